This is an optimization exercise on Yosys and OpenROAD, whose aim is small area, a short achievable clock period and few clock cycles, not a production implementation. At most, simulation tests tie the RTL to the original design; equivalence was not proved. Order is by start time. A run may have started before the one above it ended, and the first run may already hold edits. The series may have gaps, and a smaller design here may also do less where the tests do not look. Only the layout flow was run in runs 5 to 7, 9 to 11, 16, 17, 20 to 26 and 35; the RTL was not checked for function there.

===== flow/run.sh =====
#!/bin/bash
# synth_recipe.tcl (not shown) runs the flow's synth.tcl, then flattens the netlist and writes it again
# the make line also repeats each setting of config.mk as NAME=value (left out here)
make -C /OpenROAD-flow-scripts/flow DESIGN_CONFIG=/design/flow/config.mk WORK_HOME=/design/flow/orfs CLKGATE_MAP_FILE= SYNTH_SCRIPT=/design/flow/synth_recipe.tcl finish

===== flow/constraint.sdc =====
create_clock -name core_clock -period 5.0 [get_ports {clk}]
set_input_delay 1.0000 -clock core_clock [delete_from_list [all_inputs] [get_ports {clk}]]
set_output_delay 1.0000 -clock core_clock [all_outputs]
set_load 0.01 [all_outputs]

===== flow/config.mk =====
export PLATFORM = sky130hd
export DESIGN_NAME = RISC_SPM
export DESIGN_NICKNAME = RISC_SPM
export VERILOG_FILES = /design/flow/design.v
export SDC_FILE = /design/flow/constraint.sdc
export NUM_CORES = 4
export LEC_CHECK = 0
export CAP_MARGIN = 20
export CORE_MARGIN = 2
export CORE_UTILIZATION = 40
export SLEW_MARGIN = 20

===== flow/design.v =====
module RISC_SPM (clk, rst, mem_rdata, mem_addr, mem_wdata, mem_we, halted);
  parameter word_size = 8;
  parameter Sel1_size = 3;
  parameter Sel2_size = 2;
  wire [Sel1_size-1: 0] Sel_Bus_1_Mux;
  wire [Sel2_size-1: 0] Sel_Bus_2_Mux;
  input clk, rst;
  input  [word_size-1: 0] mem_rdata;
  output [word_size-1: 0] mem_addr, mem_wdata;
  output mem_we;
  output halted;
  wire zero;
  wire [word_size-1: 0] instruction, address, Bus_1, mem_word;
  wire Load_R0, Load_R1, Load_R2, Load_R3, Load_PC, Inc_PC, Load_IR;   
  wire Load_Add_R, Load_Reg_Y, Load_Reg_Z;
  wire write;
  Processing_Unit M0_Processor (instruction, zero, address, Bus_1, mem_word, Load_R0, Load_R1,
    Load_R2, Load_R3, Load_PC, Inc_PC, Sel_Bus_1_Mux, Load_IR, Load_Add_R, Load_Reg_Y,
    Load_Reg_Z,  Sel_Bus_2_Mux, clk, rst);
  Control_Unit M1_Controller (Load_R0, Load_R1, Load_R2, Load_R3, Load_PC, Inc_PC, 
    Sel_Bus_1_Mux, Sel_Bus_2_Mux , Load_IR, Load_Add_R, Load_Reg_Y, Load_Reg_Z, 
    write, halted, instruction, zero, clk, rst);
  assign mem_word  = mem_rdata;
  assign mem_addr  = address;
  assign mem_wdata = Bus_1;
  assign mem_we    = write;
endmodule
module Processing_Unit (instruction, Zflag, address, Bus_1, mem_word, Load_R0, Load_R1, Load_R2, 
  Load_R3, Load_PC, Inc_PC, Sel_Bus_1_Mux, Load_IR, Load_Add_R, Load_Reg_Y, Load_Reg_Z, 
  Sel_Bus_2_Mux, clk, rst);
  parameter word_size = 8;
  parameter op_size = 4;
  parameter Sel1_size = 3;
  parameter Sel2_size = 2;
  output [word_size-1: 0] 	instruction, address, Bus_1;
  output Zflag;
  input [word_size-1: 0]  	mem_word;
  input 			Load_R0, Load_R1, Load_R2, Load_R3, Load_PC, Inc_PC;
  input [Sel1_size-1: 0] 	Sel_Bus_1_Mux;
  input [Sel2_size-1: 0] 	Sel_Bus_2_Mux;
  input 			Load_IR, Load_Add_R, Load_Reg_Y, Load_Reg_Z;
  input 			clk, rst;
  wire			Load_R0, Load_R1, Load_R2, Load_R3;
  wire [word_size-1: 0] 	Bus_2;
  wire [word_size-1: 0] 	R0_out, R1_out, R2_out, R3_out;
  wire [word_size-1: 0] 	PC_count, Y_value, alu_out;
  wire 			alu_zero_flag;
  wire [op_size-1 : 0] 	opcode = instruction [word_size-1: word_size-op_size];
  Register_Unit 		R0 	(R0_out, Bus_2, Load_R0, clk, rst);
  Register_Unit 		R1 	(R1_out, Bus_2, Load_R1, clk, rst);
  Register_Unit 		R2 	(R2_out, Bus_2, Load_R2, clk, rst);
  Register_Unit 		R3 	(R3_out, Bus_2, Load_R3, clk, rst);
  Register_Unit 		Reg_Y 	(Y_value, Bus_2, Load_Reg_Y, clk, rst);
  D_flop 			Reg_Z 	(Zflag, alu_zero_flag, Load_Reg_Z, clk, rst);
  Address_Register 	Add_R	(address, Bus_2, Load_Add_R, clk, rst);
  Instruction_Register	IR	(instruction, Bus_2, Load_IR, clk, rst);
  Program_Counter 	PC	(PC_count, Bus_2, Load_PC, Inc_PC, clk, rst);
  Multiplexer_5ch 		Mux_1 	(Bus_1, R0_out, R1_out, R2_out, R3_out, PC_count, Sel_Bus_1_Mux);
  Multiplexer_3ch 		Mux_2	(Bus_2, alu_out, Bus_1, mem_word, Sel_Bus_2_Mux);
  Alu_RISC 		ALU	(alu_zero_flag, alu_out, Y_value, Bus_1, opcode);
endmodule 
module Register_Unit (data_out, data_in, load, clk, rst);
  parameter 		word_size = 8;
  output [word_size-1: 0] 	data_out;
  input 	[word_size-1: 0] 	data_in;
  input 			load;
  input 			clk, rst;
  reg 	[word_size-1: 0]	data_out;
  always @ (posedge clk or negedge rst)
    if (rst == 0) data_out <= 0; else if (load) data_out <= data_in;
endmodule
module D_flop (data_out, data_in, load, clk, rst);
  output 		data_out;
  input 		data_in;
  input 		load;
  input 		clk, rst;
  reg 		data_out;
  always @ (posedge clk or negedge rst)
    if (rst == 0) data_out <= 0; else if (load == 1)data_out <= data_in;
endmodule
 module Address_Register (data_out, data_in, load, clk, rst);
  parameter word_size = 8;
  output [word_size-1: 0] 	data_out;
  input 	[word_size-1: 0] 	data_in;
  input 			load, clk, rst;
  reg 	[word_size-1: 0]	data_out;
  always @ (posedge clk or negedge rst)
    if (rst == 0) data_out <= 0; else if (load) data_out <= data_in;
endmodule
module Instruction_Register (data_out, data_in, load, clk, rst);
  parameter word_size = 8;
  output [word_size-1: 0] 	data_out;
  input 	[word_size-1: 0] 	data_in;
  input 			load;
  input 			clk, rst;
  reg 	[word_size-1: 0]	data_out;
  always @ (posedge clk or negedge rst)
    if (rst == 0) data_out <= 0; else if (load) data_out <= data_in; 
endmodule
module Program_Counter (count, data_in, Load_PC, Inc_PC, clk, rst);
  parameter word_size = 8;
  output [word_size-1: 0] 	count;
  input 	[word_size-1: 0] 	data_in;
  input 			Load_PC, Inc_PC;
  input 			clk, rst;
  reg 	[word_size-1: 0]	count;
  always @ (posedge clk or negedge rst)
    if (rst == 0) count <= 0; else if (Load_PC) count <= data_in; else if  (Inc_PC) count <= count +1;
endmodule
module Multiplexer_5ch (mux_out, data_a, data_b, data_c, data_d, data_e, sel);
  parameter word_size = 8;
  output [word_size-1: 0] 	mux_out;
  input 	[word_size-1: 0] 	data_a, data_b, data_c, data_d, data_e;
  input 	[2: 0] sel;
  assign  mux_out = (sel == 0) 	? data_a: (sel == 1) 
? data_b : (sel == 2) 
? data_c: (sel == 3) 
? data_d : (sel == 4) 
? data_e : {word_size{1'b0}};
endmodule
module Multiplexer_3ch (mux_out, data_a, data_b, data_c, sel);
  parameter 	word_size = 8;
  output 		[word_size-1: 0]	 mux_out;
  input 		[word_size-1: 0] 	data_a, data_b, data_c;
  input 		[1: 0] sel;
  assign  mux_out = (sel == 0) ? data_a: (sel == 1) ? data_b : (sel == 2) ? data_c: {word_size{1'b0}};
endmodule
module Alu_RISC (alu_zero_flag, alu_out, data_1, data_2, sel);
  parameter word_size = 8;
  parameter op_size = 4;
  parameter NOP 	= 4'b0000;
  parameter ADD 	= 4'b0001;
  parameter SUB 	= 4'b0010;
  parameter AND 	= 4'b0011;
  parameter NOT 	= 4'b0100;
  parameter RD  		= 4'b0101;
  parameter WR		= 4'b0110;
  parameter BR		= 4'b0111;
  parameter BRZ 		= 4'b1000;
  output 			alu_zero_flag;
  output [word_size-1: 0] 	alu_out;
  input 	[word_size-1: 0] 	data_1, data_2;
  input 	[op_size-1: 0] 	sel;
  reg 	[word_size-1: 0]	alu_out;
  assign  alu_zero_flag = ~|alu_out;
  always @ (sel or data_1 or data_2)  
     case  (sel)
      NOP:	alu_out = 0;
      ADD:	alu_out = data_1 + data_2;   
      SUB:	alu_out = data_2 - data_1;
      AND:	alu_out = data_1 & data_2;
      NOT:	alu_out = ~ data_2;	  
      default: 	alu_out = 0;
    endcase 
endmodule
module Control_Unit (
  Load_R0, Load_R1, 
  Load_R2, Load_R3, 
  Load_PC, Inc_PC, 
  Sel_Bus_1_Mux, Sel_Bus_2_Mux,
  Load_IR, Load_Add_R, Load_Reg_Y, Load_Reg_Z, 
  write, halted, instruction, zero, clk, rst);
  parameter word_size = 8, op_size = 4, state_size = 4;
  parameter src_size = 2, dest_size = 2, Sel1_size = 3, Sel2_size = 2;
  parameter S_idle = 0, S_fet1 = 1, S_fet2 = 2, S_dec = 3;
  parameter  S_ex1 = 4, S_rd1 = 5, S_rd2 = 6;  
  parameter S_wr1 = 7, S_wr2 = 8, S_br1 = 9, S_br2 = 10, S_halt = 11;  
  parameter NOP = 0, ADD = 1, SUB = 2, AND = 3, NOT = 4;
  parameter RD  = 5, WR =  6,  BR =  7, BRZ = 8;  
  parameter R0 = 0, R1 = 1, R2 = 2, R3 = 3;  
  output Load_R0, Load_R1, Load_R2, Load_R3;
  output Load_PC, Inc_PC;
  output [Sel1_size-1:0] Sel_Bus_1_Mux;
  output Load_IR, Load_Add_R;
  output Load_Reg_Y, Load_Reg_Z;
  output [Sel2_size-1: 0] Sel_Bus_2_Mux;
  output write;
  output halted;
  input [word_size-1: 0] instruction;
  input zero;
  input clk, rst;
  reg [state_size-1: 0] state, next_state;
  reg Load_R0, Load_R1, Load_R2, Load_R3, Load_PC, Inc_PC;
  reg Load_IR, Load_Add_R, Load_Reg_Y;
  reg Sel_ALU, Sel_Bus_1, Sel_Mem;
  reg Sel_R0, Sel_R1, Sel_R2, Sel_R3, Sel_PC;
  reg Load_Reg_Z, write;
  reg err_flag;
  assign halted = (state == S_halt);
  wire [op_size-1:0] opcode = instruction [word_size-1: word_size - op_size];
  wire [src_size-1: 0] src = instruction [src_size + dest_size -1: dest_size];
  wire [dest_size-1:0] dest = instruction [dest_size -1:0];
  assign  Sel_Bus_1_Mux[Sel1_size-1:0] = Sel_R0 ? 0:
				 Sel_R1 ? 1:
				 Sel_R2 ? 2:
				 Sel_R3 ? 3:
				 Sel_PC ? 4: 3'b000;   
  assign  Sel_Bus_2_Mux[Sel2_size-1:0] = Sel_ALU ? 0:
				 Sel_Bus_1 ? 1:
				 Sel_Mem ? 2: 2'b00;
  always @ (posedge clk or negedge rst) begin: State_transitions
    if (rst == 0) state <= S_idle; else state <= next_state; end
  always @ (state or opcode or zero) begin: Output_and_next_state 
    Sel_R0 = 0; 	Sel_R1 = 0;     	Sel_R2 = 0;    	Sel_R3 = 0;     	Sel_PC = 0;
    Load_R0 = 0; 	Load_R1 = 0; 	Load_R2 = 0; 	Load_R3 = 0;	Load_PC = 0;
    Load_IR = 0;	Load_Add_R = 0;	Load_Reg_Y = 0;	Load_Reg_Z = 0;
    Inc_PC = 0; 
    Sel_Bus_1 = 0; 
    Sel_ALU = 0; 
    Sel_Mem = 0; 
    write = 0; 
    err_flag = 0;	 
    next_state = state;
     case  (state)	S_idle:		next_state = S_fet1;      
S_fet1:		begin       	  	  	
  next_state = S_fet2; 
      	  	  		  Sel_PC = 1;
      	  	  		  Sel_Bus_1 = 1;
      	  	   		  Load_Add_R = 1; 
    				end
      		S_fet2:		begin 		
  next_state = S_dec; 
  Sel_Mem = 1;
      	  	  		  Load_IR = 1; 
      	  	  		  Inc_PC = 1;
    				end
      		S_dec:  	 	case  (opcode) 
      		 		  NOP: next_state = S_fet1;
		  		  ADD, SUB, AND: begin
 		    		    next_state = S_ex1;
		    		    Sel_Bus_1 = 1;
		    		    Load_Reg_Y = 1;
		     		    case  (src)
		      		      R0: 		Sel_R0 = 1; 
		      		      R1: 		Sel_R1 = 1; 
		      		      R2: 		Sel_R2 = 1;
		      		      R3: 		Sel_R3 = 1; 
		      		      default : 	err_flag = 1;
		    		    endcase   
  end  
			 	  NOT: begin
			    	    next_state = S_fet1;
			    	    Load_Reg_Z = 1;
			    	    Sel_Bus_1 = 1; 
			    	    Sel_ALU = 1; 
		 	     	    case  (src)
			      	      R0: 		Sel_R0 = 1;			      
      				      R1: 		Sel_R1 = 1;
			      	      R2: 		Sel_R2 = 1;			      
 			      	      R3: 		Sel_R3 = 1; 
			      	      default : 	err_flag = 1;
			    	    endcase   
  			     	    case  (dest)
			      	      R0: 		Load_R0 = 1; 
			      	      R1: 		Load_R1 = 1;			      
      				      R2: 		Load_R2 = 1;
			      	      R3: 		Load_R3 = 1;			      
      				      default: 	err_flag = 1;
			    	    endcase   
  end  
  RD: begin
			    	    next_state = S_rd1;
			    	    Sel_PC = 1; Sel_Bus_1 = 1; Load_Add_R = 1; 
  end  
			  	  WR: begin
			    	    next_state = S_wr1;
			    	    Sel_PC = 1; Sel_Bus_1 = 1; Load_Add_R = 1; 
  end   
			  	  BR: begin 
			    	    next_state = S_br1;  
    Sel_PC = 1; Sel_Bus_1 = 1; Load_Add_R = 1; 
			    	  end   
  				  BRZ: if (zero == 1) begin
			    	    next_state = S_br1; 
    Sel_PC = 1; Sel_Bus_1 = 1; Load_Add_R = 1; 
			    	  end  
			  	  else begin 
    next_state = S_fet1; 
    Inc_PC = 1; 
  end
        		  		  default : next_state = S_halt;
				endcase   
    	      	S_ex1:		begin 
  			  	  next_state = S_fet1;
			  	  Load_Reg_Z = 1;
			  	  Sel_ALU = 1; 
		 	   	  case  (dest)
  	    		    	    R0: begin Sel_R0 = 1; Load_R0 = 1; end
			    	    R1: begin Sel_R1 = 1; Load_R1 = 1; end
			    	    R2: begin Sel_R2 = 1; Load_R2 = 1; end
			    	    R3: begin Sel_R3 = 1; Load_R3 = 1; end
			    	    default : err_flag = 1; 
			   	  endcase  
				end 
    	      	S_rd1:		begin 
  next_state = S_rd2;
			  	  Sel_Mem = 1;
			  	  Load_Add_R = 1; 
			  	  Inc_PC = 1;
				end
    	      	S_wr1: 		begin
			  	  next_state = S_wr2;
			  	  Sel_Mem = 1;
			  	  Load_Add_R = 1; 
			  	  Inc_PC = 1;
				end 
      		S_rd2:		begin 
  			  	  next_state = S_fet1;
			  	  Sel_Mem = 1;
		 	   	  case  (dest) 
    			    	    R0: 		Load_R0 = 1; 
		 	    	    R1: 		Load_R1 = 1; 
		 	    	    R2: 		Load_R2 = 1; 
		 	    	    R3: 		Load_R3 = 1; 
			    	    default : 	err_flag = 1;
			  	  endcase  
				end
    	      	S_wr2:		begin 
     			  	  next_state = S_fet1;
			  	  write = 1;
		 	  	  case  (src)
    			    	    R0: 		Sel_R0 = 1;		 	    
    				    R1: 		Sel_R1 = 1;		 	    
   				    R2: 		Sel_R2 = 1; 		 	    
   				    R3: 		Sel_R3 = 1;			    
    				    default : 	err_flag = 1;
			  	  endcase  
				end
    	      	S_br1:		begin next_state = S_br2; Sel_Mem = 1; Load_Add_R = 1; end
    	      	S_br2:		begin next_state = S_fet1; Sel_Mem = 1; Load_PC = 1; end
    	      	S_halt:  		next_state = S_halt;
		default:		next_state = S_idle;
     endcase    
  end
endmodule

==> metrics.md, run 1 <==
| Metric | Value |
|---|---|
| Outcome | `no timing/DRC/antenna violations` |
| Worst-path fanout max | `12` |
| Syn Nets | `503` |
| Worst-Skew Late Latency | `0.36 ns` |
| Simple-Gate Fraction of Synth Area | `20.0%` |
| I/O Pins | `28` |
| Max Clk Rate | `0.210 GHz` |
| Global route overflow | `0` |
| Synth async-reset ratio | `100%` |
| Clock transition at the registers of the reported paths | `0.07 ns` |
| Iteration-0 DRC Markers | `342` |
| # port buffers | `27` |
| Adder-cell share of the synthesized area | `3.64%` |
| CTS tree | `done` |
| Final ANT Viol Nets | `0` |
| Worst slew margin | `30.4%` |
| Worst Tran Pin Value | `1.04 ns` |
| Layout cells sized above 1 | `14.4%` |
| Final Skew | `0.00674 ns` |
| Vias per Instance | `5.95` |
| Flops & latches, synth | `69` |
| Num rows | `37` |
| Vias | `3826` |
| Root buf cell | `clkbuf_8` |
| Hold crit path type | `reg -> reg` |
| GPL Wtd Cong | `0.974` |
| Yosys warns | `7` |
| Drt total wl | `12.8 mm` |
| Area post-placement | `0.00475 mm^2` |
| Post-route DRC | `0` |
| Netlist cell types | `72` |
| Initial antenna violation count | `0` |
| Setup Viol. Count Final | `0` |
| Final instance area | `0.00499 mm^2` |
| Register area share after synthesis | `39.9%` |
| Compound-Gate Fraction of Synth Area | `24.4%` |
| Final hold violations | `0` |
| Die area | `0.0117 mm^2` |
| Post-synth EDFFs | `0` |
| DP HPWL | `9.26 mm` |
| WP data arrival | `4.99 ns` |
| CP Data Required Time | `5.24 ns` |
| Die height | `108 um` |
| ANT cells | `0` |
| Die width | `108 um` |
| Synth Cell Area | `0.00433 mm^2` |
| # clock sinks | `69` |
| CP Launch Type | `flop` |
| Area grow syn2layout | `15.2%` |
| Max Root-Sink Buffers | `2` |
| Worst setup path class | `reg -> reg` |
| Tmin final | `4.75 ns` |
| Pins Over Slew Limit | `0` |
| Vias in the first global route | `3598` |
| Multiplexer share of the synthesized area | `5.35%` |
| DR pass1 iterations | `5` |
| Inserted Clock Buffers | `9` |
| Total Nets Final | `526` |
| Synthesized area per cell | `9.00 um^2` |
| Core box area | `0.0104 mm^2` |
| CP endpoint kind | `flop` |
| H-tree depth | `3` |
| Drt wl/cell | `19.8 um` |
| First-pass GRT wire length | `20.1 mm` |
| # Max-Cap Violations | `0` |
| Starting Density | `41.6%` |
| GRT Total Usage | `22.8%` |
| Main combinational cell family by area after synthesis | `compound AO/OA/AOI/OAI gates` |
| Synth Flop Type | `dfrtp_1` |
| Hold Crit Depth | `2` |
| Crit share post-route | `95.0%` |
| # fillers | `983` |
| Path depth of the worst reg2reg path | `16` |
| Pin count of the biggest net entering global routing | `37` |
| Synth Area in XOR/XNOR | `2.63%` |
| R2R Setup Slk | `0.25 ns` |
| Post-Syn Instances | `481` |
## critical path, stage by stage, from the launching register on
cell and delay [ns]:
dfrtp_1 0.53, o21a_1 0.32, or4_1 0.65, and2_4 0.22, nand4_2 0.10, o211a_2 0.26, ha_1 0.17, inv_1 0.05
fa_1 0.41, a21o_1 0.20, a21oi_1 0.24, o21bai_1 0.10, a21oi_1 0.20, xnor2_1 0.11, a221oi_1 0.46, o21bai_2 0.28
mux2_2 0.33
## per-layer routing
metal | track usage, % | part of all wire [%]
met4 | 9.07 | 2.5
met2 | 34.1 | 45
met3 | 5.79 | 7.0
met5 | 0 | 0
met1 | 31.7 | 46
## layout by cell type (no fill, tap or decap), types with 4 or more instances in the layout
cell | synthesis | final
nand2b_1 | 6 | 6
nor2b_1 | 7 | 7
o21ai_0 | 34 | 34
nor3_1 | 6 | 6
nor2_1 | 47 | 47
and3_1 | 7 | 7
or2_2 | 4 | 4
clkbuf_8 | 0 | 10
mux2i_1 | 4 | 4
a21o_1 | 6 | 6
dfrtp_1 | 69 | 69
mux2_2 | 17 | 17
a21oi_1 | 46 | 46
a31oi_1 | 4 | 4
xnor2_1 | 12 | 12
a311oi_1 | 5 | 5
nor4_1 | 4 | 4
a22o_1 | 7 | 7
inv_1 | 18 | 18
nand3_1 | 11 | 11
and2_1 | 5 | 5
o21ai_1 | 5 | 5
a211oi_1 | 4 | 4
ha_1 | 11 | 11
buf_4 | 0 | 13
nand2_1 | 42 | 42
clkdlybuf4s50_1 | 0 | 26
## area by class of cell
class	count	area, um^2	share of cell area (%)
clock buffers	10	138	2.76
clock inverters	4	73.8	1.48
inverters	18	67.6	1.35
multi-input cells	366	2450	49.1
flip-flops and latches	69	1730	34.6
well taps	136	170	3.41
repair buffers	40	363	7.27
## per-stage QoR
stage               utilization (%)  hold slack [ns]  TNS, ns  cells  setup slack, ns
floorplan                         -            0.444        0    481            0.890
global placement               45.6            0.470        0    629            0.215
detailed placement             45.6            0.474        0    629            0.108
CTS                            47.7            0.498        0    643           0.0698
global route                   47.9            0.527  -0.0233    643         -0.00807
finish                         47.9            0.487        0    643            0.249
## timing repair
item / CTS / global route
hold buffers: 0 / 0
setup buffers: 0 / 0
resized for setup: 0 / 4
endpoints found under the setup margin: 0 / 7
## kinds of logic (layout without fill, tap and decap cells)
family / count (synthesis) / in the layout
simple gates: 164 / 164
compound gates: 156 / 156
flops: 69 / 69
buf+inv: 46 / 72
mux: 21 / 21
xor+xnor: 13 / 13
fa+ha+maj: 12 / 12
## cells in the mapped netlist (4+ instances only)
| cell | number | area [um^2] |
|---|---|---|
| a211oi_1 | 4 | 30.0 |
| a22o_1 | 7 | 61.3 |
| a21oi_1 | 46 | 230 |
| o21ai_1 | 5 | 25.0 |
| or2_2 | 4 | 25.0 |
| nor2_1 | 47 | 176 |
| inv_1 | 18 | 67.6 |
| a31oi_1 | 4 | 25.0 |
| nor2b_1 | 7 | 43.8 |
| and2_1 | 5 | 31.3 |
| nand3_1 | 11 | 55.1 |
| buf_2 | 4 | 20.0 |
| and3_1 | 7 | 43.8 |
| ha_1 | 11 | 138 |
| o21ai_0 | 34 | 170 |
| clkbuf_1 | 23 | 86.3 |
| dfrtp_1 | 69 | 1730 |
| a311oi_1 | 5 | 43.8 |
| nor3_1 | 6 | 30.0 |
| nor4_1 | 4 | 25.0 |
| xnor2_1 | 12 | 105 |
| nand2_1 | 42 | 158 |
| o21bai_1 | 4 | 30.0 |
| nand2b_1 | 6 | 37.5 |
| mux2_2 | 17 | 191 |
| a21o_1 | 6 | 45.0 |
| mux2i_1 | 4 | 40.0 |
## flip-flops by register name (all words and copies together) (netlist names)
register,cells
M0_Processor.IR.data_out,8
M0_Processor.R1.data_out,8
M0_Processor.PC.count,8
M1_Controller.state,4
M0_Processor.R3.data_out,8
M0_Processor.R2.data_out,8
M0_Processor.Reg_Z.data_out,1
M0_Processor.Reg_Y.data_out,8
M0_Processor.R0.data_out,8
M0_Processor.Add_R.data_out,8
## worst paths after layout
check,end,start
worst min-delay path,M0_Processor.Add_R.data_out[2],M0_Processor.Add_R.data_out[2]
worst min register to register,M0_Processor.Add_R.data_out[2],M0_Processor.Add_R.data_out[2]
min in group asynchronous,M0_Processor.IR.data_out[0],rst
max in group asynchronous,M0_Processor.PC.count[3],rst
worst max-delay path,M0_Processor.R2.data_out[6],M0_Processor.IR.data_out[5]
worst max register to register,M0_Processor.R2.data_out[6],M0_Processor.IR.data_out[5]
Testbench counts, summed over its fixed seeds: cycles 86,277.
Power of run 1 is not shown: the default activity estimate is doubtful for this run.
==> inputs of run 2 (changes only) <==
==> flow/design.v (replaced) <==
module RISC_SPM (clk, rst, mem_rdata, mem_addr, mem_wdata, mem_we, halted);
  input        clk, rst;
  input  [7:0] mem_rdata;
  output [7:0] mem_addr, mem_wdata;
  output       mem_we;
  output       halted;
  reg [7:0] R0, R1, R2, R3;
  reg [7:0] PC, MA;
  reg [6:0] IR;           
  reg       sA, sD;       
  reg       Z;
  reg       halted;
  wire       sF  = ~sA & ~sD & ~halted;
  wire [2:0] iop = IR[6:4];
  wire [1:0] src = IR[3:2];
  wire [1:0] dst = IR[1:0];
  wire i_add = (iop == 3'd1);
  wire i_sub = (iop == 3'd2);
  wire i_and = (iop == 3'd3);
  wire i_not = (iop == 3'd4);
  wire ex    = sF & (i_add | i_sub | i_and | i_not);
  reg [7:0] opA, opB;
  always @* begin
    case (dst)
      2'd0: opA = R0; 2'd1: opA = R1; 2'd2: opA = R2; default: opA = R3;
    endcase
    case (src)
      2'd0: opB = R0; 2'd1: opB = R1; 2'd2: opB = R2; default: opB = R3;
    endcase
  end
  reg [7:0] alu;
  always @* begin
    case (iop)
      3'd1:    alu = opA + opB;
      3'd2:    alu = opA - opB;
      3'd3:    alu = opA & opB;
      default: alu = ~opB;
    endcase
  end
  wire [7:0] axb  = opA ^ opB;
  wire [7:0] aob  = opA | opB;
  wire       zadd = ~|(axb ^ {aob[6:0], 1'b0});
  wire       zsub = ~|axb;
  wire       zand = ~|(opA & opB);
  wire       znot = &opB;
  reg        zt;
  always @* begin
    case (iop)
      3'd1:    zt = zadd;
      3'd2:    zt = zsub;
      3'd3:    zt = zand;
      default: zt = znot;
    endcase
  end
  wire Zn = ex ? zt : Z;
  wire [3:0] fo     = mem_rdata[7:4];
  wire       f_two  = ~fo[3] & fo[2] & (fo[1] | fo[0]);    
  wire       f_brz  = (fo == 4'd8);
  wire       f_halt = fo[3] & (|fo[2:0]);
  wire       f_skip = f_brz & ~Zn;
  wire d_rd = sD & (iop == 3'd5);
  wire d_wr = sD & (iop == 3'd6);
  wire d_br = sD & ~iop[2] | sD & iop[1] & iop[0];       
  wire [7:0] PC1 = PC + 8'd1;
  wire [7:0] PC2 = PC + 8'd2;
  wire [7:0] T1  = mem_rdata + 8'd1;
  wire [3:0] wsel = 4'b1 << dst;
  wire [7:0] wdat = d_rd ? mem_rdata : alu;
  wire       wen  = ex | d_rd;
  always @(posedge clk or negedge rst)
    if (!rst) begin
      R0 <= 8'd0; R1 <= 8'd0; R2 <= 8'd0; R3 <= 8'd0;
    end else begin
      if (wen & wsel[0]) R0 <= wdat;
      if (wen & wsel[1]) R1 <= wdat;
      if (wen & wsel[2]) R2 <= wdat;
      if (wen & wsel[3]) R3 <= wdat;
    end
  always @(posedge clk or negedge rst)
    if (!rst) Z <= 1'b0;
    else if (ex) Z <= zt;
  always @(posedge clk or negedge rst)
    if (!rst) begin
      PC <= 8'd1; MA <= 8'd0; IR <= 7'd0;
      sA <= 1'b0; sD <= 1'b0; halted <= 1'b0;
    end else if (sF) begin
      IR <= {fo[2:0], mem_rdata[3:0]};
      if (f_halt) halted <= 1'b1;
      else if (f_skip) begin MA <= PC1; PC <= PC2; end
      else begin
        MA <= PC; PC <= PC1;
        sA <= f_two | f_brz;
      end
    end else if (sA) begin
      MA <= mem_rdata; sA <= 1'b0; sD <= 1'b1;
    end else if (sD) begin
      sD <= 1'b0;
      if (d_br) begin MA <= mem_rdata; PC <= T1; end
      else begin MA <= PC; PC <= PC1; end
    end
  assign mem_addr  = MA;
  assign mem_wdata = opB;
  assign mem_we    = d_wr;
endmodule
==> metrics.md, run 2 <==
| Metric | Value |
|---|---|
| Outcome | `no timing/DRC/antenna violations (unchanged)` |
| Pins Over Slew Limit | `0 (unchanged)` |
| Largest cells by area after synthesis | `dfrtp_1 (32%), mux4_2 (8.4%), ha_1 (7.7%) (was dfrtp_1 (40%), a21oi_1 (5.3%), mux2_2 (4.4%))` |
| # Max-Cap Violations | `0 (unchanged)` |
| Netlist cell types | `59 (was 72)` |
| Syn Nets | `523 (was 503)` |
| Pin count of the biggest net entering global routing | `60 (was 37)` |
| Max Root-Sink Buffers | `2 (unchanged)` |
| CP Launch Type | `flop (unchanged)` |
| H-tree depth | `3 (unchanged)` |
| Die area | `0.0122 mm^2 (was 0.0117 mm^2)` |
| Post-synth top area share | `31.9% (was 39.9%)` |
| ANT cells | `0 (unchanged)` |
| Most common cell after layout, fill and taps aside | `dfrtp_1 (unchanged)` |
| Buf/Inv on CP | `1 (unchanged)` |
| CTS Hold Bufs | `0 (unchanged)` |
| Final cell count without fillers | `643 (unchanged)` |
| Die width | `111 um (was 108 um)` |
| Max Clk Rate | `0.258 GHz (was 0.210 GHz)` |
| # fillers | `1042 (was 983)` |
| First-pass GRT wire length | `21.2 mm (was 20.1 mm)` |
| Vias | `3930 (was 3826)` |
| GPL Wtd Cong | `0.927 (was 0.974)` |
| Worst-Skew Late Latency | `0.34 ns (was 0.36 ns)` |
| Num rows | `38 (was 37)` |
| Commonest non-fill, non-tap cells in the layout | `dfrtp_1 (58), nand2_1 (56), nor2_1 (33), ha_1 (28) (was dfrtp_1 (69), nor2_1 (47), a21oi_1 (46), nand2_1 (42), o21ai_0 (34))` |
| Setup Viol. Count Final | `0 (unchanged)` |
| CTS tree | `done (unchanged)` |
| Worst Hold Margin | `0.503 ns (was 0.487 ns)` |
| CP top delay family | `multiplexers (was compound AO/OA/AOI/OAI gates)` |
| Register area share after synthesis | `32.5% (was 39.9%)` |
| Drt wl/cell | `20.2 um (was 19.8 um)` |
| Inserted Clock Buffers | `9 (unchanged)` |
| Final hold violations | `0 (unchanged)` |
| Worst Tran Pin Value | `0.925 ns (was 1.04 ns)` |
| Top-count cell post-synth | `dfrtp_1 (unchanged)` |
| Slowest-stage cell, CP | `dfrtp_1 (was or4_1)` |
| Layout cells sized above 1 | `15.5% (was 14.4%)` |
| Worst setup path class | `reg -> reg (unchanged)` |
| # clock sinks | `59 (was 69)` |
| Global route overflow | `0 (unchanged)` |
| Worst-path fanout max | `10 (was 12)` |
| Initial antenna violation count | `0 (unchanged)` |
| Crit share post-route | `77.5% (was 95.0%)` |
| DR pass1 iterations | `5 (unchanged)` |
| Synth Cell Area | `0.00455 mm^2 (was 0.00433 mm^2)` |
| Flops & latches, synth | `59 (was 69)` |
| Yosys warns | `1 (was 7)` |
| Placed cells | `627 (was 629)` |
| Worst slew margin | `38.1% (was 30.4%)` |
| Clock transition at the registers of the reported paths | `0.06 ns (was 0.07 ns)` |
| Post-Syn Instances | `484 (was 481)` |
| Drt total wl | `13.0 mm (was 12.8 mm)` |
| Post-CTS Resized | `0 (unchanged)` |
| RSZ-0062 raised after global routing | `false` |
| CP endpoint kind | `flop (unchanged)` |
| WP data arrival | `4.10 ns (was 4.99 ns)` |
| Tmin final | `3.87 ns (was 4.75 ns)` |
| # port buffers | `27 (unchanged)` |
| Setup bufs post-CTS | `0 (unchanged)` |
| Synthesized area per cell | `9.39 um^2 (was 9.00 um^2)` |
| Root buf cell | `clkbuf_16 (was clkbuf_8)` |
| Crit-path cells | `mux4_2 -> inv_1 -> ha_1 -> a31oi_1 -> xnor2_1 -> ha_1 -> o2111a_1 -> nor3_1 -> or3_1 -> a31oi_1 -> nand3_1 -> mux2_2 (was o21a_1 -> or4_1 -> and2_4 -> nand4_2 -> o211a_2 -> ha_1 -> inv_1 -> fa_1 -> a21o_1 -> a21oi_1 -> o21bai_1 -> a21oi_1 -> xnor2_1 -> a221oi_1 -> o21bai_2 -> mux2_2)` |
| Synth Flop Type | `dfrtp_1 (unchanged)` |
| Area grow syn2layout | `14.7% (was 15.2%)` |
| Post-synth EDFFs | `0 (unchanged)` |
| Vias in the first global route | `3831 (was 3598)` |
| Area of the multi-input gates | `0.00288 mm^2 (was 0.00245 mm^2)` |
| Reg area | `0.00148 mm^2 (was 0.00173 mm^2)` |
| Starting Density | `41.4% (was 41.6%)` |
| Commonest cells post-synth | `dfrtp_1 (58), nand2_1 (56), nor2_1 (33), ha_1 (28), mux2_2 (26) (was dfrtp_1 (69), nor2_1 (47), a21oi_1 (46), nand2_1 (42), o21ai_0 (34))` |
| Cell taking the most area after synthesis | `dfrtp_1 (unchanged)` |
| Synth async-reset ratio | `100% (unchanged)` |
| Setup TNS Final | `0 ns (unchanged)` |
| Total Nets Final | `537 (was 526)` |
| Final ANT Viol Nets | `0 (unchanged)` |
| Die height | `111 um (was 108 um)` |
| DP HPWL | `9.64 mm (was 9.26 mm)` |
| Post-route DRC | `0 (unchanged)` |
| Hold crit path type | `reg -> reg (unchanged)` |
| CP Data Required Time | `5.22 ns (was 5.24 ns)` |
| Iteration-0 DRC Markers | `392 (was 342)` |
| I/O Pins | `28 (unchanged)` |
| Vias per Instance | `6.11 (was 5.95)` |
| Biggest cell delay along the critical path | `0.70 ns (was 0.65 ns)` |
| Final Skew | `0.00852 ns (was 0.00674 ns)` |
| GRT Total Usage | `21.9% (was 22.8%)` |
| Core box area | `0.0110 mm^2 (was 0.0104 mm^2)` |
[run 2: stage by stage]
stage	utilization (%)	cell area [um^2]	setup WS, ns
5_1_grt	47.5	5210	0.835
2_1_floorplan	-	4550	1.50
6_report	47.5	5210	1.13
3_5_place_dp	44.6	4900	1.17
3_3_place_gp	44.6	4900	1.24
4_1_cts	47.5	5210	1.13
[run 2: final timing paths]
| check | slack [ns] | to | cells past startpoint | from |
|---|---|---|---|---|
| setup / recovery | 1.13 | R0[7] | 12 | IR[2] |
| hold / removal | 0.50 | R3[5] | 2 | R3[5] |
| setup reg to reg | 1.13 | R0[7] | 12 | IR[2] |
| hold reg to reg | 0.50 | R3[5] | 2 | R3[5] |
| max in group asynchronous | 3.66 | R0[7] | 2 | rst |
| min in group asynchronous | 0.83 | PC[5] | 2 | rst |
[run 2: cell families (layout without fill, tap and decap cells)]
kind of cell | count (synthesis) | count (layout) | share of synthesized area (%)
AND/OR/NAND/NOR | 171 | 171 | 18.6
AO/OA/AOI/OAI | 94 | 94 | 14.1
flip-flops | 59 | 59 | 32.5
buffers and inverters | 51 | 70 | 4.46
multiplexers | 50 | 50 | 16.4
XOR/XNOR | 30 | 30 | 5.78
adder cells (fa/ha/maj) | 29 | 29 | 8.15
[run 2: area by class of cell]
cell class / count / share of cell area, %
Clock inverter: 6 / 1.37
Multi-Input combinational cell: 374 / 55.2
Tap cell: 140 / 3.36
Inverter: 25 / 1.80
Clock buffer: 10 / 4.58
Sequential cell: 59 / 28.3
Timing Repair Buffer: 29 / 5.38
[run 2: worst register-to-register path, cell delays in order (launching register included)]
cell and delay (ns):
dfrtp_1 0.70, mux4_2 0.65, inv_1 0.17, ha_1 0.22
a31oi_1 0.10, xnor2_1 0.16, ha_1 0.39, o2111a_1 0.24
nor3_1 0.07, or3_1 0.41, a31oi_1 0.18, nand3_1 0.15
mux2_2 0.30
[run 2: layer usage]
layer / GRT usage [%] / routed length (um) / vias up
met4: 6.92 / 314 / 0
li1: - / - / 1812
met5: 0 / 0 / -
met1: 30.3 / 5750 / 1934
met2: 34.0 / 5980 / 159
met3: 5.10 / 952 / 25
Testbench counts for the RTL of run 2, summed over its fixed seeds: cycles 39,150.
Power of run 2 is not shown: default switching activity piles up to over one toggle a cycle in this logic, so the estimate is an artifact.
==> inputs of run 3 (changes only) <==
--- a/flow/config.mk
+++ b/flow/config.mk
@@ -5,7 +5,9 @@
 export SDC_FILE = /design/flow/constraint.sdc
 export NUM_CORES = 4
 export LEC_CHECK = 0
+export ABC_CLOCK_PERIOD_IN_PS = 2500
 export CAP_MARGIN = 20
 export CORE_MARGIN = 2
 export CORE_UTILIZATION = 40
+export SETUP_SLACK_MARGIN = 2.0
 export SLEW_MARGIN = 20
==> metrics.md, run 3 <==
| Metric | Value |
|---|---|
| H-tree depth | `3 (unchanged)` |
| Post-synth EDFFs | `0 (unchanged)` |
| # Max-Cap Violations | `0 (unchanged)` |
| Pin count of the biggest net entering global routing | `60 (unchanged)` |
| Vias | `4214 (was 3930)` |
| GPL Wtd Cong | `0.909 (was 0.927)` |
| Core box area | `0.0110 mm^2 (unchanged)` |
| WP data arrival | `3.63 ns (was 4.10 ns)` |
| Area post-placement | `0.00492 mm^2 (was 0.00490 mm^2)` |
| Commonest non-fill, non-tap cells in the layout | `nand2_1 (55), dfrtp_1 (54), buf_4 (43), nor2_1 (30) (was dfrtp_1 (58), nand2_1 (56), nor2_1 (33), ha_1 (28))` |
| Vias in the first global route | `3981 (was 3831)` |
| Post-Syn Instances | `484 (unchanged)` |
| CP Launch Type | `flop (unchanged)` |
| Setup WS pre-CTS | `1.19 ns (was 1.17 ns)` |
| Num rows | `38 (unchanged)` |
| Outcome | `no timing/DRC/antenna violations (unchanged)` |
| Netlist cell types | `59 (unchanged)` |
| Final instance area | `0.00617 mm^2 (was 0.00521 mm^2)` |
| Die width | `111 um (unchanged)` |
| Root buf cell | `clkbuf_16 (unchanged)` |
| Flops & latches, synth | `59 (unchanged)` |
| Crit share post-route | `68.3% (was 77.5%)` |
| DR pass1 iterations | `8 (was 5)` |
| CP Data Required Time | `5.22 ns (about the same)` |
| Drt total wl | `15.0 mm (was 13.0 mm)` |
| Synth Flop Type | `dfrtp_1 (unchanged)` |
| CP endpoint kind | `flop (unchanged)` |
| Final hold violations | `0 (unchanged)` |
| Area grow syn2layout | `35.7% (was 14.7%)` |
| CTS Hold Bufs | `0 (unchanged)` |
| Clock transition at the registers of the reported paths | `0.05 ns (was 0.06 ns)` |
| I/O Pins | `28 (unchanged)` |
| Drt wl/cell | `21.5 um (was 20.2 um)` |
| First-pass GRT wire length | `21.6 mm (was 21.2 mm)` |
| Yosys warns | `1 (unchanged)` |
| Layout cells sized above 1 | `34.8% (was 15.5%)` |
| Worst Tran Pin Value | `0.905 ns (was 0.925 ns)` |
| # clock sinks | `59 (unchanged)` |
| GRT Total Usage | `22.2% (was 21.9%)` |
| Starting Density | `41.4% (unchanged)` |
| Iteration-0 DRC Markers | `358 (was 392)` |
| Final Skew | `0.00870 ns (was 0.00852 ns)` |
| Synth async-reset ratio | `100% (unchanged)` |
| Inserted Clock Buffers | `9 (unchanged)` |
| Vias per Instance | `6.07 (was 6.11)` |
| Worst setup path class | `reg -> reg (unchanged)` |
| Pins Over Slew Limit | `0 (unchanged)` |
| Max Root-Sink Buffers | `2 (unchanged)` |
| # port buffers | `27 (unchanged)` |
| Initial antenna violation count | `0 (unchanged)` |
| Worst-Skew Late Latency | `0.33 ns (was 0.34 ns)` |
| Die area | `0.0122 mm^2 (unchanged)` |
| Synth Cell Area | `0.00455 mm^2 (unchanged)` |
| ANT cells | `0 (unchanged)` |
| Post-route DRC | `0 (unchanged)` |
| Syn Nets | `523 (unchanged)` |
| Setup TNS Final | `0 ns (unchanged)` |
| Setup Viol. Count Final | `0 (unchanged)` |
| Commonest cells post-synth | `dfrtp_1 (58), nand2_1 (56), nor2_1 (33), ha_1 (28), mux2_2 (26) (unchanged)` |
| Largest cells by area after synthesis | `dfrtp_1 (32%), mux4_2 (8.4%), ha_1 (7.7%) (unchanged)` |
| Max Clk Rate | `0.293 GHz (was 0.258 GHz)` |
| Fin worst setup slack | `1.59 ns (was 1.13 ns)` |
| Most common cell after layout, fill and taps aside | `nand2_1 (was dfrtp_1)` |
| Die height | `111 um (unchanged)` |
| Post-synth top area share | `31.9% (unchanged)` |
| Worst Hold Margin | `0.497 ns (was 0.503 ns)` |
| Register area share after synthesis | `32.5% (unchanged)` |
| Synthesized area per cell | `9.39 um^2 (unchanged)` |
| Cell taking the most area after synthesis | `dfrtp_1 (unchanged)` |
| Worst slew margin | `39.7% (was 38.1%)` |
| Total Nets Final | `589 (was 537)` |
| Tmin final | `3.41 ns (was 3.87 ns)` |
| DP HPWL | `9.41 mm (was 9.64 mm)` |
| Global route overflow | `0 (unchanged)` |
| Top-count cell post-synth | `dfrtp_1 (unchanged)` |
| Hold crit path type | `reg -> reg (unchanged)` |
| RSZ-0062 raised after global routing | `true (was false)` |
| Worst-path fanout max | `6 (was 10)` |
| CTS tree | `done (unchanged)` |
| Final ANT Viol Nets | `0 (unchanged)` |
run 3: cell count changes in the layout (fill, tap and decap cells not counted), moves of 6 or more:
cell             change
buf_4               +41
ha_1                -10
ha_4                 +9
mux2_2               -9
mux2_4               +9
buf_6                +7
clkdlybuf4s50_1      -7
a21oi_1              -6
a21oi_2              +6
run 3: what timing repair did:
| item | in CTS | in global routing |
|---|---|---|
| pin swaps | 12 | 33 |
| buffers inserted | 25 | 28 |
| resized for setup | 23 | 84 |
| setup endpoints to repair | 57 | 51 |
run 3: critical path, cell delays in order (launching register included):
cell and delay (ns):
dfrtp_2 0.37, buf_12 0.13, mux4_2 0.62, inv_4 0.14, ha_4 0.16, nor2_1 0.06, xnor2_1 0.13, ha_1 0.37
o2111a_2 0.27, nor3_4 0.06, or3_4 0.39, a31oi_4 0.19, nand3_2 0.12, mux2_2 0.28
run 3: area by class of cell:
class,instances,area (um^2)
fillers,932,4810
multi-input cells,374,3340
flip-flops and latches,59,1490
repair buffers,81,741
clock buffers,11,253
well taps,140,175
inverters,25,104
clock inverters,4,73.8
run 3: final timing paths:
| check | cells after the start | from | end | slack, ns |
|---|---|---|---|---|
| hold / removal | 2 | MA[1] | MA[1] | 0.50 |
| setup / recovery | 13 | IR[2] | R0[7] | 1.59 |
| min in group asynchronous | 2 | rst | PC[2] | 0.82 |
| setup reg to reg | 13 | IR[2] | R0[7] | 1.59 |
| max in group asynchronous | 2 | rst | IR[0] | 3.59 |
| hold reg to reg | 2 | MA[1] | MA[1] | 0.50 |
run 3: cells by family after synthesis:
family                     synth area share, %
and+or+nand+nor                           18.6
DFF                                       32.5
buffers and inverters                     4.46
AOI/OAI and AO/OA                         14.1
xor gates and xnor gates                  5.78
muxes                                     16.4
adders and majority gates                 8.15
run 3: per-stage QoR:
| stage | instances | util [%] |
|---|---|---|
| detailed placement | 626 | 44.8 |
| global placement | 626 | 44.8 |
| floorplan | 484 | - |
| finish | 694 | 56.2 |
| global route | 694 | 56.2 |
| CTS | 666 | 50.1 |
run 3: routing by layer:
layer  share of wire (%)  global-route usage [%]  routed length, um
met5                   0                       0                  0
met3                 5.3                    3.73                796
met2                  50                    36.5               7510
met4                 3.9                    7.42                577
met1                  41                    29.7               6070
Power of run 3 is left out for the same reason.
==> inputs of run 4 (changes only) <==
==> flow/config.mk (replaced) <==
export PLATFORM = sky130hd
export DESIGN_NAME = RISC_SPM
export DESIGN_NICKNAME = RISC_SPM
export VERILOG_FILES = /design/flow/design.v
export SDC_FILE = /design/flow/constraint.sdc
export NUM_CORES = 4
export LEC_CHECK = 0
export ABC_CLOCK_PERIOD_IN_PS = 1800
export CAP_MARGIN = 20
export CORE_MARGIN = 2
export CORE_UTILIZATION = 40
export SETUP_SLACK_MARGIN = 3.0
export SLEW_MARGIN = 20
==> metrics.md, run 4 <==
| Metric | Value |
|---|---|
| First-pass GRT wire length | `22.3 mm (was 21.6 mm)` |
| H-tree depth | `3 (unchanged)` |
| Netlist cell types | `59 (unchanged)` |
| Vias in the first global route | `4066 (was 3981)` |
| Max Clk Rate | `0.290 GHz (was 0.293 GHz)` |
| Post-Syn Instances | `484 (unchanged)` |
| Final Skew | `0.00701 ns (was 0.00870 ns)` |
| DR pass1 iterations | `5 (was 8)` |
| Placed cells | `628 (was 626)` |
| Iteration-0 DRC Markers | `482 (was 358)` |
| Biggest cell delay along the critical path | `0.57 ns (was 0.62 ns)` |
| Hold Path Origin | `R3[4] (was MA[1])` |
| RSZ-0062 raised after global routing | `true (unchanged)` |
| Die area | `0.0122 mm^2 (unchanged)` |
| Post-synth top area share | `31.9% (unchanged)` |
| WP data arrival | `3.67 ns (was 3.63 ns)` |
| Synth Cell Area | `0.00455 mm^2 (unchanged)` |
| Commonest non-fill, non-tap cells in the layout | `nand2_1 (53), dfrtp_1 (51), buf_4 (44), buf_6 (33), nor2_1 (28) (was nand2_1 (55), dfrtp_1 (54), buf_4 (43), nor2_1 (30))` |
| Final hold violations | `0 (unchanged)` |
| Drt wl/cell | `21.0 um (was 21.5 um)` |
| Worst setup path class | `reg -> reg (unchanged)` |
| Total Nets Final | `611 (was 589)` |
| Cell taking the most area after synthesis | `dfrtp_1 (unchanged)` |
| Worst-path fanout max | `5 (was 6)` |
| Slowest-stage cell, CP | `mux4_2 (unchanged)` |
| Synthesized area per cell | `9.39 um^2 (unchanged)` |
| Worst Setup SP | `IR[2] (unchanged)` |
| Die width | `111 um (unchanged)` |
| Area of the multi-input gates | `0.00352 mm^2 (was 0.00334 mm^2)` |
| Vias per Instance | `6.21 (was 6.07)` |
| DP HPWL | `9.39 mm (was 9.41 mm)` |
| ANT cells | `0 (unchanged)` |
| Layout cells sized above 1 | `42.9% (was 34.8%)` |
| Pin count of the biggest net entering global routing | `60 (unchanged)` |
| Top layer in use | `met4 (unchanged)` |
| # fillers | `870 (was 932)` |
| Setup TNS Final | `0 ns (unchanged)` |
| Wl on met1 | `6.74 mm (was 6.07 mm)` |
| Die height | `111 um (unchanged)` |
| Hold crit path type | `reg -> reg (unchanged)` |
| Flops & latches, synth | `59 (unchanged)` |
| Core box area | `0.0110 mm^2 (unchanged)` |
| # Max-Cap Violations | `0 (unchanged)` |
| Setup Viol. Count Final | `0 (unchanged)` |
| Largest cells by area after synthesis | `dfrtp_1 (32%), mux4_2 (8.4%), ha_1 (7.7%) (unchanged)` |
| Fin worst setup slack | `1.55 ns (was 1.59 ns)` |
| Num rows | `38 (unchanged)` |
| CP endpoint kind | `flop (unchanged)` |
| Tmin final | `3.45 ns (was 3.41 ns)` |
| Final cell count without fillers | `716 (was 694)` |
| # clock sinks | `59 (unchanged)` |
| Vias | `4446 (was 4214)` |
| CP Launch Type | `flop (unchanged)` |
| Worst slew margin | `28.1% (was 39.7%)` |
| Yosys warns | `1 (unchanged)` |
| Crit share post-route | `69.0% (was 68.3%)` |
| Post-route DRC | `0 (unchanged)` |
| Area grow syn2layout | `43.7% (was 35.7%)` |
| GRT Total Usage | `22.9% (was 22.2%)` |
| Commonest cells post-synth | `dfrtp_1 (58), nand2_1 (56), nor2_1 (33), ha_1 (28), mux2_2 (26) (unchanged)` |
| Top-count cell post-synth | `dfrtp_1 (unchanged)` |
| Clock transition at the registers of the reported paths | `0.05 ns (about the same)` |
| Outcome | `no timing/DRC/antenna violations (unchanged)` |
| # port buffers | `27 (unchanged)` |
| I/O Pins | `28 (unchanged)` |
| Inserted Clock Buffers | `9 (unchanged)` |
| Drt total wl | `15.0 mm (about the same)` |
| Register area share after synthesis | `32.5% (unchanged)` |
| Most common cell after layout, fill and taps aside | `nand2_1 (unchanged)` |
| Met2 wire length | `6.84 mm (was 7.51 mm)` |
| Post-synth EDFFs | `0 (unchanged)` |
| Max Root-Sink Buffers | `2 (unchanged)` |
| Worst Hold Margin | `0.499 ns (was 0.497 ns)` |
| CP Data Required Time | `5.21 ns (was 5.22 ns)` |
| Syn Nets | `523 (unchanged)` |
| Initial antenna violation count | `0 (unchanged)` |
| CTS tree | `done (unchanged)` |
| Reg area | `0.00149 mm^2 (about the same)` |
| Setup WS pre-CTS | `0.956 ns (was 1.19 ns)` |
| Starting Density | `41.4% (unchanged)` |
| Synth Flop Type | `dfrtp_1 (unchanged)` |
| CP top delay family | `multiplexers (unchanged)` |
| Crit-path cells | `buf_12 -> mux4_2 -> buf_6 -> ha_4 -> mux2i_2 -> ha_1 -> nor2b_4 -> o2111a_2 -> nor3_4 -> or3_4 -> a31oi_4 -> nand3_4 -> mux2_4 (was buf_12 -> mux4_2 -> inv_4 -> ha_4 -> nor2_1 -> xnor2_1 -> ha_1 -> o2111a_2 -> nor3_4 -> or3_4 -> a31oi_4 -> nand3_2 -> mux2_2)` |
| Global route overflow | `0 (unchanged)` |
| Met3 routed WL | `1.10 mm (was 796 um)` |
| Pins Over Slew Limit | `0 (unchanged)` |
| GPL Wtd Cong | `0.913 (was 0.909)` |
| Reg-to-reg critical path startpoint | `IR[2] (unchanged)` |
| Final ANT Viol Nets | `0 (unchanged)` |
| Synth async-reset ratio | `100% (unchanged)` |
| Worst-Skew Late Latency | `0.33 ns (about the same)` |
| R2R Setup Slk | `1.55 ns (was 1.59 ns)` |
| Buf/Inv on CP | `2 (unchanged)` |
| Worst Tran Pin Value | `1.07 ns (was 0.905 ns)` |
| Root buf cell | `clkbuf_16 (unchanged)` |
run 4: cell counts after synthesis:
No cell type changed its count.
run 4: cells by family after synthesis:
logic type,share of synthesized area (%)
compound gates,14.1
xor+xnor,5.78
fa+ha+maj,8.15
buf+inv,4.46
flops,32.5
mux,16.4
simple gates,18.6
run 4: metrics by stage:
stage          util (%)  cell area, um^2
2_1_floorplan         -             4600
3_3_place_gp       45.1             4950
3_5_place_dp       45.1             4950
4_1_cts            52.6             5780
5_1_grt            59.5             6530
6_report           59.5             6530
run 4: worst paths after layout:
| check | cells past startpoint | endpoint |
|---|---|---|
| hold reg to reg | 2 | R3[4] |
| hold / removal | 2 | R3[4] |
| max in group asynchronous | 2 | IR[0] |
| setup reg to reg | 13 | R2[7] |
| min in group asynchronous | 2 | R0[3] |
| setup / recovery | 13 | R2[7] |
run 4: layout make-up:
cell class                 instances  area share (%)
clock buffer                      10            3.66
clock inverter                     5           0.460
inverter                          25            1.51
multi-input combinational        375            53.9
sequential                        59            22.8
tap                              140            2.68
timing repair buffer             102            15.0
run 4: worst min-delay path, delay by kind of cell (launching register included):
family	cells	cell delay, ns
compound gates	1	0.06
flops	1	0.35
simple gates	1	0.06
run 4: what timing repair did:
item / 4_1_cts / 5_1_grt
hold buffers: 0 / 0
pin swaps: 28 / 50
setup endpoints to repair: 69 / 65
setup buffers: 37 / 35
gates cloned: 0 / 1
resized for setup: 123 / 97
run 4: routing by layer:
metal | up-vias | global-route usage (%)
met3 | 41 | 4.01
li1 | 1962 | -
met4 | 0 | 6.67
met5 | - | 0
met2 | 187 | 34.4
met1 | 2256 | 33.8
Power of run 4 is left out for the same reason.
==> inputs of run 5 (changes only) <==
--- a/flow/design.v
+++ b/flow/design.v
@@ -28,13 +28,39 @@
       2'd0: opB = R0; 2'd1: opB = R1; 2'd2: opB = R2; default: opB = R3;
     endcase
   end
+  wire [7:0] bx = opB ^ {8{i_sub}};
+  wire [7:0] p0 = opA ^ bx;
+  wire [7:0] g0 = opA & bx;
+  wire [8:0] G0 = {g0, i_sub}, P0 = {p0, 1'b0};
+  wire [8:0] G1, P1, G2, P2, G3;
+  genvar k;
+  generate
+    for (k = 0; k < 9; k = k + 1) begin : ks
+      if (k >= 1) begin : a1
+        assign G1[k] = G0[k] | P0[k] & G0[k-1]; assign P1[k] = P0[k] & P0[k-1];
+      end else begin : b1
+        assign G1[k] = G0[k]; assign P1[k] = P0[k];
+      end
+      if (k >= 2) begin : a2
+        assign G2[k] = G1[k] | P1[k] & G1[k-2]; assign P2[k] = P1[k] & P1[k-2];
+      end else begin : b2
+        assign G2[k] = G1[k]; assign P2[k] = P1[k];
+      end
+      if (k >= 4) begin : a3
+        assign G3[k] = G2[k] | P2[k] & G2[k-4];
+      end else begin : b3
+        assign G3[k] = G2[k];
+      end
+    end
+  endgenerate
+  wire [7:0] cin = G3[7:0];
+  wire [7:0] sum = p0 ^ cin;
   reg [7:0] alu;
   always @* begin
     case (iop)
-      3'd1:    alu = opA + opB;
-      3'd2:    alu = opA - opB;
-      3'd3:    alu = opA & opB;
-      default: alu = ~opB;
+      3'd1, 3'd2: alu = sum;
+      3'd3:       alu = opA & opB;
+      default:    alu = ~opB;
     endcase
   end
   wire [7:0] axb  = opA ^ opB;
@@ -61,42 +87,42 @@
   wire d_rd = sD & (iop == 3'd5);
   wire d_wr = sD & (iop == 3'd6);
   wire d_br = sD & ~iop[2] | sD & iop[1] & iop[0];       
-  wire [7:0] PC1 = PC + 8'd1;
-  wire [7:0] PC2 = PC + 8'd2;
-  wire [7:0] T1  = mem_rdata + 8'd1;
+  wire [6:0] hi1 = PC[7:1] + 7'd1;
+  wire [7:0] PC1 = {PC[0] ? hi1 : PC[7:1], ~PC[0]};
+  wire [7:0] PC2 = {hi1, PC[0]};
   wire [3:0] wsel = 4'b1 << dst;
-  wire [7:0] wdat = d_rd ? mem_rdata : alu;
-  wire       wen  = ex | d_rd;
+  wire [3:0] wa   = {4{ex}} & wsel;
+  wire [3:0] wr   = {4{d_rd}} & wsel;
   always @(posedge clk or negedge rst)
     if (!rst) begin
       R0 <= 8'd0; R1 <= 8'd0; R2 <= 8'd0; R3 <= 8'd0;
     end else begin
-      if (wen & wsel[0]) R0 <= wdat;
-      if (wen & wsel[1]) R1 <= wdat;
-      if (wen & wsel[2]) R2 <= wdat;
-      if (wen & wsel[3]) R3 <= wdat;
+      R0 <= wa[0] ? alu : wr[0] ? mem_rdata : R0;
+      R1 <= wa[1] ? alu : wr[1] ? mem_rdata : R1;
+      R2 <= wa[2] ? alu : wr[2] ? mem_rdata : R2;
+      R3 <= wa[3] ? alu : wr[3] ? mem_rdata : R3;
     end
   always @(posedge clk or negedge rst)
     if (!rst) Z <= 1'b0;
     else if (ex) Z <= zt;
   always @(posedge clk or negedge rst)
     if (!rst) begin
-      PC <= 8'd1; MA <= 8'd0; IR <= 7'd0;
+      PC <= 8'd0; MA <= 8'd0; IR <= 7'd0;
       sA <= 1'b0; sD <= 1'b0; halted <= 1'b0;
     end else if (sF) begin
       IR <= {fo[2:0], mem_rdata[3:0]};
       if (f_halt) halted <= 1'b1;
-      else if (f_skip) begin MA <= PC1; PC <= PC2; end
       else begin
-        MA <= PC; PC <= PC1;
-        sA <= f_two | f_brz;
+        MA <= f_skip ? PC2 : PC1;
+        PC <= f_skip ? PC2 : PC1;
+        sA <= f_two | f_brz & Zn;
       end
     end else if (sA) begin
-      MA <= mem_rdata; sA <= 1'b0; sD <= 1'b1;
+      MA <= mem_rdata; PC <= PC1; sA <= 1'b0; sD <= 1'b1;
     end else if (sD) begin
       sD <= 1'b0;
-      if (d_br) begin MA <= mem_rdata; PC <= T1; end
-      else begin MA <= PC; PC <= PC1; end
+      if (d_br) begin MA <= mem_rdata; PC <= mem_rdata; end
+      else MA <= PC;
     end
   assign mem_addr  = MA;
   assign mem_wdata = opB;
==> flow/config.mk (replaced) <==
export PLATFORM = sky130hd
export DESIGN_NAME = RISC_SPM
export DESIGN_NICKNAME = RISC_SPM
export VERILOG_FILES = /design/flow/design.v
export SDC_FILE = /design/flow/constraint.sdc
export NUM_CORES = 4
export LEC_CHECK = 0
export CAP_MARGIN = 20
export CORE_MARGIN = 2
export CORE_UTILIZATION = 40
export SLEW_MARGIN = 20
==> metrics.md, run 5 <==
| Metric | Value |
|---|---|
| Post-synth EDFFs | `0 (unchanged)` |
| CTS Hold Bufs | `0 (unchanged)` |
| Syn Nets | `601 (was 523)` |
| Top layer in use | `met4 (unchanged)` |
| Netlist cell types | `63 (was 59)` |
| Global route overflow | `0 (unchanged)` |
| Iteration-0 DRC Markers | `438 (was 482)` |
| CP endpoint kind | `flop (unchanged)` |
| CP Data Required Time | `5.25 ns (was 5.21 ns)` |
| Flops & latches, synth | `59 (unchanged)` |
| Area post-placement | `0.00512 mm^2 (was 0.00495 mm^2)` |
| Total Nets Final | `611 (unchanged)` |
| Synth async-reset ratio | `100% (unchanged)` |
| Met3 routed WL | `1.01 mm (was 1.10 mm)` |
| Register area share after synthesis | `30.9% (was 32.5%)` |
| Post-synth top area share | `30.9% (was 31.9%)` |
| ANT cells | `0 (unchanged)` |
| Max Clk Rate | `0.255 GHz (was 0.290 GHz)` |
| Yosys warns | `1 (unchanged)` |
| Pin count of the biggest net entering global routing | `38 (was 60)` |
| Hold crit path type | `reg -> reg (unchanged)` |
| Post-CTS Resized | `0 (was 123)` |
| I/O Pins | `28 (unchanged)` |
| Commonest non-fill, non-tap cells in the layout | `nand2_1 (90), nor2_1 (60), dfrtp_1 (59), o21ai_0 (34), clkdlybuf4s50_1 (26) (was nand2_1 (53), dfrtp_1 (51), buf_4 (44), buf_6 (33), nor2_1 (28))` |
| Worst Tran Pin Value | `0.900 ns (was 1.07 ns)` |
| Reg area | `0.00148 mm^2 (was 0.00149 mm^2)` |
| Final Skew | `0.0112 ns (was 0.00701 ns)` |
| Final ANT Viol Nets | `0 (unchanged)` |
| Setup TNS Final | `0 ns (unchanged)` |
| Top-count cell post-synth | `nand2_1 (was dfrtp_1)` |
| Starting Density | `41.4% (about the same)` |
| GRT Total Usage | `23.3% (was 22.9%)` |
| Worst slew margin | `39.6% (was 28.1%)` |
| # Max-Cap Violations | `0 (unchanged)` |
| Reg-to-Reg End | `MA[1] (was R2[7])` |
| Worst-Skew Late Latency | `0.33 ns (about the same)` |
| Path depth of the worst reg2reg path | `9 (was 13)` |
| Reg-to-reg critical path startpoint | `IR[0] (was IR[2])` |
| Cell taking the most area after synthesis | `dfrtp_1 (unchanged)` |
| Most common cell after layout, fill and taps aside | `nand2_1 (unchanged)` |
| WP data arrival | `4.17 ns (was 3.67 ns)` |
| Fin util | `47.1% (was 59.5%)` |
| CP Launch Type | `flop (unchanged)` |
| GPL Wtd Cong | `0.922 (was 0.913)` |
| Layout cells sized above 1 | `10.3% (was 42.9%)` |
| Max Root-Sink Buffers | `2 (unchanged)` |
| Post-route DRC | `0 (unchanged)` |
| # port buffers | `27 (unchanged)` |
| # clock sinks | `59 (unchanged)` |
| Synth Flop Type | `dfrtp_1 (unchanged)` |
| Inserted Clock Buffers | `9 (unchanged)` |
| Commonest cells post-synth | `nand2_1 (90), nor2_1 (60), dfrtp_1 (59), o21ai_0 (34), clkbuf_1 (25) (was dfrtp_1 (58), nand2_1 (56), nor2_1 (33), ha_1 (28), mux2_2 (26))` |
| # fillers | `1100 (was 870)` |
| Area grow syn2layout | `13.7% (was 43.7%)` |
| Final hold violations | `0 (unchanged)` |
| Vias in the first global route | `4453 (was 4066)` |
| Root buf cell | `clkbuf_16 (unchanged)` |
| Vias | `4467 (was 4446)` |
| Tmin final | `3.93 ns (was 3.45 ns)` |
| Synth Cell Area | `0.00477 mm^2 (was 0.00455 mm^2)` |
| Final instance area | `0.00543 mm^2 (was 0.00653 mm^2)` |
| Drt wl/cell | `19.7 um (was 21.0 um)` |
| Synthesized area per cell | `8.40 um^2 (was 9.39 um^2)` |
| DR pass1 iterations | `16 (was 5)` |
| H-tree depth | `3 (unchanged)` |
| Die area | `0.0128 mm^2 (was 0.0122 mm^2)` |
| Die height | `113 um (was 111 um)` |
| Pins Over Slew Limit | `0 (unchanged)` |
| Post-Syn Instances | `568 (was 484)` |
| Crit share post-route | `78.5% (was 69.0%)` |
| CTS tree | `done (unchanged)` |
| First-pass GRT wire length | `23.5 mm (was 22.3 mm)` |
| RSZ-0062 raised after global routing | `false (was true)` |
| Worst setup path class | `reg -> reg (unchanged)` |
| Setup Viol. Count Final | `0 (unchanged)` |
| DP HPWL | `10.5 mm (was 9.39 mm)` |
| Setup bufs post-CTS | `0 (was 37)` |
| Core box area | `0.0115 mm^2 (was 0.0110 mm^2)` |
| Hold Crit Depth | `2 (unchanged)` |
| R2R Setup Slk | `1.07 ns (was 1.55 ns)` |
| Initial antenna violation count | `0 (unchanged)` |
| Num rows | `39 (was 38)` |
| Die width | `113 um (was 111 um)` |
| Met2 wire length | `6.82 mm (was 6.84 mm)` |
| Area of the multi-input gates | `0.00307 mm^2 (was 0.00352 mm^2)` |
| Outcome | `no timing/DRC/antenna violations (unchanged)` |
| Worst setup path end | `MA[1] (was R2[7])` |
| Drt total wl | `14.3 mm (was 15.0 mm)` |
| Clock transition at the registers of the reported paths | `0.05 ns (about the same)` |
| Worst Setup SP | `IR[0] (was IR[2])` |
| Vias per Instance | `6.15 (was 6.21)` |
| Wl on met1 | `6.18 mm (was 6.74 mm)` |
| Largest cells by area after synthesis | `dfrtp_1 (31%), mux4_2 (7.6%), nand2_1 (7.1%) (was dfrtp_1 (32%), mux4_2 (8.4%), ha_1 (7.7%))` |
| Worst-path fanout max | `13 (was 5)` |
## run 5: cell count changes in the layout (fill, tap and decap cells not counted), moves of 8 or more
cell / change
mux2_4: -15
a21oi_2: -11
o31ai_1: +9
nand2_1: +37
o21ai_0: +31
dfrtp_1: +8
clkdlybuf4s50_1: +18
nor3_1: +9
ha_4: -8
buf_4: -36
xnor2_1: +11
buf_6: -33
nor4_1: +10
nor2_1: +32
## run 5: routing by layer
layer,up-vias,GRT usage (%)
met1,2147,32.0
li1,2089,-
met3,28,3.27
met2,203,37.0
met4,0,10.1
met5,-,0
## run 5: final cells by class
type	instances	area share [%]
Multi-Input combinational cell	453	56.5
Timing Repair Buffer	35	6.00
Sequential cell	59	27.2
Clock buffer	10	4.40
Inverter	20	1.38
Clock inverter	6	1.20
Tap cell	143	3.30
## run 5: cells by family (layout without fill, tap and decap cells)
kind of cell / count (synthesis) / in the layout / share of synthesized area, %
AOI/OAI and AO/OA: 136 / 136 / 19.1
xor gates and xnor gates: 32 / 32 / 5.87
adders and majority gates: 23 / 23 / 6.03
buffers and inverters: 56 / 71 / 4.90
DFF: 59 / 59 / 30.9
muxes: 30 / 30 / 10.6
and+or+nand+nor: 232 / 232 / 22.4
## run 5: worst max-delay path: stages, from the launching register on
cell and delay, ns:
dfrtp_1 0.77, mux4_2 0.65, ha_1 0.35, or4b_2 0.63, nor4_1 0.24, a2111o_1 0.21
o21ai_2 0.19, mux2_2 0.37, mux2_2 0.27, a31oi_1 0.16
## run 5: worst min-delay path by stage
stage | to | slack, ns | start
4_1_cts | MA[2] | 0.49 | MA[2]
3_5_place_dp | MA[2] | 0.48 | MA[2]
6_report | MA[2] | 0.49 | MA[2]
3_3_place_gp | R2[3] | 0.47 | R2[3]
2_1_floorplan | R2[0] | 0.46 | R2[0]
5_1_grt | MA[2] | 0.51 | MA[2]
## run 5: stage by stage
step / std cells / hold WS [ns] / worst slack [ns]
final: 726 / 0.493 / 1.07
after global routing: 726 / 0.512 / 0.870
after CTS: 726 / 0.493 / 1.10
after detailed placement: 710 / 0.481 / 0.818
after global placement: 710 / 0.471 / 0.895
after floorplan: 568 / 0.460 / 1.60
Power of run 5 is not shown: the default activity estimate is doubtful for this run.
==> inputs of run 6 (changes only) <==
--- a/flow/config.mk
+++ b/flow/config.mk
@@ -5,7 +5,9 @@
 export SDC_FILE = /design/flow/constraint.sdc
 export NUM_CORES = 4
 export LEC_CHECK = 0
+export ABC_CLOCK_PERIOD_IN_PS = 2200
 export CAP_MARGIN = 20
 export CORE_MARGIN = 2
 export CORE_UTILIZATION = 40
+export SETUP_SLACK_MARGIN = 2.5
 export SLEW_MARGIN = 20
==> metrics.md, run 6 <==
| Metric | Value |
|---|---|
| Fin worst setup slack | `1.75 ns (was 1.07 ns)` |
| Synth Flop Type | `dfrtp_1 (unchanged)` |
| Root buf cell | `clkbuf_16 (unchanged)` |
| Core box area | `0.0115 mm^2 (unchanged)` |
| Worst Tran Pin Value | `0.988 ns (was 0.900 ns)` |
| DP HPWL | `10.5 mm (about the same)` |
| Worst-path fanout max | `5 (was 13)` |
| Drt wl/cell | `20.3 um (was 19.7 um)` |
| CP Data Required Time | `5.26 ns (was 5.25 ns)` |
| Biggest cell delay along the critical path | `0.61 ns (was 0.77 ns)` |
| Global route overflow | `0 (unchanged)` |
| Tmin final | `3.25 ns (was 3.93 ns)` |
| Final hold violations | `0 (unchanged)` |
| Drt total wl | `16.0 mm (was 14.3 mm)` |
| Slowest-stage cell, CP | `mux4_2 (was dfrtp_1)` |
| Initial antenna violation count | `0 (unchanged)` |
| Yosys warns | `1 (unchanged)` |
| DR pass1 iterations | `16 (unchanged)` |
| Netlist cell types | `63 (unchanged)` |
| Iteration-0 DRC Markers | `472 (was 438)` |
| Largest cells by area after synthesis | `dfrtp_1 (31%), mux4_2 (7.6%), nand2_1 (7.1%) (unchanged)` |
| Starting Density | `41.4% (unchanged)` |
| Pins Over Slew Limit | `0 (unchanged)` |
| Die width | `113 um (unchanged)` |
| # Max-Cap Violations | `0 (unchanged)` |
| Post-Syn Instances | `568 (unchanged)` |
| Vias | `4776 (was 4467)` |
| Area post-placement | `0.00530 mm^2 (was 0.00512 mm^2)` |
| Vias in the first global route | `4967 (was 4453)` |
| WP data arrival | `3.51 ns (was 4.17 ns)` |
| Top-count cell post-synth | `nand2_1 (unchanged)` |
| Setup Viol. Count Final | `0 (unchanged)` |
| Pin count of the biggest net entering global routing | `60 (was 38)` |
| Setup TNS Final | `0 ns (unchanged)` |
| Worst slew margin | `33.6% (was 39.6%)` |
| Setup WS pre-CTS | `0.739 ns (was 0.818 ns)` |
| Most common cell after layout, fill and taps aside | `nand2_1 (unchanged)` |
| CTS Hold Bufs | `0 (unchanged)` |
| GRT Total Usage | `25.5% (was 23.3%)` |
| Synth async-reset ratio | `100% (unchanged)` |
| # clock sinks | `59 (unchanged)` |
| CP Launch Type | `flop (unchanged)` |
| Inserted Clock Buffers | `9 (unchanged)` |
| Cell taking the most area after synthesis | `dfrtp_1 (unchanged)` |
| Clock transition at the registers of the reported paths | `0.06 ns (was 0.05 ns)` |
| GPL Wtd Cong | `0.917 (was 0.922)` |
| Total Nets Final | `672 (was 611)` |
| Final Skew | `0.00563 ns (was 0.0112 ns)` |
| Post-synth EDFFs | `0 (unchanged)` |
| Commonest cells post-synth | `nand2_1 (90), nor2_1 (60), dfrtp_1 (59), o21ai_0 (34), clkbuf_1 (25) (unchanged)` |
| Die area | `0.0128 mm^2 (unchanged)` |
| Syn Nets | `601 (unchanged)` |
| Num rows | `39 (unchanged)` |
| Max Clk Rate | `0.308 GHz (was 0.255 GHz)` |
| I/O Pins | `28 (unchanged)` |
| ANT cells | `0 (unchanged)` |
| Final instance area | `0.00685 mm^2 (was 0.00543 mm^2)` |
| # port buffers | `27 (unchanged)` |
| Area grow syn2layout | `43.5% (was 13.7%)` |
| Vias per Instance | `6.07 (was 6.15)` |
| RSZ-0062 raised after global routing | `true (was false)` |
| Die height | `113 um (unchanged)` |
| Flops & latches, synth | `59 (unchanged)` |
| Max Root-Sink Buffers | `2 (unchanged)` |
| Crit share post-route | `65.0% (was 78.5%)` |
| CP endpoint kind | `flop (unchanged)` |
| Register area share after synthesis | `30.9% (unchanged)` |
| Outcome | `no timing/DRC/antenna violations (unchanged)` |
| Worst-Skew Late Latency | `0.33 ns (about the same)` |
| H-tree depth | `3 (unchanged)` |
| Final ANT Viol Nets | `0 (unchanged)` |
| Synthesized area per cell | `8.40 um^2 (unchanged)` |
| Cell mode on critical path | `mux2_4 (was mux2_2)` |
| Layout cells sized above 1 | `35.9% (was 10.3%)` |
| Post-synth top area share | `30.9% (unchanged)` |
| Post-route DRC | `0 (unchanged)` |
| Crit-path cells | `mux4_2 -> ha_4 -> or4b_4 -> nor4_4 -> a2111o_1 -> o21ai_4 -> buf_12 -> mux2_4 -> mux2_4 -> a31oi_1 (was mux4_2 -> ha_1 -> or4b_2 -> nor4_1 -> a2111o_1 -> o21ai_2 -> mux2_2 -> mux2_2 -> a31oi_1)` |
| Commonest non-fill, non-tap cells in the layout | `nand2_1 (86), nor2_1 (54), dfrtp_1 (53), buf_4 (39), buf_6 (29) (was nand2_1 (90), nor2_1 (60), dfrtp_1 (59), o21ai_0 (34), clkdlybuf4s50_1 (26))` |
| First-pass GRT wire length | `26.0 mm (was 23.5 mm)` |
| Synth Cell Area | `0.00477 mm^2 (unchanged)` |
| Worst setup path class | `reg -> reg (unchanged)` |
| CTS tree | `done (unchanged)` |
| Hold crit path type | `reg -> reg (unchanged)` |
## run 6: what timing repair did
action                     in CTS  in global routing
pin swaps                      37                 41
resized for setup             123                 67
setup endpoints to repair      59                 58
setup buffers                  46                 17
## run 6: path summary, 6_finish.rpt
path | end | slack (ns) | cells past startpoint | startpoint
min in group asynchronous | halted | 0.84 | 2 | rst
max in group asynchronous | IR[2] | 3.57 | 2 | rst
setup / recovery | MA[1] | 1.75 | 10 | IR[2]
setup reg to reg | MA[1] | 1.75 | 10 | IR[2]
hold reg to reg | MA[0] | 0.48 | 2 | MA[0]
hold / removal | MA[0] | 0.48 | 2 | MA[0]
## run 6: per-stage QoR
| stage | utilization [%] | cells | hold slack (ns) |
|---|---|---|---|
| after floorplan | - | 568 | 0.460 |
| after global placement | 46.0 | 708 | 0.473 |
| after detailed placement | 46.0 | 708 | 0.471 |
| after CTS | 55.9 | 770 | 0.483 |
| after global routing | 59.5 | 787 | 0.522 |
| final | 59.5 | 787 | 0.485 |
## run 6: kinds of logic (layout without fill, tap and decap cells)
family / Yosys count / after routing / share of synthesized area [%]
simple gates: 232 / 232 / 22.4
compound gates: 136 / 136 / 19.1
flops: 59 / 59 / 30.9
buf+inv: 56 / 132 / 4.90
xor+xnor: 32 / 32 / 5.87
mux: 30 / 30 / 10.6
fa+ha+maj: 23 / 23 / 6.03
## run 6: final cells by class
cell class | count | area (um^2)
clock inverters | 7 | 92.6
well taps | 143 | 179
inverters | 20 | 78.8
clock buffers | 9 | 225
repair buffers | 96 | 923
multi-input cells | 453 | 3860
fillers | 945 | 4670
flip-flops and latches | 59 | 1490
## run 6: layer usage
layer,share of wire [%],vias up,wire [um],GRT usage (%)
met2,50,178,7950,42.3
li1,-,2217,-,-
met5,0,-,0,0
met1,41,2340,6630,33.7
met3,5.6,41,888,3.27
met4,3.3,0,521,11.1
## run 6: critical path, delay by kind of cell (launching register included)
family | cells | cell delay [ns]
muxes | 3 | 1.12
and+or+nand+nor | 2 | 0.65
DFF | 1 | 0.48
AOI/OAI and AO/OA | 3 | 0.46
adders and majority gates | 1 | 0.28
buffers and inverters | 1 | 0.18
Power of run 6 is not shown: the default activity estimate is doubtful for this run.
==> inputs of run 7 (changes only) <==
==> flow/config.mk (replaced) <==
export PLATFORM = sky130hd
export DESIGN_NAME = RISC_SPM
export DESIGN_NICKNAME = RISC_SPM
export VERILOG_FILES = /design/flow/design.v
export SDC_FILE = /design/flow/constraint.sdc
export NUM_CORES = 4
export LEC_CHECK = 0
export ABC_AREA = 1
export CAP_MARGIN = 20
export CORE_MARGIN = 2
export CORE_UTILIZATION = 40
export SLEW_MARGIN = 20
==> metrics.md, run 7 <==
| Metric | Value |
|---|---|
| Worst-Skew Late Latency | `0.33 ns (about the same)` |
| Max Root-Sink Buffers | `2 (unchanged)` |
| Synth Cell Area | `0.00484 mm^2 (was 0.00477 mm^2)` |
| DP HPWL | `10.9 mm (was 10.5 mm)` |
| Cell taking the most area after synthesis | `dfrtp_1 (unchanged)` |
| RSZ-0062 raised after global routing | `false (was true)` |
| Tmin final | `3.46 ns (was 3.25 ns)` |
| # port buffers | `27 (unchanged)` |
| CTS Hold Bufs | `0 (unchanged)` |
| Outcome | `no timing/DRC/antenna violations (unchanged)` |
| Global route overflow | `0 (unchanged)` |
| Vias in the first global route | `4483 (was 4967)` |
| Post-route DRC | `0 (unchanged)` |
| Max Clk Rate | `0.289 GHz (was 0.308 GHz)` |
| Final ANT Viol Nets | `0 (unchanged)` |
| Most common cell after layout, fill and taps aside | `nand2_1 (unchanged)` |
| GRT Total Usage | `23.2% (was 25.5%)` |
| Starting Density | `40.6% (was 41.4%)` |
| Iteration-0 DRC Markers | `385 (was 472)` |
| H-tree depth | `3 (unchanged)` |
| Die width | `114 um (was 113 um)` |
| Register area share after synthesis | `30.5% (was 30.9%)` |
| Post-CTS Resized | `0 (was 123)` |
| Crit share post-route | `69.2% (was 65.0%)` |
| CTS tree | `done (unchanged)` |
| Setup Viol. Count Final | `0 (unchanged)` |
| Pins Over Slew Limit | `0 (unchanged)` |
| Initial antenna violation count | `0 (unchanged)` |
| Yosys warns | `1 (unchanged)` |
| Netlist cell types | `41 (was 63)` |
| Final Skew | `0.00706 ns (was 0.00563 ns)` |
| Vias per Instance | `5.52 (was 6.07)` |
| Commonest non-fill, non-tap cells in the layout | `nand2_1 (163), nor2_1 (74), inv_1 (68), o21ai_0 (67), dfrtp_1 (59) (was nand2_1 (86), nor2_1 (54), dfrtp_1 (53), buf_4 (39), buf_6 (29))` |
| I/O Pins | `28 (unchanged)` |
| Total Nets Final | `752 (was 672)` |
| WP data arrival | `3.68 ns (was 3.51 ns)` |
| Commonest cells post-synth | `nand2_1 (163), nor2_1 (74), inv_1 (68), o21ai_0 (67), dfrtp_1 (59) (was nand2_1 (90), nor2_1 (60), dfrtp_1 (59), o21ai_0 (34), clkbuf_1 (25))` |
| Setup bufs post-CTS | `0 (was 46)` |
| Post-Syn Instances | `697 (was 568)` |
| Final hold violations | `0 (unchanged)` |
| Top-count cell post-synth | `nand2_1 (unchanged)` |
| Drt total wl | `14.4 mm (was 16.0 mm)` |
| Syn Nets | `730 (was 601)` |
| Post-synth EDFFs | `0 (unchanged)` |
| Synth async-reset ratio | `100% (unchanged)` |
| GPL Wtd Cong | `0.923 (was 0.917)` |
| Vias | `4799 (was 4776)` |
| Hold crit path type | `reg -> reg (unchanged)` |
| CP Data Required Time | `5.21 ns (was 5.26 ns)` |
| Worst slew margin | `42.5% (was 33.6%)` |
| Largest cells by area after synthesis | `dfrtp_1 (31%), nand2_1 (13%), o21ai_0 (6.9%) (was dfrtp_1 (31%), mux4_2 (7.6%), nand2_1 (7.1%))` |
| Post-synth top area share | `30.5% (was 30.9%)` |
| CP endpoint kind | `flop (unchanged)` |
| Die height | `114 um (was 113 um)` |
| Worst setup path class | `reg -> reg (unchanged)` |
| DR pass1 iterations | `5 (was 16)` |
| Pin count of the biggest net entering global routing | `60 (unchanged)` |
| # clock sinks | `59 (unchanged)` |
| Synth Flop Type | `dfrtp_1 (unchanged)` |
| Drt wl/cell | `16.5 um (was 20.3 um)` |
| Layout cells sized above 1 | `11.9% (was 35.9%)` |
| Die area | `0.0130 mm^2 (was 0.0128 mm^2)` |
| Clock transition at the registers of the reported paths | `0.05 ns (was 0.06 ns)` |
| Root buf cell | `clkbuf_16 (unchanged)` |
| CP Launch Type | `flop (unchanged)` |
| Area grow syn2layout | `13.6% (was 43.5%)` |
| Inserted Clock Buffers | `9 (unchanged)` |
| First-pass GRT wire length | `23.4 mm (was 26.0 mm)` |
| # Max-Cap Violations | `0 (unchanged)` |
| Worst-path fanout max | `11 (was 5)` |
| ANT cells | `0 (unchanged)` |
| Synthesized area per cell | `6.94 um^2 (was 8.40 um^2)` |
| Num rows | `40 (was 39)` |
| Flops & latches, synth | `59 (unchanged)` |
| Core box area | `0.0119 mm^2 (was 0.0115 mm^2)` |
| Worst Tran Pin Value | `0.854 ns (was 0.988 ns)` |
| Setup TNS Final | `0 ns (unchanged)` |
-- run 7: kinds of logic after synthesis --
family | count (synthesis) | share of synthesized area, %
fa+ha+maj | 23 | 5.95
buf+inv | 100 | 8.35
simple gates | 346 | 33.9
xor+xnor | 15 | 2.72
flops | 59 | 30.5
compound gates | 154 | 18.5
-- run 7: stage by stage --
stage               instances  worst slack [ns]  util, %  area [um^2]  hold slack, ns
floorplan                 697              2.53        -         4840           0.458
global placement          855              1.59     43.8         5210           0.469
detailed placement        855              1.64     43.8         5210           0.482
CTS                       870              1.61     46.1         5500           0.494
global route              870              1.23     46.1         5500           0.507
finish                    870              1.54     46.1         5500           0.498
-- run 7: final cells by class --
| cell class | instances | area (um^2) |
|---|---|---|
| clock inverters | 5 | 55.1 |
| flip-flops and latches | 59 | 1480 |
| repair buffers | 31 | 295 |
| fillers | 1188 | 6410 |
| clock buffers | 10 | 229 |
| multi-input cells | 538 | 2960 |
| well taps | 147 | 184 |
| inverters | 80 | 300 |
-- run 7: critical path, cell delays in order (launching register included) --
cell and delay, ns:
dfrtp_1 0.54, inv_1 0.12, nor2_1 0.43, inv_1 0.18
o221ai_1 0.24, o21ai_0 0.22, inv_1 0.14, ha_1 0.28
nand2_1 0.08, inv_1 0.04, nor2_1 0.07, nand2_1 0.05
nor2_1 0.15, nand3_1 0.09, nand2_1 0.07, o21bai_4 0.13
nand2_8 0.14, nand2_8 0.14, nand2_2 0.07, nand3_2 0.08
a21oi_1 0.07
-- run 7: worst paths after layout --
check / from / end / slack [ns] / cells past startpoint
max reg2reg: IR[0] / PC[2] / 1.54 / 20
max in group asynchronous: rst / MA[5] / 3.64 / 2
min in group asynchronous: rst / MA[4] / 0.81 / 2
min reg2reg: sA / sD / 0.50 / 0
min: sA / sD / 0.50 / 0
max: IR[0] / PC[2] / 1.54 / 20
-- run 7: per-layer routing --
metal  track usage [%]  part of all wire [%]  up-vias
met1              32.7                    47     2242
met3              3.77                   6.4       29
met5                 0                     0        -
li1                  -                     -     2348
met2              35.4                    44      180
met4              9.51                   3.0        0
Power of run 7 is not shown: the default activity estimate is doubtful for this run.
==> inputs of run 8 (changes only) <==
==> flow/design.v: back to that of run 2 <==
==> metrics.md, run 8 <==
| Metric | Value |
|---|---|
| I/O Pins | `28 (unchanged)` |
| Tmin final | `3.93 ns (was 3.46 ns)` |
| Hold crit path type | `reg -> reg (unchanged)` |
| Vias | `4789 (was 4799)` |
| Max Clk Rate | `0.254 GHz (was 0.289 GHz)` |
| Cell mode on critical path | `nand2_1 (was inv_1)` |
| Num rows | `40 (unchanged)` |
| Path depth of the worst reg2reg path | `19 (was 20)` |
| Iteration-0 DRC Markers | `370 (was 385)` |
| GPL Wtd Cong | `0.894 (was 0.923)` |
| Root buf cell | `clkbuf_16 (unchanged)` |
| RSZ-0062 raised after global routing | `false (unchanged)` |
| Worst setup path class | `reg -> reg (unchanged)` |
| CP endpoint kind | `flop (unchanged)` |
| # clock sinks | `59 (unchanged)` |
| Die area | `0.0129 mm^2 (was 0.0130 mm^2)` |
| Cell taking the most area after synthesis | `dfrtp_1 (unchanged)` |
| Grt met2 use | `38.7% (was 35.4%)` |
| Final hold violations | `0 (unchanged)` |
| Core box area | `0.0119 mm^2 (about the same)` |
| Total Nets Final | `774 (was 752)` |
| Synth Flop Type | `dfrtp_1 (unchanged)` |
| Slowest-stage cell, CP | `dfrtp_1 (unchanged)` |
| Post-synth top area share | `30.2% (was 30.5%)` |
| Vias in the first global route | `4631 (was 4483)` |
| DP HPWL | `11.2 mm (was 10.9 mm)` |
| Syn Nets | `756 (was 730)` |
| Commonest cells post-synth | `nand2_1 (180), nand3_1 (84), o21ai_0 (79), inv_1 (78) (was nand2_1 (163), nor2_1 (74), inv_1 (68), o21ai_0 (67), dfrtp_1 (59))` |
| DR pass1 iterations | `5 (unchanged)` |
| Grt met1 use | `30.5% (was 32.7%)` |
| Worst setup path end | `R3[6] (was PC[2])` |
| CTS Hold Bufs | `0 (unchanged)` |
| ANT cells | `0 (unchanged)` |
| Setup Viol. Count Final | `0 (unchanged)` |
| # Max-Cap Violations | `0 (unchanged)` |
| First-pass GRT wire length | `23.6 mm (was 23.4 mm)` |
| Vias per Instance | `5.40 (was 5.52)` |
| H-tree depth | `3 (unchanged)` |
| CP Launch Type | `flop (unchanged)` |
| Netlist cell types | `42 (was 41)` |
| Drt total wl | `14.6 mm (was 14.4 mm)` |
| Die width | `114 um (about the same)` |
| Die height | `114 um (about the same)` |
| Met3 usage | `2.71% (was 3.77%)` |
| Grt peak-use layer | `met2 (unchanged)` |
| Worst Setup SP | `IR[2] (was IR[0])` |
| # port buffers | `27 (unchanged)` |
| Crit share post-route | `78.6% (was 69.2%)` |
| Commonest non-fill, non-tap cells in the layout | `nand2_1 (180), nand3_1 (84), o21ai_0 (79), inv_1 (78), dfrtp_1 (58) (was nand2_1 (163), nor2_1 (74), inv_1 (68), o21ai_0 (67), dfrtp_1 (59))` |
| Setup bufs post-CTS | `0 (unchanged)` |
| R2R Setup Slk | `1.07 ns (was 1.54 ns)` |
| Reg-to-Reg End | `R3[6] (was PC[2])` |
| Crit-path cells | `nand2_2 -> or2_2 -> nand2_1 -> inv_1 -> ha_1 -> o21ai_0 -> fa_1 -> nand2_1 -> inv_1 -> o21ai_0 -> and2_1 -> nor2_1 -> o21ai_0 -> nand2_1 -> nand2_1 -> nand2_1 -> o21ai_0 -> nand3_1 -> nand2_1 (was inv_1 -> nor2_1 -> inv_1 -> o221ai_1 -> o21ai_0 -> inv_1 -> ha_1 -> nand2_1 -> inv_1 -> nor2_1 -> nand2_1 -> nor2_1 -> nand3_1 -> nand2_1 -> o21bai_4 -> nand2_8 -> nand2_8 -> nand2_2 -> nand3_2 -> a21oi_1)` |
| Area grow syn2layout | `13.5% (was 13.6%)` |
| Synthesized area per cell | `6.70 um^2 (was 6.94 um^2)` |
| Most common cell after layout, fill and taps aside | `nand2_1 (unchanged)` |
| Final instance area | `0.00546 mm^2 (was 0.00550 mm^2)` |
| WP data arrival | `4.19 ns (was 3.68 ns)` |
| Worst Tran Pin Value | `0.777 ns (was 0.854 ns)` |
| Worst Hold Margin | `0.474 ns (was 0.498 ns)` |
| Pins Over Slew Limit | `0 (unchanged)` |
| Synth async-reset ratio | `100% (unchanged)` |
| Initial antenna violation count | `0 (unchanged)` |
| Post-synth EDFFs | `0 (unchanged)` |
| Largest cells by area after synthesis | `dfrtp_1 (30%), nand2_1 (14%), nand3_1 (8.7%) (was dfrtp_1 (31%), nand2_1 (13%), o21ai_0 (6.9%))` |
| GRT Total Usage | `23.4% (was 23.2%)` |
| Drt wl/cell | `16.4 um (was 16.5 um)` |
| Biggest cell delay along the critical path | `0.70 ns (was 0.54 ns)` |
| Layout cells sized above 1 | `7.84% (was 11.9%)` |
| Worst-path fanout max | `18 (was 11)` |
| Inserted Clock Buffers | `9 (unchanged)` |
| CP Data Required Time | `5.26 ns (was 5.21 ns)` |
| Worst slew margin | `48.0% (was 42.5%)` |
| Clock transition at the registers of the reported paths | `0.05 ns (about the same)` |
| Global route overflow | `0 (unchanged)` |
| Area post-placement | `0.00516 mm^2 (was 0.00521 mm^2)` |
| CTS tree | `done (unchanged)` |
| Register area share after synthesis | `30.7% (was 30.5%)` |
| Pin count of the biggest net entering global routing | `60 (unchanged)` |
| Outcome | `no timing/DRC/antenna violations (unchanged)` |
| Post-CTS Resized | `0 (unchanged)` |
| Final ANT Viol Nets | `0 (unchanged)` |
| Reg-to-reg critical path startpoint | `IR[2] (was IR[0])` |
| Yosys warns | `1 (unchanged)` |
| Starting Density | `40.5% (was 40.6%)` |
| Synth Cell Area | `0.00481 mm^2 (was 0.00484 mm^2)` |
| Post-route DRC | `0 (unchanged)` |
| Top-count cell post-synth | `nand2_1 (unchanged)` |
| Max Root-Sink Buffers | `2 (unchanged)` |
| Post-Syn Instances | `717 (was 697)` |
| Worst-Skew Late Latency | `0.33 ns (about the same)` |
| Setup TNS Final | `0 ns (unchanged)` |
| Flops & latches, synth | `59 (unchanged)` |
| Final Skew | `0.00977 ns (was 0.00706 ns)` |
run 8: changes by cell type in the layout (fill, tap and decap cells not counted), moves of 5 or more:
cell      before  now
nand3_1       45   84
nand3_2       22    3
a21oi_1       42   25
nand2_1      163  180
nor2_1        74   57
o21ai_0       67   79
o211ai_1      17    6
inv_1         68   78
xor2_1        10   19
a22oi_1        7    2
ha_1          23   28
run 8: cells by family (layout without fill, tap and decap cells):
group,Yosys count,after routing,synth area share (%)
AOI/OAI and AO/OA,133,133,14.9
buffers and inverters,111,134,9.37
DFF,59,59,30.7
and+or+nand+nor,364,364,33.4
xor gates and xnor gates,21,21,3.83
adders and majority gates,29,29,7.70
run 8: worst min-delay path by stage:
| stage | start | end | slack [ns] | depth (start not counted) |
|---|---|---|---|---|
| global placement | sA | sD | 0.44 | 0 |
| detailed placement | sA | sD | 0.46 | 0 |
| global route | sA | sD | 0.49 | 0 |
| floorplan | R3[7] | R3[7] | 0.45 | 2 |
| CTS | sA | sD | 0.47 | 0 |
| finish | sA | sD | 0.47 | 0 |
run 8: through the flow:
| step | util, % | instances | setup WS, ns |
|---|---|---|---|
| 3_3_place_gp | 43.5 | 871 | 1.31 |
| 3_5_place_dp | 43.5 | 871 | 1.12 |
| 6_report | 46.0 | 887 | 1.07 |
| 5_1_grt | 46.0 | 887 | 0.599 |
| 4_1_cts | 46.0 | 887 | 1.09 |
| 2_1_floorplan | - | 717 | 1.86 |
run 8: cell type report:
class                   count  area [um^2]
multi-input cells         547         2880
well taps                 147          184
fillers                  1213         6400
repair buffers             30          288
inverters                  88          330
clock buffers              11          243
flip-flops and latches     59         1480
clock inverters             5         52.6
run 8: metal layers:
layer  wire, um  vias up
met3        478       35
met5          0        -
met1       6510     2230
met2       7020      143
li1           -     2381
met4        576        0
run 8: critical path: cells and delay by family, from the launching register on:
kind            cells  cell delay [ns]
simple gates       11             1.31
fa+ha+maj           2             0.79
compound gates      4             0.88
buf+inv             2             0.19
flops               1             0.70
Testbench counts for the RTL of run 8, summed over its fixed seeds: cycles 39,150.
Power of run 8 is not shown: the default activity estimate is doubtful for this run.
==> inputs of run 9 (changes only) <==
==> flow/design.v: back to that of run 5 <==
--- a/flow/config.mk
+++ b/flow/config.mk
@@ -9,4 +9,5 @@
 export CAP_MARGIN = 20
 export CORE_MARGIN = 2
 export CORE_UTILIZATION = 40
+export SETUP_SLACK_MARGIN = 1.7
 export SLEW_MARGIN = 20
==> metrics.md, run 9 <==
| Metric | Value |
|---|---|
| Commonest non-fill, non-tap cells in the layout | `nand2_1 (162), nor2_1 (73), inv_1 (68), o21ai_0 (66), dfrtp_1 (56) (was nand2_1 (180), nand3_1 (84), o21ai_0 (79), inv_1 (78), dfrtp_1 (58))` |
| Worst Tran Pin Value | `0.907 ns (was 0.777 ns)` |
| GRT Total Usage | `23.2% (was 23.4%)` |
| # port buffers | `27 (unchanged)` |
| Core box area | `0.0119 mm^2 (about the same)` |
| Drt wl/cell | `16.6 um (was 16.4 um)` |
| Post-route DRC | `0 (unchanged)` |
| DP HPWL | `10.9 mm (was 11.2 mm)` |
| Flops & latches, synth | `59 (unchanged)` |
| # Max-Cap Violations | `0 (unchanged)` |
| # clock sinks | `59 (unchanged)` |
| Pins Over Slew Limit | `0 (unchanged)` |
| Worst-Skew Late Latency | `0.33 ns (about the same)` |
| Area post-placement | `0.00521 mm^2 (was 0.00516 mm^2)` |
| Register area share after synthesis | `30.5% (was 30.7%)` |
| Syn Nets | `730 (was 756)` |
| Tmin final | `3.10 ns (was 3.93 ns)` |
| CTS Hold Bufs | `0 (unchanged)` |
| Vias per Instance | `5.52 (was 5.40)` |
| Area grow syn2layout | `14.7% (was 13.5%)` |
| H-tree depth | `3 (unchanged)` |
| Synth Flop Type | `dfrtp_1 (unchanged)` |
| Num rows | `40 (unchanged)` |
| ANT cells | `0 (unchanged)` |
| Final instance area | `0.00555 mm^2 (was 0.00546 mm^2)` |
| GPL Wtd Cong | `0.923 (was 0.894)` |
| I/O Pins | `28 (unchanged)` |
| Post-Syn Instances | `697 (was 717)` |
| Synth async-reset ratio | `100% (unchanged)` |
| Outcome | `no timing/DRC/antenna violations (unchanged)` |
| Die width | `114 um (about the same)` |
| First-pass GRT wire length | `23.3 mm (was 23.6 mm)` |
| Global route overflow | `0 (unchanged)` |
| Max Root-Sink Buffers | `2 (unchanged)` |
| Vias | `4814 (was 4789)` |
| Inserted Clock Buffers | `9 (unchanged)` |
| Final Skew | `0.00747 ns (was 0.00977 ns)` |
| Iteration-0 DRC Markers | `488 (was 370)` |
| Top-count cell post-synth | `nand2_1 (unchanged)` |
| CTS tree | `done (unchanged)` |
| Vias in the first global route | `4483 (was 4631)` |
| Initial antenna violation count | `0 (unchanged)` |
| Pin count of the biggest net entering global routing | `60 (unchanged)` |
| CP endpoint kind | `output port (was flop)` |
| # fillers | `1177 (was 1213)` |
| Total Nets Final | `754 (was 774)` |
| Die height | `114 um (about the same)` |
| Post-synth top area share | `30.5% (was 30.2%)` |
| CP Data Required Time | `4.00 ns (was 5.26 ns)` |
| RSZ-0062 raised after global routing | `false (unchanged)` |
| Final ANT Viol Nets | `0 (unchanged)` |
| CP Launch Type | `flop (unchanged)` |
| Largest cells by area after synthesis | `dfrtp_1 (31%), nand2_1 (13%), o21ai_0 (6.9%) (was dfrtp_1 (30%), nand2_1 (14%), nand3_1 (8.7%))` |
| Synthesized area per cell | `6.94 um^2 (was 6.70 um^2)` |
| Synth Cell Area | `0.00484 mm^2 (was 0.00481 mm^2)` |
| WP data arrival | `2.10 ns (was 4.19 ns)` |
| Hold crit path type | `reg -> reg (unchanged)` |
| Crit share post-route | `61.9% (was 78.6%)` |
| Worst slew margin | `38.9% (was 48.0%)` |
| Post-synth EDFFs | `0 (unchanged)` |
| Cell taking the most area after synthesis | `dfrtp_1 (unchanged)` |
| Die area | `0.0130 mm^2 (was 0.0129 mm^2)` |
| Worst-path fanout max | `12 (was 18)` |
| Layout cells sized above 1 | `12.8% (was 7.84%)` |
| Worst setup path class | `reg -> out (was reg -> reg)` |
| Commonest cells post-synth | `nand2_1 (163), nor2_1 (74), inv_1 (68), o21ai_0 (67), dfrtp_1 (59) (was nand2_1 (180), nand3_1 (84), o21ai_0 (79), inv_1 (78))` |
| DR pass1 iterations | `6 (was 5)` |
| Final hold violations | `0 (unchanged)` |
| Max Clk Rate | `0.323 GHz (was 0.254 GHz)` |
| Starting Density | `40.6% (was 40.5%)` |
| Setup TNS Final | `0 ns (unchanged)` |
| Drt total wl | `14.4 mm (was 14.6 mm)` |
| Setup Viol. Count Final | `0 (unchanged)` |
| Root buf cell | `clkbuf_16 (unchanged)` |
| Yosys warns | `1 (unchanged)` |
| Netlist cell types | `41 (was 42)` |
| Clock transition at the registers of the reported paths | `0.06 ns (was 0.05 ns)` |
| Most common cell after layout, fill and taps aside | `nand2_1 (unchanged)` |
## run 9: cell count changes after synthesis, sizes merged, moves of 9 or more
cell and change:
nor2 +21, nand2 -14, nand3 -20, o21ai -13, a21oi +16, xor2 -9, o211ai +11
## run 9: per-stage QoR
step	instances	hold slack, ns	util [%]	setup slack [ns]
floorplan	697	0.458	-	2.53
global placement	855	0.469	43.8	1.59
detailed placement	855	0.482	43.8	1.64
CTS	870	0.494	46.2	1.77
global route	872	0.507	46.6	1.71
finish	872	0.492	46.6	1.90
## run 9: repair_timing
item / 4_1_cts / 5_1_grt
endpoints found under the setup margin: 16 / 43
setup buffers: 0 / 2
gates resized for setup: 1 / 8
## run 9: kinds of logic (layout without fill, tap and decap cells)
| family | count (synthesis) | after routing | synth area share, % |
|---|---|---|---|
| AO/OA/AOI/OAI | 154 | 154 | 18.5 |
| buffers and inverters | 100 | 128 | 8.35 |
| AND/OR/NAND/NOR | 346 | 346 | 33.9 |
| flip-flops | 59 | 59 | 30.5 |
| adder cells (fa/ha/maj) | 23 | 23 | 5.95 |
| XOR/XNOR | 15 | 15 | 2.72 |
## run 9: worst paths after layout
| check | depth (start not counted) | start | end | slack [ns] |
|---|---|---|---|---|
| min | 0 | sA | sD | 0.49 |
| max in group asynchronous | 2 | rst | IR[2] | 3.59 |
| min in group asynchronous | 2 | rst | MA[4] | 0.82 |
| max reg2reg | 10 | sA | R0[1] | 1.95 |
| min reg2reg | 0 | sA | sD | 0.49 |
| max | 6 | IR[3] | mem_wdata[7] | 1.90 |
## run 9: layer usage
| layer | track usage [%] | wire, um | up-vias |
|---|---|---|---|
| met5 | 0 | 0 | - |
| met4 | 8.86 | 378 | 0 |
| met3 | 3.72 | 980 | 28 |
| met2 | 35.7 | 6520 | 176 |
| met1 | 32.7 | 6560 | 2255 |
| li1 | - | - | 2355 |
## run 9: critical path, cell delays in order (launching register included)
cell,delay (ns)
dfrtp_1,0.51
nor2_4,0.25
nand2_1,0.08
nand3_1,0.10
nand2_1,0.12
inv_1,0.16
clkdlybuf4s50_1,0.56
## run 9: cell type report
| class | instances | area [um^2] | share of cell area, % |
|---|---|---|---|
| sequential | 59 | 1480 | 26.7 |
| timing repair buffer | 33 | 323 | 5.82 |
| multi-input combinational | 538 | 2980 | 53.7 |
| tap | 147 | 184 | 3.32 |
| clock buffer | 10 | 229 | 4.13 |
| inverter | 80 | 300 | 5.41 |
| clock inverter | 5 | 55.1 | 0.992 |
Power of run 9 is not shown: the default activity estimate is doubtful for this run.
==> inputs of run 10 (changes only) <==
--- a/flow/config.mk
+++ b/flow/config.mk
@@ -9,5 +9,5 @@
 export CAP_MARGIN = 20
 export CORE_MARGIN = 2
 export CORE_UTILIZATION = 40
-export SETUP_SLACK_MARGIN = 1.7
+export SETUP_SLACK_MARGIN = 2.0
 export SLEW_MARGIN = 20
==> metrics.md, run 10 <==
| Metric | Value |
|---|---|
| Outcome | `no timing/DRC/antenna violations (unchanged)` |
| Synth Cell Area | `0.00484 mm^2 (unchanged)` |
| Tmin final | `2.93 ns (was 3.10 ns)` |
| Starting Density | `40.6% (unchanged)` |
| WP data arrival | `1.93 ns (was 2.10 ns)` |
| Commonest non-fill, non-tap cells in the layout | `nand2_1 (159), nor2_1 (72), inv_1 (65), o21ai_0 (57), dfrtp_1 (55) (was nand2_1 (162), nor2_1 (73), inv_1 (68), o21ai_0 (66), dfrtp_1 (56))` |
| # clock sinks | `59 (unchanged)` |
| Top layer in use | `met4 (unchanged)` |
| Wl on met1 | `6.77 mm (was 6.56 mm)` |
| ANT cells | `0 (unchanged)` |
| Netlist cell types | `41 (unchanged)` |
| Reg area | `0.00148 mm^2 (about the same)` |
| I/O Pins | `28 (unchanged)` |
| Flops & latches, synth | `59 (unchanged)` |
| Met2 wire length | `6.86 mm (was 6.52 mm)` |
| Max Root-Sink Buffers | `2 (unchanged)` |
| Die area | `0.0130 mm^2 (unchanged)` |
| Most common cell after layout, fill and taps aside | `nand2_1 (unchanged)` |
| Syn Nets | `730 (unchanged)` |
| Layout cells sized above 1 | `18.8% (was 12.8%)` |
| Synth async-reset ratio | `100% (unchanged)` |
| GRT Total Usage | `23.3% (was 23.2%)` |
| RSZ-0062 raised after global routing | `true (was false)` |
| Pin count of the biggest net entering global routing | `60 (unchanged)` |
| Worst Tran Pin Value | `0.820 ns (was 0.907 ns)` |
| Global route overflow | `0 (unchanged)` |
| Yosys warns | `1 (unchanged)` |
| Post-route DRC | `0 (unchanged)` |
| # fillers | `1144 (was 1177)` |
| Buf/Inv on CP | `2 (unchanged)` |
| H-tree depth | `3 (unchanged)` |
| Die height | `114 um (unchanged)` |
| Top-count cell post-synth | `nand2_1 (unchanged)` |
| # port buffers | `27 (unchanged)` |
| Worst setup path class | `reg -> out (unchanged)` |
| Worst-Skew Late Latency | `0.34 ns (was 0.33 ns)` |
| Final hold violations | `0 (unchanged)` |
| GPL Wtd Cong | `0.923 (unchanged)` |
| Placed cells | `855 (unchanged)` |
| Worst slew margin | `45.3% (was 38.9%)` |
| Slowest-stage cell, CP | `clkdlybuf4s50_1 (unchanged)` |
| Cell taking the most area after synthesis | `dfrtp_1 (unchanged)` |
| Post-Syn Instances | `697 (unchanged)` |
| CP Data Required Time | `4.00 ns (about the same)` |
| Register area share after synthesis | `30.5% (unchanged)` |
| Synth Flop Type | `dfrtp_1 (unchanged)` |
| Total Nets Final | `775 (was 754)` |
| Largest cells by area after synthesis | `dfrtp_1 (31%), nand2_1 (13%), o21ai_0 (6.9%) (unchanged)` |
| CP Launch Type | `flop (unchanged)` |
| Fin util | `49.1% (was 46.6%)` |
| Area of the multi-input gates | `0.00311 mm^2 (was 0.00298 mm^2)` |
| Drt total wl | `15.1 mm (was 14.4 mm)` |
| CTS tree | `done (unchanged)` |
| Synthesized area per cell | `6.94 um^2 (unchanged)` |
| DR pass1 iterations | `5 (was 6)` |
| Setup TNS Final | `0 ns (unchanged)` |
| Area post-placement | `0.00521 mm^2 (unchanged)` |
| First-pass GRT wire length | `23.6 mm (was 23.3 mm)` |
| Pins Over Slew Limit | `0 (unchanged)` |
| CP endpoint kind | `output port (unchanged)` |
| Root buf cell | `clkbuf_16 (unchanged)` |
| Die width | `114 um (unchanged)` |
| Worst-path fanout max | `8 (was 12)` |
| Vias | `4956 (was 4814)` |
| Num rows | `40 (unchanged)` |
| Inserted Clock Buffers | `9 (unchanged)` |
| Initial antenna violation count | `0 (unchanged)` |
| Iteration-0 DRC Markers | `593 (was 488)` |
| Final cell count without fillers | `893 (was 872)` |
| Final instance area | `0.00585 mm^2 (was 0.00555 mm^2)` |
| Hold crit path type | `reg -> reg (unchanged)` |
| DP HPWL | `10.9 mm (unchanged)` |
| Core box area | `0.0119 mm^2 (unchanged)` |
| Setup Viol. Count Final | `0 (unchanged)` |
| # Max-Cap Violations | `0 (unchanged)` |
| Post-synth EDFFs | `0 (unchanged)` |
| Max Clk Rate | `0.342 GHz (was 0.323 GHz)` |
| Met3 routed WL | `1.01 mm (was 980 um)` |
| Final Skew | `0.00865 ns (was 0.00747 ns)` |
| Crit share post-route | `58.5% (was 61.9%)` |
| Biggest cell delay along the critical path | `0.54 ns (was 0.56 ns)` |
| Post-synth top area share | `30.5% (unchanged)` |
| Vias in the first global route | `4536 (was 4483)` |
| Vias per Instance | `5.55 (was 5.52)` |
| Final ANT Viol Nets | `0 (unchanged)` |
| Clock transition at the registers of the reported paths | `0.05 ns (was 0.06 ns)` |
| Area grow syn2layout | `21.0% (was 14.7%)` |
| CP top delay family | `buffers and inverters (unchanged)` |
| Drt wl/cell | `16.9 um (was 16.6 um)` |
| Crit-path cells | `nor2_4 -> nand2_1 -> nand3_2 -> nand2_4 -> inv_1 -> clkdlybuf4s50_1 (was nor2_4 -> nand2_1 -> nand3_1 -> nand2_1 -> inv_1 -> clkdlybuf4s50_1)` |
| Commonest cells post-synth | `nand2_1 (163), nor2_1 (74), inv_1 (68), o21ai_0 (67), dfrtp_1 (59) (unchanged)` |
## run 10: cell counts after synthesis
Identical to the previous run, type by type.
## run 10: per-layer routing
layer	track usage, %	vias up
li1	-	2394
met4	9.27	0
met2	36.0	223
met1	32.6	2303
met5	0	-
met3	3.83	36
## run 10: per-stage QoR
step	hold slack [ns]	worst slack, ns
final	0.486	2.07
after detailed placement	0.482	1.64
after floorplan	0.458	2.53
after global placement	0.469	1.59
after CTS	0.494	2.00
after global routing	0.507	1.96
## run 10: worst register-to-register path, cell delays in order (launching register included)
cell,delay (ns)
dfrtp_2,0.42
buf_12,0.14
nor2_4,0.14
inv_1,0.13
o221ai_2,0.23
o21ai_2,0.11
inv_1,0.15
ha_4,0.23
nand2_1,0.07
inv_1,0.04
nor2_1,0.07
nand2_1,0.05
nor2_1,0.15
nand3_1,0.09
nand2_1,0.07
o21bai_4,0.17
nand2_8,0.12
nand2_8,0.14
nand2_2,0.07
nand3_2,0.08
a21oi_1,0.07
## run 10: timing repair
action / in CTS / in global routing
hold buffers: 0 / 0
gates cloned: 0 / 1
endpoints found under the setup margin: 51 / 53
endpoints found under the hold margin: 0 / 0
pin swaps: 1 / 5
setup buffers: 4 / 18
gates resized for setup: 11 / 41
## run 10: area by class of cell
type	count	area share (%)
Clock buffer	10	3.91
Clock inverter	5	0.941
Inverter	80	5.13
Multi-Input combinational cell	539	53.2
Sequential cell	59	25.3
Tap cell	147	3.14
Timing Repair Buffer	53	8.34
## run 10: logic make-up (layout without fill, tap and decap cells)
family	after synthesis	in the layout	synth area share, %
xor gates and xnor gates	15	15	2.72
buffers and inverters	100	148	8.35
and+or+nand+nor	346	347	33.9
AOI/OAI and AO/OA	154	154	18.5
adders and majority gates	23	23	5.95
DFF	59	59	30.5
## run 10: final timing paths
kind	from	slack (ns)	endpoint	cells past startpoint
hold reg to reg	sA	0.49	sD	0
min in group asynchronous	rst	0.82	MA[4]	2
setup / recovery	IR[3]	2.07	mem_wdata[6]	6
max in group asynchronous	rst	3.60	IR[2]	2
setup reg to reg	IR[0]	2.13	PC[2]	20
hold / removal	sA	0.49	sD	0
Power of run 10 is not shown: the default activity estimate is doubtful for this run.
==> inputs of run 11 (changes only) <==
--- a/flow/config.mk
+++ b/flow/config.mk
@@ -9,5 +9,5 @@
 export CAP_MARGIN = 20
 export CORE_MARGIN = 2
 export CORE_UTILIZATION = 40
-export SETUP_SLACK_MARGIN = 2.0
+export SETUP_SLACK_MARGIN = 2.2
 export SLEW_MARGIN = 20
==> metrics.md, run 11 <==
| Metric | Value |
|---|---|
| Outcome | `no timing/DRC/antenna violations (unchanged)` |
| Yosys warns | `1 (unchanged)` |
| Worst Setup SP | `IR[1] (was IR[3])` |
| Register area share after synthesis | `30.5% (unchanged)` |
| Num rows | `40 (unchanged)` |
| Netlist cell types | `41 (unchanged)` |
| Crit share post-route | `55.7% (was 58.5%)` |
| Synth Flop Type | `dfrtp_1 (unchanged)` |
| Iteration-0 DRC Markers | `576 (was 593)` |
| Vias | `5226 (was 4956)` |
| Worst-Skew Late Latency | `0.34 ns (about the same)` |
| Vias in the first global route | `4654 (was 4536)` |
| Most common cell after layout, fill and taps aside | `nand2_1 (unchanged)` |
| Final ANT Viol Nets | `0 (unchanged)` |
| Area grow syn2layout | `36.5% (was 21.0%)` |
| # port buffers | `27 (unchanged)` |
| WP data arrival | `3.01 ns (was 1.93 ns)` |
| Synthesized area per cell | `6.94 um^2 (unchanged)` |
| Inserted Clock Buffers | `9 (unchanged)` |
| Die width | `114 um (unchanged)` |
| First-pass GRT wire length | `24.3 mm (was 23.6 mm)` |
| Hold crit path type | `reg -> reg (unchanged)` |
| Synth async-reset ratio | `100% (unchanged)` |
| Post-synth EDFFs | `0 (unchanged)` |
| Final Skew | `0.00648 ns (was 0.00865 ns)` |
| Vias per Instance | `5.66 (was 5.55)` |
| CP endpoint kind | `flop (was output port)` |
| # fillers | `1062 (was 1144)` |
| Worst-path fanout max | `6 (was 8)` |
| Die height | `114 um (unchanged)` |
| Max Clk Rate | `0.359 GHz (was 0.342 GHz)` |
| Hold Path Origin | `sA (unchanged)` |
| Global route overflow | `0 (unchanged)` |
| Tmin final | `2.78 ns (was 2.93 ns)` |
| Commonest non-fill, non-tap cells in the layout | `nand2_1 (143), nor2_1 (65), dfrtp_1 (53), inv_1 (52) (was nand2_1 (159), nor2_1 (72), inv_1 (65), o21ai_0 (57), dfrtp_1 (55))` |
| CTS Hold Bufs | `0 (unchanged)` |
| Total Nets Final | `806 (was 775)` |
| Post-Syn Instances | `697 (unchanged)` |
| Fin util | `55.4% (was 49.1%)` |
| Setup TNS Final | `0 ns (unchanged)` |
| Clock transition at the registers of the reported paths | `0.06 ns (was 0.05 ns)` |
| Pins Over Slew Limit | `0 (unchanged)` |
| RSZ-0062 raised after global routing | `true (unchanged)` |
| Flops & latches, synth | `59 (unchanged)` |
| Worst Tran Pin Value | `0.804 ns (was 0.820 ns)` |
| Die area | `0.0130 mm^2 (unchanged)` |
| CP Launch Type | `flop (unchanged)` |
| Top-count cell post-synth | `nand2_1 (unchanged)` |
| Max Root-Sink Buffers | `2 (unchanged)` |
| Cell taking the most area after synthesis | `dfrtp_1 (unchanged)` |
| Drt total wl | `16.8 mm (was 15.1 mm)` |
| GRT Total Usage | `24.0% (was 23.3%)` |
| ANT cells | `0 (unchanged)` |
| Largest cells by area after synthesis | `dfrtp_1 (31%), nand2_1 (13%), o21ai_0 (6.9%) (unchanged)` |
| CP Data Required Time | `5.23 ns (was 4.00 ns)` |
| H-tree depth | `3 (unchanged)` |
| Worst slew margin | `46.4% (was 45.3%)` |
| Starting Density | `40.6% (unchanged)` |
| DR pass1 iterations | `7 (was 5)` |
| Layout cells sized above 1 | `33.5% (was 18.8%)` |
| Worst setup path class | `reg -> reg (was reg -> out)` |
| DP HPWL | `10.9 mm (unchanged)` |
| Core box area | `0.0119 mm^2 (unchanged)` |
| Setup Viol. Count Final | `0 (unchanged)` |
| # Max-Cap Violations | `0 (unchanged)` |
| CTS tree | `done (unchanged)` |
| Commonest cells post-synth | `nand2_1 (163), nor2_1 (74), inv_1 (68), o21ai_0 (67), dfrtp_1 (59) (unchanged)` |
| Initial antenna violation count | `0 (unchanged)` |
| Post-route DRC | `0 (unchanged)` |
| Pin count of the biggest net entering global routing | `60 (unchanged)` |
| # clock sinks | `59 (unchanged)` |
| I/O Pins | `28 (unchanged)` |
| GPL Wtd Cong | `0.923 (unchanged)` |
| Drt wl/cell | `18.1 um (was 16.9 um)` |
| Reg-to-reg critical path startpoint | `IR[1] (was IR[0])` |
| Syn Nets | `730 (unchanged)` |
| Post-synth top area share | `30.5% (unchanged)` |
| Final hold violations | `0 (unchanged)` |
| Root buf cell | `clkbuf_16 (unchanged)` |
| Synth Cell Area | `0.00484 mm^2 (unchanged)` |
run 11: changes by cell type in the layout (fill, tap and decap cells not counted), moves of 8 or more:
cell,previous run,this run
nand2_4,2,15
inv_1,65,52
a21oi_1,40,26
buf_4,24,46
a21oi_2,2,16
nand3_2,22,36
o21ai_0,57,46
nand2_1,159,143
nand3_1,44,26
o21ai_2,9,17
run 11: cell families (layout without fill, tap and decap cells):
family | count (synthesis) | after routing | synth area share [%]
flops | 59 | 59 | 30.5
buf+inv | 100 | 179 | 8.35
fa+ha+maj | 23 | 23 | 5.95
compound gates | 154 | 154 | 18.5
xor+xnor | 15 | 15 | 2.72
simple gates | 346 | 347 | 33.9
run 11: critical path: stages (launching register included):
cell and delay [ns]:
dfrtp_2 0.50, clkbuf_2 0.21, o21ai_0 0.15, nand3_2 0.14
nand2_2 0.12, inv_2 0.05, buf_4 0.14, ha_4 0.26
nand2_1 0.06, o21ai_2 0.18, nand2_1 0.09, nand2_1 0.08
a21oi_2 0.06, or2_1 0.27, nand3_4 0.13, nand3_2 0.09
nand2_1 0.10, nand2_1 0.05
run 11: path summary, 6_finish.rpt:
path / endpoint / depth (start not counted) / slack, ns
max in group asynchronous: IR[2] / 2 / 3.58
min reg2reg: sD / 0 / 0.49
max: R3[4] / 17 / 2.22
min: sD / 0 / 0.49
max reg2reg: R3[4] / 17 / 2.22
min in group asynchronous: MA[6] / 2 / 0.83
run 11: area by class of cell:
type / count / area [um^2] / share of cell area [%]
repair buffers: 84 / 743 / 11.3
clock buffers: 10 / 229 / 3.47
inverters: 80 / 320 / 4.85
flip-flops and latches: 59 / 1480 / 22.5
well taps: 147 / 184 / 2.79
multi-input cells: 539 / 3590 / 54.3
clock inverters: 5 / 55.1 / 0.834
run 11: per-layer routing:
metal / up-vias / part of all wire, % / GRT usage, % / routed length, um
li1: 2452 / - / - / -
met1: 2469 / 43 / 33.2 / 7140
met2: 255 / 47 / 36.7 / 7880
met3: 50 / 6.5 / 4.36 / 1090
met4: 0 / 3.8 / 10.7 / 643
met5: - / 0 / 0 / 0
run 11: repair_timing:
item                       CTS  global route
setup buffers               17            36
gates cloned                 0             1
pin swaps                    7            47
setup endpoints to repair   58            53
resized for setup           39           157
run 11: metrics by stage:
stage,instances,setup slack (ns),instance area (um^2),hold WS [ns]
final,924,2.22,6600,0.492
after global routing,924,2.05,6600,0.514
after CTS,887,2.19,5730,0.494
after detailed placement,855,1.64,5210,0.482
after global placement,855,1.59,5210,0.469
after floorplan,697,2.53,4840,0.458
Power of run 11 is not shown: the default activity estimate is doubtful for this run.
==> inputs of run 12 (changes only) <==
--- a/flow/design.v
+++ b/flow/design.v
@@ -6,28 +6,18 @@
   output       halted;
   reg [7:0] R0, R1, R2, R3;
   reg [7:0] PC, MA;
-  reg [6:0] IR;           
-  reg       sA, sD;       
+  reg [2:0] iop;          
+  reg [3:0] srcv, dstv;   
+  reg       sA, sB, sD;   
   reg       Z;
   reg       halted;
-  wire       sF  = ~sA & ~sD & ~halted;
-  wire [2:0] iop = IR[6:4];
-  wire [1:0] src = IR[3:2];
-  wire [1:0] dst = IR[1:0];
   wire i_add = (iop == 3'd1);
   wire i_sub = (iop == 3'd2);
   wire i_and = (iop == 3'd3);
   wire i_not = (iop == 3'd4);
-  wire ex    = sF & (i_add | i_sub | i_and | i_not);
-  reg [7:0] opA, opB;
-  always @* begin
-    case (dst)
-      2'd0: opA = R0; 2'd1: opA = R1; 2'd2: opA = R2; default: opA = R3;
-    endcase
-    case (src)
-      2'd0: opB = R0; 2'd1: opB = R1; 2'd2: opB = R2; default: opB = R3;
-    endcase
-  end
+  wire ex    = i_add | i_sub | i_and | i_not;
+  wire [7:0] opA = {8{dstv[0]}} & R0 | {8{dstv[1]}} & R1 | {8{dstv[2]}} & R2 | {8{dstv[3]}} & R3;
+  wire [7:0] opB = {8{srcv[0]}} & R0 | {8{srcv[1]}} & R1 | {8{srcv[2]}} & R2 | {8{srcv[3]}} & R3;
   wire [7:0] bx = opB ^ {8{i_sub}};
   wire [7:0] p0 = opA ^ bx;
   wire [7:0] g0 = opA & bx;
@@ -53,8 +43,7 @@
       end
     end
   endgenerate
-  wire [7:0] cin = G3[7:0];
-  wire [7:0] sum = p0 ^ cin;
+  wire [7:0] sum = p0 ^ G3[7:0];
   reg [7:0] alu;
   always @* begin
     case (iop)
@@ -78,21 +67,20 @@
       default: zt = znot;
     endcase
   end
-  wire Zn = ex ? zt : Z;
+  wire fF = ~sA & ~sD & ~halted & (~sB | ~Z);
+  wire bT = sB & Z;                                        
   wire [3:0] fo     = mem_rdata[7:4];
   wire       f_two  = ~fo[3] & fo[2] & (fo[1] | fo[0]);    
   wire       f_brz  = (fo == 4'd8);
   wire       f_halt = fo[3] & (|fo[2:0]);
-  wire       f_skip = f_brz & ~Zn;
   wire d_rd = sD & (iop == 3'd5);
   wire d_wr = sD & (iop == 3'd6);
   wire d_br = sD & ~iop[2] | sD & iop[1] & iop[0];       
   wire [6:0] hi1 = PC[7:1] + 7'd1;
   wire [7:0] PC1 = {PC[0] ? hi1 : PC[7:1], ~PC[0]};
   wire [7:0] PC2 = {hi1, PC[0]};
-  wire [3:0] wsel = 4'b1 << dst;
-  wire [3:0] wa   = {4{ex}} & wsel;
-  wire [3:0] wr   = {4{d_rd}} & wsel;
+  wire [3:0] wa = {4{ex}} & dstv;
+  wire [3:0] wr = {4{d_rd}} & dstv;
   always @(posedge clk or negedge rst)
     if (!rst) begin
       R0 <= 8'd0; R1 <= 8'd0; R2 <= 8'd0; R3 <= 8'd0;
@@ -107,24 +95,29 @@
     else if (ex) Z <= zt;
   always @(posedge clk or negedge rst)
     if (!rst) begin
-      PC <= 8'd0; MA <= 8'd0; IR <= 7'd0;
-      sA <= 1'b0; sD <= 1'b0; halted <= 1'b0;
-    end else if (sF) begin
-      IR <= {fo[2:0], mem_rdata[3:0]};
+      PC <= 8'd0; MA <= 8'd0; iop <= 3'd0; srcv <= 4'd0; dstv <= 4'd0;
+      sA <= 1'b0; sB <= 1'b0; sD <= 1'b0; halted <= 1'b0;
+    end else if (fF) begin
+      iop  <= fo[2:0] & {3{~fo[3]}};    
+      srcv <= 4'b1 << mem_rdata[3:2];
+      dstv <= 4'b1 << mem_rdata[1:0];
+      sB   <= 1'b0;
       if (f_halt) halted <= 1'b1;
       else begin
-        MA <= f_skip ? PC2 : PC1;
-        PC <= f_skip ? PC2 : PC1;
-        sA <= f_two | f_brz & Zn;
+        MA <= PC1;
+        PC <= f_brz ? PC2 : PC1;
+        sA <= f_two;
+        sB <= f_brz;
       end
-    end else if (sA) begin
-      MA <= mem_rdata; PC <= PC1; sA <= 1'b0; sD <= 1'b1;
+    end else if (sA | bT) begin
+      MA <= mem_rdata; sA <= 1'b0; sB <= 1'b0; sD <= 1'b1;
+      if (sA) PC <= PC1;
     end else if (sD) begin
       sD <= 1'b0;
       if (d_br) begin MA <= mem_rdata; PC <= mem_rdata; end
       else MA <= PC;
     end
-  assign mem_addr  = MA;
+  assign mem_addr  = (sB & ~Z) ? PC : MA;
   assign mem_wdata = opB;
   assign mem_we    = d_wr;
 endmodule
==> flow/flow/run.sh (new file) <==
#!/bin/bash
# The standard layout, with the port buffers made from buf_2 instead of the
# delay cell the resizer picks by default.
set -euo pipefail
export BUFFER_PORTS_ARGS="-buffer_cell sky130_fd_sc_hd__buf_2"
bash standard.sh finish > standard.log 2>&1
==> flow/standard.sh (new file) <==
#!/bin/bash
# synth_recipe.tcl (not shown) runs the flow's synth.tcl, then flattens the netlist and writes it again
# the make line also repeats each setting of config.mk as NAME=value (left out here)
make -C /OpenROAD-flow-scripts/flow DESIGN_CONFIG=/design/flow/config.mk WORK_HOME=/design/flow/orfs CLKGATE_MAP_FILE= SYNTH_SCRIPT=/design/flow/synth_recipe.tcl "${@:-finish}"
--- a/flow/config.mk
+++ b/flow/config.mk
@@ -9,5 +9,5 @@
 export CAP_MARGIN = 20
 export CORE_MARGIN = 2
 export CORE_UTILIZATION = 40
-export SETUP_SLACK_MARGIN = 2.2
+export SETUP_SLACK_MARGIN = 2.0
 export SLEW_MARGIN = 20
removed: flow/run.sh
==> metrics.md, run 12 <==
| Metric | Value |
|---|---|
| Reg-to-Reg End | `R3[6] (was R3[4])` |
| Setup bufs post-CTS | `0 (was 17)` |
| GPL Wtd Cong | `0.896 (was 0.923)` |
| Tmin final | `2.84 ns (was 2.78 ns)` |
| First-pass GRT wire length | `24.1 mm (was 24.3 mm)` |
| Post-CTS Resized | `1 (was 39)` |
| R2R Setup Slk | `2.22 ns (about the same)` |
| Top-count cell post-synth | `nand2_1 (unchanged)` |
| GRT Total Usage | `23.7% (was 24.0%)` |
| Path depth of the worst reg2reg path | `15 (was 17)` |
| Max Clk Rate | `0.352 GHz (was 0.359 GHz)` |
| Total Nets Final | `756 (was 806)` |
| # Max-Cap Violations | `0 (unchanged)` |
| Hold crit path type | `reg -> reg (unchanged)` |
| # port buffers | `27 (unchanged)` |
| Synth Flop Type | `dfrtp_1 (unchanged)` |
| Synth Cell Area | `0.00486 mm^2 (was 0.00484 mm^2)` |
| Setup Viol. Count Final | `0 (unchanged)` |
| Reg-to-reg critical path startpoint | `srcv[0] (was IR[1])` |
| Starting Density | `40.7% (was 40.6%)` |
| Initial antenna violation count | `0 (unchanged)` |
| Die area | `0.0131 mm^2 (was 0.0130 mm^2)` |
| Worst-Skew Late Latency | `0.33 ns (was 0.34 ns)` |
| Drt total wl | `15.1 mm (was 16.8 mm)` |
| Worst-path fanout max | `7 (was 6)` |
| Worst Hold Margin | `0.483 ns (was 0.492 ns)` |
| Hold Path Origin | `MA[2] (was sA)` |
| Die width | `114 um (about the same)` |
| Pin count of the biggest net entering global routing | `38 (was 60)` |
| Vias in the first global route | `4733 (was 4654)` |
| Flops & latches, synth | `64 (was 59)` |
| Worst Tran Pin Value | `0.736 ns (was 0.804 ns)` |
| Syn Nets | `736 (was 730)` |
| Vias | `4931 (was 5226)` |
| Iteration-0 DRC Markers | `446 (was 576)` |
| Pins Over Slew Limit | `0 (unchanged)` |
| Setup TNS Final | `0 ns (unchanged)` |
| WP data arrival | `1.84 ns (was 3.01 ns)` |
| Num rows | `40 (unchanged)` |
| Vias per Instance | `5.64 (was 5.66)` |
| H-tree depth | `3 (unchanged)` |
| Grt met1 use | `31.2% (was 33.2%)` |
| Root buf cell | `clkbuf_16 (unchanged)` |
| Max Root-Sink Buffers | `2 (unchanged)` |
| DP HPWL | `11.2 mm (was 10.9 mm)` |
| Outcome | `no timing/DRC/antenna violations (unchanged)` |
| Worst slew margin | `50.9% (was 46.4%)` |
| CTS tree | `done (unchanged)` |
| Inserted Clock Buffers | `9 (unchanged)` |
| Post-synth top area share | `32.9% (was 30.5%)` |
| CP endpoint kind | `output port (was flop)` |
| Post-synth EDFFs | `0 (unchanged)` |
| DR pass1 iterations | `6 (was 7)` |
| Commonest cells post-synth | `nand2_1 (183), inv_1 (87), nor2_1 (68), dfrtp_1 (64), o21ai_0 (58) (was nand2_1 (163), nor2_1 (74), inv_1 (68), o21ai_0 (67), dfrtp_1 (59))` |
| ANT cells | `0 (unchanged)` |
| Final Skew | `0.00988 ns (was 0.00648 ns)` |
| Hold EP | `MA[2] (was sD)` |
| Post-Syn Instances | `703 (was 697)` |
| Worst setup path class | `reg -> out (was reg -> reg)` |
| Grt peak-use layer | `met2 (unchanged)` |
| Final hold violations | `0 (unchanged)` |
| Global route overflow | `0 (unchanged)` |
| CP Data Required Time | `4.00 ns (was 5.23 ns)` |
| Commonest non-fill, non-tap cells in the layout | `nand2_1 (183), inv_1 (86), dfrtp_1 (64), nor2_1 (64), o21ai_0 (58) (was nand2_1 (143), nor2_1 (65), dfrtp_1 (53), inv_1 (52))` |
| Cell taking the most area after synthesis | `dfrtp_1 (unchanged)` |
| Area grow syn2layout | `11.6% (was 36.5%)` |
| Drt wl/cell | `17.3 um (was 18.1 um)` |
| Register area share after synthesis | `32.9% (was 30.5%)` |
| Crit share post-route | `56.8% (was 55.7%)` |
| CTS Hold Bufs | `0 (unchanged)` |
| Clock transition at the registers of the reported paths | `0.06 ns (about the same)` |
| Hold Crit Depth | `2 (was 0)` |
| I/O Pins | `28 (unchanged)` |
| Post-route DRC | `0 (unchanged)` |
| Layout cells sized above 1 | `10.7% (was 33.5%)` |
| Met3 usage | `3.55% (was 4.36%)` |
| Core box area | `0.0120 mm^2 (was 0.0119 mm^2)` |
| Yosys warns | `1 (unchanged)` |
| Grt met2 use | `39.3% (was 36.7%)` |
| RSZ-0062 raised after global routing | `true (unchanged)` |
| # clock sinks | `64 (was 59)` |
| Synthesized area per cell | `6.92 um^2 (was 6.94 um^2)` |
| CP Launch Type | `flop (unchanged)` |
| Netlist cell types | `45 (was 41)` |
| Largest cells by area after synthesis | `dfrtp_1 (33%), nand2_1 (14%), inv_1 (6.7%) (was dfrtp_1 (31%), nand2_1 (13%), o21ai_0 (6.9%))` |
| Die height | `114 um (about the same)` |
| Synth async-reset ratio | `100% (unchanged)` |
| Most common cell after layout, fill and taps aside | `nand2_1 (unchanged)` |
| Final ANT Viol Nets | `0 (unchanged)` |
-- run 12: worst max-delay path by stage --
| stage | startpoint | end | slack [ns] | cells after the start |
|---|---|---|---|---|
| 2_1_floorplan | iop[2] | R0[4] | 2.67 | 15 |
| 3_3_place_gp | iop[2] | R0[4] | 2.05 | 13 |
| 3_5_place_dp | iop[2] | R1[6] | 1.99 | 15 |
| 4_1_cts | srcv[0] | mem_wdata[2] | 2.05 | 5 |
| 5_1_grt | Z | PC[3] | 1.95 | 9 |
| 6_report | srcv[0] | mem_wdata[5] | 2.16 | 5 |
-- run 12: area by class of cell --
type,count,area [um^2]
Fill cell,1232,6540
Sequential cell,64,1600
Timing Repair Buffer,28,143
Multi-Input combinational cell,526,2820
Clock inverter,3,65.1
Clock buffer,12,256
Tap cell,147,184
Inverter,94,359
-- run 12: stage by stage --
stage                     instance area, um^2  std cells  setup WS, ns  utilization [%]
after floorplan                          4860        703          2.67                -
after global placement                   5080        859          2.05             42.5
after detailed placement                 5080        859          1.99             42.5
after CTS                                5410        874          2.05             45.2
after global routing                     5430        874          1.95             45.4
final                                    5430        874          2.16             45.4
-- run 12: logic make-up after synthesis --
| group | Yosys count | synth area share (%) |
|---|---|---|
| AO/OA/AOI/OAI | 155 | 19.2 |
| XOR/XNOR | 18 | 3.24 |
| adder cells (fa/ha/maj) | 23 | 5.92 |
| buffers and inverters | 113 | 9.60 |
| flip-flops | 64 | 32.9 |
| multiplexers | 1 | 0.206 |
| AND/OR/NAND/NOR | 329 | 28.9 |
-- run 12: worst max-delay path, cell delays in order (launching register included) --
cell     delay (ns)
dfrtp_1        0.40
inv_1          0.28
o22ai_1        0.14
nor2_1         0.38
inv_1          0.13
buf_2          0.16
-- run 12: routing by layer --
layer | routed length [um] | share of wire [%] | up-vias
met4 | 369 | 2.4 | 0
met3 | 1010 | 6.7 | 30
met5 | 0 | 0 | -
met1 | 6590 | 44 | 2310
met2 | 7120 | 47 | 213
li1 | - | - | 2378
Testbench counts for the RTL of run 12, summed over its fixed seeds: cycles 39,150.
Power of run 12 is not shown: the default activity estimate is doubtful for this run.
==> inputs of run 13 (changes only) <==
==> flow/run.sh (new file) <==
#!/bin/bash
# synth_recipe.tcl (not shown) runs the flow's synth.tcl, then flattens the netlist and writes it again
# the make line also repeats each setting of config.mk as NAME=value (left out here)
make -C /OpenROAD-flow-scripts/flow DESIGN_CONFIG=/design/flow/config.mk WORK_HOME=/design/flow/orfs CLKGATE_MAP_FILE= SYNTH_SCRIPT=/design/flow/synth_recipe.tcl finish
removed: flow/flow/run.sh
removed: flow/standard.sh
==> metrics.md, run 13 <==
| Metric | Value |
|---|---|
| DR pass1 iterations | `5 (was 6)` |
| Drt total wl | `14.7 mm (was 15.1 mm)` |
| Initial antenna violation count | `0 (unchanged)` |
| H-tree depth | `3 (unchanged)` |
| Setup Viol. Count Final | `0 (unchanged)` |
| Synth Cell Area | `0.00486 mm^2 (unchanged)` |
| Multiplexer share of the synthesized area | `0.206% (unchanged)` |
| Drt wl/cell | `16.7 um (was 17.3 um)` |
| Pin count of the biggest net entering global routing | `65 (was 38)` |
| # Max-Cap Violations | `0 (unchanged)` |
| Placed cells | `859 (unchanged)` |
| Post-route DRC | `0 (unchanged)` |
| Commonest cells post-synth | `nand2_1 (183), inv_1 (87), nor2_1 (68), dfrtp_1 (64), o21ai_0 (58) (unchanged)` |
| GRT Total Usage | `23.8% (was 23.7%)` |
| Global route overflow | `0 (unchanged)` |
| Die height | `114 um (unchanged)` |
| Largest cells by area after synthesis | `dfrtp_1 (33%), nand2_1 (14%), inv_1 (6.7%) (unchanged)` |
| Synth async-reset ratio | `100% (unchanged)` |
| Total Nets Final | `758 (was 756)` |
| Main combinational cell family by area after synthesis | `simple AND/OR/NAND/NOR gates (unchanged)` |
| CTS Hold Bufs | `0 (unchanged)` |
| Hold Path Origin | `R1[6] (was MA[2])` |
| Hold EP | `R1[6] (was MA[2])` |
| Worst setup path class | `reg -> out (unchanged)` |
| RSZ-0062 raised after global routing | `false (was true)` |
| ANT cells | `0 (unchanged)` |
| Num rows | `40 (unchanged)` |
| Most common cell after layout, fill and taps aside | `nand2_1 (unchanged)` |
| Worst slew margin | `43.5% (was 50.9%)` |
| CP Launch Type | `flop (unchanged)` |
| Final instance area | `0.00554 mm^2 (was 0.00543 mm^2)` |
| Worst Tran Pin Value | `0.848 ns (was 0.736 ns)` |
| Top-count cell post-synth | `nand2_1 (unchanged)` |
| Netlist cell types | `45 (unchanged)` |
| Reg-to-reg critical path startpoint | `sB (was srcv[0])` |
| Final ANT Viol Nets | `0 (unchanged)` |
| CP endpoint kind | `output port (unchanged)` |
| Inserted Clock Buffers | `9 (unchanged)` |
| Area post-placement | `0.00521 mm^2 (was 0.00508 mm^2)` |
| Synth Flop Type | `dfrtp_1 (unchanged)` |
| Register area share after synthesis | `32.9% (unchanged)` |
| Root buf cell | `clkbuf_16 (unchanged)` |
| Tmin final | `2.92 ns (was 2.84 ns)` |
| Area grow syn2layout | `13.9% (was 11.6%)` |
| Post-synth EDFFs | `0 (unchanged)` |
| Iteration-0 DRC Markers | `264 (was 446)` |
| Hold crit path type | `reg -> reg (unchanged)` |
| Final hold violations | `0 (unchanged)` |
| Synth Area in XOR/XNOR | `3.24% (unchanged)` |
| # port buffers | `27 (unchanged)` |
| Slowest-stage cell, CP | `clkdlybuf4s50_1 (was dfrtp_1)` |
| Setup TNS Final | `0 ns (unchanged)` |
| Flops & latches, synth | `64 (unchanged)` |
| Syn Nets | `736 (unchanged)` |
| Reg-to-Reg End | `PC[3] (was R3[6])` |
| Worst-Skew Late Latency | `0.33 ns (about the same)` |
| Final Skew | `0.00469 ns (was 0.00988 ns)` |
| CP top delay family | `buffers and inverters (unchanged)` |
| I/O Pins | `28 (unchanged)` |
| Crit-path cells | `inv_2 -> o22ai_1 -> nor2_2 -> inv_1 -> clkdlybuf4s50_1 (was inv_1 -> o22ai_1 -> nor2_1 -> inv_1 -> buf_2)` |
| Simple-Gate Fraction of Synth Area | `28.9% (unchanged)` |
| # clock sinks | `64 (unchanged)` |
| Commonest non-fill, non-tap cells in the layout | `nand2_1 (182), inv_1 (85), nor2_1 (62), dfrtp_1 (61), o21ai_0 (58) (was nand2_1 (183), inv_1 (86), dfrtp_1 (64), nor2_1 (64), o21ai_0 (58))` |
| Die area | `0.0131 mm^2 (unchanged)` |
| Post-synth top area share | `32.9% (unchanged)` |
| CP Data Required Time | `4.00 ns (about the same)` |
| First-pass GRT wire length | `24.3 mm (was 24.1 mm)` |
| Hold Crit Depth | `2 (unchanged)` |
| Path depth of the worst reg2reg path | `9 (was 15)` |
| DP HPWL | `11.1 mm (was 11.2 mm)` |
| Vias in the first global route | `4839 (was 4733)` |
| Vias per Instance | `5.51 (was 5.64)` |
| Core box area | `0.0120 mm^2 (unchanged)` |
| Layout cells sized above 1 | `8.36% (was 10.7%)` |
| Yosys warns | `1 (unchanged)` |
| Max Root-Sink Buffers | `2 (unchanged)` |
| Buf/Inv on CP | `3 (unchanged)` |
| Biggest cell delay along the critical path | `0.49 ns (was 0.40 ns)` |
| GPL Wtd Cong | `0.955 (was 0.896)` |
| Cell taking the most area after synthesis | `dfrtp_1 (unchanged)` |
| Synthesized area per cell | `6.92 um^2 (unchanged)` |
| R2R Setup Slk | `2.26 ns (was 2.22 ns)` |
| Adder-cell share of the synthesized area | `5.92% (unchanged)` |
| Starting Density | `40.7% (unchanged)` |
| # fillers | `1230 (was 1232)` |
| WP data arrival | `1.92 ns (was 1.84 ns)` |
| Pins Over Slew Limit | `0 (unchanged)` |
| Vias | `4835 (was 4931)` |
| Worst-path fanout max | `7 (unchanged)` |
| Crit share post-route | `58.4% (was 56.8%)` |
| Post-Syn Instances | `703 (unchanged)` |
| Max Clk Rate | `0.342 GHz (was 0.352 GHz)` |
| Die width | `114 um (unchanged)` |
| CTS tree | `done (unchanged)` |
| Clock transition at the registers of the reported paths | `0.05 ns (was 0.06 ns)` |
| Final cell count without fillers | `877 (was 874)` |
| Compound-Gate Fraction of Synth Area | `19.2% (unchanged)` |
| Outcome | `no timing/DRC/antenna violations (unchanged)` |
run 13: per-layer routing:
metal | GRT usage, % | vias up | share of wire [%] | routed length, um
li1 | - | 2378 | - | -
met1 | 30.7 | 2260 | 44 | 6460
met2 | 40.1 | 161 | 47 | 6920
met3 | 3.55 | 36 | 5.5 | 806
met4 | 9.67 | 0 | 3.2 | 466
met5 | 0 | - | 0 | 0
run 13: logic make-up after synthesis:
logic type | Yosys count
buffers and inverters | 113
DFF | 64
and+or+nand+nor | 329
muxes | 1
adders and majority gates | 23
AOI/OAI and AO/OA | 155
xor gates and xnor gates | 18
run 13: per-stage QoR:
step | hold WS (ns) | utilization, % | setup slack [ns]
after floorplan | 0.449 | - | 2.67
after global placement | 0.467 | 43.5 | 1.96
after detailed placement | 0.466 | 43.5 | 1.86
after CTS | 0.481 | 46.0 | 2.00
after global routing | 0.515 | 46.3 | 2.00
final | 0.479 | 46.3 | 2.08
run 13: layout make-up:
type                    count  area (um^2)  share of cell area [%]
clock inverters             4         20.0                   0.362
flip-flops and latches     64         1610                    29.0
well taps                 147          184                    3.32
multi-input cells         526         2830                    51.2
repair buffers             30          288                    5.20
clock buffers              12          246                    4.45
inverters                  94          362                    6.53
run 13: what timing repair did:
action / 4_1_cts / 5_1_grt
pin swaps: 1 / 2
setup endpoints to repair: 10 / 34
setup buffers: 0 / 2
gates resized for setup: 10 / 7
hold endpoints to repair: 0 / 0
gates cloned: 0 / 0
run 13: worst reg2reg max path: stages (launching register included):
cell and delay, ns:
dfrtp_1 0.38, nand2_1 0.10, nand2_1 0.40, inv_2 0.25, nand2_2 0.37, clkinvlp_4 0.59
o21ai_0 0.24, a21oi_1 0.06, o21ai_0 0.16, o21ai_1 0.08
run 13: worst max path at each step:
stage	startpoint	endpoint	slack (ns)	depth (start not counted)
floorplan	iop[2]	R0[4]	2.67	15
detailed placement	mem_rdata[4]	PC[7]	1.86	10
global route	srcv[0]	mem_wdata[5]	2.00	5
CTS	sB	PC[3]	2.00	9
finish	srcv[0]	mem_wdata[5]	2.08	5
global placement	mem_rdata[4]	PC[7]	1.96	10
Power of run 13 is not shown: the default activity estimate is doubtful for this run.
==> inputs of run 14 (changes only) <==
==> flow/flow/run.sh (new file) <==
#!/bin/bash
# The standard layout, with the port buffers made from buf_2 instead of the
# delay cell the resizer picks by default.
set -euo pipefail
export BUFFER_PORTS_ARGS="-buffer_cell sky130_fd_sc_hd__buf_2"
bash standard.sh finish > standard.log 2>&1
==> flow/standard.sh (new file) <==
#!/bin/bash
# synth_recipe.tcl (not shown) runs the flow's synth.tcl, then flattens the netlist and writes it again
# the make line also repeats each setting of config.mk as NAME=value (left out here)
make -C /OpenROAD-flow-scripts/flow DESIGN_CONFIG=/design/flow/config.mk WORK_HOME=/design/flow/orfs CLKGATE_MAP_FILE= SYNTH_SCRIPT=/design/flow/synth_recipe.tcl "${@:-finish}"
--- a/flow/config.mk
+++ b/flow/config.mk
@@ -8,6 +8,6 @@
 export ABC_AREA = 1
 export CAP_MARGIN = 20
 export CORE_MARGIN = 2
-export CORE_UTILIZATION = 40
+export CORE_UTILIZATION = 65
 export SETUP_SLACK_MARGIN = 2.0
 export SLEW_MARGIN = 20
removed: flow/run.sh
==> metrics.md, run 14 <==
| Metric | Value |
|---|---|
| Die height | `90.5 um (was 114 um)` |
| Drt wl/cell | `17.2 um (was 16.7 um)` |
| Synth Flop Type | `dfrtp_1 (unchanged)` |
| DR pass1 iterations | `6 (was 5)` |
| Worst setup path end | `R1[4] (was mem_wdata[5])` |
| Tmin final | `2.85 ns (was 2.92 ns)` |
| Max Clk Rate | `0.351 GHz (was 0.342 GHz)` |
| Top layer in use | `met4 (unchanged)` |
| Top-count cell post-synth | `nand2_1 (unchanged)` |
| CTS tree | `done (unchanged)` |
| Drt total wl | `14.3 mm (was 14.7 mm)` |
| Synth async-reset ratio | `100% (unchanged)` |
| RSZ-0062 raised after global routing | `false (unchanged)` |
| Area grow syn2layout | `7.31% (was 13.9%)` |
| Syn Nets | `736 (unchanged)` |
| Final instance area | `0.00522 mm^2 (was 0.00554 mm^2)` |
| H-tree depth | `3 (unchanged)` |
| Max Root-Sink Buffers | `2 (unchanged)` |
| GPL Wtd Cong | `0.994 (was 0.955)` |
| Worst slew margin | `55.2% (was 43.5%)` |
| Setup bufs post-CTS | `0 (unchanged)` |
| Largest cells by area after synthesis | `dfrtp_1 (33%), nand2_1 (14%), inv_1 (6.7%) (unchanged)` |
| Final hold violations | `0 (unchanged)` |
| Met3 routed WL | `1.55 mm (was 806 um)` |
| Initial antenna violation count | `0 (unchanged)` |
| Crit-path cells | `a22o_1 -> nor2_2 -> xor2_1 -> ha_1 -> a21oi_1 -> o21ai_2 -> nand2_1 -> nor2_2 -> nor2_1 -> nand2_1 -> nand3_1 -> nand3_1 -> o21ai_0 -> nand2_1 (was inv_2 -> o22ai_1 -> nor2_2 -> inv_1 -> clkdlybuf4s50_1)` |
| Iteration-0 DRC Markers | `706 (was 264)` |
| WP data arrival | `3.08 ns (was 1.92 ns)` |
| Pins Over Slew Limit | `0 (unchanged)` |
| # Max-Cap Violations | `0 (unchanged)` |
| Hold crit path type | `reg -> reg (unchanged)` |
| Vias per Instance | `6.18 (was 5.51)` |
| Pin count of the biggest net entering global routing | `41 (was 65)` |
| Path depth of the worst reg2reg path | `14 (was 9)` |
| Cell mode on critical path | `nand2_1` |
| Worst-path fanout max | `7 (unchanged)` |
| # port buffers | `27 (unchanged)` |
| Post-route DRC | `0 (unchanged)` |
| Slowest-stage cell, CP | `dfrtp_1 (was clkdlybuf4s50_1)` |
| Worst Setup SP | `srcv[2] (was srcv[0])` |
| Area post-placement | `0.00502 mm^2 (was 0.00521 mm^2)` |
| Global route overflow | `0 (unchanged)` |
| Commonest non-fill, non-tap cells in the layout | `nand2_1 (183), inv_1 (87), dfrtp_1 (64), nor2_1 (64), o21ai_0 (58) (was nand2_1 (182), inv_1 (85), nor2_1 (62), dfrtp_1 (61), o21ai_0 (58))` |
| I/O Pins | `28 (unchanged)` |
| Layout cells sized above 1 | `10.7% (was 8.36%)` |
| R2R Setup Slk | `2.15 ns (was 2.26 ns)` |
| Reg-to-Reg End | `R1[4] (was PC[3])` |
| Most common cell after layout, fill and taps aside | `nand2_1 (unchanged)` |
| # clock sinks | `64 (unchanged)` |
| Cell taking the most area after synthesis | `dfrtp_1 (unchanged)` |
| Starting Density | `67.1% (was 40.7%)` |
| CP Launch Type | `flop (unchanged)` |
| Worst Tran Pin Value | `0.672 ns (was 0.848 ns)` |
| Core box area | `0.00725 mm^2 (was 0.0120 mm^2)` |
| # fillers | `622 (was 1230)` |
| Flops & latches, synth | `64 (unchanged)` |
| Netlist cell types | `45 (unchanged)` |
| Worst-Skew Late Latency | `0.36 ns (was 0.33 ns)` |
| Vias in the first global route | `4635 (was 4839)` |
| Worst setup path class | `reg -> reg (was reg -> out)` |
| DP HPWL | `10.6 mm (was 11.1 mm)` |
| CP endpoint kind | `flop (was output port)` |
| CTS Hold Bufs | `0 (unchanged)` |
| Total Nets Final | `756 (was 758)` |
| Biggest cell delay along the critical path | `0.51 ns (was 0.49 ns)` |
| Final Skew | `0.0146 ns (was 0.00469 ns)` |
| Num rows | `31 (was 40)` |
| Post-synth EDFFs | `0 (unchanged)` |
| Setup TNS Final | `0 ns (unchanged)` |
| Inserted Clock Buffers | `9 (unchanged)` |
| Final ANT Viol Nets | `0 (unchanged)` |
| Register area share after synthesis | `32.9% (unchanged)` |
| Wl on met1 | `5.96 mm (was 6.46 mm)` |
| Synthesized area per cell | `6.92 um^2 (unchanged)` |
| Met2 wire length | `6.26 mm (was 6.92 mm)` |
| Clock transition at the registers of the reported paths | `0.07 ns (was 0.05 ns)` |
| CP Data Required Time | `5.23 ns (was 4.00 ns)` |
| Die area | `0.00819 mm^2 (was 0.0131 mm^2)` |
| Post-synth top area share | `32.9% (unchanged)` |
| Synth Cell Area | `0.00486 mm^2 (unchanged)` |
| Yosys warns | `1 (unchanged)` |
| Post-Syn Instances | `703 (unchanged)` |
| Outcome | `no timing/DRC/antenna violations (unchanged)` |
| ANT cells | `0 (unchanged)` |
| Root buf cell | `clkbuf_8 (was clkbuf_16)` |
| Vias | `5114 (was 4835)` |
| Commonest cells post-synth | `nand2_1 (183), inv_1 (87), nor2_1 (68), dfrtp_1 (64), o21ai_0 (58) (unchanged)` |
| Setup Viol. Count Final | `0 (unchanged)` |
| GRT Total Usage | `35.9% (was 23.8%)` |
| Die width | `90.5 um (was 114 um)` |
| First-pass GRT wire length | `23.1 mm (was 24.3 mm)` |
| Crit share post-route | `57.0% (was 58.4%)` |
| Reg-to-reg critical path startpoint | `srcv[2] (was sB)` |
[run 14: cell counts after synthesis]
Identical to the previous run, type by type.
[run 14: how the worst min path moves through the flow]
stage	from	end	slack [ns]	cells past startpoint
after CTS	MA[4]	MA[4]	0.48	2
after detailed placement	MA[4]	MA[4]	0.47	2
after global routing	R0[4]	R0[4]	0.51	2
after global placement	R0[4]	R0[4]	0.46	2
after floorplan	R0[6]	R0[6]	0.45	2
final	MA[4]	MA[4]	0.49	2
[run 14: cell type report]
type / instances / area [um^2] / area share, %
Multi-Input combinational cell: 526 / 2820 / 54.0
Tap cell: 99 / 124 / 2.37
Timing Repair Buffer: 28 / 143 / 2.73
Clock inverter: 5 / 32.5 / 0.623
Inverter: 94 / 359 / 6.88
Sequential cell: 64 / 1600 / 30.7
Clock buffer: 11 / 141 / 2.71
[run 14: per-layer routing]
metal | vias up | global-route usage (%)
met4 | 0 | 14.2
met5 | - | 0
met3 | 50 | 7.68
li1 | 2373 | -
met2 | 326 | 52.9
met1 | 2365 | 51.6
[run 14: repair_timing]
action,in CTS,in global routing
gates resized for setup,1,6
endpoints found under the setup margin,1,33
pin swaps,0,1
[run 14: worst max-delay path: cells and delay by family (launching register included)]
| family | cells | cell delay, ns |
|---|---|---|
| xor gates and xnor gates | 1 | 0.20 |
| adders and majority gates | 1 | 0.31 |
| DFF | 1 | 0.51 |
| AOI/OAI and AO/OA | 4 | 0.82 |
| and+or+nand+nor | 8 | 0.88 |
[run 14: logic make-up after synthesis]
group	count (synthesis)	share of synthesized area (%)
AO/OA/AOI/OAI	155	19.2
XOR/XNOR	18	3.24
adder cells (fa/ha/maj)	23	5.92
buffers and inverters	113	9.60
flip-flops	64	32.9
multiplexers	1	0.206
AND/OR/NAND/NOR	329	28.9
[run 14: per-stage QoR]
| stage | util, % | hold WS, ns | worst slack [ns] | cells |
|---|---|---|---|---|
| 2_1_floorplan | - | 0.449 | 2.67 | 703 |
| 3_3_place_gp | 69.2 | 0.464 | 2.22 | 811 |
| 3_5_place_dp | 69.2 | 0.465 | 2.06 | 811 |
| 4_1_cts | 71.7 | 0.484 | 2.13 | 827 |
| 5_1_grt | 72.0 | 0.514 | 1.98 | 827 |
| 6_report | 72.0 | 0.485 | 2.15 | 827 |
Power of run 14 is not shown: the default activity estimate is doubtful for this run.
==> inputs of run 15 (changes only) <==
--- a/flow/config.mk
+++ b/flow/config.mk
@@ -8,6 +8,6 @@
 export ABC_AREA = 1
 export CAP_MARGIN = 20
 export CORE_MARGIN = 2
-export CORE_UTILIZATION = 65
-export SETUP_SLACK_MARGIN = 2.0
+export CORE_UTILIZATION = 40
+export SETUP_SLACK_MARGIN = 2.3
 export SLEW_MARGIN = 20
==> metrics.md, run 15 <==
| Metric | Value |
|---|---|
| Outcome | `no timing/DRC/antenna violations (unchanged)` |
| CP endpoint kind | `output port (was flop)` |
| Register area share after synthesis | `32.9% (unchanged)` |
| Die width | `114 um (was 90.5 um)` |
| Final ANT Viol Nets | `0 (unchanged)` |
| Worst slew margin | `51.3% (was 55.2%)` |
| Drt total wl | `15.3 mm (was 14.3 mm)` |
| Vias per Instance | `5.61 (was 6.18)` |
| Vias | `4994 (was 5114)` |
| GPL Wtd Cong | `0.896 (was 0.994)` |
| Pin count of the biggest net entering global routing | `38 (was 41)` |
| Iteration-0 DRC Markers | `381 (was 706)` |
| Global route overflow | `0 (unchanged)` |
| Pins Over Slew Limit | `0 (unchanged)` |
| CTS tree | `done (unchanged)` |
| DP HPWL | `11.2 mm (was 10.6 mm)` |
| Critical Path Stages | `6 (was 14)` |
| Synth Flop Type | `dfrtp_1 (unchanged)` |
| Setup Viol. Count Final | `0 (unchanged)` |
| Root buf cell | `clkbuf_16 (was clkbuf_8)` |
| Netlist cell types | `45 (unchanged)` |
| ANT cells | `0 (unchanged)` |
| Clock transition at the registers of the reported paths | `0.06 ns (was 0.07 ns)` |
| Commonest cells post-synth | `nand2_1 (183), inv_1 (87), nor2_1 (68), dfrtp_1 (64), o21ai_0 (58) (unchanged)` |
| CP Launch Type | `flop (unchanged)` |
| DR pass1 iterations | `5 (was 6)` |
| Hold Crit Depth | `2 (unchanged)` |
| CP top delay family | `buffers and inverters (was simple AND/OR/NAND/NOR gates)` |
| Post-Syn Instances | `703 (unchanged)` |
| Worst setup path class | `reg -> out (was reg -> reg)` |
| Setup TNS Final | `0 ns (unchanged)` |
| Final Skew | `0.00988 ns (was 0.0146 ns)` |
| Biggest cell delay along the critical path | `0.40 ns (was 0.51 ns)` |
| Area grow syn2layout | `18.8% (was 7.31%)` |
| Die area | `0.0131 mm^2 (was 0.00819 mm^2)` |
| Path depth of the worst reg2reg path | `16 (was 14)` |
| Post-synth top area share | `32.9% (unchanged)` |
| CP Data Required Time | `4.00 ns (was 5.23 ns)` |
| Hold crit path type | `reg -> reg (unchanged)` |
| Largest cells by area after synthesis | `dfrtp_1 (33%), nand2_1 (14%), inv_1 (6.7%) (unchanged)` |
| Slowest-stage cell, CP | `dfrtp_1 (unchanged)` |
| Worst-Skew Late Latency | `0.33 ns (was 0.36 ns)` |
| First-pass GRT wire length | `24.2 mm (was 23.1 mm)` |
| Starting Density | `40.7% (was 67.1%)` |
| Synth async-reset ratio | `100% (unchanged)` |
| Post-route DRC | `0 (unchanged)` |
| Syn Nets | `736 (unchanged)` |
| Hold EP | `MA[2] (was MA[4])` |
| CTS Hold Bufs | `0 (unchanged)` |
| Commonest non-fill, non-tap cells in the layout | `nand2_1 (180), inv_1 (82), nor2_1 (61), dfrtp_1 (59), o21ai_0 (55) (was nand2_1 (183), inv_1 (87), dfrtp_1 (64), nor2_1 (64), o21ai_0 (58))` |
| Worst-path fanout max | `7 (unchanged)` |
| Synthesized area per cell | `6.92 um^2 (unchanged)` |
| Tmin final | `2.70 ns (was 2.85 ns)` |
| # Max-Cap Violations | `0 (unchanged)` |
| Worst Tran Pin Value | `0.731 ns (was 0.672 ns)` |
| Reg-to-Reg End | `R2[6] (was R1[4])` |
| Cell taking the most area after synthesis | `dfrtp_1 (unchanged)` |
| Crit share post-route | `54.0% (was 57.0%)` |
| Total Nets Final | `772 (was 756)` |
| GRT Total Usage | `23.8% (was 35.9%)` |
| Die height | `114 um (was 90.5 um)` |
| RSZ-0062 raised after global routing | `true (was false)` |
| Most common cell after layout, fill and taps aside | `nand2_1 (unchanged)` |
| Post-synth EDFFs | `0 (unchanged)` |
| Initial antenna violation count | `0 (unchanged)` |
| # clock sinks | `64 (unchanged)` |
| Layout cells sized above 1 | `17.9% (was 10.7%)` |
| H-tree depth | `3 (unchanged)` |
| Max Clk Rate | `0.371 GHz (was 0.351 GHz)` |
| Buf/Inv on CP | `4 (was 0)` |
| Final hold violations | `0 (unchanged)` |
| R2R Setup Slk | `2.35 ns (was 2.15 ns)` |
| Reg-to-reg critical path startpoint | `srcv[1] (was srcv[2])` |
| Crit-path cells | `clkinvlp_4 -> buf_6 -> o22ai_2 -> nor2_2 -> inv_1 -> buf_2 (was a22o_1 -> nor2_2 -> xor2_1 -> ha_1 -> a21oi_1 -> o21ai_2 -> nand2_1 -> nor2_2 -> nor2_1 -> nand2_1 -> nand3_1 -> nand3_1 -> o21ai_0 -> nand2_1)` |
| Yosys warns | `1 (unchanged)` |
| WP data arrival | `1.70 ns (was 3.08 ns)` |
| Num rows | `40 (was 31)` |
| Max Root-Sink Buffers | `2 (unchanged)` |
| Flops & latches, synth | `64 (unchanged)` |
| # port buffers | `27 (unchanged)` |
| Inserted Clock Buffers | `9 (unchanged)` |
| I/O Pins | `28 (unchanged)` |
| Core box area | `0.0120 mm^2 (was 0.00725 mm^2)` |
| Hold Path Origin | `MA[2] (was MA[4])` |
| Drt wl/cell | `17.2 um (about the same)` |
| Vias in the first global route | `4751 (was 4635)` |
| Synth Cell Area | `0.00486 mm^2 (unchanged)` |
| Top-count cell post-synth | `nand2_1 (unchanged)` |
-- run 15: changes by cell type in the layout (fill, tap and decap cells not counted), moves of 5 or more --
cell / before / now
buf_4: 1 / 15
clkbuf_16: 0 / 9
clkbuf_8: 10 / 2
o22ai_1: 22 / 14
nand3_1: 37 / 30
dfrtp_1: 64 / 59
dfrtp_2: 0 / 5
inv_1: 87 / 82
nor2_4: 1 / 6
o22ai_2: 0 / 5
-- run 15: worst max-delay path by stage --
stage | startpoint | endpoint | slack [ns]
CTS | srcv[2] | R1[6] | 2.30
global placement | iop[2] | R0[4] | 2.05
finish | srcv[1] | mem_wdata[5] | 2.30
global route | srcv[1] | R2[6] | 2.19
detailed placement | iop[2] | R1[6] | 1.99
floorplan | iop[2] | R0[4] | 2.67
-- run 15: through the flow --
| step | instance area [um^2] | setup slack [ns] | hold slack [ns] | cells | util [%] |
|---|---|---|---|---|---|
| floorplan | 4860 | 2.67 | 0.449 | 703 | - |
| global placement | 5080 | 2.05 | 0.466 | 859 | 42.5 |
| detailed placement | 5080 | 1.99 | 0.467 | 859 | 42.5 |
| CTS | 5450 | 2.30 | 0.482 | 875 | 45.6 |
| global route | 5780 | 2.19 | 0.503 | 890 | 48.3 |
| finish | 5780 | 2.30 | 0.485 | 890 | 48.3 |
-- run 15: per-layer routing --
layer	vias up	GRT usage, %	share of wire (%)
li1	2408	-	-
met1	2329	31.2	42
met5	-	0	0
met3	32	2.96	7.1
met4	0	10.1	2.6
met2	225	39.8	48
-- run 15: cell families (layout without fill, tap and decap cells) --
group                    Yosys count  in the layout  synth area share (%)
buffers and inverters            113            153                  9.60
XOR/XNOR                          18             18                  3.24
flip-flops                        64             64                  32.9
AND/OR/NAND/NOR                  329            329                  28.9
AO/OA/AOI/OAI                    155            155                  19.2
multiplexers                       1              1                 0.206
adder cells (fa/ha/maj)           23             23                  5.92
-- run 15: layout make-up --
cell class	instances	area, um^2
Fill cell	1214	6180
Inverter	94	372
Tap cell	147	184
Clock buffer	12	256
Sequential cell	64	1610
Timing Repair Buffer	44	270
Clock inverter	3	65.1
Multi-Input combinational cell	526	3020
-- run 15: what timing repair did --
action | in CTS | in global routing
resized for setup | 11 | 52
cloned | 0 | 0
pin swaps | 1 | 16
setup buffers | 1 | 15
endpoints found under the setup margin | 46 | 38
-- run 15: worst register-to-register path: stages (launching register included) --
cell        delay (ns)
dfrtp_1           0.40
clkinvlp_4        0.29
o22ai_4           0.26
nor2_4            0.07
xor2_1            0.14
ha_1              0.33
nand2_1           0.08
o21ai_2           0.14
nand2_1           0.08
nor2_2            0.16
nand3_2           0.11
nand2_1           0.08
nand2_2           0.06
nand3_4           0.10
nand3_2           0.08
nand2_1           0.10
nand2_1           0.05
Power of run 15 is not shown: the default activity estimate is doubtful for this run.
==> inputs of run 16 (changes only) <==
--- a/flow/design.v
+++ b/flow/design.v
@@ -93,14 +93,17 @@
   always @(posedge clk or negedge rst)
     if (!rst) Z <= 1'b0;
     else if (ex) Z <= zt;
+  always @(posedge clk)
+    if (fF) begin
+      srcv <= 4'b1 << mem_rdata[3:2];
+      dstv <= 4'b1 << mem_rdata[1:0];
+    end
   always @(posedge clk or negedge rst)
     if (!rst) begin
-      PC <= 8'd0; MA <= 8'd0; iop <= 3'd0; srcv <= 4'd0; dstv <= 4'd0;
+      PC <= 8'd0; MA <= 8'd0; iop <= 3'd0;
       sA <= 1'b0; sB <= 1'b0; sD <= 1'b0; halted <= 1'b0;
     end else if (fF) begin
       iop  <= fo[2:0] & {3{~fo[3]}};    
-      srcv <= 4'b1 << mem_rdata[3:2];
-      dstv <= 4'b1 << mem_rdata[1:0];
       sB   <= 1'b0;
       if (f_halt) halted <= 1'b1;
       else begin
==> flow/flow/run.sh (replaced) <==
#!/bin/bash
# The standard layout (standard.sh) with two changes:
#  - the port buffers are buf_2 cells instead of the delay cell the resizer
#    picks by default (every port still gets its buffer);
#  - Yosys's abc step runs with flow/abc.script (or yosys's own default abc
#    script if the file says "default") instead of ORFS's script.
# Everything else, registers included, is ORFS's standard synthesis and flow.
set -euo pipefail
here=$(pwd)
export BUFFER_PORTS_ARGS="-buffer_cell sky130_fd_sc_hd__buf_2"
if [[ -f flow/abc.script ]]; then
  if grep -qx default flow/abc.script; then sc=default; else sc=$here/flow/abc.script; fi
  python3 - synth_recipe.tcl "$sc" <<'PY'
import sys
f, sc = sys.argv[1], sys.argv[2]
first, rest = open(f).read().split('\n', 1)
ov = """proc abc {args} {
  set i [lsearch -exact $args -script]
  if {$i >= 0} { set args [lreplace $args $i [expr {$i+1}]] }
  if {"%s" ne "default"} { set args [linsert $args 0 -script %s] }
  puts "abc override: $args"
  yosys abc {*}$args
}""" % (sc, sc)
open(f, 'w').write(first + '\n' + ov + '\n' + rest)
PY
fi
bash standard.sh finish > standard.log 2>&1
--- a/flow/config.mk
+++ b/flow/config.mk
@@ -8,6 +8,6 @@
 export ABC_AREA = 1
 export CAP_MARGIN = 20
 export CORE_MARGIN = 2
-export CORE_UTILIZATION = 40
-export SETUP_SLACK_MARGIN = 2.3
+export CORE_UTILIZATION = 85
+export SETUP_SLACK_MARGIN = 2.2
 export SLEW_MARGIN = 20
==> metrics.md, run 16 <==
| Metric | Value |
|---|---|
| Err | `[ERROR GPL-0301] Utilization 102.032 % exceeds 100%.` |
| Commonest cells post-synth | `nand2_1 (196), inv_1 (86), nor2_1 (75), dfrtp_1 (56), o21ai_0 (37) (was nand2_1 (183), inv_1 (87), nor2_1 (68), dfrtp_1 (64), o21ai_0 (58))` |
| Synthesized area per cell | `7.01 um^2 (was 6.92 um^2)` |
| Register area share after synthesis | `33.2% (was 32.9%)` |
| Post-synth top area share | `28.3% (was 32.9%)` |
| Post-synth EDFFs | `8 (was 0)` |
| Synth Cell Area | `0.00494 mm^2 (was 0.00486 mm^2)` |
| Die height | `80.3 um (was 114 um)` |
| Synth async-reset ratio | `87.5% (was 100%)` |
| Largest cells by area after synthesis | `dfrtp_1 (28%), nand2_1 (15%), inv_1 (6.5%) (was dfrtp_1 (33%), nand2_1 (14%), inv_1 (6.7%))` |
| Starting Density | `88.7% (was 40.7%)` |
| Flops & latches, synth | `64 (unchanged)` |
| Num rows | `27 (was 40)` |
| Die width | `80.3 um (was 114 um)` |
| Cell taking the most area after synthesis | `dfrtp_1 (unchanged)` |
| Top-count cell post-synth | `nand2_1 (unchanged)` |
| Post-Syn Instances | `705 (was 703)` |
| Halt point of the flow | `global placement without I/O (3_1_place_gp_skip_io)` |
| Yosys warns | `1 (unchanged)` |
| Netlist cell types | `47 (was 45)` |
| Syn Nets | `738 (was 736)` |
| Outcome | `aborted with a tool error (was no timing/DRC/antenna violations)` |
| Synth Flop Type | `dfrtp_1 (unchanged)` |
-- run 16: changes by cell type after synthesis, sizes merged, moves of 6 or more --
cell    delta
nand2     +21
a21oi      -8
dfrtp      -8
edfxtp     +8
nor2       +8
o21ai      -8
o22ai      -7
nand4      -6
-- run 16: cells by family after synthesis --
| family | share of synthesized area (%) |
|---|---|
| buf+inv | 9.34 |
| xor+xnor | 3.19 |
| flops | 33.2 |
| fa+ha+maj | 5.82 |
| compound gates | 17.3 |
| simple gates | 31.1 |
==> inputs of run 17 (changes only) <==
--- a/flow/config.mk
+++ b/flow/config.mk
@@ -8,6 +8,6 @@
 export ABC_AREA = 1
 export CAP_MARGIN = 20
 export CORE_MARGIN = 2
-export CORE_UTILIZATION = 85
+export CORE_UTILIZATION = 75
 export SETUP_SLACK_MARGIN = 2.2
 export SLEW_MARGIN = 20
==> metrics.md, run 17 <==
| Metric | Value |
|---|---|
| Pins Over Slew Limit | `0` |
| RSZ-0062 raised after global routing | `true` |
| Drt total wl | `16.0 mm` |
| Vias in the first global route | `5016` |
| Critical Path Stages | `14` |
| CP endpoint kind | `flop` |
| Synth Area in XOR/XNOR | `3.19% (unchanged)` |
| Yosys warns | `1 (unchanged)` |
| Pin count of the biggest net entering global routing | `57` |
| Layout cells sized above 1 | `16.6%` |
| Worst Tran Pin Value | `0.764 ns` |
| Crit-path cells | `buf_4 -> a22o_1 -> nor2_1 -> inv_1 -> ha_1 -> inv_1 -> nor3_2 -> nand2_1 -> nand2_1 -> nand2_1 -> nand3_1 -> nand3_2 -> o21ai_1 -> nand2_1` |
| Max Clk Rate | `0.350 GHz` |
| CTS tree | `done` |
| I/O Pins | `28` |
| Buf/Inv on CP | `3` |
| Vias | `5418` |
| Worst-path fanout max | `6` |
| H-tree depth | `3` |
| Worst-Skew Late Latency | `0.35 ns` |
| Commonest cells post-synth | `nand2_1 (196), inv_1 (86), nor2_1 (75), dfrtp_1 (56), o21ai_0 (37) (unchanged)` |
| Outcome | `no timing/DRC/antenna violations (was aborted with a tool error)` |
| Clock transition at the registers of the reported paths | `0.08 ns` |
| CP top delay family | `simple AND/OR/NAND/NOR gates` |
| Post-Syn Instances | `705 (unchanged)` |
| # clock sinks | `64` |
| Synthesized area per cell | `7.01 um^2 (unchanged)` |
| Die height | `85.2 um (was 80.3 um)` |
| Slowest-stage cell, CP | `edfxtp_1` |
| Die width | `85.2 um (was 80.3 um)` |
| Post-synth top area share | `28.3% (unchanged)` |
| CTS Hold Bufs | `0` |
| DR pass1 iterations | `12` |
| Netlist cell types | `47 (unchanged)` |
| Largest cells by area after synthesis | `dfrtp_1 (28%), nand2_1 (15%), inv_1 (6.5%) (unchanged)` |
| Tmin final | `2.86 ns` |
| Syn Nets | `738 (unchanged)` |
| # port buffers | `27` |
| Post-route DRC | `0` |
| Final Skew | `0.0148 ns` |
| Area of the multi-input gates | `0.00296 mm^2` |
| Compound-Gate Fraction of Synth Area | `17.3% (unchanged)` |
| Starting Density | `77.9% (was 88.7%)` |
| Synth async-reset ratio | `87.5% (unchanged)` |
| DP HPWL | `10.8 mm` |
| # Max-Cap Violations | `0` |
| Vias per Instance | `6.56` |
| Max Root-Sink Buffers | `2` |
| Flops & latches, synth | `64 (unchanged)` |
| Num rows | `29 (was 27)` |
| GPL Wtd Cong | `1.05` |
| Cell taking the most area after synthesis | `dfrtp_1 (unchanged)` |
| Setup Viol. Count Final | `0` |
| Post-synth EDFFs | `8 (unchanged)` |
| First-pass GRT wire length | `23.7 mm` |
| Multiplexer share of the synthesized area | `0% (unchanged)` |
| Global route overflow | `0` |
| Cell mode on critical path | `nand2_1` |
| Inserted Clock Buffers | `9` |
| Commonest non-fill, non-tap cells in the layout | `nand2_1 (196), inv_1 (81), nor2_1 (67), dfrtp_1 (55), o21ai_0 (37)` |
| # fillers | `347` |
| ANT cells | `0` |
| Final ANT Viol Nets | `0` |
| Crit share post-route | `57.2%` |
| Path depth of the worst reg2reg path | `14` |
| Reg area | `0.00164 mm^2` |
| Drt wl/cell | `19.4 um` |
| Final hold violations | `0` |
| Core box area | `0.00635 mm^2` |
| Top-count cell post-synth | `nand2_1 (unchanged)` |
| Hold crit path type | `reg -> reg` |
| Root buf cell | `clkbuf_8` |
| Synth Flop Type | `dfrtp_1 (unchanged)` |
| Final instance area | `0.00550 mm^2` |
| Synth Cell Area | `0.00494 mm^2 (unchanged)` |
| CP Launch Type | `flop` |
| Simple-Gate Fraction of Synth Area | `31.1% (unchanged)` |
| Worst slew margin | `49.1%` |
| Iteration-0 DRC Markers | `1034` |
| Register area share after synthesis | `33.2% (unchanged)` |
| Initial antenna violation count | `0` |
| WP data arrival | `3.09 ns` |
| CP Data Required Time | `5.23 ns` |
| Hold Crit Depth | `2` |
| Adder-cell share of the synthesized area | `5.82% (unchanged)` |
| Main combinational cell family by area after synthesis | `simple AND/OR/NAND/NOR gates (unchanged)` |
| Worst setup path class | `reg -> reg` |
| Setup TNS Final | `0 ns` |
| Most common cell after layout, fill and taps aside | `nand2_1` |
| Biggest cell delay along the critical path | `0.44 ns` |
| Die area | `0.00726 mm^2` |
| Area post-placement | `0.00507 mm^2` |
| Area grow syn2layout | `11.3%` |
| GRT Total Usage | `41.7%` |
| Total Nets Final | `777` |
## run 17: cell counts after synthesis
No cell type changed its count.
## run 17: logic make-up (layout without fill, tap and decap cells)
| logic type | Yosys count | after routing |
|---|---|---|
| compound gates | 137 | 137 |
| xor+xnor | 18 | 18 |
| fa+ha+maj | 23 | 23 |
| buf+inv | 112 | 155 |
| flops | 64 | 64 |
| simple gates | 351 | 352 |
## run 17: area by class of cell
class | count | area share (%)
tap | 77 | 1.75
clock buffer | 9 | 2.25
clock inverter | 7 | 0.819
sequential | 64 | 29.9
multi-input combinational | 530 | 53.7
timing repair buffer | 46 | 5.28
inverter | 93 | 6.34
## run 17: per-stage QoR
| step | worst slack, ns | instances | hold WS, ns | utilization (%) |
|---|---|---|---|---|
| detailed placement | 2.11 | 791 | 0.471 | 79.8 |
| CTS | 2.21 | 808 | 0.490 | 82.7 |
| floorplan | 2.50 | 705 | 0.449 | - |
| global route | 2.05 | 826 | 0.520 | 86.7 |
| finish | 2.14 | 826 | 0.505 | 86.7 |
| global placement | 2.27 | 791 | 0.466 | 79.8 |
## run 17: repair_timing
item	in CTS	in global routing
gates resized for setup	1	30
pin swaps	1	6
gates cloned	1	0
buffers inserted	0	18
endpoints found under the setup margin	7	32
## run 17: worst paths after layout
check	startpoint	slack (ns)	to
worst min-delay path	R0[4]	0.51	R0[4]
worst max-delay path	dstv[2]	2.14	R2[6]
min in group asynchronous	rst	0.80	R3[2]
worst max register to register	dstv[2]	2.14	R2[6]
max in group asynchronous	rst	3.64	iop[2]
worst min register to register	R0[4]	0.51	R0[4]
## run 17: worst min-delay path, cell delays in order (launching register included)
cell	delay, ns
dfrtp_1	0.36
nand2_1	0.06
nand2_1	0.06
## run 17: per-layer routing
| layer | GRT usage (%) | part of all wire [%] | vias up |
|---|---|---|---|
| met4 | 24.7 | 8.0 | 0 |
| met3 | 7.49 | 13 | 147 |
| li1 | - | - | 2397 |
| met1 | 48.8 | 32 | 2353 |
| met5 | 0 | 0 | - |
| met2 | 71.4 | 46 | 521 |
Power of run 17 is not shown: the default activity estimate is doubtful for this run.
==> inputs of run 18 (changes only) <==
--- a/flow/design.v
+++ b/flow/design.v
@@ -93,17 +93,14 @@
   always @(posedge clk or negedge rst)
     if (!rst) Z <= 1'b0;
     else if (ex) Z <= zt;
-  always @(posedge clk)
-    if (fF) begin
-      srcv <= 4'b1 << mem_rdata[3:2];
-      dstv <= 4'b1 << mem_rdata[1:0];
-    end
   always @(posedge clk or negedge rst)
     if (!rst) begin
-      PC <= 8'd0; MA <= 8'd0; iop <= 3'd0;
+      PC <= 8'd0; MA <= 8'd0; iop <= 3'd0; srcv <= 4'd0; dstv <= 4'd0;
       sA <= 1'b0; sB <= 1'b0; sD <= 1'b0; halted <= 1'b0;
     end else if (fF) begin
       iop  <= fo[2:0] & {3{~fo[3]}};    
+      srcv <= 4'b1 << mem_rdata[3:2];
+      dstv <= 4'b1 << mem_rdata[1:0];
       sB   <= 1'b0;
       if (f_halt) halted <= 1'b1;
       else begin
==> metrics.md, run 18 <==
| Metric | Value |
|---|---|
| Iteration-0 DRC Markers | `707 (was 1034)` |
| Buf/Inv on CP | `2 (was 3)` |
| Most common cell after layout, fill and taps aside | `nand2_1 (unchanged)` |
| Worst-path fanout max | `7 (was 6)` |
| Die height | `84.5 um (was 85.2 um)` |
| DR pass1 iterations | `7 (was 12)` |
| Worst setup path class | `reg -> out (was reg -> reg)` |
| Multiplexer share of the synthesized area | `0.206% (was 0%)` |
| Critical Path Stages | `4 (was 14)` |
| CTS Hold Bufs | `0 (unchanged)` |
| Num rows | `29 (unchanged)` |
| Post-Syn Instances | `703 (was 705)` |
| Root buf cell | `clkbuf_8 (unchanged)` |
| Compound-Gate Fraction of Synth Area | `19.2% (was 17.3%)` |
| Biggest cell delay along the critical path | `0.49 ns (was 0.44 ns)` |
| Reg-to-Reg End | `R2[5] (was R2[6])` |
| Synth Area in XOR/XNOR | `3.24% (was 3.19%)` |
| Final Skew | `0.0121 ns (was 0.0148 ns)` |
| Worst Tran Pin Value | `0.818 ns (was 0.764 ns)` |
| Max Root-Sink Buffers | `2 (unchanged)` |
| Vias in the first global route | `4953 (was 5016)` |
| Clock transition at the registers of the reported paths | `0.07 ns (was 0.08 ns)` |
| Slowest-stage cell, CP | `dfrtp_2 (was edfxtp_1)` |
| Vias per Instance | `6.61 (was 6.56)` |
| DP HPWL | `10.5 mm (was 10.8 mm)` |
| Die area | `0.00714 mm^2 (was 0.00726 mm^2)` |
| GRT Total Usage | `41.9% (was 41.7%)` |
| Synth async-reset ratio | `100% (was 87.5%)` |
| Worst Setup SP | `srcv[2] (was dstv[2])` |
| Worst setup path end | `mem_wdata[6] (was R2[6])` |
| Largest cells by area after synthesis | `dfrtp_1 (33%), nand2_1 (14%), inv_1 (6.7%) (was dfrtp_1 (28%), nand2_1 (15%), inv_1 (6.5%))` |
| Register area share after synthesis | `32.9% (was 33.2%)` |
| Crit share post-route | `54.0% (was 57.2%)` |
| Crit-path cells | `a22o_1 -> nor2_1 -> inv_1 -> buf_2 (was buf_4 -> a22o_1 -> nor2_1 -> inv_1 -> ha_1 -> inv_1 -> nor3_2 -> nand2_1 -> nand2_1 -> nand2_1 -> nand3_1 -> nand3_2 -> o21ai_1 -> nand2_1)` |
| # port buffers | `27 (unchanged)` |
| WP data arrival | `1.70 ns (was 3.09 ns)` |
| Area grow syn2layout | `9.00% (was 11.3%)` |
| Syn Nets | `736 (was 738)` |
| Final hold violations | `0 (unchanged)` |
| Synth Cell Area | `0.00486 mm^2 (was 0.00494 mm^2)` |
| Commonest non-fill, non-tap cells in the layout | `nand2_1 (183), inv_1 (83), dfrtp_1 (61), nor2_1 (61), o21ai_0 (58) (was nand2_1 (196), inv_1 (81), nor2_1 (67), dfrtp_1 (55), o21ai_0 (37))` |
| Inserted Clock Buffers | `9 (unchanged)` |
| Outcome | `no timing/DRC/antenna violations (unchanged)` |
| Pin count of the biggest net entering global routing | `65 (was 57)` |
| Post-synth top area share | `32.9% (was 28.3%)` |
| Synthesized area per cell | `6.92 um^2 (was 7.01 um^2)` |
| Commonest cells post-synth | `nand2_1 (183), inv_1 (87), nor2_1 (68), dfrtp_1 (64), o21ai_0 (58) (was nand2_1 (196), inv_1 (86), nor2_1 (75), dfrtp_1 (56), o21ai_0 (37))` |
| Main combinational cell family by area after synthesis | `simple AND/OR/NAND/NOR gates (unchanged)` |
| Max Clk Rate | `0.370 GHz (was 0.350 GHz)` |
| Flops & latches, synth | `64 (unchanged)` |
| Adder-cell share of the synthesized area | `5.92% (was 5.82%)` |
| Top-count cell post-synth | `nand2_1 (unchanged)` |
| RSZ-0062 raised after global routing | `true (unchanged)` |
| Final ANT Viol Nets | `0 (unchanged)` |
| Hold crit path type | `reg -> reg (unchanged)` |
| # Max-Cap Violations | `0 (unchanged)` |
| CTS tree | `done (unchanged)` |
| ANT cells | `0 (unchanged)` |
| Post-route DRC | `0 (unchanged)` |
| Total Nets Final | `759 (was 777)` |
| Post-synth EDFFs | `0 (was 8)` |
| Worst-Skew Late Latency | `0.36 ns (was 0.35 ns)` |
| Path depth of the worst reg2reg path | `16 (was 14)` |
| GPL Wtd Cong | `1.03 (was 1.05)` |
| Starting Density | `77.0% (was 77.9%)` |
| Cell taking the most area after synthesis | `dfrtp_1 (unchanged)` |
| H-tree depth | `3 (unchanged)` |
| Vias | `5342 (was 5418)` |
| Layout cells sized above 1 | `12.7% (was 16.6%)` |
| # fillers | `418 (was 347)` |
| CP Launch Type | `flop (unchanged)` |
| Setup TNS Final | `0 ns (unchanged)` |
| Worst slew margin | `45.5% (was 49.1%)` |
| Die width | `84.5 um (was 85.2 um)` |
| Initial antenna violation count | `0 (unchanged)` |
| Global route overflow | `0 (unchanged)` |
| # clock sinks | `64 (unchanged)` |
| CP top delay family | `flip-flops (was simple AND/OR/NAND/NOR gates)` |
| Tmin final | `2.70 ns (was 2.86 ns)` |
| R2R Setup Slk | `2.34 ns (was 2.14 ns)` |
| Hold Crit Depth | `2 (unchanged)` |
| CP endpoint kind | `output port (was flop)` |
| Yosys warns | `1 (unchanged)` |
| Drt wl/cell | `18.3 um (was 19.4 um)` |
| Reg-to-reg critical path startpoint | `dstv[3] (was dstv[2])` |
| CP Data Required Time | `4.00 ns (was 5.23 ns)` |
| Core box area | `0.00631 mm^2 (was 0.00635 mm^2)` |
| First-pass GRT wire length | `23.7 mm (about the same)` |
| Simple-Gate Fraction of Synth Area | `28.9% (was 31.1%)` |
| I/O Pins | `28 (unchanged)` |
| Setup Viol. Count Final | `0 (unchanged)` |
| Drt total wl | `14.8 mm (was 16.0 mm)` |
| Pins Over Slew Limit | `0 (unchanged)` |
| Netlist cell types | `45 (was 47)` |
| Synth Flop Type | `dfrtp_1 (unchanged)` |
[run 18: worst min path at each step]
stage / to / slack [ns] / start
finish: R1[6] / 0.49 / R1[6]
CTS: R1[6] / 0.48 / R1[6]
global placement: R1[5] / 0.46 / R1[5]
floorplan: R0[6] / 0.45 / R0[6]
detailed placement: R1[6] / 0.47 / R1[6]
global route: R1[6] / 0.50 / R1[6]
[run 18: logic make-up after synthesis]
group                      Yosys count
and+or+nand+nor                    329
AOI/OAI and AO/OA                  155
adders and majority gates           23
DFF                                 64
muxes                                1
xor gates and xnor gates            18
buffers and inverters              113
[run 18: per-stage QoR]
step / utilization [%] / hold WS, ns / cell area [um^2] / cells / worst slack, ns
2_1_floorplan: - / 0.449 / 4860 / 703 / 2.67
3_3_place_gp: 79.1 / 0.464 / 4990 / 789 / 2.23
3_5_place_dp: 79.1 / 0.465 / 4990 / 789 / 2.12
4_1_cts: 82.9 / 0.483 / 5230 / 805 / 2.23
5_1_grt: 84.0 / 0.496 / 5300 / 808 / 2.19
6_report: 84.0 / 0.486 / 5300 / 808 / 2.30
[run 18: routing by layer]
layer	share of wire, %	track usage, %	routed length (um)	up-vias
met4	6.6	25.3	973	0
li1	-	-	-	2378
met5	0	0	0	-
met3	11	6.88	1610	111
met2	46	69.1	6870	452
met1	36	51.7	5360	2401
[run 18: what timing repair did]
item / CTS / global route
setup buffers: 0 / 3
endpoints found under the hold margin: 0 / 0
pin swaps: 0 / 2
endpoints found under the setup margin: 23 / 54
gates resized for setup: 6 / 15
[run 18: cell type report]
cell class                      count  area [um^2]  share of cell area [%]
Sequential cell                    64         1610                    30.3
Inverter                           94          363                    6.84
Tap cell                           77         96.3                    1.82
Clock buffer                       13          179                    3.38
Clock inverter                      3         46.3                   0.873
Multi-Input combinational cell    526         2850                    53.7
Timing Repair Buffer               31          165                    3.12
[run 18: worst register-to-register path, cell delays in order (launching register included)]
cell and delay (ns):
dfrtp_1 0.53, inv_1 0.20, o22ai_1 0.11, nor2_2 0.22, inv_1 0.11, ha_1 0.36
nand2_1 0.06, inv_1 0.05, nand3_1 0.07, nand2_1 0.17, nand2_1 0.11, nand2_1 0.07
nand2_1 0.04, nand3_1 0.16, nand4_1 0.14, nand2_1 0.10, nand2_1 0.05
Testbench counts for the RTL of run 18, summed over its fixed seeds: cycles 39,150.
Power of run 18 is not shown: the default activity estimate is doubtful for this run.
==> inputs of run 19 (changes only) <==
--- a/flow/config.mk
+++ b/flow/config.mk
@@ -9,5 +9,7 @@
 export CAP_MARGIN = 20
 export CORE_MARGIN = 2
 export CORE_UTILIZATION = 75
+export CTS_BUF_LIST = sky130_fd_sc_hd__clkbuf_4 sky130_fd_sc_hd__clkbuf_8
+export CTS_CLUSTER_SIZE = 24
 export SETUP_SLACK_MARGIN = 2.2
 export SLEW_MARGIN = 20
==> metrics.md, run 19 <==
| Metric | Value |
|---|---|
| Clock transition at the registers of the reported paths | `0.07 ns (about the same)` |
| Top-count cell post-synth | `nand2_1 (unchanged)` |
| Max Root-Sink Buffers | `2 (unchanged)` |
| Area grow syn2layout | `9.00% (unchanged)` |
| Root buf cell | `clkbuf_8 (unchanged)` |
| Post-route DRC | `0 (unchanged)` |
| Cell taking the most area after synthesis | `dfrtp_1 (unchanged)` |
| CP Data Required Time | `4.00 ns (about the same)` |
| # Max-Cap Violations | `0 (unchanged)` |
| CP Launch Type | `flop (unchanged)` |
| Worst setup path class | `reg -> out (unchanged)` |
| Flops & latches, synth | `64 (unchanged)` |
| Commonest cells post-synth | `nand2_1 (183), inv_1 (87), nor2_1 (68), dfrtp_1 (64), o21ai_0 (58) (unchanged)` |
| Total Nets Final | `759 (unchanged)` |
| Worst slew margin | `45.5% (unchanged)` |
| Hold crit path type | `reg -> reg (unchanged)` |
| Worst Tran Pin Value | `0.818 ns (unchanged)` |
| Num rows | `29 (unchanged)` |
| Iteration-0 DRC Markers | `707 (unchanged)` |
| Vias in the first global route | `4953 (unchanged)` |
| Synthesized area per cell | `6.92 um^2 (unchanged)` |
| Synth Flop Type | `dfrtp_1 (unchanged)` |
| I/O Pins | `28 (unchanged)` |
| Global route overflow | `0 (unchanged)` |
| Layout cells sized above 1 | `12.7% (unchanged)` |
| CTS Hold Bufs | `0 (unchanged)` |
| Drt wl/cell | `18.3 um (unchanged)` |
| Synth Cell Area | `0.00486 mm^2 (unchanged)` |
| Die area | `0.00714 mm^2 (unchanged)` |
| GPL Wtd Cong | `1.03 (unchanged)` |
| # clock sinks | `64 (unchanged)` |
| Final ANT Viol Nets | `0 (unchanged)` |
| WP data arrival | `1.70 ns (about the same)` |
| DP HPWL | `10.5 mm (unchanged)` |
| Drt total wl | `14.8 mm (unchanged)` |
| GRT Total Usage | `41.9% (unchanged)` |
| Synth async-reset ratio | `100% (unchanged)` |
| Starting Density | `77.0% (unchanged)` |
| Post-synth EDFFs | `0 (unchanged)` |
| Pin count of the biggest net entering global routing | `65 (unchanged)` |
| H-tree depth | `3 (unchanged)` |
| Outcome | `no timing/DRC/antenna violations (unchanged)` |
| Die height | `84.5 um (unchanged)` |
| Setup Viol. Count Final | `0 (unchanged)` |
| Initial antenna violation count | `0 (unchanged)` |
| Crit share post-route | `54.0% (unchanged)` |
| Yosys warns | `1 (unchanged)` |
| Worst-Skew Late Latency | `0.36 ns (about the same)` |
| CP endpoint kind | `output port (unchanged)` |
| Most common cell after layout, fill and taps aside | `nand2_1 (unchanged)` |
| Final hold violations | `0 (unchanged)` |
| DR pass1 iterations | `7 (unchanged)` |
| Commonest non-fill, non-tap cells in the layout | `nand2_1 (183), inv_1 (83), dfrtp_1 (61), nor2_1 (61), o21ai_0 (58) (unchanged)` |
| Netlist cell types | `45 (unchanged)` |
| Tmin final | `2.70 ns (unchanged)` |
| # fillers | `418 (unchanged)` |
| Max Clk Rate | `0.370 GHz (unchanged)` |
| Inserted Clock Buffers | `9 (unchanged)` |
| Register area share after synthesis | `32.9% (unchanged)` |
| CTS tree | `done (unchanged)` |
| Post-synth top area share | `32.9% (unchanged)` |
| Pins Over Slew Limit | `0 (unchanged)` |
| Setup TNS Final | `0 ns (unchanged)` |
| Final Skew | `0.0121 ns (unchanged)` |
| # port buffers | `27 (unchanged)` |
| ANT cells | `0 (unchanged)` |
| Largest cells by area after synthesis | `dfrtp_1 (33%), nand2_1 (14%), inv_1 (6.7%) (unchanged)` |
| RSZ-0062 raised after global routing | `true (unchanged)` |
| Die width | `84.5 um (unchanged)` |
| Core box area | `0.00631 mm^2 (unchanged)` |
| Syn Nets | `736 (unchanged)` |
| Worst-path fanout max | `7 (unchanged)` |
| First-pass GRT wire length | `23.7 mm (unchanged)` |
| Post-Syn Instances | `703 (unchanged)` |
| Vias per Instance | `6.61 (unchanged)` |
| Vias | `5342 (unchanged)` |
[run 19: final timing paths]
| kind | from | to | slack (ns) | cells after the start |
|---|---|---|---|---|
| max | srcv[2] | mem_wdata[6] | 2.30 | 4 |
| min | R1[6] | R1[6] | 0.49 | 2 |
| max reg2reg | dstv[3] | R2[5] | 2.34 | 16 |
| min reg2reg | R1[6] | R1[6] | 0.49 | 2 |
| max in group asynchronous | rst | srcv[2] | 3.59 | 2 |
| min in group asynchronous | rst | R3[0] | 0.82 | 2 |
[run 19: metal layers]
layer  global-route usage [%]  part of all wire [%]  vias to the layer above
li1                         -                     -                     2378
met1                     51.7                    36                     2401
met2                     69.1                    46                      452
met3                     6.88                    11                      111
met4                     25.3                   6.6                        0
met5                        0                     0                        -
[run 19: critical path, cell delays in order, from the launching register on]
cell	delay, ns
dfrtp_2	0.49
a22o_1	0.24
nor2_1	0.34
inv_1	0.12
buf_2	0.16
[run 19: final cells by class]
| cell class | count | area, um^2 | area share [%] |
|---|---|---|---|
| timing repair buffer | 31 | 165 | 3.12 |
| sequential | 64 | 1610 | 30.3 |
| tap | 77 | 96.3 | 1.82 |
| clock inverter | 3 | 46.3 | 0.873 |
| inverter | 94 | 363 | 6.84 |
| multi-input combinational | 526 | 2850 | 53.7 |
| clock buffer | 13 | 179 | 3.38 |
[run 19: per-stage QoR]
stage / area (um^2) / std cells / util, % / hold slack [ns] / setup slack (ns)
3_5_place_dp: 4990 / 789 / 79.1 / 0.465 / 2.12
2_1_floorplan: 4860 / 703 / - / 0.449 / 2.67
4_1_cts: 5230 / 805 / 82.9 / 0.483 / 2.23
6_report: 5300 / 808 / 84.0 / 0.486 / 2.30
3_3_place_gp: 4990 / 789 / 79.1 / 0.464 / 2.23
5_1_grt: 5300 / 808 / 84.0 / 0.496 / 2.19
[run 19: cell families (layout without fill, tap and decap cells)]
logic type,Yosys count,count (layout),synth area share (%)
and+or+nand+nor,329,329,28.9
muxes,1,1,0.206
adders and majority gates,23,23,5.92
AOI/OAI and AO/OA,155,155,19.2
xor gates and xnor gates,18,18,3.24
DFF,64,64,32.9
buffers and inverters,113,141,9.60
[run 19: what timing repair did]
action	4_1_cts	5_1_grt
cloned	0	0
pin swaps	0	2
gates resized for setup	6	15
setup buffers	0	3
setup endpoints to repair	23	54
Power of run 19 is not shown: the default activity estimate is doubtful for this run.
==> inputs of run 20 (changes only) <==
--- a/flow/design.v
+++ b/flow/design.v
@@ -93,22 +93,22 @@
   always @(posedge clk or negedge rst)
     if (!rst) Z <= 1'b0;
     else if (ex) Z <= zt;
+  always @(posedge clk)
+    if (fF) begin
+      srcv <= 4'b1 << mem_rdata[3:2];
+      dstv <= 4'b1 << mem_rdata[1:0];
+    end
   always @(posedge clk or negedge rst)
     if (!rst) begin
-      PC <= 8'd0; MA <= 8'd0; iop <= 3'd0; srcv <= 4'd0; dstv <= 4'd0;
+      PC <= 8'd0; MA <= 8'd0; iop <= 3'd0;
       sA <= 1'b0; sB <= 1'b0; sD <= 1'b0; halted <= 1'b0;
     end else if (fF) begin
       iop  <= fo[2:0] & {3{~fo[3]}};    
-      srcv <= 4'b1 << mem_rdata[3:2];
-      dstv <= 4'b1 << mem_rdata[1:0];
-      sB   <= 1'b0;
-      if (f_halt) halted <= 1'b1;
-      else begin
-        MA <= PC1;
-        PC <= f_brz ? PC2 : PC1;
-        sA <= f_two;
-        sB <= f_brz;
-      end
+      halted <= f_halt;
+      MA <= PC1;
+      PC <= f_brz ? PC2 : PC1;
+      sA <= f_two;
+      sB <= f_brz;
     end else if (sA | bT) begin
       MA <= mem_rdata; sA <= 1'b0; sB <= 1'b0; sD <= 1'b1;
       if (sA) PC <= PC1;
--- a/flow/config.mk
+++ b/flow/config.mk
@@ -9,7 +9,5 @@
 export CAP_MARGIN = 20
 export CORE_MARGIN = 2
 export CORE_UTILIZATION = 75
-export CTS_BUF_LIST = sky130_fd_sc_hd__clkbuf_4 sky130_fd_sc_hd__clkbuf_8
-export CTS_CLUSTER_SIZE = 24
 export SETUP_SLACK_MARGIN = 2.2
 export SLEW_MARGIN = 20
==> metrics.md, run 20 <==
| Metric | Value |
|---|---|
| Outcome | `no timing/DRC/antenna violations (unchanged)` |
| Hold Path Origin | `R1[4] (was R1[6])` |
| Hold crit path type | `reg -> reg (unchanged)` |
| Slowest-stage cell, CP | `edfxtp_1 (was dfrtp_2)` |
| Initial antenna violation count | `0 (unchanged)` |
| CP endpoint kind | `output port (unchanged)` |
| # port buffers | `27 (unchanged)` |
| Most common cell after layout, fill and taps aside | `nand2_1 (unchanged)` |
| CP Data Required Time | `4.00 ns (about the same)` |
| Reg-to-reg critical path startpoint | `srcv[3] (was dstv[3])` |
| GRT Total Usage | `41.1% (was 41.9%)` |
| Crit share post-route | `55.2% (was 54.0%)` |
| Pins Over Slew Limit | `0 (unchanged)` |
| Core box area | `0.00631 mm^2 (unchanged)` |
| Top-count cell post-synth | `nand2_1 (unchanged)` |
| Area grow syn2layout | `8.89% (was 9.00%)` |
| # Max-Cap Violations | `0 (unchanged)` |
| Reg-to-Reg End | `R0[3] (was R2[5])` |
| Inserted Clock Buffers | `9 (unchanged)` |
| Register area share after synthesis | `33.7% (was 32.9%)` |
| Synth Flop Type | `dfrtp_1 (unchanged)` |
| I/O Pins | `28 (unchanged)` |
| Critical Path Stages | `5 (was 4)` |
| Global route overflow | `0 (unchanged)` |
| Pin count of the biggest net entering global routing | `57 (was 65)` |
| Layout cells sized above 1 | `11.6% (was 12.7%)` |
| Drt total wl | `14.6 mm (was 14.8 mm)` |
| Die width | `84.6 um (was 84.5 um)` |
| CTS Hold Bufs | `0 (unchanged)` |
| Worst Tran Pin Value | `0.738 ns (was 0.818 ns)` |
| Setup TNS Final | `0 ns (unchanged)` |
| Max Clk Rate | `0.362 GHz (was 0.370 GHz)` |
| Buf/Inv on CP | `3 (was 2)` |
| Iteration-0 DRC Markers | `783 (was 707)` |
| ANT cells | `0 (unchanged)` |
| Tmin final | `2.76 ns (was 2.70 ns)` |
| Netlist cell types | `47 (was 45)` |
| Worst slew margin | `50.8% (was 45.5%)` |
| DR pass1 iterations | `6 (was 7)` |
| Worst-Skew Late Latency | `0.35 ns (was 0.36 ns)` |
| Die height | `84.6 um (was 84.5 um)` |
| Starting Density | `77.1% (was 77.0%)` |
| Vias in the first global route | `4780 (was 4953)` |
| Synthesized area per cell | `7.00 um^2 (was 6.92 um^2)` |
| Clock transition at the registers of the reported paths | `0.07 ns (about the same)` |
| Biggest cell delay along the critical path | `0.54 ns (was 0.49 ns)` |
| Worst-path fanout max | `7 (unchanged)` |
| H-tree depth | `3 (unchanged)` |
| Synth Cell Area | `0.00487 mm^2 (was 0.00486 mm^2)` |
| Cell taking the most area after synthesis | `dfrtp_1 (unchanged)` |
| Synth async-reset ratio | `87.5% (was 100%)` |
| GPL Wtd Cong | `0.988 (was 1.03)` |
| Worst setup path class | `reg -> out (unchanged)` |
| Worst Hold Margin | `0.484 ns (was 0.486 ns)` |
| Final Skew | `0.00968 ns (was 0.0121 ns)` |
| Path depth of the worst reg2reg path | `14 (was 16)` |
| Total Nets Final | `760 (was 759)` |
| Hold Crit Depth | `2 (unchanged)` |
| DP HPWL | `10.5 mm (about the same)` |
| CTS tree | `done (unchanged)` |
| Post-Syn Instances | `695 (was 703)` |
| Flops & latches, synth | `64 (unchanged)` |
| Num rows | `29 (unchanged)` |
| Commonest non-fill, non-tap cells in the layout | `nand2_1 (186), inv_1 (85), nor2_1 (72), dfrtp_1 (56), o21ai_0 (51) (was nand2_1 (183), inv_1 (83), dfrtp_1 (61), nor2_1 (61), o21ai_0 (58))` |
| Post-route DRC | `0 (unchanged)` |
| Die area | `0.00715 mm^2 (was 0.00714 mm^2)` |
| Vias per Instance | `6.49 (was 6.61)` |
| Hold EP | `R1[4] (was R1[6])` |
| # clock sinks | `64 (unchanged)` |
| Commonest cells post-synth | `nand2_1 (186), inv_1 (89), nor2_1 (76), dfrtp_1 (56), o21ai_0 (55) (was nand2_1 (183), inv_1 (87), nor2_1 (68), dfrtp_1 (64), o21ai_0 (58))` |
| Syn Nets | `728 (was 736)` |
| Root buf cell | `clkbuf_8 (unchanged)` |
| Max Root-Sink Buffers | `2 (unchanged)` |
| RSZ-0062 raised after global routing | `false (was true)` |
| # fillers | `412 (was 418)` |
| Post-synth EDFFs | `8 (was 0)` |
| Crit-path cells | `inv_1 -> o22ai_1 -> nor2_1 -> inv_1 -> buf_2 (was a22o_1 -> nor2_1 -> inv_1 -> buf_2)` |
| CP top delay family | `flip-flops (unchanged)` |
| Cell mode on critical path | `inv_1` |
| Yosys warns | `1 (unchanged)` |
| Setup Viol. Count Final | `0 (unchanged)` |
| R2R Setup Slk | `2.27 ns (was 2.34 ns)` |
| Largest cells by area after synthesis | `dfrtp_1 (29%), nand2_1 (14%), inv_1 (6.9%) (was dfrtp_1 (33%), nand2_1 (14%), inv_1 (6.7%))` |
| Final ANT Viol Nets | `0 (unchanged)` |
| Final hold violations | `0 (unchanged)` |
| Drt wl/cell | `18.0 um (was 18.3 um)` |
| First-pass GRT wire length | `23.1 mm (was 23.7 mm)` |
| Post-synth top area share | `28.8% (was 32.9%)` |
| Vias | `5248 (was 5342)` |
| CP Launch Type | `flop (unchanged)` |
| WP data arrival | `1.76 ns (was 1.70 ns)` |
run 20: metrics by stage:
| stage | instances | setup slack [ns] | util [%] | cell area (um^2) |
|---|---|---|---|---|
| after floorplan | 695 | 2.77 | - | 4870 |
| after global placement | 785 | 2.03 | 79.4 | 5010 |
| after detailed placement | 785 | 1.78 | 79.4 | 5010 |
| after CTS | 801 | 2.22 | 82.7 | 5220 |
| after global routing | 809 | 2.19 | 84.0 | 5300 |
| final | 809 | 2.24 | 84.0 | 5300 |
run 20: cell type report:
class / count / area, um^2 / area share, %
sequential: 64 / 1640 / 31.0
inverter: 96 / 372 / 7.01
tap: 77 / 96.3 / 1.82
multi-input combinational: 520 / 2790 / 52.6
clock buffer: 13 / 159 / 3.00
clock inverter: 3 / 40.0 / 0.755
timing repair buffer: 36 / 203 / 3.82
run 20: worst min-delay path, stage by stage (launching register included):
cell,delay [ns]
dfrtp_1,0.34
nand2_1,0.05
nand2_1,0.06
run 20: logic make-up after synthesis:
logic type	share of synthesized area, %
and+or+nand+nor	29.1
adders and majority gates	5.91
DFF	33.7
xor gates and xnor gates	2.88
AOI/OAI and AO/OA	18.9
buffers and inverters	9.54
run 20: timing repair:
| action | in CTS | in global routing |
|---|---|---|
| pin swaps | 0 | 2 |
| buffers inserted | 0 | 8 |
| endpoints found under the setup margin | 25 | 27 |
| resized for setup | 3 | 13 |
run 20: worst max path at each step:
stage,from,end
6_report,srcv[3],mem_wdata[2]
2_1_floorplan,iop[2],R2[4]
4_1_cts,srcv[1],mem_wdata[6]
3_3_place_gp,Z,PC[1]
3_5_place_dp,Z,PC[1]
5_1_grt,dstv[0],R3[4]
run 20: routing by layer:
metal  part of all wire [%]  GRT usage, %
met5                      0             0
met4                    3.5          14.4
met3                     13          11.7
met2                     44          61.1
met1                     40          58.0
Power of run 20 is not shown: the default activity estimate is doubtful for this run.
==> inputs of run 21 (changes only) <==
--- a/flow/config.mk
+++ b/flow/config.mk
@@ -9,5 +9,6 @@
 export CAP_MARGIN = 20
 export CORE_MARGIN = 2
 export CORE_UTILIZATION = 75
+export CTS_BUF_LIST = sky130_fd_sc_hd__clkbuf_4
 export SETUP_SLACK_MARGIN = 2.2
 export SLEW_MARGIN = 20
==> metrics.md, run 21 <==
| Metric | Value |
|---|---|
| Root buf cell | `clkbuf_4 (was clkbuf_8)` |
| Register area share after synthesis | `33.7% (unchanged)` |
| Worst-Skew Late Latency | `0.43 ns (was 0.35 ns)` |
| Flops & latches, synth | `64 (unchanged)` |
| # port buffers | `27 (unchanged)` |
| Vias in the first global route | `4757 (was 4780)` |
| CP top delay family | `flip-flops (unchanged)` |
| Hold crit path type | `reg -> reg (unchanged)` |
| Buf/Inv on CP | `3 (unchanged)` |
| # fillers | `417 (was 412)` |
| Crit-path cells | `inv_1 -> o22ai_1 -> nor2_2 -> inv_1 -> buf_2 (was inv_1 -> o22ai_1 -> nor2_1 -> inv_1 -> buf_2)` |
| Syn Nets | `728 (unchanged)` |
| # clock sinks | `64 (unchanged)` |
| GPL Wtd Cong | `0.988 (unchanged)` |
| ANT cells | `0 (unchanged)` |
| Setup TNS Final | `0 ns (unchanged)` |
| Synthesized area per cell | `7.00 um^2 (unchanged)` |
| Placed cells | `785 (unchanged)` |
| Post-route DRC | `0 (unchanged)` |
| Largest cells by area after synthesis | `dfrtp_1 (29%), nand2_1 (14%), inv_1 (6.9%) (unchanged)` |
| Initial antenna violation count | `0 (unchanged)` |
| Total Nets Final | `764 (was 760)` |
| # Max-Cap Violations | `0 (unchanged)` |
| Inserted Clock Buffers | `9 (unchanged)` |
| Global route overflow | `0 (unchanged)` |
| Fin util | `83.5% (was 84.0%)` |
| CP Data Required Time | `4.00 ns (about the same)` |
| Die area | `0.00715 mm^2 (unchanged)` |
| Max Clk Rate | `0.363 GHz (was 0.362 GHz)` |
| Synth Flop Type | `dfrtp_1 (unchanged)` |
| Clock transition at the registers of the reported paths | `0.11 ns (was 0.07 ns)` |
| CTS tree | `done (unchanged)` |
| Final ANT Viol Nets | `0 (unchanged)` |
| Max Root-Sink Buffers | `2 (unchanged)` |
| Path depth of the worst reg2reg path | `11 (was 14)` |
| Final hold violations | `0 (unchanged)` |
| Post-synth EDFFs | `8 (unchanged)` |
| Drt wl/cell | `18.0 um (about the same)` |
| Crit share post-route | `55.1% (was 55.2%)` |
| Iteration-0 DRC Markers | `737 (was 783)` |
| Reg-to-Reg End | `R1[6] (was R0[3])` |
| Commonest non-fill, non-tap cells in the layout | `nand2_1 (185), inv_1 (84), nor2_1 (70), dfrtp_1 (56), o21ai_0 (54) (was nand2_1 (186), inv_1 (85), nor2_1 (72), dfrtp_1 (56), o21ai_0 (51))` |
| Post-Syn Instances | `695 (unchanged)` |
| Yosys warns | `1 (unchanged)` |
| Num rows | `29 (unchanged)` |
| Worst Tran Pin Value | `0.737 ns (was 0.738 ns)` |
| R2R Setup Slk | `2.33 ns (was 2.27 ns)` |
| Die width | `84.6 um (unchanged)` |
| GRT Total Usage | `40.7% (was 41.1%)` |
| Pins Over Slew Limit | `0 (unchanged)` |
| First-pass GRT wire length | `22.9 mm (was 23.1 mm)` |
| Biggest cell delay along the critical path | `0.56 ns (was 0.54 ns)` |
| Synth Cell Area | `0.00487 mm^2 (unchanged)` |
| Hold Crit Depth | `2 (unchanged)` |
| DP HPWL | `10.5 mm (unchanged)` |
| Netlist cell types | `47 (unchanged)` |
| Drt total wl | `14.6 mm (about the same)` |
| Cell mode on critical path | `inv_1 (unchanged)` |
| Vias per Instance | `6.42 (was 6.49)` |
| CP Launch Type | `flop (unchanged)` |
| Hold Path Origin | `R1[4] (unchanged)` |
| RSZ-0062 raised after global routing | `true (was false)` |
| Area grow syn2layout | `8.30% (was 8.89%)` |
| Vias | `5217 (was 5248)` |
| Pin count of the biggest net entering global routing | `57 (unchanged)` |
| CTS Hold Bufs | `0 (unchanged)` |
| Final instance area | `0.00527 mm^2 (was 0.00530 mm^2)` |
| Worst Setup SP | `srcv[3] (unchanged)` |
| H-tree depth | `3 (unchanged)` |
| CP endpoint kind | `output port (unchanged)` |
| Most common cell after layout, fill and taps aside | `nand2_1 (unchanged)` |
| Tmin final | `2.76 ns (about the same)` |
| Worst-path fanout max | `7 (unchanged)` |
| Hold EP | `R1[4] (unchanged)` |
| Layout cells sized above 1 | `12.6% (was 11.6%)` |
| Critical Path Stages | `5 (unchanged)` |
| Die height | `84.6 um (unchanged)` |
| Starting Density | `77.1% (unchanged)` |
| Reg-to-reg critical path startpoint | `srcv[3] (unchanged)` |
| Setup Viol. Count Final | `0 (unchanged)` |
| Worst setup path class | `reg -> out (unchanged)` |
| Cell taking the most area after synthesis | `dfrtp_1 (unchanged)` |
| DR pass1 iterations | `9 (was 6)` |
| Final cell count without fillers | `813 (was 809)` |
| Worst slew margin | `50.9% (was 50.8%)` |
| Synth async-reset ratio | `87.5% (unchanged)` |
| Commonest cells post-synth | `nand2_1 (186), inv_1 (89), nor2_1 (76), dfrtp_1 (56), o21ai_0 (55) (unchanged)` |
| Outcome | `no timing/DRC/antenna violations (unchanged)` |
| I/O Pins | `28 (unchanged)` |
| Top-count cell post-synth | `nand2_1 (unchanged)` |
| Core box area | `0.00631 mm^2 (unchanged)` |
| WP data arrival | `1.76 ns (about the same)` |
| Area post-placement | `0.00501 mm^2 (unchanged)` |
| Slowest-stage cell, CP | `edfxtp_1 (unchanged)` |
| Final Skew | `0.0133 ns (was 0.00968 ns)` |
| Post-synth top area share | `28.8% (unchanged)` |
## run 21: cell counts after synthesis
Identical to the previous run, type by type.
## run 21: cell type report
class                      count  area [um^2]  share of cell area, %
sequential                    64         1640                   31.1
clock buffer                  11         82.6                   1.57
timing repair buffer          40          230                   4.37
inverter                      96          372                   7.05
multi-input combinational    520         2800                   53.2
clock inverter                 5         47.5                  0.902
tap                           77         96.3                   1.83
## run 21: what timing repair did
item                                    4_1_cts  5_1_grt
endpoints found under the hold margin         0        0
buffers inserted                              0       12
pin swaps                                     0        2
endpoints found under the setup margin       31       29
cloned                                        0        0
gates resized for setup                       9        9
## run 21: cells by family (layout without fill, tap and decap cells)
kind of cell               Yosys count  in the layout  share of synthesized area, %
adders and majority gates           23             23                          5.91
buffers and inverters              111            152                          9.54
and+or+nand+nor                    332            332                          29.1
DFF                                 64             64                          33.7
AOI/OAI and AO/OA                  149            149                          18.9
xor gates and xnor gates            16             16                          2.88
## run 21: stage by stage
stage | hold slack (ns) | setup slack, ns
after floorplan | 0.449 | 2.77
after detailed placement | 0.468 | 1.78
after CTS | 0.492 | 2.25
final | 0.493 | 2.24
after global placement | 0.464 | 2.03
after global routing | 0.518 | 2.16
## run 21: worst min-delay path: cells and delay by family, from the launching register on
kind             cells  cell delay, ns
and+or+nand+nor      2            0.11
DFF                  1            0.35
## run 21: routing by layer
layer / vias up / routed length (um) / GRT usage, %
met1: 2332 / 5780 / 57.2
li1: 2371 / - / -
met2: 434 / 6270 / 60.1
met5: - / 0 / 0
met4: 0 / 554 / 14.9
met3: 80 / 2010 / 12.4
## run 21: worst max path at each step
stage / end
2_1_floorplan: R2[4]
3_3_place_gp: PC[1]
3_5_place_dp: PC[1]
4_1_cts: mem_wdata[2]
5_1_grt: mem_wdata[7]
6_report: mem_wdata[2]
Power of run 21 is not shown: the default activity estimate is doubtful for this run.
==> inputs of run 22 (changes only) <==
--- a/flow/config.mk
+++ b/flow/config.mk
@@ -9,6 +9,5 @@
 export CAP_MARGIN = 20
 export CORE_MARGIN = 2
 export CORE_UTILIZATION = 75
-export CTS_BUF_LIST = sky130_fd_sc_hd__clkbuf_4
-export SETUP_SLACK_MARGIN = 2.2
+export SETUP_SLACK_MARGIN = 2.4
 export SLEW_MARGIN = 20
==> metrics.md, run 22 <==
| Metric | Value |
|---|---|
| Num rows | `29 (unchanged)` |
| Slowest-stage cell, CP | `edfxtp_1 (unchanged)` |
| Core box area | `0.00631 mm^2 (unchanged)` |
| Vias | `5883 (was 5217)` |
| Area grow syn2layout | `16.3% (was 8.30%)` |
| Clock transition at the registers of the reported paths | `0.07 ns (was 0.11 ns)` |
| GRT Total Usage | `42.3% (was 40.7%)` |
| # Max-Cap Violations | `0 (unchanged)` |
| Synth Flop Type | `dfrtp_1 (unchanged)` |
| Post-synth top area share | `28.8% (unchanged)` |
| Post-route DRC | `0 (unchanged)` |
| Crit-path cells | `nand2_1 -> nand2_1 -> nor2_2 -> xor2_1 -> ha_1 -> nand2_1 -> o21ai_2 -> nand4_1 -> nand2_1 -> nand2_1 -> nand3_2 -> nand2_4 -> o21ai_1 -> nand2_1 (was inv_1 -> o22ai_1 -> nor2_2 -> inv_1 -> buf_2)` |
| Die width | `84.6 um (unchanged)` |
| DR pass1 iterations | `10 (was 9)` |
| Drt total wl | `18.4 mm (was 14.6 mm)` |
| Fin util | `89.7% (was 83.5%)` |
| GPL Wtd Cong | `0.988 (unchanged)` |
| Synth Cell Area | `0.00487 mm^2 (unchanged)` |
| Setup TNS Final | `0 ns (unchanged)` |
| Grt met2 use | `64.2% (was 60.1%)` |
| Post-Syn Instances | `695 (unchanged)` |
| Tmin final | `2.85 ns (was 2.76 ns)` |
| Outcome | `no timing/DRC/antenna violations (unchanged)` |
| Vias per Instance | `7.09 (was 6.42)` |
| Crit share post-route | `57.0% (was 55.1%)` |
| Register area share after synthesis | `33.7% (unchanged)` |
| Synth async-reset ratio | `87.5% (unchanged)` |
| Worst Tran Pin Value | `0.731 ns (was 0.737 ns)` |
| Pin count of the biggest net entering global routing | `57 (unchanged)` |
| ANT cells | `0 (unchanged)` |
| # clock sinks | `64 (unchanged)` |
| DP HPWL | `10.5 mm (unchanged)` |
| Synthesized area per cell | `7.00 um^2 (unchanged)` |
| Grt met1 use | `59.4% (was 57.2%)` |
| Root buf cell | `clkbuf_8 (was clkbuf_4)` |
| Yosys warns | `1 (unchanged)` |
| Total Nets Final | `781 (was 764)` |
| Syn Nets | `728 (unchanged)` |
| Netlist cell types | `47 (unchanged)` |
| Hold crit path type | `reg -> reg (unchanged)` |
| Vias in the first global route | `4916 (was 4757)` |
| WP data arrival | `3.08 ns (was 1.76 ns)` |
| Max Root-Sink Buffers | `2 (unchanged)` |
| Starting Density | `77.1% (unchanged)` |
| Final ANT Viol Nets | `0 (unchanged)` |
| Layout cells sized above 1 | `18.9% (was 12.6%)` |
| First-pass GRT wire length | `23.8 mm (was 22.9 mm)` |
| Post-synth EDFFs | `8 (unchanged)` |
| H-tree depth | `3 (unchanged)` |
| CP Data Required Time | `5.23 ns (was 4.00 ns)` |
| Final hold violations | `0 (unchanged)` |
| RSZ-0062 raised after global routing | `true (unchanged)` |
| Setup Viol. Count Final | `0 (unchanged)` |
| Grt peak-use layer | `met2 (unchanged)` |
| CP Launch Type | `flop (unchanged)` |
| # fillers | `314 (was 417)` |
| Worst-Skew Late Latency | `0.36 ns (was 0.43 ns)` |
| Die area | `0.00715 mm^2 (unchanged)` |
| Flops & latches, synth | `64 (unchanged)` |
| Max Clk Rate | `0.351 GHz (was 0.363 GHz)` |
| Biggest cell delay along the critical path | `0.50 ns (was 0.56 ns)` |
| Inserted Clock Buffers | `9 (unchanged)` |
| Commonest cells post-synth | `nand2_1 (186), inv_1 (89), nor2_1 (76), dfrtp_1 (56), o21ai_0 (55) (unchanged)` |
| Pins Over Slew Limit | `0 (unchanged)` |
| Global route overflow | `0 (unchanged)` |
| I/O Pins | `28 (unchanged)` |
| Commonest non-fill, non-tap cells in the layout | `nand2_1 (180), inv_1 (78), nor2_1 (66), dfrtp_1 (56), o21ai_0 (49) (was nand2_1 (185), inv_1 (84), nor2_1 (70), dfrtp_1 (56), o21ai_0 (54))` |
| Worst-path fanout max | `4 (was 7)` |
| Initial antenna violation count | `1 (was 0)` |
| Cell mode on critical path | `nand2_1 (was inv_1)` |
| CTS tree | `done (unchanged)` |
| Top-count cell post-synth | `nand2_1 (unchanged)` |
| Final Skew | `0.0115 ns (was 0.0133 ns)` |
| # port buffers | `27 (unchanged)` |
| R2R Setup Slk | `2.15 ns (was 2.33 ns)` |
| Worst slew margin | `51.3% (was 50.9%)` |
| Cell taking the most area after synthesis | `dfrtp_1 (unchanged)` |
| Iteration-0 DRC Markers | `1161 (was 737)` |
| Die height | `84.6 um (unchanged)` |
| CP endpoint kind | `flop (was output port)` |
| Most common cell after layout, fill and taps aside | `nand2_1 (unchanged)` |
| Largest cells by area after synthesis | `dfrtp_1 (29%), nand2_1 (14%), inv_1 (6.9%) (unchanged)` |
| Met3 usage | `10.6% (was 12.4%)` |
| Worst setup path class | `reg -> reg (was reg -> out)` |
| Drt wl/cell | `22.1 um (was 18.0 um)` |
[run 22: cell counts after synthesis]
No cell type changed its count.
[run 22: metal layers]
metal	vias to the layer above	part of all wire, %	wire length (um)
met2	665	43	7800
met3	217	15	2810
met4	0	8.9	1630
li1	2410	-	-
met1	2591	33	6110
met5	-	0	0
[run 22: worst max-delay path, delay by kind of cell (launching register included)]
| kind | cells | cell delay, ns |
|---|---|---|
| xor+xnor | 1 | 0.13 |
| compound gates | 2 | 0.42 |
| simple gates | 10 | 1.30 |
| fa+ha+maj | 1 | 0.37 |
| flops | 1 | 0.50 |
[run 22: per-stage QoR]
| stage | cell area [um^2] | setup WS [ns] | hold slack [ns] | cells |
|---|---|---|---|---|
| global route | 5660 | 2.06 | 0.509 | 830 |
| floorplan | 4870 | 2.77 | 0.449 | 695 |
| detailed placement | 5010 | 1.78 | 0.468 | 785 |
| global placement | 5010 | 2.03 | 0.464 | 785 |
| CTS | 5300 | 2.39 | 0.484 | 809 |
| finish | 5660 | 2.15 | 0.484 | 830 |
[run 22: repair_timing]
action                     in CTS  in global routing
pin swaps                       2                 22
hold buffers                    0                  0
setup endpoints to repair      58                 34
cloned                          0                  0
setup buffers                   8                 21
gates resized for setup        15                 57
[run 22: area by class of cell]
type                       count  area (um^2)  share of cell area [%]
tap                           77         96.3                    1.70
multi-input combinational    520         2960                    52.3
clock inverter                 3         40.0                   0.707
timing repair buffer          57          387                    6.83
inverter                      96          379                    6.70
clock buffer                  13          159                    2.81
sequential                    64         1640                    29.0
[run 22: logic make-up (layout without fill, tap and decap cells)]
logic type,after synthesis,in the layout,share of synthesized area [%]
flip-flops,64,64,33.7
XOR/XNOR,16,16,2.88
AO/OA/AOI/OAI,149,149,18.9
adder cells (fa/ha/maj),23,23,5.91
buffers and inverters,111,169,9.54
AND/OR/NAND/NOR,332,332,29.1
[run 22: worst paths after layout]
path                          from     end  cells after the start
setup / recovery           srcv[0]   R2[6]                     14
hold / removal               R1[4]   R1[4]                      2
setup reg to reg           srcv[0]   R2[6]                     14
hold reg to reg              R1[4]   R1[4]                      2
max in group asynchronous      rst  iop[0]                      2
min in group asynchronous      rst   MA[3]                      2
Power of run 22 is not shown: the default activity estimate is doubtful for this run.
==> inputs of run 23 (changes only) <==
--- a/flow/flow/run.sh
+++ b/flow/flow/run.sh
@@ -8,6 +8,7 @@
 set -euo pipefail
 here=$(pwd)
 export BUFFER_PORTS_ARGS="-buffer_cell sky130_fd_sc_hd__buf_2"
+export RECOVER_POWER=50
 if [[ -f flow/abc.script ]]; then
   if grep -qx default flow/abc.script; then sc=default; else sc=$here/flow/abc.script; fi
   python3 - synth_recipe.tcl "$sc" <<'PY'
--- a/flow/config.mk
+++ b/flow/config.mk
@@ -9,5 +9,6 @@
 export CAP_MARGIN = 20
 export CORE_MARGIN = 2
 export CORE_UTILIZATION = 75
-export SETUP_SLACK_MARGIN = 2.4
+export CTS_BUF_LIST = sky130_fd_sc_hd__clkbuf_4
+export SETUP_SLACK_MARGIN = 2.2
 export SLEW_MARGIN = 20
==> metrics.md, run 23 <==
| Metric | Value |
|---|---|
| Inserted Clock Buffers | `9 (unchanged)` |
| Post-synth EDFFs | `8 (unchanged)` |
| Biggest cell delay along the critical path | `0.98 ns (was 0.50 ns)` |
| # clock sinks | `64 (unchanged)` |
| ANT cells | `0 (unchanged)` |
| # Max-Cap Violations | `0 (unchanged)` |
| Flops & latches, synth | `64 (unchanged)` |
| Crit-path cells | `nand2_1 -> inv_1 -> nor2_1 -> nand3_2 -> clkinvlp_4 -> nor2_1 -> nor3_1 -> a21oi_1 (was nand2_1 -> nand2_1 -> nor2_2 -> xor2_1 -> ha_1 -> nand2_1 -> o21ai_2 -> nand4_1 -> nand2_1 -> nand2_1 -> nand3_2 -> nand2_4 -> o21ai_1 -> nand2_1)` |
| Worst-Skew Late Latency | `0.43 ns (was 0.36 ns)` |
| Synth async-reset ratio | `87.5% (unchanged)` |
| Core box area | `0.00631 mm^2 (unchanged)` |
| RSZ-0062 raised after global routing | `true (unchanged)` |
| I/O Pins | `28 (unchanged)` |
| Drt wl/cell | `18.0 um (was 22.1 um)` |
| Die width | `84.6 um (unchanged)` |
| Post-route DRC | `0 (unchanged)` |
| Area grow syn2layout | `7.61% (was 16.3%)` |
| Yosys warns | `1 (unchanged)` |
| Root buf cell | `clkbuf_4 (was clkbuf_8)` |
| Starting Density | `77.1% (unchanged)` |
| Cell mode on critical path | `nor2_1 (was nand2_1)` |
| Num rows | `29 (unchanged)` |
| Outcome | `no timing/DRC/antenna violations (unchanged)` |
| Iteration-0 DRC Markers | `730 (was 1161)` |
| Setup Viol. Count Final | `0 (unchanged)` |
| # port buffers | `27 (unchanged)` |
| Pin count of the biggest net entering global routing | `57 (unchanged)` |
| CP Launch Type | `flop (unchanged)` |
| Vias | `5250 (was 5883)` |
| Synthesized area per cell | `7.00 um^2 (unchanged)` |
| Final instance area | `0.00524 mm^2 (was 0.00566 mm^2)` |
| Worst Tran Pin Value | `1.31 ns (was 0.731 ns)` |
| Syn Nets | `728 (unchanged)` |
| Final hold violations | `0 (unchanged)` |
| Global route overflow | `0 (unchanged)` |
| Fin util | `83.0% (was 89.7%)` |
| Vias in the first global route | `4757 (was 4916)` |
| Max Clk Rate | `0.295 GHz (was 0.351 GHz)` |
| Cell taking the most area after synthesis | `dfrtp_1 (unchanged)` |
| Final Skew | `0.0174 ns (was 0.0115 ns)` |
| First-pass GRT wire length | `22.9 mm (was 23.8 mm)` |
| Register area share after synthesis | `33.7% (unchanged)` |
| Commonest cells post-synth | `nand2_1 (186), inv_1 (89), nor2_1 (76), dfrtp_1 (56), o21ai_0 (55) (unchanged)` |
| Hold crit path type | `reg -> reg (unchanged)` |
| Post-Syn Instances | `695 (unchanged)` |
| Most common cell after layout, fill and taps aside | `nand2_1 (unchanged)` |
| CTS tree | `done (unchanged)` |
| Top-count cell post-synth | `nand2_1 (unchanged)` |
| DR pass1 iterations | `7 (was 10)` |
| Worst-path fanout max | `23 (was 4)` |
| Worst setup path class | `reg -> reg (unchanged)` |
| GRT Total Usage | `40.7% (was 42.3%)` |
| Tmin final | `3.39 ns (was 2.85 ns)` |
| CP top delay family | `simple AND/OR/NAND/NOR gates (unchanged)` |
| Max Root-Sink Buffers | `2 (unchanged)` |
| Layout cells sized above 1 | `11.5% (was 18.9%)` |
| WP data arrival | `3.70 ns (was 3.08 ns)` |
| Die area | `0.00715 mm^2 (unchanged)` |
| GPL Wtd Cong | `0.988 (unchanged)` |
| Buf/Inv on CP | `2 (was 0)` |
| DP HPWL | `10.5 mm (unchanged)` |
| Largest cells by area after synthesis | `dfrtp_1 (29%), nand2_1 (14%), inv_1 (6.9%) (unchanged)` |
| Drt total wl | `14.6 mm (was 18.4 mm)` |
| Area post-placement | `0.00501 mm^2 (unchanged)` |
| CP endpoint kind | `flop (unchanged)` |
| Post-synth top area share | `28.8% (unchanged)` |
| Initial antenna violation count | `0 (was 1)` |
| Setup TNS Final | `0 ns (unchanged)` |
| H-tree depth | `3 (unchanged)` |
| Worst slew margin | `12.1% (was 51.3%)` |
| Vias per Instance | `6.46 (was 7.09)` |
| Clock transition at the registers of the reported paths | `0.12 ns (was 0.07 ns)` |
| Netlist cell types | `47 (unchanged)` |
| Synth Flop Type | `dfrtp_1 (unchanged)` |
| Final ANT Viol Nets | `0 (unchanged)` |
| Worst Hold Margin | `0.493 ns (was 0.484 ns)` |
| Crit share post-route | `67.9% (was 57.0%)` |
| Total Nets Final | `764 (was 781)` |
| Slowest-stage cell, CP | `nor2_1 (was edfxtp_1)` |
| Die height | `84.6 um (unchanged)` |
| Commonest non-fill, non-tap cells in the layout | `nand2_1 (185), inv_1 (84), nor2_1 (72), dfrtp_1 (56), o21ai_0 (55) (was nand2_1 (180), inv_1 (78), nor2_1 (66), dfrtp_1 (56), o21ai_0 (49))` |
| Pins Over Slew Limit | `0 (unchanged)` |
| Synth Cell Area | `0.00487 mm^2 (unchanged)` |
| CP Data Required Time | `5.31 ns (was 5.23 ns)` |
run 23: repair_timing:
item / 4_1_cts / 5_1_grt
endpoints found under the setup margin: 31 / 29
pin swaps: 0 / 2
hold buffers: 0 / 0
setup buffers: 0 / 12
cloned: 0 / 0
gates resized for setup: 9 / 9
run 23: worst paths after layout:
check                       from     to  slack, ns  cells after the start
max                           sB  PC[0]       1.61                      8
min                        R1[4]  R1[4]       0.49                      2
max reg2reg                   sB  PC[0]       1.61                      8
min reg2reg                R1[4]  R1[4]       0.49                      2
max in group asynchronous    rst  R0[6]       3.81                      2
min in group asynchronous    rst  MA[3]       0.69                      2
run 23: final cells by class:
cell class / instances / area [um^2]
Multi-Input combinational cell: 520 / 2770
Sequential cell: 64 / 1640
Fill cell: 422 / 1070
Inverter: 96 / 372
Timing Repair Buffer: 40 / 225
Tap cell: 77 / 96.3
Clock buffer: 11 / 82.6
Clock inverter: 5 / 47.5
run 23: logic make-up (layout without fill, tap and decap cells):
group / Yosys count / in the layout / synth area share (%)
flip-flops: 64 / 64 / 33.7
XOR/XNOR: 16 / 16 / 2.88
buffers and inverters: 111 / 152 / 9.54
AND/OR/NAND/NOR: 332 / 332 / 29.1
AO/OA/AOI/OAI: 149 / 149 / 18.9
adder cells (fa/ha/maj): 23 / 23 / 5.91
run 23: metal layers:
metal  up-vias  global-route usage, %  part of all wire, %
met1      2362                   57.2                   40
li1       2376                      -                    -
met2       428                   60.1                   43
met3        84                   12.4                   13
met4         0                   14.9                  3.9
met5         -                      0                    0
run 23: through the flow:
step / setup WS, ns / cells
final: 1.61 / 813
after global routing: 1.33 / 813
after CTS: 2.25 / 801
after detailed placement: 1.78 / 785
after global placement: 2.03 / 785
after floorplan: 2.77 / 695
run 23: worst min-delay path, delay by kind of cell, from the launching register on:
family	cells	cell delay [ns]
and+or+nand+nor	2	0.11
DFF	1	0.35
Power of run 23 is not shown: the default activity estimate is doubtful for this run.
==> inputs of run 24 (changes only) <==
--- a/flow/design.v
+++ b/flow/design.v
@@ -7,17 +7,18 @@
   reg [7:0] R0, R1, R2, R3;
   reg [7:0] PC, MA;
   reg [2:0] iop;          
-  reg [3:0] srcv, dstv;   
+  reg [3:0] dstv;         
+  reg [7:0] opA, opB;     
   reg       sA, sB, sD;   
+  reg       sBn;          
+  reg       k_sub;        
   reg       Z;
   reg       halted;
   wire i_add = (iop == 3'd1);
-  wire i_sub = (iop == 3'd2);
+  wire i_sub = k_sub;
   wire i_and = (iop == 3'd3);
   wire i_not = (iop == 3'd4);
   wire ex    = i_add | i_sub | i_and | i_not;
-  wire [7:0] opA = {8{dstv[0]}} & R0 | {8{dstv[1]}} & R1 | {8{dstv[2]}} & R2 | {8{dstv[3]}} & R3;
-  wire [7:0] opB = {8{srcv[0]}} & R0 | {8{srcv[1]}} & R1 | {8{srcv[2]}} & R2 | {8{srcv[3]}} & R3;
   wire [7:0] bx = opB ^ {8{i_sub}};
   wire [7:0] p0 = opA ^ bx;
   wire [7:0] g0 = opA & bx;
@@ -67,8 +68,8 @@
       default: zt = znot;
     endcase
   end
-  wire fF = ~sA & ~sD & ~halted & (~sB | ~Z);
-  wire bT = sB & Z;                                        
+  wire fF = ~sA & ~sD & ~halted & (~sB | sBn);
+  wire bT = sB & ~sBn;                                     
   wire [3:0] fo     = mem_rdata[7:4];
   wire       f_two  = ~fo[3] & fo[2] & (fo[1] | fo[0]);    
   wire       f_brz  = (fo == 4'd8);
@@ -93,15 +94,29 @@
   always @(posedge clk or negedge rst)
     if (!rst) Z <= 1'b0;
     else if (ex) Z <= zt;
+  wire [1:0] fs = mem_rdata[3:2];
+  wire [1:0] fd = mem_rdata[1:0];
+  reg  [7:0] rS, rD;
+  always @* begin
+    case (fs)
+      2'd0: rS = R0; 2'd1: rS = R1; 2'd2: rS = R2; default: rS = R3;
+    endcase
+    case (fd)
+      2'd0: rD = R0; 2'd1: rD = R1; 2'd2: rD = R2; default: rD = R3;
+    endcase
+  end
+  wire fwS = ex & dstv[fs];
+  wire fwD = ex & dstv[fd];
   always @(posedge clk)
     if (fF) begin
-      srcv <= 4'b1 << mem_rdata[3:2];
-      dstv <= 4'b1 << mem_rdata[1:0];
+      dstv <= 4'b1 << fd;
+      opA  <= fwD ? alu : rD;
+      opB  <= fwS ? alu : rS;
     end
   always @(posedge clk or negedge rst)
     if (!rst) begin
       PC <= 8'd0; MA <= 8'd0; iop <= 3'd0;
-      sA <= 1'b0; sB <= 1'b0; sD <= 1'b0; halted <= 1'b0;
+      sA <= 1'b0; sB <= 1'b0; sBn <= 1'b0; sD <= 1'b0; halted <= 1'b0; k_sub <= 1'b0;
     end else if (fF) begin
       iop  <= fo[2:0] & {3{~fo[3]}};    
       halted <= f_halt;
@@ -109,15 +124,17 @@
       PC <= f_brz ? PC2 : PC1;
       sA <= f_two;
       sB <= f_brz;
+      sBn <= f_brz & ~(ex ? zt : Z);
+      k_sub <= (fo == 4'd2);
     end else if (sA | bT) begin
-      MA <= mem_rdata; sA <= 1'b0; sB <= 1'b0; sD <= 1'b1;
+      MA <= mem_rdata; sA <= 1'b0; sB <= 1'b0; sBn <= 1'b0; sD <= 1'b1;
       if (sA) PC <= PC1;
     end else if (sD) begin
       sD <= 1'b0;
       if (d_br) begin MA <= mem_rdata; PC <= mem_rdata; end
       else MA <= PC;
     end
-  assign mem_addr  = (sB & ~Z) ? PC : MA;
+  assign mem_addr  = sBn ? PC : MA;
   assign mem_wdata = opB;
   assign mem_we    = d_wr;
 endmodule
--- a/flow/flow/run.sh
+++ b/flow/flow/run.sh
@@ -8,7 +8,6 @@
 set -euo pipefail
 here=$(pwd)
 export BUFFER_PORTS_ARGS="-buffer_cell sky130_fd_sc_hd__buf_2"
-export RECOVER_POWER=50
 if [[ -f flow/abc.script ]]; then
   if grep -qx default flow/abc.script; then sc=default; else sc=$here/flow/abc.script; fi
   python3 - synth_recipe.tcl "$sc" <<'PY'
--- a/flow/config.mk
+++ b/flow/config.mk
@@ -9,6 +9,5 @@
 export CAP_MARGIN = 20
 export CORE_MARGIN = 2
 export CORE_UTILIZATION = 75
-export CTS_BUF_LIST = sky130_fd_sc_hd__clkbuf_4
 export SETUP_SLACK_MARGIN = 2.2
 export SLEW_MARGIN = 20
==> metrics.md, run 24 <==
| Metric | Value |
|---|---|
| Outcome | `no timing/DRC/antenna violations (unchanged)` |
| Final Skew | `0.0134 ns (was 0.0174 ns)` |
| Hold crit path type | `reg -> reg (unchanged)` |
| Post-Syn Instances | `804 (was 695)` |
| Top-count cell post-synth | `nand2_1 (unchanged)` |
| Total Nets Final | `861 (was 764)` |
| Synth async-reset ratio | `74.4% (was 87.5%)` |
| Multiplexer share of the synthesized area | `0% (unchanged)` |
| Worst-Skew Late Latency | `0.37 ns (was 0.43 ns)` |
| Tmin final | `2.67 ns (was 3.39 ns)` |
| GPL Wtd Cong | `1.00 (was 0.988)` |
| CTS Hold Bufs | `0 (unchanged)` |
| Commonest cells post-synth | `nand2_1 (233), inv_1 (90), o21ai_0 (65), dfrtp_1 (58), nand3_1 (57) (was nand2_1 (186), inv_1 (89), nor2_1 (76), dfrtp_1 (56), o21ai_0 (55))` |
| Buf/Inv on CP | `2 (unchanged)` |
| Slowest-stage cell, CP | `nand4_2 (was nor2_1)` |
| Setup Viol. Count Final | `0 (unchanged)` |
| Cell mode on critical path | `nor2_1 (unchanged)` |
| Max Root-Sink Buffers | `2 (unchanged)` |
| Clock transition at the registers of the reported paths | `0.08 ns (was 0.12 ns)` |
| Worst slew margin | `46.7% (was 12.1%)` |
| Synth Area in XOR/XNOR | `1.51% (was 2.88%)` |
| Simple-Gate Fraction of Synth Area | `31.2% (was 29.1%)` |
| GRT Total Usage | `41.4% (was 40.7%)` |
| Adder-cell share of the synthesized area | `5.18% (was 5.91%)` |
| Iteration-0 DRC Markers | `947 (was 730)` |
| Synthesized area per cell | `7.21 um^2 (was 7.00 um^2)` |
| Yosys warns | `1 (unchanged)` |
| Register area share after synthesis | `35.4% (was 33.7%)` |
| Core box area | `0.00761 mm^2 (was 0.00631 mm^2)` |
| Fin util | `81.8% (was 83.0%)` |
| Num rows | `32 (was 29)` |
| H-tree depth | `3 (unchanged)` |
| # clock sinks | `78 (was 64)` |
| Setup TNS Final | `0 ns (unchanged)` |
| Layout cells sized above 1 | `12.1% (was 11.5%)` |
| Global route overflow | `0 (unchanged)` |
| CP Launch Type | `flop (unchanged)` |
| Critical Path Stages | `8 (unchanged)` |
| CP Data Required Time | `5.28 ns (was 5.31 ns)` |
| CP endpoint kind | `flop (unchanged)` |
| ANT cells | `0 (unchanged)` |
| Hold Path Origin | `R2[6] (was R1[4])` |
| Starting Density | `76.2% (was 77.1%)` |
| Largest cells by area after synthesis | `dfrtp_1 (25%), nand2_1 (15%), edfxtp_1 (10%) (was dfrtp_1 (29%), nand2_1 (14%), inv_1 (6.9%))` |
| Area grow syn2layout | `7.32% (was 7.61%)` |
| Vias per Instance | `6.52 (was 6.46)` |
| Pins Over Slew Limit | `0 (unchanged)` |
| Final ANT Viol Nets | `0 (unchanged)` |
| Crit share post-route | `53.5% (was 67.9%)` |
| Worst setup path class | `reg -> reg (unchanged)` |
| Worst-path fanout max | `24 (was 23)` |
| Hold EP | `R2[6] (was R1[4])` |
| Final hold violations | `0 (unchanged)` |
| Most common cell after layout, fill and taps aside | `nand2_1 (unchanged)` |
| Biggest cell delay along the critical path | `0.61 ns (was 0.98 ns)` |
| Synth Cell Area | `0.00580 mm^2 (was 0.00487 mm^2)` |
| Post-synth top area share | `25.0% (was 28.8%)` |
| CTS tree | `done (unchanged)` |
| Initial antenna violation count | `1 (was 0)` |
| CP top delay family | `simple AND/OR/NAND/NOR gates (unchanged)` |
| Netlist cell types | `50 (was 47)` |
| Flops & latches, synth | `78 (was 64)` |
| Path depth of the worst reg2reg path | `8 (unchanged)` |
| Vias in the first global route | `5670 (was 4757)` |
| Cell taking the most area after synthesis | `dfrtp_1 (unchanged)` |
| WP data arrival | `2.96 ns (was 3.70 ns)` |
| Syn Nets | `838 (was 728)` |
| DR pass1 iterations | `8 (was 7)` |
| Inserted Clock Buffers | `9 (unchanged)` |
| # port buffers | `27 (unchanged)` |
| Post-synth EDFFs | `20 (was 8)` |
| Hold Crit Depth | `2 (unchanged)` |
| Die height | `91.9 um (was 84.6 um)` |
| DP HPWL | `12.6 mm (was 10.5 mm)` |
| R2R Setup Slk | `2.33 ns (was 1.61 ns)` |
| Die width | `91.9 um (was 84.6 um)` |
| Worst Tran Pin Value | `0.797 ns (was 1.31 ns)` |
| Commonest non-fill, non-tap cells in the layout | `nand2_1 (233), inv_1 (89), o21ai_0 (65), dfrtp_1 (58), nand3_1 (57) (was nand2_1 (185), inv_1 (84), nor2_1 (72), dfrtp_1 (56), o21ai_0 (55))` |
| Pin count of the biggest net entering global routing | `59 (was 57)` |
| I/O Pins | `28 (unchanged)` |
| # Max-Cap Violations | `0 (unchanged)` |
| Crit-path cells | `inv_2 -> nand2_4 -> nand4_2 -> nor2_1 -> inv_1 -> o21ai_0 -> nor2_1 -> a21oi_1 (was nand2_1 -> inv_1 -> nor2_1 -> nand3_2 -> clkinvlp_4 -> nor2_1 -> nor3_1 -> a21oi_1)` |
| Root buf cell | `clkbuf_8 (was clkbuf_4)` |
| Post-route DRC | `0 (unchanged)` |
| Drt wl/cell | `18.1 um (was 18.0 um)` |
| Reg-to-reg critical path startpoint | `sBn (was sB)` |
| Compound-Gate Fraction of Synth Area | `18.0% (was 18.9%)` |
| First-pass GRT wire length | `27.4 mm (was 22.9 mm)` |
| Main combinational cell family by area after synthesis | `simple AND/OR/NAND/NOR gates (unchanged)` |
| Die area | `0.00845 mm^2 (was 0.00715 mm^2)` |
| Vias | `6093 (was 5250)` |
| Synth Flop Type | `dfrtp_1 (unchanged)` |
| Drt total wl | `16.9 mm (was 14.6 mm)` |
| RSZ-0062 raised after global routing | `true (unchanged)` |
| Reg-to-Reg End | `PC[3] (was PC[0])` |
| Max Clk Rate | `0.374 GHz (was 0.295 GHz)` |
## run 24: worst reg2reg max path: stages (launching register included)
cell and delay (ns):
dfrtp_1 0.59, inv_2 0.14, nand2_4 0.11, nand4_2 0.61, nor2_1 0.58, inv_1 0.16
o21ai_0 0.18, nor2_1 0.08, a21oi_1 0.16
## run 24: area by class of cell
cell class                 instances  area [um^2]
clock buffer                      12          176
fill                             525         1390
timing repair inverter             1         5.00
sequential                        78         2050
multi-input combinational        605         3240
tap                              102          128
clock inverter                     4         73.8
inverter                         104          403
timing repair buffer              28          143
## run 24: through the flow
stage | hold WS [ns] | std cells | cell area (um^2) | setup WS, ns
6_report | 0.503 | 934 | 6220 | 2.33
5_1_grt | 0.535 | 934 | 6220 | 2.15
3_5_place_dp | 0.488 | 917 | 5960 | 2.04
3_3_place_gp | 0.470 | 917 | 5960 | 2.21
4_1_cts | 0.506 | 933 | 6220 | 2.31
2_1_floorplan | 0.449 | 804 | 5800 | 2.78
## run 24: repair_timing
action	in CTS	in global routing
endpoints found under the setup margin	30	1
gates cloned	0	1
setup buffers	0	0
gates resized for setup	1	0
## run 24: logic make-up after synthesis
kind of cell	after synthesis
simple gates	393
compound gates	178
buf+inv	121
flops	78
fa+ha+maj	24
xor+xnor	10
## run 24: how the worst max path moves through the flow
stage,startpoint,end
6_report,sBn,PC[3]
5_1_grt,sBn,PC[3]
4_1_cts,sBn,k_sub
3_5_place_dp,sBn,k_sub
3_3_place_gp,sBn,k_sub
2_1_floorplan,mem_rdata[1],opA[0]
## run 24: layer usage
layer	vias up	global-route usage (%)	wire, um
met2	508	65.4	7680
met3	80	8.96	2340
met4	2	13.9	513
met5	-	0	13
li1	2730	-	-
met1	2773	57.1	6380
Power of run 24 is not shown: the default activity estimate is doubtful for this run.
==> inputs of run 25 (changes only) <==
--- a/flow/config.mk
+++ b/flow/config.mk
@@ -9,5 +9,5 @@
 export CAP_MARGIN = 20
 export CORE_MARGIN = 2
 export CORE_UTILIZATION = 75
-export SETUP_SLACK_MARGIN = 2.2
+export SETUP_SLACK_MARGIN = 2.5
 export SLEW_MARGIN = 20
==> metrics.md, run 25 <==
| Metric | Value |
|---|---|
| Worst Hold Margin | `0.503 ns (about the same)` |
| CP Launch Type | `flop (unchanged)` |
| Syn Nets | `838 (unchanged)` |
| Drt wl/cell | `18.2 um (was 18.1 um)` |
| First-pass GRT wire length | `27.4 mm (about the same)` |
| Flops & latches, synth | `78 (unchanged)` |
| Max Root-Sink Buffers | `2 (unchanged)` |
| Pins Over Slew Limit | `0 (unchanged)` |
| Core box area | `0.00761 mm^2 (unchanged)` |
| Die height | `91.9 um (unchanged)` |
| Final hold violations | `0 (unchanged)` |
| # clock sinks | `78 (unchanged)` |
| Post-Syn Instances | `804 (unchanged)` |
| Die width | `91.9 um (unchanged)` |
| Netlist cell types | `50 (unchanged)` |
| Post-synth top area share | `25.0% (unchanged)` |
| Cell taking the most area after synthesis | `dfrtp_1 (unchanged)` |
| Crit share post-route | `49.2% (was 53.5%)` |
| CP endpoint kind | `output port (was flop)` |
| Initial antenna violation count | `1 (unchanged)` |
| Worst-path fanout max | `4 (was 24)` |
| Vias per Instance | `6.52 (about the same)` |
| RSZ-0062 raised after global routing | `false (was true)` |
| Top-count cell post-synth | `nand2_1 (unchanged)` |
| Most common cell after layout, fill and taps aside | `nand2_1 (unchanged)` |
| Total Nets Final | `867 (was 861)` |
| Register area share after synthesis | `35.4% (unchanged)` |
| Worst-Skew Late Latency | `0.37 ns (about the same)` |
| Worst setup path class | `reg -> out (was reg -> reg)` |
| Layout cells sized above 1 | `13.6% (was 12.1%)` |
| Iteration-0 DRC Markers | `990 (was 947)` |
| Synthesized area per cell | `7.21 um^2 (unchanged)` |
| Area post-placement | `0.00596 mm^2 (unchanged)` |
| Vias in the first global route | `5735 (was 5670)` |
| Vias | `6129 (was 6093)` |
| Setup Viol. Count Final | `0 (unchanged)` |
| Setup TNS Final | `0 ns (unchanged)` |
| Synth Flop Type | `dfrtp_1 (unchanged)` |
| Die area | `0.00845 mm^2 (unchanged)` |
| Worst Tran Pin Value | `0.774 ns (was 0.797 ns)` |
| Tmin final | `2.46 ns (was 2.67 ns)` |
| WP data arrival | `1.46 ns (was 2.96 ns)` |
| Commonest non-fill, non-tap cells in the layout | `nand2_1 (233), inv_1 (89), o21ai_0 (64), nand3_1 (55), dfrtp_1 (54) (was nand2_1 (233), inv_1 (89), o21ai_0 (65), dfrtp_1 (58), nand3_1 (57))` |
| CTS Hold Bufs | `0 (unchanged)` |
| Final Skew | `0.0139 ns (was 0.0134 ns)` |
| Pin count of the biggest net entering global routing | `59 (unchanged)` |
| GPL Wtd Cong | `1.00 (unchanged)` |
| Area grow syn2layout | `8.57% (was 7.32%)` |
| H-tree depth | `3 (unchanged)` |
| Commonest cells post-synth | `nand2_1 (233), inv_1 (90), o21ai_0 (65), dfrtp_1 (58), nand3_1 (57) (unchanged)` |
| ANT cells | `0 (unchanged)` |
| GRT Total Usage | `41.4% (about the same)` |
| Synth Cell Area | `0.00580 mm^2 (unchanged)` |
| Final instance area | `0.00629 mm^2 (was 0.00622 mm^2)` |
| CTS tree | `done (unchanged)` |
| I/O Pins | `28 (unchanged)` |
| Post-synth EDFFs | `20 (unchanged)` |
| CP Data Required Time | `4.00 ns (was 5.28 ns)` |
| Hold crit path type | `reg -> reg (unchanged)` |
| Final ANT Viol Nets | `0 (unchanged)` |
| Synth async-reset ratio | `74.4% (unchanged)` |
| # Max-Cap Violations | `0 (unchanged)` |
| Drt total wl | `17.1 mm (was 16.9 mm)` |
| DP HPWL | `12.6 mm (unchanged)` |
| Clock transition at the registers of the reported paths | `0.09 ns (was 0.08 ns)` |
| Global route overflow | `0 (unchanged)` |
| Worst slew margin | `48.4% (was 46.7%)` |
| Yosys warns | `1 (unchanged)` |
| Num rows | `32 (unchanged)` |
| Starting Density | `76.2% (unchanged)` |
| Post-route DRC | `0 (unchanged)` |
| # port buffers | `27 (unchanged)` |
| Root buf cell | `clkbuf_8 (unchanged)` |
| Max Clk Rate | `0.406 GHz (was 0.374 GHz)` |
| Inserted Clock Buffers | `9 (unchanged)` |
| DR pass1 iterations | `6 (was 8)` |
| Outcome | `no timing/DRC/antenna violations (unchanged)` |
| Largest cells by area after synthesis | `dfrtp_1 (25%), nand2_1 (15%), edfxtp_1 (10%) (unchanged)` |
-- run 25: layer usage --
layer | share of wire (%) | track usage (%)
met3 | 13 | 8.96
met2 | 45 | 65.1
met5 | 0.24 | 0
met1 | 38 | 56.4
met4 | 3.4 | 16.3
-- run 25: final cells by class --
class	instances	area, um^2
Multi-Input combinational cell	605	3270
Fill cell	514	1310
Tap cell	102	128
Timing Repair inverter	1	5.00
Sequential cell	78	2060
Inverter	104	403
Clock buffer	12	176
Clock inverter	4	73.8
Timing Repair Buffer	34	185
-- run 25: through the flow --
step | utilization, % | setup slack [ns] | cells
2_1_floorplan | - | 2.78 | 804
3_3_place_gp | 78.4 | 2.21 | 917
3_5_place_dp | 78.4 | 2.04 | 917
4_1_cts | 81.8 | 2.44 | 934
5_1_grt | 82.7 | 2.51 | 940
6_report | 82.7 | 2.54 | 940
-- run 25: cells by family after synthesis --
family,Yosys count,share of synthesized area (%)
and+or+nand+nor,393,31.2
AOI/OAI and AO/OA,178,18.0
buffers and inverters,121,8.70
DFF,78,35.4
adders and majority gates,24,5.18
xor gates and xnor gates,10,1.51
-- run 25: worst paths after layout --
check	from	endpoint	slack [ns]	cells past startpoint
min in group asynchronous	rst	MA[6]	0.76	2
worst max register to register	k_sub	opB[6]	2.65	11
worst min register to register	R2[6]	R2[6]	0.50	2
worst min-delay path	R2[6]	R2[6]	0.50	2
worst max-delay path	sD	mem_we	2.54	3
max in group asynchronous	rst	sBn	3.67	2
-- run 25: critical path: stages, from the launching register on --
cell	delay [ns]
dfrtp_1	0.45
inv_1	0.14
nor4_2	0.32
buf_2	0.19
-- run 25: timing repair --
item,in CTS,in global routing
setup buffers,0,6
endpoints found under the hold margin,0,0
cloned,1,0
endpoints found under the setup margin,35,47
resized for setup,3,7
Power of run 25 is not shown: the default activity estimate is doubtful for this run.
==> inputs of run 26 (changes only) <==
--- a/flow/design.v
+++ b/flow/design.v
@@ -7,8 +7,7 @@
   reg [7:0] R0, R1, R2, R3;
   reg [7:0] PC, MA;
   reg [2:0] iop;          
-  reg [3:0] dstv;         
-  reg [7:0] opA, opB;     
+  reg [3:0] srcv, dstv;   
   reg       sA, sB, sD;   
   reg       sBn;          
   reg       k_sub;        
@@ -19,6 +18,8 @@
   wire i_and = (iop == 3'd3);
   wire i_not = (iop == 3'd4);
   wire ex    = i_add | i_sub | i_and | i_not;
+  wire [7:0] opA = {8{dstv[0]}} & R0 | {8{dstv[1]}} & R1 | {8{dstv[2]}} & R2 | {8{dstv[3]}} & R3;
+  wire [7:0] opB = {8{srcv[0]}} & R0 | {8{srcv[1]}} & R1 | {8{srcv[2]}} & R2 | {8{srcv[3]}} & R3;
   wire [7:0] bx = opB ^ {8{i_sub}};
   wire [7:0] p0 = opA ^ bx;
   wire [7:0] g0 = opA & bx;
@@ -94,24 +95,10 @@
   always @(posedge clk or negedge rst)
     if (!rst) Z <= 1'b0;
     else if (ex) Z <= zt;
-  wire [1:0] fs = mem_rdata[3:2];
-  wire [1:0] fd = mem_rdata[1:0];
-  reg  [7:0] rS, rD;
-  always @* begin
-    case (fs)
-      2'd0: rS = R0; 2'd1: rS = R1; 2'd2: rS = R2; default: rS = R3;
-    endcase
-    case (fd)
-      2'd0: rD = R0; 2'd1: rD = R1; 2'd2: rD = R2; default: rD = R3;
-    endcase
-  end
-  wire fwS = ex & dstv[fs];
-  wire fwD = ex & dstv[fd];
   always @(posedge clk)
     if (fF) begin
-      dstv <= 4'b1 << fd;
-      opA  <= fwD ? alu : rD;
-      opB  <= fwS ? alu : rS;
+      srcv <= 4'b1 << mem_rdata[3:2];
+      dstv <= 4'b1 << mem_rdata[1:0];
     end
   always @(posedge clk or negedge rst)
     if (!rst) begin
--- a/flow/config.mk
+++ b/flow/config.mk
@@ -9,5 +9,5 @@
 export CAP_MARGIN = 20
 export CORE_MARGIN = 2
 export CORE_UTILIZATION = 75
-export SETUP_SLACK_MARGIN = 2.5
+export SETUP_SLACK_MARGIN = 2.2
 export SLEW_MARGIN = 20
==> metrics.md, run 26 <==
| Metric | Value |
|---|---|
| Outcome | `no timing/DRC/antenna violations (unchanged)` |
| Flops & latches, synth | `66 (was 78)` |
| Final cell count without fillers | `816 (was 940)` |
| CP Launch Type | `flop (unchanged)` |
| Die width | `85.4 um (was 91.9 um)` |
| Reg-to-Reg End | `R2[7] (was opB[6])` |
| Final ANT Viol Nets | `0 (unchanged)` |
| Synthesized area per cell | `7.10 um^2 (was 7.21 um^2)` |
| Post-route DRC | `0 (unchanged)` |
| R2R Setup Slk | `2.11 ns (was 2.65 ns)` |
| Grt peak-use layer | `met2 (unchanged)` |
| Largest cells by area after synthesis | `dfrtp_1 (29%), nand2_1 (15%), inv_1 (6.0%) (was dfrtp_1 (25%), nand2_1 (15%), edfxtp_1 (10%))` |
| Starting Density | `77.8% (was 76.2%)` |
| Inserted Clock Buffers | `9 (unchanged)` |
| Top-count cell post-synth | `nand2_1 (unchanged)` |
| WP data arrival | `3.13 ns (was 1.46 ns)` |
| Tmin final | `2.89 ns (was 2.46 ns)` |
| Setup WS pre-CTS | `1.97 ns (was 2.04 ns)` |
| Area grow syn2layout | `9.56% (was 8.57%)` |
| Commonest cells post-synth | `nand2_1 (198), inv_1 (79), dfrtp_1 (58), a21oi_1 (49) (was nand2_1 (233), inv_1 (90), o21ai_0 (65), dfrtp_1 (58), nand3_1 (57))` |
| Worst slew margin | `48.4% (about the same)` |
| RSZ-0062 raised after global routing | `true (was false)` |
| Post-synth EDFFs | `8 (was 20)` |
| Synth async-reset ratio | `87.9% (was 74.4%)` |
| Worst-Skew Late Latency | `0.36 ns (was 0.37 ns)` |
| Path depth of the worst reg2reg path | `13 (was 11)` |
| # port buffers | `27 (unchanged)` |
| First-pass GRT wire length | `23.3 mm (was 27.4 mm)` |
| DP HPWL | `10.3 mm (was 12.6 mm)` |
| Reg-to-reg critical path startpoint | `srcv[2] (was k_sub)` |
| # fillers | `401 (was 514)` |
| Vias per Instance | `6.69 (was 6.52)` |
| Worst Setup SP | `srcv[2] (was sD)` |
| Root buf cell | `clkbuf_8 (unchanged)` |
| GPL Wtd Cong | `0.968 (was 1.00)` |
| Post-Syn Instances | `700 (was 804)` |
| I/O Pins | `28 (unchanged)` |
| Worst-path fanout max | `7 (was 4)` |
| GRT Total Usage | `41.1% (was 41.4%)` |
| Synth Flop Type | `dfrtp_1 (unchanged)` |
| CP Data Required Time | `5.24 ns (was 4.00 ns)` |
| Die area | `0.00729 mm^2 (was 0.00845 mm^2)` |
| Grt met1 use | `50.9% (was 56.4%)` |
| Syn Nets | `733 (was 838)` |
| Register area share after synthesis | `34.0% (was 35.4%)` |
| CP endpoint kind | `flop (was output port)` |
| Hold crit path type | `reg -> reg (unchanged)` |
| Commonest non-fill, non-tap cells in the layout | `nand2_1 (198), inv_1 (74), dfrtp_1 (57), a21oi_1 (48), o21ai_0 (47) (was nand2_1 (233), inv_1 (89), o21ai_0 (64), nand3_1 (55), dfrtp_1 (54))` |
| Max Root-Sink Buffers | `2 (unchanged)` |
| Drt wl/cell | `19.2 um (was 18.2 um)` |
| Clock transition at the registers of the reported paths | `0.08 ns (was 0.09 ns)` |
| Final hold violations | `0 (unchanged)` |
| Most common cell after layout, fill and taps aside | `nand2_1 (unchanged)` |
| Total Nets Final | `767 (was 867)` |
| Setup TNS Final | `0 ns (unchanged)` |
| Initial antenna violation count | `0 (was 1)` |
| Worst setup path end | `R2[7] (was mem_we)` |
| Worst setup path class | `reg -> reg (was reg -> out)` |
| Vias | `5462 (was 6129)` |
| Pins Over Slew Limit | `0 (unchanged)` |
| # clock sinks | `66 (was 78)` |
| Synth Cell Area | `0.00497 mm^2 (was 0.00580 mm^2)` |
| Netlist cell types | `44 (was 50)` |
| Setup Viol. Count Final | `0 (unchanged)` |
| Fin util | `85.3% (was 82.7%)` |
| Fin worst setup slack | `2.11 ns (was 2.54 ns)` |
| Max Clk Rate | `0.346 GHz (was 0.406 GHz)` |
| Vias in the first global route | `4847 (was 5735)` |
| Layout cells sized above 1 | `13.8% (was 13.6%)` |
| Pin count of the biggest net entering global routing | `59 (unchanged)` |
| DR pass1 iterations | `6 (unchanged)` |
| Placed cells | `784 (was 917)` |
| Core box area | `0.00639 mm^2 (was 0.00761 mm^2)` |
| Final Skew | `0.0183 ns (was 0.0139 ns)` |
| # Max-Cap Violations | `0 (unchanged)` |
| Die height | `85.4 um (was 91.9 um)` |
| Grt met2 use | `66.8% (was 65.1%)` |
| ANT cells | `0 (unchanged)` |
| Drt total wl | `15.7 mm (was 17.1 mm)` |
| Iteration-0 DRC Markers | `855 (was 990)` |
| CTS tree | `done (unchanged)` |
| Yosys warns | `1 (unchanged)` |
| Cell taking the most area after synthesis | `dfrtp_1 (unchanged)` |
| H-tree depth | `3 (unchanged)` |
| Crit share post-route | `57.9% (was 49.2%)` |
| Global route overflow | `0 (unchanged)` |
| Post-synth top area share | `29.2% (was 25.0%)` |
| Worst Tran Pin Value | `0.775 ns (was 0.774 ns)` |
| Met3 usage | `5.93% (was 8.96%)` |
| Num rows | `29 (was 32)` |
## run 26: worst max-delay path, stage by stage (launching register included)
cell and delay [ns]:
edfxtp_1 0.55, nand2_1 0.13, nand2_1 0.07, nor2_1 0.31, xor2_1 0.12, ha_1 0.38, a21oi_1 0.27, nor2_1 0.07
a211oi_1 0.28, nand3_1 0.15, nand3_2 0.13, nand3_1 0.12, nand2_1 0.12, nand2_1 0.07
## run 26: repair_timing
item,CTS,global route
resized for setup,5,9
setup endpoints to repair,26,21
buffers inserted,0,15
pin swaps,0,1
gates cloned,1,0
hold buffers,0,0
## run 26: kinds of logic after synthesis
group / synth area share (%)
multiplexers: 0.201
adder cells (fa/ha/maj): 5.79
flip-flops: 34.0
XOR/XNOR: 2.47
AO/OA/AOI/OAI: 20.5
buffers and inverters: 9.11
AND/OR/NAND/NOR: 27.9
## run 26: layout make-up
| cell class | count | area [um^2] | share of cell area, % |
|---|---|---|---|
| Inverter | 88 | 337 | 6.18 |
| Clock inverter | 4 | 30.0 | 0.551 |
| Timing Repair inverter | 1 | 5.00 | 0.0919 |
| Timing Repair Buffer | 43 | 255 | 4.69 |
| Tap cell | 77 | 96.3 | 1.77 |
| Multi-Input combinational cell | 525 | 2850 | 52.4 |
| Clock buffer | 12 | 176 | 3.24 |
| Sequential cell | 66 | 1690 | 31.1 |
## run 26: worst min-delay path by stage
stage / slack, ns / to / start / cells past startpoint
after global placement: 0.47 / R1[6] / R1[6] / 2
after global routing: 0.52 / R1[6] / R1[6] / 2
after detailed placement: 0.48 / R1[6] / R1[6] / 2
after floorplan: 0.45 / R0[5] / R0[5] / 2
final: 0.50 / R1[6] / R1[6] / 2
after CTS: 0.49 / R0[6] / R0[6] / 2
## run 26: routing by layer
layer  up-vias  share of wire (%)  wire length (um)
li1       2404                  -                 -
met1      2452                 35              5540
met2       470                 46              7230
met3       136                 10              1600
met4         0                8.5              1340
met5         -                  0                 0
## run 26: through the flow
step           area (um^2)  hold WS, ns
5_1_grt               5450        0.520
2_1_floorplan         4970        0.449
3_5_place_dp          5090        0.477
3_3_place_gp          5090        0.470
4_1_cts               5320        0.493
6_report              5450        0.497
Power of run 26 is not shown: the default activity estimate is doubtful for this run.
==> inputs of run 27 (changes only) <==
--- a/flow/design.v
+++ b/flow/design.v
@@ -9,12 +9,10 @@
   reg [2:0] iop;          
   reg [3:0] srcv, dstv;   
   reg       sA, sB, sD;   
-  reg       sBn;          
-  reg       k_sub;        
   reg       Z;
   reg       halted;
   wire i_add = (iop == 3'd1);
-  wire i_sub = k_sub;
+  wire i_sub = (iop == 3'd2);
   wire i_and = (iop == 3'd3);
   wire i_not = (iop == 3'd4);
   wire ex    = i_add | i_sub | i_and | i_not;
@@ -69,8 +67,8 @@
       default: zt = znot;
     endcase
   end
-  wire fF = ~sA & ~sD & ~halted & (~sB | sBn);
-  wire bT = sB & ~sBn;                                     
+  wire fF = ~sA & ~sD & ~halted & (~sB | ~Z);
+  wire bT = sB & Z;                                        
   wire [3:0] fo     = mem_rdata[7:4];
   wire       f_two  = ~fo[3] & fo[2] & (fo[1] | fo[0]);    
   wire       f_brz  = (fo == 4'd8);
@@ -95,33 +93,31 @@
   always @(posedge clk or negedge rst)
     if (!rst) Z <= 1'b0;
     else if (ex) Z <= zt;
-  always @(posedge clk)
-    if (fF) begin
+  always @(posedge clk or negedge rst)
+    if (!rst) begin
+      PC <= 8'd0; MA <= 8'd0; iop <= 3'd0; srcv <= 4'd0; dstv <= 4'd0;
+      sA <= 1'b0; sB <= 1'b0; sD <= 1'b0; halted <= 1'b0;
+    end else if (fF) begin
+      iop  <= fo[2:0] & {3{~fo[3]}};    
       srcv <= 4'b1 << mem_rdata[3:2];
       dstv <= 4'b1 << mem_rdata[1:0];
-    end
-  always @(posedge clk or negedge rst)
-    if (!rst) begin
-      PC <= 8'd0; MA <= 8'd0; iop <= 3'd0;
-      sA <= 1'b0; sB <= 1'b0; sBn <= 1'b0; sD <= 1'b0; halted <= 1'b0; k_sub <= 1'b0;
-    end else if (fF) begin
-      iop  <= fo[2:0] & {3{~fo[3]}};    
-      halted <= f_halt;
-      MA <= PC1;
-      PC <= f_brz ? PC2 : PC1;
-      sA <= f_two;
-      sB <= f_brz;
-      sBn <= f_brz & ~(ex ? zt : Z);
-      k_sub <= (fo == 4'd2);
+      sB   <= 1'b0;
+      if (f_halt) halted <= 1'b1;
+      else begin
+        MA <= PC1;
+        PC <= f_brz ? PC2 : PC1;
+        sA <= f_two;
+        sB <= f_brz;
+      end
     end else if (sA | bT) begin
-      MA <= mem_rdata; sA <= 1'b0; sB <= 1'b0; sBn <= 1'b0; sD <= 1'b1;
+      MA <= mem_rdata; sA <= 1'b0; sB <= 1'b0; sD <= 1'b1;
       if (sA) PC <= PC1;
     end else if (sD) begin
       sD <= 1'b0;
       if (d_br) begin MA <= mem_rdata; PC <= mem_rdata; end
       else MA <= PC;
     end
-  assign mem_addr  = sBn ? PC : MA;
+  assign mem_addr  = (sB & ~Z) ? PC : MA;
   assign mem_wdata = opB;
   assign mem_we    = d_wr;
 endmodule
--- a/flow/flow/run.sh
+++ b/flow/flow/run.sh
@@ -8,6 +8,7 @@
 set -euo pipefail
 here=$(pwd)
 export BUFFER_PORTS_ARGS="-buffer_cell sky130_fd_sc_hd__buf_2"
+export ADDER_MAP_FILE=
 if [[ -f flow/abc.script ]]; then
   if grep -qx default flow/abc.script; then sc=default; else sc=$here/flow/abc.script; fi
   python3 - synth_recipe.tcl "$sc" <<'PY'
==> metrics.md, run 27 <==
| Metric | Value |
|---|---|
| Outcome | `no timing/DRC/antenna violations (unchanged)` |
| Synth async-reset ratio | `100% (was 87.9%)` |
| Inserted Clock Buffers | `9 (unchanged)` |
| Crit share post-route | `54.1% (was 57.9%)` |
| Total Nets Final | `827 (was 767)` |
| Drt total wl | `15.4 mm (was 15.7 mm)` |
| Num rows | `29 (unchanged)` |
| Reg-to-reg critical path startpoint | `iop[0] (was srcv[2])` |
| CTS Hold Bufs | `0 (unchanged)` |
| # clock sinks | `64 (was 66)` |
| Setup Viol. Count Final | `0 (unchanged)` |
| Commonest cells post-synth | `nand2_1 (322), inv_1 (78), nor2_1 (68), dfrtp_1 (64), o21ai_0 (49) (was nand2_1 (198), inv_1 (79), dfrtp_1 (58), a21oi_1 (49))` |
| Pin count of the biggest net entering global routing | `49 (was 59)` |
| Most common cell after layout, fill and taps aside | `nand2_1 (unchanged)` |
| Top-count cell post-synth | `nand2_1 (unchanged)` |
| Clock transition at the registers of the reported paths | `0.08 ns (about the same)` |
| DR pass1 iterations | `6 (unchanged)` |
| Flops & latches, synth | `64 (was 66)` |
| CP Data Required Time | `4.00 ns (was 5.24 ns)` |
| Synthesized area per cell | `6.18 um^2 (was 7.10 um^2)` |
| # Max-Cap Violations | `0 (unchanged)` |
| Die area | `0.00729 mm^2 (unchanged)` |
| Hold crit path type | `reg -> reg (unchanged)` |
| GPL Wtd Cong | `1.02 (was 0.968)` |
| Iteration-0 DRC Markers | `744 (was 855)` |
| Max Clk Rate | `0.370 GHz (was 0.346 GHz)` |
| Register area share after synthesis | `32.2% (was 34.0%)` |
| DP HPWL | `10.9 mm (was 10.3 mm)` |
| Initial antenna violation count | `0 (unchanged)` |
| Vias | `5677 (was 5462)` |
| Hold Path Origin | `R1[7] (was R1[6])` |
| Cell taking the most area after synthesis | `dfrtp_1 (unchanged)` |
| Worst-path fanout max | `8 (was 7)` |
| Fin util | `83.1% (was 85.3%)` |
| Starting Density | `77.8% (unchanged)` |
| WP data arrival | `1.71 ns (was 3.13 ns)` |
| Vias in the first global route | `5336 (was 4847)` |
| Synth Area in XOR/XNOR | `1.06% (was 2.47%)` |
| Largest cells by area after synthesis | `dfrtp_1 (32%), nand2_1 (24%), inv_1 (5.9%) (was dfrtp_1 (29%), nand2_1 (15%), inv_1 (6.0%))` |
| Vias per Instance | `6.31 (was 6.69)` |
| Worst slew margin | `55.4% (was 48.4%)` |
| Final hold violations | `0 (unchanged)` |
| Worst Tran Pin Value | `0.663 ns (was 0.775 ns)` |
| Setup TNS Final | `0 ns (unchanged)` |
| Worst Setup SP | `srcv[0] (was srcv[2])` |
| Final ANT Viol Nets | `0 (unchanged)` |
| ANT cells | `0 (unchanged)` |
| Die height | `85.4 um (unchanged)` |
| Multiplexer share of the synthesized area | `0% (was 0.201%)` |
| I/O Pins | `28 (unchanged)` |
| Post-route DRC | `0 (unchanged)` |
| Final Skew | `0.0206 ns (was 0.0183 ns)` |
| Netlist cell types | `41 (was 44)` |
| Worst-Skew Late Latency | `0.36 ns (about the same)` |
| Adder-cell share of the synthesized area | `0% (was 5.79%)` |
| Synth Cell Area | `0.00497 mm^2 (unchanged)` |
| Layout cells sized above 1 | `11.2% (was 13.8%)` |
| CTS tree | `done (unchanged)` |
| CP Launch Type | `flop (unchanged)` |
| Simple-Gate Fraction of Synth Area | `42.3% (was 27.9%)` |
| H-tree depth | `3 (unchanged)` |
| Commonest non-fill, non-tap cells in the layout | `nand2_1 (322), inv_1 (78), nor2_1 (67), dfrtp_1 (64), o21ai_0 (49) (was nand2_1 (198), inv_1 (74), dfrtp_1 (57), a21oi_1 (48), o21ai_0 (47))` |
| Max Root-Sink Buffers | `2 (unchanged)` |
| Post-synth EDFFs | `0 (was 8)` |
| Drt wl/cell | `17.1 um (was 19.2 um)` |
| RSZ-0062 raised after global routing | `false (was true)` |
| Synth Flop Type | `dfrtp_1 (unchanged)` |
| Compound-Gate Fraction of Synth Area | `15.2% (was 20.5%)` |
| First-pass GRT wire length | `24.8 mm (was 23.3 mm)` |
| Die width | `85.4 um (unchanged)` |
| # fillers | `449 (was 401)` |
| Global route overflow | `0 (unchanged)` |
| Post-Syn Instances | `804 (was 700)` |
| Root buf cell | `clkbuf_8 (unchanged)` |
| Worst setup path class | `reg -> out (was reg -> reg)` |
| GRT Total Usage | `43.2% (was 41.1%)` |
| Post-synth top area share | `32.2% (was 29.2%)` |
| Main combinational cell family by area after synthesis | `simple AND/OR/NAND/NOR gates (unchanged)` |
| # port buffers | `27 (unchanged)` |
| Tmin final | `2.71 ns (was 2.89 ns)` |
| Setup bufs post-CTS | `0 (unchanged)` |
| Core box area | `0.00639 mm^2 (unchanged)` |
| CP endpoint kind | `output port (was flop)` |
| Yosys warns | `1 (unchanged)` |
| Area grow syn2layout | `6.70% (was 9.56%)` |
| Syn Nets | `814 (was 733)` |
| Pins Over Slew Limit | `0 (unchanged)` |
run 27: cell types whose count changed in the layout (fill, tap and decap cells not counted), sizes merged, moves of 15 or more:
| cell | before | now |
|---|---|---|
| nand4 | 3 | 23 |
| ha | 23 | 0 |
| nand2 | 205 | 342 |
| nor2 | 54 | 74 |
| buf | 43 | 28 |
| a21oi | 51 | 31 |
| o211ai | 30 | 14 |
run 27: kinds of logic after synthesis:
group | after synthesis
and+or+nand+nor | 494
buffers and inverters | 113
AOI/OAI and AO/OA | 127
xor gates and xnor gates | 6
DFF | 64
run 27: worst paths after layout:
path	end	slack, ns	cells past startpoint
setup / recovery	mem_wdata[7]	2.29	5
hold / removal	R1[7]	0.50	2
setup reg to reg	R3[6]	2.41	16
hold reg to reg	R1[7]	0.50	2
max in group asynchronous	iop[2]	3.47	2
min in group asynchronous	R3[2]	0.55	1
run 27: layout make-up:
| cell class | instances | area [um^2] | share of cell area, % |
|---|---|---|---|
| clock inverters | 4 | 51.3 | 0.967 |
| inverters | 87 | 337 | 6.35 |
| clock buffers | 12 | 155 | 2.93 |
| well taps | 77 | 96.3 | 1.82 |
| multi-input cells | 627 | 2920 | 55.1 |
| repair buffers | 28 | 143 | 2.69 |
| flip-flops and latches | 64 | 1600 | 30.2 |
run 27: worst max-delay path, stage by stage, from the launching register on:
cell     delay [ns]
dfrtp_1        0.56
inv_1          0.17
o22ai_1        0.11
nor2_2         0.24
inv_1          0.12
buf_2          0.15
run 27: what timing repair did:
action	4_1_cts	5_1_grt
endpoints found under the setup margin	5	9
resized for setup	1	6
endpoints found under the hold margin	0	0
run 27: routing by layer:
metal | up-vias | global-route usage [%] | wire length (um)
met4 | 0 | 27.3 | 975
met1 | 2502 | 51.4 | 5630
met5 | - | 0 | 0
li1 | 2628 | - | -
met2 | 438 | 71.3 | 7110
met3 | 109 | 8.95 | 1670
run 27: stage by stage:
step / worst slack [ns] / area [um^2] / instances / hold WS (ns)
2_1_floorplan: 2.79 / 4970 / 804 / 0.449
3_3_place_gp: 2.27 / 5080 / 883 / 0.466
3_5_place_dp: 2.15 / 5080 / 883 / 0.479
4_1_cts: 2.26 / 5290 / 899 / 0.497
5_1_grt: 2.22 / 5300 / 899 / 0.525
6_report: 2.29 / 5300 / 899 / 0.502
Testbench counts for the RTL of run 27, summed over its fixed seeds: cycles 39,150.
Power of run 27 is not shown: the default activity estimate is doubtful for this run.
==> inputs of run 28 (changes only) <==
--- a/flow/flow/run.sh
+++ b/flow/flow/run.sh
@@ -8,7 +8,6 @@
 set -euo pipefail
 here=$(pwd)
 export BUFFER_PORTS_ARGS="-buffer_cell sky130_fd_sc_hd__buf_2"
-export ADDER_MAP_FILE=
 if [[ -f flow/abc.script ]]; then
   if grep -qx default flow/abc.script; then sc=default; else sc=$here/flow/abc.script; fi
   python3 - synth_recipe.tcl "$sc" <<'PY'
--- a/flow/config.mk
+++ b/flow/config.mk
@@ -9,5 +9,5 @@
 export CAP_MARGIN = 20
 export CORE_MARGIN = 2
 export CORE_UTILIZATION = 75
-export SETUP_SLACK_MARGIN = 2.2
+export SETUP_SLACK_MARGIN = 2.1
 export SLEW_MARGIN = 20
==> metrics.md, run 28 <==
| Metric | Value |
|---|---|
| Outcome | `no timing/DRC/antenna violations (unchanged)` |
| Register area share after synthesis | `32.9% (was 32.2%)` |
| Largest cells by area after synthesis | `dfrtp_1 (33%), nand2_1 (14%), inv_1 (6.7%) (was dfrtp_1 (32%), nand2_1 (24%), inv_1 (5.9%))` |
| Vias | `5281 (was 5677)` |
| Die width | `84.5 um (was 85.4 um)` |
| Crit share post-route | `55.3% (was 54.1%)` |
| Vias in the first global route | `4954 (was 5336)` |
| Inserted Clock Buffers | `9 (unchanged)` |
| Die height | `84.5 um (was 85.4 um)` |
| Drt wl/cell | `18.2 um (was 17.1 um)` |
| # fillers | `427 (was 449)` |
| Total Nets Final | `756 (was 827)` |
| First-pass GRT wire length | `23.7 mm (was 24.8 mm)` |
| Global route overflow | `0 (unchanged)` |
| Synthesized area per cell | `6.92 um^2 (was 6.18 um^2)` |
| Max Root-Sink Buffers | `2 (unchanged)` |
| Core box area | `0.00631 mm^2 (was 0.00639 mm^2)` |
| # Max-Cap Violations | `0 (unchanged)` |
| Worst setup path class | `reg -> out (unchanged)` |
| Grt peak-use layer | `met2 (unchanged)` |
| GRT Total Usage | `41.8% (was 43.2%)` |
| Final hold violations | `0 (unchanged)` |
| Hold crit path type | `reg -> reg (unchanged)` |
| # port buffers | `27 (unchanged)` |
| GPL Wtd Cong | `1.03 (was 1.02)` |
| Yosys warns | `1 (unchanged)` |
| DP HPWL | `10.5 mm (was 10.9 mm)` |
| Most common cell after layout, fill and taps aside | `nand2_1 (unchanged)` |
| ANT cells | `0 (unchanged)` |
| CP Launch Type | `flop (unchanged)` |
| Post-synth top area share | `32.9% (was 32.2%)` |
| Clock transition at the registers of the reported paths | `0.07 ns (was 0.08 ns)` |
| Synth Flop Type | `dfrtp_1 (unchanged)` |
| Pins Over Slew Limit | `0 (unchanged)` |
| Area grow syn2layout | `8.21% (was 6.70%)` |
| Synth Cell Area | `0.00486 mm^2 (was 0.00497 mm^2)` |
| Post-synth EDFFs | `0 (unchanged)` |
| Setup Viol. Count Final | `0 (unchanged)` |
| Initial antenna violation count | `0 (unchanged)` |
| Post-Syn Instances | `703 (was 804)` |
| Max Clk Rate | `0.361 GHz (was 0.370 GHz)` |
| Worst Tran Pin Value | `0.825 ns (was 0.663 ns)` |
| DR pass1 iterations | `6 (unchanged)` |
| Flops & latches, synth | `64 (unchanged)` |
| Root buf cell | `clkbuf_8 (unchanged)` |
| CP endpoint kind | `output port (unchanged)` |
| Drt total wl | `14.6 mm (was 15.4 mm)` |
| Reg area | `0.00160 mm^2 (about the same)` |
| RSZ-0062 raised after global routing | `false (unchanged)` |
| Syn Nets | `736 (was 814)` |
| CTS tree | `done (unchanged)` |
| Vias per Instance | `6.56 (was 6.31)` |
| Worst slew margin | `45.0% (was 55.4%)` |
| Final ANT Viol Nets | `0 (unchanged)` |
| Synth async-reset ratio | `100% (unchanged)` |
| I/O Pins | `28 (unchanged)` |
| Worst-Skew Late Latency | `0.36 ns (about the same)` |
| Num rows | `29 (unchanged)` |
| Final Skew | `0.0148 ns (was 0.0206 ns)` |
| # clock sinks | `64 (unchanged)` |
| H-tree depth | `3 (unchanged)` |
| Top-count cell post-synth | `nand2_1 (unchanged)` |
| Iteration-0 DRC Markers | `775 (was 744)` |
| CP Data Required Time | `4.00 ns (about the same)` |
| Netlist cell types | `45 (was 41)` |
| Grt met2 use | `69.5% (was 71.3%)` |
| WP data arrival | `1.77 ns (was 1.71 ns)` |
| Die area | `0.00714 mm^2 (was 0.00729 mm^2)` |
| Worst-path fanout max | `7 (was 8)` |
| Setup bufs post-CTS | `0 (unchanged)` |
| Layout cells sized above 1 | `11.7% (was 11.2%)` |
| Commonest non-fill, non-tap cells in the layout | `nand2_1 (183), inv_1 (83), dfrtp_1 (63), nor2_1 (63), o21ai_0 (58) (was nand2_1 (322), inv_1 (78), nor2_1 (67), dfrtp_1 (64), o21ai_0 (49))` |
| Setup TNS Final | `0 ns (unchanged)` |
| Starting Density | `77.0% (was 77.8%)` |
| Commonest cells post-synth | `nand2_1 (183), inv_1 (87), nor2_1 (68), dfrtp_1 (64), o21ai_0 (58) (was nand2_1 (322), inv_1 (78), nor2_1 (68), dfrtp_1 (64), o21ai_0 (49))` |
| Pin count of the biggest net entering global routing | `65 (was 49)` |
| Post-route DRC | `0 (unchanged)` |
| Area of the multi-input gates | `0.00283 mm^2 (was 0.00292 mm^2)` |
| Cell taking the most area after synthesis | `dfrtp_1 (unchanged)` |
| Met3 usage | `6.78% (was 8.95%)` |
| Grt met1 use | `51.6% (was 51.4%)` |
| Tmin final | `2.77 ns (was 2.71 ns)` |
run 28: cell count changes in the layout (fill, tap and decap cells not counted), sizes merged, moves of 4 or more:
cell	change
ha	+23
nand3	-10
nand2	-154
nor4	+4
o21ai	+15
inv	+6
nor3	+5
o22ai	+18
xor2	+15
nand4	-11
a21oi	-5
a22o	+7
o221ai	-4
run 28: path summary, 6_finish.rpt:
check / startpoint / to / cells past startpoint / slack (ns)
max: srcv[0] / mem_wdata[5] / 5 / 2.23
min: R1[6] / R1[6] / 2 / 0.49
max reg2reg: srcv[2] / R2[5] / 16 / 2.27
min reg2reg: R1[6] / R1[6] / 2 / 0.49
max in group asynchronous: rst / srcv[3] / 2 / 3.59
min in group asynchronous: rst / R3[0] / 2 / 0.82
run 28: what timing repair did:
item / 4_1_cts / 5_1_grt
resized for setup: 1 / 14
setup endpoints to repair: 1 / 41
hold buffers: 0 / 0
run 28: through the flow:
step / instance area, um^2 / cells / hold slack (ns) / util [%] / worst slack [ns]
after floorplan: 4860 / 703 / 0.449 / - / 2.67
after global placement: 4990 / 789 / 0.464 / 79.1 / 2.23
after detailed placement: 4990 / 789 / 0.465 / 79.1 / 2.12
after CTS: 5220 / 805 / 0.483 / 82.7 / 2.13
after global routing: 5260 / 805 / 0.496 / 83.4 / 2.11
final: 5260 / 805 / 0.488 / 83.4 / 2.23
run 28: critical path, stage by stage, from the launching register on:
cell	delay (ns)
dfrtp_1	0.41
inv_2	0.18
o22ai_1	0.13
nor2_1	0.38
inv_1	0.14
buf_2	0.17
run 28: cells by family (layout without fill, tap and decap cells):
| kind of cell | Yosys count | count (layout) | share of synthesized area, % |
|---|---|---|---|
| AO/OA/AOI/OAI | 155 | 155 | 19.2 |
| buffers and inverters | 113 | 138 | 9.60 |
| XOR/XNOR | 18 | 18 | 3.24 |
| flip-flops | 64 | 64 | 32.9 |
| AND/OR/NAND/NOR | 329 | 329 | 28.9 |
| adder cells (fa/ha/maj) | 23 | 23 | 5.92 |
| multiplexers | 1 | 1 | 0.206 |
run 28: area by class of cell:
| type | count | area share (%) |
|---|---|---|
| multi-input combinational | 526 | 53.8 |
| sequential | 64 | 30.5 |
| tap | 77 | 1.83 |
| timing repair buffer | 28 | 2.71 |
| clock inverter | 3 | 0.880 |
| inverter | 94 | 6.89 |
| clock buffer | 13 | 3.40 |
run 28: layer usage:
| layer | wire length, um | part of all wire [%] | up-vias |
|---|---|---|---|
| met4 | 838 | 5.7 | 0 |
| met1 | 5370 | 37 | 2408 |
| met2 | 6920 | 47 | 409 |
| met5 | 0 | 0 | - |
| li1 | - | - | 2378 |
| met3 | 1500 | 10 | 86 |
Power of run 28 is not shown: the default activity estimate is doubtful for this run.
==> inputs of run 29 (changes only) <==
--- a/flow/config.mk
+++ b/flow/config.mk
@@ -8,6 +8,7 @@
 export ABC_AREA = 1
 export CAP_MARGIN = 20
 export CORE_MARGIN = 2
-export CORE_UTILIZATION = 75
-export SETUP_SLACK_MARGIN = 2.1
+export CORE_UTILIZATION = 60
+export PLACE_DENSITY = 0.9
+export SETUP_SLACK_MARGIN = 2.2
 export SLEW_MARGIN = 20
==> metrics.md, run 29 <==
| Metric | Value |
|---|---|
| DR pass1 iterations | `6 (unchanged)` |
| Final hold violations | `0 (unchanged)` |
| Synth Area in XOR/XNOR | `3.24% (unchanged)` |
| RSZ-0062 raised after global routing | `true (was false)` |
| Max Root-Sink Buffers | `2 (unchanged)` |
| Die width | `94.0 um (was 84.5 um)` |
| Simple-Gate Fraction of Synth Area | `28.9% (unchanged)` |
| Drt wl/cell | `17.3 um (was 18.2 um)` |
| Flops & latches, synth | `64 (unchanged)` |
| Worst-Skew Late Latency | `0.36 ns (about the same)` |
| CP Data Required Time | `5.25 ns (was 4.00 ns)` |
| Synth Cell Area | `0.00486 mm^2 (unchanged)` |
| Die height | `94.0 um (was 84.5 um)` |
| Setup TNS Final | `0 ns (unchanged)` |
| Core box area | `0.00781 mm^2 (was 0.00631 mm^2)` |
| Cell mode on critical path | `nand2_1` |
| Final cell count without fillers | `835 (was 805)` |
| Clock transition at the registers of the reported paths | `0.07 ns (about the same)` |
| # Max-Cap Violations | `0 (unchanged)` |
| Setup WS pre-CTS | `2.03 ns (was 2.12 ns)` |
| Total Nets Final | `761 (was 756)` |
| H-tree depth | `3 (unchanged)` |
| Most common cell after layout, fill and taps aside | `nand2_1 (unchanged)` |
| Final Skew | `0.00984 ns (was 0.0148 ns)` |
| Yosys warns | `1 (unchanged)` |
| Synth Flop Type | `dfrtp_1 (unchanged)` |
| Post-synth EDFFs | `0 (unchanged)` |
| Setup Viol. Count Final | `0 (unchanged)` |
| Commonest non-fill, non-tap cells in the layout | `nand2_1 (183), inv_1 (82), nor2_1 (62), dfrtp_1 (60), o21ai_0 (58) (was nand2_1 (183), inv_1 (83), dfrtp_1 (63), nor2_1 (63), o21ai_0 (58))` |
| Main combinational cell family by area after synthesis | `simple AND/OR/NAND/NOR gates (unchanged)` |
| Adder-cell share of the synthesized area | `5.92% (unchanged)` |
| Inserted Clock Buffers | `9 (unchanged)` |
| Post-Syn Instances | `703 (unchanged)` |
| Vias | `5174 (was 5281)` |
| First-pass GRT wire length | `23.3 mm (was 23.7 mm)` |
| DP HPWL | `10.4 mm (was 10.5 mm)` |
| Multiplexer share of the synthesized area | `0.206% (unchanged)` |
| Synthesized area per cell | `6.92 um^2 (unchanged)` |
| # clock sinks | `64 (unchanged)` |
| Netlist cell types | `45 (unchanged)` |
| Top-count cell post-synth | `nand2_1 (unchanged)` |
| Vias per Instance | `6.20 (was 6.56)` |
| Hold crit path type | `reg -> reg (unchanged)` |
| Crit-path cells | `buf_4 -> a22o_1 -> nor2_2 -> xor2_1 -> ha_1 -> a21oi_2 -> o21bai_1 -> a21oi_1 -> nand3_1 -> nand3_2 -> nand4_1 -> nand2_1 -> nand2_1 (was inv_2 -> o22ai_1 -> nor2_1 -> inv_1 -> buf_2)` |
| Post-route DRC | `0 (unchanged)` |
| Max Clk Rate | `0.367 GHz (was 0.361 GHz)` |
| Outcome | `no timing/DRC/antenna violations (unchanged)` |
| Placed cells | `814 (was 789)` |
| Tmin final | `2.73 ns (was 2.77 ns)` |
| Layout cells sized above 1 | `12.8% (was 11.7%)` |
| CP endpoint kind | `flop (was output port)` |
| Iteration-0 DRC Markers | `622 (was 775)` |
| Commonest cells post-synth | `nand2_1 (183), inv_1 (87), nor2_1 (68), dfrtp_1 (64), o21ai_0 (58) (unchanged)` |
| Root buf cell | `clkbuf_8 (unchanged)` |
| CP Launch Type | `flop (unchanged)` |
| Worst-path fanout max | `7 (unchanged)` |
| Pins Over Slew Limit | `0 (unchanged)` |
| Register area share after synthesis | `32.9% (unchanged)` |
| ANT cells | `0 (unchanged)` |
| Initial antenna violation count | `0 (unchanged)` |
| Vias in the first global route | `4765 (was 4954)` |
| Fin worst setup slack | `2.27 ns (was 2.23 ns)` |
| CTS Hold Bufs | `0 (unchanged)` |
| Pin count of the biggest net entering global routing | `65 (unchanged)` |
| # fillers | `637 (was 427)` |
| GRT Total Usage | `34.0% (was 41.8%)` |
| I/O Pins | `28 (unchanged)` |
| WP data arrival | `2.97 ns (was 1.77 ns)` |
| Slowest-stage cell, CP | `dfrtp_2 (was dfrtp_1)` |
| Cell taking the most area after synthesis | `dfrtp_1 (unchanged)` |
| GPL Wtd Cong | `1.06 (was 1.03)` |
| Num rows | `32 (was 29)` |
| Global route overflow | `0 (unchanged)` |
| Worst slew margin | `44.5% (was 45.0%)` |
| Crit share post-route | `54.6% (was 55.3%)` |
| CTS tree | `done (unchanged)` |
| Largest cells by area after synthesis | `dfrtp_1 (33%), nand2_1 (14%), inv_1 (6.7%) (unchanged)` |
| Compound-Gate Fraction of Synth Area | `19.2% (unchanged)` |
| Starting Density | `62.3% (was 77.0%)` |
| Final ANT Viol Nets | `0 (unchanged)` |
| Drt total wl | `14.4 mm (was 14.6 mm)` |
| Syn Nets | `736 (unchanged)` |
| Post-synth top area share | `32.9% (unchanged)` |
| # port buffers | `27 (unchanged)` |
| Biggest cell delay along the critical path | `0.49 ns (was 0.41 ns)` |
| Synth async-reset ratio | `100% (unchanged)` |
| Fin util | `68.0% (was 83.4%)` |
| Worst Tran Pin Value | `0.832 ns (was 0.825 ns)` |
| Die area | `0.00884 mm^2 (was 0.00714 mm^2)` |
| Worst setup path class | `reg -> reg (was reg -> out)` |
| Area grow syn2layout | `9.16% (was 8.21%)` |
run 29: area by class of cell:
| class | count | area, um^2 | area share, % |
|---|---|---|---|
| multi-input cells | 526 | 2840 | 53.5 |
| flip-flops and latches | 64 | 1610 | 30.3 |
| inverters | 94 | 357 | 6.72 |
| repair buffers | 33 | 180 | 3.39 |
| clock buffers | 14 | 163 | 3.06 |
| well taps | 102 | 128 | 2.40 |
| clock inverters | 2 | 37.5 | 0.707 |
run 29: layer usage:
| layer | GRT usage (%) | vias up | wire (um) |
|---|---|---|---|
| li1 | - | 2379 | - |
| met1 | 44.6 | 2324 | 5510 |
| met2 | 53.3 | 395 | 6610 |
| met3 | 6.34 | 76 | 1560 |
| met4 | 18.1 | 0 | 736 |
| met5 | 0 | - | 0 |
run 29: kinds of logic after synthesis:
logic type,Yosys count
and+or+nand+nor,329
AOI/OAI and AO/OA,155
buffers and inverters,113
DFF,64
adders and majority gates,23
xor gates and xnor gates,18
muxes,1
run 29: stage by stage:
| step | cell area (um^2) | hold WS [ns] |
|---|---|---|
| detailed placement | 5020 | 0.470 |
| global placement | 5020 | 0.466 |
| finish | 5310 | 0.486 |
| CTS | 5230 | 0.489 |
| floorplan | 4860 | 0.449 |
| global route | 5310 | 0.513 |
run 29: final timing paths:
check	startpoint	endpoint	slack (ns)	cells past startpoint
setup / recovery	srcv[2]	R1[7]	2.27	13
hold / removal	R1[5]	R1[5]	0.49	2
setup reg to reg	srcv[2]	R1[7]	2.27	13
hold reg to reg	R1[5]	R1[5]	0.49	2
max in group asynchronous	rst	dstv[2]	3.59	2
min in group asynchronous	rst	PC[2]	0.83	2
run 29: timing repair:
item,in CTS,in global routing
gates resized for setup,2,19
buffers inserted,0,5
pin swaps,0,5
endpoints found under the setup margin,22,39
run 29: worst max-delay path, delay by kind of cell, from the launching register on:
| family | cells | cell delay, ns |
|---|---|---|
| AO/OA/AOI/OAI | 4 | 0.76 |
| XOR/XNOR | 1 | 0.11 |
| adder cells (fa/ha/maj) | 1 | 0.39 |
| buffers and inverters | 1 | 0.16 |
| flip-flops | 1 | 0.49 |
| AND/OR/NAND/NOR | 6 | 0.73 |
Power of run 29 is not shown: the default activity estimate is doubtful for this run.
==> inputs of run 30 (changes only) <==
--- a/flow/config.mk
+++ b/flow/config.mk
@@ -8,7 +8,7 @@
 export ABC_AREA = 1
 export CAP_MARGIN = 20
 export CORE_MARGIN = 2
-export CORE_UTILIZATION = 60
-export PLACE_DENSITY = 0.9
+export CORE_UTILIZATION = 75
+export PLACE_DENSITY = 0.85
 export SETUP_SLACK_MARGIN = 2.2
 export SLEW_MARGIN = 20
==> metrics.md, run 30 <==
| Metric | Value |
|---|---|
| Outcome | `no timing/DRC/antenna violations (unchanged)` |
| Final cell count without fillers | `808 (was 835)` |
| Die width | `84.5 um (was 94.0 um)` |
| Num rows | `29 (was 32)` |
| Setup Viol. Count Final | `0 (unchanged)` |
| Slowest-stage cell, CP | `dfrtp_2 (unchanged)` |
| ANT cells | `0 (unchanged)` |
| RSZ-0062 raised after global routing | `true (unchanged)` |
| CP Data Required Time | `4.00 ns (was 5.25 ns)` |
| Simple-Gate Fraction of Synth Area | `28.9% (unchanged)` |
| DP HPWL | `10.5 mm (was 10.4 mm)` |
| I/O Pins | `28 (unchanged)` |
| Initial antenna violation count | `0 (unchanged)` |
| Biggest cell delay along the critical path | `0.49 ns (about the same)` |
| Final ANT Viol Nets | `0 (unchanged)` |
| Synth Flop Type | `dfrtp_1 (unchanged)` |
| GRT Total Usage | `41.9% (was 34.0%)` |
| Hold crit path type | `reg -> reg (unchanged)` |
| Setup TNS Final | `0 ns (unchanged)` |
| Netlist cell types | `45 (unchanged)` |
| Reg area | `0.00161 mm^2 (about the same)` |
| Hold Crit Depth | `2 (unchanged)` |
| WP data arrival | `1.70 ns (was 2.97 ns)` |
| Inserted Clock Buffers | `9 (unchanged)` |
| # port buffers | `27 (unchanged)` |
| Largest cells by area after synthesis | `dfrtp_1 (33%), nand2_1 (14%), inv_1 (6.7%) (unchanged)` |
| Max Clk Rate | `0.370 GHz (was 0.367 GHz)` |
| Pin count of the biggest net entering global routing | `65 (unchanged)` |
| CTS tree | `done (unchanged)` |
| Flops & latches, synth | `64 (unchanged)` |
| Root buf cell | `clkbuf_8 (unchanged)` |
| Worst-path fanout max | `7 (unchanged)` |
| Post-synth top area share | `32.9% (unchanged)` |
| Post-Syn Instances | `703 (unchanged)` |
| Die area | `0.00714 mm^2 (was 0.00884 mm^2)` |
| Crit-path cells | `a22o_1 -> nor2_1 -> inv_1 -> buf_2 (was buf_4 -> a22o_1 -> nor2_2 -> xor2_1 -> ha_1 -> a21oi_2 -> o21bai_1 -> a21oi_1 -> nand3_1 -> nand3_2 -> nand4_1 -> nand2_1 -> nand2_1)` |
| # clock sinks | `64 (unchanged)` |
| GPL Wtd Cong | `1.03 (was 1.06)` |
| Path depth of the worst reg2reg path | `16 (was 13)` |
| Iteration-0 DRC Markers | `707 (was 622)` |
| Buf/Inv on CP | `2 (was 1)` |
| Total Nets Final | `759 (was 761)` |
| Main combinational cell family by area after synthesis | `simple AND/OR/NAND/NOR gates (unchanged)` |
| Commonest non-fill, non-tap cells in the layout | `nand2_1 (183), inv_1 (83), dfrtp_1 (61), nor2_1 (61), o21ai_0 (58) (was nand2_1 (183), inv_1 (82), nor2_1 (62), dfrtp_1 (60), o21ai_0 (58))` |
| Vias in the first global route | `4953 (was 4765)` |
| Synthesized area per cell | `6.92 um^2 (unchanged)` |
| Register area share after synthesis | `32.9% (unchanged)` |
| Final hold violations | `0 (unchanged)` |
| Core box area | `0.00631 mm^2 (was 0.00781 mm^2)` |
| Final Skew | `0.0121 ns (was 0.00984 ns)` |
| Worst slew margin | `45.5% (was 44.5%)` |
| Most common cell after layout, fill and taps aside | `nand2_1 (unchanged)` |
| Post-route DRC | `0 (unchanged)` |
| Top-count cell post-synth | `nand2_1 (unchanged)` |
| Commonest cells post-synth | `nand2_1 (183), inv_1 (87), nor2_1 (68), dfrtp_1 (64), o21ai_0 (58) (unchanged)` |
| Global route overflow | `0 (unchanged)` |
| Cell taking the most area after synthesis | `dfrtp_1 (unchanged)` |
| CP Launch Type | `flop (unchanged)` |
| Drt wl/cell | `18.3 um (was 17.3 um)` |
| CP top delay family | `flip-flops (was compound AO/OA/AOI/OAI gates)` |
| Multiplexer share of the synthesized area | `0.206% (unchanged)` |
| H-tree depth | `3 (unchanged)` |
| Final instance area | `0.00530 mm^2 (was 0.00531 mm^2)` |
| Layout cells sized above 1 | `12.7% (was 12.8%)` |
| Adder-cell share of the synthesized area | `5.92% (unchanged)` |
| Area of the multi-input gates | `0.00285 mm^2 (was 0.00284 mm^2)` |
| Synth async-reset ratio | `100% (unchanged)` |
| # fillers | `418 (was 637)` |
| DR pass1 iterations | `7 (was 6)` |
| Worst Tran Pin Value | `0.818 ns (was 0.832 ns)` |
| Max Root-Sink Buffers | `2 (unchanged)` |
| Critical Path Stages | `4 (was 13)` |
| Post-synth EDFFs | `0 (unchanged)` |
| Area grow syn2layout | `9.00% (was 9.16%)` |
| Setup WS pre-CTS | `2.12 ns (was 2.03 ns)` |
| Vias per Instance | `6.61 (was 6.20)` |
| First-pass GRT wire length | `23.7 mm (was 23.3 mm)` |
| Syn Nets | `736 (unchanged)` |
| Vias | `5342 (was 5174)` |
| Placed cells | `789 (was 814)` |
| Tmin final | `2.70 ns (was 2.73 ns)` |
| CP endpoint kind | `output port (was flop)` |
| Die height | `84.5 um (was 94.0 um)` |
| Synth Cell Area | `0.00486 mm^2 (unchanged)` |
| Yosys warns | `1 (unchanged)` |
| Synth Area in XOR/XNOR | `3.24% (unchanged)` |
| Clock transition at the registers of the reported paths | `0.07 ns (about the same)` |
| Area post-placement | `0.00499 mm^2 (was 0.00502 mm^2)` |
| Compound-Gate Fraction of Synth Area | `19.2% (unchanged)` |
| Worst-Skew Late Latency | `0.36 ns (about the same)` |
| Worst setup path class | `reg -> out (was reg -> reg)` |
| Starting Density | `77.0% (was 62.3%)` |
| Crit share post-route | `54.0% (was 54.6%)` |
| Pins Over Slew Limit | `0 (unchanged)` |
| Drt total wl | `14.8 mm (was 14.4 mm)` |
| # Max-Cap Violations | `0 (unchanged)` |
| Fin worst setup slack | `2.30 ns (was 2.27 ns)` |
run 30: cell count changes in the layout (fill, tap and decap cells not counted), moves of 2 or more:
cell,delta
nor2_4,+2
clkbuf_8,+2
buf_4,-2
clkinvlp_4,+2
clkbuf_1,-3
inv_2,-2
run 30: stage by stage:
step / hold slack (ns) / util [%]
final: 0.486 / 84.0
after global routing: 0.496 / 84.0
after floorplan: 0.449 / -
after CTS: 0.483 / 82.9
after global placement: 0.464 / 79.1
after detailed placement: 0.465 / 79.1
run 30: final cells by class:
class                      count  area share, %
clock buffer                  13           3.38
clock inverter                 3          0.873
inverter                      94           6.84
multi-input combinational    526           53.7
sequential                    64           30.3
tap                           77           1.82
timing repair buffer          31           3.12
run 30: what timing repair did:
item,in CTS,in global routing
hold buffers,0,0
gates resized for setup,6,15
setup buffers,0,3
cloned,0,0
pin swaps,0,2
setup endpoints to repair,23,54
run 30: worst register-to-register path, stage by stage, from the launching register on:
cell	delay [ns]
dfrtp_1	0.53
inv_1	0.20
o22ai_1	0.11
nor2_2	0.22
inv_1	0.11
ha_1	0.36
nand2_1	0.06
inv_1	0.05
nand3_1	0.07
nand2_1	0.17
nand2_1	0.11
nand2_1	0.07
nand2_1	0.04
nand3_1	0.16
nand4_1	0.14
nand2_1	0.10
nand2_1	0.05
run 30: cells by family (layout without fill, tap and decap cells):
kind of cell,after synthesis,after routing
compound gates,155,155
buf+inv,113,141
flops,64,64
fa+ha+maj,23,23
xor+xnor,18,18
mux,1,1
simple gates,329,329
run 30: per-layer routing:
layer  wire (um)  up-vias  global-route usage [%]
met5           0        -                       0
met1        5360     2401                    51.7
li1            -     2378                       -
met4         973        0                    25.3
met2        6870      452                    69.1
met3        1610      111                    6.88
run 30: path summary, 6_finish.rpt:
path / slack, ns / to / from
worst max-delay path: 2.30 / mem_wdata[6] / srcv[2]
worst min-delay path: 0.49 / R1[6] / R1[6]
worst max register to register: 2.34 / R2[5] / dstv[3]
worst min register to register: 0.49 / R1[6] / R1[6]
max in group asynchronous: 3.59 / srcv[2] / rst
min in group asynchronous: 0.82 / R3[0] / rst
Power of run 30 is not shown: the default activity estimate is doubtful for this run.
==> inputs of run 31 (changes only) <==
--- a/flow/config.mk
+++ b/flow/config.mk
@@ -9,6 +9,8 @@
 export CAP_MARGIN = 20
 export CORE_MARGIN = 2
 export CORE_UTILIZATION = 75
-export PLACE_DENSITY = 0.85
+export CTS_BUF_LIST = sky130_fd_sc_hd__clkbuf_8
+export CTS_CLUSTER_DIAMETER = 300
+export CTS_CLUSTER_SIZE = 32
 export SETUP_SLACK_MARGIN = 2.2
 export SLEW_MARGIN = 20
==> metrics.md, run 31 <==
| Metric | Value |
|---|---|
| Outcome | `no timing/DRC/antenna violations (unchanged)` |
| Synth Cell Area | `0.00486 mm^2 (unchanged)` |
| R2R Setup Slk | `2.34 ns (about the same)` |
| Synth async-reset ratio | `100% (unchanged)` |
| # Max-Cap Violations | `0 (unchanged)` |
| Synthesized area per cell | `6.92 um^2 (unchanged)` |
| CTS Hold Bufs | `0 (unchanged)` |
| Final Skew | `0.0121 ns (unchanged)` |
| DR pass1 iterations | `7 (unchanged)` |
| GPL Wtd Cong | `1.03 (unchanged)` |
| Die width | `84.5 um (unchanged)` |
| Area grow syn2layout | `9.00% (unchanged)` |
| Root buf cell | `clkbuf_8 (unchanged)` |
| ANT cells | `0 (unchanged)` |
| Top-count cell post-synth | `nand2_1 (unchanged)` |
| Post-route DRC | `0 (unchanged)` |
| Most common cell after layout, fill and taps aside | `nand2_1 (unchanged)` |
| Die height | `84.5 um (unchanged)` |
| DP HPWL | `10.5 mm (unchanged)` |
| Num rows | `29 (unchanged)` |
| Setup Viol. Count Final | `0 (unchanged)` |
| Synth Flop Type | `dfrtp_1 (unchanged)` |
| Initial antenna violation count | `0 (unchanged)` |
| Global route overflow | `0 (unchanged)` |
| Clock transition at the registers of the reported paths | `0.07 ns (about the same)` |
| Drt total wl | `14.8 mm (unchanged)` |
| # clock sinks | `64 (unchanged)` |
| Final hold violations | `0 (unchanged)` |
| Max Clk Rate | `0.370 GHz (unchanged)` |
| Vias | `5342 (unchanged)` |
| Register area share after synthesis | `32.9% (unchanged)` |
| CTS tree | `done (unchanged)` |
| Commonest non-fill, non-tap cells in the layout | `nand2_1 (183), inv_1 (83), dfrtp_1 (61), nor2_1 (61), o21ai_0 (58) (unchanged)` |
| H-tree depth | `3 (unchanged)` |
| Hold crit path type | `reg -> reg (unchanged)` |
| RSZ-0062 raised after global routing | `true (unchanged)` |
| Largest cells by area after synthesis | `dfrtp_1 (33%), nand2_1 (14%), inv_1 (6.7%) (unchanged)` |
| Worst-path fanout max | `7 (unchanged)` |
| Vias in the first global route | `4953 (unchanged)` |
| Max Root-Sink Buffers | `2 (unchanged)` |
| Yosys warns | `1 (unchanged)` |
| Total Nets Final | `759 (unchanged)` |
| Drt wl/cell | `18.3 um (unchanged)` |
| Worst-Skew Late Latency | `0.36 ns (about the same)` |
| Post-synth top area share | `32.9% (unchanged)` |
| CP Launch Type | `flop (unchanged)` |
| Inserted Clock Buffers | `9 (unchanged)` |
| CP Data Required Time | `4.00 ns (about the same)` |
| Flops & latches, synth | `64 (unchanged)` |
| Worst setup path class | `reg -> out (unchanged)` |
| Post-Syn Instances | `703 (unchanged)` |
| Vias per Instance | `6.61 (unchanged)` |
| Worst slew margin | `45.5% (unchanged)` |
| I/O Pins | `28 (unchanged)` |
| Iteration-0 DRC Markers | `707 (unchanged)` |
| Pin count of the biggest net entering global routing | `65 (unchanged)` |
| # port buffers | `27 (unchanged)` |
| Starting Density | `77.0% (unchanged)` |
| WP data arrival | `1.70 ns (about the same)` |
| Syn Nets | `736 (unchanged)` |
| CP endpoint kind | `output port (unchanged)` |
| Layout cells sized above 1 | `12.7% (unchanged)` |
| Die area | `0.00714 mm^2 (unchanged)` |
| Core box area | `0.00631 mm^2 (unchanged)` |
| Setup TNS Final | `0 ns (unchanged)` |
| Crit share post-route | `54.0% (unchanged)` |
| Final ANT Viol Nets | `0 (unchanged)` |
| Tmin final | `2.70 ns (unchanged)` |
| Netlist cell types | `45 (unchanged)` |
| Cell taking the most area after synthesis | `dfrtp_1 (unchanged)` |
| Post-synth EDFFs | `0 (unchanged)` |
| Pins Over Slew Limit | `0 (unchanged)` |
| Worst Tran Pin Value | `0.818 ns (unchanged)` |
| GRT Total Usage | `41.9% (unchanged)` |
| Commonest cells post-synth | `nand2_1 (183), inv_1 (87), nor2_1 (68), dfrtp_1 (64), o21ai_0 (58) (unchanged)` |
| First-pass GRT wire length | `23.7 mm (unchanged)` |
run 31: cell counts in the layout (fill, tap and decap cells not counted):
No cell type changed its count.
run 31: metal layers:
layer / wire length (um) / vias up / global-route usage, %
li1: - / 2378 / -
met1: 5360 / 2401 / 51.7
met2: 6870 / 452 / 69.1
met3: 1610 / 111 / 6.88
met4: 973 / 0 / 25.3
met5: 0 / - / 0
run 31: cells by family (layout without fill, tap and decap cells):
| family | Yosys count | in the layout | share of synthesized area (%) |
|---|---|---|---|
| AND/OR/NAND/NOR | 329 | 329 | 28.9 |
| AO/OA/AOI/OAI | 155 | 155 | 19.2 |
| buffers and inverters | 113 | 141 | 9.60 |
| flip-flops | 64 | 64 | 32.9 |
| adder cells (fa/ha/maj) | 23 | 23 | 5.92 |
| XOR/XNOR | 18 | 18 | 3.24 |
| multiplexers | 1 | 1 | 0.206 |
run 31: area by class of cell:
class	instances	area, um^2
Multi-Input combinational cell	526	2850
Clock inverter	3	46.3
Inverter	94	363
Fill cell	418	1010
Clock buffer	13	179
Timing Repair Buffer	31	165
Sequential cell	64	1610
Tap cell	77	96.3
run 31: final timing paths:
path                          from            to  depth (start not counted)
max                        srcv[2]  mem_wdata[6]                          4
min                          R1[6]         R1[6]                          2
max reg2reg                dstv[3]         R2[5]                         16
min reg2reg                  R1[6]         R1[6]                          2
max in group asynchronous      rst       srcv[2]                          2
min in group asynchronous      rst         R3[0]                          2
run 31: stage by stage:
step / setup slack [ns] / hold slack (ns) / cell area (um^2) / utilization, % / cells
final: 2.30 / 0.486 / 5300 / 84.0 / 808
after global routing: 2.19 / 0.496 / 5300 / 84.0 / 808
after global placement: 2.23 / 0.464 / 4990 / 79.1 / 789
after floorplan: 2.67 / 0.449 / 4860 / - / 703
after CTS: 2.23 / 0.483 / 5230 / 82.9 / 805
after detailed placement: 2.12 / 0.465 / 4990 / 79.1 / 789
run 31: worst max-delay path, stage by stage, from the launching register on:
cell,delay (ns)
dfrtp_2,0.49
a22o_1,0.24
nor2_1,0.34
inv_1,0.12
buf_2,0.16
run 31: repair_timing:
item                       CTS  global route
hold endpoints to repair     0             0
resized for setup            6            15
pin swaps                    0             2
buffers inserted             0             3
setup endpoints to repair   23            54
Power of run 31 is not shown: the default activity estimate is doubtful for this run.
==> inputs of run 32 (changes only) <==
--- a/flow/config.mk
+++ b/flow/config.mk
@@ -9,8 +9,8 @@
 export CAP_MARGIN = 20
 export CORE_MARGIN = 2
 export CORE_UTILIZATION = 75
-export CTS_BUF_LIST = sky130_fd_sc_hd__clkbuf_8
+export CTS_BUF_LIST = sky130_fd_sc_hd__clkbuf_16
 export CTS_CLUSTER_DIAMETER = 300
-export CTS_CLUSTER_SIZE = 32
+export CTS_CLUSTER_SIZE = 64
 export SETUP_SLACK_MARGIN = 2.2
 export SLEW_MARGIN = 20
==> metrics.md, run 32 <==
| Metric | Value |
|---|---|
| Inserted Clock Buffers | `9 (unchanged)` |
| Largest cells by area after synthesis | `dfrtp_1 (33%), nand2_1 (14%), inv_1 (6.7%) (unchanged)` |
| Vias per Instance | `6.67 (was 6.61)` |
| Pins Over Slew Limit | `0 (unchanged)` |
| Max Clk Rate | `0.364 GHz (was 0.370 GHz)` |
| Syn Nets | `736 (unchanged)` |
| Cell mode on critical path | `nand2_1` |
| GRT Total Usage | `43.4% (was 41.9%)` |
| Crit-path cells | `inv_2 -> o22ai_1 -> nor2_2 -> xor2_1 -> ha_1 -> nand2_1 -> inv_1 -> nand3_1 -> nand2_1 -> nand2_1 -> nand2_1 -> nand2_1 -> nand3_1 -> nand4_1 -> nand2_1 -> nand2_1 (was a22o_1 -> nor2_1 -> inv_1 -> buf_2)` |
| Global route overflow | `0 (unchanged)` |
| Worst slew margin | `45.3% (was 45.5%)` |
| WP data arrival | `2.97 ns (was 1.70 ns)` |
| Total Nets Final | `765 (was 759)` |
| Setup TNS Final | `0 ns (unchanged)` |
| Synth Flop Type | `dfrtp_1 (unchanged)` |
| Die area | `0.00714 mm^2 (unchanged)` |
| # Max-Cap Violations | `0 (unchanged)` |
| Hold crit path type | `reg -> reg (unchanged)` |
| Biggest cell delay along the critical path | `0.41 ns (was 0.49 ns)` |
| Drt total wl | `15.5 mm (was 14.8 mm)` |
| CP endpoint kind | `flop (was output port)` |
| First-pass GRT wire length | `24.6 mm (was 23.7 mm)` |
| Netlist cell types | `45 (unchanged)` |
| Layout cells sized above 1 | `13.3% (was 12.7%)` |
| Worst-Skew Late Latency | `0.33 ns (was 0.36 ns)` |
| H-tree depth | `3 (unchanged)` |
| Final hold violations | `0 (unchanged)` |
| Setup Viol. Count Final | `0 (unchanged)` |
| Synth async-reset ratio | `100% (unchanged)` |
| Die width | `84.5 um (unchanged)` |
| Pin count of the biggest net entering global routing | `65 (unchanged)` |
| Area grow syn2layout | `11.2% (was 9.00%)` |
| Die height | `84.5 um (unchanged)` |
| Slowest-stage cell, CP | `dfrtp_1 (was dfrtp_2)` |
| CP Launch Type | `flop (unchanged)` |
| Most common cell after layout, fill and taps aside | `nand2_1 (unchanged)` |
| Crit share post-route | `55.0% (was 54.0%)` |
| Vias in the first global route | `5154 (was 4953)` |
| DR pass1 iterations | `7 (unchanged)` |
| ANT cells | `0 (unchanged)` |
| Commonest non-fill, non-tap cells in the layout | `nand2_1 (183), inv_1 (82), dfrtp_1 (60), nor2_1 (60), o21ai_0 (57) (was nand2_1 (183), inv_1 (83), dfrtp_1 (61), nor2_1 (61), o21ai_0 (58))` |
| Final Skew | `0.0102 ns (was 0.0121 ns)` |
| Post-synth EDFFs | `0 (unchanged)` |
| CTS tree | `done (unchanged)` |
| Flops & latches, synth | `64 (unchanged)` |
| Root buf cell | `clkbuf_16 (was clkbuf_8)` |
| Initial antenna violation count | `0 (unchanged)` |
| Post-Syn Instances | `703 (unchanged)` |
| Core box area | `0.00631 mm^2 (unchanged)` |
| Commonest cells post-synth | `nand2_1 (183), inv_1 (87), nor2_1 (68), dfrtp_1 (64), o21ai_0 (58) (unchanged)` |
| Yosys warns | `1 (unchanged)` |
| GPL Wtd Cong | `1.03 (unchanged)` |
| Max Root-Sink Buffers | `2 (unchanged)` |
| Synth Cell Area | `0.00486 mm^2 (unchanged)` |
| # fillers | `387 (was 418)` |
| Post-synth top area share | `32.9% (unchanged)` |
| Top-count cell post-synth | `nand2_1 (unchanged)` |
| # port buffers | `27 (unchanged)` |
| Worst Tran Pin Value | `0.821 ns (was 0.818 ns)` |
| Starting Density | `77.0% (unchanged)` |
| # clock sinks | `64 (unchanged)` |
| DP HPWL | `10.5 mm (unchanged)` |
| Num rows | `29 (unchanged)` |
| Final instance area | `0.00541 mm^2 (was 0.00530 mm^2)` |
| Cell taking the most area after synthesis | `dfrtp_1 (unchanged)` |
| Synthesized area per cell | `6.92 um^2 (unchanged)` |
| Register area share after synthesis | `32.9% (unchanged)` |
| RSZ-0062 raised after global routing | `true (unchanged)` |
| Clock transition at the registers of the reported paths | `0.06 ns (was 0.07 ns)` |
| Post-route DRC | `0 (unchanged)` |
| Tmin final | `2.75 ns (was 2.70 ns)` |
| Drt wl/cell | `19.0 um (was 18.3 um)` |
| I/O Pins | `28 (unchanged)` |
| Worst-path fanout max | `7 (unchanged)` |
| Iteration-0 DRC Markers | `833 (was 707)` |
| Vias | `5429 (was 5342)` |
| CP Data Required Time | `5.22 ns (was 4.00 ns)` |
| Final ANT Viol Nets | `0 (unchanged)` |
| Area post-placement | `0.00499 mm^2 (unchanged)` |
| Worst setup path class | `reg -> reg (was reg -> out)` |
| Outcome | `no timing/DRC/antenna violations (unchanged)` |
-- run 32: timing repair --
item | 4_1_cts | 5_1_grt
gates resized for setup | 4 | 22
endpoints found under the setup margin | 21 | 57
buffers inserted | 0 | 8
gates cloned | 0 | 1
hold buffers | 0 | 0
pin swaps | 0 | 3
-- run 32: final cells by class --
class                      instances  area (um^2)  share of cell area [%]
timing repair buffer              36          203                    3.75
clock inverter                     7         61.3                    1.13
clock buffer                       9          225                    4.16
inverter                          94          362                    6.69
multi-input combinational        526         2850                    52.7
timing repair inverter             1         5.00                  0.0925
sequential                        64         1610                    29.7
tap                               77         96.3                    1.78
-- run 32: final timing paths --
path,from,to,slack (ns),cells past startpoint
setup / recovery,srcv[1],R1[5],2.25,16
hold / removal,R1[6],R1[6],0.48,2
setup reg to reg,srcv[1],R1[5],2.25,16
hold reg to reg,R1[6],R1[6],0.48,2
max in group asynchronous,rst,dstv[2],3.57,2
min in group asynchronous,rst,R0[1],0.84,2
-- run 32: cells by family (layout without fill, tap and decap cells) --
| group | count (synthesis) | in the layout | share of synthesized area (%) |
|---|---|---|---|
| AND/OR/NAND/NOR | 329 | 329 | 28.9 |
| AO/OA/AOI/OAI | 155 | 155 | 19.2 |
| buffers and inverters | 113 | 147 | 9.60 |
| flip-flops | 64 | 64 | 32.9 |
| adder cells (fa/ha/maj) | 23 | 23 | 5.92 |
| XOR/XNOR | 18 | 18 | 3.24 |
| multiplexers | 1 | 1 | 0.206 |
-- run 32: worst max-delay path: cells and delay by family, from the launching register on --
| family | cells | cell delay, ns |
|---|---|---|
| AOI/OAI and AO/OA | 1 | 0.16 |
| and+or+nand+nor | 11 | 1.32 |
| DFF | 1 | 0.41 |
| adders and majority gates | 1 | 0.37 |
| xor gates and xnor gates | 1 | 0.12 |
| buffers and inverters | 2 | 0.23 |
-- run 32: routing by layer --
| metal | GRT usage (%) | part of all wire, % | vias up |
|---|---|---|---|
| met2 | 73.1 | 47 | 476 |
| met4 | 24.1 | 6.6 | 0 |
| met3 | 9.14 | 11 | 120 |
| met1 | 51.6 | 35 | 2431 |
| met5 | 0 | 0 | - |
| li1 | - | - | 2402 |
-- run 32: metrics by stage --
stage	cells	utilization, %	setup WS [ns]	hold slack, ns
floorplan	703	-	2.67	0.449
global placement	789	79.1	2.23	0.464
detailed placement	789	79.1	2.12	0.465
CTS	805	83.8	2.16	0.480
global route	814	85.7	2.09	0.492
finish	814	85.7	2.25	0.480
Power of run 32 is not shown: the default activity estimate is doubtful for this run.
==> inputs of run 33 (changes only) <==
--- a/flow/flow/run.sh
+++ b/flow/flow/run.sh
@@ -8,6 +8,7 @@
 set -euo pipefail
 here=$(pwd)
 export BUFFER_PORTS_ARGS="-buffer_cell sky130_fd_sc_hd__buf_2"
+export CTS_ARGS="-sink_clustering_enable -repair_clock_nets -buf_list sky130_fd_sc_hd__clkbuf_16 -root_buf sky130_fd_sc_hd__clkbuf_16 -sink_clustering_size 64 -sink_clustering_max_diameter 300 -sink_buffer_max_cap_derate 1.0"
 if [[ -f flow/abc.script ]]; then
   if grep -qx default flow/abc.script; then sc=default; else sc=$here/flow/abc.script; fi
   python3 - synth_recipe.tcl "$sc" <<'PY'
--- a/flow/config.mk
+++ b/flow/config.mk
@@ -9,8 +9,5 @@
 export CAP_MARGIN = 20
 export CORE_MARGIN = 2
 export CORE_UTILIZATION = 75
-export CTS_BUF_LIST = sky130_fd_sc_hd__clkbuf_16
-export CTS_CLUSTER_DIAMETER = 300
-export CTS_CLUSTER_SIZE = 64
 export SETUP_SLACK_MARGIN = 2.2
 export SLEW_MARGIN = 20
==> metrics.md, run 33 <==
| Metric | Value |
|---|---|
| Outcome | `no timing/DRC/antenna violations (unchanged)` |
| First-pass GRT wire length | `24.6 mm (unchanged)` |
| Post-synth EDFFs | `0 (unchanged)` |
| Fin worst setup slack | `2.25 ns (unchanged)` |
| Post-synth top area share | `32.9% (unchanged)` |
| Vias | `5429 (unchanged)` |
| # port buffers | `27 (unchanged)` |
| # fillers | `387 (unchanged)` |
| Max Clk Rate | `0.364 GHz (unchanged)` |
| Synth Flop Type | `dfrtp_1 (unchanged)` |
| Drt wl/cell | `19.0 um (unchanged)` |
| Initial antenna violation count | `0 (unchanged)` |
| DR pass1 iterations | `7 (unchanged)` |
| GRT Total Usage | `43.4% (unchanged)` |
| CP endpoint kind | `flop (unchanged)` |
| Grt met1 use | `51.6% (unchanged)` |
| Area grow syn2layout | `11.2% (unchanged)` |
| RSZ-0062 raised after global routing | `true (unchanged)` |
| Worst-path fanout max | `7 (unchanged)` |
| Setup TNS Final | `0 ns (unchanged)` |
| Yosys warns | `1 (unchanged)` |
| CP Data Required Time | `5.22 ns (about the same)` |
| Vias in the first global route | `5154 (unchanged)` |
| Layout cells sized above 1 | `13.3% (unchanged)` |
| Final Skew | `0.0102 ns (unchanged)` |
| Worst Tran Pin Value | `0.821 ns (unchanged)` |
| CP Launch Type | `flop (unchanged)` |
| Netlist cell types | `45 (unchanged)` |
| Hold crit path type | `reg -> reg (unchanged)` |
| WP data arrival | `2.97 ns (about the same)` |
| Die height | `84.5 um (unchanged)` |
| Synthesized area per cell | `6.92 um^2 (unchanged)` |
| Syn Nets | `736 (unchanged)` |
| Area of the multi-input gates | `0.00285 mm^2 (unchanged)` |
| CTS Hold Bufs | `0 (unchanged)` |
| Num rows | `29 (unchanged)` |
| Die area | `0.00714 mm^2 (unchanged)` |
| Synth async-reset ratio | `100% (unchanged)` |
| CTS tree | `done (unchanged)` |
| I/O Pins | `28 (unchanged)` |
| Global route overflow | `0 (unchanged)` |
| Grt met2 use | `73.1% (unchanged)` |
| GPL Wtd Cong | `1.03 (unchanged)` |
| Clock transition at the registers of the reported paths | `0.06 ns (about the same)` |
| Commonest non-fill, non-tap cells in the layout | `nand2_1 (183), inv_1 (82), dfrtp_1 (60), nor2_1 (60), o21ai_0 (57) (unchanged)` |
| Flops & latches, synth | `64 (unchanged)` |
| Core box area | `0.00631 mm^2 (unchanged)` |
| Post-route DRC | `0 (unchanged)` |
| Post-Syn Instances | `703 (unchanged)` |
| Setup WS pre-CTS | `2.12 ns (unchanged)` |
| Final hold violations | `0 (unchanged)` |
| Crit share post-route | `55.0% (unchanged)` |
| # clock sinks | `64 (unchanged)` |
| Worst-Skew Late Latency | `0.33 ns (about the same)` |
| Commonest cells post-synth | `nand2_1 (183), inv_1 (87), nor2_1 (68), dfrtp_1 (64), o21ai_0 (58) (unchanged)` |
| Root buf cell | `clkbuf_16 (unchanged)` |
| Largest cells by area after synthesis | `dfrtp_1 (33%), nand2_1 (14%), inv_1 (6.7%) (unchanged)` |
| Vias per Instance | `6.67 (unchanged)` |
| Worst slew margin | `45.3% (unchanged)` |
| Iteration-0 DRC Markers | `833 (unchanged)` |
| Register area share after synthesis | `32.9% (unchanged)` |
| Die width | `84.5 um (unchanged)` |
| Grt peak-use layer | `met2 (unchanged)` |
| Reg area | `0.00161 mm^2 (unchanged)` |
| Synth Cell Area | `0.00486 mm^2 (unchanged)` |
| Max Root-Sink Buffers | `2 (unchanged)` |
| Starting Density | `77.0% (unchanged)` |
| ANT cells | `0 (unchanged)` |
| Setup Viol. Count Final | `0 (unchanged)` |
| Pins Over Slew Limit | `0 (unchanged)` |
| Drt total wl | `15.5 mm (unchanged)` |
| Met3 usage | `9.14% (unchanged)` |
| # Max-Cap Violations | `0 (unchanged)` |
| Cell taking the most area after synthesis | `dfrtp_1 (unchanged)` |
| Worst setup path class | `reg -> reg (unchanged)` |
| DP HPWL | `10.5 mm (unchanged)` |
| Tmin final | `2.75 ns (unchanged)` |
| Pin count of the biggest net entering global routing | `65 (unchanged)` |
| Total Nets Final | `765 (unchanged)` |
| Inserted Clock Buffers | `9 (unchanged)` |
| Final ANT Viol Nets | `0 (unchanged)` |
| Top-count cell post-synth | `nand2_1 (unchanged)` |
| H-tree depth | `3 (unchanged)` |
| Most common cell after layout, fill and taps aside | `nand2_1 (unchanged)` |
==> run 33: cell counts in the layout (fill, tap and decap cells not counted) <==
Identical to the previous run, type by type.
==> run 33: cell type report <==
cell class	instances	area share, %
well taps	77	1.78
flip-flops and latches	64	29.7
clock inverters	7	1.13
multi-input cells	526	52.7
repair buffers	36	3.75
inverters	94	6.69
clock buffers	9	4.16
repair inverters	1	0.0925
==> run 33: timing repair <==
item                                    in CTS  in global routing
cloned                                       0                  1
endpoints found under the setup margin      21                 57
pin swaps                                    0                  3
buffers inserted                             0                  8
gates resized for setup                      4                 22
==> run 33: through the flow <==
step           hold WS (ns)  area, um^2  utilization, %  instances
3_3_place_gp          0.464        4990            79.1        789
6_report              0.480        5410            85.7        814
3_5_place_dp          0.465        4990            79.1        789
5_1_grt               0.492        5410            85.7        814
2_1_floorplan         0.449        4860               -        703
4_1_cts               0.480        5290            83.8        805
==> run 33: cells by family after synthesis <==
family	Yosys count	share of synthesized area [%]
compound gates	155	19.2
buf+inv	113	9.60
mux	1	0.206
xor+xnor	18	3.24
simple gates	329	28.9
flops	64	32.9
fa+ha+maj	23	5.92
==> run 33: path summary, 6_finish.rpt <==
kind	from	end	slack, ns	cells after the start
min	R1[6]	R1[6]	0.48	2
max	srcv[1]	R1[5]	2.25	16
max reg2reg	srcv[1]	R1[5]	2.25	16
max in group asynchronous	rst	dstv[2]	3.57	2
min reg2reg	R1[6]	R1[6]	0.48	2
min in group asynchronous	rst	R0[1]	0.84	2
==> run 33: per-layer routing <==
metal	part of all wire, %	vias to the layer above
li1	-	2402
met1	35	2431
met2	47	476
met3	11	120
met4	6.6	0
met5	0	-
==> run 33: critical path, stage by stage (launching register included) <==
cell and delay [ns]:
dfrtp_1 0.41, inv_2 0.18, o22ai_1 0.16, nor2_2 0.30
xor2_1 0.12, ha_1 0.37, nand2_1 0.06, inv_1 0.05
nand3_1 0.07, nand2_1 0.16, nand2_1 0.11, nand2_1 0.07
nand2_1 0.04, nand3_1 0.16, nand4_1 0.15, nand2_1 0.14
nand2_1 0.06
Power of run 33 is not shown: the default activity estimate is doubtful for this run.
==> inputs of run 34 (changes only) <==
--- a/flow/flow/run.sh
+++ b/flow/flow/run.sh
@@ -8,7 +8,7 @@
 set -euo pipefail
 here=$(pwd)
 export BUFFER_PORTS_ARGS="-buffer_cell sky130_fd_sc_hd__buf_2"
-export CTS_ARGS="-sink_clustering_enable -repair_clock_nets -buf_list sky130_fd_sc_hd__clkbuf_16 -root_buf sky130_fd_sc_hd__clkbuf_16 -sink_clustering_size 64 -sink_clustering_max_diameter 300 -sink_buffer_max_cap_derate 1.0"
+export CTS_ARGS="-sink_clustering_enable -repair_clock_nets -buf_list sky130_fd_sc_hd__clkbuf_8 -root_buf sky130_fd_sc_hd__clkbuf_8 -sink_clustering_size 32 -sink_clustering_max_diameter 300 -sink_buffer_max_cap_derate 1.0"
 if [[ -f flow/abc.script ]]; then
   if grep -qx default flow/abc.script; then sc=default; else sc=$here/flow/abc.script; fi
   python3 - synth_recipe.tcl "$sc" <<'PY'
==> metrics.md, run 34 <==
| Metric | Value |
|---|---|
| Cell taking the most area after synthesis | `dfrtp_1 (unchanged)` |
| Post-synth EDFFs | `0 (unchanged)` |
| Commonest cells post-synth | `nand2_1 (183), inv_1 (87), nor2_1 (68), dfrtp_1 (64), o21ai_0 (58) (unchanged)` |
| Hold crit path type | `reg -> reg (unchanged)` |
| DP HPWL | `10.5 mm (unchanged)` |
| Worst slew margin | `45.5% (was 45.3%)` |
| Vias in the first global route | `4953 (was 5154)` |
| Drt total wl | `14.8 mm (was 15.5 mm)` |
| Setup WS pre-CTS | `2.12 ns (unchanged)` |
| Pins Over Slew Limit | `0 (unchanged)` |
| CTS tree | `done (unchanged)` |
| Crit share post-route | `54.0% (was 55.0%)` |
| First-pass GRT wire length | `23.7 mm (was 24.6 mm)` |
| Global route overflow | `0 (unchanged)` |
| Layout cells sized above 1 | `12.7% (was 13.3%)` |
| Total Nets Final | `759 (was 765)` |
| Synth Cell Area | `0.00486 mm^2 (unchanged)` |
| Netlist cell types | `45 (unchanged)` |
| Post-Syn Instances | `703 (unchanged)` |
| # port buffers | `27 (unchanged)` |
| Final Skew | `0.0121 ns (was 0.0102 ns)` |
| Pin count of the biggest net entering global routing | `65 (unchanged)` |
| GPL Wtd Cong | `1.03 (unchanged)` |
| Die area | `0.00714 mm^2 (unchanged)` |
| Core box area | `0.00631 mm^2 (unchanged)` |
| # Max-Cap Violations | `0 (unchanged)` |
| Initial antenna violation count | `0 (unchanged)` |
| Num rows | `29 (unchanged)` |
| Die width | `84.5 um (unchanged)` |
| Max Clk Rate | `0.370 GHz (was 0.364 GHz)` |
| CP endpoint kind | `output port (was flop)` |
| Commonest non-fill, non-tap cells in the layout | `nand2_1 (183), inv_1 (83), dfrtp_1 (61), nor2_1 (61), o21ai_0 (58) (was nand2_1 (183), inv_1 (82), dfrtp_1 (60), nor2_1 (60), o21ai_0 (57))` |
| DR pass1 iterations | `7 (unchanged)` |
| I/O Pins | `28 (unchanged)` |
| Synth async-reset ratio | `100% (unchanged)` |
| Yosys warns | `1 (unchanged)` |
| Most common cell after layout, fill and taps aside | `nand2_1 (unchanged)` |
| CP Data Required Time | `4.00 ns (was 5.22 ns)` |
| Fin worst setup slack | `2.30 ns (was 2.25 ns)` |
| CP Launch Type | `flop (unchanged)` |
| Tmin final | `2.70 ns (was 2.75 ns)` |
| Largest cells by area after synthesis | `dfrtp_1 (33%), nand2_1 (14%), inv_1 (6.7%) (unchanged)` |
| Vias per Instance | `6.61 (was 6.67)` |
| Starting Density | `77.0% (unchanged)` |
| Die height | `84.5 um (unchanged)` |
| Outcome | `no timing/DRC/antenna violations (unchanged)` |
| Register area share after synthesis | `32.9% (unchanged)` |
| Worst Tran Pin Value | `0.818 ns (was 0.821 ns)` |
| Drt wl/cell | `18.3 um (was 19.0 um)` |
| Worst setup path class | `reg -> out (was reg -> reg)` |
| Post-synth top area share | `32.9% (unchanged)` |
| H-tree depth | `3 (unchanged)` |
| Iteration-0 DRC Markers | `707 (was 833)` |
| RSZ-0062 raised after global routing | `true (unchanged)` |
| Flops & latches, synth | `64 (unchanged)` |
| Max Root-Sink Buffers | `2 (unchanged)` |
| ANT cells | `0 (unchanged)` |
| Vias | `5342 (was 5429)` |
| Inserted Clock Buffers | `9 (unchanged)` |
| Setup TNS Final | `0 ns (unchanged)` |
| Synth Flop Type | `dfrtp_1 (unchanged)` |
| WP data arrival | `1.70 ns (was 2.97 ns)` |
| Worst-Skew Late Latency | `0.36 ns (was 0.33 ns)` |
| Top-count cell post-synth | `nand2_1 (unchanged)` |
| Synthesized area per cell | `6.92 um^2 (unchanged)` |
| Syn Nets | `736 (unchanged)` |
| Worst-path fanout max | `7 (unchanged)` |
| Setup Viol. Count Final | `0 (unchanged)` |
| Post-route DRC | `0 (unchanged)` |
| # clock sinks | `64 (unchanged)` |
| Clock transition at the registers of the reported paths | `0.07 ns (was 0.06 ns)` |
| Final ANT Viol Nets | `0 (unchanged)` |
| Final hold violations | `0 (unchanged)` |
| Area grow syn2layout | `9.00% (was 11.2%)` |
| GRT Total Usage | `41.9% (was 43.4%)` |
| Root buf cell | `clkbuf_8 (was clkbuf_16)` |
run 34: changes by cell type in the layout (fill, tap and decap cells not counted), moves of 2 or more:
cell / change
clkbuf_16: -9
clkbuf_8: +13
buf_4: -5
nor2_2: -2
clkinv_1: -4
run 34: worst paths after layout:
path,from,end,slack (ns),cells past startpoint
max,srcv[2],mem_wdata[6],2.30,4
min,R1[6],R1[6],0.49,2
max reg2reg,dstv[3],R2[5],2.34,16
min reg2reg,R1[6],R1[6],0.49,2
max in group asynchronous,rst,srcv[2],3.59,2
min in group asynchronous,rst,R3[0],0.82,2
run 34: cell type report:
| cell class | instances | area, um^2 |
|---|---|---|
| clock inverters | 3 | 46.3 |
| flip-flops and latches | 64 | 1610 |
| multi-input cells | 526 | 2850 |
| clock buffers | 13 | 179 |
| repair buffers | 31 | 165 |
| inverters | 94 | 363 |
| well taps | 77 | 96.3 |
| fillers | 418 | 1010 |
run 34: per-stage QoR:
stage | hold WS, ns | std cells | cell area (um^2) | util (%)
after floorplan | 0.449 | 703 | 4860 | -
after global placement | 0.464 | 789 | 4990 | 79.1
after detailed placement | 0.465 | 789 | 4990 | 79.1
after CTS | 0.483 | 805 | 5230 | 82.9
after global routing | 0.496 | 808 | 5300 | 84.0
final | 0.486 | 808 | 5300 | 84.0
run 34: critical path, cell delays in order, from the launching register on:
cell and delay [ns]:
dfrtp_2 0.49, a22o_1 0.24, nor2_1 0.34, inv_1 0.12, buf_2 0.16
run 34: logic make-up after synthesis:
logic type,Yosys count,synth area share [%]
xor+xnor,18,3.24
compound gates,155,19.2
buf+inv,113,9.60
simple gates,329,28.9
mux,1,0.206
flops,64,32.9
fa+ha+maj,23,5.92
run 34: metal layers:
layer | track usage, % | share of wire (%) | vias to the layer above | wire length (um)
li1 | - | - | 2378 | -
met1 | 51.7 | 36 | 2401 | 5360
met2 | 69.1 | 46 | 452 | 6870
met3 | 6.88 | 11 | 111 | 1610
met4 | 25.3 | 6.6 | 0 | 973
met5 | 0 | 0 | - | 0
run 34: what timing repair did:
| action | CTS | global route |
|---|---|---|
| resized for setup | 6 | 15 |
| endpoints found under the setup margin | 23 | 54 |
| hold buffers | 0 | 0 |
| setup buffers | 0 | 3 |
| gates cloned | 0 | 0 |
| pin swaps | 0 | 2 |
Power of run 34 is not shown: the default activity estimate is doubtful for this run.
==> inputs of run 35 (changes only) <==
--- a/flow/design.v
+++ b/flow/design.v
@@ -93,22 +93,22 @@
   always @(posedge clk or negedge rst)
     if (!rst) Z <= 1'b0;
     else if (ex) Z <= zt;
+  always @(posedge clk)
+    if (fF) begin
+      srcv <= 4'b1 << mem_rdata[3:2];
+      dstv <= 4'b1 << mem_rdata[1:0];
+    end
   always @(posedge clk or negedge rst)
     if (!rst) begin
-      PC <= 8'd0; MA <= 8'd0; iop <= 3'd0; srcv <= 4'd0; dstv <= 4'd0;
+      PC <= 8'd0; MA <= 8'd0; iop <= 3'd0;
       sA <= 1'b0; sB <= 1'b0; sD <= 1'b0; halted <= 1'b0;
     end else if (fF) begin
       iop  <= fo[2:0] & {3{~fo[3]}};    
-      srcv <= 4'b1 << mem_rdata[3:2];
-      dstv <= 4'b1 << mem_rdata[1:0];
-      sB   <= 1'b0;
-      if (f_halt) halted <= 1'b1;
-      else begin
-        MA <= PC1;
-        PC <= f_brz ? PC2 : PC1;
-        sA <= f_two;
-        sB <= f_brz;
-      end
+      halted <= f_halt;
+      MA <= PC1;
+      PC <= f_brz ? PC2 : PC1;
+      sA <= f_two;
+      sB <= f_brz;
     end else if (sA | bT) begin
       MA <= mem_rdata; sA <= 1'b0; sB <= 1'b0; sD <= 1'b1;
       if (sA) PC <= PC1;
--- a/flow/flow/run.sh
+++ b/flow/flow/run.sh
@@ -8,7 +8,6 @@
 set -euo pipefail
 here=$(pwd)
 export BUFFER_PORTS_ARGS="-buffer_cell sky130_fd_sc_hd__buf_2"
-export CTS_ARGS="-sink_clustering_enable -repair_clock_nets -buf_list sky130_fd_sc_hd__clkbuf_8 -root_buf sky130_fd_sc_hd__clkbuf_8 -sink_clustering_size 32 -sink_clustering_max_diameter 300 -sink_buffer_max_cap_derate 1.0"
 if [[ -f flow/abc.script ]]; then
   if grep -qx default flow/abc.script; then sc=default; else sc=$here/flow/abc.script; fi
   python3 - synth_recipe.tcl "$sc" <<'PY'
--- a/flow/config.mk
+++ b/flow/config.mk
@@ -9,5 +9,6 @@
 export CAP_MARGIN = 20
 export CORE_MARGIN = 2
 export CORE_UTILIZATION = 75
-export SETUP_SLACK_MARGIN = 2.2
+export CTS_BUF_LIST = sky130_fd_sc_hd__clkbuf_4 sky130_fd_sc_hd__clkbuf_8
+export SETUP_SLACK_MARGIN = 2.25
 export SLEW_MARGIN = 20
==> metrics.md, run 35 <==
| Metric | Value |
|---|---|
| Setup TNS Final | `0 ns (unchanged)` |
| Worst setup path class | `reg -> reg (was reg -> out)` |
| Final hold violations | `0 (unchanged)` |
| Worst-Skew Late Latency | `0.36 ns (about the same)` |
| Synth Flop Type | `dfrtp_1 (unchanged)` |
| Initial antenna violation count | `0 (unchanged)` |
| Clock transition at the registers of the reported paths | `0.07 ns (about the same)` |
| First-pass GRT wire length | `23.2 mm (was 23.7 mm)` |
| Cell taking the most area after synthesis | `dfrtp_1 (unchanged)` |
| Synthesized area per cell | `7.00 um^2 (was 6.92 um^2)` |
| Num rows | `29 (unchanged)` |
| Global route overflow | `0 (unchanged)` |
| Layout cells sized above 1 | `13.1% (was 12.7%)` |
| Final ANT Viol Nets | `0 (unchanged)` |
| RSZ-0062 raised after global routing | `true (unchanged)` |
| Largest cells by area after synthesis | `dfrtp_1 (29%), nand2_1 (14%), inv_1 (6.9%) (was dfrtp_1 (33%), nand2_1 (14%), inv_1 (6.7%))` |
| Vias per Instance | `6.47 (was 6.61)` |
| Total Nets Final | `763 (was 759)` |
| Post-synth EDFFs | `8 (was 0)` |
| Synth Cell Area | `0.00487 mm^2 (was 0.00486 mm^2)` |
| Setup Viol. Count Final | `0 (unchanged)` |
| Worst Tran Pin Value | `0.731 ns (was 0.818 ns)` |
| CTS tree | `done (unchanged)` |
| Commonest non-fill, non-tap cells in the layout | `nand2_1 (185), inv_1 (84), nor2_1 (70), dfrtp_1 (56), o21ai_0 (51) (was nand2_1 (183), inv_1 (83), dfrtp_1 (61), nor2_1 (61), o21ai_0 (58))` |
| Netlist cell types | `47 (was 45)` |
| Outcome | `no timing/DRC/antenna violations (unchanged)` |
| WP data arrival | `2.91 ns (was 1.70 ns)` |
| Iteration-0 DRC Markers | `712 (was 707)` |
| GRT Total Usage | `41.1% (was 41.9%)` |
| Die height | `84.6 um (was 84.5 um)` |
| Post-route DRC | `0 (unchanged)` |
| # Max-Cap Violations | `0 (unchanged)` |
| Commonest cells post-synth | `nand2_1 (186), inv_1 (89), nor2_1 (76), dfrtp_1 (56), o21ai_0 (55) (was nand2_1 (183), inv_1 (87), nor2_1 (68), dfrtp_1 (64), o21ai_0 (58))` |
| DP HPWL | `10.5 mm (about the same)` |
| Pins Over Slew Limit | `0 (unchanged)` |
| I/O Pins | `28 (unchanged)` |
| Reg-to-reg critical path startpoint | `dstv[2] (was dstv[3])` |
| Register area share after synthesis | `33.7% (was 32.9%)` |
| Yosys warns | `1 (unchanged)` |
| Synth async-reset ratio | `87.5% (was 100%)` |
| Tmin final | `2.69 ns (was 2.70 ns)` |
| Pin count of the biggest net entering global routing | `57 (was 65)` |
| Max Root-Sink Buffers | `2 (unchanged)` |
| ANT cells | `0 (unchanged)` |
| Final Skew | `0.00529 ns (was 0.0121 ns)` |
| Vias | `5253 (was 5342)` |
| Vias in the first global route | `4770 (was 4953)` |
| Area grow syn2layout | `10.2% (was 9.00%)` |
| Worst Hold Margin | `0.488 ns (was 0.486 ns)` |
| Starting Density | `77.1% (was 77.0%)` |
| Top-count cell post-synth | `nand2_1 (unchanged)` |
| Die area | `0.00715 mm^2 (was 0.00714 mm^2)` |
| CP Launch Type | `flop (unchanged)` |
| Worst slew margin | `51.3% (was 45.5%)` |
| GPL Wtd Cong | `0.988 (was 1.03)` |
| Core box area | `0.00631 mm^2 (unchanged)` |
| Flops & latches, synth | `64 (unchanged)` |
| Inserted Clock Buffers | `9 (unchanged)` |
| CP endpoint kind | `flop (was output port)` |
| CP Data Required Time | `5.23 ns (was 4.00 ns)` |
| Hold Path Origin | `R1[4] (was R1[6])` |
| Post-synth top area share | `28.8% (was 32.9%)` |
| # clock sinks | `64 (unchanged)` |
| # port buffers | `27 (unchanged)` |
| Post-Syn Instances | `695 (was 703)` |
| Worst-path fanout max | `7 (unchanged)` |
| Final cell count without fillers | `812 (was 808)` |
| Root buf cell | `clkbuf_8 (unchanged)` |
| Crit share post-route | `53.7% (was 54.0%)` |
| Most common cell after layout, fill and taps aside | `nand2_1 (unchanged)` |
| CTS Hold Bufs | `0 (unchanged)` |
| H-tree depth | `3 (unchanged)` |
| Drt wl/cell | `18.2 um (was 18.3 um)` |
| Max Clk Rate | `0.372 GHz (was 0.370 GHz)` |
| Hold crit path type | `reg -> reg (unchanged)` |
| Syn Nets | `728 (was 736)` |
| Die width | `84.6 um (was 84.5 um)` |
| DR pass1 iterations | `6 (was 7)` |
| Drt total wl | `14.7 mm (was 14.8 mm)` |
| Placed cells | `785 (was 789)` |
| Worst Setup SP | `dstv[2] (was srcv[2])` |
[run 35: cell count changes in the layout (fill, tap and decap cells not counted), moves of 4 or more]
cell	previous run	this run
nand3_2	2	6
nor2_1	61	70
o211ai_1	12	20
buf_4	4	12
o21ai_0	58	51
o22ai_1	22	14
dfrtp_1	61	56
edfxtp_1	0	8
nand4_1	12	6
[run 35: kinds of logic after synthesis]
family / synth area share, %
buffers and inverters: 9.54
xor gates and xnor gates: 2.88
adders and majority gates: 5.91
and+or+nand+nor: 29.1
DFF: 33.7
AOI/OAI and AO/OA: 18.9
[run 35: worst max-delay path: stages, from the launching register on]
cell and delay (ns):
edfxtp_1 0.54, buf_4 0.22, nand2_1 0.08, nand2_1 0.07, nor2_1 0.15, inv_1 0.10
ha_1 0.36, nand2_1 0.07, inv_1 0.05, nand3_1 0.10, nand2_1 0.13, nand2_1 0.07
nand3_1 0.07, nand2_1 0.14, o21ai_0 0.26, o21ai_0 0.14
[run 35: path summary, 6_finish.rpt]
kind                         end  slack (ns)  cells after the start
hold reg to reg            R1[4]        0.49                      2
min in group asynchronous  MA[3]        0.78                      2
setup / recovery           R0[3]        2.31                     15
setup reg to reg           R0[3]        2.31                     15
hold / removal             R1[4]        0.49                      2
max in group asynchronous  R3[6]        3.74                      2
[run 35: per-layer routing]
layer	track usage, %	vias up	share of wire [%]
met1	58.5	2342	39
li1	-	2373	-
met5	0	-	0
met2	61.6	439	43
met4	14.4	0	4.5
met3	10.6	99	14
[run 35: final cells by class]
cell class | count | area, um^2
tap | 77 | 96.3
fill | 396 | 951
sequential | 64 | 1640
clock inverter | 3 | 40.0
multi-input combinational | 520 | 2820
clock buffer | 13 | 166
timing repair buffer | 39 | 225
inverter | 96 | 374
[run 35: through the flow]
| stage | setup WS [ns] | util, % | area (um^2) |
|---|---|---|---|
| final | 2.31 | 84.9 | 5360 |
| after global routing | 2.21 | 84.9 | 5360 |
| after CTS | 2.26 | 83.0 | 5240 |
| after detailed placement | 1.78 | 79.4 | 5010 |
| after global placement | 2.03 | 79.4 | 5010 |
| after floorplan | 2.77 | - | 4870 |
[run 35: repair_timing]
item | 4_1_cts | 5_1_grt
cloned | 0 | 0
setup buffers | 0 | 11
pin swaps | 0 | 2
endpoints found under the setup margin | 29 | 24
gates resized for setup | 7 | 18
Power of run 35 is not shown: the default activity estimate is doubtful for this run.
==> inputs of run 36 (changes only) <==
--- a/flow/design.v
+++ b/flow/design.v
@@ -81,34 +81,35 @@
   wire [7:0] PC2 = {hi1, PC[0]};
   wire [3:0] wa = {4{ex}} & dstv;
   wire [3:0] wr = {4{d_rd}} & dstv;
+  wire [7:0] wdat = sD ? mem_rdata : alu;
   always @(posedge clk or negedge rst)
     if (!rst) begin
       R0 <= 8'd0; R1 <= 8'd0; R2 <= 8'd0; R3 <= 8'd0;
     end else begin
-      R0 <= wa[0] ? alu : wr[0] ? mem_rdata : R0;
-      R1 <= wa[1] ? alu : wr[1] ? mem_rdata : R1;
-      R2 <= wa[2] ? alu : wr[2] ? mem_rdata : R2;
-      R3 <= wa[3] ? alu : wr[3] ? mem_rdata : R3;
+      if (wa[0] | wr[0]) R0 <= wdat;
+      if (wa[1] | wr[1]) R1 <= wdat;
+      if (wa[2] | wr[2]) R2 <= wdat;
+      if (wa[3] | wr[3]) R3 <= wdat;
     end
   always @(posedge clk or negedge rst)
     if (!rst) Z <= 1'b0;
     else if (ex) Z <= zt;
-  always @(posedge clk)
-    if (fF) begin
-      srcv <= 4'b1 << mem_rdata[3:2];
-      dstv <= 4'b1 << mem_rdata[1:0];
-    end
   always @(posedge clk or negedge rst)
     if (!rst) begin
-      PC <= 8'd0; MA <= 8'd0; iop <= 3'd0;
+      PC <= 8'd0; MA <= 8'd0; iop <= 3'd0; srcv <= 4'd0; dstv <= 4'd0;
       sA <= 1'b0; sB <= 1'b0; sD <= 1'b0; halted <= 1'b0;
     end else if (fF) begin
       iop  <= fo[2:0] & {3{~fo[3]}};    
-      halted <= f_halt;
-      MA <= PC1;
-      PC <= f_brz ? PC2 : PC1;
-      sA <= f_two;
-      sB <= f_brz;
+      srcv <= 4'b1 << mem_rdata[3:2];
+      dstv <= 4'b1 << mem_rdata[1:0];
+      sB   <= 1'b0;
+      if (f_halt) halted <= 1'b1;
+      else begin
+        MA <= PC1;
+        PC <= f_brz ? PC2 : PC1;
+        sA <= f_two;
+        sB <= f_brz;
+      end
     end else if (sA | bT) begin
       MA <= mem_rdata; sA <= 1'b0; sB <= 1'b0; sD <= 1'b1;
       if (sA) PC <= PC1;
--- a/flow/config.mk
+++ b/flow/config.mk
@@ -9,6 +9,5 @@
 export CAP_MARGIN = 20
 export CORE_MARGIN = 2
 export CORE_UTILIZATION = 75
-export CTS_BUF_LIST = sky130_fd_sc_hd__clkbuf_4 sky130_fd_sc_hd__clkbuf_8
-export SETUP_SLACK_MARGIN = 2.25
+export SETUP_SLACK_MARGIN = 2.2
 export SLEW_MARGIN = 20
==> metrics.md, run 36 <==
| Metric | Value |
|---|---|
| DP HPWL | `10.6 mm (was 10.5 mm)` |
| CP endpoint kind | `flop (unchanged)` |
| Vias per Instance | `6.64 (was 6.47)` |
| Top-count cell post-synth | `nand2_1 (unchanged)` |
| Total Nets Final | `747 (was 763)` |
| Iteration-0 DRC Markers | `818 (was 712)` |
| Synthesized area per cell | `6.92 um^2 (was 7.00 um^2)` |
| Clock transition at the registers of the reported paths | `0.08 ns (was 0.07 ns)` |
| Area of the multi-input gates | `0.00273 mm^2 (was 0.00282 mm^2)` |
| GPL Wtd Cong | `1.04 (was 0.988)` |
| Setup WS pre-CTS | `2.26 ns (was 1.78 ns)` |
| CP Launch Type | `flop (unchanged)` |
| Root buf cell | `clkbuf_8 (unchanged)` |
| Worst-Skew Late Latency | `0.35 ns (was 0.36 ns)` |
| # port buffers | `27 (unchanged)` |
| Setup TNS Final | `0 ns (unchanged)` |
| Fin util | `86.0% (was 84.9%)` |
| Synth async-reset ratio | `100% (was 87.5%)` |
| Post-synth EDFFs | `0 (was 8)` |
| Vias | `5269 (was 5253)` |
| Final hold violations | `0 (unchanged)` |
| Drt wl/cell | `19.0 um (was 18.2 um)` |
| Synth Flop Type | `dfrtp_1 (unchanged)` |
| Netlist cell types | `40 (was 47)` |
| Worst-path fanout max | `7 (unchanged)` |
| Max Root-Sink Buffers | `2 (unchanged)` |
| DR pass1 iterations | `7 (was 6)` |
| GRT Total Usage | `43.3% (was 41.1%)` |
| Setup Viol. Count Final | `0 (unchanged)` |
| Outcome | `no timing/DRC/antenna violations (unchanged)` |
| Drt total wl | `15.1 mm (was 14.7 mm)` |
| Worst setup path class | `reg -> reg (unchanged)` |
| ANT cells | `0 (unchanged)` |
| Cell taking the most area after synthesis | `dfrtp_1 (unchanged)` |
| Fin worst setup slack | `2.24 ns (was 2.31 ns)` |
| Die width | `83.3 um (was 84.6 um)` |
| Core box area | `0.00599 mm^2 (was 0.00631 mm^2)` |
| Final instance area | `0.00515 mm^2 (was 0.00536 mm^2)` |
| Yosys warns | `1 (unchanged)` |
| Largest cells by area after synthesis | `dfrtp_1 (34%), nand2_1 (16%), inv_1 (6.7%) (was dfrtp_1 (29%), nand2_1 (14%), inv_1 (6.9%))` |
| Num rows | `28 (was 29)` |
| Commonest non-fill, non-tap cells in the layout | `nand2_1 (206), inv_1 (79), dfrtp_1 (64), o21ai_0 (56), nand3_1 (48) (was nand2_1 (185), inv_1 (84), nor2_1 (70), dfrtp_1 (56), o21ai_0 (51))` |
| Global route overflow | `0 (unchanged)` |
| I/O Pins | `28 (unchanged)` |
| Final ANT Viol Nets | `0 (unchanged)` |
| Die height | `83.3 um (was 84.6 um)` |
| Path depth of the worst reg2reg path | `12 (was 15)` |
| Synth Cell Area | `0.00472 mm^2 (was 0.00487 mm^2)` |
| Pins Over Slew Limit | `0 (unchanged)` |
| Crit share post-route | `55.2% (was 53.7%)` |
| Most common cell after layout, fill and taps aside | `nand2_1 (unchanged)` |
| Hold crit path type | `reg -> reg (unchanged)` |
| WP data arrival | `2.96 ns (was 2.91 ns)` |
| First-pass GRT wire length | `24.0 mm (was 23.2 mm)` |
| Reg area | `0.00160 mm^2 (was 0.00164 mm^2)` |
| Vias in the first global route | `4938 (was 4770)` |
| Flops & latches, synth | `64 (unchanged)` |
| Hold Path Origin | `MA[5] (was R1[4])` |
| # fillers | `350 (was 396)` |
| # clock sinks | `64 (unchanged)` |
| Starting Density | `78.7% (was 77.1%)` |
| Tmin final | `2.76 ns (was 2.69 ns)` |
| CP Data Required Time | `5.20 ns (was 5.23 ns)` |
| Area grow syn2layout | `9.26% (was 10.2%)` |
| Area post-placement | `0.00490 mm^2 (was 0.00501 mm^2)` |
| Worst Setup SP | `srcv[0] (was dstv[2])` |
| Post-Syn Instances | `682 (was 695)` |
| CTS tree | `done (unchanged)` |
| Initial antenna violation count | `0 (unchanged)` |
| Max Clk Rate | `0.362 GHz (was 0.372 GHz)` |
| Post-route DRC | `0 (unchanged)` |
| RSZ-0062 raised after global routing | `true (unchanged)` |
| Commonest cells post-synth | `nand2_1 (206), inv_1 (84), dfrtp_1 (64), o21ai_0 (56), nand3_1 (48) (was nand2_1 (186), inv_1 (89), nor2_1 (76), dfrtp_1 (56), o21ai_0 (55))` |
| Final Skew | `0.00839 ns (was 0.00529 ns)` |
| Worst slew margin | `57.6% (was 51.3%)` |
| Layout cells sized above 1 | `12.9% (was 13.1%)` |
| Post-synth top area share | `34.0% (was 28.8%)` |
| Pin count of the biggest net entering global routing | `41 (was 57)` |
| CTS Hold Bufs | `0 (unchanged)` |
| H-tree depth | `3 (unchanged)` |
| Die area | `0.00694 mm^2 (was 0.00715 mm^2)` |
| # Max-Cap Violations | `0 (unchanged)` |
| Reg-to-reg critical path startpoint | `srcv[0] (was dstv[2])` |
| Syn Nets | `715 (was 728)` |
| Worst Tran Pin Value | `0.633 ns (was 0.731 ns)` |
| Inserted Clock Buffers | `9 (unchanged)` |
| Hold Crit Depth | `2 (unchanged)` |
| Register area share after synthesis | `34.0% (was 33.7%)` |
## run 36: cell count changes in the layout (fill, tap and decap cells not counted), sizes merged, moves of 4 or more
cell and change:
a21oi +10, clkbuf -4, clkinvlp +4, dfrtp +8
edfxtp -8, inv -6, nand2 +22, nand3 +6
nand4 -4, nor2 -38, nor4 +5, o211ai -12
xnor2 +5
## run 36: through the flow
step                cells  hold WS (ns)
finish                794         0.495
global route          794         0.520
detailed placement    772         0.470
global placement      772         0.465
CTS                   788         0.490
floorplan             682         0.449
## run 36: cell families (layout without fill, tap and decap cells)
family,after synthesis,in the layout,share of synthesized area (%)
AND/OR/NAND/NOR,325,325,29.2
buffers and inverters,107,144,8.94
adder cells (fa/ha/maj),23,23,6.10
AO/OA/AOI/OAI,143,143,18.1
XOR/XNOR,20,20,3.71
flip-flops,64,64,34.0
## run 36: cell type report
class / count / area share (%)
sequential: 64 / 31.1
tap: 75 / 1.82
clock buffer: 9 / 2.40
timing repair buffer: 38 / 4.22
clock inverter: 7 / 0.947
multi-input combinational: 511 / 52.9
inverter: 90 / 6.63
## run 36: path summary, 6_finish.rpt
| path | slack (ns) | to |
|---|---|---|
| worst max-delay path | 2.24 | R1[2] |
| worst min-delay path | 0.49 | MA[5] |
| worst max register to register | 2.24 | R1[2] |
| worst min register to register | 0.49 | MA[5] |
| max in group asynchronous | 3.41 | sB |
| min in group asynchronous | 0.64 | R1[6] |
## run 36: layer usage
| layer | wire (um) | vias to the layer above | global-route usage, % |
|---|---|---|---|
| met3 | 2190 | 127 | 14.2 |
| met4 | 898 | 0 | 18.5 |
| li1 | - | 2310 | - |
| met1 | 5490 | 2350 | 58.5 |
| met5 | 0 | - | 0 |
| met2 | 6500 | 482 | 64.1 |
## run 36: worst max-delay path, cell delays in order, from the launching register on
cell,delay [ns]
dfrtp_1,0.42
inv_1,0.21
o22ai_1,0.12
nor2_2,0.22
xor2_1,0.21
ha_1,0.32
a21oi_1,0.19
o21ai_1,0.12
or2_0,0.22
nand3_1,0.09
o2111ai_2,0.19
nand3_1,0.16
o21ai_0,0.14
## run 36: repair_timing
item,4_1_cts,5_1_grt
buffers inserted,0,6
endpoints found under the setup margin,0,34
resized for setup,0,15
Testbench counts for the RTL of run 36, summed over its fixed seeds: cycles 39,150.
Power of run 36 is not shown: the default activity estimate is doubtful for this run.
==> inputs of run 37 (changes only) <==
--- a/flow/config.mk
+++ b/flow/config.mk
@@ -8,6 +8,6 @@
 export ABC_AREA = 1
 export CAP_MARGIN = 20
 export CORE_MARGIN = 2
-export CORE_UTILIZATION = 75
+export CORE_UTILIZATION = 70
 export SETUP_SLACK_MARGIN = 2.2
 export SLEW_MARGIN = 20
==> metrics.md, run 37 <==
| Metric | Value |
|---|---|
| CTS tree | `done (unchanged)` |
| Die area | `0.00741 mm^2 (was 0.00694 mm^2)` |
| Placed cells | `774 (was 772)` |
| DP HPWL | `10.3 mm (was 10.6 mm)` |
| Commonest non-fill, non-tap cells in the layout | `nand2_1 (206), inv_1 (79), dfrtp_1 (62), o21ai_0 (56), nand3_1 (48) (was nand2_1 (206), inv_1 (79), dfrtp_1 (64), o21ai_0 (56), nand3_1 (48))` |
| Synth async-reset ratio | `100% (unchanged)` |
| Worst-Skew Late Latency | `0.35 ns (about the same)` |
| Crit share post-route | `54.6% (was 55.2%)` |
| Path depth of the worst reg2reg path | `14 (was 12)` |
| Pin count of the biggest net entering global routing | `40 (was 41)` |
| Syn Nets | `715 (unchanged)` |
| Final cell count without fillers | `794 (unchanged)` |
| Flops & latches, synth | `64 (unchanged)` |
| Max Clk Rate | `0.366 GHz (was 0.362 GHz)` |
| Hold Path Origin | `MA[5] (unchanged)` |
| Worst Hold Margin | `0.484 ns (was 0.495 ns)` |
| Core box area | `0.00642 mm^2 (was 0.00599 mm^2)` |
| Commonest cells post-synth | `nand2_1 (206), inv_1 (84), dfrtp_1 (64), o21ai_0 (56), nand3_1 (48) (unchanged)` |
| Vias | `5060 (was 5269)` |
| Starting Density | `73.4% (was 78.7%)` |
| I/O Pins | `28 (unchanged)` |
| Root buf cell | `clkbuf_8 (unchanged)` |
| Cell taking the most area after synthesis | `dfrtp_1 (unchanged)` |
| Drt wl/cell | `17.8 um (was 19.0 um)` |
| Pins Over Slew Limit | `0 (unchanged)` |
| GPL Wtd Cong | `1.10 (was 1.04)` |
| CP Data Required Time | `5.23 ns (was 5.20 ns)` |
| Netlist cell types | `40 (unchanged)` |
| Largest cells by area after synthesis | `dfrtp_1 (34%), nand2_1 (16%), inv_1 (6.7%) (unchanged)` |
| R2R Setup Slk | `2.27 ns (was 2.24 ns)` |
| Hold crit path type | `reg -> reg (unchanged)` |
| Clock transition at the registers of the reported paths | `0.08 ns (about the same)` |
| Worst-path fanout max | `7 (unchanged)` |
| Tmin final | `2.73 ns (was 2.76 ns)` |
| Post-route DRC | `0 (unchanged)` |
| # Max-Cap Violations | `0 (unchanged)` |
| Reg-to-reg critical path startpoint | `dstv[2] (was srcv[0])` |
| Top-count cell post-synth | `nand2_1 (unchanged)` |
| Yosys warns | `1 (unchanged)` |
| # port buffers | `27 (unchanged)` |
| Reg-to-Reg End | `R2[4] (was R1[2])` |
| CP Launch Type | `flop (unchanged)` |
| RSZ-0062 raised after global routing | `false (was true)` |
| Vias per Instance | `6.37 (was 6.64)` |
| Global route overflow | `0 (unchanged)` |
| # clock sinks | `64 (unchanged)` |
| Die height | `86.1 um (was 83.3 um)` |
| Inserted Clock Buffers | `9 (unchanged)` |
| Post-synth top area share | `34.0% (unchanged)` |
| Area post-placement | `0.00490 mm^2 (about the same)` |
| Drt total wl | `14.2 mm (was 15.1 mm)` |
| Area grow syn2layout | `9.26% (unchanged)` |
| Most common cell after layout, fill and taps aside | `nand2_1 (unchanged)` |
| Max Root-Sink Buffers | `2 (unchanged)` |
| Layout cells sized above 1 | `12.4% (was 12.9%)` |
| DR pass1 iterations | `8 (was 7)` |
| First-pass GRT wire length | `22.8 mm (was 24.0 mm)` |
| Worst Tran Pin Value | `1.06 ns (was 0.633 ns)` |
| Worst setup path class | `reg -> reg (unchanged)` |
| Final hold violations | `0 (unchanged)` |
| Post-synth EDFFs | `0 (unchanged)` |
| Final instance area | `0.00515 mm^2 (unchanged)` |
| Post-Syn Instances | `682 (unchanged)` |
| Vias in the first global route | `4724 (was 4938)` |
| Hold EP | `MA[5] (unchanged)` |
| H-tree depth | `3 (unchanged)` |
| Initial antenna violation count | `0 (unchanged)` |
| CP endpoint kind | `flop (unchanged)` |
| Num rows | `29 (was 28)` |
| Final Skew | `0.0106 ns (was 0.00839 ns)` |
| Setup Viol. Count Final | `0 (unchanged)` |
| # fillers | `469 (was 350)` |
| Register area share after synthesis | `34.0% (unchanged)` |
| WP data arrival | `2.96 ns (about the same)` |
| Synthesized area per cell | `6.92 um^2 (unchanged)` |
| Hold Crit Depth | `2 (unchanged)` |
| Synth Cell Area | `0.00472 mm^2 (unchanged)` |
| Outcome | `no timing/DRC/antenna violations (unchanged)` |
| Total Nets Final | `745 (was 747)` |
| Worst slew margin | `29.0% (was 57.6%)` |
| Synth Flop Type | `dfrtp_1 (unchanged)` |
| Iteration-0 DRC Markers | `571 (was 818)` |
| Final ANT Viol Nets | `0 (unchanged)` |
| ANT cells | `0 (unchanged)` |
| Setup TNS Final | `0 ns (unchanged)` |
| GRT Total Usage | `39.6% (was 43.3%)` |
| Die width | `86.1 um (was 83.3 um)` |
-- run 37: critical path, stage by stage (launching register included) --
cell,delay [ns]
dfrtp_1,0.48
nand2_1,0.13
nand2_1,0.09
nor2_1,0.33
inv_1,0.12
ha_1,0.33
nand2_1,0.06
o21ai_1,0.25
nand2_1,0.17
o21ai_1,0.14
nand2_1,0.06
nand3_1,0.09
nand3_1,0.17
nand3_1,0.14
nand2_1,0.06
-- run 37: repair_timing --
item | CTS | global route
gates resized for setup | 1 | 12
hold endpoints to repair | 0 | 0
cloned | 0 | 0
buffers inserted | 0 | 4
pin swaps | 0 | 1
setup endpoints to repair | 1 | 23
hold buffers | 0 | 0
-- run 37: stage by stage --
step	worst slack, ns	utilization (%)
final	2.27	80.2
after global routing	2.21	80.2
after CTS	2.26	79.5
after detailed placement	2.26	76.3
after global placement	2.37	76.3
after floorplan	2.70	-
-- run 37: routing by layer --
layer	part of all wire, %	routed length, um	global-route usage, %
met3	13	1860	7.70
met4	3.6	514	13.6
met2	44	6180	60.4
met5	0	0	0
met1	40	5610	56.8
-- run 37: logic make-up after synthesis --
group | Yosys count | synth area share, %
buf+inv | 107 | 8.94
xor+xnor | 20 | 3.71
flops | 64 | 34.0
simple gates | 325 | 29.2
fa+ha+maj | 23 | 6.10
compound gates | 143 | 18.1
-- run 37: how the worst max path moves through the flow --
stage / from / endpoint
finish: dstv[2] / R2[4]
global route: srcv[2] / R3[6]
CTS: srcv[0] / R0[6]
detailed placement: srcv[0] / R0[6]
global placement: srcv[1] / R2[6]
floorplan: iop[0] / R3[6]
-- run 37: cell type report --
class                   instances  area (um^2)  share of cell area, %
multi-input cells             511         2720                   52.7
flip-flops and latches         64         1600                   31.1
inverters                      90          338                   6.55
repair buffers                 36          203                   3.93
clock buffers                  10          138                   2.67
well taps                      77         96.3                   1.87
clock inverters                 6         58.8                   1.14
Power of run 37 is not shown: the default activity estimate is doubtful for this run.
==> inputs of run 38 (changes only) <==
--- a/flow/flow/run.sh
+++ b/flow/flow/run.sh
@@ -8,6 +8,7 @@
 set -euo pipefail
 here=$(pwd)
 export BUFFER_PORTS_ARGS="-buffer_cell sky130_fd_sc_hd__buf_2"
+export ADDER_MAP_FILE=
 if [[ -f flow/abc.script ]]; then
   if grep -qx default flow/abc.script; then sc=default; else sc=$here/flow/abc.script; fi
   python3 - synth_recipe.tcl "$sc" <<'PY'
--- a/flow/config.mk
+++ b/flow/config.mk
@@ -8,6 +8,6 @@
 export ABC_AREA = 1
 export CAP_MARGIN = 20
 export CORE_MARGIN = 2
-export CORE_UTILIZATION = 70
+export CORE_UTILIZATION = 75
 export SETUP_SLACK_MARGIN = 2.2
 export SLEW_MARGIN = 20
==> metrics.md, run 38 <==
| Metric | Value |
|---|---|
| Outcome | `no timing/DRC/antenna violations (unchanged)` |
| First-pass GRT wire length | `22.6 mm (was 22.8 mm)` |
| Synthesized area per cell | `6.43 um^2 (was 6.92 um^2)` |
| Reg-to-Reg End | `PC[6] (was R2[4])` |
| Total Nets Final | `761 (was 745)` |
| Root buf cell | `clkbuf_8 (unchanged)` |
| Inserted Clock Buffers | `9 (unchanged)` |
| Largest cells by area after synthesis | `dfrtp_1 (34%), nand2_1 (22%), o21ai_0 (5.7%) (was dfrtp_1 (34%), nand2_1 (16%), inv_1 (6.7%))` |
| Post-route DRC | `0 (unchanged)` |
| Starting Density | `78.6% (was 73.4%)` |
| Post-synth top area share | `34.0% (about the same)` |
| RSZ-0062 raised after global routing | `false (unchanged)` |
| Met3 routed WL | `1.97 mm (was 1.86 mm)` |
| Synth async-reset ratio | `100% (unchanged)` |
| Final ANT Viol Nets | `0 (unchanged)` |
| GPL Wtd Cong | `1.10 (about the same)` |
| Worst-Skew Late Latency | `0.35 ns (about the same)` |
| Final hold violations | `0 (unchanged)` |
| Die height | `83.2 um (was 86.1 um)` |
| Syn Nets | `742 (was 715)` |
| Setup TNS Final | `0 ns (unchanged)` |
| DR pass1 iterations | `6 (was 8)` |
| Final cell count without fillers | `831 (was 794)` |
| Most common cell after layout, fill and taps aside | `nand2_1 (unchanged)` |
| CTS tree | `done (unchanged)` |
| Worst-path fanout max | `16 (was 7)` |
| Worst Tran Pin Value | `0.822 ns (was 1.06 ns)` |
| # port buffers | `27 (unchanged)` |
| Flops & latches, synth | `64 (unchanged)` |
| Drt wl/cell | `16.9 um (was 17.8 um)` |
| CP Launch Type | `flop (unchanged)` |
| Setup WS pre-CTS | `2.08 ns (was 2.26 ns)` |
| Pin count of the biggest net entering global routing | `44 (was 40)` |
| Placed cells | `815 (was 774)` |
| Setup Viol. Count Final | `0 (unchanged)` |
| Max Clk Rate | `0.378 GHz (was 0.366 GHz)` |
| Global route overflow | `0 (unchanged)` |
| Reg-to-reg critical path startpoint | `sB (was dstv[2])` |
| # Max-Cap Violations | `0 (unchanged)` |
| Hold Path Origin | `R0[6] (was MA[5])` |
| R2R Setup Slk | `2.37 ns (was 2.27 ns)` |
| Synth Cell Area | `0.00471 mm^2 (was 0.00472 mm^2)` |
| Path depth of the worst reg2reg path | `13 (was 14)` |
| Top layer in use | `met4 (unchanged)` |
| Layout cells sized above 1 | `14.0% (was 12.4%)` |
| Hold Crit Depth | `2 (unchanged)` |
| Max Root-Sink Buffers | `2 (unchanged)` |
| Die width | `83.2 um (was 86.1 um)` |
| Worst Setup SP | `sB (was dstv[2])` |
| Vias | `5283 (was 5060)` |
| Synth Flop Type | `dfrtp_1 (unchanged)` |
| Netlist cell types | `39 (was 40)` |
| Wl on met1 | `5.47 mm (was 5.61 mm)` |
| Top-count cell post-synth | `nand2_1 (unchanged)` |
| I/O Pins | `28 (unchanged)` |
| Fin util | `84.0% (was 80.2%)` |
| Vias in the first global route | `4645 (was 4724)` |
| Crit share post-route | `52.9% (was 54.6%)` |
| Iteration-0 DRC Markers | `746 (was 571)` |
| Drt total wl | `14.0 mm (was 14.2 mm)` |
| GRT Total Usage | `40.7% (was 39.6%)` |
| Num rows | `28 (was 29)` |
| Biggest cell delay along the critical path | `0.44 ns (was 0.48 ns)` |
| Commonest cells post-synth | `nand2_1 (281), inv_1 (71), dfrtp_1 (64), o21ai_0 (54), nand3_1 (48) (was nand2_1 (206), inv_1 (84), dfrtp_1 (64), o21ai_0 (56), nand3_1 (48))` |
| ANT cells | `0 (unchanged)` |
| H-tree depth | `3 (unchanged)` |
| DP HPWL | `10.2 mm (was 10.3 mm)` |
| # clock sinks | `64 (unchanged)` |
| Post-Syn Instances | `732 (was 682)` |
| Die area | `0.00692 mm^2 (was 0.00741 mm^2)` |
| Commonest non-fill, non-tap cells in the layout | `nand2_1 (280), inv_1 (71), dfrtp_1 (63), o21ai_0 (54), nand3_1 (48) (was nand2_1 (206), inv_1 (79), dfrtp_1 (62), o21ai_0 (56), nand3_1 (48))` |
| Register area share after synthesis | `34.0% (about the same)` |
| Area grow syn2layout | `6.99% (was 9.26%)` |
| Final Skew | `0.0150 ns (was 0.0106 ns)` |
| Met2 wire length | `6.18 mm (about the same)` |
| Yosys warns | `1 (unchanged)` |
| Slowest-stage cell, CP | `nand2_1 (was dfrtp_1)` |
| Hold crit path type | `reg -> reg (unchanged)` |
| Tmin final | `2.65 ns (was 2.73 ns)` |
| CP endpoint kind | `output port (was flop)` |
| Initial antenna violation count | `0 (unchanged)` |
| Worst slew margin | `44.8% (was 29.0%)` |
| CP Data Required Time | `4.00 ns (was 5.23 ns)` |
| Crit-path cells | `nand2_1 -> nand2_1 -> o21ai_0 -> buf_2 (was nand2_1 -> nand2_1 -> nor2_1 -> inv_1 -> ha_1 -> nand2_1 -> o21ai_1 -> nand2_1 -> o21ai_1 -> nand2_1 -> nand3_1 -> nand3_1 -> nand3_1 -> nand2_1)` |
| Post-synth EDFFs | `0 (unchanged)` |
| Hold EP | `R0[6] (was MA[5])` |
| CTS Hold Bufs | `0 (unchanged)` |
| Clock transition at the registers of the reported paths | `0.08 ns (about the same)` |
| Fin worst setup slack | `2.35 ns (was 2.27 ns)` |
| Cell mode on critical path | `nand2_1 (unchanged)` |
| Core box area | `0.00599 mm^2 (was 0.00642 mm^2)` |
| WP data arrival | `1.65 ns (was 2.96 ns)` |
| Worst setup path class | `reg -> out (was reg -> reg)` |
| Vias per Instance | `6.36 (was 6.37)` |
| Cell taking the most area after synthesis | `dfrtp_1 (unchanged)` |
| Pins Over Slew Limit | `0 (unchanged)` |
==> run 38: repair_timing <==
action | CTS | global route
setup buffers | 0 | 0
endpoints found under the hold margin | 0 | 0
setup endpoints to repair | 7 | 9
gates resized for setup | 1 | 4
==> run 38: per-layer routing <==
metal	up-vias	track usage, %
met5	-	0
li1	2425	-
met2	422	59.6
met1	2373	59.9
met4	0	11.2
met3	63	10.8
==> run 38: worst max path at each step <==
stage	to	slack [ns]	cells after the start
after floorplan	PC[5]	2.79	10
after global placement	PC[5]	2.28	13
after detailed placement	PC[5]	2.08	13
after CTS	PC[6]	2.22	13
after global routing	PC[6]	2.27	13
final	mem_addr[1]	2.35	4
==> run 38: layout make-up <==
type                       count  area [um^2]
clock buffer                  11          141
clock inverter                 5         56.3
fill                         392          956
inverter                      85          327
multi-input combinational    563         2670
sequential                    64         1600
tap                           75         93.8
timing repair buffer          28          143
==> run 38: critical path, delay by kind of cell (launching register included) <==
family          cells  cell delay (ns)
compound gates      1             0.11
buf+inv             1             0.16
flops               1             0.40
simple gates        2             0.62
==> run 38: kinds of logic after synthesis <==
| kind of cell | Yosys count | synth area share, % |
|---|---|---|
| xor gates and xnor gates | 3 | 0.558 |
| buffers and inverters | 105 | 9.25 |
| and+or+nand+nor | 429 | 39.5 |
| DFF | 64 | 34.0 |
| AOI/OAI and AO/OA | 131 | 16.7 |
==> run 38: stage by stage <==
stage	hold slack, ns	area, um^2
3_5_place_dp	0.477	4830
3_3_place_gp	0.465	4830
4_1_cts	0.494	5030
2_1_floorplan	0.449	4710
5_1_grt	0.533	5030
6_report	0.499	5030
Power of run 38 is not shown: the default activity estimate is doubtful for this run.
==> inputs of run 39 (changes only) <==
--- a/flow/flow/run.sh
+++ b/flow/flow/run.sh
@@ -8,7 +8,6 @@
 set -euo pipefail
 here=$(pwd)
 export BUFFER_PORTS_ARGS="-buffer_cell sky130_fd_sc_hd__buf_2"
-export ADDER_MAP_FILE=
 if [[ -f flow/abc.script ]]; then
   if grep -qx default flow/abc.script; then sc=default; else sc=$here/flow/abc.script; fi
   python3 - synth_recipe.tcl "$sc" <<'PY'
--- a/flow/config.mk
+++ b/flow/config.mk
@@ -9,5 +9,5 @@
 export CAP_MARGIN = 20
 export CORE_MARGIN = 2
 export CORE_UTILIZATION = 75
-export SETUP_SLACK_MARGIN = 2.2
+export SETUP_SLACK_MARGIN = 2.35
 export SLEW_MARGIN = 20
==> metrics.md, run 39 <==
| Metric | Value |
|---|---|
| Outcome | `no timing/DRC/antenna violations (unchanged)` |
| Biggest cell delay along the critical path | `0.41 ns (was 0.44 ns)` |
| Grt peak-use layer | `met2 (was met1)` |
| Starting Density | `78.7% (was 78.6%)` |
| Worst setup path class | `reg -> reg (was reg -> out)` |
| Setup Viol. Count Final | `0 (unchanged)` |
| Layout cells sized above 1 | `15.6% (was 14.0%)` |
| Initial antenna violation count | `0 (unchanged)` |
| Grt met1 use | `59.5% (was 59.9%)` |
| Max Clk Rate | `0.383 GHz (was 0.378 GHz)` |
| Post-route DRC | `0 (unchanged)` |
| Vias per Instance | `6.80 (was 6.36)` |
| Die height | `83.3 um (was 83.2 um)` |
| Yosys warns | `1 (unchanged)` |
| DP HPWL | `10.6 mm (was 10.2 mm)` |
| Cell taking the most area after synthesis | `dfrtp_1 (unchanged)` |
| Netlist cell types | `40 (was 39)` |
| Met3 usage | `15.6% (was 10.8%)` |
| Setup TNS Final | `0 ns (unchanged)` |
| Final Skew | `0.00941 ns (was 0.0150 ns)` |
| Total Nets Final | `748 (was 761)` |
| Worst-Skew Late Latency | `0.36 ns (was 0.35 ns)` |
| WP data arrival | `2.83 ns (was 1.65 ns)` |
| Post-synth top area share | `34.0% (about the same)` |
| Drt total wl | `15.6 mm (was 14.0 mm)` |
| Iteration-0 DRC Markers | `741 (was 746)` |
| Worst Tran Pin Value | `0.615 ns (was 0.822 ns)` |
| # port buffers | `27 (unchanged)` |
| Pin count of the biggest net entering global routing | `41 (was 44)` |
| GPL Wtd Cong | `1.04 (was 1.10)` |
| RSZ-0062 raised after global routing | `true (was false)` |
| Top-count cell post-synth | `nand2_1 (unchanged)` |
| Largest cells by area after synthesis | `dfrtp_1 (34%), nand2_1 (16%), inv_1 (6.7%) (was dfrtp_1 (34%), nand2_1 (22%), o21ai_0 (5.7%))` |
| GRT Total Usage | `44.5% (was 40.7%)` |
| Synthesized area per cell | `6.92 um^2 (was 6.43 um^2)` |
| CP Launch Type | `flop (unchanged)` |
| Vias | `5403 (was 5283)` |
| # clock sinks | `64 (unchanged)` |
| Syn Nets | `715 (was 742)` |
| CP Data Required Time | `5.22 ns (was 4.00 ns)` |
| Slowest-stage cell, CP | `dfrtp_1 (was nand2_1)` |
| Flops & latches, synth | `64 (unchanged)` |
| Die width | `83.3 um (was 83.2 um)` |
| Core box area | `0.00599 mm^2 (unchanged)` |
| Tmin final | `2.61 ns (was 2.65 ns)` |
| Commonest cells post-synth | `nand2_1 (206), inv_1 (84), dfrtp_1 (64), o21ai_0 (56), nand3_1 (48) (was nand2_1 (281), inv_1 (71), dfrtp_1 (64), o21ai_0 (54), nand3_1 (48))` |
| Worst slew margin | `58.9% (was 44.8%)` |
| Cell mode on critical path | `nand3_1 (was nand2_1)` |
| Global route overflow | `0 (unchanged)` |
| Post-synth EDFFs | `0 (unchanged)` |
| # Max-Cap Violations | `0 (unchanged)` |
| H-tree depth | `3 (unchanged)` |
| Grt met2 use | `65.9% (was 59.6%)` |
| CTS tree | `done (unchanged)` |
| Most common cell after layout, fill and taps aside | `nand2_1 (unchanged)` |
| Root buf cell | `clkbuf_8 (unchanged)` |
| CP endpoint kind | `flop (was output port)` |
| Clock transition at the registers of the reported paths | `0.08 ns (about the same)` |
| ANT cells | `0 (unchanged)` |
| Max Root-Sink Buffers | `2 (unchanged)` |
| Post-Syn Instances | `682 (was 732)` |
| DR pass1 iterations | `10 (was 6)` |
| Drt wl/cell | `19.6 um (was 16.9 um)` |
| I/O Pins | `28 (unchanged)` |
| Synth Flop Type | `dfrtp_1 (unchanged)` |
| Inserted Clock Buffers | `9 (unchanged)` |
| Final hold violations | `0 (unchanged)` |
| Area grow syn2layout | `10.5% (was 6.99%)` |
| Synth async-reset ratio | `100% (unchanged)` |
| Vias in the first global route | `5023 (was 4645)` |
| Worst-path fanout max | `7 (was 16)` |
| Path depth of the worst reg2reg path | `12 (was 13)` |
| Synth Cell Area | `0.00472 mm^2 (was 0.00471 mm^2)` |
| Pins Over Slew Limit | `0 (unchanged)` |
| Final ANT Viol Nets | `0 (unchanged)` |
| Crit-path cells | `inv_2 -> o22ai_1 -> nor2_2 -> xor2_1 -> ha_1 -> a21oi_1 -> o21ai_1 -> or2_0 -> nand3_1 -> o2111ai_2 -> nand3_1 -> o21ai_0 (was nand2_1 -> nand2_1 -> o21ai_0 -> buf_2)` |
| First-pass GRT wire length | `24.6 mm (was 22.6 mm)` |
| Commonest non-fill, non-tap cells in the layout | `nand2_1 (203), inv_1 (75), dfrtp_1 (60), o21ai_0 (56), nand3_1 (47) (was nand2_1 (280), inv_1 (71), dfrtp_1 (63), o21ai_0 (54), nand3_1 (48))` |
| Crit share post-route | `52.2% (was 52.9%)` |
| Register area share after synthesis | `34.0% (about the same)` |
| Num rows | `28 (unchanged)` |
| Hold Crit Depth | `2 (unchanged)` |
| Die area | `0.00694 mm^2 (was 0.00692 mm^2)` |
| Hold crit path type | `reg -> reg (unchanged)` |
==> run 39: metrics by stage <==
step | utilization, % | cells | worst slack [ns] | cell area (um^2) | hold slack, ns
after floorplan | - | 682 | 2.70 | 4720 | 0.449
after global placement | 81.8 | 772 | 2.33 | 4900 | 0.465
after detailed placement | 81.8 | 772 | 2.26 | 4900 | 0.470
after CTS | 85.0 | 788 | 2.36 | 5090 | 0.490
after global routing | 87.0 | 795 | 2.26 | 5210 | 0.520
final | 87.0 | 795 | 2.39 | 5210 | 0.494
==> run 39: worst paths after layout <==
path | start | slack (ns) | endpoint
setup / recovery | srcv[1] | 2.39 | R3[2]
hold / removal | R1[6] | 0.49 | R1[6]
setup reg to reg | srcv[1] | 2.39 | R3[2]
hold reg to reg | R1[6] | 0.49 | R1[6]
max in group asynchronous | rst | 3.36 | srcv[2]
min in group asynchronous | rst | 0.64 | R2[7]
==> run 39: layer usage <==
metal / up-vias / wire length, um
met3: 146 / 2540
met2: 577 / 6670
li1: 2309 / -
met4: 0 / 942
met5: - / 0
met1: 2371 / 5440
==> run 39: kinds of logic after synthesis <==
group           count (synthesis)  synth area share [%]
buf+inv                       107                  8.94
flops                          64                  34.0
compound gates                143                  18.1
fa+ha+maj                      23                  6.10
xor+xnor                       20                  3.71
simple gates                  325                  29.2
==> run 39: final cells by class <==
class,count,area (um^2)
sequential,64,1610
multi-input combinational,511,2770
fill,334,778
clock inverter,7,48.8
inverter,90,342
timing repair buffer,39,225
tap,75,93.8
clock buffer,9,124
==> run 39: timing repair <==
action	in CTS	in global routing
resized for setup	6	29
hold buffers	0	0
setup endpoints to repair	21	60
setup buffers	0	7
pin swaps	0	7
==> run 39: worst max-delay path, delay by kind of cell (launching register included) <==
kind	cells	cell delay, ns
AOI/OAI and AO/OA	5	0.70
xor gates and xnor gates	1	0.23
adders and majority gates	1	0.31
buffers and inverters	1	0.14
DFF	1	0.41
and+or+nand+nor	4	0.67
Power of run 39 is not shown: the default activity estimate is doubtful for this run.
==> inputs of run 40 (changes only) <==
--- a/flow/config.mk
+++ b/flow/config.mk
@@ -8,6 +8,6 @@
 export ABC_AREA = 1
 export CAP_MARGIN = 20
 export CORE_MARGIN = 2
-export CORE_UTILIZATION = 75
-export SETUP_SLACK_MARGIN = 2.35
+export CORE_UTILIZATION = 70
+export SETUP_SLACK_MARGIN = 2.5
 export SLEW_MARGIN = 20
==> metrics.md, run 40 <==
| Metric | Value |
|---|---|
| Commonest cells post-synth | `nand2_1 (206), inv_1 (84), dfrtp_1 (64), o21ai_0 (56), nand3_1 (48) (unchanged)` |
| Commonest non-fill, non-tap cells in the layout | `nand2_1 (201), inv_1 (71), dfrtp_1 (58), o21ai_0 (54), nand3_1 (47) (was nand2_1 (203), inv_1 (75), dfrtp_1 (60), o21ai_0 (56), nand3_1 (47))` |
| Placed cells | `774 (was 772)` |
| Post-Syn Instances | `682 (unchanged)` |
| Drt wl/cell | `19.1 um (was 19.6 um)` |
| GPL Wtd Cong | `1.10 (was 1.04)` |
| Vias in the first global route | `4751 (was 5023)` |
| Hold crit path type | `reg -> reg (unchanged)` |
| Total Nets Final | `766 (was 748)` |
| Syn Nets | `715 (unchanged)` |
| ANT cells | `0 (unchanged)` |
| Buf/Inv on CP | `3 (was 1)` |
| Drt total wl | `15.6 mm (about the same)` |
| Final cell count without fillers | `815 (was 795)` |
| Die height | `86.1 um (was 83.3 um)` |
| Post-synth top area share | `34.0% (unchanged)` |
| Slowest-stage cell, CP | `dfrtp_2 (was dfrtp_1)` |
| Starting Density | `73.4% (was 78.7%)` |
| CTS tree | `done (unchanged)` |
| Tmin final | `2.56 ns (was 2.61 ns)` |
| Synth Cell Area | `0.00472 mm^2 (unchanged)` |
| Die area | `0.00741 mm^2 (was 0.00694 mm^2)` |
| Flops & latches, synth | `64 (unchanged)` |
| RSZ-0062 raised after global routing | `true (unchanged)` |
| Pins Over Slew Limit | `0 (unchanged)` |
| # Max-Cap Violations | `0 (unchanged)` |
| Final hold violations | `0 (unchanged)` |
| DP HPWL | `10.3 mm (was 10.6 mm)` |
| Layout cells sized above 1 | `20.1% (was 15.6%)` |
| Worst Tran Pin Value | `0.760 ns (was 0.615 ns)` |
| Root buf cell | `clkbuf_8 (unchanged)` |
| Outcome | `no timing/DRC/antenna violations (unchanged)` |
| Clock transition at the registers of the reported paths | `0.08 ns (about the same)` |
| Worst-Skew Late Latency | `0.34 ns (was 0.36 ns)` |
| Synthesized area per cell | `6.92 um^2 (unchanged)` |
| Core box area | `0.00642 mm^2 (was 0.00599 mm^2)` |
| Iteration-0 DRC Markers | `697 (was 741)` |
| Worst setup path class | `reg -> out (was reg -> reg)` |
| Max Clk Rate | `0.391 GHz (was 0.383 GHz)` |
| CP Launch Type | `flop (unchanged)` |
| Vias per Instance | `6.58 (was 6.80)` |
| Worst slew margin | `49.3% (was 58.9%)` |
| Area grow syn2layout | `16.4% (was 10.5%)` |
| CP Data Required Time | `4.00 ns (was 5.22 ns)` |
| First-pass GRT wire length | `23.1 mm (was 24.6 mm)` |
| Yosys warns | `1 (unchanged)` |
| Final Skew | `0.00936 ns (was 0.00941 ns)` |
| Cell taking the most area after synthesis | `dfrtp_1 (unchanged)` |
| Num rows | `29 (was 28)` |
| Top-count cell post-synth | `nand2_1 (unchanged)` |
| Setup TNS Final | `0 ns (unchanged)` |
| Hold Path Origin | `MA[5] (was R1[6])` |
| Vias | `5363 (was 5403)` |
| Largest cells by area after synthesis | `dfrtp_1 (34%), nand2_1 (16%), inv_1 (6.7%) (unchanged)` |
| Post-synth EDFFs | `0 (unchanged)` |
| Initial antenna violation count | `0 (unchanged)` |
| Reg-to-reg critical path startpoint | `iop[2] (was srcv[1])` |
| Cell mode on critical path | `buf_4 (was nand3_1)` |
| Biggest cell delay along the critical path | `0.45 ns (was 0.41 ns)` |
| DR pass1 iterations | `5 (was 10)` |
| # fillers | `390 (was 334)` |
| Crit-path cells | `buf_4 -> buf_4 -> nand2_1 -> nand4_1 -> buf_2 (was inv_2 -> o22ai_1 -> nor2_2 -> xor2_1 -> ha_1 -> a21oi_1 -> o21ai_1 -> or2_0 -> nand3_1 -> o2111ai_2 -> nand3_1 -> o21ai_0)` |
| Most common cell after layout, fill and taps aside | `nand2_1 (unchanged)` |
| CP endpoint kind | `output port (was flop)` |
| Synth async-reset ratio | `100% (unchanged)` |
| Netlist cell types | `40 (unchanged)` |
| Final ANT Viol Nets | `0 (unchanged)` |
| Synth Flop Type | `dfrtp_1 (unchanged)` |
| I/O Pins | `28 (unchanged)` |
| Max Root-Sink Buffers | `2 (unchanged)` |
| GRT Total Usage | `40.3% (was 44.5%)` |
| Register area share after synthesis | `34.0% (unchanged)` |
| Crit share post-route | `51.1% (was 52.2%)` |
| Setup Viol. Count Final | `0 (unchanged)` |
| H-tree depth | `3 (unchanged)` |
| # port buffers | `27 (unchanged)` |
| # clock sinks | `64 (unchanged)` |
| Global route overflow | `0 (unchanged)` |
| Pin count of the biggest net entering global routing | `40 (was 41)` |
| CP top delay family | `buffers and inverters (was compound AO/OA/AOI/OAI gates)` |
| Inserted Clock Buffers | `9 (unchanged)` |
| Post-route DRC | `0 (unchanged)` |
| WP data arrival | `1.56 ns (was 2.83 ns)` |
| Die width | `86.1 um (was 83.3 um)` |
| Worst Setup SP | `srcv[2] (was srcv[1])` |
| Worst-path fanout max | `6 (was 7)` |
run 40: final timing paths:
kind | to | slack, ns | cells after the start
worst max-delay path | mem_wdata[7] | 2.44 | 5
worst min-delay path | MA[5] | 0.48 | 2
worst max register to register | R2[4] | 2.48 | 14
worst min register to register | MA[5] | 0.48 | 2
max in group asynchronous | dstv[2] | 3.31 | 2
min in group asynchronous | R2[6] | 0.73 | 1
run 40: cell families (layout without fill, tap and decap cells):
kind of cell / count (synthesis) / count (layout) / synth area share [%]
compound gates: 143 / 143 / 18.1
buf+inv: 107 / 163 / 8.94
xor+xnor: 20 / 20 / 3.71
simple gates: 325 / 325 / 29.2
fa+ha+maj: 23 / 23 / 6.10
flops: 64 / 64 / 34.0
run 40: stage by stage:
step	hold slack (ns)	area [um^2]	util, %	setup slack (ns)
2_1_floorplan	0.449	4720	-	2.70
3_3_place_gp	0.463	4900	76.3	2.37
3_5_place_dp	0.470	4900	76.3	2.26
4_1_cts	0.488	5200	81.0	2.50
5_1_grt	0.511	5490	85.5	2.39
6_report	0.483	5490	85.5	2.44
run 40: tightest hold or removal path, stage by stage (launching register included):
cell	delay, ns
dfrtp_1	0.35
nand2_1	0.05
nand2_1	0.05
run 40: metal layers:
layer	GRT usage [%]	vias to the layer above	share of wire, %
li1	-	2346	-
met1	56.8	2443	37
met2	61.8	476	44
met3	9.05	98	13
met4	13.1	0	4.9
met5	0	-	0
run 40: timing repair:
action	CTS	global route
pin swaps	6	14
setup endpoints to repair	39	48
hold buffers	0	0
gates resized for setup	23	43
buffers inserted	7	18
run 40: cell type report:
| type | count | area (um^2) | area share [%] |
|---|---|---|---|
| well taps | 77 | 96.3 | 1.76 |
| inverters | 90 | 358 | 6.52 |
| repair buffers | 57 | 364 | 6.63 |
| clock buffers | 10 | 138 | 2.51 |
| clock inverters | 6 | 58.8 | 1.07 |
| multi-input cells | 511 | 2870 | 52.2 |
| flip-flops and latches | 64 | 1610 | 29.3 |
Power of run 40 is not shown: the default activity estimate is doubtful for this run.
==> inputs of run 41 (changes only) <==
--- a/flow/config.mk
+++ b/flow/config.mk
@@ -9,5 +9,5 @@
 export CAP_MARGIN = 20
 export CORE_MARGIN = 2
 export CORE_UTILIZATION = 70
-export SETUP_SLACK_MARGIN = 2.5
+export SETUP_SLACK_MARGIN = 2.35
 export SLEW_MARGIN = 20
==> metrics.md, run 41 <==
| Metric | Value |
|---|---|
| # fillers | `441 (was 390)` |
| DR pass1 iterations | `7 (was 5)` |
| Pin count of the biggest net entering global routing | `40 (unchanged)` |
| Cell mode on critical path | `nand2_1 (was buf_4)` |
| Root buf cell | `clkbuf_8 (unchanged)` |
| Post-synth EDFFs | `0 (unchanged)` |
| Top-count cell post-synth | `nand2_1 (unchanged)` |
| Clock transition at the registers of the reported paths | `0.08 ns (about the same)` |
| Num rows | `29 (unchanged)` |
| Worst-path fanout max | `7 (was 6)` |
| Starting Density | `73.4% (unchanged)` |
| Crit-path cells | `inv_2 -> o22ai_1 -> nor2_1 -> inv_1 -> ha_1 -> nand2_1 -> nand2_1 -> inv_1 -> o21a_1 -> nand3_1 -> nand2_1 -> o21ai_0 -> nand2_1 -> nand2_1 -> nand2_1 -> nand2_1 (was buf_4 -> buf_4 -> nand2_1 -> nand4_1 -> buf_2)` |
| Area grow syn2layout | `11.5% (was 16.4%)` |
| Pins Over Slew Limit | `0 (unchanged)` |
| Final ANT Viol Nets | `0 (unchanged)` |
| GPL Wtd Cong | `1.10 (unchanged)` |
| CP endpoint kind | `flop (was output port)` |
| First-pass GRT wire length | `22.8 mm (was 23.1 mm)` |
| Tmin final | `2.56 ns (about the same)` |
| GRT Total Usage | `39.6% (was 40.3%)` |
| Vias per Instance | `6.37 (was 6.58)` |
| Inserted Clock Buffers | `9 (unchanged)` |
| CP Data Required Time | `5.29 ns (was 4.00 ns)` |
| Area post-placement | `0.00490 mm^2 (unchanged)` |
| Syn Nets | `715 (unchanged)` |
| Post-synth top area share | `34.0% (unchanged)` |
| Worst slew margin | `49.9% (was 49.3%)` |
| WP data arrival | `2.86 ns (was 1.56 ns)` |
| Max Root-Sink Buffers | `2 (unchanged)` |
| # port buffers | `27 (unchanged)` |
| Final hold violations | `0 (unchanged)` |
| Die height | `86.1 um (unchanged)` |
| Drt wl/cell | `18.3 um (was 19.1 um)` |
| RSZ-0062 raised after global routing | `true (unchanged)` |
| Worst Tran Pin Value | `0.751 ns (was 0.760 ns)` |
| # clock sinks | `64 (unchanged)` |
| Core box area | `0.00642 mm^2 (unchanged)` |
| Slowest-stage cell, CP | `dfrtp_1 (was dfrtp_2)` |
| Hold crit path type | `reg -> reg (unchanged)` |
| Crit share post-route | `51.3% (was 51.1%)` |
| Max Clk Rate | `0.390 GHz (was 0.391 GHz)` |
| I/O Pins | `28 (unchanged)` |
| CP Launch Type | `flop (unchanged)` |
| Drt total wl | `14.6 mm (was 15.6 mm)` |
| Vias in the first global route | `4724 (was 4751)` |
| Biggest cell delay along the critical path | `0.48 ns (was 0.45 ns)` |
| Commonest non-fill, non-tap cells in the layout | `nand2_1 (205), inv_1 (76), dfrtp_1 (61), o21ai_0 (56), nand3_1 (47) (was nand2_1 (201), inv_1 (71), dfrtp_1 (58), o21ai_0 (54), nand3_1 (47))` |
| Final instance area | `0.00526 mm^2 (was 0.00549 mm^2)` |
| Post-Syn Instances | `682 (unchanged)` |
| H-tree depth | `3 (unchanged)` |
| Initial antenna violation count | `0 (unchanged)` |
| Flops & latches, synth | `64 (unchanged)` |
| Setup WS pre-CTS | `2.26 ns (unchanged)` |
| Total Nets Final | `751 (was 766)` |
| Commonest cells post-synth | `nand2_1 (206), inv_1 (84), dfrtp_1 (64), o21ai_0 (56), nand3_1 (48) (unchanged)` |
| Fin worst setup slack | `2.44 ns (about the same)` |
| DP HPWL | `10.3 mm (unchanged)` |
| Layout cells sized above 1 | `15.4% (was 20.1%)` |
| # Max-Cap Violations | `0 (unchanged)` |
| Synth Flop Type | `dfrtp_1 (unchanged)` |
| Setup TNS Final | `0 ns (unchanged)` |
| Worst-Skew Late Latency | `0.36 ns (was 0.34 ns)` |
| Worst setup path class | `reg -> reg (was reg -> out)` |
| Die area | `0.00741 mm^2 (unchanged)` |
| Synth async-reset ratio | `100% (unchanged)` |
| Synthesized area per cell | `6.92 um^2 (unchanged)` |
| Vias | `5097 (was 5363)` |
| Most common cell after layout, fill and taps aside | `nand2_1 (unchanged)` |
| Global route overflow | `0 (unchanged)` |
| Die width | `86.1 um (unchanged)` |
| ANT cells | `0 (unchanged)` |
| Netlist cell types | `40 (unchanged)` |
| Iteration-0 DRC Markers | `815 (was 697)` |
| CTS tree | `done (unchanged)` |
| Outcome | `no timing/DRC/antenna violations (unchanged)` |
| Synth Cell Area | `0.00472 mm^2 (unchanged)` |
| Register area share after synthesis | `34.0% (unchanged)` |
| Setup Viol. Count Final | `0 (unchanged)` |
| Yosys warns | `1 (unchanged)` |
| Post-route DRC | `0 (unchanged)` |
| Cell taking the most area after synthesis | `dfrtp_1 (unchanged)` |
| Final Skew | `0.0125 ns (was 0.00936 ns)` |
| Largest cells by area after synthesis | `dfrtp_1 (34%), nand2_1 (16%), inv_1 (6.7%) (unchanged)` |
[run 41: critical path, delay by kind of cell (launching register included)]
kind	cells	cell delay, ns
AO/OA/AOI/OAI	3	0.44
flip-flops	1	0.48
buffers and inverters	3	0.31
adder cells (fa/ha/maj)	1	0.38
AND/OR/NAND/NOR	9	0.89
[run 41: worst paths after layout]
check / from / to / slack [ns] / cells after the start
min reg2reg: MA[5] / MA[5] / 0.49 / 2
max reg2reg: dstv[2] / R0[5] / 2.44 / 16
min: MA[5] / MA[5] / 0.49 / 2
min in group asynchronous: rst / R2[4] / 0.71 / 1
max in group asynchronous: rst / srcv[2] / 3.34 / 2
max: dstv[2] / R0[5] / 2.44 / 16
[run 41: kinds of logic after synthesis]
family	Yosys count	synth area share [%]
xor gates and xnor gates	20	3.71
adders and majority gates	23	6.10
AOI/OAI and AO/OA	143	18.1
and+or+nand+nor	325	29.2
DFF	64	34.0
buffers and inverters	107	8.94
[run 41: final cells by class]
type | count | area (um^2) | share of cell area [%]
Clock buffer | 10 | 138 | 2.62
Sequential cell | 64 | 1610 | 30.5
Multi-Input combinational cell | 512 | 2780 | 52.8
Timing Repair Buffer | 41 | 240 | 4.57
Inverter | 90 | 344 | 6.54
Clock inverter | 6 | 58.8 | 1.12
Tap cell | 77 | 96.3 | 1.83
[run 41: routing by layer]
metal  share of wire, %  vias up  track usage (%)
met4                4.0        0             13.6
met3                 12       69             7.70
met5                  0        -                0
li1                   -     2310                -
met2                 44      376             60.4
met1                 40     2342             56.7
[run 41: per-stage QoR]
| stage | utilization, % | cells | hold slack [ns] |
|---|---|---|---|
| 4_1_cts | 79.7 | 790 | 0.488 |
| 3_3_place_gp | 76.3 | 774 | 0.463 |
| 2_1_floorplan | - | 682 | 0.449 |
| 5_1_grt | 81.9 | 800 | 0.502 |
| 6_report | 81.9 | 800 | 0.485 |
| 3_5_place_dp | 76.3 | 774 | 0.470 |
[run 41: repair_timing]
item,in CTS,in global routing
buffers inserted,0,9
cloned,0,1
pin swaps,0,6
gates resized for setup,7,24
hold buffers,0,0
setup endpoints to repair,21,34
Power of run 41 is not shown: the default activity estimate is doubtful for this run.
==> inputs of run 42 (changes only) <==
--- a/flow/config.mk
+++ b/flow/config.mk
@@ -9,5 +9,5 @@
 export CAP_MARGIN = 20
 export CORE_MARGIN = 2
 export CORE_UTILIZATION = 70
-export SETUP_SLACK_MARGIN = 2.35
+export SETUP_SLACK_MARGIN = 2.42
 export SLEW_MARGIN = 20
==> metrics.md, run 42 <==
| Metric | Value |
|---|---|
| Outcome | `no timing/DRC/antenna violations (unchanged)` |
| Setup TNS Final | `0 ns (unchanged)` |
| Synthesized area per cell | `6.92 um^2 (unchanged)` |
| GRT Total Usage | `39.8% (was 39.6%)` |
| # clock sinks | `64 (unchanged)` |
| Drt total wl | `14.7 mm (was 14.6 mm)` |
| CTS Hold Bufs | `0 (unchanged)` |
| Commonest non-fill, non-tap cells in the layout | `nand2_1 (203), inv_1 (75), dfrtp_1 (60), o21ai_0 (55), nand3_1 (47) (was nand2_1 (205), inv_1 (76), dfrtp_1 (61), o21ai_0 (56), nand3_1 (47))` |
| CP Launch Type | `flop (unchanged)` |
| Largest cells by area after synthesis | `dfrtp_1 (34%), nand2_1 (16%), inv_1 (6.7%) (unchanged)` |
| Fin util | `82.7% (was 81.9%)` |
| Vias | `5101 (was 5097)` |
| Vias in the first global route | `4730 (was 4724)` |
| Global route overflow | `0 (unchanged)` |
| DR pass1 iterations | `5 (was 7)` |
| Flops & latches, synth | `64 (unchanged)` |
| RSZ-0062 raised after global routing | `true (unchanged)` |
| Max Clk Rate | `0.395 GHz (was 0.390 GHz)` |
| Post-Syn Instances | `682 (unchanged)` |
| Total Nets Final | `756 (was 751)` |
| Syn Nets | `715 (unchanged)` |
| Final hold violations | `0 (unchanged)` |
| Die height | `86.1 um (unchanged)` |
| Post-synth EDFFs | `0 (unchanged)` |
| Most common cell after layout, fill and taps aside | `nand2_1 (unchanged)` |
| Grt peak-use layer | `met2 (unchanged)` |
| Final ANT Viol Nets | `0 (unchanged)` |
| Pin count of the biggest net entering global routing | `40 (unchanged)` |
| Inserted Clock Buffers | `9 (unchanged)` |
| Met3 usage | `8.37% (was 7.70%)` |
| H-tree depth | `3 (unchanged)` |
| Biggest cell delay along the critical path | `0.45 ns (was 0.48 ns)` |
| Setup Viol. Count Final | `0 (unchanged)` |
| Pins Over Slew Limit | `0 (unchanged)` |
| Worst Tran Pin Value | `0.738 ns (was 0.751 ns)` |
| Grt met2 use | `61.5% (was 60.4%)` |
| ANT cells | `0 (unchanged)` |
| Layout cells sized above 1 | `16.8% (was 15.4%)` |
| Root buf cell | `clkbuf_8 (unchanged)` |
| Drt wl/cell | `18.2 um (was 18.3 um)` |
| Starting Density | `73.4% (unchanged)` |
| Crit share post-route | `50.7% (was 51.3%)` |
| Worst slew margin | `50.8% (was 49.9%)` |
| Die area | `0.00741 mm^2 (unchanged)` |
| Post-synth top area share | `34.0% (unchanged)` |
| WP data arrival | `1.53 ns (was 2.86 ns)` |
| Final cell count without fillers | `805 (was 800)` |
| CP Data Required Time | `4.00 ns (was 5.29 ns)` |
| Synth Cell Area | `0.00472 mm^2 (unchanged)` |
| GPL Wtd Cong | `1.10 (unchanged)` |
| CP endpoint kind | `output port (was flop)` |
| # Max-Cap Violations | `0 (unchanged)` |
| Cell taking the most area after synthesis | `dfrtp_1 (unchanged)` |
| Max Root-Sink Buffers | `2 (unchanged)` |
| Netlist cell types | `40 (unchanged)` |
| # port buffers | `27 (unchanged)` |
| Commonest cells post-synth | `nand2_1 (206), inv_1 (84), dfrtp_1 (64), o21ai_0 (56), nand3_1 (48) (unchanged)` |
| Top-count cell post-synth | `nand2_1 (unchanged)` |
| Slowest-stage cell, CP | `dfrtp_2 (was dfrtp_1)` |
| First-pass GRT wire length | `22.9 mm (was 22.8 mm)` |
| Area grow syn2layout | `12.7% (was 11.5%)` |
| I/O Pins | `28 (unchanged)` |
| Post-route DRC | `0 (unchanged)` |
| Area post-placement | `0.00490 mm^2 (unchanged)` |
| Vias per Instance | `6.34 (was 6.37)` |
| Yosys warns | `1 (unchanged)` |
| Placed cells | `774 (unchanged)` |
| Iteration-0 DRC Markers | `665 (was 815)` |
| Hold crit path type | `reg -> reg (unchanged)` |
| Worst-Skew Late Latency | `0.35 ns (was 0.36 ns)` |
| Final instance area | `0.00531 mm^2 (was 0.00526 mm^2)` |
| Grt met1 use | `56.2% (was 56.7%)` |
| Crit-path cells | `inv_1 -> o22ai_1 -> nor2_2 -> inv_2 -> buf_2 (was inv_2 -> o22ai_1 -> nor2_1 -> inv_1 -> ha_1 -> nand2_1 -> nand2_1 -> inv_1 -> o21a_1 -> nand3_1 -> nand2_1 -> o21ai_0 -> nand2_1 -> nand2_1 -> nand2_1 -> nand2_1)` |
| Die width | `86.1 um (unchanged)` |
| Worst setup path class | `reg -> out (was reg -> reg)` |
| Initial antenna violation count | `0 (unchanged)` |
| Register area share after synthesis | `34.0% (unchanged)` |
| Final Skew | `0.00765 ns (was 0.0125 ns)` |
| Clock transition at the registers of the reported paths | `0.07 ns (was 0.08 ns)` |
| Num rows | `29 (unchanged)` |
| CTS tree | `done (unchanged)` |
| Synth Flop Type | `dfrtp_1 (unchanged)` |
| Synth async-reset ratio | `100% (unchanged)` |
| Core box area | `0.00642 mm^2 (unchanged)` |
| Tmin final | `2.53 ns (was 2.56 ns)` |
| Worst-path fanout max | `7 (unchanged)` |
| DP HPWL | `10.3 mm (unchanged)` |
==> run 42: layout make-up <==
class                           instances  area (um^2)
Multi-Input combinational cell        511         2790
Timing Repair Buffer                   47          285
Clock inverter                          6         58.8
Tap cell                               77         96.3
Sequential cell                        64         1610
Fill cell                             443         1110
Clock buffer                           10          138
Inverter                               90          344
==> run 42: routing by layer <==
layer / routed length (um) / part of all wire (%)
met1: 5720 / 39
met2: 6600 / 45
met3: 1860 / 13
met4: 500 / 3.4
met5: 0 / 0
==> run 42: path summary, 6_finish.rpt <==
path | startpoint | to | slack, ns | depth (start not counted)
worst min-delay path | MA[5] | MA[5] | 0.48 | 2
max in group asynchronous | rst | iop[2] | 3.34 | 2
worst min register to register | MA[5] | MA[5] | 0.48 | 2
worst max-delay path | srcv[2] | mem_wdata[2] | 2.47 | 5
min in group asynchronous | rst | R3[5] | 0.72 | 1
worst max register to register | srcv[2] | R1[3] | 2.47 | 14
==> run 42: worst max-delay path: cells and delay by family (launching register included) <==
| kind | cells | cell delay [ns] |
|---|---|---|
| AO/OA/AOI/OAI | 1 | 0.11 |
| AND/OR/NAND/NOR | 1 | 0.26 |
| flip-flops | 1 | 0.45 |
| buffers and inverters | 3 | 0.37 |
==> run 42: per-stage QoR <==
| stage | setup slack [ns] | hold slack (ns) |
|---|---|---|
| 2_1_floorplan | 2.70 | 0.449 |
| 3_3_place_gp | 2.37 | 0.463 |
| 3_5_place_dp | 2.26 | 0.470 |
| 4_1_cts | 2.41 | 0.488 |
| 5_1_grt | 2.38 | 0.500 |
| 6_report | 2.47 | 0.484 |
==> run 42: kinds of logic (layout without fill, tap and decap cells) <==
family	after synthesis	in the layout	synth area share, %
buffers and inverters	107	153	8.94
adder cells (fa/ha/maj)	23	23	6.10
AND/OR/NAND/NOR	325	325	29.2
XOR/XNOR	20	20	3.71
flip-flops	64	64	34.0
AO/OA/AOI/OAI	143	143	18.1
==> run 42: repair_timing <==
action	in CTS	in global routing
resized for setup	11	29
pin swaps	6	8
gates cloned	0	0
buffers inserted	5	10
endpoints found under the setup margin	27	45
Power of run 42 is not shown: the default activity estimate is doubtful for this run.
==> inputs of run 43 (changes only) <==
--- a/flow/config.mk
+++ b/flow/config.mk
@@ -8,6 +8,6 @@
 export ABC_AREA = 1
 export CAP_MARGIN = 20
 export CORE_MARGIN = 2
-export CORE_UTILIZATION = 70
+export CORE_UTILIZATION = 65
 export SETUP_SLACK_MARGIN = 2.42
 export SLEW_MARGIN = 20
==> metrics.md, run 43 <==
| Metric | Value |
|---|---|
| Commonest non-fill, non-tap cells in the layout | `nand2_1 (201), inv_1 (75), dfrtp_1 (58), o21ai_0 (54), nand3_1 (44) (was nand2_1 (203), inv_1 (75), dfrtp_1 (60), o21ai_0 (55), nand3_1 (47))` |
| Clock transition at the registers of the reported paths | `0.09 ns (was 0.07 ns)` |
| Setup Viol. Count Final | `0 (unchanged)` |
| Worst-Skew Late Latency | `0.36 ns (was 0.35 ns)` |
| RSZ-0062 raised after global routing | `false (was true)` |
| Post-synth EDFFs | `0 (unchanged)` |
| Syn Nets | `715 (unchanged)` |
| Post-route DRC | `0 (unchanged)` |
| Final hold violations | `0 (unchanged)` |
| Worst setup path class | `reg -> out (unchanged)` |
| Drt wl/cell | `17.9 um (was 18.2 um)` |
| ANT cells | `0 (unchanged)` |
| Netlist cell types | `40 (unchanged)` |
| Layout cells sized above 1 | `18.0% (was 16.8%)` |
| GRT Total Usage | `38.0% (was 39.8%)` |
| CTS Hold Bufs | `0 (unchanged)` |
| Vias per Instance | `6.13 (was 6.34)` |
| WP data arrival | `1.57 ns (was 1.53 ns)` |
| Vias | `5055 (was 5101)` |
| DP HPWL | `10.6 mm (was 10.3 mm)` |
| Worst Hold Margin | `0.488 ns (was 0.484 ns)` |
| Num rows | `31 (was 29)` |
| Die area | `0.00795 mm^2 (was 0.00741 mm^2)` |
| Worst Tran Pin Value | `0.849 ns (was 0.738 ns)` |
| CP Data Required Time | `4.00 ns (about the same)` |
| Post-Syn Instances | `682 (unchanged)` |
| Flops & latches, synth | `64 (unchanged)` |
| Iteration-0 DRC Markers | `539 (was 665)` |
| Outcome | `no timing/DRC/antenna violations (unchanged)` |
| # fillers | `580 (was 443)` |
| I/O Pins | `28 (unchanged)` |
| Largest cells by area after synthesis | `dfrtp_1 (34%), nand2_1 (16%), inv_1 (6.7%) (unchanged)` |
| Setup TNS Final | `0 ns (unchanged)` |
| # port buffers | `27 (unchanged)` |
| Yosys warns | `1 (unchanged)` |
| Synthesized area per cell | `6.92 um^2 (unchanged)` |
| Pin count of the biggest net entering global routing | `65 (was 40)` |
| Placed cells | `792 (was 774)` |
| Root buf cell | `clkbuf_8 (unchanged)` |
| Drt total wl | `14.8 mm (was 14.7 mm)` |
| Area grow syn2layout | `14.7% (was 12.7%)` |
| Max Clk Rate | `0.389 GHz (was 0.395 GHz)` |
| Final ANT Viol Nets | `0 (unchanged)` |
| Worst-path fanout max | `6 (was 7)` |
| Hold crit path type | `reg -> reg (unchanged)` |
| Starting Density | `66.1% (was 73.4%)` |
| Synth Flop Type | `dfrtp_1 (unchanged)` |
| Global route overflow | `0 (unchanged)` |
| Final Skew | `0.0193 ns (was 0.00765 ns)` |
| Worst slew margin | `42.8% (was 50.8%)` |
| # Max-Cap Violations | `0 (unchanged)` |
| Core box area | `0.00714 mm^2 (was 0.00642 mm^2)` |
| Commonest cells post-synth | `nand2_1 (206), inv_1 (84), dfrtp_1 (64), o21ai_0 (56), nand3_1 (48) (unchanged)` |
| Max Root-Sink Buffers | `2 (unchanged)` |
| Final cell count without fillers | `825 (was 805)` |
| Inserted Clock Buffers | `9 (unchanged)` |
| First-pass GRT wire length | `22.8 mm (was 22.9 mm)` |
| Most common cell after layout, fill and taps aside | `nand2_1 (unchanged)` |
| Initial antenna violation count | `0 (unchanged)` |
| Vias in the first global route | `4484 (was 4730)` |
| Setup WS pre-CTS | `2.13 ns (was 2.26 ns)` |
| Tmin final | `2.57 ns (was 2.53 ns)` |
| # clock sinks | `64 (unchanged)` |
| GPL Wtd Cong | `1.07 (was 1.10)` |
| Die width | `89.2 um (was 86.1 um)` |
| CP Launch Type | `flop (unchanged)` |
| Post-synth top area share | `34.0% (unchanged)` |
| Synth async-reset ratio | `100% (unchanged)` |
| Fin worst setup slack | `2.43 ns (was 2.47 ns)` |
| Pins Over Slew Limit | `0 (unchanged)` |
| Cell taking the most area after synthesis | `dfrtp_1 (unchanged)` |
| Die height | `89.2 um (was 86.1 um)` |
| CP endpoint kind | `output port (unchanged)` |
| Register area share after synthesis | `34.0% (unchanged)` |
| H-tree depth | `3 (unchanged)` |
| Crit share post-route | `51.5% (was 50.7%)` |
| Top-count cell post-synth | `nand2_1 (unchanged)` |
| DR pass1 iterations | `6 (was 5)` |
| Synth Cell Area | `0.00472 mm^2 (unchanged)` |
| CTS tree | `done (unchanged)` |
| Total Nets Final | `754 (was 756)` |
## run 43: layout make-up
cell class | instances | area, um^2 | share of cell area [%]
well taps | 99 | 124 | 2.29
flip-flops and latches | 64 | 1610 | 29.7
clock inverters | 6 | 43.8 | 0.810
multi-input cells | 511 | 2860 | 52.9
repair buffers | 45 | 290 | 5.37
inverters | 90 | 345 | 6.38
clock buffers | 10 | 138 | 2.54
## run 43: what timing repair did
action,in CTS,in global routing
gates resized for setup,17,41
setup endpoints to repair,33,33
setup buffers,6,10
pin swaps,4,19
## run 43: cells by family (layout without fill, tap and decap cells)
kind of cell / Yosys count / in the layout / synth area share [%]
flip-flops: 64 / 64 / 34.0
AND/OR/NAND/NOR: 325 / 325 / 29.2
AO/OA/AOI/OAI: 143 / 143 / 18.1
adder cells (fa/ha/maj): 23 / 23 / 6.10
XOR/XNOR: 20 / 20 / 3.71
buffers and inverters: 107 / 151 / 8.94
## run 43: routing by layer
layer	wire [um]	vias up	global-route usage, %
met3	1620	61	7.76
li1	-	2323	-
met4	707	0	17.0
met2	6730	353	57.8
met5	0	-	0
met1	5740	2318	52.6
## run 43: final timing paths
kind | startpoint | depth (start not counted) | slack [ns] | end
max | srcv[3] | 5 | 2.43 | mem_wdata[2]
min | R1[6] | 2 | 0.49 | R1[6]
max reg2reg | srcv[0] | 17 | 2.52 | R2[6]
min reg2reg | R1[6] | 2 | 0.49 | R1[6]
max in group asynchronous | rst | 2 | 3.57 | sD
min in group asynchronous | rst | 2 | 0.79 | R1[7]
## run 43: worst max-delay path: stages, from the launching register on
cell and delay (ns):
dfrtp_2 0.45, inv_1 0.11, o22ai_1 0.13, nor2_2 0.21, inv_1 0.15, buf_2 0.17
## run 43: stage by stage
stage	instance area, um^2	utilization (%)
after detailed placement	4900	68.7
after CTS	5180	72.5
after global placement	4900	68.7
final	5410	75.8
after floorplan	4720	-
after global routing	5410	75.8
Power of run 43 is not shown: the default activity estimate is doubtful for this run.
==> inputs of run 44 (changes only) <==
--- a/flow/config.mk
+++ b/flow/config.mk
@@ -8,6 +8,6 @@
 export ABC_AREA = 1
 export CAP_MARGIN = 20
 export CORE_MARGIN = 2
-export CORE_UTILIZATION = 65
-export SETUP_SLACK_MARGIN = 2.42
+export CORE_UTILIZATION = 70
+export SETUP_SLACK_MARGIN = 2.46
 export SLEW_MARGIN = 20
==> metrics.md, run 44 <==
| Metric | Value |
|---|---|
| Outcome | `no timing/DRC/antenna violations (unchanged)` |
| RSZ-0062 raised after global routing | `true (was false)` |
| Die area | `0.00741 mm^2 (was 0.00795 mm^2)` |
| Root buf cell | `clkbuf_8 (unchanged)` |
| Yosys warns | `1 (unchanged)` |
| Iteration-0 DRC Markers | `685 (was 539)` |
| Drt wl/cell | `19.1 um (was 17.9 um)` |
| DP HPWL | `10.3 mm (was 10.6 mm)` |
| Inserted Clock Buffers | `9 (unchanged)` |
| Global route overflow | `0 (unchanged)` |
| Worst-Skew Late Latency | `0.35 ns (was 0.36 ns)` |
| Cell taking the most area after synthesis | `dfrtp_1 (unchanged)` |
| Slowest-stage cell, CP | `dfrtp_2 (unchanged)` |
| ANT cells | `0 (unchanged)` |
| Synthesized area per cell | `6.92 um^2 (unchanged)` |
| CP Data Required Time | `4.00 ns (about the same)` |
| Crit-path cells | `buf_4 -> buf_4 -> nand2_1 -> nand4_1 -> buf_2 (was inv_1 -> o22ai_1 -> nor2_2 -> inv_1 -> buf_2)` |
| GPL Wtd Cong | `1.10 (was 1.07)` |
| Setup WS pre-CTS | `2.26 ns (was 2.13 ns)` |
| CP endpoint kind | `output port (unchanged)` |
| Synth async-reset ratio | `100% (unchanged)` |
| CP Launch Type | `flop (unchanged)` |
| Cell mode on critical path | `buf_4 (was inv_1)` |
| Worst slew margin | `48.8% (was 42.8%)` |
| Syn Nets | `715 (unchanged)` |
| Drt total wl | `15.7 mm (was 14.8 mm)` |
| Initial antenna violation count | `0 (unchanged)` |
| Setup TNS Final | `0 ns (unchanged)` |
| Commonest cells post-synth | `nand2_1 (206), inv_1 (84), dfrtp_1 (64), o21ai_0 (56), nand3_1 (48) (unchanged)` |
| GRT Total Usage | `40.1% (was 38.0%)` |
| Reg area | `0.00161 mm^2 (unchanged)` |
| Hold crit path type | `reg -> reg (unchanged)` |
| Post-synth top area share | `34.0% (unchanged)` |
| Max Clk Rate | `0.389 GHz (about the same)` |
| Layout cells sized above 1 | `20.0% (was 18.0%)` |
| Tmin final | `2.57 ns (about the same)` |
| Vias per Instance | `6.50 (was 6.13)` |
| Biggest cell delay along the critical path | `0.46 ns (was 0.45 ns)` |
| Num rows | `29 (was 31)` |
| Post-synth EDFFs | `0 (unchanged)` |
| Worst-path fanout max | `6 (unchanged)` |
| Synth Flop Type | `dfrtp_1 (unchanged)` |
| Vias | `5339 (was 5055)` |
| Flops & latches, synth | `64 (unchanged)` |
| Vias in the first global route | `4777 (was 4484)` |
| Top-count cell post-synth | `nand2_1 (unchanged)` |
| Largest cells by area after synthesis | `dfrtp_1 (34%), nand2_1 (16%), inv_1 (6.7%) (unchanged)` |
| Clock transition at the registers of the reported paths | `0.08 ns (was 0.09 ns)` |
| Final Skew | `0.0109 ns (was 0.0193 ns)` |
| Netlist cell types | `40 (unchanged)` |
| First-pass GRT wire length | `23.1 mm (was 22.8 mm)` |
| Setup Viol. Count Final | `0 (unchanged)` |
| Core box area | `0.00642 mm^2 (was 0.00714 mm^2)` |
| Die height | `86.1 um (was 89.2 um)` |
| # clock sinks | `64 (unchanged)` |
| Area of the multi-input gates | `0.00280 mm^2 (was 0.00286 mm^2)` |
| Register area share after synthesis | `34.0% (unchanged)` |
| Pins Over Slew Limit | `0 (unchanged)` |
| Post-route DRC | `0 (unchanged)` |
| Crit share post-route | `51.4% (was 51.5%)` |
| DR pass1 iterations | `8 (was 6)` |
| Starting Density | `73.4% (was 66.1%)` |
| Most common cell after layout, fill and taps aside | `nand2_1 (unchanged)` |
| Post-Syn Instances | `682 (unchanged)` |
| Total Nets Final | `773 (was 754)` |
| Worst Tran Pin Value | `0.767 ns (was 0.849 ns)` |
| Pin count of the biggest net entering global routing | `40 (was 65)` |
| Fin worst setup slack | `2.43 ns (about the same)` |
| Max Root-Sink Buffers | `2 (unchanged)` |
| Synth Cell Area | `0.00472 mm^2 (unchanged)` |
| Commonest non-fill, non-tap cells in the layout | `nand2_1 (202), inv_1 (71), dfrtp_1 (58), o21ai_0 (55), nand3_1 (47) (was nand2_1 (201), inv_1 (75), dfrtp_1 (58), o21ai_0 (54), nand3_1 (44))` |
| Worst setup path class | `reg -> out (unchanged)` |
| CTS tree | `done (unchanged)` |
| Final ANT Viol Nets | `0 (unchanged)` |
| I/O Pins | `28 (unchanged)` |
| Die width | `86.1 um (was 89.2 um)` |
| # Max-Cap Violations | `0 (unchanged)` |
| Final hold violations | `0 (unchanged)` |
| # port buffers | `27 (unchanged)` |
| WP data arrival | `1.57 ns (about the same)` |
| # fillers | `415 (was 580)` |
| H-tree depth | `3 (unchanged)` |
| Area grow syn2layout | `15.9% (was 14.7%)` |
## run 44: path summary, 6_finish.rpt
kind,depth (start not counted),start,slack [ns],to
worst max-delay path,5,srcv[2],2.43,mem_wdata[7]
worst min-delay path,2,MA[5],0.48,MA[5]
worst max register to register,14,iop[2],2.48,R2[4]
worst min register to register,2,MA[5],0.48,MA[5]
max in group asynchronous,2,rst,3.29,dstv[2]
min in group asynchronous,1,rst,0.73,R0[6]
## run 44: stage by stage
stage / std cells / instance area (um^2) / hold slack (ns) / util [%]
2_1_floorplan: 682 / 4720 / 0.449 / -
3_3_place_gp: 774 / 4900 / 0.463 / 76.3
3_5_place_dp: 774 / 4900 / 0.470 / 76.3
4_1_cts: 797 / 5190 / 0.488 / 80.8
5_1_grt: 822 / 5470 / 0.502 / 85.1
6_report: 822 / 5470 / 0.484 / 85.1
## run 44: cell families after synthesis
| family | after synthesis | share of synthesized area (%) |
|---|---|---|
| compound gates | 143 | 18.1 |
| xor+xnor | 20 | 3.71 |
| fa+ha+maj | 23 | 6.10 |
| buf+inv | 107 | 8.94 |
| flops | 64 | 34.0 |
| simple gates | 325 | 29.2 |
## run 44: cell type report
cell class                 instances  share of cell area (%)
clock buffer                      10                    2.52
timing repair buffer              64                    7.55
clock inverter                     6                    1.08
sequential                        64                    29.4
multi-input combinational        511                    51.2
inverter                          90                    6.41
tap                               77                    1.76
## run 44: what timing repair did
item	in CTS	in global routing
endpoints found under the hold margin	0	0
cloned	0	0
pin swaps	6	13
hold buffers	0	0
setup buffers	7	25
endpoints found under the setup margin	33	42
resized for setup	18	32
## run 44: metal layers
metal | wire (um) | track usage (%)
met5 | 0 | 0
met4 | 632 | 13.3
met3 | 2240 | 8.85
met2 | 7060 | 62.3
met1 | 5780 | 56.0
## run 44: critical path: cells and delay by family, from the launching register on
family,cells,cell delay (ns)
AND/OR/NAND/NOR,2,0.27
flip-flops,1,0.46
buffers and inverters,3,0.49
Power of run 44 is not shown: the default activity estimate is doubtful for this run.
==> inputs of run 45 (changes only) <==
--- a/flow/config.mk
+++ b/flow/config.mk
@@ -8,6 +8,6 @@
 export ABC_AREA = 1
 export CAP_MARGIN = 20
 export CORE_MARGIN = 2
-export CORE_UTILIZATION = 70
-export SETUP_SLACK_MARGIN = 2.46
+export CORE_UTILIZATION = 73
+export SETUP_SLACK_MARGIN = 2.42
 export SLEW_MARGIN = 20
==> metrics.md, run 45 <==
| Metric | Value |
|---|---|
| Outcome | `no timing/DRC/antenna violations (unchanged)` |
| Yosys warns | `1 (unchanged)` |
| Post-route DRC | `0 (unchanged)` |
| # clock sinks | `64 (unchanged)` |
| I/O Pins | `28 (unchanged)` |
| Starting Density | `74.7% (was 73.4%)` |
| DP HPWL | `10.4 mm (was 10.3 mm)` |
| Root buf cell | `clkbuf_8 (unchanged)` |
| RSZ-0062 raised after global routing | `true (unchanged)` |
| Core box area | `0.00631 mm^2 (was 0.00642 mm^2)` |
| Largest cells by area after synthesis | `dfrtp_1 (34%), nand2_1 (16%), inv_1 (6.7%) (unchanged)` |
| Synth async-reset ratio | `100% (unchanged)` |
| Pin count of the biggest net entering global routing | `65 (was 40)` |
| Synth Cell Area | `0.00472 mm^2 (unchanged)` |
| Hold crit path type | `reg -> reg (unchanged)` |
| Reg area | `0.00161 mm^2 (unchanged)` |
| Cell taking the most area after synthesis | `dfrtp_1 (unchanged)` |
| CTS Hold Bufs | `0 (unchanged)` |
| Worst Hold Margin | `0.491 ns (was 0.484 ns)` |
| First-pass GRT wire length | `23.6 mm (was 23.1 mm)` |
| Setup TNS Final | `0 ns (unchanged)` |
| GRT Total Usage | `41.9% (was 40.1%)` |
| Placed cells | `774 (unchanged)` |
| R2R Setup Slk | `2.44 ns (was 2.48 ns)` |
| Vias in the first global route | `4819 (was 4777)` |
| Most common cell after layout, fill and taps aside | `nand2_1 (unchanged)` |
| Path depth of the worst reg2reg path | `12 (was 14)` |
| Total Nets Final | `762 (was 773)` |
| Hold Crit Depth | `2 (unchanged)` |
| Final cell count without fillers | `811 (was 822)` |
| Initial antenna violation count | `0 (unchanged)` |
| Commonest non-fill, non-tap cells in the layout | `nand2_1 (200), inv_1 (72), dfrtp_1 (58), o21ai_0 (56), nand3_1 (47) (was nand2_1 (202), inv_1 (71), dfrtp_1 (58), o21ai_0 (55), nand3_1 (47))` |
| Clock transition at the registers of the reported paths | `0.07 ns (was 0.08 ns)` |
| # port buffers | `27 (unchanged)` |
| Post-Syn Instances | `682 (unchanged)` |
| Crit-path cells | `inv_2 -> o22ai_1 -> nor2_2 -> inv_1 -> buf_2 (was buf_4 -> buf_4 -> nand2_1 -> nand4_1 -> buf_2)` |
| H-tree depth | `3 (unchanged)` |
| Reg-to-Reg End | `R2[2] (was R2[4])` |
| Reg-to-reg critical path startpoint | `srcv[1] (was iop[2])` |
| Worst Tran Pin Value | `0.836 ns (was 0.767 ns)` |
| Hold EP | `R1[6] (was MA[5])` |
| Final hold violations | `0 (unchanged)` |
| Biggest cell delay along the critical path | `0.41 ns (was 0.46 ns)` |
| CP Launch Type | `flop (unchanged)` |
| Num rows | `29 (unchanged)` |
| Inserted Clock Buffers | `9 (unchanged)` |
| DR pass1 iterations | `7 (was 8)` |
| Layout cells sized above 1 | `19.2% (was 20.0%)` |
| # Max-Cap Violations | `0 (unchanged)` |
| Final ANT Viol Nets | `0 (unchanged)` |
| Drt wl/cell | `18.8 um (was 19.1 um)` |
| CTS tree | `done (unchanged)` |
| Worst setup path class | `reg -> out (unchanged)` |
| Die height | `84.4 um (was 86.1 um)` |
| Flops & latches, synth | `64 (unchanged)` |
| Crit share post-route | `51.8% (was 51.4%)` |
| Final Skew | `0.00630 ns (was 0.0109 ns)` |
| Tmin final | `2.59 ns (was 2.57 ns)` |
| Syn Nets | `715 (unchanged)` |
| Post-synth top area share | `34.0% (unchanged)` |
| WP data arrival | `1.59 ns (was 1.57 ns)` |
| GPL Wtd Cong | `1.05 (was 1.10)` |
| Netlist cell types | `40 (unchanged)` |
| Area grow syn2layout | `16.1% (was 15.9%)` |
| CP endpoint kind | `output port (unchanged)` |
| Synthesized area per cell | `6.92 um^2 (unchanged)` |
| Die width | `84.4 um (was 86.1 um)` |
| Max Clk Rate | `0.386 GHz (was 0.389 GHz)` |
| Global route overflow | `0 (unchanged)` |
| Worst-Skew Late Latency | `0.36 ns (was 0.35 ns)` |
| Setup Viol. Count Final | `0 (unchanged)` |
| Worst slew margin | `44.3% (was 48.8%)` |
| ANT cells | `0 (unchanged)` |
| Worst-path fanout max | `6 (unchanged)` |
| Iteration-0 DRC Markers | `761 (was 685)` |
| # fillers | `348 (was 415)` |
| Register area share after synthesis | `34.0% (unchanged)` |
| Die area | `0.00712 mm^2 (was 0.00741 mm^2)` |
| Max Root-Sink Buffers | `2 (unchanged)` |
| CP Data Required Time | `4.00 ns (about the same)` |
| Slowest-stage cell, CP | `dfrtp_1 (was dfrtp_2)` |
| Post-synth EDFFs | `0 (unchanged)` |
| Pins Over Slew Limit | `0 (unchanged)` |
| Vias | `5315 (was 5339)` |
| Drt total wl | `15.2 mm (was 15.7 mm)` |
| Top-count cell post-synth | `nand2_1 (unchanged)` |
| Synth Flop Type | `dfrtp_1 (unchanged)` |
| Area of the multi-input gates | `0.00285 mm^2 (was 0.00280 mm^2)` |
| Vias per Instance | `6.55 (was 6.50)` |
| Hold Path Origin | `R1[6] (was MA[5])` |
| Commonest cells post-synth | `nand2_1 (206), inv_1 (84), dfrtp_1 (64), o21ai_0 (56), nand3_1 (48) (unchanged)` |
run 45: cell counts after synthesis:
No cell type changed its count.
run 45: worst max-delay path by stage:
| stage | depth (start not counted) | start | slack [ns] | end |
|---|---|---|---|---|
| 6_report | 5 | srcv[1] | 2.41 | mem_wdata[2] |
| 5_1_grt | 16 | srcv[2] | 2.40 | R3[6] |
| 4_1_cts | 3 | sD | 2.41 | mem_we |
| 3_5_place_dp | 16 | iop[0] | 2.25 | R0[6] |
| 3_3_place_gp | 16 | iop[0] | 2.36 | R3[6] |
| 2_1_floorplan | 17 | iop[0] | 2.70 | R3[6] |
run 45: logic make-up after synthesis:
logic type      Yosys count  share of synthesized area, %
compound gates          143                          18.1
buf+inv                 107                          8.94
fa+ha+maj                23                          6.10
flops                    64                          34.0
xor+xnor                 20                          3.71
simple gates            325                          29.2
run 45: layout make-up:
class / count / area share (%)
timing repair buffer: 53 / 6.21
inverter: 90 / 6.37
clock inverter: 5 / 1.44
multi-input combinational: 511 / 52.1
sequential: 64 / 29.4
tap: 77 / 1.76
clock buffer: 11 / 2.76
run 45: timing repair:
item                       4_1_cts  5_1_grt
pin swaps                        4       14
setup endpoints to repair       27       49
gates resized for setup          9       48
buffers inserted                 6       15
run 45: layer usage:
layer | vias up | global-route usage [%] | part of all wire [%] | wire [um]
met2 | 444 | 64.4 | 45 | 6820
met4 | 0 | 16.5 | 5.1 | 774
li1 | 2346 | - | - | -
met3 | 111 | 10.7 | 13 | 2040
met1 | 2414 | 57.6 | 37 | 5580
met5 | - | 0 | 0 | 0
run 45: stage by stage:
stage / utilization [%] / area [um^2] / worst slack [ns]
2_1_floorplan: - / 4720 / 2.70
3_3_place_gp: 77.6 / 4900 / 2.36
3_5_place_dp: 77.6 / 4900 / 2.25
4_1_cts: 82.4 / 5200 / 2.41
5_1_grt: 86.7 / 5480 / 2.40
6_report: 86.7 / 5480 / 2.41
run 45: critical path, delay by kind of cell (launching register included):
family,cells,cell delay [ns]
buffers and inverters,3,0.45
AO/OA/AOI/OAI,1,0.14
flip-flops,1,0.41
AND/OR/NAND/NOR,1,0.24
Power of run 45 is not shown: the default activity estimate is doubtful for this run.

-- re-timing with driven ports --
Ports are ideal in the flow. The routed layouts listed here were re-timed in OpenROAD.
Step 1 sets driving cells, clkbuf_16 on the clock port and buf_2 on the other inputs (assumed; they add their load-dependent delay and slew).
Step 2, shift: input delay + t, output delay - t, t = (earliest + latest rising clock arrival at the registers) / 2. This alone moves slack from input paths to output paths.
a / b / c = ideal / step 1 / step 2; a / b = the first two.
run	t (ns)	slack for setup (ns)	hold WS [ns]	worst setup path after step 2
run 1	0.389	0.249 / 0.249 / 0.249	0.487 / 0.487 / 0.487	register to register
run 2	0.373	1.126 / 1.126 / 1.126	0.503 / 0.503 / 0.503	register to register
run 3	0.366	1.585 / 1.585 / 1.359	0.497 / 0.497 / 0.497	input to register
run 4	0.368	1.548 / 1.548 / 1.345	0.499 / 0.499 / 0.499	input to register
run 5	0.362	1.075 / 1.075 / 0.778	0.493 / 0.493 / 0.493	input to register
run 6	0.368	1.751 / 1.751 / 1.458	0.485 / 0.485 / 0.485	input to register
run 7	0.369	1.538 / 1.538 / 1.538	0.498 / 0.498 / 0.498	register to register
run 8	0.362	1.069 / 1.069 / 1.069	0.474 / 0.474 / 0.474	register to register
run 9	0.370	1.903 / 1.863 / 1.950	0.492 / 0.492 / 0.492	register to register
run 10	0.376	2.075 / 2.034 / 1.929	0.486 / 0.486 / 0.486	input to register
run 11	0.372	2.216 / 2.185 / 2.025	0.492 / 0.492 / 0.492	input to register
run 12	0.367	2.161 / 2.123 / 2.221	0.483 / 0.483 / 0.483	register to register
run 13	0.366	2.080 / 2.040 / 1.904	0.479 / 0.479 / 0.479	input to register
run 14	0.392	2.152 / 2.152 / 2.152	0.485 / 0.485 / 0.485	register to register
run 15	0.368	2.302 / 2.261 / 2.285	0.485 / 0.485 / 0.485	input to register
run 17	0.368	2.140 / 2.140 / 2.140	0.505 / 0.505 / 0.505	register to register
run 18	0.387	2.301 / 2.270 / 2.302	0.486 / 0.486 / 0.486	input to register
run 19	0.387	2.301 / 2.270 / 2.302	0.486 / 0.486 / 0.486	input to register
run 20	0.383	2.239 / 2.206 / 2.273	0.484 / 0.484 / 0.484	register to register
run 21	0.450	2.243 / 2.213 / 2.331	0.493 / 0.493 / 0.493	register to register
run 22	0.385	2.151 / 2.151 / 2.151	0.484 / 0.484 / 0.484	register to register
run 23	0.455	1.605 / 1.605 / 1.605	0.493 / 0.493 / 0.493	register to register
run 24	0.396	2.326 / 2.293 / 2.326	0.503 / 0.503 / 0.503	register to register
run 25	0.394	2.539 / 2.505 / 2.394	0.503 / 0.503 / 0.503	input to register
run 26	0.382	2.107 / 2.107 / 2.068	0.497 / 0.497 / 0.497	input to register
run 27	0.381	2.294 / 2.262 / 2.309	0.502 / 0.502 / 0.502	input to register
run 28	0.387	2.233 / 2.202 / 2.263	0.488 / 0.488 / 0.488	input to register
run 29	0.384	2.272 / 2.256 / 2.272	0.486 / 0.486 / 0.486	register to register
run 30	0.387	2.301 / 2.270 / 2.302	0.486 / 0.486 / 0.486	input to register
run 31	0.387	2.301 / 2.270 / 2.302	0.486 / 0.486 / 0.486	input to register
run 32	0.366	2.250 / 2.250 / 2.250	0.480 / 0.480 / 0.480	register to register
run 33	0.366	2.250 / 2.250 / 2.250	0.480 / 0.480 / 0.480	register to register
run 34	0.387	2.301 / 2.270 / 2.302	0.486 / 0.486 / 0.486	input to register
run 35	0.389	2.314 / 2.297 / 2.314	0.488 / 0.488 / 0.488	register to register
run 36	0.378	2.238 / 2.232 / 2.238	0.495 / 0.495 / 0.495	register to register
run 37	0.376	2.270 / 2.270 / 2.270	0.484 / 0.484 / 0.484	register to register
run 38	0.378	2.353 / 2.323 / 2.199	0.499 / 0.499 / 0.499	input to register
run 39	0.383	2.392 / 2.386 / 2.392	0.494 / 0.494 / 0.494	register to register
run 40	0.373	2.443 / 2.409 / 2.394	0.483 / 0.483 / 0.483	input to register
run 41	0.382	2.437 / 2.408 / 2.379	0.485 / 0.485 / 0.485	input to register
run 42	0.376	2.465 / 2.432 / 2.381	0.484 / 0.484 / 0.484	input to register
run 43	0.378	2.427 / 2.395 / 2.416	0.488 / 0.488 / 0.488	input to register
run 44	0.377	2.431 / 2.397 / 2.330	0.484 / 0.484 / 0.484	input to register
run 45	0.385	2.409 / 2.379 / 2.329	0.491 / 0.491 / 0.491	input to register
After both steps every run listed still meets setup and hold. For run 5, which loses most, drivers alone change the setup slack by 0.000 ns; drivers and shift together by -0.297 ns.
